This design comes from an exercise in tuning for small area and a short achievable clock period on the open sky130 flow, not from production work.
Where RTL was checked, it was by simulation tests only, not by an equivalence proof against the original.
Runs are listed by start time; runs that overlapped did not see each other's results, and the first one shown may already differ from the original design.
Some runs may be left out. An edit can pass the tests and still lose a function that they never use.
Function not checked in runs 3 to 6, 8, 11, 12, 14 and 19: the RTL went through the layout flow alone.
Power and IR drop assume default switching activity.

==> design.v <==
`timescale 1ns / 1ps
module half_adder(
    output logic sum,
    output logic carry,
    input logic inp1,
    input logic inp2
    );
    assign sum = inp1^inp2;
    assign carry = inp1 & inp2;
endmodule
`timescale 1ns / 1ps
module full_adder_one_bit(
    output logic sum,
    output logic carry,
    input logic inp0,
    input logic inp1,
    input logic cin
    );
    logic sumToSecond, carryToXor0,carryToXor1;
    half_adder u0(.sum(sumToSecond), .carry(carryToXor0),.inp1(inp0), .inp2(inp1));
    half_adder u1(.sum(sum), .carry(carryToXor1), .inp1(sumToSecond), .inp2(cin));
    assign carry = carryToXor0 | carryToXor1;
endmodule
`timescale 1ns / 1ps
module full_adder_four_bit(
    output logic [3:0] sum,
    output logic carry,
    input logic [3:0] inp0,
    input logic [3:0] inp1,
    input logic cin
    );
    logic carry0, carry1, carry2;
    full_adder_one_bit u0(.sum(sum[0]), .carry(carry0), .inp0(inp0[0]), .inp1(inp1[0]), .cin(cin));
    full_adder_one_bit u1(.sum(sum[1]), .carry(carry1), .inp0(inp0[1]), .inp1(inp1[1]), .cin(carry0));
    full_adder_one_bit u2(.sum(sum[2]), .carry(carry2), .inp0(inp0[2]), .inp1(inp1[2]), .cin(carry1));
    full_adder_one_bit u3(.sum(sum[3]), .carry(carry), .inp0(inp0[3]), .inp1(inp1[3]), .cin(carry2));
endmodule
`timescale 1ns / 1ps
module full_adder_sixteen_bit(
    output logic [15:0] sum,
    output logic carry,
    input logic [15:0] inp0,
    input logic [15:0] inp1,
    input logic cin
    );
    logic carry0, carry1, carry2;
    full_adder_four_bit u0(.sum(sum[3:0]), .carry(carry0), .inp0(inp0[3:0]), .inp1(inp1[3:0]), .cin(cin));
    full_adder_four_bit u1(.sum(sum[7:4]), .carry(carry1), .inp0(inp0[7:4]), .inp1(inp1[7:4]), .cin(carry0));
    full_adder_four_bit u2(.sum(sum[11:8]), .carry(carry2), .inp0(inp0[11:8]), .inp1(inp1[11:8]), .cin(carry1));
    full_adder_four_bit u3(.sum(sum[15:12]), .carry(carry), .inp0(inp0[15:12]), .inp1(inp1[15:12]), .cin(carry2));
endmodule
`timescale 1ns / 1ps
module full_adder_thirtytwo_bit(
    output logic [31:0] sum,
    output logic carry,
    input logic [31:0] inp0,
    input logic [31:0] inp1,
    input logic sign,
    input logic cin
    );
    logic carry0;
    full_adder_sixteen_bit u0(.sum(sum[15:0]), .carry(carry0), .inp0(inp0[15:0]), .inp1(inp1[15:0]), .cin(cin));
    full_adder_sixteen_bit u1(.sum(sum[31:16]), .carry(carry), .inp0(inp0[31:16]), .inp1(inp1[31:16]), .cin(carry0));
endmodule
`timescale 1ns / 1ps
module and_thirtytwo_bit(
    output logic [31:0] result,
    input logic [31:0] inpA,
    input logic [31:0] inpB
    );
    always @* begin
        for(integer i=0; i<32; i++) begin
            if(inpA[i]==1 && inpB[i]==1) result[i]=1;
            else result[i]=0;
        end
    end
endmodule
`timescale 1ns / 1ps
module or_thirtytwo_bit(
    output logic [31:0] result,
    input logic [31:0] inpA,
    input logic [31:0] inpB
    );
    always @* begin
        for(integer i=0; i<32; i++) begin
            if(inpA[i]==1 || inpB[i]==1) result[i] = 1;
            else result[i] = 0;
        end    
    end
endmodule
`timescale 1ns / 1ps
module xor_thirtytwo_bit(
    output logic [31:0] result,
    input logic [31:0] inpA,
    input logic [31:0] inpB
    );
    always @* begin
        for(integer i=0; i<32; i++) begin
            if(inpA[i]==inpB[i]) result[i]=0;
            else result[i]=1;
        end
    end
endmodule
`timescale 1ns / 1ps
module multiplier(
    output logic [31:0] outMult,
    input logic [31:0] inpMultA,
    input logic [31:0] inpMultB
    );
    logic [63:0] product; 
    logic [5:0] count;
    always @* begin
        product = {32'd0, inpMultB};
        for(count = 6'd0; count < 6'd32; count++) begin
            if(product[0] == 1'b1) begin
                product[63:32] = product[63:32] + inpMultA;
            end
            product = product >>> 1;
        end
        outMult = product[31:0];   
    end 
endmodule
`timescale 1ns / 1ps
module divider(
    output logic [31:0] result,
    input logic [31:0] divisorIn,
    input logic [31:0] dividendIn
    );
    logic [31:0] divisor, dividend;
    logic signDivisor,signDividend;
    logic [63:0] remainder;
    logic [5:0] count;
    always @* begin
        divisor = divisorIn;
        dividend = dividendIn;
        signDivisor = divisor[31];
        signDividend = dividend[31];
        if(signDivisor == 1'b1) divisor[31:0] = ~divisor[31:0] + 1'b1;
        if(signDividend == 1'b1) dividend[31:0] = ~dividend[31:0] + 1'b1;
        remainder = {32'b0, dividend};
        remainder = remainder <<< 1;
        for(count = 6'd0; count < 6'd32; count++) begin
            remainder[63:32] = remainder[63:32] - divisor;
            if(remainder[63] == 1'b0) begin
                remainder = remainder <<< 1;
                remainder[0] = 1'b1;
            end
            else if(remainder[63] == 1'b1) begin
                remainder[63:32] = remainder[63:32] + divisor;
                remainder = remainder <<< 1'b1;
                remainder[0] = 1'b0;
            end
        end
        remainder[63:32] = remainder[63:32] >>> 1;
        if(signDivisor == signDividend) result = remainder[31:0];
        else result = ~remainder[31:0] +1'b1;
    end
endmodule
`timescale 1ns / 1ps
module arithmetic_logic_unit(
    output logic [31:0] aluResult,
    output logic outZero,
    input logic [31:0] inpReadData1,
    input logic [31:0] inpData2,
    input logic [2:0] aluControl
    );
    logic [31:0] outDivide, outAdd, outSub, outMult, outOr, outXor, outAnd, inpData3;
    logic overflow, overflowSub;
    assign inpData3 = ~inpData2 + 1'b1;
    full_adder_thirtytwo_bit u0( .sum(outAdd), .carry(overflow), .inp0(inpReadData1), .inp1(inpData2), .cin(1'b0));
    divider u1(.result(outDivide), .divisorIn(inpData2), .dividendIn(inpReadData1));    
    multiplier u2(.outMult(outMult), .inpMultA(inpReadData1), .inpMultB(inpData2));
    or_thirtytwo_bit u3(.result(outOr), .inpA(inpReadData1), .inpB(inpData2));
    xor_thirtytwo_bit u4(.result(outXor), .inpA(inpReadData1), .inpB(inpData2));
    and_thirtytwo_bit u5(.result(outAnd), .inpA(inpReadData1), .inpB(inpData2));
    full_adder_thirtytwo_bit u6( .sum(outSub), .carry(overflowSub), .inp0(inpReadData1), .inp1(inpData3), .cin(1'b0));
    always @* begin
        outZero <= 1'b0;
        case(aluControl[2:0])
            3'b000: aluResult <= outAdd;
            3'b001: begin
                aluResult <= outSub;
                if(outSub==32'd0)outZero <= 1'b1;                
            end
            3'b010: aluResult <= outMult;
            3'b011: aluResult <= outDivide;
            3'b100: aluResult <= outAnd;
            3'b101: aluResult <= outOr;
            3'b110: aluResult <= outXor;
            default: aluResult <= inpReadData1;  
        endcase    
    end
endmodule
`timescale 1ns / 1ps
module ALU_control(
    output logic [2:0] alu_control_out,
    input logic [5:0] func,
    input logic [1:0] alu_op
    );
    assign alu_control_out[0] = ((alu_op==2'b00 && func===6'b100010)||(alu_op==2'b00 && func===6'b011010)||(alu_op==2'b00 && func===6'b100101)||(alu_op===2'b01)) ? 1'b1:1'b0;
    assign alu_control_out[1] = ((alu_op==2'b00 && func===6'b010010)||(alu_op==2'b00 && func===6'b011010)||(alu_op==2'b00 && func===6'b100110)) ? 1'b1:1'b0;
    assign alu_control_out[2] = ((alu_op==2'b00 && func===6'b101000)||(alu_op===2'b00 && func===6'b100101)||(alu_op===2'b00 && func===6'b100110)||(alu_op===2'b10)) ? 1'b1:1'b0;
endmodule
`timescale 1ns / 1ps
module control(
    output logic regDst,
    output logic aluSrc,
    output logic memToReg,
    output logic regWrite,
    output logic memRead,
    output logic memWrite,
    output logic branch, 
    output logic jump,
    output logic [1:0] aluOp,
    input logic [5:0] instruction
    );
    assign regDst = (instruction == 6'b000000) ? 1:0;
    assign jump = (instruction == 6'b000010)? 1:0;
    assign branch = (instruction == 6'b000100) ? 1:0;
    assign memRead = (instruction == 6'b100011) ? 1:0;
    assign memToReg = (instruction == 6'b100011) ? 1:0;
    assign memWrite = (instruction == 6'b101011) ? 1:0;
    assign aluSrc = ((instruction == 6'b100011)||(instruction==6'b101011)|| instruction==6'b001000) ? 1:0;
    assign regWrite = ((instruction == 6'b000000 ) || (instruction==6'b100011)|| instruction==6'b001000) ? 1:0;
    assign aluOp[0] = ((instruction==6'b100011)||(instruction==6'b101011)||(instruction==6'b000100)|| instruction==6'b001000) ? 1:0;
    assign aluOp[1] = ((instruction==6'b100011)||(instruction==6'b101011)|| instruction==6'b001000 || instruction==6'b000010) ? 1:0;
endmodule
`timescale 1ns / 1ps
module program_counter(
    output logic [31:0] outPC,
    input logic [31:0] inpPC,
    input logic rst,
    input logic clk
    );
    always @(posedge clk or posedge rst) begin
        if(rst) outPC <= 32'b000000;
        else outPC <= inpPC;
    end    
endmodule
`timescale 1ns / 1ps
module register_files(
    output [31:0] read_Data_One,
    output [31:0] read_Data_Two,
    input [31:0] write_Data,
    input [4:0] read_Reg_One_Addr,
    input [4:0] read_Reg_Two_Addr,
    input [4:0] write_Addr,
    input write_Ena,
    input rst,  
    input clk
    );
    logic [31:0] q_regfile [0:31];
    always @(posedge clk or posedge rst) begin
        if(rst) begin
           for(integer i=0; i<32; i++) begin
                q_regfile[i] = 32'd0;
            end 
        end
        else if(write_Ena == 1 && write_Addr!=5'd0) q_regfile[write_Addr] = write_Data;
    end
    assign read_Data_One = q_regfile[read_Reg_One_Addr];
    assign read_Data_Two = q_regfile[read_Reg_Two_Addr];
endmodule
`timescale 1ns / 1ps
module sign_extension(
    output [31:0] sign_Extended_Out,
    input [15:0] inp_Instruction
    );
    assign sign_Extended_Out = (inp_Instruction[15]) ? {16'hFFFF , inp_Instruction} : {16'h0000 , inp_Instruction};
endmodule
`timescale 1ns / 1ps
module shift_register_from_sign_extension(
    output logic [31:0] shiftData,
    input logic [31:0] inpData
    );
    assign shiftData = {inpData[29:0], 2'b00};
endmodule
`timescale 1ns / 1ps
module shift_register_from_instruction_memory(
    output logic [27:0] shiftedOutput,
    input logic [25:0] inpData
    );
    assign shiftedOutput = {inpData[25:0], 2'b00}; 
endmodule
`timescale 1ns / 1ps
module mux_2x1 #(parameter BIT_SIZE=32)(
    output logic [BIT_SIZE-1:0] dataOut,
    input logic [BIT_SIZE-1:0] dataA,
    input logic [BIT_SIZE-1:0] dataB,
    input logic dataSel
    );
    assign dataOut = (dataSel) ? dataB : dataA;
endmodule
`timescale 1ns / 1ps
module and_gate(
    output logic andOut,
    input logic inpBranch,
    input logic inpZero
    );
    assign andOut = (inpBranch * inpZero);
endmodule
`timescale 1ns / 1ps
module top_CPU_Design(
    output logic [31:0] topPCOut, 
    input logic clk, 
    input logic rst,
    input logic [31:0] instr,
    output logic [31:0] dmem_addr,
    output logic [31:0] dmem_wdata,
    output logic dmem_we,
    output logic dmem_re,
    input logic [31:0] dmem_rdata
    );
    logic regDst, jump, branch, memRead, memToReg, memWrite, aluSrc, regWrite, zero, andOut;
    logic [1:0] aluOp;
    logic [2:0] aluCtrlToAlu;
    logic [4:0] muxLRegOut;
    logic [31:0] pcOut; 
    logic [27:0] upperLShift2Out;
    logic [31:0] instrMemOut, regData1Out, regData2Out, signExtendOut, lowerRShift2Out, dataMemReadOut;
    logic [31:0] muxTopR1Out, muxTopR2Out, muxLAluOut, muxRDataMem;
    logic [31:0] aluResultOut, pcAdderOut, jbrAdderOut;
    logic pcAdderCarry, jbrAdderCarry;
    assign instrMemOut = instr;
    assign dataMemReadOut = memRead ? dmem_rdata : 32'b0;
    assign dmem_addr = aluResultOut;
    assign dmem_wdata = regData2Out;
    assign dmem_we = memWrite;
    assign dmem_re = memRead;
    program_counter u0(.outPC(pcOut), .inpPC(muxTopR2Out), .rst(rst), .clk(clk));
    register_files u2(.read_Data_One(regData1Out), .read_Data_Two(regData2Out), .write_Data(muxRDataMem), .read_Reg_One_Addr(instrMemOut[25:21]), .read_Reg_Two_Addr(instrMemOut[20:16]), .write_Addr(muxLRegOut), .write_Ena(regWrite), .rst(rst), .clk(clk));
    control u4(.regDst(regDst), .aluSrc(aluSrc), .memToReg(memToReg), .regWrite(regWrite), .memRead(memRead), .memWrite(memWrite), .branch(branch), .jump(jump), .aluOp(aluOp), .instruction(instrMemOut[31:26]));
    ALU_control u5(.alu_control_out(aluCtrlToAlu), .func(instrMemOut[5:0]), .alu_op(aluOp));
    sign_extension u6(.sign_Extended_Out(signExtendOut), .inp_Instruction(instrMemOut[15:0]));
    shift_register_from_sign_extension u7(.shiftData(lowerRShift2Out), .inpData(signExtendOut));
    shift_register_from_instruction_memory u8(.shiftedOutput(upperLShift2Out), .inpData(instrMemOut[25:0]));  
    mux_2x1 #(.BIT_SIZE(5))u9(.dataOut(muxLRegOut), .dataA(instrMemOut[20:16]), .dataB(instrMemOut[15:11]), .dataSel(regDst));         
    mux_2x1 #(.BIT_SIZE(32)) u10(.dataOut(muxLAluOut), .dataA(regData2Out), .dataB(signExtendOut), .dataSel(aluSrc));     
    mux_2x1 #(.BIT_SIZE(32)) u11(.dataOut(muxRDataMem), .dataA(aluResultOut), .dataB(dataMemReadOut), .dataSel(memToReg));                                                                     
    mux_2x1 #(.BIT_SIZE(32)) u12(.dataOut(muxTopR1Out), .dataA(pcAdderOut), .dataB(jbrAdderOut), .dataSel(andOut));                                                                                           
    mux_2x1 #(.BIT_SIZE(32)) u13(.dataOut(muxTopR2Out), .dataA(muxTopR1Out), .dataB({pcAdderOut[31:28],upperLShift2Out}), .dataSel(jump));
    arithmetic_logic_unit u14(.aluResult(aluResultOut), .outZero(zero), .inpReadData1(regData1Out), .inpData2(muxLAluOut), .aluControl(aluCtrlToAlu));
    full_adder_thirtytwo_bit u15(.sum(pcAdderOut), .carry(pcAdderCarry), .inp0(pcOut), .inp1(32'd4), .sign(1'b0), .cin(1'b0));
    full_adder_thirtytwo_bit u16(.sum(jbrAdderOut), .carry(jbrAdderCarry), .inp0(pcAdderOut), .inp1(lowerRShift2Out), .sign(1'b0), .cin(1'b0));
    and_gate u17(.andOut(andOut), .inpBranch(branch), .inpZero(zero));                                                                                           
 always @* begin
    topPCOut = pcOut;
 end
endmodule
==> run.sh <==
#!/bin/bash
# synth_recipe.tcl (not shown) runs the flow's synth.tcl, then flattens the netlist and writes it again
# the make line also repeats each setting of config.mk as NAME=value (left out here)
make -C /OpenROAD-flow-scripts/flow DESIGN_CONFIG=/design/flow/config.mk WORK_HOME=/design/flow/orfs CLKGATE_MAP_FILE= SYNTH_SCRIPT=/design/flow/synth_recipe.tcl finish
==> config.mk <==
export PLATFORM = sky130hd
export DESIGN_NAME = top_CPU_Design
export DESIGN_NICKNAME = top_CPU_Design
export VERILOG_FILES = /design/flow/design.v
export SDC_FILE = /design/flow/constraint.sdc
export NUM_CORES = 8
export LEC_CHECK = 0
export CAP_MARGIN = 20
export CORE_MARGIN = 2
export CORE_UTILIZATION = 40
export SETUP_SLACK_MARGIN = 5
export SLEW_MARGIN = 20
==> constraint.sdc <==
create_clock -name core_clock -period 360.0 [get_ports {clk}]
set_input_delay 72.0000 -clock core_clock [delete_from_list [all_inputs] [get_ports {clk}]]
set_output_delay 72.0000 -clock core_clock [all_outputs]
set_load 0.01 [all_outputs]
==> flow_results.org, run 1 <==
** Timing
- The number of pins with negative max-slew slack in the final report was 0.
- Hold timing on the final database bottoms out at a slack of a little over 0.4 ns.
- Final setup viols :: 0
- Max-slew headroom :: between 10% and 20%
- The worst path in the final design needs a cycle of approximately 340 ns, including I/O delays and setup.
- Measured slew at the worst slew-check pin :: around 1.3 ns
- Worst clock skew :: between 0.07 and 0.08 ns
- For this run, the top clock speed supported by timing is between 2 and 3 MHz.
- Setup repair after global routing left no endpoint under its margin.
- Setup total negative slack on the finished layout was measured at 0 ns.
- Of the available clock period, the critical path in the final layout requires between 90 and 100%.
- Total count of hold-check failures in the final report :: 0

** Worst setup path
- Counting stages on the worst path, the most repeated cell is sky130_fd_sc_hd__o21ai_0.
- Required time worst endpoint :: around 290 ns
- Worst Setup SP :: instr[19]
- Number of stages on the worst setup path :: 821
- Of all nets on the critical path, the largest fanout is 63.
- Worst path slowest cell :: sky130_fd_sc_hd__clkdlybuf4s50_1
- Minimum setup slack among reg-to-reg paths :: approximately 170 ns
- In this design, the largest share of critical-path delay is due to compound AO/OA/AOI/OAI gates.
- STA classifies the critical path endpoint as an output pin.
- Destination of the worst register-to-register timing path :: u2.q_regfile[8][16]
- Length in cells of the worst reg-to-reg path :: 1102
- CP Class :: primary input to output pin
- Critical R2R Launch :: u2.q_regfile[21][5]
- For the worst setup path, the data arrival time is 263.81 ns.
- Startpoint kind of the worst setup timing path :: primary input
- Counting both buffers and inverters, the worst setup path holds a total of 38.
- The most critical setup path has its endpoint at dmem_addr[18].
- Slowest Stage Delay on Critical Path :: about 0.64 ns

** Logic synthesis
- The mapped netlist covers approximately 170000 um2.
- The synthesized design contains 0 enable-type register cells.
- Among all flip-flop cells after synthesis, the most frequent one is sky130_fd_sc_hd__dfrtp_1.
- Synthesis inferred ~1.1k register bits.
- After synthesis, the share of cell area in mux cells is about 3.3%.
- Ranked by total cell area, the synthesized netlist is headed by sky130_fd_sc_hd__ha_1 18%, sky130_fd_sc_hd__dfrtp_1 16%, sky130_fd_sc_hd__xnor2_1 8.3%, sky130_fd_sc_hd__a21oi_1 6.8%, sky130_fd_sc_hd__o21ai_0 5.7%.
- The biggest area contributor in the post-synthesis netlist is sky130_fd_sc_hd__ha_1.
- After Yosys synthesis, and, or, nand and nor cells account for between 10% and 20% of the synthesized area.
- The synthesized netlist devotes a little over a quarter of its cell area to compound gates.
- The synthesized netlist devotes 20.71% of its cell area to adder and majority cells.
- Number of instances in the synthesized netlist :: 22.38k
- Proportion of register bits with asynchronous set or reset after synthesis :: between 90% and 100%
- After synthesis, the mean cell area works out to 7.532 um2.
- Register area share after synthesis :: between 10% and 20%
- After synthesis, the netlist uses approximately 120 different library cells.
- Summed over its instances, the top area cell type makes up a little under a fifth of the synthesized netlist area.
- After Yosys synthesis, XOR and XNOR cells account for 10.70% of the synthesized area.
- Number of warning messages in the yosys log :: 10
- By area, the combinational part of the netlist is dominated by compound AO/OA/AOI/OAI gates.

** Routing
- After detailed routing, the number of vias per cell comes to roughly 6.2.
- Dividing the detail-routed wire length by the instance count gives around 28 um.
- Number of nets with antenna violations after detailed routing :: 0
- The routed design has approximately 800000 um of wire.
- Summing over every cut layer, the via total after detailed routing is between 150k and 200k.
- After detailed routing, the number of remaining DRC violations is 0.
- After the first detailed-routing iteration, the DRC count stood at just under 20k.
- Length of the first detailed-routing pass in iterations :: 8

** Floorplan
- about 160 I/O pins were placed.
- Floorplan row count :: about 240
- The total area inside the core boundary comes to around 420000 um2.
- Die Height :: approximately 650 um
- The die is about 650 um wide.
- The floorplan step defined a die boundary enclosing 426600 um2.
- For this configuration, the core starts out at a cell density of about two fifths.

** GRT
- The initial antenna violation count is 66.
- Vias in the first global route :: 162.4k
- Entering global routing, the biggest net connects ~180 pins.
- The total overflow left after global routing is 0.
- All-layer global routing usage :: between 30% and 40%
- Wire length of the first global-routing pass :: approximately 1100000 um

** Clocking
- The H-tree was split into 3 levels.
- No sink is reached through more buffers than the 3 on the longest clock path.
- Latest clock arrival within the worst-skew pair :: about 0.82 ns
- For this design, the sink count on the clock tree is 1054.
- TritonCTS clock tree :: done
- The number of clock buffers added by TritonCTS is roughly 120.
- Number of buffers added to fix hold violations after cts :: 0
- Clock-pin slew was measured on the worst setup and hold paths at around 0.070 ns.
- Library cell used as clock root buffer :: sky130_fd_sc_hd__clkbuf_16

** Cells and area
- Summing all multi-input logic gate instances after layout gives 134900 um2.
- After the last flow step, the layout net total stands at ~25k.
- Once layout is done, the placed cells without fillers occupy about 190000 um2.
- Number of fill cells :: between 40k and 50k
- Number of standard cells in the final layout excluding fillers :: roughly 28k
- Proportion of layout cells with a drive suffix above 1 :: between 8 and 9%
- Register area :: 26380 um2
- Area growth from synthesis to final layout :: 9.994%

** Placed design
- Total cell area at the placement stage :: about 180000 um2
- Placed cell count :: about 28k
- IO Port Bufs :: ~160
- Final weighted congestion in routability-driven placement :: about 1.1
- Half-perimeter wire length after placement :: around 570000 um

** Min path
- Endpoint of the worst hold path :: u2.q_regfile[0][20]
- Number of cells on the worst hold path :: 0
- In this run the most critical hold path is launched from u2.q_regfile[0][20].
- HP Class :: flip-flop to flip-flop

** Run
- Max-cap violations :: 0

** Run status
- Result of the run :: timing/DRC/antenna clean
==> cells in the final DEF (no fill, tap or decap), drive strengths merged, types with 408 or more instances in the layout <==
cell	n
dfrtp	1054
xor2	436
buf	620
o31ai	408
o21bai	624
o21ai	1938
a21o	477
nor2	1978
inv	1619
nand3	543
xnor2	1602
mux2	414
nand2	2052
ha	2491
a21oi	2286
==> metal layers <==
layer | routed length [um] | part of all wire (%) | vias up | global-route usage [%]
met1 | 302600 | 38 | 81890 | 42.31
met5 | 1121 | 0.14 | - | 0.6112
met4 | 68170 | 8.6 | 65 | 24.01
li1 | - | - | 79530 | -
met2 | 331700 | 42 | 9204 | 54.76
met3 | 84620 | 11 | 2993 | 10.30
==> what timing repair did <==
item,in CTS,in global routing
pin swaps,1,63
gates cloned,0,14
setup buffers,2,85
setup endpoints to repair,32,32
resized for setup,31,405
==> sequential cells by signal, summed over array words and instances, names as in the netlist <==
name          count
u2.q_regfile   1024
u0.outPC         30
==> area by class of cell <==
cell class | instances | area share [%]
sequential | 1054 | 14.22
clock inverter | 62 | 0.5250
timing repair buffer | 785 | 3.715
inverter | 1621 | 3.286
antenna | 27 | 0.03644
tap | 5520 | 3.725
clock buffer | 149 | 1.757
multi-input combinational | 18710 | 72.73
==> cell usage after synthesis, types with 31 or more instances <==
master and count:
sky130_fd_sc_hd__dfrtp_1 1054, sky130_fd_sc_hd__mux2_2 413, sky130_fd_sc_hd__buf_1 101, sky130_fd_sc_hd__buf_4 39
sky130_fd_sc_hd__nor3_1 172, sky130_fd_sc_hd__o21bai_1 624, sky130_fd_sc_hd__nand2_1 2052, sky130_fd_sc_hd__a22o_1 204
sky130_fd_sc_hd__ha_1 2491, sky130_fd_sc_hd__and3_1 174, sky130_fd_sc_hd__o21a_1 149, sky130_fd_sc_hd__nand4_1 221
sky130_fd_sc_hd__o21ai_0 1926, sky130_fd_sc_hd__o31ai_1 393, sky130_fd_sc_hd__a21boi_0 253, sky130_fd_sc_hd__clkbuf_1 798
sky130_fd_sc_hd__a22oi_1 379, sky130_fd_sc_hd__nor4_1 71, sky130_fd_sc_hd__xnor2_1 1600, sky130_fd_sc_hd__mux2i_1 90
sky130_fd_sc_hd__inv_1 1596, sky130_fd_sc_hd__and2_1 153, sky130_fd_sc_hd__a21oi_1 2286, sky130_fd_sc_hd__buf_2 59
sky130_fd_sc_hd__nor2_1 1974, sky130_fd_sc_hd__a2111oi_0 34, sky130_fd_sc_hd__or2_2 32, sky130_fd_sc_hd__nand2b_1 277
sky130_fd_sc_hd__nor2b_1 200, sky130_fd_sc_hd__and4_1 31, sky130_fd_sc_hd__a31oi_1 74, sky130_fd_sc_hd__nand3_1 539
sky130_fd_sc_hd__a211oi_1 42, sky130_fd_sc_hd__xor2_1 436, sky130_fd_sc_hd__or3_1 81, sky130_fd_sc_hd__a21o_1 477
sky130_fd_sc_hd__fa_1 187, sky130_fd_sc_hd__a221oi_1 204
==> stage by stage <==
step                      utilization [%]  setup slack [ns]
final                               44.16             24.19
after global routing                44.15             4.333
after global placement              42.49            0.1849
after CTS                           43.59             5.061
after floorplan                         -             27.63
after detailed placement            42.54             2.843
==> logic make-up (layout without fill, tap and decap cells) <==
group / after synthesis / count (layout)
other: 1 / 29
XOR/XNOR: 2045 / 2045
flip-flops: 1054 / 1054
buffers and inverters: 2625 / 2617
adder cells (fa/ha/maj): 2678 / 2678
AO/OA/AOI/OAI: 7386 / 7386
AND/OR/NAND/NOR: 6087 / 6093
multiplexers: 505 / 505
Power of run 1 is not shown: the default activity estimate is doubtful for this run.
==> run 2: too many edits to list; what changed since run 1 <==
design.v: 349 -> 11777 lines; modules unchanged: 16
  multiplier: edited, 18 -> 7 lines
  multiplier_core: new, 3016 lines, not shown
  divider: edited, 35 -> 16 lines
  divider_core: new, 8428 lines, shown in part
  arithmetic_logic_unit: edited, 34 -> 26 lines
  register_files: edited, 23 -> 35 lines
  top_CPU_Design: edited, 47 -> 59 lines
  code outside the modules changed too, not shown
==> module multiplier as of run 2 <==
module multiplier(
    output logic [31:0] outMult,
    input  logic [31:0] inpMultA,
    input  logic [31:0] inpMultB
    );
    multiplier_core u_core(.p(outMult), .x(inpMultA), .y(inpMultB));
endmodule
==> module divider as of run 2 <==
module divider(
    output logic [31:0] result,
    input  logic [31:0] divisorIn,
    input  logic [31:0] dividendIn
    );
    logic sx, sd, bz;
    logic [31:0] a, b, q, qf;
    assign sx = dividendIn[31];
    assign sd = divisorIn[31];
    assign a = sx ? -dividendIn : dividendIn;
    assign b = sd ? -divisorIn : divisorIn;
    assign bz = (divisorIn == 32'd0);
    divider_core u_core(.q(q), .a(a), .b(b));
    assign qf = {q[31:1], q[0] & ~(bz & a[31])};
    assign result = (sx ^ sd) ? -qf : qf;
endmodule
==> module divider_core as of run 2, first 95 of 8428 lines <==
module divider_core(
    output logic [31:0] q,
    input  logic [31:0] a,
    input  logic [31:0] b
    );
    logic [31:0] z;
    assign z[31] = 1'b1;
    genvar i;
    for (i = 30; i >= 0; i--) begin : g_z
        assign z[i] = z[i+1] & ~b[i+1];
    end
    logic r0g0_1;
    logic r0s_2;
    logic r0R_3;
    logic r1g0_4;
    logic r1gi_5;
    logic r1pi_6;
    logic r1g_7;
    logic r1p_8;
    logic r1s_9;
    logic r1s_10;
    logic r1R_11;
    logic r1R_12;
    logic r2g0_13;
    logic r2gi_14;
    logic r2pi_15;
    logic r2gi_16;
    logic r2pi_17;
    logic r2g_18;
    logic r2p_19;
    logic r2g_20;
    logic r2p_21;
    logic r2s_22;
    logic r2s_23;
    logic r2s_24;
    logic r2R_25;
    logic r2R_26;
    logic r2R_27;
    logic r3g0_28;
    logic r3gi_29;
    logic r3pi_30;
    logic r3gi_31;
    logic r3pi_32;
    logic r3gi_33;
    logic r3pi_34;
    logic r3g_35;
    logic r3p_36;
    logic r3g_37;
    logic r3p_38;
    logic r3g_39;
    logic r3p_40;
    logic r3g_41;
    logic r3p_42;
    logic r3s_43;
    logic r3s_44;
    logic r3s_45;
    logic r3s_46;
    logic r3R_47;
    logic r3R_48;
    logic r3R_49;
    logic r3R_50;
    logic r4g0_51;
    logic r4gi_52;
    logic r4pi_53;
    logic r4gi_54;
    logic r4pi_55;
    logic r4gi_56;
    logic r4pi_57;
    logic r4gi_58;
    logic r4pi_59;
    logic r4g_60;
    logic r4p_61;
    logic r4g_62;
    logic r4p_63;
    logic r4g_64;
    logic r4p_65;
    logic r4g_66;
    logic r4p_67;
    logic r4g_68;
    logic r4p_69;
    logic r4s_70;
    logic r4s_71;
    logic r4s_72;
    logic r4s_73;
    logic r4s_74;
    logic r4R_75;
    logic r4R_76;
    logic r4R_77;
    logic r4R_78;
    logic r4R_79;
    logic r5g0_80;
    logic r5gi_81;
    logic r5pi_82;
    logic r5gi_83;
    logic r5pi_84;
==> module arithmetic_logic_unit as of run 2 <==
module arithmetic_logic_unit(
    output logic [31:0] aluResult,
    output logic [31:0] sumOut,
    input logic [31:0] opA,
    input logic [31:0] opB,
    input logic [31:0] regB,
    input logic sub,
    input logic selMul,
    input logic selDiv,
    input logic selAnd,
    input logic selOr,
    input logic selXor
    );
    logic [31:0] outDivide, outMult, outOther;
    assign sumOut = opA + (opB ^ {32{sub}}) + {31'd0, sub};
    divider u1(.result(outDivide), .divisorIn(regB), .dividendIn(opA));
    multiplier u2(.outMult(outMult), .inpMultA(opA), .inpMultB(regB));
    always_comb begin
        if (selMul) outOther = outMult;
        else if (selAnd) outOther = opA & regB;
        else if (selOr) outOther = opA | regB;
        else if (selXor) outOther = opA ^ regB;
        else outOther = sumOut;
    end
    assign aluResult = selDiv ? outDivide : outOther;
endmodule
==> module register_files as of run 2 <==
module register_files(
    output [31:0] read_Data_One,
    output [31:0] read_Data_Two,
    input [31:0] write_Data,
    input [4:0] read_Reg_One_Addr,
    input [4:0] read_Reg_Two_Addr,
    input [4:0] write_Addr,
    input write_Ena,
    input rst,
    input clk
    );
    logic [31:0] rf [0:31];
    logic [31:0] valid;
    logic [31:0] wsel;
    assign rf[0] = 32'd0;
    assign valid[0] = 1'b0;
    assign wsel[0] = 1'b0;
    genvar i;
    for (i = 1; i < 32; i++) begin : g_reg
        logic [31:0] data;
        logic v;
        assign wsel[i] = write_Ena && (write_Addr == i);
        always_ff @(posedge clk) begin
            if (wsel[i]) data <= write_Data;
        end
        always_ff @(posedge clk or posedge rst) begin
            if (rst) v <= 1'b0;
            else if (wsel[i]) v <= 1'b1;
        end
        assign rf[i] = data;
        assign valid[i] = v;
    end
    assign read_Data_One = rf[read_Reg_One_Addr] & {32{valid[read_Reg_One_Addr]}};
    assign read_Data_Two = rf[read_Reg_Two_Addr] & {32{valid[read_Reg_Two_Addr]}};
endmodule
==> module top_CPU_Design as of run 2 <==
module top_CPU_Design(
    output logic [31:0] topPCOut,
    input logic clk,
    input logic rst,
    input logic [31:0] instr,
    output logic [31:0] dmem_addr,
    output logic [31:0] dmem_wdata,
    output logic dmem_we,
    output logic dmem_re,
    input logic [31:0] dmem_rdata
    );
    logic [5:0] op, funct;
    logic isR, isAddi, isLw, isSw, isBeq, isJ, regWrite;
    logic sub, selMul, selDiv, selAnd, selOr, selXor;
    logic [4:0] wAddr;
    logic [31:0] simm, regA, regB, opB, aluResult, sumOut, wData;
    logic [31:2] pc, pc4, brTarget, pcNext;
    assign op = instr[31:26];
    assign funct = instr[5:0];
    assign isR = (op == 6'b000000);
    assign isAddi = (op == 6'b001000);
    assign isLw = (op == 6'b100011);
    assign isSw = (op == 6'b101011);
    assign isBeq = (op == 6'b000100);
    assign isJ = (op == 6'b000010);
    assign regWrite = isR | isLw | isAddi;
    assign wAddr = isR ? instr[15:11] : instr[20:16];
    assign sub = isR & (funct == 6'b100010);
    assign selMul = isR & (funct == 6'b010010);
    assign selDiv = isR & (funct == 6'b011010);
    assign selAnd = isR & (funct == 6'b101000);
    assign selOr = isR & (funct == 6'b100101);
    assign selXor = isR & (funct == 6'b100110);
    assign simm = {{16{instr[15]}}, instr[15:0]};
    assign opB = (isAddi | isLw | isSw) ? simm : regB;
    register_files u2(.read_Data_One(regA), .read_Data_Two(regB), .write_Data(wData),
        .read_Reg_One_Addr(instr[25:21]), .read_Reg_Two_Addr(instr[20:16]),
        .write_Addr(wAddr), .write_Ena(regWrite), .rst(rst), .clk(clk));
    arithmetic_logic_unit u14(.aluResult(aluResult), .sumOut(sumOut), .opA(regA), .opB(opB),
        .regB(regB), .sub(sub), .selMul(selMul), .selDiv(selDiv), .selAnd(selAnd),
        .selOr(selOr), .selXor(selXor));
    assign wData = isLw ? dmem_rdata : aluResult;
    assign dmem_addr = sumOut;
    assign dmem_wdata = regB;
    assign dmem_we = isSw;
    assign dmem_re = isLw;
    assign pc4 = pc + 30'd1;
    assign brTarget = pc4 + simm[29:0];
    always_comb begin
        if (isJ) pcNext = {pc4[31:28], instr[25:0]};
        else if (isBeq && regA == regB) pcNext = brTarget;
        else pcNext = pc4;
    end
    always_ff @(posedge clk or posedge rst) begin
        if (rst) pc <= 30'd0;
        else pc <= pcNext;
    end
    assign topPCOut = {pc, 2'b00};
endmodule
==> run 2 against run 1 <==
  * Design area fell by 42%
  * First-iteration DRC count fell by 18%
  * Largest cell class unchanged
  * Synthesized area fell by 43%
  * Clock skew fell by 0.015 ns
  * Worst hold slack improved by 0.085 ns
  * Still clean on timing, DRC and antenna
==> flow_results.org, run 2 <==
** Floorplan
- Die Footprint :: 244500 um2 (-43%)
- Total core area :: 239900 um2 (-43%)
- X dimension of the die :: 494.5 um (-24%)
- The overall die height is 494.5 um (-24%).
- Initial cell density of the core :: 40.12% (about the same)
- The I/O pin total came to 164 (unchanged).
- The count of standard-cell rows came to 180 (-24%).

** Worst setup path
- CP Data Arrival Time :: 190.51 ns (-73.30 ns)
- Critical R2R Launch :: u2.g_reg[23].v
- Slowest Stage Delay on Critical Path :: 1.07 ns (+0.43 ns)
- Cell repeated most along the worst path :: sky130_fd_sc_hd__o21a_1
- The maximum fanout count along the critical path was 41 (-35%).
- The most critical setup path has its startpoint at instr[21].
- On the critical path, the stage with the largest delay is an instance of sky130_fd_sc_hd__a222oi_1.
- The required arrival time at the worst endpoint is 360.41 ns (+72.41 ns).
- The worst setup path is of the primary input to flip-flop kind.
- The slack of the worst reg-to-reg path was 242.38 ns (+73.83 ns).
- Startpoint kind of the worst setup timing path :: primary input
- Crit path capture type :: flip-flop

** Run status
- The run finished with no timing, DRC or antenna violations.

** Logic synthesis
- The cell count after synthesis was 10.10k (-55%).
- Yosys top cell area share :: 30.95% (+12 points)
- Number of warning messages in the yosys log :: 4 (-6)
- Post-synth top area cell :: sky130_fd_sc_hd__edfxtp_1
- Most frequent cells after synthesis :: 992 x sky130_fd_sc_hd__edfxtp_1, 977 x sky130_fd_sc_hd__nand2_1, 810 x sky130_fd_sc_hd__nor2_1
- The count of state elements after synthesis came to 1053 (-0.095%).
- The share of synthesized area occupied by flip-flops and latches is 32.54% (+17 points).
- Proportion of register bits with asynchronous set or reset after synthesis :: 5.793% (-94 points)
- Most common cell in the synthesized netlist :: sky130_fd_sc_hd__edfxtp_1
- Most instantiated flip-flop cell in the synthesis netlist :: sky130_fd_sc_hd__edfxtp_1
- Avg Inst Size Synth :: 9.527 um2 (+26%)
- Sorting the synthesized cells by area gives the leading types as sky130_fd_sc_hd__edfxtp_1 31%, sky130_fd_sc_hd__fa_1 12%, sky130_fd_sc_hd__ha_1 8.5%, sky130_fd_sc_hd__a22oi_1 3.8%, sky130_fd_sc_hd__nand2_1 3.8%.
- The netlist area before placement is 96240 um2 (-43%).
- The distinct cell type count of the synthesized netlist was 131 (+5.6%).
- Number of flops mapped to enable cells by yosys :: 992 (+992)

** Routing
- Via density :: 7.035 (+13%)
- Total Wirelength :: 533200 um (-32%)
- The detail-routed net length per standard cell came to 39.47 um (+40%).
- Number of nets with antenna violations after detailed routing :: 0 (unchanged)
- DRC violation total after the first TritonRoute iteration :: 16.27k (-18%)
- The post-route DRC violation count was 0 (unchanged).
- The total number of vias was 95.02k (-45%).
- Length of the first detailed-routing pass in iterations :: 17 (+9)

** GRT
- The largest net degree at the start of global routing came to 62 (-65%).
- The initial antenna violation count is 58 (-12%).
- The global router's overall resource usage is 42.41% (+7.0 points).
- Vias in the first global route :: 91.37k (-44%)
- Wire length of the first global-routing pass :: 728200 um (-35%)
- The total overflow reported by the global router was 0 (unchanged).

** Clocking
- The clock insertion delay at the later pin of the skew report was 0.81 ns (about the same).
- The hold-fix buffer count after cts came to 0 (unchanged).
- Library cell used as clock root buffer :: sky130_fd_sc_hd__clkbuf_16
- The number of cells upsized or downsized after cts came to 0 (-100%).
- The buffer count from post-CTS setup fixing came to 0 (-2).
- TritonCTS clock tree :: done
- The number of levels in the clock H-tree is 3 (unchanged).
- The maximum buffer depth of the clock tree was 3 (unchanged).
- Worst-path clk slew :: 0.06 ns (about the same)
- Num Clock Sinks :: 1053 (-0.095%)
- Num CTS Buffers :: 100 (-14%)

** Min path
- HP Start :: u2.g_reg[14].v
- The tightest min-delay check is of the flip-flop to flip-flop type.

** Timing
- The sum of negative setup slack is 0 ns (unchanged).
- Measured slew at the worst slew-check pin :: 1.278 ns (-0.05001 ns)
- Final setup viols :: 0 (unchanged)
- Total count of hold-check failures in the final report :: 0 (unchanged)
- The timing-limited maximum frequency was 5.261 MHz (+77%).
- The number of pins with negative max-slew slack in the final report came to 0 (unchanged).
- The clock skew came to 0.05639 ns (-0.01475 ns).
- Max-slew headroom :: 14.82% (+3.5 points)
- The time the worst path needs with I/O delays and setup was 190.10 ns (-145.71 ns).
- The fraction of the cycle the final worst path needs came to 52.80% (-40 points).
- The worst setup margin came to 169.91 ns (+145.71 ns).
- RSZ-0062 raised after global routing :: false

** Cells and area
- Final standard cell area without fillers :: 106800 um2 (-42%)
- Area growth from synthesis to final layout :: 11.01%
- The layout net count is 11.48k (-54%).
- Largest register FFs :: 992 (-3.1%)
- Post-layout utilization of the core :: 44.54% (+0.38 points)
- Leading cell type in the layout, fill and taps excluded :: sky130_fd_sc_hd__edfxtp_1
- Leading cell types in the layout, fill and taps excluded :: 992 x sky130_fd_sc_hd__edfxtp_1, 977 x sky130_fd_sc_hd__nand2_1, 735 x sky130_fd_sc_hd__nor2_1
- The fraction of final layout cells sized beyond drive strength 1 was 9.911% (+1.8 points).

** Placed design
- IO Port Bufs :: 161 (unchanged)
- Half-perimeter wire length after placement :: 365400 um (-36%)
- Worst setup timing slack at the placement stage :: 171.90 ns (+169.06 ns)
- The final RePlAce weighted congestion is 1.064 (+1.1%).
- The cell area after placement came to 103300 um2 (-42%).

** Run
- The number of maximum-capacitance violations was 0 (unchanged).
[run 2: worst max-delay path: cells and delay by family]
| kind | cells | cell delay [ns] |
|---|---|---|
| xor+xnor | 1 | 0.43 |
| simple gates | 116 | 29.53 |
| buf+inv | 43 | 9.27 |
| fa+ha+maj | 37 | 12.27 |
| compound gates | 260 | 60.93 |
| mux | 15 | 5.64 |
[run 2: area by class of cell]
type / count / area [um2]
diodes: 41 / 102.6
multi-input cells: 7850 / 61130
well taps: 3185 / 3985
repair buffers: 552 / 4553
inverters: 641 / 2409
clock buffers: 112 / 2609
flip-flops and latches: 1053 / 31320
fillers: 22920 / 133000
clock inverters: 74 / 726.9
[run 2: routing by layer]
layer  share of wire [%]  track usage [%]  up-vias  wire length [um]
li1                    -                -    37390                 -
met1                  34            49.43    46280            181200
met2                  41            61.95     8454            220100
met3                  13            14.69     2858             71870
met4                  11            36.85       42             59560
met5               0.092           0.7436        -               490
[run 2: metrics by stage]
stage	instances	hold slack (ns)
after global placement	13280	0.4718
after global routing	13480	0.5155
after CTS	13470	0.4944
after floorplan	10100	0.4515
after detailed placement	13280	0.4783
final	13510	0.4942
[run 2: worst paths after layout]
| check | cells past startpoint | endpoint |
|---|---|---|
| worst max register to register | 472 | u2.g_reg[23].data[26] |
| worst min-delay path | 1 | u2.g_reg[14].v |
| worst max-delay path | 472 | u2.g_reg[23].data[26] |
| worst min register to register | 1 | u2.g_reg[14].v |
| max in group asynchronous | 3 | u2.g_reg[17].v |
| min in group asynchronous | 3 | pc[10] |
[run 2: logic make-up after synthesis]
family          after synthesis  share of synthesized area (%)
mux                         185                          2.196
other cells                   1                       0.003897
compound gates             2279                          16.72
flops                      1053                          32.54
xor+xnor                    482                          4.394
simple gates               3691                          19.02
fa+ha+maj                  1211                          20.12
buf+inv                    1200                          5.007
Power of run 2 is not shown: default switching activity piles up to over one toggle a cycle in this logic, so the estimate is an artifact.
## Run 3: large edit since run 2, in outline
design.v: 11777 -> 10753 lines; modules unchanged: 18
  divider: edited, 16 -> 7398 lines, shown in part
  arithmetic_logic_unit: edited, 26 -> 26 lines
  register_files: edited, 35 -> 55 lines
  top_CPU_Design: edited, 59 -> 61 lines
  removed: divider_core
==> module divider, changes in run 3, first 75 of 7405 lines <==
@@ -1,16 +1,7398 @@
 module divider(
     output logic [31:0] result,
+    input  logic clk,
     input  logic [31:0] divisorIn,
     input  logic [31:0] dividendIn
     );
-    logic sx, sd, bz;
-    logic [31:0] a, b, q, qf;
+    logic sx, sd, neg, fix;
+    logic [31:0] a, b, z1, z2;
     assign sx = dividendIn[31];
     assign sd = divisorIn[31];
     assign a = sx ? -dividendIn : dividendIn;
     assign b = sd ? -divisorIn : divisorIn;
-    assign bz = (divisorIn == 32'd0);
-    divider_core u_core(.q(q), .a(a), .b(b));
-    assign qf = {q[31:1], q[0] & ~(bz & a[31])};
-    assign result = (sx ^ sd) ? -qf : qf;
+    assign neg = sx ^ sd;
+    assign fix = (divisorIn == 32'd0) && a[31];
+    assign z1[31] = 1'b1;
+    assign z2[31] = 1'b1;
+    genvar i;
+    for (i = 30; i >= 0; i--) begin : g_z
+        assign z1[i] = z1[i+1] & ~b[i+1];
+        assign z2[i] = z2[i+1] & ~s_b[i+1];
+    end
+    logic r0c_1;
+    logic r0s_2;
+    logic r0q_3;
+    logic r0R_4;
+    logic r1c_5;
+    logic r1s_6;
+    logic r1s_7;
+    logic r1c_8;
+    logic r1q_9;
+    logic r1R_10;
+    logic r1R_11;
+    logic r2c_12;
+    logic r2s_13;
+    logic r2s_14;
+    logic r2c_15;
+    logic r2s_16;
+    logic r2c_17;
+    logic r2q_18;
+    logic r2R_19;
+    logic r2R_20;
+    logic r2R_21;
+    logic r3c_22;
+    logic r3s_23;
+    logic r3s_24;
+    logic r3c_25;
+    logic r3s_26;
+    logic r3c_27;
+    logic r3s_28;
+    logic r3c_29;
+    logic r3q_30;
+    logic r3R_31;
+    logic r3R_32;
+    logic r3R_33;
+    logic r3R_34;
+    logic r4c_35;
+    logic r4s_36;
+    logic r4s_37;
+    logic r4c_38;
+    logic r4s_39;
+    logic r4c_40;
+    logic r4s_41;
+    logic r4c_42;
+    logic r4s_43;
+    logic r4c_44;
+    logic r4q_45;
+    logic r4R_46;
+    logic r4R_47;
==> module arithmetic_logic_unit as of run 3 <==
module arithmetic_logic_unit(
    output logic [31:0] aluResult,
    output logic [31:0] sumOut,
    output logic [31:0] divResult,
    input logic clk,
    input logic [31:0] opA,
    input logic [31:0] opB,
    input logic [31:0] regB,
    input logic sub,
    input logic selMul,
    input logic selAnd,
    input logic selOr,
    input logic selXor
    );
    logic [31:0] outMult;
    assign sumOut = opA + (opB ^ {32{sub}}) + {31'd0, sub};
    divider u1(.result(divResult), .clk(clk), .divisorIn(regB), .dividendIn(opA));
    multiplier u2(.outMult(outMult), .inpMultA(opA), .inpMultB(regB));
    always_comb begin
        if (selMul) aluResult = outMult;
        else if (selAnd) aluResult = opA & regB;
        else if (selOr) aluResult = opA | regB;
        else if (selXor) aluResult = opA ^ regB;
        else aluResult = sumOut;
    end
endmodule
==> module register_files as of run 3 <==
module register_files(
    output logic [31:0] read_Data_One,
    output logic [31:0] read_Data_Two,
    input [31:0] write_Data,
    input [4:0] read_Reg_One_Addr,
    input [4:0] read_Reg_Two_Addr,
    input [4:0] write_Addr,
    input write_Ena,
    input write_Div,
    input [31:0] div_Result,
    input rst,
    input clk
    );
    logic [31:0] rf [0:31];
    logic [31:0] valid, readable;
    logic pend_v, pend_div;
    logic [4:0] pend_tag;
    logic [31:0] pend_data, pend_value;
    always_ff @(posedge clk or posedge rst) begin
        if (rst) pend_v <= 1'b0;
        else pend_v <= write_Ena && (write_Addr != 5'd0);
    end
    always_ff @(posedge clk) begin
        pend_tag <= write_Addr;
        pend_div <= write_Div;
        pend_data <= write_Data;
    end
    assign pend_value = pend_div ? div_Result : pend_data;
    assign rf[0] = 32'd0;
    assign valid[0] = 1'b0;
    assign readable[0] = 1'b0;
    genvar i;
    for (i = 1; i < 32; i++) begin : g_reg
        logic [31:0] data;
        logic v, we;
        assign we = pend_v && (pend_tag == i);
        always_ff @(posedge clk) begin
            if (we) data <= pend_value;
        end
        always_ff @(posedge clk or posedge rst) begin
            if (rst) v <= 1'b0;
            else if (we) v <= 1'b1;
        end
        assign rf[i] = data;
        assign valid[i] = v;
        assign readable[i] = v && !we;
    end
    logic byp1, byp2;
    assign byp1 = pend_v && (pend_tag == read_Reg_One_Addr);
    assign byp2 = pend_v && (pend_tag == read_Reg_Two_Addr);
    assign read_Data_One = (rf[read_Reg_One_Addr] & {32{readable[read_Reg_One_Addr]}})
                         | (pend_value & {32{byp1}});
    assign read_Data_Two = (rf[read_Reg_Two_Addr] & {32{readable[read_Reg_Two_Addr]}})
                         | (pend_value & {32{byp2}});
endmodule
==> module top_CPU_Design, changes in run 3 <==
@@ -13,7 +13,7 @@
     logic isR, isAddi, isLw, isSw, isBeq, isJ, regWrite;
     logic sub, selMul, selDiv, selAnd, selOr, selXor;
     logic [4:0] wAddr;
-    logic [31:0] simm, regA, regB, opB, aluResult, sumOut, wData;
+    logic [31:0] simm, regA, regB, opB, aluResult, sumOut, wData, divResult;
     logic [31:2] pc, pc4, brTarget, pcNext;
     assign op = instr[31:26];
     assign funct = instr[5:0];
@@ -35,9 +35,11 @@
     assign opB = (isAddi | isLw | isSw) ? simm : regB;
     register_files u2(.read_Data_One(regA), .read_Data_Two(regB), .write_Data(wData),
         .read_Reg_One_Addr(instr[25:21]), .read_Reg_Two_Addr(instr[20:16]),
-        .write_Addr(wAddr), .write_Ena(regWrite), .rst(rst), .clk(clk));
-    arithmetic_logic_unit u14(.aluResult(aluResult), .sumOut(sumOut), .opA(regA), .opB(opB),
-        .regB(regB), .sub(sub), .selMul(selMul), .selDiv(selDiv), .selAnd(selAnd),
+        .write_Addr(wAddr), .write_Ena(regWrite), .write_Div(selDiv),
+        .div_Result(divResult), .rst(rst), .clk(clk));
+    arithmetic_logic_unit u14(.aluResult(aluResult), .sumOut(sumOut), .divResult(divResult),
+        .clk(clk), .opA(regA), .opB(opB),
+        .regB(regB), .sub(sub), .selMul(selMul), .selAnd(selAnd),
         .selOr(selOr), .selXor(selXor));
     assign wData = isLw ? dmem_rdata : aluResult;
     assign dmem_addr = sumOut;
==> run 3 against run 2 <==
  * Die area decreased by 1.7%
  * Synthesized cell count down 6.9%
  * Register-to-register slack gained 1.9 ns
  * Design area fell by 0.85%
  * Sequential share of layout area increased by 2.5 points
  * Still clean
  * Routed wire length shrank 13%
  * Maximum frequency rose by 24%
  * Via count shrank 8.7%
  * Utilization up 0.50 points
  * Setup slack improved by 36 ns
==> flow_results.org, run 3 <==
** Run status
- Result of the run :: timing/DRC/antenna clean

** Logic synthesis
- The netlist area before placement was 94560 um2 (-1.7%).
- Cells taking the most area after synthesis :: sky130_fd_sc_hd__edfxtp_1 32%, sky130_fd_sc_hd__fa_1 13%, sky130_fd_sc_hd__ha_1 7.2%, sky130_fd_sc_hd__a22oi_1 5.6%, sky130_fd_sc_hd__nand2_1 3.8%
- The cell count after synthesis was 9407 (-6.9%).
- The distinct cell type count of the synthesized netlist was 118 (-9.9%).
- Most common cell in the synthesized netlist :: sky130_fd_sc_hd__edfxtp_1
- Avg Inst Size Synth :: 10.05 um2 (+5.5%)
- Number of warning messages in the yosys log :: 5 (+1)
- Post-synth top area cell :: sky130_fd_sc_hd__edfxtp_1
- Number of flops mapped to enable cells by yosys :: 992 (unchanged)
- The count of state elements after synthesis came to 1174 (+11%).
- The fraction of post-synthesis cell area in the top cell type by area was 31.50% (+0.55 points).
- The fraction of registers with async set/reset is 5.281% (-0.51 points).
- The share of synthesized area occupied by flip-flops and latches is 35.68% (+3.1 points).
- Most instantiated flip-flop cell in the synthesis netlist :: sky130_fd_sc_hd__edfxtp_1
- In the synthesized netlist, the cells that appear most often are 992 x sky130_fd_sc_hd__edfxtp_1, 945 x sky130_fd_sc_hd__nand2_1, 778 x sky130_fd_sc_hd__nor2_1.

** Run
- Max-cap violations :: 0 (unchanged)

** GRT
- All-layer global routing usage :: 37.50% (-4.9 points)
- The total overflow reported by the global router came to 0 (unchanged).
- The largest net degree at the start of global routing was 63 (+1.6%).
- Wire length of the first global-routing pass :: 644200 um (-12%)
- Vias in the first global route :: 84.32k (-7.7%)
- Number of antenna violations at the first check in global routing :: 23 (-60%)

** Timing
- Worst hold margin :: 0.4700 ns (-0.02413 ns)
- The number of setup violations in the final report was 0 (unchanged).
- The fraction of the cycle the final worst path needs came to 42.69% (-10 points).
- The time the worst path needs with I/O delays and setup came to 153.70 ns (-36.39 ns).
- Fmax :: 6.506 MHz (+24%)
- The actual slew at the worst max-slew pin came to 1.249 ns (-0.02876 ns).
- Worst clock skew :: 0.08909 ns (+0.03270 ns)
- Setup repair after global routing left no endpoint under its margin.
- The relative slew slack was 16.09% (+1.3 points).
- Pins over their slew limit :: 0 (unchanged)
- The final hold violation count was 0 (unchanged).
- Setup tns final :: 0 ns (unchanged)

** Cells and area
- The area growth from synthesis to layout is 12.02%.
- Leading cell type in the layout, fill and taps excluded :: sky130_fd_sc_hd__edfxtp_1
- The fraction of final layout cells sized beyond drive strength 1 is 10.41% (+0.50 points).
- The layout net count was 10.77k (-6.2%).
- The number of flip-flops under the largest register name came to 992 (unchanged).
- The number of filler instances in the final layout came to 22.31k (-2.6%).
- In the layout the commonest cells are 992 x sky130_fd_sc_hd__edfxtp_1, 944 x sky130_fd_sc_hd__nand2_1, 707 x sky130_fd_sc_hd__a22oi_1.

** Floorplan
- The area of the core is 235200 um2 (-1.9%).
- The count of standard-cell rows is 178 (-1.1%).
- The overall die height is 490.2 um (-0.87%).
- The I/O pin total was 164 (unchanged).
- X dimension of the die :: 490.2 um (-0.87%)
- The initial core utilization was 40.21% (+0.082 points).
- The total die area was 240300 um2 (-1.7%).

** Routing
- Count of unresolved DRC violations after routing :: 0 (unchanged)
- The overall routed net length is 465400 um (-13%).
- The total number of vias is 86.78k (-8.7%).
- The post-detailed-route via-to-cell ratio came to 6.785 (-3.6%).
- The detail-routed net length per standard cell is 36.39 um (-7.8%).
- Number of nets with antenna violations after detailed routing :: 0 (unchanged)
- Length of the first detailed-routing pass in iterations :: 12 (-5)
- DRC violation total after the first TritonRoute iteration :: 14.36k (-12%)

** Clocking
- Post-CTS Resized :: 0 (unchanged)
- Number of buffers added to fix hold violations after cts :: 0 (unchanged)
- The maximum buffer depth of the clock tree came to 3 (unchanged).
- Post-CTS setup buffer count :: 0 (unchanged)
- Library cell used as clock root buffer :: sky130_fd_sc_hd__clkbuf_16
- Num CTS Buffers :: 119 (+19%)
- The clock-pin slew on the worst setup and hold paths is 0.06 ns (about the same).
- TritonCTS clock tree :: done
- The number of levels in the clock H-tree is 3 (unchanged).
- The clock insertion delay at the later pin of the skew report was 0.81 ns (about the same).
- Num Clock Sinks :: 1174 (+11%)

** Worst setup path
- The number of buffers and inverters on the critical path came to 5 (-88%).
- Worst path slowest cell :: sky130_fd_sc_hd__nor2_4
- The most critical setup path has its startpoint at instr[23].
- Minimum setup slack among reg-to-reg paths :: 244.28 ns (+1.90 ns)
- The required arrival time at the worst endpoint is 288.00 ns (-72.41 ns).
- Critical R2R Launch :: u14.u1.s_b[1]
- Startpoint kind of the worst setup timing path :: primary input
- Length in cells of the worst reg-to-reg path :: 378 (-20%)
- Crit path capture type :: output pin
- The arrival time reported for the critical path endpoint was 81.70 ns (-108.81 ns).
- In this design, the largest share of critical-path delay is due to compound AO/OA/AOI/OAI gates.
- The cell that appears most often on the critical path is sky130_fd_sc_hd__o21ai_0.
- The worst setup path is of the primary input to output pin kind.
- The maximum fanout count along the critical path came to 24 (-41%).
- In this run the critical register-to-register path is captured at u14.u1.s_R[13].
- The biggest cell delay along the critical path was 1.09 ns (+0.02 ns).

** Min path
- The tightest min-delay check is of the flip-flop to flip-flop type.
- The hold-critical path depth came to 1 (unchanged).
- HP Start :: u2.g_reg[7].v
- Endpoint of the worst hold path :: u2.g_reg[7].v

** Placed design
- The count of input and output buffers is 161 (unchanged).
- The post-detailed-placement half-perimeter wirelength was 317200 um (-13%).
- The final RePlAce weighted congestion is 1.044 (-1.9%).
## run 3: routing by layer
layer  up-vias  routed length [um]  global-route usage [%]
met5         -                 153                       0
met1     42810              169000                   46.73
met2      7180              195600                   56.06
met4        22               38800                   23.83
met3      2096               61810                   12.05
li1      34660                   -                       -
## run 3: how the worst max path moves through the flow
stage                               end  slack [ns]  depth (start not counted)
after floorplan           dmem_addr[30]      209.23                         37
after global placement    dmem_addr[30]      206.42                         32
after detailed placement  dmem_addr[30]      206.81                         32
after CTS                 dmem_addr[30]      206.77                         33
after global routing      dmem_addr[30]      205.77                         32
final                     dmem_addr[30]      206.30                         32
## run 3: metrics by stage
stage / std cells / setup slack, ns / util (%) / area (um2)
2_1_floorplan: 9408 / 209.23 / - / 94560
3_3_place_gp: 12550 / 206.42 / 43.22 / 101600
3_5_place_dp: 12550 / 206.81 / 43.23 / 101700
4_1_cts: 12770 / 206.77 / 44.99 / 105800
5_1_grt: 12770 / 205.77 / 45.02 / 105900
6_report: 12790 / 206.30 / 45.04 / 105900
## run 3: cell families (layout without fill, tap and decap cells)
group / after synthesis / count (layout) / synth area share [%]
AND/OR/NAND/NOR: 2714 / 2714 / 13.25
AO/OA/AOI/OAI: 2434 / 2434 / 18.16
adder cells (fa/ha/maj): 1179 / 1179 / 20.62
flip-flops: 1174 / 1174 / 35.68
buffers and inverters: 1152 / 1366 / 4.658
XOR/XNOR: 479 / 479 / 4.437
multiplexers: 274 / 274 / 3.194
other: 1 / 20 / 0.003966
## run 3: layout make-up
cell class | instances | area (um2) | share of cell area [%]
clock inverter | 86 | 1070 | 1.010
sequential | 1174 | 33740 | 31.86
clock buffer | 137 | 3077 | 2.905
tap | 3150 | 3941 | 3.721
antenna | 18 | 45.04 | 0.04252
inverter | 648 | 2434 | 2.297
timing repair buffer | 495 | 4134 | 3.903
multi-input combinational | 7082 | 57480 | 54.27
Power of run 3 is left out for the same reason.
==> run 4: too many edits to list; what changed since run 3 <==
design.v: 10753 -> 9489 lines; modules unchanged: 19
  multiplier_core: edited, 3016 -> 1734 lines, shown in part
  register_files: edited, 55 -> 66 lines
  top_CPU_Design: edited, 61 -> 68 lines
==> module multiplier_core as of run 4, first 98 of 1734 lines <==
module multiplier_core(
    output logic [31:0] p,
    input  logic [31:0] x,
    input  logic [31:0] y
    );
    logic b0one_1;
    logic b0two_2;
    logic b0neg_3;
    logic pp0_4;
    logic pp0_5;
    logic pp0_6;
    logic pp0_7;
    logic pp0_8;
    logic pp0_9;
    logic pp0_10;
    logic pp0_11;
    logic pp0_12;
    logic pp0_13;
    logic pp0_14;
    logic pp0_15;
    logic pp0_16;
    logic pp0_17;
    logic pp0_18;
    logic pp0_19;
    logic pp0_20;
    logic pp0_21;
    logic pp0_22;
    logic pp0_23;
    logic pp0_24;
    logic pp0_25;
    logic pp0_26;
    logic pp0_27;
    logic pp0_28;
    logic pp0_29;
    logic pp0_30;
    logic pp0_31;
    logic pp0_32;
    logic pp0_33;
    logic pp0_34;
    logic pp0_35;
    logic b1one_36;
    logic b1two_37;
    logic b1neg_38;
    logic pp1_39;
    logic pp1_40;
    logic pp1_41;
    logic pp1_42;
    logic pp1_43;
    logic pp1_44;
    logic pp1_45;
    logic pp1_46;
    logic pp1_47;
    logic pp1_48;
    logic pp1_49;
    logic pp1_50;
    logic pp1_51;
    logic pp1_52;
    logic pp1_53;
    logic pp1_54;
    logic pp1_55;
    logic pp1_56;
    logic pp1_57;
    logic pp1_58;
    logic pp1_59;
    logic pp1_60;
    logic pp1_61;
    logic pp1_62;
    logic pp1_63;
    logic pp1_64;
    logic pp1_65;
    logic pp1_66;
    logic pp1_67;
    logic pp1_68;
    logic b2one_69;
    logic b2two_70;
    logic b2neg_71;
    logic pp2_72;
    logic pp2_73;
    logic pp2_74;
    logic pp2_75;
    logic pp2_76;
    logic pp2_77;
    logic pp2_78;
    logic pp2_79;
    logic pp2_80;
    logic pp2_81;
    logic pp2_82;
    logic pp2_83;
    logic pp2_84;
    logic pp2_85;
    logic pp2_86;
    logic pp2_87;
    logic pp2_88;
    logic pp2_89;
    logic pp2_90;
    logic pp2_91;
    logic pp2_92;
    logic pp2_93;
==> module register_files, changes in run 4 <==
@@ -48,8 +48,19 @@
     logic byp1, byp2;
     assign byp1 = pend_v && (pend_tag == read_Reg_One_Addr);
     assign byp2 = pend_v && (pend_tag == read_Reg_Two_Addr);
-    assign read_Data_One = (rf[read_Reg_One_Addr] & {32{readable[read_Reg_One_Addr]}})
-                         | (pend_value & {32{byp1}});
-    assign read_Data_Two = (rf[read_Reg_Two_Addr] & {32{readable[read_Reg_Two_Addr]}})
-                         | (pend_value & {32{byp2}});
+    logic [31:0] sel1, sel2;
+    assign sel1[0] = 1'b0;
+    assign sel2[0] = 1'b0;
+    for (i = 1; i < 32; i++) begin : g_sel
+        assign sel1[i] = (read_Reg_One_Addr == i) && readable[i];
+        assign sel2[i] = (read_Reg_Two_Addr == i) && readable[i];
+    end
+    always_comb begin
+        read_Data_One = pend_value & {32{byp1}};
+        read_Data_Two = pend_value & {32{byp2}};
+        for (int k = 1; k < 32; k++) begin
+            read_Data_One = read_Data_One | (rf[k] & {32{sel1[k]}});
+            read_Data_Two = read_Data_Two | (rf[k] & {32{sel2[k]}});
+        end
+    end
 endmodule
==> module top_CPU_Design, changes in run 4 <==
@@ -46,8 +46,15 @@
     assign dmem_wdata = regB;
     assign dmem_we = isSw;
     assign dmem_re = isLw;
-    assign pc4 = pc + 30'd1;
-    assign brTarget = pc4 + simm[29:0];
+    logic [30:0] incCarry, brCarry;
+    assign incCarry[0] = 1'b1;
+    assign brCarry[0] = 1'b0;
+    for (genvar i = 0; i < 30; i++) begin : g_pcadd
+        assign pc4[i+2] = pc[i+2] ^ incCarry[i];
+        assign incCarry[i+1] = pc[i+2] & incCarry[i];
+        assign brTarget[i+2] = pc4[i+2] ^ simm[i] ^ brCarry[i];
+        assign brCarry[i+1] = (pc4[i+2] & simm[i]) | (brCarry[i] & (pc4[i+2] ^ simm[i]));
+    end
     always_comb begin
         if (isJ) pcNext = {pc4[31:28], instr[25:0]};
         else if (isBeq && regA == regB) pcNext = brTarget;
==> run 4 against run 3 <==
  * Still clean on timing, DRC and antenna
  * Worst hold slack improved by 0.030 ns
  * Critical path depth increased by 5
  * Clock skew decreased by 0.027 ns
  * Critical endpoint unchanged
  * Largest cell class unchanged
==> flow_results.org, run 4 <==
** Timing
- Final critical-path required period :: 153.49 ns (-0.2090 ns)
- The relative slew slack was 12.21% (-3.9 points).
- Pins over their slew limit :: 0 (unchanged)
- Final setup viols :: 0 (unchanged)
- Worst setup margin :: 206.51 ns (+0.2090 ns)
- Setup tns final :: 0 ns (unchanged)
- The clock skew came to 0.06233 ns (-0.02676 ns).
- Measured slew at the worst slew-check pin :: 1.307 ns (+0.05785 ns)
- The final hold violation count came to 0 (unchanged).
- The timing-limited maximum frequency is 6.515 MHz (+0.14%).
- Fin crit share :: 42.64% (-0.058 points)
- Setup repair after global routing left no endpoint under its margin.

** Clocking
- Post-CTS setup buffer count :: 0 (unchanged)
- Latest clock arrival within the worst-skew pair :: 0.85 ns (+0.04 ns)
- Post-CTS Resized :: 0 (unchanged)
- Num Clock Sinks :: 1174 (unchanged)
- Library cell used as clock root buffer :: sky130_fd_sc_hd__clkbuf_16
- The hold-fix buffer count after cts is 0 (unchanged).
- Buffer depth of the longest clock path :: 3 (unchanged)
- TritonCTS built the clock tree.
- H-tree level count :: 4 (+1)
- Num CTS Buffers :: 130 (+9.2%)
- Worst-path clk slew :: 0.05 ns (about the same)

** Floorplan
- The total die area is 230300 um2 (-4.2%).
- Die Height :: 479.9 um (-2.1%)
- X dimension of the die :: 479.9 um (-2.1%)
- Total core area :: 224900 um2 (-4.4%)
- The I/O pin total came to 164 (unchanged).
- The count of standard-cell rows is 174 (-2.2%).
- Initial cell density of the core :: 40.29% (+0.080 points)

** Logic synthesis
- The commonest cells after synthesis are 992 x sky130_fd_sc_hd__edfxtp_1, 564 x sky130_fd_sc_hd__ha_1, 555 x sky130_fd_sc_hd__nand2_1.
- Avg Inst Size Synth :: 10.34 um2 (+2.8%)
- Netlist area before placement :: 90600 um2 (-4.2%)
- The share of synthesized area occupied by flip-flops and latches is 37.24% (+1.6 points).
- Proportion of register bits with asynchronous set or reset after synthesis :: 5.281% (unchanged)
- The cell count after synthesis was 8764 (-6.8%).
- sky130_fd_sc_hd__edfxtp_1 is the most common cell in the netlist.
- Simple-Gate Fraction of Synth Area :: 10.94% (-2.3 points)
- Number of warning messages in the yosys log :: 5 (unchanged)
- Ranked by total cell area, the synthesized netlist is headed by sky130_fd_sc_hd__edfxtp_1 33%, sky130_fd_sc_hd__fa_1 9.7%, sky130_fd_sc_hd__ha_1 7.8%, sky130_fd_sc_hd__xnor2_1 5.0%, sky130_fd_sc_hd__a22oi_1 4.1%.
- Main combinational cell family by area after synthesis :: compound AO/OA/AOI/OAI gates
- The distinct cell type count of the synthesized netlist is 112 (-5.1%).
- Most instantiated flip-flop cell in the synthesis netlist :: sky130_fd_sc_hd__edfxtp_1
- The area fraction in compound gates after synthesis is 20.53% (+2.4 points).
- Post-synth top area cell :: sky130_fd_sc_hd__edfxtp_1
- Xor/xnor cell area share of the yosys netlist :: 6.458% (+2.0 points)
- Adder-Cell Fraction of Synth Area :: 17.53% (-3.1 points)
- Portion of netlist area occupied by mux cells :: 2.989% (-0.21 points)
- Number of storage elements in the synthesis netlist :: 1174 (unchanged)
- The number of flops mapped to enable cells by yosys was 992 (unchanged).
- The fraction of post-synthesis cell area in the top cell type by area was 32.88% (+1.4 points).

** Worst setup path
- The cell that appears most often on the critical path is sky130_fd_sc_hd__o21ai_0.
- Startpoint kind of the worst setup timing path :: primary input
- The worst setup path is captured at an output pin.
- Required time worst endpoint :: 288.00 ns (about the same)
- CP Data Arrival Time :: 81.49 ns (-0.21 ns)
- Worst path slowest cell :: sky130_fd_sc_hd__clkdlybuf4s50_1
- The critical path in this run is classified as primary input to output pin.
- Slowest Stage Delay on Critical Path :: 0.70 ns (-0.39 ns)
- The maximum fanout count along the critical path came to 26 (+8.3%).

** GRT
- The total overflow reported by the global router is 0 (unchanged).
- Vias in the first global route :: 81.00k (-3.9%)
- The largest net degree at the start of global routing is 63 (unchanged).
- Number of antenna violations at the first check in global routing :: 40 (+74%)
- Wire length of the first global-routing pass :: 638900 um (-0.82%)
- All-layer global routing usage :: 39.39% (+1.9 points)

** Routing
- Routed length per placed instance :: 38.87 um (+6.8%)
- The remaining antenna violation count after routing came to 0 (unchanged).
- The total number of vias is 83.67k (-3.6%).
- The first-pass iteration count of the detailed router was 14 (+2).
- The post-detailed-route via-to-cell ratio came to 6.977 (+2.8%).
- Count of unresolved DRC violations after routing :: 0 (unchanged)
- The initial DRC count was 14.61k (+1.7%).
- Total Wirelength :: 466200 um (+0.16%)

** Run
- The number of maximum-capacitance violations came to 0 (unchanged).

** Run status
- The flow ran to the end and the layout has no timing, DRC or antenna violations.

** Placed design
- The post-detailed-placement half-perimeter wirelength was 320500 um (+1.0%).
- Final weighted congestion in routability-driven placement :: 1.054 (+0.92%)
- The count of input and output buffers is 161 (unchanged).
- The worst slack at placement came to 206.84 ns (+0.03100 ns).

** Cells and area
- The fraction of final layout cells sized beyond drive strength 1 was 11.05% (+0.63 points).
- Nets :: 9947 (-7.6%)
- The library cell used most frequently in the layout, excluding fill and tap cells, is sky130_fd_sc_hd__edfxtp_1.
- Area growth from synthesis to final layout :: 12.65%
- The number of flip-flops under the largest register name came to 992 (unchanged).
- The final core area utilization is 45.38% (+0.34 points).
- Leading cell types in the layout, fill and taps excluded :: 992 x sky130_fd_sc_hd__edfxtp_1, 564 x sky130_fd_sc_hd__ha_1, 554 x sky130_fd_sc_hd__nand2_1

** Min path
- HP Class :: flip-flop to flip-flop
[run 4: final timing paths]
check	from	end	cells after the start	slack, ns
setup / recovery	instr[21]	dmem_addr[30]	37	206.51
hold / removal	u2.g_reg[4].v	u2.g_reg[4].v	1	0.50
setup reg to reg	u14.u1.s_b[0]	u14.u1.s_R[6]	371	244.44
hold reg to reg	u2.g_reg[4].v	u2.g_reg[4].v	1	0.50
max in group asynchronous	rst	u2.g_reg[27].v	3	287.67
min in group asynchronous	rst	pc[11]	3	71.74
[run 4: cell type report]
type	count	area [um2]
Multi-Input combinational cell	6573	54200
Inverter	483	1817
Antenna cell	21	52.55
Clock buffer	154	3374
Fill cell	20800	122800
Sequential cell	1174	33750
Tap cell	2992	3744
Clock inverter	81	860.8
Timing Repair Buffer	514	4265
[run 4: worst max-delay path: cells and delay by family]
| kind | cells | cell delay (ns) |
|---|---|---|
| AO/OA/AOI/OAI | 20 | 4.15 |
| XOR/XNOR | 1 | 0.16 |
| adder cells (fa/ha/maj) | 1 | 0.42 |
| buffers and inverters | 6 | 2.53 |
| AND/OR/NAND/NOR | 9 | 2.17 |
[run 4: through the flow]
step                      hold WS, ns  instance area [um2]  instances
after floorplan                0.4236                90600       8765
after global placement         0.4672                97730      11740
after detailed placement       0.4730                97760      11740
after CTS                      0.4941               102000      11970
after global routing           0.5213               102000      11980
final                          0.5003               102100      11990
[run 4: logic make-up (layout without fill, tap and decap cells)]
kind of cell	Yosys count	after routing
xor+xnor	668	668
mux	249	249
buf+inv	1018	1232
fa+ha+maj	1005	1005
flops	1174	1174
compound gates	2612	2612
other cells	1	23
simple gates	2037	2037
[run 4: routing by layer]
| layer | GRT usage [%] | routed length [um] | up-vias |
|---|---|---|---|
| met5 | 0.8906 | 669 | - |
| met4 | 32.22 | 48040 | 50 |
| met3 | 12.56 | 55120 | 2331 |
| met2 | 60.38 | 203300 | 6742 |
| met1 | 45.01 | 159100 | 40960 |
| li1 | - | - | 33580 |
Power of run 4 is left out for the same reason.
==> run 5: too many edits to list; what changed since run 4 <==
design.v: 9489 -> 8967 lines; modules unchanged: 21
  divider: edited, 7398 -> 6876 lines, shown in part
==> module divider, changes in run 5, first 68 of 12536 lines <==
@@ -443,6 +443,58 @@
     logic r15R_422;
     logic r15R_423;
     logic r15R_424;
+    logic r16c_425;
+    logic r16s_426;
+    logic r16s_427;
+    logic r16c_428;
+    logic r16s_429;
+    logic r16c_430;
+    logic r16s_431;
+    logic r16c_432;
+    logic r16s_433;
+    logic r16c_434;
+    logic r16s_435;
+    logic r16c_436;
+    logic r16s_437;
+    logic r16c_438;
+    logic r16s_439;
+    logic r16c_440;
+    logic r16s_441;
+    logic r16c_442;
+    logic r16s_443;
+    logic r16c_444;
+    logic r16s_445;
+    logic r16c_446;
+    logic r16s_447;
+    logic r16c_448;
+    logic r16s_449;
+    logic r16c_450;
+    logic r16s_451;
+    logic r16c_452;
+    logic r16s_453;
+    logic r16c_454;
+    logic r16s_455;
+    logic r16c_456;
+    logic r16s_457;
+    logic r16c_458;
+    logic r16q_459;
+    logic r16R_460;
+    logic r16R_461;
+    logic r16R_462;
+    logic r16R_463;
+    logic r16R_464;
+    logic r16R_465;
+    logic r16R_466;
+    logic r16R_467;
+    logic r16R_468;
+    logic r16R_469;
+    logic r16R_470;
+    logic r16R_471;
+    logic r16R_472;
+    logic r16R_473;
+    logic r16R_474;
+    logic r16R_475;
+    logic r16R_476;
     assign r0c_1 = a[31] | ~b[0];
     assign r0s_2 = a[31] ^ b[0];
     assign r0q_3 = z1[0] & r0c_1;
@@ -867,6532 +919,5958 @@
     assign r15R_422 = r15q_408 ? r15s_402 : r14R_373;
     assign r15R_423 = r15q_408 ? r15s_404 : r14R_374;
     assign r15R_424 = r15q_408 ? r15s_406 : r14R_375;
+    assign r16c_425 = a[15] | ~b[0];
+    assign r16s_426 = a[15] ^ b[0];
+    assign r16s_427 = r15R_409 ^ ~b[1] ^ r16c_425;
+    assign r16c_428 = (r15R_409 & ~b[1]) | (r16c_425 & (r15R_409 ^ ~b[1]));
+    assign r16s_429 = r15R_410 ^ ~b[2] ^ r16c_428;
--- a/config.mk
+++ b/config.mk
@@ -7,6 +7,7 @@
 export LEC_CHECK = 0
 export CAP_MARGIN = 20
 export CORE_MARGIN = 2
-export CORE_UTILIZATION = 40
+export CORE_UTILIZATION = 55
+export CTS_BUF_LIST = sky130_fd_sc_hd__clkbuf_4 sky130_fd_sc_hd__clkbuf_8
 export SETUP_SLACK_MARGIN = 5
 export SLEW_MARGIN = 20
==> run 5 against run 4 <==
  * Via count grew 2.1%
  * Maximum frequency shrank 0.13%
  * Synthesized cell count shrank 1.4%
  * Clock skew grew 0.077 ns
  * Register-to-register slack lost 14 ns
  * Design area shrank 1.5%
  * Setup slack lost 0.20 ns
  * Die area shrank 27%
  * Routed wire length shrank 5.4%
==> flow_results.org, run 5 <==
** Cells and area
- The fraction of final layout cells sized beyond drive strength 1 came to 12.43% (+1.4 points).
- In the layout the commonest cells are 992 x sky130_fd_sc_hd__edfxtp_1, 671 x sky130_fd_sc_hd__a22oi_1, 527 x sky130_fd_sc_hd__xnor2_1.
- Number of fill cells :: 13.41k (-36%)
- Area growth from synthesis to final layout :: 10.97%
- Leaving out fill and tap cells, the most frequent cell in the layout is sky130_fd_sc_hd__edfxtp_1.
- Largest register FFs :: 992 (unchanged)
- The layout net count is 9861 (-0.86%).

** Routing
- The post-detailed-route via-to-cell ratio is 7.659 (+9.8%).
- The total number of vias came to 85.44k (+2.1%).
- Count of unresolved DRC violations after routing :: 0 (unchanged)
- The remaining antenna violation count after routing came to 0 (unchanged).
- The detail-routed net length per standard cell was 39.52 um (+1.7%).
- The overall routed net length is 440800 um (-5.4%).
- Length of the first detailed-routing pass in iterations :: 17 (+3)
- DRC violation total after the first TritonRoute iteration :: 17.41k (+19%)

** Timing
- Pins over their slew limit :: 0 (unchanged)
- Final setup viols :: 0 (unchanged)
- Measured slew at the worst slew-check pin :: 1.289 ns (-0.01758 ns)
- The final hold violation count is 0 (unchanged).
- Fmax :: 6.507 MHz (-0.13%)
- The worst hold slack after final layout came to 0.4704 ns (-0.02987 ns).
- Worst clock skew :: 0.1393 ns (+0.07700 ns)
- Fin crit share :: 42.69% (+0.055 points)
- The sum of negative setup slack was 0 ns (unchanged).
- The time the worst path needs with I/O delays and setup was 153.69 ns (+0.1980 ns).
- The relative slew slack was 13.83% (+1.6 points).
- RSZ-0062 raised after global routing :: false

** Run status
- Result of the run :: timing/DRC/antenna clean

** Floorplan
- Die Height :: 409.9 um (-15%)
- Die Footprint :: 168000 um2 (-27%)
- The count of standard-cell rows is 148 (-15%).
- The I/O pin total was 164 (unchanged).
- The initial core utilization was 55.54% (+15 points).
- The area of the core was 163100 um2 (-27%).
- The floorplan die width is 409.9 um (-15%).

** Logic synthesis
- The distinct cell type count of the synthesized netlist was 116 (+3.6%).
- Register area share after synthesis :: 37.26% (about the same)
- Number of warning messages in the yosys log :: 5 (unchanged)
- Avg Inst Size Synth :: 10.48 um2 (+1.4%)
- Number of storage elements in the synthesis netlist :: 1175 (+0.085%)
- The post-synthesis share of cell area spent on xor and xnor gates came to 6.196% (-0.26 points).
- Main combinational cell family by area after synthesis :: compound AO/OA/AOI/OAI gates
- By area the synthesized netlist is led by sky130_fd_sc_hd__edfxtp_1 33%, sky130_fd_sc_hd__fa_1 11%, sky130_fd_sc_hd__ha_1 7.1%, sky130_fd_sc_hd__a22oi_1 5.6%, sky130_fd_sc_hd__xnor2_1 5.1%.
- Portion of netlist area occupied by mux cells :: 3.564% (+0.58 points)
- Simple-Gate Fraction of Synth Area :: 10.82% (-0.13 points)
- Yosys top cell area share :: 32.87% (about the same)
- After synthesis, the most frequently instantiated cells are 992 x sky130_fd_sc_hd__edfxtp_1, 671 x sky130_fd_sc_hd__a22oi_1, 532 x sky130_fd_sc_hd__xnor2_1.
- Most common cell in the synthesized netlist :: sky130_fd_sc_hd__edfxtp_1
- The synthesized design spends more area on one cell type than any other, namely sky130_fd_sc_hd__edfxtp_1.
- Netlist area before placement :: 90620 um2 (about the same)
- Adder-Cell Fraction of Synth Area :: 17.68% (+0.14 points)
- Synthesized-area fraction occupied by ao, oa, aoi and oai cells :: 20.23% (-0.30 points)
- In the synthesized netlist the dominant register cell turns out to be sky130_fd_sc_hd__edfxtp_1.
- Proportion of register bits with asynchronous set or reset after synthesis :: 5.277% (about the same)
- Number of flops mapped to enable cells by yosys :: 992 (unchanged)
- Number of instances in the synthesized netlist :: 8644 (-1.4%)

** Min path
- HP Class :: flip-flop to flip-flop

** Clocking
- Num Clock Sinks :: 1175 (+0.085%)
- Number of buffers added to fix hold violations after cts :: 0 (unchanged)
- Latest clock arrival within the worst-skew pair :: 1.06 ns (+0.21 ns)
- Worst-path clk slew :: 0.06 ns (about the same)
- The buffer count from post-CTS setup fixing came to 0 (unchanged).
- The number of cells upsized or downsized after cts came to 0 (unchanged).
- The number of clock buffers inserted by TritonCTS came to 192 (+48%).
- The maximum buffer depth of the clock tree came to 3 (unchanged).
- TritonCTS built the clock tree.
- The number of levels in the clock H-tree came to 4 (unchanged).
- Library cell used as clock root buffer :: sky130_fd_sc_hd__clkbuf_8

** Worst setup path
- CP Data Arrival Time :: 81.69 ns (+0.20 ns)
- Slowest Stage Delay on Critical Path :: 1.01 ns (+0.31 ns)
- Required time worst endpoint :: 288.00 ns (about the same)
- STA classifies the critical path endpoint as an output pin.
- The slowest stage of the critical path belongs to the cell sky130_fd_sc_hd__nor4_1.
- The maximum fanout count along the critical path was 21 (-19%).
- The worst setup path is of the primary input to output pin kind.
- Cell repeated most along the worst path :: sky130_fd_sc_hd__o21ai_0
- Startpoint kind of the worst setup timing path :: primary input

** GRT
- Wire length of the first global-routing pass :: 611000 um (-4.4%)
- The total overflow reported by the global router is 0 (unchanged).
- Vias in the first global route :: 81.24k (+0.30%)
- The largest net degree at the start of global routing came to 63 (unchanged).
- The global router's overall resource usage came to 51.29% (+12 points).
- The initial antenna violation count is 36 (-10%).

** Placed design
- Half-perimeter wire length after placement :: 298000 um (-7.0%)
- The count of input and output buffers was 161 (unchanged).
- Final weighted congestion in routability-driven placement :: 1.101 (+4.5%)

** Run
- The number of maximum-capacitance violations was 0 (unchanged).
[run 5: cell count changes in the layout (fill, tap and decap cells not counted), moves of 34 or more]
cell and delta:
sky130_fd_sc_hd__nand3_1 +34, sky130_fd_sc_hd__clkbuf_4 +51, sky130_fd_sc_hd__clkbuf_8 +200, sky130_fd_sc_hd__a222oi_1 -34, sky130_fd_sc_hd__ha_1 -47, sky130_fd_sc_hd__a21oi_1 -51
sky130_fd_sc_hd__a22oi_1 +181, sky130_fd_sc_hd__clkbuf_16 -131, sky130_fd_sc_hd__fa_1 +36, sky130_fd_sc_hd__xor2_1 -39, sky130_fd_sc_hd__o22ai_1 -127, sky130_fd_sc_hd__nor2_1 -39
[run 5: final cells by class]
cell class	instances	area (um2)	area share [%]
Tap cell	2175	2721	2.706
Sequential cell	1175	33760	33.58
Timing Repair Buffer	489	4094	4.071
Inverter	471	1768	1.758
Antenna cell	25	62.56	0.06222
Multi-Input combinational cell	6472	54080	53.79
Clock buffer	251	3142	3.124
Clock inverter	98	919.6	0.9146
[run 5: cells by family (layout without fill, tap and decap cells)]
| group | count (synthesis) | count (layout) |
|---|---|---|
| compound gates | 2548 | 2548 |
| simple gates | 1987 | 1987 |
| flops | 1175 | 1175 |
| buf+inv | 998 | 1309 |
| fa+ha+maj | 994 | 994 |
| xor+xnor | 641 | 641 |
| mux | 300 | 300 |
| other cells | 1 | 27 |
[run 5: per-stage QoR]
| step | worst slack [ns] | cells | area, um2 | util (%) |
|---|---|---|---|---|
| after floorplan | 208.98 | 8645 | 90620 | - |
| after global placement | 207.03 | 10780 | 96280 | 59.02 |
| after detailed placement | 206.95 | 10780 | 96320 | 59.04 |
| after CTS | 206.92 | 11130 | 100400 | 61.53 |
| after global routing | 205.95 | 11140 | 100500 | 61.61 |
| final | 206.31 | 11160 | 100600 | 61.64 |
[run 5: worst max-delay path: cells and delay by family]
| family | cells | cell delay [ns] |
|---|---|---|
| buf+inv | 3 | 1.60 |
| fa+ha+maj | 1 | 0.43 |
| xor+xnor | 2 | 0.39 |
| simple gates | 6 | 2.34 |
| compound gates | 20 | 4.88 |
[run 5: path summary, 6_finish.rpt]
check | start | end | slack [ns] | depth (start not counted)
worst max-delay path | instr[16] | dmem_addr[30] | 206.31 | 32
worst min-delay path | u2.g_reg[5].v | u2.g_reg[5].v | 0.47 | 1
min in group asynchronous | rst | pc[7] | 71.71 | 3
worst min register to register | u2.g_reg[5].v | u2.g_reg[5].v | 0.47 | 1
max in group asynchronous | rst | u2.g_reg[11].v | 287.63 | 3
worst max register to register | u14.u1.s_b[1] | u14.u1.s_R[13] | 230.70 | 396
[run 5: metal layers]
layer	GRT usage, %	part of all wire, %
met5	3.879	0.27
met4	37.48	10
met3	24.49	17
met2	72.44	40
met1	60.33	33
Power of run 5 is left out for the same reason.
==> run 6, diff against run 5 <==
==> flow/run.sh (new file) <==
#!/bin/bash
# The standard layout, with two changes: the ports are buffered by buf_2
# cells (faster than the default delay buffers), and clock tree synthesis
# uses clkbuf_4/clkbuf_8 cells without dummy loads.
set -euo pipefail
export BUFFER_PORTS_ARGS="-buffer_cell sky130_fd_sc_hd__buf_2"
export CTS_ARGS="-sink_clustering_enable -repair_clock_nets -buf_list {sky130_fd_sc_hd__clkbuf_4 sky130_fd_sc_hd__clkbuf_8} -dont_use_dummy_load"
bash standard.sh > standard.log 2>&1
==> standard.sh (new file) <==
#!/bin/bash
# synth_recipe.tcl (not shown) runs the flow's synth.tcl, then flattens the netlist and writes it again
# the make line also repeats each setting of config.mk as NAME=value (left out here)
make -C /OpenROAD-flow-scripts/flow DESIGN_CONFIG=/design/flow/config.mk WORK_HOME=/design/flow/orfs CLKGATE_MAP_FILE= SYNTH_SCRIPT=/design/flow/synth_recipe.tcl "${@:-finish}"
--- a/config.mk
+++ b/config.mk
@@ -8,6 +8,5 @@
 export CAP_MARGIN = 20
 export CORE_MARGIN = 2
 export CORE_UTILIZATION = 55
-export CTS_BUF_LIST = sky130_fd_sc_hd__clkbuf_4 sky130_fd_sc_hd__clkbuf_8
 export SETUP_SLACK_MARGIN = 5
 export SLEW_MARGIN = 20
removed: run.sh
==> run 6 against run 5 <==
  * Maximum frequency up 0.63%
  * Synthesized cell count unchanged
  * Clock skew decreased by 0.0062 ns
  * First-iteration DRC count down 3.7%
  * Worst hold slack lost 0.011 ns
  * Non-clock buffer count rose by 4
==> flow_results.org, run 6 <==
** Worst setup path
- Startpoint kind of the worst setup timing path :: primary input
- STA classifies the critical path endpoint as an output pin.
- Slowest Stage Delay on Critical Path :: 1.13 ns (+0.12 ns)
- The arrival time reported for the critical path endpoint was 80.73 ns (-0.96 ns).
- Largest fanout of any net on the critical path :: 26 (+24%)
- The number of buffers and inverters on the critical path is 5 (+2).
- Required time worst endpoint :: 288.00 ns (about the same)
- CP Class :: primary input to output pin
- Among the stages of the critical path, the cell type that occurs most often is sky130_fd_sc_hd__o21ai_0.
- Worst path slowest cell :: sky130_fd_sc_hd__a211oi_1
- On the critical path the largest part of the delay comes from compound AO/OA/AOI/OAI gates.

** Routing
- Number of nets with antenna violations after detailed routing :: 0 (unchanged)
- Count of vias placed by the detailed router :: 85.02k (-0.49%)
- The post-route DRC violation count came to 0 (unchanged).
- The detail-routed net length per standard cell is 40.46 um (+2.4%).
- The post-detailed-route via-to-cell ratio came to 7.731 (+0.94%).
- The overall routed net length was 444900 um (+0.93%).
- The first-pass iteration count of the detailed router is 14 (-3).
- The initial DRC count was 16.75k (-3.7%).

** Cells and area
- Number of fill cells :: 13.47k (+0.49%)
- Area growth from synthesis to final layout :: 8.470%
- Leading cell types in the layout, fill and taps excluded :: 992 x sky130_fd_sc_hd__edfxtp_1, 671 x sky130_fd_sc_hd__a22oi_1, 531 x sky130_fd_sc_hd__xnor2_1
- The fraction of final layout cells sized beyond drive strength 1 was 13.08% (+0.65 points).
- The layout net count is 9865 (+0.041%).
- The library cell used most frequently in the layout, excluding fill and tap cells, is sky130_fd_sc_hd__edfxtp_1.
- The area taken by flip-flops and latches is 33760 um2 (unchanged).
- The number of flip-flops under the largest register name was 992 (unchanged).
- Area used by multi-input combinational logic :: 54050 um2 (about the same)

** Logic synthesis
- Counting instances in the post-synthesis netlist gives the leading cell types as 992 x sky130_fd_sc_hd__edfxtp_1, 671 x sky130_fd_sc_hd__a22oi_1, 532 x sky130_fd_sc_hd__xnor2_1.
- The warning count from the yosys run was 5 (unchanged).
- Count of unique library cells instantiated by Yosys :: 116 (unchanged)
- Number of flops mapped to enable cells by yosys :: 992 (unchanged)
- Proportion of register bits with asynchronous set or reset after synthesis :: 5.277% (unchanged)
- The fraction of post-synthesis cell area in the top cell type by area came to 32.87% (unchanged).
- Number of instances in the synthesized netlist :: 8644 (unchanged)
- Number of storage elements in the synthesis netlist :: 1175 (unchanged)
- The netlist area before placement came to 90620 um2 (unchanged).
- Avg Inst Size Synth :: 10.48 um2 (unchanged)
- Yosys instantiated no cell more often than sky130_fd_sc_hd__edfxtp_1.
- The most used flip-flop cell after synthesis is sky130_fd_sc_hd__edfxtp_1.
- The synthesized design spends more area on one cell type than any other, namely sky130_fd_sc_hd__edfxtp_1.
- Register area share after synthesis :: 37.26% (unchanged)
- Cells taking the most area after synthesis :: sky130_fd_sc_hd__edfxtp_1 33%, sky130_fd_sc_hd__fa_1 11%, sky130_fd_sc_hd__ha_1 7.1%, sky130_fd_sc_hd__a22oi_1 5.6%, sky130_fd_sc_hd__xnor2_1 5.1%

** Timing
- The sum of negative setup slack came to 0 ns (unchanged).
- The number of setup violations in the final report is 0 (unchanged).
- Max-slew headroom :: 8.671% (-5.2 points)
- Worst setup margin :: 207.27 ns (+0.9610 ns)
- The timing-limited maximum frequency came to 6.548 MHz (+0.63%).
- RSZ-0062 raised after global routing :: false
- Measured slew at the worst slew-check pin :: 1.370 ns (+0.08067 ns)
- Fin crit share :: 42.42% (-0.27 points)
- Total count of hold-check failures in the final report :: 0 (unchanged)
- The clock skew was 0.1331 ns (-0.006192 ns).
- Final critical-path required period :: 152.73 ns (-0.9610 ns)
- Pins over their slew limit :: 0 (unchanged)

** GRT
- Overall overflow remaining after global route :: 0 (unchanged)
- The initial antenna violation count was 32 (-11%).
- The largest net degree at the start of global routing is 58 (-7.9%).
- The wire length of the first global-routing pass is 614400 um (+0.55%).
- The global router's overall resource usage came to 51.72% (+0.43 points).
- Vias in the first global route :: 81.50k (+0.32%)

** Floorplan
- The count of standard-cell rows came to 148 (unchanged).
- X dimension of the die :: 409.9 um (unchanged)
- Initial cell density of the core :: 55.54% (unchanged)
- Total core area :: 163100 um2 (unchanged)
- Die Footprint :: 168000 um2 (unchanged)
- Die Height :: 409.9 um (unchanged)
- Top Ports :: 164 (unchanged)

** Placed design
- The post-detailed-placement half-perimeter wirelength is 301700 um (+1.3%).
- Worst setup timing slack at the placement stage :: 207.83 ns (+0.8780 ns)
- Final weighted congestion in routability-driven placement :: 1.096 (-0.44%)
- The count of input and output buffers was 161 (unchanged).

** Clocking
- Buffer depth of the longest clock path :: 3 (unchanged)
- Post-CTS Resized :: 0 (unchanged)
- CTS placed an instance of sky130_fd_sc_hd__clkbuf_8 at the clock tree root.
- Num Clock Sinks :: 1175 (unchanged)
- Worst-path clk slew :: 0.05 ns (about the same)
- Num CTS Buffers :: 192 (unchanged)
- Post-CTS setup buffer count :: 0 (unchanged)
- The clock insertion delay at the later pin of the skew report is 1.03 ns (-0.03 ns).
- TritonCTS built the clock tree.
- The number of levels in the clock H-tree was 4 (unchanged).
- Number of buffers added to fix hold violations after cts :: 0 (unchanged)

** Run status
- Result of the run :: timing/DRC/antenna clean

** Run
- Max-cap violations :: 0 (unchanged)

** Min path
- HP Class :: flip-flop to flip-flop
run 6: cell counts after synthesis:
Identical to the previous run, type by type.
run 6: final timing paths:
path                                  endpoint  slack, ns  depth (start not counted)          start
worst max-delay path             dmem_addr[30]     207.27                         34      instr[17]
worst min-delay path             u2.g_reg[5].v       0.46                          1  u2.g_reg[5].v
worst max register to register  u14.u1.s_R[12]     230.63                        400  u14.u1.s_b[1]
worst min register to register   u2.g_reg[5].v       0.46                          1  u2.g_reg[5].v
max in group asynchronous               pc[11]     287.81                          3            rst
min in group asynchronous        u2.g_reg[1].v      71.10                          2            rst
run 6: area by class of cell:
| cell class | instances | share of cell area [%] |
|---|---|---|
| Antenna cell | 20 | 0.05092 |
| Clock buffer | 192 | 2.688 |
| Inverter | 471 | 1.799 |
| Multi-Input combinational cell | 6472 | 54.99 |
| Sequential cell | 1175 | 34.35 |
| Tap cell | 2175 | 2.769 |
| Timing Repair Buffer | 493 | 3.356 |
run 6: cell families after synthesis:
logic type | synth area share [%]
AO/OA/AOI/OAI | 20.23
AND/OR/NAND/NOR | 10.82
flip-flops | 37.26
buffers and inverters | 4.257
adder cells (fa/ha/maj) | 17.68
XOR/XNOR | 6.196
multiplexers | 3.564
other | 0.004138
run 6: per-layer routing:
metal / vias up / part of all wire, % / track usage (%)
li1: 33080 / - / -
met1: 40980 / 33 / 60.74
met2: 8207 / 40 / 73.37
met3: 2726 / 16 / 24.57
met4: 36 / 10 / 37.91
met5: - / 0.17 / 1.983
run 6: metrics by stage:
| stage | cell area (um2) | hold slack (ns) | utilization [%] | std cells |
|---|---|---|---|---|
| after floorplan | 90620 | 0.4324 | - | 8645 |
| after global placement | 95520 | 0.4506 | 58.55 | 10780 |
| after detailed placement | 95530 | 0.4539 | 58.56 | 10780 |
| after CTS | 98170 | 0.4618 | 60.18 | 10980 |
| after global routing | 98250 | 0.4760 | 60.22 | 10980 |
| final | 98290 | 0.4595 | 60.25 | 11000 |
run 6: worst reg2reg max path, delay by kind of cell (launching register included):
| kind | cells | cell delay (ns) |
|---|---|---|
| AOI/OAI and AO/OA | 95 | 28.45 |
| xor gates and xnor gates | 1 | 0.37 |
| adders and majority gates | 181 | 70.18 |
| buffers and inverters | 50 | 9.96 |
| DFF | 1 | 0.96 |
| muxes | 14 | 4.16 |
| and+or+nand+nor | 59 | 15.18 |
Power of run 6 is left out for the same reason.
==> run 7, diff against run 6 <==
--- a/design.v
+++ b/design.v
@@ -8734,7 +8734,7 @@
     input logic selXor
     );
     logic [31:0] outMult;
-    assign sumOut = opA + (opB ^ {32{sub}}) + {31'd0, sub};
+    alu_adder u0(.sum(sumOut), .a(opA), .b(opB ^ {32{sub}}), .cin(sub));
     divider u1(.result(divResult), .clk(clk), .divisorIn(regB), .dividendIn(opA));
     multiplier u2(.outMult(outMult), .inpMultA(opA), .inpMultB(regB));
     always_comb begin
@@ -8745,6 +8745,32 @@
         else aluResult = sumOut;
     end
 endmodule
+module alu_adder(
+    output logic [31:0] sum,
+    input logic [31:0] a,
+    input logic [31:0] b,
+    input logic cin
+    );
+    logic [31:0] g [0:5];
+    logic [31:0] p [0:5];
+    logic [31:0] p0;
+    assign p0 = a ^ b;
+    assign g[0] = {a[31:1] & b[31:1], (a[0] & b[0]) | (cin & p0[0])};
+    assign p[0] = p0;
+    for (genvar l = 0; l < 5; l++) begin : g_lvl
+        for (genvar i = 0; i < 32; i++) begin : g_bit
+            if (((i >> l) & 1) == 1) begin : g_node
+                localparam int J = ((i >> l) << l) - 1;
+                assign g[l+1][i] = g[l][i] | (p[l][i] & g[l][J]);
+                assign p[l+1][i] = p[l][i] & p[l][J];
+            end else begin : g_pass
+                assign g[l+1][i] = g[l][i];
+                assign p[l+1][i] = p[l][i];
+            end
+        end
+    end
+    assign sum = p0 ^ {g[5][30:0], cin};
+endmodule
 `timescale 1ns / 1ps
 module ALU_control(
     output logic [2:0] alu_control_out,
==> flow/run.sh (replaced) <==
#!/bin/bash
# The standard layout (standard.sh, the standard flow's own flow and synthesis), with
# two changes: the ports are buffered by buf_2 cells instead of the default
# delay buffers, and clock tree synthesis clusters up to 22 flip-flops per
# clkbuf_16 leaf buffer without dummy loads. ORFS writes each tool's log
# under orfs/logs; standard.log holds make's own output.
set -euo pipefail
export BUFFER_PORTS_ARGS="-buffer_cell sky130_fd_sc_hd__buf_2"
export CTS_ARGS="-sink_clustering_enable -repair_clock_nets -sink_clustering_size 22 -sink_clustering_max_diameter 70 -buf_list sky130_fd_sc_hd__clkbuf_16 -dont_use_dummy_load"
bash standard.sh > standard.log 2>&1
--- a/config.mk
+++ b/config.mk
@@ -7,6 +7,6 @@
 export LEC_CHECK = 0
 export CAP_MARGIN = 20
 export CORE_MARGIN = 2
-export CORE_UTILIZATION = 55
+export CORE_UTILIZATION = 40
 export SETUP_SLACK_MARGIN = 5
 export SLEW_MARGIN = 20
==> run 7 against run 6 <==
  * Still clean
  * Non-clock buffer count up 29
  * Die area grew 38%
  * Utilization decreased by 16 points
  * Setup slack better by 0.19 ns
  * Synthesized area grew 0.51%
  * Critical path depth shrank 5
  * Sequential share of layout area fell by 0.46 points
  * Maximum frequency up 0.13%
  * Flip-flop and latch count unchanged
  * Design area rose by 1.4%
  * Critical path type unchanged
  * Largest cell class unchanged
==> flow_results.org, run 7 <==
** Run status
- Result of the run :: timing/DRC/antenna clean

** Timing
- The worst setup margin was 207.46 ns (+0.1910 ns).
- Final critical-path required period :: 152.54 ns (-0.1910 ns)
- RSZ-0062 raised after global routing :: false
- The actual slew at the worst max-slew pin was 1.285 ns (-0.08487 ns).
- Total count of hold-check failures in the final report :: 0 (unchanged)
- Max-slew headroom :: 13.54% (+4.9 points)
- Pins over their slew limit :: 0 (unchanged)
- The timing-limited maximum frequency is 6.556 MHz (+0.13%).
- The fraction of the cycle the final worst path needs is 42.37% (-0.053 points).
- Worst clock skew :: 0.1194 ns (-0.01372 ns)
- The number of setup violations in the final report came to 0 (unchanged).
- The sum of negative setup slack came to 0 ns (unchanged).

** Placed design
- The worst slack at placement was 208.00 ns (+0.1750 ns).
- IO Port Bufs :: 161 (unchanged)
- Final weighted congestion in routability-driven placement :: 1.028 (-6.2%)
- The post-detailed-placement half-perimeter wirelength was 322700 um (+7.0%).

** Floorplan
- Total core area :: 226800 um2 (+39%)
- Initial cell density of the core :: 40.15% (-15 points)
- Floorplan row count :: 175 (+18%)
- The floorplan die width came to 481.2 um (+17%).
- The I/O pin total was 164 (unchanged).
- Die Footprint :: 231500 um2 (+38%)
- Die Height :: 481.2 um (+17%)

** Logic synthesis
- The fraction of registers with async set/reset is 5.277% (unchanged).
- The area share of fa/ha/maj cells after synthesis was 17.66% (about the same).
- The share of cell area taken by muxes after synthesis is 3.257% (-0.31 points).
- Number of storage elements in the synthesis netlist :: 1175 (unchanged)
- The netlist area before placement came to 91080 um2 (+0.51%).
- Yosys top cell area share :: 32.71% (-0.17 points)
- Avg Inst Size Synth :: 10.39 um2 (-0.90%)
- Number of warning messages in the yosys log :: 8 (+3)
- The largest total area in the synthesized netlist belongs to sky130_fd_sc_hd__edfxtp_1.
- Main combinational cell family by area after synthesis :: compound AO/OA/AOI/OAI gates
- The distinct cell type count of the synthesized netlist was 112 (-3.4%).
- Xor/xnor cell area share of the yosys netlist :: 6.087% (-0.11 points)
- Counting instances in the post-synthesis netlist gives the leading cell types as 992 x sky130_fd_sc_hd__edfxtp_1, 660 x sky130_fd_sc_hd__a22oi_1, 560 x sky130_fd_sc_hd__nand2_1.
- Synthesized-area fraction occupied by ao, oa, aoi and oai cells :: 20.26% (+0.038 points)
- Number of instances in the synthesized netlist :: 8767 (+1.4%)
- Number of flops mapped to enable cells by yosys :: 992 (unchanged)
- In the post-synthesis netlist, the biggest area contributors are sky130_fd_sc_hd__edfxtp_1 33%, sky130_fd_sc_hd__fa_1 11%, sky130_fd_sc_hd__ha_1 7.1%, sky130_fd_sc_hd__a22oi_1 5.4%, sky130_fd_sc_hd__xnor2_1 4.9%.
- For this run, the leading register cell type out of synthesis is sky130_fd_sc_hd__edfxtp_1.
- Register area share after synthesis :: 37.07% (-0.19 points)
- The simple logic cell fraction of the synthesized area was 11.42% (+0.60 points).
- Most common cell in the synthesized netlist :: sky130_fd_sc_hd__edfxtp_1

** Cells and area
- Number of fill cells :: 21.46k (+59%)
- Area used by multi-input combinational logic :: 54530 um2 (+0.89%)
- Register area :: 33760 um2 (unchanged)
- Largest register FFs :: 992 (unchanged)
- Nets :: 9907 (+0.43%)
- The library cells used most frequently in the layout, excluding fill and tap cells, are 992 x sky130_fd_sc_hd__edfxtp_1, 660 x sky130_fd_sc_hd__a22oi_1, 556 x sky130_fd_sc_hd__nand2_1.
- Leaving out fill and tap cells, the most frequent cell in the layout is sky130_fd_sc_hd__edfxtp_1.
- Proportion of layout cells with a drive suffix above 1 :: 11.86% (-1.2 points)
- Area growth from synthesis to final layout :: 9.400%

** Worst setup path
- In this run the critical register-to-register path is captured at u14.u1.s_R[16].
- Worst path slowest cell :: sky130_fd_sc_hd__nor4_1
- The number of cells traversed by the worst register-to-register path was 403 (+0.75%).
- The worst setup path is of the primary input to output pin kind.
- The slack of the worst reg-to-reg path is 229.28 ns (-1.35 ns).
- Critical R2R Launch :: u14.u1.s_b[2]
- Delay-heaviest family, CP :: compound AO/OA/AOI/OAI gates
- The biggest cell delay along the critical path is 1.09 ns (-0.04 ns).
- Required time worst endpoint :: 288.00 ns (about the same)
- The maximum fanout count along the critical path came to 19 (-27%).
- The number of buffers and inverters on the critical path was 5 (unchanged).
- Among the stages of the critical path, the cell type that occurs most often is sky130_fd_sc_hd__a21o_1.
- The arrival time reported for the critical path endpoint was 80.54 ns (-0.19 ns).
- STA classifies the critical path startpoint as a primary input.
- Crit path capture type :: output pin

** Clocking
- The clock insertion delay at the later pin of the skew report came to 0.79 ns (-0.24 ns).
- Post-CTS setup buffer count :: 0 (unchanged)
- The number of cells upsized or downsized after cts is 0 (unchanged).
- The tree is rooted in a sky130_fd_sc_hd__clkbuf_16.
- TritonCTS clock tree :: done
- The number of sinks on the clock net came to 1175 (unchanged).
- The maximum buffer depth of the clock tree is 3 (unchanged).
- Number of buffers added to fix hold violations after cts :: 0 (unchanged)
- Num CTS Buffers :: 90 (-53%)
- H-tree level count :: 3 (-1)
- The clock-pin slew on the worst setup and hold paths was 0.06 ns (about the same).

** Routing
- DRC violation total after the first TritonRoute iteration :: 14.95k (-11%)
- Count of vias placed by the detailed router :: 83.28k (-2.1%)
- Total Wirelength :: 467700 um (+5.1%)
- Length of the first detailed-routing pass in iterations :: 13 (-1)
- Via density :: 7.019 (-9.2%)
- Routed length per placed instance :: 39.42 um (-2.6%)
- The remaining antenna violation count after routing is 0 (unchanged).
- The post-route DRC violation count is 0 (unchanged).

** GRT
- Wire length of the first global-routing pass :: 639600 um (+4.1%)
- The initial antenna violation count is 35 (+9.4%).
- The global router's overall resource usage is 39.27% (-12 points).
- The largest net degree at the start of global routing came to 63 (+8.6%).
- Overall overflow remaining after global route :: 0 (unchanged)
- The via count of the first global-routing pass came to 79.83k (-2.0%).

** Run
- The number of maximum-capacitance violations was 0 (unchanged).

** Min path
- The min-delay analysis places its worst path in the category flip-flop to flip-flop.
- Endpoint of the worst hold path :: u2.g_reg[12].v
- Number of cells on the worst hold path :: 1 (unchanged)
- HP Start :: u2.g_reg[12].v
[run 7: changes by cell type after synthesis, moves of 18 or more]
cell and change:
sky130_fd_sc_hd__xor2_1 +18, sky130_fd_sc_hd__a2111oi_0 -25, sky130_fd_sc_hd__nand3_1 +20, sky130_fd_sc_hd__clkbuf_1 +19, sky130_fd_sc_hd__nand2_1 +38, sky130_fd_sc_hd__a222oi_1 +32
sky130_fd_sc_hd__nand4_1 -26, sky130_fd_sc_hd__xnor2_1 -26, sky130_fd_sc_hd__mux2_2 -19, sky130_fd_sc_hd__nor3_1 +46, sky130_fd_sc_hd__o22ai_1 -26, sky130_fd_sc_hd__nor2_1 +26
[run 7: metal layers]
metal	track usage [%]	up-vias	wire (um)
li1	-	33310	-
met1	47.58	41070	168000
met2	58.17	6744	196600
met3	13.89	2130	60910
met4	27.42	30	42000
met5	0.1864	-	209
[run 7: cell families after synthesis]
family          Yosys count
compound gates         2558
xor+xnor                633
fa+ha+maj               997
buf+inv                1009
flops                  1175
mux                     275
other cells               1
simple gates           2119
[run 7: area by class of cell]
class                      instances  area share (%)
antenna                           13         0.03265
clock buffer                      90           2.260
inverter                         471           1.776
multi-input combinational       6584           54.72
sequential                      1175           33.89
tap                             3009           3.779
timing repair buffer             522           3.541
[run 7: worst max-delay path by stage]
stage | startpoint | to | slack (ns) | cells after the start
after global routing | instr[16] | dmem_addr[25] | 207.40 | 29
final | instr[16] | dmem_addr[25] | 207.46 | 29
after detailed placement | instr[16] | dmem_addr[31] | 208.00 | 32
after floorplan | instr[18] | dmem_addr[31] | 209.18 | 32
after CTS | instr[16] | dmem_addr[31] | 207.98 | 32
after global placement | instr[16] | dmem_addr[31] | 207.87 | 33
[run 7: metrics by stage]
step | cell area, um2 | hold slack [ns] | cells | utilization, %
floorplan | 91080 | 0.4324 | 8768 | -
global placement | 97210 | 0.4500 | 11760 | 42.86
detailed placement | 97240 | 0.4526 | 11760 | 42.87
CTS | 99500 | 0.4714 | 11850 | 43.86
global route | 99610 | 0.4771 | 11850 | 43.91
finish | 99640 | 0.4713 | 11860 | 43.92
[run 7: worst reg2reg max path, delay by kind of cell (launching register included)]
family | cells | cell delay [ns]
adder cells (fa/ha/maj) | 182 | 71.17
AND/OR/NAND/NOR | 68 | 16.30
AO/OA/AOI/OAI | 87 | 26.59
buffers and inverters | 48 | 10.86
flip-flops | 1 | 0.89
multiplexers | 18 | 4.82
Power of run 7 is left out for the same reason.
==> run 8: too many edits to list; what changed since run 7 <==
design.v: 8993 -> 4266 lines; modules unchanged: 20
  divider: edited, 6876 -> 36 lines
  div_stage1: new, 980 lines, not shown
  div_stage2: new, 1159 lines, shown in part
  arithmetic_logic_unit: edited, 26 -> 26 lines
  removed: alu_adder
==> module divider as of run 8 <==
module divider(
    output logic [31:0] result,
    input  logic clk,
    input  logic [31:0] divisorIn,
    input  logic [31:0] dividendIn
    );
    logic sx, sd, neg, fix;
    logic [31:0] a, b, nb;
    assign sx = dividendIn[31];
    assign sd = divisorIn[31];
    assign a = sx ? -dividendIn : dividendIn;
    assign b = sd ? -divisorIn : divisorIn;
    assign nb = ~b;
    assign neg = sx ^ sd;
    assign fix = (divisorIn == 32'd0) && a[31];
    logic [20:0] R1, q1;
    div_stage1 u_s1(.R(R1), .q(q1), .a(a), .nb(nb));
    logic [31:0] s_nb;
    logic [10:0] s_a;
    logic [20:0] s_R, s_q;
    logic s_neg, s_fix;
    always_ff @(posedge clk) begin
        s_nb <= nb;
        s_a <= a[10:0];
        s_R <= R1;
        s_q <= q1;
        s_neg <= neg;
        s_fix <= fix;
    end
    logic [10:0] q2;
    div_stage2 u_s2(.q(q2), .s_a(s_a), .s_R(s_R), .s_nb(s_nb));
    logic [31:0] q, qf;
    assign q = {s_q, q2};
    assign qf = {q[31:1], q[0] & ~s_fix};
    assign result = s_neg ? -qf : qf;
endmodule
==> module div_stage2 as of run 8, first 91 of 1159 lines <==
module div_stage2(
    output logic [10:0] q,
    input  logic [10:0] s_a,
    input  logic [20:0] s_R,
    input  logic [31:0] s_nb
    );
    logic [31:0] z2;
    assign z2[31] = 1'b1;
    for (genvar i = 30; i >= 0; i--) begin : g_z
        assign z2[i] = z2[i+1] & s_nb[i+1];
    end
    logic r21c_1;
    logic r21c_2;
    logic r21c_3;
    logic r21c_4;
    logic r21c_5;
    logic r21c_6;
    logic r21c_7;
    logic r21c_8;
    logic r21c_9;
    logic r21c_10;
    logic r21c_11;
    logic r21c_12;
    logic r21c_13;
    logic r21c_14;
    logic r21c_15;
    logic r21c_16;
    logic r21c_17;
    logic r21c_18;
    logic r21c_19;
    logic r21c_20;
    logic r21c_21;
    logic r21c_22;
    logic r21q_23;
    logic r21R_24;
    logic r21R_25;
    logic r21R_26;
    logic r21R_27;
    logic r21R_28;
    logic r21R_29;
    logic r21R_30;
    logic r21R_31;
    logic r21R_32;
    logic r21R_33;
    logic r21R_34;
    logic r21R_35;
    logic r21R_36;
    logic r21R_37;
    logic r21R_38;
    logic r21R_39;
    logic r21R_40;
    logic r21R_41;
    logic r21R_42;
    logic r21R_43;
    logic r21R_44;
    logic r21R_45;
    logic r22c_46;
    logic r22c_47;
    logic r22c_48;
    logic r22c_49;
    logic r22c_50;
    logic r22c_51;
    logic r22c_52;
    logic r22c_53;
    logic r22c_54;
    logic r22c_55;
    logic r22c_56;
    logic r22c_57;
    logic r22c_58;
    logic r22c_59;
    logic r22c_60;
    logic r22c_61;
    logic r22c_62;
    logic r22c_63;
    logic r22c_64;
    logic r22c_65;
    logic r22c_66;
    logic r22c_67;
    logic r22c_68;
    logic r22q_69;
    logic r22R_70;
    logic r22R_71;
    logic r22R_72;
    logic r22R_73;
    logic r22R_74;
    logic r22R_75;
    logic r22R_76;
    logic r22R_77;
    logic r22R_78;
    logic r22R_79;
    logic r22R_80;
==> module arithmetic_logic_unit, changes in run 8 <==
@@ -13,7 +13,7 @@
     input logic selXor
     );
     logic [31:0] outMult;
-    alu_adder u0(.sum(sumOut), .a(opA), .b(opB ^ {32{sub}}), .cin(sub));
+    assign sumOut = opA + (opB ^ {32{sub}}) + {31'd0, sub};
     divider u1(.result(divResult), .clk(clk), .divisorIn(regB), .dividendIn(opA));
     multiplier u2(.outMult(outMult), .inpMultA(opA), .inpMultB(regB));
     always_comb begin
==> flow/run.sh (replaced) <==
#!/bin/bash
# The standard layout (standard.sh) with these changes:
# - synthesis: flow/synth.tcl, the standard synthesis with the divider row
#   blocks and the multiplier mapped by ABC area scripts (see synth.tcl);
# - the ports are buffered by buf_2 cells instead of the default delay
#   buffers;
# - clock tree synthesis clusters up to 22 flip-flops per clkbuf_16 leaf
#   buffer, without dummy loads.
# ORFS writes each tool's log under orfs/logs; make's output is in
# standard.log.
set -euo pipefail
F=$(pwd)/flow
export SYNTH_KEEP_MODULES="div_stage1 div_stage2 multiplier"
export MY_ABC_MAP="div_stage1=$F/area_a.script div_stage2=$F/area_a.script multiplier=$F/area_a.script"
export BUFFER_PORTS_ARGS="-buffer_cell sky130_fd_sc_hd__buf_2"
export CTS_ARGS="-sink_clustering_enable -repair_clock_nets -sink_clustering_size 22 -sink_clustering_max_diameter 70 -buf_list sky130_fd_sc_hd__clkbuf_16 -dont_use_dummy_load"
bash standard.sh SYNTH_SCRIPT=$F/synth.tcl finish > standard.log 2>&1
==> flow/area_a.script (new file) <==
strash
dch
map -a
topo
stime -c
==> flow/area_b.script (new file) <==
strash
&get -n
&st
&dch
&nf -a
&put
topo
stime -c
==> flow/synth.tcl (new file) <==
# The standard synthesis (synth_recipe.tcl: ORFS synth.tcl without the fsm
# and share passes, then flattened and renamed), with one change: the
# divider's two row blocks and the multiplier are kept as separate modules
# through technology mapping (SYNTH_KEEP_MODULES) and mapped by ABC with the
# area scripts named in MY_ABC_MAP; the rest of the design is mapped with
# ORFS's standard script as before. Flip-flops are mapped before ABC and are
# the same cells, with the same names, as in the standard synthesis.
proc synth {args} { yosys synth -nofsm -noshare {*}$args }
proc abc {args} {
  set i [lsearch -exact $args -script]
  set d [lsearch -exact $args -D]
  set base $args
  if {$d >= 0} { set base [lreplace $base $d [expr {$d+1}]] }
  foreach item $::env(MY_ABC_MAP) {
    lassign [split $item =] m scr
    yosys abc {*}[lreplace $base $i [expr {$i+1}] -script $scr] $m
  }
  yosys abc {*}$args $::env(DESIGN_NAME)
}
source $::env(SCRIPTS_DIR)/synth.tcl
# left out here: clear keep_hierarchy, flatten, clean up, hide names made inside functions, write 1_2_yosys.v
==> run 8 against run 7 <==
  * Highest routed layer unchanged
  * Die area fell by 7.7%
  * Worst hold slack improved by 0.042 ns
  * Non-clock buffer count fell by 43
  * Register-to-register slack got worse by 15 ns
  * Clock skew fell by 0.0013 ns
==> flow_results.org, run 8 <==
** Placed design
- The count of input and output buffers came to 161 (unchanged).
- The cell area after placement was 89760 um2 (-7.7%).
- Half-perimeter wire length after placement :: 267100 um (-17%)
- Final weighted congestion in routability-driven placement :: 1.032 (+0.30%)

** Routing
- The detail-routed net length per standard cell is 35.15 um (-11%).
- The first-pass iteration count of the detailed router was 13 (unchanged).
- The post-route DRC violation count came to 0 (unchanged).
- The post-detailed-route via-to-cell ratio came to 6.702 (-4.5%).
- The initial DRC count is 14.02k (-6.3%).
- The overall routed net length was 413700 um (-12%).
- Count of vias placed by the detailed router :: 78.87k (-5.3%)
- Number of nets with antenna violations after detailed routing :: 0 (unchanged)

** Min path
- The path with the worst hold slack has its endpoint at u2.g_reg[3].v.
- HP Start :: u2.g_reg[3].v
- The path class of the tightest hold or removal check is flip-flop to flip-flop.
- The hold-critical path depth was 1 (unchanged).

** Timing
- Measured slew at the worst slew-check pin :: 1.353 ns (+0.06751 ns)
- Setup repair after global routing left no endpoint under its margin.
- The fraction of the cycle the final worst path needs came to 42.38% (about the same).
- The number of setup violations in the final report is 0 (unchanged).
- Setup tns final :: 0 ns (unchanged)
- The clock skew was 0.1181 ns (-0.001280 ns).
- Total count of hold-check failures in the final report :: 0 (unchanged)
- Final critical-path required period :: 152.55 ns (+0.01500 ns)
- The worst hold slack after final layout came to 0.5135 ns (+0.04226 ns).
- Fmax :: 6.555 MHz (about the same)
- The number of pins with negative max-slew slack in the final report was 0 (unchanged).
- Max-slew headroom :: 9.135% (-4.4 points)

** Worst setup path
- The worst register-to-register path begins at u14.u1.s_nb[0].
- Crit path capture type :: output pin
- Number of stages on the worst setup path :: 553 (+1800%)
- The worst setup path is launched from a flip-flop.
- In this run the critical register-to-register path is captured at u14.u1.s_R[16].
- Cell repeated most along the worst path :: sky130_fd_sc_hd__o21ai_0
- On the critical path, the stage with the largest delay is an instance of sky130_fd_sc_hd__nand4_1.
- Delay-heaviest family, CP :: compound AO/OA/AOI/OAI gates
- Slowest Stage Delay on Critical Path :: 0.83 ns (-0.26 ns)
- The critical path is of the flip-flop to output pin type.
- Length in cells of the worst reg-to-reg path :: 1031 (+160%)
- Worst Setup SP :: u14.u1.s_nb[0]
- CP Data Arrival Time :: 80.55 ns (about the same)
- Required time worst endpoint :: 288.00 ns (about the same)
- Endpoint of the most critical setup path :: dmem_addr[23]
- The slack of the worst reg-to-reg path was 213.87 ns (-15.41 ns).
- Bufs and invs on worst path :: 27 (+22)
- The maximum fanout count along the critical path came to 33 (+14).

** Logic synthesis
- The distinct cell type count of the synthesized netlist was 87 (-22%).
- Most frequent cells after synthesis :: 1327 x sky130_fd_sc_hd__nand2_1, 992 x sky130_fd_sc_hd__edfxtp_1, 884 x sky130_fd_sc_hd__xor2_1
- Avg Inst Size Synth :: 9.588 um2 (-7.7%)
- Of all cell types, the one taking the most synthesized area is sky130_fd_sc_hd__edfxtp_1.
- Number of storage elements in the synthesis netlist :: 1179 (+0.34%)
- Among all flip-flop cells after synthesis, the most frequent one is sky130_fd_sc_hd__edfxtp_1.
- The fraction of post-synthesis cell area in the top cell type by area came to 35.44% (+2.7 points).
- The warning count from the yosys run is 5 (-3).
- Yosys attributes the largest share of cell area to sky130_fd_sc_hd__edfxtp_1 35%, sky130_fd_sc_hd__xor2_1 9.2%, sky130_fd_sc_hd__nand2_1 5.9%, sky130_fd_sc_hd__fa_1 5.9%, sky130_fd_sc_hd__xnor2_1 4.3%.
- Most common cell in the synthesized netlist :: sky130_fd_sc_hd__nand2_1
- Netlist area before placement :: 84050 um2 (-7.7%)
- Register area share after synthesis :: 40.26% (+3.2 points)
- Number of instances in the synthesized netlist :: 8766 (-0.011%)
- Number of flops mapped to enable cells by yosys :: 992 (unchanged)
- The fraction of registers with async set/reset is 5.259% (-0.018 points).

** Cells and area
- The layout net count is 9409 (-5.0%).
- Leaving out fill and tap cells, the most frequent cells in the layout are 1327 x sky130_fd_sc_hd__nand2_1, 992 x sky130_fd_sc_hd__edfxtp_1, 884 x sky130_fd_sc_hd__xor2_1.
- The number of flip-flops under the largest register name came to 992 (unchanged).
- The fraction of final layout cells sized beyond drive strength 1 was 8.749% (-3.1 points).
- Final standard cell area without fillers :: 92080 um2 (-7.6%)
- Leading cell type in the layout, fill and taps excluded :: sky130_fd_sc_hd__nand2_1
- Register area :: 33840 um2 (+0.24%)
- Number of fill cells :: 19.97k (-6.9%)
- Area growth from synthesis to final layout :: 9.559%
- Area used by multi-input combinational logic :: 46870 um2 (-14%)

** GRT
- Wire length of the first global-routing pass :: 568100 um (-11%)
- The global router's overall resource usage came to 37.13% (-2.1 points).
- The largest net degree at the start of global routing came to 63 (unchanged).
- The total overflow reported by the global router is 0 (unchanged).
- Number of antenna violations at the first check in global routing :: 24 (-31%)
- Vias in the first global route :: 73.64k (-7.8%)

** Clocking
- The buffer count from post-CTS setup fixing is 0 (unchanged).
- Clock tree synthesis selected as its root buffer the cell sky130_fd_sc_hd__clkbuf_16.
- Post-CTS Resized :: 0 (unchanged)
- Worst-path clk slew :: 0.05 ns (about the same)
- The number of clock buffers inserted by TritonCTS is 89 (-1.1%).
- H-tree level count :: 3 (unchanged)
- Num Clock Sinks :: 1179 (+0.34%)
- TritonCTS clock tree :: done
- The hold-fix buffer count after cts was 0 (unchanged).
- The clock insertion delay at the later pin of the skew report came to 0.80 ns (about the same).
- Buffer depth of the longest clock path :: 3 (unchanged)

** Floorplan
- The total die area is 213800 um2 (-7.7%).
- The count of standard-cell rows was 168 (-4.0%).
- The overall die height came to 462.4 um (-3.9%).
- Initial cell density of the core :: 40.19% (about the same)
- Total core area :: 209200 um2 (-7.8%)
- Top Ports :: 164 (unchanged)
- X dimension of the die :: 462.4 um (-3.9%)

** Run
- The number of maximum-capacitance violations came to 0 (unchanged).

** Run status
- Result of the run :: timing/DRC/antenna clean
==> run 8: logic make-up (layout without fill, tap and decap cells) <==
logic type      count (synthesis)  after routing  synth area share [%]
compound gates               2453           2453                 20.08
simple gates                 2351           2351                 12.22
xor+xnor                     1294           1294                 13.48
flops                        1179           1179                 40.26
buf+inv                      1029           1200                 5.070
fa+ha+maj                     431            431                 8.530
mux                            28             28                0.3543
other cells                     1             27              0.004462
==> run 8: worst min-delay path by stage <==
stage,startpoint,to,slack (ns),cells after the start
floorplan,u2.g_reg[10].v,u2.g_reg[10].v,0.44,2
global placement,u2.g_reg[3].v,u2.g_reg[3].v,0.49,1
==> run 8: layout make-up <==
cell class                      instances  share of cell area (%)
Clock buffer                           89                   2.419
Sequential cell                      1179                   36.75
Inverter                              632                   2.583
Tap cell                             2805                   3.811
Timing Repair Buffer                  479                   3.468
Multi-Input combinational cell       6559                   50.90
Antenna cell                           25                 0.06794
==> run 8: Yosys stat by module, one instance, submodules excluded <==
module	cells inside	flops+latches	area, um2
top_CPU_Design	4454	1179	56060
multiplier	1155	0	10470
div_stage2	1716	0	9543
div_stage1	1441	0	7980
==> run 8: layer usage <==
layer | up-vias | global-route usage, % | wire, um
met5 | - | 0.6684 | 149
met4 | 18 | 25.55 | 36510
met3 | 1953 | 14.79 | 59260
met2 | 6499 | 55.44 | 173700
met1 | 38080 | 43.61 | 144100
li1 | 32320 | - | -
==> run 8: stage by stage <==
stage               util, %  instances  worst slack [ns]
floorplan                 -       8767            210.03
global placement      42.91      11650            208.86
detailed placement    42.92      11650            209.01
CTS                   43.98      11740            207.95
global route          44.00      11750            192.93
finish                44.03      11770            207.45
Power of run 8 is not shown: the default activity estimate is doubtful for this run.
==> run 9: too many edits to list; what changed since run 8 <==
design.v: 4266 -> 4266 lines; modules unchanged: 21
  divider: edited, 36 -> 36 lines
  div_stage1: edited, 980 -> 812 lines, not shown
  div_stage2: edited, 1159 -> 1327 lines, shown in part
==> module divider as of run 9 <==
module divider(
    output logic [31:0] result,
    input  logic clk,
    input  logic [31:0] divisorIn,
    input  logic [31:0] dividendIn
    );
    logic sx, sd, neg, fix;
    logic [31:0] a, b, nb;
    assign sx = dividendIn[31];
    assign sd = divisorIn[31];
    assign a = sx ? -dividendIn : dividendIn;
    assign b = sd ? -divisorIn : divisorIn;
    assign nb = ~b;
    assign neg = sx ^ sd;
    assign fix = (divisorIn == 32'd0) && a[31];
    logic [18:0] R1, q1;
    div_stage1 u_s1(.R(R1), .q(q1), .a(a), .nb(nb));
    logic [31:0] s_nb;
    logic [12:0] s_a;
    logic [18:0] s_R, s_q;
    logic s_neg, s_fix;
    always_ff @(posedge clk) begin
        s_nb <= nb;
        s_a <= a[12:0];
        s_R <= R1;
        s_q <= q1;
        s_neg <= neg;
        s_fix <= fix;
    end
    logic [12:0] q2;
    div_stage2 u_s2(.q(q2), .s_a(s_a), .s_R(s_R), .s_nb(s_nb));
    logic [31:0] q, qf;
    assign q = {s_q, q2};
    assign qf = {q[31:1], q[0] & ~s_fix};
    assign result = s_neg ? -qf : qf;
endmodule
==> module div_stage2 as of run 9, first 91 of 1327 lines <==
module div_stage2(
    output logic [12:0] q,
    input  logic [12:0] s_a,
    input  logic [18:0] s_R,
    input  logic [31:0] s_nb
    );
    logic [31:0] z2;
    assign z2[31] = 1'b1;
    for (genvar i = 30; i >= 0; i--) begin : g_z
        assign z2[i] = z2[i+1] & s_nb[i+1];
    end
    logic r19c_1;
    logic r19c_2;
    logic r19c_3;
    logic r19c_4;
    logic r19c_5;
    logic r19c_6;
    logic r19c_7;
    logic r19c_8;
    logic r19c_9;
    logic r19c_10;
    logic r19c_11;
    logic r19c_12;
    logic r19c_13;
    logic r19c_14;
    logic r19c_15;
    logic r19c_16;
    logic r19c_17;
    logic r19c_18;
    logic r19c_19;
    logic r19c_20;
    logic r19q_21;
    logic r19R_22;
    logic r19R_23;
    logic r19R_24;
    logic r19R_25;
    logic r19R_26;
    logic r19R_27;
    logic r19R_28;
    logic r19R_29;
    logic r19R_30;
    logic r19R_31;
    logic r19R_32;
    logic r19R_33;
    logic r19R_34;
    logic r19R_35;
    logic r19R_36;
    logic r19R_37;
    logic r19R_38;
    logic r19R_39;
    logic r19R_40;
    logic r19R_41;
    logic r20c_42;
    logic r20c_43;
    logic r20c_44;
    logic r20c_45;
    logic r20c_46;
    logic r20c_47;
    logic r20c_48;
    logic r20c_49;
    logic r20c_50;
    logic r20c_51;
    logic r20c_52;
    logic r20c_53;
    logic r20c_54;
    logic r20c_55;
    logic r20c_56;
    logic r20c_57;
    logic r20c_58;
    logic r20c_59;
    logic r20c_60;
    logic r20c_61;
    logic r20c_62;
    logic r20q_63;
    logic r20R_64;
    logic r20R_65;
    logic r20R_66;
    logic r20R_67;
    logic r20R_68;
    logic r20R_69;
    logic r20R_70;
    logic r20R_71;
    logic r20R_72;
    logic r20R_73;
    logic r20R_74;
    logic r20R_75;
    logic r20R_76;
    logic r20R_77;
    logic r20R_78;
    logic r20R_79;
    logic r20R_80;
--- a/flow/run.sh
+++ b/flow/run.sh
@@ -11,7 +11,7 @@
 set -euo pipefail
 F=$(pwd)/flow
 export SYNTH_KEEP_MODULES="div_stage1 div_stage2 multiplier"
-export MY_ABC_MAP="div_stage1=$F/area_a.script div_stage2=$F/area_a.script multiplier=$F/area_a.script"
+export MY_ABC_MAP="div_stage1=$F/area_a.script div_stage2=$F/area_b.script multiplier=$F/area_a.script"
 export BUFFER_PORTS_ARGS="-buffer_cell sky130_fd_sc_hd__buf_2"
 export CTS_ARGS="-sink_clustering_enable -repair_clock_nets -sink_clustering_size 22 -sink_clustering_max_diameter 70 -buf_list sky130_fd_sc_hd__clkbuf_16 -dont_use_dummy_load"
 bash standard.sh SYNTH_SCRIPT=$F/synth.tcl finish > standard.log 2>&1
==> run 9 against run 8 <==
  * Highest routed layer unchanged
  * Clock skew up 0.050 ns
  * Clock-buffer cell count grew 2
  * Worst hold slack worse by 0.042 ns
  * Critical endpoint is now dmem_addr[30]
  * Maximum frequency grew 0.10%
  * Still clean on timing, DRC and antenna
  * Die area up 1.5%
  * Design area rose by 1.9%
  * Global-route usage rose by 0.26 points
  * Setup slack gained 0.16 ns
  * Routed wire length up 1.5%
  * Critical path type is now primary input to output pin
  * Largest cell class unchanged
  * Utilization rose by 0.21 points
  * Via count rose by 2.2%
==> flow_results.org, run 9 <==
** Run status
- Result of the run :: timing/DRC/antenna clean

** Logic synthesis
- The simple logic cell fraction of the synthesized area came to 13.55% (+1.3 points).
- Cells taking the most area after synthesis :: sky130_fd_sc_hd__edfxtp_1 35%, sky130_fd_sc_hd__xor2_1 7.6%, sky130_fd_sc_hd__xnor2_1 5.9%, sky130_fd_sc_hd__fa_1 5.8%, sky130_fd_sc_hd__nand2_1 3.8%
- By area, the combinational part of the netlist is dominated by compound AO/OA/AOI/OAI gates.
- Xor/xnor cell area share of the yosys netlist :: 13.46% (-0.022 points)
- Avg Inst Size Synth :: 9.767 um2 (+1.9%)
- The warning count from the yosys run is 5 (unchanged).
- The share of synthesized area occupied by flip-flops and latches came to 39.63% (-0.63 points).
- Synthesized-area fraction occupied by ao, oa, aoi and oai cells :: 20.43% (+0.35 points)
- Yosys top cell area share :: 34.92% (-0.52 points)
- The cell count after synthesis was 8733 (-0.38%).
- The most used flip-flop cell after synthesis is sky130_fd_sc_hd__edfxtp_1.
- Most frequent cells after synthesis :: 992 x sky130_fd_sc_hd__edfxtp_1, 868 x sky130_fd_sc_hd__nand2_1, 746 x sky130_fd_sc_hd__nor2_1
- The largest total area in the synthesized netlist belongs to sky130_fd_sc_hd__edfxtp_1.
- The share of cell area taken by muxes after synthesis came to 0.2142% (-0.14 points).
- Most common cell in the synthesized netlist :: sky130_fd_sc_hd__edfxtp_1
- The count of state elements after synthesis is 1177 (-0.17%).
- Adder-Cell Fraction of Synth Area :: 8.300% (-0.23 points)
- Netlist area before placement :: 85290 um2 (+1.5%)
- Number of flops mapped to enable cells by yosys :: 992 (unchanged)
- The fraction of registers with async set/reset came to 5.268% (+0.0089 points).
- Count of unique library cells instantiated by Yosys :: 97 (+11%)

** Worst setup path
- The required arrival time at the worst endpoint was 288.00 ns (about the same).
- CP Data Arrival Time :: 80.39 ns (-0.16 ns)
- Startpoint kind of the worst setup timing path :: primary input
- On the critical path, the stage with the largest delay is an instance of sky130_fd_sc_hd__or2_0.
- Largest fanout of any net on the critical path :: 21 (-36%)
- The biggest cell delay along the critical path was 0.93 ns (+0.10 ns).
- Crit path capture type :: output pin
- The number of buffers and inverters on the critical path is 6 (-78%).
- Cell repeated most along the worst path :: sky130_fd_sc_hd__buf_4
- CP Class :: primary input to output pin
- Broken down by cell family, the worst path's largest delay share belongs to compound AO/OA/AOI/OAI gates.

** Floorplan
- The I/O pin total came to 164 (unchanged).
- The count of standard-cell rows came to 169 (+0.60%).
- Die Height :: 465.8 um (+0.73%)
- The total die area is 216900 um2 (+1.5%).
- X dimension of the die :: 465.8 um (+0.73%)
- Initial cell density of the core :: 40.22% (about the same)
- The area of the core is 212100 um2 (+1.4%).

** Timing
- The final hold violation count is 0 (unchanged).
- The relative slew slack is 9.221% (+0.086 points).
- Final critical-path required period :: 152.39 ns (-0.1600 ns)
- Fin crit share :: 42.33% (-0.044 points)
- The worst hold slack after final layout was 0.4716 ns (-0.04197 ns).
- The clock skew was 0.1685 ns (+0.05034 ns).
- RSZ-0062 raised after global routing :: false
- Pins over their slew limit :: 0 (unchanged)
- The number of setup violations in the final report is 0 (unchanged).
- The sum of negative setup slack is 0 ns (unchanged).
- Fmax :: 6.562 MHz (+0.10%)
- The actual slew at the worst max-slew pin was 1.357 ns (+0.004511 ns).

** Cells and area
- Leading cell type in the layout, fill and taps excluded :: sky130_fd_sc_hd__edfxtp_1
- Number of fill cells :: 20.02k (+0.25%)
- Register area :: 33800 um2 (-0.12%)
- Leading cell types in the layout, fill and taps excluded :: 992 x sky130_fd_sc_hd__edfxtp_1, 868 x sky130_fd_sc_hd__nand2_1, 738 x sky130_fd_sc_hd__xor2_1
- Largest register FFs :: 992 (unchanged)
- The area growth from synthesis to layout is 10.00%.
- The fraction of final layout cells sized beyond drive strength 1 is 9.058% (+0.31 points).
- The layout net count is 9435 (+0.28%).
- Area used by multi-input combinational logic :: 48670 um2 (+3.8%)

** Clocking
- Latest clock arrival within the worst-skew pair :: 0.85 ns (+0.05 ns)
- The number of sinks on the clock net is 1177 (-0.17%).
- The number of cells upsized or downsized after cts was 0 (unchanged).
- TritonCTS clock tree :: done
- Library cell used as clock root buffer :: sky130_fd_sc_hd__clkbuf_16
- The hold-fix buffer count after cts was 0 (unchanged).
- Post-CTS setup buffer count :: 0 (unchanged)
- H-tree level count :: 3 (unchanged)
- Buffer depth of the longest clock path :: 3 (unchanged)
- The clock-pin slew on the worst setup and hold paths is 0.07 ns (+0.02 ns).
- The number of clock buffers inserted by TritonCTS is 91 (+2.2%).

** GRT
- The via count of the first global-routing pass was 75.59k (+2.7%).
- The global router's overall resource usage is 37.39% (+0.26 points).
- Largest net degree at the start of global routing :: 63 (unchanged)
- Overall overflow remaining after global route :: 0 (unchanged)
- Wire length of the first global-routing pass :: 580300 um (+2.1%)
- The initial antenna violation count is 24 (unchanged).

** Routing
- The remaining antenna violation count after routing came to 0 (unchanged).
- Total Wirelength :: 420100 um (+1.5%)
- The detail-routed net length per standard cell was 35.58 um (+1.2%).
- The first-pass iteration count of the detailed router is 29 (+16).
- Count of unresolved DRC violations after routing :: 0 (unchanged)
- Via density :: 6.828 (+1.9%)
- The initial DRC count is 14.58k (+4.0%).
- Count of vias placed by the detailed router :: 80.60k (+2.2%)

** Min path
- The tightest min-delay check is of the flip-flop to flip-flop type.

** Run
- The number of maximum-capacitance violations came to 0 (unchanged).

** Pwr
- Worst IR Drop VDD :: about 0.009 mV
- In this run the static leakage power is about 33 nW.
- In this run the power density over the cells is around 7.6 nW/um2.
- Power comes to slightly above 700 uW.

** Placed design
- Half-perimeter wire length after placement :: 278200 um (+4.2%)
- Final weighted congestion in routability-driven placement :: 1.016 (-1.5%)
- IO Port Bufs :: 161 (unchanged)
## run 9: per-layer routing
metal	GRT usage (%)	share of wire (%)	vias up
li1	-	-	32780
met1	45.31	35	39130
met2	55.03	42	6697
met3	13.24	14	1984
met4	26.89	9.4	14
met5	0	0.030	-
## run 9: final cells by class
class | instances | share of cell area [%]
diodes | 20 | 0.05334
clock buffers | 91 | 2.427
inverters | 513 | 2.056
multi-input cells | 6654 | 51.87
flip-flops and latches | 1177 | 36.03
well taps | 2821 | 3.762
repair buffers | 529 | 3.801
## run 9: worst reg2reg max path, delay by kind of cell, from the launching register on
family / cells / cell delay [ns]
flip-flops: 1 / 0.51
XOR/XNOR: 26 / 5.91
AO/OA/AOI/OAI: 333 / 84.20
AND/OR/NAND/NOR: 200 / 28.23
buffers and inverters: 33 / 5.93
adder cells (fa/ha/maj): 16 / 5.05
## run 9: power breakdown
part	total (mW)	internal (mW)	switching, mW
registers	0.161	0.156	0.00540
clock network	0.0922	0.0442	0.0479
logic	0.463	0.170	0.293
total	0.717	0.370	0.346
## run 9: stage by stage
stage,setup WS [ns],cells,util [%],cell area [um2]
after floorplan,209.45,8734,-,85300
after global placement,207.74,11690,43.13,91480
after detailed placement,208.11,11690,43.14,91490
after CTS,208.08,11790,44.21,93770
after global routing,204.31,11790,44.22,93780
final,207.61,11810,44.24,93830
## run 9: modules after synthesis, one instance, submodules excluded
| module | area (um2) | copies in the design |
|---|---|---|
| div_stage1 | 6613 | 1 |
| div_stage2 | 12820 | 1 |
| multiplier | 10460 | 1 |
| top_CPU_Design | 55400 | 1 |
## run 9: cell families after synthesis
logic type | count (synthesis)
fa+ha+maj | 422
mux | 18
other cells | 1
simple gates | 2494
flops | 1177
xor+xnor | 1311
buf+inv | 903
compound gates | 2407
## run 9: final timing paths
| kind | endpoint | slack [ns] | from | cells after the start |
|---|---|---|---|---|
| max | dmem_addr[30] | 207.61 | instr[17] | 27 |
| max in group asynchronous | pc[3] | 287.76 | rst | 3 |
| min in group asynchronous | u2.g_reg[12].v | 71.56 | rst | 3 |
| min | u2.g_reg[1].v | 0.47 | u2.g_reg[1].v | 1 |
| max reg2reg | u14.u1.s_R[13] | 229.89 | u14.u1.s_nb[1] | 608 |
| min reg2reg | u2.g_reg[1].v | 0.47 | u2.g_reg[1].v | 1 |
==> run 10, diff against run 9 <==
==> flow/run.sh (replaced) <==
#!/bin/bash
# The standard layout (standard.sh) with these changes:
# - synthesis: flow/synth.tcl, the standard synthesis with the divider row
#   blocks and the multiplier mapped by ABC area scripts (see synth.tcl);
# - the ports are buffered by buf_2 cells instead of the default delay
#   buffers;
# - clock tree synthesis clusters up to 12 flip-flops per leaf
#   buffer, without dummy loads.
# ORFS writes each tool's log under orfs/logs; make's output is in
# standard.log.
set -euo pipefail
F=$(pwd)/flow
export SYNTH_KEEP_MODULES="div_stage1 div_stage2 multiplier"
export MY_ABC_MAP="div_stage1=$F/area_a.script div_stage2=$F/area_b.script multiplier=$F/area_a.script"
export BUFFER_PORTS_ARGS="-buffer_cell sky130_fd_sc_hd__buf_2"
export CTS_ARGS="-sink_clustering_enable -repair_clock_nets -sink_clustering_size 12 -sink_clustering_max_diameter 50 -buf_list {sky130_fd_sc_hd__clkbuf_8 sky130_fd_sc_hd__clkbuf_16} -dont_use_dummy_load"
bash standard.sh SYNTH_SCRIPT=$F/synth.tcl finish > standard.log 2>&1
--- a/config.mk
+++ b/config.mk
@@ -5,8 +5,8 @@
 export SDC_FILE = /design/flow/constraint.sdc
 export NUM_CORES = 8
 export LEC_CHECK = 0
-export CAP_MARGIN = 20
+export CAP_MARGIN = 10
 export CORE_MARGIN = 2
 export CORE_UTILIZATION = 40
 export SETUP_SLACK_MARGIN = 5
-export SLEW_MARGIN = 20
+export SLEW_MARGIN = 10
==> run 10 against run 9 <==
  * Routed wire length up 0.53%
  * Design area up 1.5%
  * The layout now fails its checks (max-capacitance violations)
  * Utilization up 0.67 points
  * Total power up 4.9%
==> flow_results.org, run 10 <==
** Cells and area
- Nets :: 9492 (+0.60%)
- Proportion of layout cells with a drive suffix above 1 :: 9.633% (+0.57 points)
- Area growth from synthesis to final layout :: 11.68%
- The top cell types in the final layout, fill and taps aside, are 992 x sky130_fd_sc_hd__edfxtp_1, 868 x sky130_fd_sc_hd__nand2_1, 738 x sky130_fd_sc_hd__xor2_1.
- The number of flip-flops under the largest register name was 992 (unchanged).
- Leading cell type in the layout, fill and taps excluded :: sky130_fd_sc_hd__edfxtp_1

** Run status
- Layout check faults :: max-capacitance violations
- Result of the run :: failed layout checks

** Logic synthesis
- In the post-synthesis netlist, the biggest area contributors are sky130_fd_sc_hd__edfxtp_1 35%, sky130_fd_sc_hd__xor2_1 7.6%, sky130_fd_sc_hd__xnor2_1 5.9%, sky130_fd_sc_hd__fa_1 5.8%, sky130_fd_sc_hd__nand2_1 3.8%.
- The netlist area before placement is 85290 um2 (unchanged).
- Avg Inst Size Synth :: 9.767 um2 (unchanged)
- Number of warning messages in the yosys log :: 5 (unchanged)
- Of all cell types, the one taking the most synthesized area is sky130_fd_sc_hd__edfxtp_1.
- Number of instances in the synthesized netlist :: 8733 (unchanged)
- The share of synthesized area occupied by flip-flops and latches came to 39.63% (unchanged).
- The count of state elements after synthesis came to 1177 (unchanged).
- Number of flops mapped to enable cells by yosys :: 992 (unchanged)
- Count of unique library cells instantiated by Yosys :: 97 (unchanged)
- By instance count, the leading cell after synthesis is sky130_fd_sc_hd__edfxtp_1.
- By count the netlist is led by 992 x sky130_fd_sc_hd__edfxtp_1, 868 x sky130_fd_sc_hd__nand2_1, 746 x sky130_fd_sc_hd__nor2_1.
- For this run, the leading register cell type out of synthesis is sky130_fd_sc_hd__edfxtp_1.
- Yosys top cell area share :: 34.92% (unchanged)
- The fraction of registers with async set/reset is 5.268% (unchanged).

** Placed design
- The post-detailed-placement half-perimeter wirelength was 278000 um (about the same).
- The final RePlAce weighted congestion was 1.016 (unchanged).
- The count of input and output buffers came to 161 (unchanged).
- Worst setup timing slack at the placement stage :: 208.09 ns (-0.01700 ns)

** Clocking
- Post-CTS setup buffer count :: 0 (unchanged)
- The clock insertion delay at the later pin of the skew report came to 0.88 ns (+0.03 ns).
- The hold-fix buffer count after cts was 0 (unchanged).
- Num CTS Buffers :: 149 (+64%)
- Buffer depth of the longest clock path :: 3 (unchanged)
- The number of levels in the clock H-tree is 4 (+1).
- Post-CTS Resized :: 0 (unchanged)
- TritonCTS built the clock tree.
- Num Clock Sinks :: 1177 (unchanged)
- The clock-pin slew on the worst setup and hold paths is 0.04 ns (-0.03 ns).
- The cell sitting at the root of the clock tree is a sky130_fd_sc_hd__clkbuf_16.

** Timing
- The actual slew at the worst max-slew pin was 1.557 ns (+0.1995 ns).
- The number of pins with negative max-slew slack in the final report is 3 (+3).
- Total count of hold-check failures in the final report :: 0 (unchanged)
- Fin crit share :: 42.27% (-0.066 points)
- Setup repair after global routing left no endpoint under its margin.
- The number of setup violations in the final report is 0 (unchanged).
- Final critical-path required period :: 152.16 ns (-0.2380 ns)
- Max-slew headroom :: -4.731% (-14 points)
- Worst setup margin :: 207.85 ns (+0.2380 ns)
- Setup tns final :: 0 ns (unchanged)
- The clock skew came to 0.1742 ns (+0.005748 ns).
- Fmax :: 6.572 MHz (+0.16%)

** Worst setup path
- Among the stages of the critical path, the cell type that occurs most often is sky130_fd_sc_hd__buf_4.
- Required time worst endpoint :: 288.00 ns (about the same)
- Crit path capture type :: output pin
- Startpoint kind of the worst setup timing path :: primary input
- CP Class :: primary input to output pin
- On the critical path, the stage with the largest delay is an instance of sky130_fd_sc_hd__or2_0.
- The arrival time reported for the critical path endpoint came to 80.15 ns (-0.24 ns).
- Largest fanout of any net on the critical path :: 21 (unchanged)
- The biggest cell delay along the critical path is 0.92 ns (about the same).

** GRT
- The initial antenna violation count is 24 (unchanged).
- The largest net degree at the start of global routing came to 63 (unchanged).
- The global router's overall resource usage came to 37.65% (+0.26 points).
- The total overflow reported by the global router is 0 (unchanged).
- The via count of the first global-routing pass was 76.08k (+0.64%).
- The wire length of the first global-routing pass came to 583400 um (+0.53%).

** Routing
- Routed length per placed instance :: 35.63 um (+0.12%)
- The detailed-route wire length on metal 1 is 149600 um (+0.81%).
- Highest signal layer in the routed design :: met5
- DRC violation total after the first TritonRoute iteration :: 14.44k (-0.93%)
- Met3 wire len :: 57630 um (+0.10%)
- Number of nets with antenna violations after detailed routing :: 0 (unchanged)
- The overall routed net length is 422300 um (+0.53%).
- Via density :: 6.832 (about the same)
- Count of unresolved DRC violations after routing :: 0 (unchanged)
- Detailed-routed wire length on met2 :: 176700 um (+1.2%)
- Count of vias placed by the detailed router :: 80.99k (+0.48%)
- The first-pass iteration count of the detailed router was 29 (unchanged).

** Pwr
- Worst IR Drop VDD :: 0.009364 mV (+6.7%)
- The net switching power is 353.2 uW (+2.0%).
- Combinational power share :: 61.8% (-2.8 points)
- The power density relative to cell area is 7.888 nW/um2 (+3.3%).
- The sequential share of power is 21.5% (-1.0 points).
- The leakage dissipation came to 33.62 nW (+2.2%).
- Portion of total power attributed to the clock network :: 16.7% (+3.8 points)
- Total power :: 751.4 uW (+4.9%)
- The switching share of total power came to 47.01% (-1.3 points).
- Internal Dissipation :: 398.1 uW (+7.5%)

** Floorplan
- Top Ports :: 164 (unchanged)
- Initial cell density of the core :: 40.22% (unchanged)
- Floorplan row count :: 169 (unchanged)
- X dimension of the die :: 465.8 um (unchanged)
- The total die area is 216900 um2 (unchanged).
- Total core area :: 212100 um2 (unchanged)
- The overall die height is 465.8 um (unchanged).

** Run
- The number of maximum-capacitance violations is 1 (+1).

** Min path
- HP Class :: flip-flop to flip-flop
==> run 10: changes by cell type in the layout (fill, tap and decap cells not counted), sizes merged <==
cell / before / now
clkbuf: 91 / 149
diode: 20 / 12
buf: 529 / 528
==> run 10: kinds of logic after synthesis <==
| kind of cell | after synthesis | synth area share (%) |
|---|---|---|
| compound gates | 2407 | 20.43 |
| fa+ha+maj | 422 | 8.300 |
| flops | 1177 | 39.63 |
| simple gates | 2494 | 13.55 |
| other cells | 1 | 0.004397 |
| xor+xnor | 1311 | 13.46 |
| buf+inv | 903 | 4.405 |
| mux | 18 | 0.2142 |
==> run 10: power groups by stage <==
stage	sequential, mW	clock [mW]	combinational (mW)
after floorplan	0.164	0	0.363
after global placement	0.164	0	0.446
after detailed placement	0.164	0	0.455
after CTS	0.162	0.125	0.459
after global routing	0.162	0.130	0.513
final	0.162	0.126	0.464
==> run 10: layout make-up <==
type	count	area [um2]
Timing Repair Buffer	528	3561
Multi-Input combinational cell	6654	48670
Fill cell	19890	116800
Sequential cell	1177	33800
Clock buffer	149	3729
Antenna cell	12	30.03
Inverter	513	1929
Tap cell	2821	3530
==> run 10: worst paths after layout <==
kind,start,end,slack [ns],cells past startpoint
worst min register to register,u2.g_reg[1].v,u2.g_reg[1].v,0.48,1
min in group asynchronous,rst,pc[16],71.53,3
max in group asynchronous,rst,u2.g_reg[26].v,287.85,3
worst max register to register,u14.u1.s_nb[1],u14.u1.s_R[6],230.14,607
worst min-delay path,u2.g_reg[1].v,u2.g_reg[1].v,0.48,1
worst max-delay path,instr[16],dmem_addr[30],207.85,27
==> run 10: worst max-delay path, delay by kind of cell <==
family | cells | cell delay (ns)
XOR/XNOR | 2 | 0.30
AND/OR/NAND/NOR | 7 | 2.16
AO/OA/AOI/OAI | 11 | 3.54
adder cells (fa/ha/maj) | 1 | 0.39
buffers and inverters | 6 | 1.68
==> run 10: per-stage QoR <==
| step | instances | hold slack, ns | utilization, % | instance area (um2) |
|---|---|---|---|---|
| after CTS | 11840 | 0.4737 | 44.89 | 95210 |
| final | 11850 | 0.4793 | 44.91 | 95250 |
| after floorplan | 8734 | 0.4329 | - | 85300 |
| after global placement | 11690 | 0.4565 | 43.13 | 91480 |
| after detailed placement | 11690 | 0.4645 | 43.13 | 91480 |
| after global routing | 11840 | 0.4965 | 44.90 | 95230 |
==> run 10: routing by layer <==
layer | vias to the layer above | global-route usage (%)
li1 | 32890 | -
met1 | 39410 | 45.68
met2 | 6696 | 55.95
met3 | 1969 | 13.12
met4 | 24 | 26.13
met5 | - | 0.1098
==> run 10: Yosys stat by module (local to each module, per instance) <==
module / cell area (um2) / cells
top_CPU_Design: 55400 / 4347
div_stage2: 12820 / 2045
multiplier: 10460 / 1154
div_stage1: 6613 / 1187
--- run 11: outline of the changes from run 10 ---
design.v: 4266 -> 4629 lines; modules unchanged: 20
  divider: edited, 36 -> 36 lines
  div_stage1: edited, 812 -> 1158 lines, not shown
  div_stage2: edited, 1327 -> 1337 lines, shown in part
  register_files: edited, 66 -> 63 lines
  rf_read: new, 10 lines
==> module divider as of run 11 <==
module divider(
    output logic [31:0] result,
    input  logic clk,
    input  logic [31:0] divisorIn,
    input  logic [31:0] dividendIn
    );
    logic sx, sd, neg, fix;
    logic [31:0] a, b, nb;
    assign sx = dividendIn[31];
    assign sd = divisorIn[31];
    assign a = sx ? -dividendIn : dividendIn;
    assign b = sd ? -divisorIn : divisorIn;
    assign nb = ~b;
    assign neg = sx ^ sd;
    assign fix = (divisorIn == 32'd0) && a[31];
    logic [20:0] R1, q1;
    div_stage1 u_s1(.R(R1), .q(q1), .a(a), .nb(nb));
    logic [31:0] s_nb;
    logic [10:0] s_a;
    logic [20:0] s_R, s_q;
    logic s_neg, s_fix;
    always_ff @(posedge clk) begin
        s_nb <= nb;
        s_a <= a[10:0];
        s_R <= R1;
        s_q <= q1;
        s_neg <= neg;
        s_fix <= fix;
    end
    logic [10:0] q2;
    div_stage2 u_s2(.q(q2), .s_a(s_a), .s_R(s_R), .s_nb(s_nb));
    logic [31:0] q, qf;
    assign q = {s_q, q2};
    assign qf = {q[31:1], q[0] & ~s_fix};
    assign result = s_neg ? -qf : qf;
endmodule
==> module div_stage2, changes in run 11, first 58 of 2659 lines <==
@@ -1,1327 +1,1337 @@
 module div_stage2(
-    output logic [12:0] q,
-    input  logic [12:0] s_a,
-    input  logic [18:0] s_R,
+    output logic [10:0] q,
+    input  logic [10:0] s_a,
+    input  logic [20:0] s_R,
     input  logic [31:0] s_nb
     );
     logic [31:0] z2;
+    logic z2_l0_1;
+    assign z2_l0_1 = s_nb[30] & s_nb[31];
+    logic z2_l0_3;
+    assign z2_l0_3 = s_nb[28] & s_nb[29];
+    logic z2_l0_5;
+    assign z2_l0_5 = s_nb[26] & s_nb[27];
+    logic z2_l0_7;
+    assign z2_l0_7 = s_nb[24] & s_nb[25];
+    logic z2_l0_9;
+    assign z2_l0_9 = s_nb[22] & s_nb[23];
+    logic z2_l0_11;
+    assign z2_l0_11 = s_nb[20] & s_nb[21];
+    logic z2_l0_13;
+    assign z2_l0_13 = s_nb[18] & s_nb[19];
+    logic z2_l0_15;
+    assign z2_l0_15 = s_nb[16] & s_nb[17];
+    logic z2_l0_17;
+    assign z2_l0_17 = s_nb[14] & s_nb[15];
+    logic z2_l0_19;
+    assign z2_l0_19 = s_nb[12] & s_nb[13];
+    logic z2_l0_21;
+    assign z2_l0_21 = s_nb[10] & s_nb[11];
+    logic z2_l0_23;
+    assign z2_l0_23 = s_nb[8] & s_nb[9];
+    logic z2_l0_25;
+    assign z2_l0_25 = s_nb[6] & s_nb[7];
+    logic z2_l0_27;
+    assign z2_l0_27 = s_nb[4] & s_nb[5];
+    logic z2_l0_29;
+    assign z2_l0_29 = s_nb[2] & s_nb[3];
+    logic z2_l1_2;
+    assign z2_l1_2 = s_nb[29] & z2_l0_1;
+    logic z2_l1_3;
+    assign z2_l1_3 = z2_l0_3 & z2_l0_1;
+    logic z2_l1_6;
+    assign z2_l1_6 = s_nb[25] & z2_l0_5;
+    logic z2_l1_7;
+    assign z2_l1_7 = z2_l0_7 & z2_l0_5;
+    logic z2_l1_10;
+    assign z2_l1_10 = s_nb[21] & z2_l0_9;
+    logic z2_l1_11;
+    assign z2_l1_11 = z2_l0_11 & z2_l0_9;
+    logic z2_l1_14;
+    assign z2_l1_14 = s_nb[17] & z2_l0_13;
+    logic z2_l1_15;
+    assign z2_l1_15 = z2_l0_15 & z2_l0_13;
+    logic z2_l1_18;
==> module register_files, changes in run 11 <==
@@ -49,18 +49,15 @@
     assign byp1 = pend_v && (pend_tag == read_Reg_One_Addr);
     assign byp2 = pend_v && (pend_tag == read_Reg_Two_Addr);
     logic [31:0] sel1, sel2;
-    assign sel1[0] = 1'b0;
-    assign sel2[0] = 1'b0;
-    for (i = 1; i < 32; i++) begin : g_sel
-        assign sel1[i] = (read_Reg_One_Addr == i) && readable[i];
-        assign sel2[i] = (read_Reg_Two_Addr == i) && readable[i];
+    logic [1023:0] rdata;
+    for (i = 0; i < 31; i++) begin : g_sel
+        assign sel1[i] = (read_Reg_One_Addr == i + 1) && readable[i+1];
+        assign sel2[i] = (read_Reg_Two_Addr == i + 1) && readable[i+1];
+        assign rdata[32*i +: 32] = rf[i+1];
     end
-    always_comb begin
-        read_Data_One = pend_value & {32{byp1}};
-        read_Data_Two = pend_value & {32{byp2}};
-        for (int k = 1; k < 32; k++) begin
-            read_Data_One = read_Data_One | (rf[k] & {32{sel1[k]}});
-            read_Data_Two = read_Data_Two | (rf[k] & {32{sel2[k]}});
-        end
-    end
+    assign sel1[31] = byp1;
+    assign sel2[31] = byp2;
+    assign rdata[1023:992] = pend_value;
+    rf_read u_r1(.rd(read_Data_One), .sel(sel1), .data(rdata));
+    rf_read u_r2(.rd(read_Data_Two), .sel(sel2), .data(rdata));
 endmodule
==> module rf_read as of run 11 <==
module rf_read(
    output logic [31:0] rd,
    input logic [31:0] sel,
    input logic [1023:0] data
    );
    always_comb begin
        rd = 32'd0;
        for (int k = 0; k < 32; k++) rd = rd | (data[32*k +: 32] & {32{sel[k]}});
    end
endmodule
==> flow/run.sh (replaced) <==
#!/bin/bash
# The standard layout (standard.sh) with these changes:
# - synthesis: flow/synth.tcl, the standard synthesis with the divider row
#   blocks and the multiplier mapped by ABC area scripts (see synth.tcl);
# - the ports are buffered by buf_2 cells instead of the default delay
#   buffers;
# - clock tree synthesis clusters up to 22 flip-flops per clkbuf_16 leaf
#   buffer, without dummy loads.
# ORFS writes each tool's log under orfs/logs; make's output is in
# standard.log.
set -euo pipefail
F=$(pwd)/flow
export SYNTH_KEEP_MODULES="div_stage1 div_stage2 multiplier rf_read"
export MY_ABC_MAP="div_stage1=$F/area_a.script div_stage2=$F/area_a.script multiplier=$F/area_a.script rf_read=$F/area_b.script"
export BUFFER_PORTS_ARGS="-buffer_cell sky130_fd_sc_hd__buf_2"
export CTS_ARGS="-sink_clustering_enable -repair_clock_nets -sink_clustering_size 22 -sink_clustering_max_diameter 70 -buf_list sky130_fd_sc_hd__clkbuf_16 -dont_use_dummy_load"
bash standard.sh SYNTH_SCRIPT=$F/synth.tcl finish > standard.log 2>&1
--- a/config.mk
+++ b/config.mk
@@ -5,8 +5,8 @@
 export SDC_FILE = /design/flow/constraint.sdc
 export NUM_CORES = 8
 export LEC_CHECK = 0
-export CAP_MARGIN = 10
+export CAP_MARGIN = 20
 export CORE_MARGIN = 2
 export CORE_UTILIZATION = 40
 export SETUP_SLACK_MARGIN = 5
-export SLEW_MARGIN = 10
+export SLEW_MARGIN = 20
==> run 11 against run 10 <==
  * The run now finishes clean
  * Maximum frequency is 0.56% higher
  * Sequential share of layout area is 2.0 points higher
  * Design area is 5.3% lower
  * Routed wire length is 20% lower
  * Worst hold slack worse by 0.016 ns
  * Setup slack better by 0.85 ns
  * Non-clock buffer count is 80 lower
  * Via count is 11% lower
  * Clock-buffer cell count is 68 lower
==> flow_results.org, run 11 <==
** Run status
- The flow ran to the end and the layout has no timing, DRC or antenna violations.

** Cells and area
- Largest register FFs :: 992 (unchanged)
- Nets :: 9177 (-3.3%)
- Final standard cell area without fillers :: 90190 um2 (-5.3%)
- Leading cell types in the layout, fill and taps excluded :: 1287 x sky130_fd_sc_hd__nand2_1, 992 x sky130_fd_sc_hd__edfxtp_1, 896 x sky130_fd_sc_hd__xor2_1
- Proportion of layout cells with a drive suffix above 1 :: 8.431% (-1.2 points)
- The count of placed standard cells in the final layout, fillers left out was 11.41k (-3.8%).
- The final core area utilization is 44.17% (-0.74 points).
- Leading cell type in the layout, fill and taps excluded :: sky130_fd_sc_hd__nand2_1
- Area growth from synthesis to final layout :: 10.04%

** Worst setup path
- Cell repeated most along the worst path :: sky130_fd_sc_hd__o21ai_0
- The number of buffers and inverters on the critical path is 16 (+10).
- The number of cells traversed by the worst register-to-register path is 1000 (+65%).
- The biggest cell delay along the critical path was 0.82 ns (-0.10 ns).
- Worst path slowest cell :: sky130_fd_sc_hd__xor2_1
- The most critical setup path has its startpoint at u14.u1.s_nb[2].
- The slack of the worst reg-to-reg path came to 218.90 ns (-11.24 ns).
- Required time worst endpoint :: 288.00 ns (about the same)
- The kind of cell with the highest combined delay along the critical path is compound AO/OA/AOI/OAI gates.
- Startpoint kind of the worst setup timing path :: flip-flop
- The most critical setup path has its endpoint at dmem_addr[31].
- The worst setup path is of the flip-flop to output pin kind.
- CP Data Arrival Time :: 79.31 ns (-0.84 ns)
- Crit path capture type :: output pin
- Critical R2R Launch :: u14.u1.s_nb[2]
- The critical path depth was 548 (+1900%).
- The maximum fanout count along the critical path is 33 (+57%).
- The endpoint identified for the worst register-to-register timing path is u14.u1.s_R[16].

** Routing
- The initial DRC count was 9621 (-33%).
- The post-detailed-route via-to-cell ratio is 6.353 (-7.0%).
- The overall routed net length is 338700 um (-20%).
- The first-pass iteration count of the detailed router came to 7 (-76%).
- The remaining antenna violation count after routing is 0 (unchanged).
- Routed length per placed instance :: 29.69 um (-17%)
- The total number of vias came to 72.47k (-11%).
- The post-route DRC violation count was 0 (unchanged).

** Logic synthesis
- Number of flops mapped to enable cells by yosys :: 992 (unchanged)
- Most instantiated flip-flop cell in the synthesis netlist :: sky130_fd_sc_hd__edfxtp_1
- Count of unique library cells instantiated by Yosys :: 77 (-21%)
- The largest total area in the synthesized netlist belongs to sky130_fd_sc_hd__edfxtp_1.
- Simple-Gate Fraction of Synth Area :: 12.44% (-1.1 points)
- The share of cell area taken by muxes after synthesis is 0.3191% (+0.10 points).
- The average cell area after synthesis is 9.818 um2 (+0.52%).
- The netlist area before placement came to 81960 um2 (-3.9%).
- Number of storage elements in the synthesis netlist :: 1179 (+0.17%)
- The area fraction in compound gates after synthesis is 19.49% (-0.94 points).
- The area share of fa/ha/maj cells after synthesis is 8.748% (+0.45 points).
- Cells taking the most area after synthesis :: sky130_fd_sc_hd__edfxtp_1 36%, sky130_fd_sc_hd__xor2_1 9.6%, sky130_fd_sc_hd__fa_1 6.0%, sky130_fd_sc_hd__nand2_1 5.9%, sky130_fd_sc_hd__a22oi_1 4.8%
- Most frequent cells after synthesis :: 1287 x sky130_fd_sc_hd__nand2_1, 992 x sky130_fd_sc_hd__edfxtp_1, 896 x sky130_fd_sc_hd__xor2_1
- Number of instances in the synthesized netlist :: 8348 (-4.4%)
- The share of synthesized area occupied by flip-flops and latches came to 41.29% (+1.7 points).
- Main combinational cell family by area after synthesis :: compound AO/OA/AOI/OAI gates
- Among all cell types in the netlist, the one instantiated most often is sky130_fd_sc_hd__nand2_1.
- The fraction of post-synthesis cell area in the top cell type by area is 36.35% (+1.4 points).
- Proportion of register bits with asynchronous set or reset after synthesis :: 5.259% (-0.0089 points)
- The post-synthesis share of cell area spent on xor and xnor gates came to 13.87% (+0.41 points).
- The warning count from the yosys run came to 6 (+1).

** Clocking
- Number of buffers added to fix hold violations after cts :: 0 (unchanged)
- Latest clock arrival within the worst-skew pair :: 0.74 ns (-0.14 ns)
- Buffer depth of the longest clock path :: 3 (unchanged)
- The number of sinks on the clock net is 1179 (+0.17%).
- TritonCTS clock tree :: done
- Post-CTS setup buffer count :: 0 (unchanged)
- The number of levels in the clock H-tree was 3 (-1).
- Worst-path clk slew :: 0.05 ns (about the same)
- CTS placed an instance of sky130_fd_sc_hd__clkbuf_16 at the clock tree root.
- The number of clock buffers inserted by TritonCTS is 81 (-46%).
- The number of cells upsized or downsized after cts was 0 (unchanged).

** Timing
- Fmax :: 6.609 MHz (+0.56%)
- The clock skew was 0.1140 ns (-0.06018 ns).
- Setup tns final :: 0 ns (unchanged)
- Total count of hold-check failures in the final report :: 0 (unchanged)
- Fin crit share :: 42.03% (-0.24 points)
- Final critical-path required period :: 151.31 ns (-0.8490 ns)
- Setup repair after global routing left no endpoint under its margin.
- Pins over their slew limit :: 0 (-3)
- Measured slew at the worst slew-check pin :: 1.310 ns (-0.2463 ns)
- The number of setup violations in the final report is 0 (unchanged).
- The relative slew slack was 11.90% (+17 points).

** GRT
- The met1 layer usage reported by global route came to 38.85% (-6.8 points).
- The routing usage on met2 is 48.82% (-7.1 points).
- The total overflow reported by the global router came to 0 (unchanged).
- Layer carrying the most global-route usage :: met2
- All-layer global routing usage :: 31.45% (-6.2 points)
- The initial antenna violation count came to 28 (+17%).
- Vias in the first global route :: 69.50k (-8.6%)
- The wire length of the first global-routing pass came to 485800 um (-17%).
- The largest net degree at the start of global routing was 63 (unchanged).
- The met3 track demand over resource in global routing is 8.265% (-4.9 points).

** Floorplan
- Floorplan row count :: 166 (-1.8%)
- The total die area is 208500 um2 (-3.9%).
- The overall die height was 456.7 um (-2.0%).
- Total core area :: 204200 um2 (-3.7%)
- X dimension of the die :: 456.7 um (-2.0%)
- The initial core utilization was 40.14% (-0.075 points).
- Top Ports :: 164 (unchanged)

** Placed design
- The post-detailed-placement half-perimeter wirelength is 225900 um (-19%).
- The cell count after placement was 11.31k (-3.3%).
- IO Port Bufs :: 161 (unchanged)
- Final weighted congestion in routability-driven placement :: 1.039 (+2.2%)
- The cell area after placement came to 88090 um2 (-3.7%).

** Min path
- Number of cells on the worst hold path :: 1 (unchanged)
- HP Class :: flip-flop to flip-flop
- Endpoint of the worst hold path :: u2.g_reg[31].v
- The startpoint identified for the worst hold timing path is u2.g_reg[31].v.

** Run
- The number of maximum-capacitance violations was 0 (-1).
run 11: cell count changes after synthesis, moves of 146 or more:
cell	previous run	this run
sky130_fd_sc_hd__nand2_1	868	1287
sky130_fd_sc_hd__and2_0	147	1
sky130_fd_sc_hd__clkbuf_1	238	80
sky130_fd_sc_hd__xnor2_1	573	402
sky130_fd_sc_hd__xor2_1	738	896
sky130_fd_sc_hd__o21ai_0	371	609
sky130_fd_sc_hd__nor2_1	746	389
run 11: cell type report:
cell class	count	area, um2
fill	19420	114000
antenna	12	30.03
tap	2688	3363
multi-input combinational	6420	45770
inverter	578	2172
sequential	1179	33850
timing repair buffer	448	2980
clock buffer	81	2027
run 11: cell families after synthesis:
| logic type | Yosys count |
|---|---|
| flip-flops | 1179 |
| multiplexers | 25 |
| other | 1 |
| AO/OA/AOI/OAI | 2351 |
| adder cells (fa/ha/maj) | 431 |
| AND/OR/NAND/NOR | 2313 |
| XOR/XNOR | 1298 |
| buffers and inverters | 750 |
run 11: stage by stage:
step	setup slack [ns]	hold slack (ns)
2_1_floorplan	209.18	0.4324
6_report	208.69	0.4637
3_3_place_gp	209.55	0.4451
4_1_cts	209.27	0.4627
3_5_place_dp	209.62	0.4482
5_1_grt	197.16	0.4747
run 11: how the worst max path moves through the flow:
| stage | slack [ns] | endpoint | from |
|---|---|---|---|
| after detailed placement | 209.62 | dmem_addr[16] | instr[17] |
| after global placement | 209.55 | dmem_addr[16] | instr[17] |
| after floorplan | 209.18 | dmem_addr[30] | instr[17] |
run 11: per-module statistics from Yosys (local to each module, per instance):
module	times used	area (um2)	cells inside
rf_read	2	4965	640
div_stage1	1	8066	1466
multiplier	1	10470	1154
div_stage2	1	9482	1700
top_CPU_Design	1	44010	2748
run 11: metal layers:
| metal | part of all wire [%] | vias to the layer above | wire length [um] |
|---|---|---|---|
| met5 | 0.053 | - | 181 |
| met4 | 7.7 | 28 | 26000 |
| met3 | 11 | 1075 | 36960 |
| met2 | 44 | 4438 | 149200 |
| met1 | 37 | 35540 | 126300 |
| li1 | - | 31380 | - |
Power of run 11 is not shown: the default activity estimate is doubtful for this run.
## Run 12: large edit since run 11, in outline
design.v: 4629 -> 4649 lines; modules unchanged: 22
  divider: edited, 36 -> 31 lines
  div_abs: new, 18 lines
  div_negate: new, 7 lines
  div_stage1: edited, 1158 -> 1248 lines, not shown
  div_stage2: edited, 1337 -> 1247 lines, shown in part
==> module divider as of run 12 <==
module divider(
    output logic [31:0] result,
    input  logic clk,
    input  logic [31:0] divisorIn,
    input  logic [31:0] dividendIn
    );
    logic neg, fix;
    logic [31:0] a, nb;
    div_abs u_abs(.a(a), .nb(nb), .neg(neg), .fix(fix), .divisorIn(divisorIn),
        .dividendIn(dividendIn));
    logic [21:0] R1, q1;
    div_stage1 u_s1(.R(R1), .q(q1), .a(a), .nb(nb));
    logic [31:0] s_nb;
    logic [9:0] s_a;
    logic [21:0] s_R, s_q;
    logic s_neg, s_fix;
    always_ff @(posedge clk) begin
        s_nb <= nb;
        s_a <= a[9:0];
        s_R <= R1;
        s_q <= q1;
        s_neg <= neg;
        s_fix <= fix;
    end
    logic [9:0] q2;
    div_stage2 u_s2(.q(q2), .s_a(s_a), .s_R(s_R), .s_nb(s_nb));
    logic [31:0] q, qf;
    assign q = {s_q, q2};
    assign qf = {q[31:1], q[0] & ~s_fix};
    div_negate u_neg(.result(result), .qf(qf), .neg(s_neg));
endmodule
==> module div_abs as of run 12 <==
module div_abs(
    output logic [31:0] a,
    output logic [31:0] nb,
    output logic neg,
    output logic fix,
    input  logic [31:0] divisorIn,
    input  logic [31:0] dividendIn
    );
    logic sx, sd;
    logic [31:0] b;
    assign sx = dividendIn[31];
    assign sd = divisorIn[31];
    assign a = sx ? -dividendIn : dividendIn;
    assign b = sd ? -divisorIn : divisorIn;
    assign nb = ~b;
    assign neg = sx ^ sd;
    assign fix = (divisorIn == 32'd0) && a[31];
endmodule
==> module div_negate as of run 12 <==
module div_negate(
    output logic [31:0] result,
    input  logic [31:0] qf,
    input  logic neg
    );
    assign result = neg ? -qf : qf;
endmodule
==> module div_stage2 as of run 12, first 60 of 1247 lines <==
module div_stage2(
    output logic [9:0] q,
    input  logic [9:0] s_a,
    input  logic [21:0] s_R,
    input  logic [31:0] s_nb
    );
    logic [31:0] z2;
    logic z2_l0_1;
    assign z2_l0_1 = s_nb[30] & s_nb[31];
    logic z2_l0_3;
    assign z2_l0_3 = s_nb[28] & s_nb[29];
    logic z2_l0_5;
    assign z2_l0_5 = s_nb[26] & s_nb[27];
    logic z2_l0_7;
    assign z2_l0_7 = s_nb[24] & s_nb[25];
    logic z2_l0_9;
    assign z2_l0_9 = s_nb[22] & s_nb[23];
    logic z2_l0_11;
    assign z2_l0_11 = s_nb[20] & s_nb[21];
    logic z2_l0_13;
    assign z2_l0_13 = s_nb[18] & s_nb[19];
    logic z2_l0_15;
    assign z2_l0_15 = s_nb[16] & s_nb[17];
    logic z2_l0_17;
    assign z2_l0_17 = s_nb[14] & s_nb[15];
    logic z2_l0_19;
    assign z2_l0_19 = s_nb[12] & s_nb[13];
    logic z2_l0_21;
    assign z2_l0_21 = s_nb[10] & s_nb[11];
    logic z2_l0_23;
    assign z2_l0_23 = s_nb[8] & s_nb[9];
    logic z2_l0_25;
    assign z2_l0_25 = s_nb[6] & s_nb[7];
    logic z2_l0_27;
    assign z2_l0_27 = s_nb[4] & s_nb[5];
    logic z2_l0_29;
    assign z2_l0_29 = s_nb[2] & s_nb[3];
    logic z2_l1_2;
    assign z2_l1_2 = s_nb[29] & z2_l0_1;
    logic z2_l1_3;
    assign z2_l1_3 = z2_l0_3 & z2_l0_1;
    logic z2_l1_6;
    assign z2_l1_6 = s_nb[25] & z2_l0_5;
    logic z2_l1_7;
    assign z2_l1_7 = z2_l0_7 & z2_l0_5;
    logic z2_l1_10;
    assign z2_l1_10 = s_nb[21] & z2_l0_9;
    logic z2_l1_11;
    assign z2_l1_11 = z2_l0_11 & z2_l0_9;
    logic z2_l1_14;
    assign z2_l1_14 = s_nb[17] & z2_l0_13;
    logic z2_l1_15;
    assign z2_l1_15 = z2_l0_15 & z2_l0_13;
    logic z2_l1_18;
    assign z2_l1_18 = s_nb[13] & z2_l0_17;
    logic z2_l1_19;
    assign z2_l1_19 = z2_l0_19 & z2_l0_17;
    logic z2_l1_22;
    assign z2_l1_22 = s_nb[9] & z2_l0_21;
    logic z2_l1_23;
--- a/flow/run.sh
+++ b/flow/run.sh
@@ -10,8 +10,8 @@
 # standard.log.
 set -euo pipefail
 F=$(pwd)/flow
-export SYNTH_KEEP_MODULES="div_stage1 div_stage2 multiplier rf_read"
-export MY_ABC_MAP="div_stage1=$F/area_a.script div_stage2=$F/area_a.script multiplier=$F/area_a.script rf_read=$F/area_b.script"
+export SYNTH_KEEP_MODULES="div_stage1 div_stage2 multiplier rf_read div_abs div_negate"
+export MY_ABC_MAP="div_stage1=$F/area_a.script div_stage2=$F/area_a.script multiplier=$F/area_a.script rf_read=$F/area_b.script div_abs=speed div_negate=speed"
 export BUFFER_PORTS_ARGS="-buffer_cell sky130_fd_sc_hd__buf_2"
 export CTS_ARGS="-sink_clustering_enable -repair_clock_nets -sink_clustering_size 22 -sink_clustering_max_diameter 70 -buf_list sky130_fd_sc_hd__clkbuf_16 -dont_use_dummy_load"
 bash standard.sh SYNTH_SCRIPT=$F/synth.tcl finish > standard.log 2>&1
==> flow/synth.tcl (replaced) <==
# The standard synthesis (synth_recipe.tcl: ORFS synth.tcl without the fsm
# and share passes, then flattened and renamed), with one change: the
# divider's two row blocks and the multiplier are kept as separate modules
# through technology mapping (SYNTH_KEEP_MODULES) and mapped by ABC with the
# scripts named in MY_ABC_MAP ("speed": ORFS's standard script); the rest
# of the design is mapped with ORFS's standard script as before. Flip-flops are mapped before ABC and are
# the same cells, with the same names, as in the standard synthesis.
proc synth {args} { yosys synth -nofsm -noshare {*}$args }
proc abc {args} {
  set i [lsearch -exact $args -script]
  set d [lsearch -exact $args -D]
  set base $args
  if {$d >= 0} { set base [lreplace $base $d [expr {$d+1}]] }
  foreach item $::env(MY_ABC_MAP) {
    lassign [split $item =] m scr
    if {$scr eq "speed"} {
      yosys abc {*}$args $m
    } else {
      yosys abc {*}[lreplace $base $i [expr {$i+1}] -script $scr] $m
    }
  }
  yosys abc {*}$args $::env(DESIGN_NAME)
}
source $::env(SCRIPTS_DIR)/synth.tcl
# left out here: clear keep_hierarchy, flatten, clean up, hide names made inside functions, write 1_2_yosys.v
==> run 12 against run 11 <==
  * First-iteration DRC count shrank 9.2%
  * Utilization about the same
  * Routed wire length down 5.7%
  * Critical path depth fell by 526
  * Cell count grew 0.39%
  * Critical endpoint is now dmem_addr[28]
  * Worst hold slack gained 0.0026 ns
  * Highest routed layer unchanged
  * Global-route usage down 2.0 points
  * Design area increased by 0.48%
  * Die area up 0.98%
  * Clock skew barely moved
  * Sequential share of layout area is 0.16 points lower
  * Synthesized area grew 0.99%
==> flow_results.org, run 12 <==
** Logic synthesis
- The share of synthesized area occupied by flip-flops and latches was 40.91% (-0.38 points).
- Number of flops mapped to enable cells by yosys :: 992 (unchanged)
- The share of cell area taken by muxes after synthesis was 0.6394% (+0.32 points).
- Number of storage elements in the synthesis netlist :: 1180 (+0.085%)
- Avg Inst Size Synth :: 9.837 um2 (+0.20%)
- The post-synthesis share of cell area spent on xor and xnor gates was 13.56% (-0.32 points).
- Simple-Gate Fraction of Synth Area :: 12.69% (+0.25 points)
- Synthesized-area fraction occupied by ao, oa, aoi and oai cells :: 19.60% (+0.10 points)
- Cells taking the most area after synthesis :: sky130_fd_sc_hd__edfxtp_1 36%, sky130_fd_sc_hd__xor2_1 9.3%, sky130_fd_sc_hd__fa_1 5.9%, sky130_fd_sc_hd__nand2_1 5.9%, sky130_fd_sc_hd__a22oi_1 4.8%
- The distinct cell type count of the synthesized netlist came to 86 (+12%).
- Adder-Cell Fraction of Synth Area :: 8.686% (-0.062 points)
- Most frequent cells after synthesis :: 1298 x sky130_fd_sc_hd__nand2_1, 992 x sky130_fd_sc_hd__edfxtp_1, 879 x sky130_fd_sc_hd__xor2_1
- Netlist area before placement :: 82770 um2 (+0.99%)
- Number of instances in the synthesized netlist :: 8414 (+0.79%)
- The warning count from the yosys run was 6 (unchanged).
- Proportion of register bits with asynchronous set or reset after synthesis :: 5.254% (about the same)
- The biggest area contributor in the post-synthesis netlist is sky130_fd_sc_hd__edfxtp_1.
- The most used flip-flop cell after synthesis is sky130_fd_sc_hd__edfxtp_1.
- Yosys top cell area share :: 35.99% (-0.36 points)
- Yosys instantiated no cell more often than sky130_fd_sc_hd__nand2_1.
- Main combinational cell family by area after synthesis :: compound AO/OA/AOI/OAI gates

** Timing
- The relative slew slack is 27.82% (+16 points).
- Worst clock skew :: 0.1138 ns (-0.0002110 ns)
- The final hold violation count came to 0 (unchanged).
- The actual slew at the worst max-slew pin was 1.081 ns (-0.2291 ns).
- Setup repair after global routing left no endpoint under its margin.
- Fin crit share :: 41.72% (-0.31 points)
- Pins over their slew limit :: 0 (unchanged)
- Setup tns final :: 0 ns (unchanged)
- The number of setup violations in the final report came to 0 (unchanged).
- Fmax :: 6.659 MHz (+0.75%)
- Final critical-path required period :: 150.18 ns (-1.125 ns)

** Clocking
- The maximum buffer depth of the clock tree was 3 (unchanged).
- The number of cells upsized or downsized after cts is 0 (unchanged).
- The clock-pin slew on the worst setup and hold paths was 0.03 ns (-0.02 ns).
- Post-CTS setup buffer count :: 0 (unchanged)
- TritonCTS clock tree :: done
- The number of sinks on the clock net was 1180 (+0.085%).
- The number of levels in the clock H-tree came to 3 (unchanged).
- Library cell used as clock root buffer :: sky130_fd_sc_hd__clkbuf_16
- Number of buffers added to fix hold violations after cts :: 0 (unchanged)
- The clock insertion delay at the later pin of the skew report was 0.75 ns (about the same).
- The number of clock buffers inserted by TritonCTS was 80 (-1.2%).

** Floorplan
- Die Footprint :: 210600 um2 (+0.98%)
- Total core area :: 205200 um2 (+0.51%)
- X dimension of the die :: 458.9 um (+0.49%)
- The count of standard-cell rows was 166 (unchanged).
- The overall die height was 458.9 um (+0.49%).
- The initial core utilization was 40.33% (+0.19 points).
- The I/O pin total is 164 (unchanged).

** Routing
- The remaining antenna violation count after routing was 0 (unchanged).
- DRC violation total after the first TritonRoute iteration :: 8733 (-9.2%)
- Total Wirelength :: 319300 um (-5.7%)
- Routed length per placed instance :: 27.88 um (-6.1%)
- The first-pass iteration count of the detailed router came to 6 (-1).
- The post-route DRC violation count came to 0 (unchanged).
- The post-detailed-route via-to-cell ratio was 6.286 (-1.1%).
- Count of vias placed by the detailed router :: 71.97k (-0.68%)

** Pwr
- Summed over all cells, the static leakage comes to around 32 nW.
- IR analysis of the VDD net gives a maximum drop of about 0.0071 mV.
- For this design the ratio of total power to cell area is roughly 6.7 nW/um2.
- Power comes to 604.5 uW.

** GRT
- The met1 layer usage reported by global route came to 36.67% (-2.2 points).
- Wire length of the first global-routing pass :: 460500 um (-5.2%)
- Global-route track usage on met3 :: 6.719% (-1.5 points)
- The via count of the first global-routing pass came to 69.64k (+0.20%).
- The total overflow reported by the global router was 0 (unchanged).
- Layer carrying the most global-route usage :: met2
- Largest net degree at the start of global routing :: 63 (unchanged)
- The routing usage on met2 was 46.80% (-2.0 points).
- The initial antenna violation count is 42 (+50%).
- The global router's overall resource usage is 29.42% (-2.0 points).

** Placed design
- The final RePlAce weighted congestion came to 1.024 (-1.5%).
- IO Port Bufs :: 161 (unchanged)
- Half-perimeter wire length after placement :: 212100 um (-6.1%)

** Cells and area
- In the layout the commonest cells are 1298 x sky130_fd_sc_hd__nand2_1, 992 x sky130_fd_sc_hd__edfxtp_1, 870 x sky130_fd_sc_hd__xor2_1.
- Proportion of layout cells with a drive suffix above 1 :: 8.598% (+0.17 points)
- Number of fill cells :: 19.62k (+0.99%)
- From synthesis to final layout, the design area changed by 9.480%.
- Leading cell type in the layout, fill and taps excluded :: sky130_fd_sc_hd__nand2_1
- Largest register FFs :: 992 (unchanged)
- Nets :: 9217 (+0.44%)

** Run
- Max-cap violations :: 0 (unchanged)

** Worst setup path
- CP Class :: primary input to output pin
- CP Data Arrival Time :: 78.18 ns (-1.13 ns)
- Minimum setup slack among reg-to-reg paths :: 217.17 ns (-1.73 ns)
- Required time worst endpoint :: 288.00 ns (about the same)
- Startpoint kind of the worst setup timing path :: primary input
- The maximum fanout count along the critical path was 32 (-3.0%).
- The worst setup path is captured at an output pin.

** Min path
- HP Class :: flip-flop to flip-flop

** Run status
- The flow ran to the end and the layout has no timing, DRC or antenna violations.
==> run 12: cell types whose count changed after synthesis, sizes merged, moves of 14 or more <==
cell / delta
mux2: +28
a222oi: -16
a21o: +16
o21ai: +16
xor2: -17
a21oi: -37
nand3: +14
nor2: -46
==> run 12: critical path: stages <==
cell,delay (ns)
sky130_fd_sc_hd__buf_2,0.26
sky130_fd_sc_hd__nand2b_1,0.32
sky130_fd_sc_hd__or2_2,0.25
sky130_fd_sc_hd__nor3_2,0.06
sky130_fd_sc_hd__buf_4,0.30
sky130_fd_sc_hd__a22o_1,0.27
sky130_fd_sc_hd__a221oi_1,0.30
sky130_fd_sc_hd__nand4_1,0.58
sky130_fd_sc_hd__or3_1,0.54
sky130_fd_sc_hd__buf_4,0.27
sky130_fd_sc_hd__a21oi_1,0.21
sky130_fd_sc_hd__xor2_1,0.17
sky130_fd_sc_hd__ha_1,0.40
sky130_fd_sc_hd__nand4_1,0.19
sky130_fd_sc_hd__nor2_1,0.07
sky130_fd_sc_hd__a211o_1,0.30
sky130_fd_sc_hd__o31ai_1,0.61
sky130_fd_sc_hd__o21ai_1,0.32
sky130_fd_sc_hd__a21o_1,0.24
sky130_fd_sc_hd__a21oi_1,0.17
sky130_fd_sc_hd__xnor2_1,0.14
sky130_fd_sc_hd__buf_2,0.16
==> run 12: logic make-up (layout without fill, tap and decap cells) <==
group / after synthesis / in the layout
mux: 47 / 47
buf+inv: 773 / 1104
compound gates: 2365 / 2365
fa+ha+maj: 433 / 433
simple gates: 2334 / 2334
other cells: 1 / 18
xor+xnor: 1281 / 1281
flops: 1180 / 1180
==> run 12: layer usage <==
layer / up-vias / part of all wire (%)
met3: 970 / 10
met1: 35360 / 38
met2: 4048 / 45
met5: - / 0.039
li1: 31570 / -
met4: 20 / 6.6
==> run 12: worst paths after layout <==
path                       cells after the start             end           start
max                                           22   dmem_addr[28]       instr[17]
min reg2reg                                    1   u2.g_reg[9].v   u2.g_reg[9].v
min                                            1   u2.g_reg[9].v   u2.g_reg[9].v
min in group asynchronous                      3          pc[28]             rst
max reg2reg                                 1010  u14.u1.s_R[16]  u14.u1.s_nb[0]
max in group asynchronous                      3   u2.g_reg[9].v             rst
==> run 12: through the flow <==
stage / hold slack, ns / instances / area, um2 / util, % / setup slack (ns)
floorplan: 0.4324 / 8415 / 82770 / - / 209.33
finish: 0.4662 / 11450 / 90620 / 44.16 / 209.82
CTS: 0.4659 / 11430 / 90580 / 44.14 / 210.06
global route: 0.4812 / 11440 / 90590 / 44.14 / 197.25
detailed placement: 0.4492 / 11350 / 88570 / 43.16 / 210.08
global placement: 0.4453 / 11350 / 88570 / 43.16 / 210.07
==> run 12: per-module statistics from Yosys (local to each module, per instance) <==
| module | cells inside | copies in the design |
|---|---|---|
| div_abs | 190 | 1 |
| div_negate | 99 | 1 |
| div_stage1 | 1611 | 1 |
| div_stage2 | 1570 | 1 |
| multiplier | 1151 | 1 |
| rf_read | 640 | 2 |
| top_CPU_Design | 2513 | 1 |
==> run 12: report_power, final <==
| part | switching, mW | internal, mW | total (mW) | leakage, nW |
|---|---|---|---|---|
| Clock | 0.0450 | 0.0393 | 0.0843 | 0.986 |
| Combinational | 0.228 | 0.131 | 0.358 | 19.6 |
| Sequential | 0.00539 | 0.157 | 0.162 | 11.0 |
==> run 12: cell type report <==
type / count / area [um2] / share of cell area, %
inverters: 590 / 2215 / 2.444
flip-flops and latches: 1180 / 33860 / 37.37
multi-input cells: 6462 / 46280 / 51.07
clock buffers: 80 / 2002 / 2.209
repair buffers: 434 / 2855 / 3.151
diodes: 16 / 40.04 / 0.04418
well taps: 2688 / 3363 / 3.712
==> run 13, diff against run 12 <==
--- a/design.v
+++ b/design.v
@@ -1848,10 +1848,15 @@
     input  logic [31:0] divisorIn,
     input  logic [31:0] dividendIn
     );
-    logic neg, fix;
-    logic [31:0] a, nb;
-    div_abs u_abs(.a(a), .nb(nb), .neg(neg), .fix(fix), .divisorIn(divisorIn),
-        .dividendIn(dividendIn));
+    logic sx, sd, neg, fix;
+    logic [31:0] a, b, nb;
+    assign sx = dividendIn[31];
+    assign sd = divisorIn[31];
+    assign a = sx ? -dividendIn : dividendIn;
+    assign b = sd ? -divisorIn : divisorIn;
+    assign nb = ~b;
+    assign neg = sx ^ sd;
+    assign fix = (divisorIn == 32'd0) && a[31];
     logic [21:0] R1, q1;
     div_stage1 u_s1(.R(R1), .q(q1), .a(a), .nb(nb));
     logic [31:0] s_nb;
@@ -1871,32 +1876,7 @@
     logic [31:0] q, qf;
     assign q = {s_q, q2};
     assign qf = {q[31:1], q[0] & ~s_fix};
-    div_negate u_neg(.result(result), .qf(qf), .neg(s_neg));
-endmodule
-module div_abs(
-    output logic [31:0] a,
-    output logic [31:0] nb,
-    output logic neg,
-    output logic fix,
-    input  logic [31:0] divisorIn,
-    input  logic [31:0] dividendIn
-    );
-    logic sx, sd;
-    logic [31:0] b;
-    assign sx = dividendIn[31];
-    assign sd = divisorIn[31];
-    assign a = sx ? -dividendIn : dividendIn;
-    assign b = sd ? -divisorIn : divisorIn;
-    assign nb = ~b;
-    assign neg = sx ^ sd;
-    assign fix = (divisorIn == 32'd0) && a[31];
-endmodule
-module div_negate(
-    output logic [31:0] result,
-    input  logic [31:0] qf,
-    input  logic neg
-    );
-    assign result = neg ? -qf : qf;
+    assign result = s_neg ? -qf : qf;
 endmodule
 module div_stage1(
     output logic [21:0] R,
--- a/flow/run.sh
+++ b/flow/run.sh
@@ -10,8 +10,8 @@
 # standard.log.
 set -euo pipefail
 F=$(pwd)/flow
-export SYNTH_KEEP_MODULES="div_stage1 div_stage2 multiplier rf_read div_abs div_negate"
-export MY_ABC_MAP="div_stage1=$F/area_a.script div_stage2=$F/area_a.script multiplier=$F/area_a.script rf_read=$F/area_b.script div_abs=speed div_negate=speed"
+export SYNTH_KEEP_MODULES="div_stage1 div_stage2 multiplier rf_read"
+export MY_ABC_MAP="div_stage1=$F/area_a.script div_stage2=$F/area_a.script multiplier=$F/area_a.script rf_read=$F/area_b.script"
 export BUFFER_PORTS_ARGS="-buffer_cell sky130_fd_sc_hd__buf_2"
 export CTS_ARGS="-sink_clustering_enable -repair_clock_nets -sink_clustering_size 22 -sink_clustering_max_diameter 70 -buf_list sky130_fd_sc_hd__clkbuf_16 -dont_use_dummy_load"
 bash standard.sh SYNTH_SCRIPT=$F/synth.tcl finish > standard.log 2>&1
==> flow/synth.tcl (replaced) <==
# The standard synthesis (synth_recipe.tcl: ORFS synth.tcl without the fsm
# and share passes, then flattened and renamed), with one change: the
# divider's two row blocks and the multiplier are kept as separate modules
# through technology mapping (SYNTH_KEEP_MODULES) and mapped by ABC with the
# area scripts named in MY_ABC_MAP; the rest of the design is mapped with
# ORFS's standard script as before. Flip-flops are mapped before ABC and are
# the same cells, with the same names, as in the standard synthesis.
proc synth {args} { yosys synth -nofsm -noshare {*}$args }
proc abc {args} {
  set i [lsearch -exact $args -script]
  set d [lsearch -exact $args -D]
  set base $args
  if {$d >= 0} { set base [lreplace $base $d [expr {$d+1}]] }
  foreach item $::env(MY_ABC_MAP) {
    lassign [split $item =] m scr
    yosys abc {*}[lreplace $base $i [expr {$i+1}] -script $scr] $m
  }
  yosys abc {*}$args $::env(DESIGN_NAME)
}
source $::env(SCRIPTS_DIR)/synth.tcl
# left out here: clear keep_hierarchy, flatten, clean up, hide names made inside functions, write 1_2_yosys.v
==> run 13 against run 12 <==
  * Still clean
  * Sequential share of layout area up 0.075 points
  * Via count up 0.98%
  * Maximum frequency up 0.20%
  * Register-to-register slack worse by 1.5 ns
  * Synthesized area is 0.69% lower
  * Design area shrank 0.19%
  * Die area decreased by 0.69%
  * Clock skew is 0.019 ns higher
  * Largest cell class unchanged
  * Combinational power grew 3%
==> flow_results.org, run 13 <==
** Logic synthesis
- The average cell area after synthesis is 9.796 um2 (-0.42%).
- Register area share after synthesis :: 41.20% (+0.28 points)
- Most common cell in the synthesized netlist :: sky130_fd_sc_hd__nand2_1
- The largest total area in the synthesized netlist belongs to sky130_fd_sc_hd__edfxtp_1.
- In the post-synthesis netlist, the biggest area contributors are sky130_fd_sc_hd__edfxtp_1 36%, sky130_fd_sc_hd__xor2_1 9.4%, sky130_fd_sc_hd__fa_1 6.0%, sky130_fd_sc_hd__nand2_1 5.9%, sky130_fd_sc_hd__a22oi_1 4.8%.
- Netlist area before placement :: 82200 um2 (-0.69%)
- Most instantiated flip-flop cell in the synthesis netlist :: sky130_fd_sc_hd__edfxtp_1
- Most frequent cells after synthesis :: 1291 x sky130_fd_sc_hd__nand2_1, 992 x sky130_fd_sc_hd__edfxtp_1, 880 x sky130_fd_sc_hd__xor2_1
- Number of instances in the synthesized netlist :: 8391 (-0.27%)
- The count of state elements after synthesis was 1180 (unchanged).
- The distinct cell type count of the synthesized netlist is 75 (-13%).
- The warning count from the yosys run was 6 (unchanged).
- The fraction of post-synthesis cell area in the top cell type by area is 36.24% (+0.25 points).
- Proportion of register bits with asynchronous set or reset after synthesis :: 5.254% (unchanged)
- Number of flops mapped to enable cells by yosys :: 992 (unchanged)

** Placed design
- The count of input and output buffers is 161 (unchanged).
- The post-detailed-placement half-perimeter wirelength was 231100 um (+8.9%).
- The final RePlAce weighted congestion came to 1.036 (+1.2%).

** Clocking
- TritonCTS built the clock tree.
- The number of levels in the clock H-tree came to 3 (unchanged).
- Buffer depth of the longest clock path :: 3 (unchanged)
- Num CTS Buffers :: 85 (+6.3%)
- Post-CTS Resized :: 0 (unchanged)
- Library cell used as clock root buffer :: sky130_fd_sc_hd__clkbuf_16
- Num Clock Sinks :: 1180 (unchanged)
- Latest clock arrival within the worst-skew pair :: 0.75 ns (about the same)
- The buffer count from post-CTS setup fixing is 0 (unchanged).
- The hold-fix buffer count after cts is 0 (unchanged).
- Worst-path clk slew :: 0.06 ns (+0.03 ns)

** Timing
- The sum of negative setup slack was 0 ns (unchanged).
- The relative slew slack came to 21.57% (-6.2 points).
- The final hold violation count is 0 (unchanged).
- The number of pins with negative max-slew slack in the final report is 0 (unchanged).
- The worst hold slack after final layout was 0.4603 ns (-0.005968 ns).
- The fraction of the cycle the final worst path needs was 41.63% (-0.085 points).
- RSZ-0062 raised after global routing :: false
- Worst clock skew :: 0.1325 ns (+0.01867 ns)
- The time the worst path needs with I/O delays and setup came to 149.87 ns (-0.3070 ns).
- Final setup viols :: 0 (unchanged)
- Fmax :: 6.672 MHz (+0.20%)
- Measured slew at the worst slew-check pin :: 1.176 ns (+0.09521 ns)

** GRT
- Number of antenna violations at the first check in global routing :: 30 (-29%)
- GRT met2 Usage :: 49.85% (+3.1 points)
- The via count of the first global-routing pass came to 69.47k (-0.25%).
- Met1 Use GR :: 38.35% (+1.7 points)
- The total overflow reported by the global router came to 0 (unchanged).
- All-layer global routing usage :: 31.63% (+2.2 points)
- Wire length of the first global-routing pass :: 486200 um (+5.6%)
- After global routing, the most crowded layer is met2.
- The largest net degree at the start of global routing came to 63 (unchanged).
- The met3 track demand over resource in global routing was 7.796% (+1.1 points).

** Floorplan
- The total die area was 209100 um2 (-0.69%).
- The floorplan die width is 457.3 um (-0.34%).
- Top Ports :: 164 (unchanged)
- The initial core utilization was 40.22% (-0.12 points).
- The overall die height came to 457.3 um (-0.34%).
- Total core area :: 204400 um2 (-0.40%)
- The count of standard-cell rows is 166 (unchanged).

** Min path
- In this run the worst hold path is classified as flip-flop to flip-flop.

** Cells and area
- In the layout the commonest cells are 1291 x sky130_fd_sc_hd__nand2_1, 992 x sky130_fd_sc_hd__edfxtp_1, 880 x sky130_fd_sc_hd__xor2_1.
- The final core area utilization was 44.25% (+0.095 points).
- Proportion of layout cells with a drive suffix above 1 :: 8.713% (+0.11 points)
- Largest register FFs :: 992 (unchanged)
- Leading cell type in the layout, fill and taps excluded :: sky130_fd_sc_hd__nand2_1
- Nets :: 9217 (unchanged)
- Area growth from synthesis to final layout :: 10.03%

** Worst setup path
- Startpoint kind of the worst setup timing path :: primary input
- Slowest Stage Delay on Critical Path :: 0.57 ns (-0.04 ns)
- The required arrival time at the worst endpoint is 288.00 ns (about the same).
- The critical path is of the primary input to output pin type.
- The maximum fanout count along the critical path was 32 (unchanged).
- Worst path slowest cell :: sky130_fd_sc_hd__or3b_2
- CP Data Arrival Time :: 77.87 ns (-0.31 ns)
- Cell repeated most along the worst path :: sky130_fd_sc_hd__a21oi_1
- Crit path capture type :: output pin
- The critical path goes through buf_2 > or3b_2 > nor3_2 > buf_4 > a22o_1 > a221oi_1 > nand4_1 > or3_1 > buf_4 > a21oi_1 > xor2_1 > ha_1 > nand2_1 > o21bai_1 > a21oi_1 > o21ai_0 > nor2b_1 > a211o_1 > a21oi_1 > xnor2_1 > buf_2.

** Pwr
- The worst-case vdd ir drop is 0.01046 mV (+47%).
- The internal power component was 329.1 uW (+0.80%).
- Leakage power summed over all cells :: 31.54 nW (-0.24%)
- Relative contribution of sequential cells to total power :: 26.1% (-0.7 points)
- The overall power after layout came to 619.8 uW (+2.5%).
- Areal power density over the cells :: 6.853 nW/um2 (+2.7%)
- The part of the power in combinational logic is 59.7% (+0.4 points).
- The net switching power was 290.7 uW (+4.6%).
- The clock share of power is 14.2% (+0.3 points).
- The switching share of total power is 46.90% (+0.91 points).

** Routing
- DRC violation total after the first TritonRoute iteration :: 8869 (+1.6%)
- Length of the first detailed-routing pass in iterations :: 10 (+4)
- Count of vias placed by the detailed router :: 72.68k (+0.98%)
- The post-detailed-route via-to-cell ratio is 6.349 (+1.0%).
- The overall routed net length came to 341400 um (+6.9%).
- The post-route DRC violation count was 0 (unchanged).
- Number of nets with antenna violations after detailed routing :: 0 (unchanged)
- Routed length per placed instance :: 29.83 um (+7.0%)

** Run
- The number of maximum-capacitance violations was 0 (unchanged).

** Run status
- The flow ran to the end and the layout has no timing, DRC or antenna violations.
[run 13: cell type report]
type / count / area, um2
inverter: 589 / 2211
fill: 19470 / 113900
antenna: 13 / 32.53
clock buffer: 85 / 2127
multi-input combinational: 6446 / 45900
tap: 2688 / 3363
timing repair buffer: 446 / 2945
sequential: 1180 / 33870
[run 13: kinds of logic after synthesis]
| kind of cell | synth area share (%) |
|---|---|
| AND/OR/NAND/NOR | 12.44 |
| adder cells (fa/ha/maj) | 8.746 |
| XOR/XNOR | 13.64 |
| other | 0.004562 |
| buffers and inverters | 3.918 |
| flip-flops | 41.20 |
| multiplexers | 0.3303 |
| AO/OA/AOI/OAI | 19.72 |
[run 13: power groups by stage]
stage | clock, mW | combinational [mW] | sequential [mW]
after global placement | 0 | 0.358 | 0.165
final | 0.0879 | 0.370 | 0.162
after CTS | 0.0887 | 0.367 | 0.162
after floorplan | 0 | 0.295 | 0.164
after detailed placement | 0 | 0.363 | 0.165
[run 13: stage by stage]
| stage | std cells | setup slack (ns) | cell area [um2] |
|---|---|---|---|
| finish | 11450 | 210.13 | 90440 |
| global placement | 11350 | 210.21 | 88280 |
| floorplan | 8392 | 209.96 | 82200 |
| CTS | 11430 | 210.21 | 90400 |
| global route | 11440 | 194.92 | 90410 |
| detailed placement | 11350 | 210.23 | 88280 |
[run 13: path summary, 6_finish.rpt]
kind | start | end | slack [ns] | cells after the start
setup reg to reg | u14.u1.s_nb[0] | u14.u1.s_R[4] | 215.63 | 995
max in group asynchronous | rst | u2.g_reg[10].v | 287.90 | 3
setup / recovery | instr[16] | dmem_addr[31] | 210.13 | 21
hold reg to reg | u2.g_reg[20].v | u2.g_reg[20].v | 0.46 | 1
hold / removal | u2.g_reg[20].v | u2.g_reg[20].v | 0.46 | 1
min in group asynchronous | rst | pc[24] | 71.52 | 3
[run 13: per-layer routing]
metal / share of wire, % / up-vias / routed length, um
li1: - / 31510 / -
met1: 37 / 35540 / 127300
met2: 45 / 4312 / 152300
met3: 10 / 1291 / 34640
met4: 7.9 / 24 / 26980
met5: 0.056 / - / 192
[run 13: critical path: cells and delay by family]
kind	cells	cell delay, ns
xor gates and xnor gates	2	0.70
buffers and inverters	4	1.41
and+or+nand+nor	6	1.66
AOI/OAI and AO/OA	8	1.55
adders and majority gates	1	0.46
[run 13: Yosys stat by module (local to each module, per instance)]
module          cells  area [um2]  copies in the design
top_CPU_Design   2780       44200                     1
multiplier       1150       10450                     1
div_stage1       1611        8856                     1
div_stage2       1570        8753                     1
rf_read           640        4965                     2
==> run 14, diff against run 13 <==
--- a/design.v
+++ b/design.v
@@ -4515,10 +4515,16 @@
     input logic [31:0] sel,
     input logic [1023:0] data
     );
-    always_comb begin
-        rd = 32'd0;
-        for (int k = 0; k < 32; k++) rd = rd | (data[32*k +: 32] & {32{sel[k]}});
+    logic [31:0] t [0:10];
+    logic [1055:0] dx;
+    logic [32:0] sx;
+    assign dx = {32'd0, data};
+    assign sx = {1'b0, sel};
+    for (genvar g = 0; g < 11; g++) begin : g_grp
+        assign t[g] = ~((dx[96*g +: 32] & {32{sx[3*g]}}) | (dx[96*g+32 +: 32] & {32{sx[3*g+1]}})
+                      | (dx[96*g+64 +: 32] & {32{sx[3*g+2]}}));
     end
+    assign rd = ~(t[0] & t[1] & t[2] & t[3] & t[4] & t[5] & t[6] & t[7] & t[8] & t[9] & t[10]);
 endmodule
 `timescale 1ns / 1ps
 module sign_extension(
--- a/flow/run.sh
+++ b/flow/run.sh
@@ -11,7 +11,7 @@
 set -euo pipefail
 F=$(pwd)/flow
 export SYNTH_KEEP_MODULES="div_stage1 div_stage2 multiplier rf_read"
-export MY_ABC_MAP="div_stage1=$F/area_a.script div_stage2=$F/area_a.script multiplier=$F/area_a.script rf_read=$F/area_b.script"
+export MY_ABC_MAP="div_stage1=$F/area_a.script div_stage2=$F/area_a.script multiplier=$F/area_a.script rf_read=$F/area_c.script"
 export BUFFER_PORTS_ARGS="-buffer_cell sky130_fd_sc_hd__buf_2"
 export CTS_ARGS="-sink_clustering_enable -repair_clock_nets -sink_clustering_size 22 -sink_clustering_max_diameter 70 -buf_list sky130_fd_sc_hd__clkbuf_16 -dont_use_dummy_load"
 bash standard.sh SYNTH_SCRIPT=$F/synth.tcl finish > standard.log 2>&1
==> flow/area_c.script (new file) <==
strash
dch
amap
topo
stime -c
==> run 14 against run 13 <==
  * Via count shrank 3.3%
  * Clock skew grew 0.013 ns
  * Sequential share of layout area grew 0.46 points
  * Utilization is essentially flat
  * Highest routed layer unchanged
  * Total power shrank 1.0%
  * Setup slack lost 0.34 ns
  * Flip-flop and latch count is the same
  * Combinational power shrank 2%
  * First-iteration DRC count grew 30%
  * Still clean
==> flow_results.org, run 14 <==
** Run status
- Result of the run :: timing/DRC/antenna clean

** Worst setup path
- In this run the critical register-to-register path is captured at u14.u1.s_R[16].
- In this run the critical register-to-register path is launched from u14.u1.s_nb[0].
- The required arrival time at the worst endpoint is 288.00 ns (about the same).
- Crit path capture type :: output pin
- The maximum fanout count along the critical path was 32 (unchanged).
- The worst setup path is of the primary input to output pin kind.
- The number of cells traversed by the worst register-to-register path came to 1006 (+1.1%).
- Startpoint kind of the worst setup timing path :: primary input
- The slack of the worst reg-to-reg path was 216.72 ns (+1.09 ns).
- CP Data Arrival Time :: 78.22 ns (+0.35 ns)

** Min path
- In this run the worst hold path is classified as flip-flop to flip-flop.
- Endpoint of the worst hold path :: u2.g_reg[21].v
- Number of cells on the worst hold path :: 1 (unchanged)
- HP Start :: u2.g_reg[21].v

** Cells and area
- Leading cell type in the layout, fill and taps excluded :: sky130_fd_sc_hd__nand2_1
- The post-route standard cell area excluding fillers is 89340 um2 (-1.2%).
- Leading cell types in the layout, fill and taps excluded :: 1291 x sky130_fd_sc_hd__nand2_1, 992 x sky130_fd_sc_hd__edfxtp_1, 880 x sky130_fd_sc_hd__xor2_1
- Proportion of layout cells with a drive suffix above 1 :: 8.791% (+0.078 points)
- Largest register FFs :: 992 (unchanged)
- The final core area utilization came to 44.25% (about the same).
- Area growth from synthesis to final layout :: 10.18%
- The layout net count is 8946 (-2.9%).

** Timing
- The clock skew was 0.1451 ns (+0.01258 ns).
- The number of setup violations in the final report was 0 (unchanged).
- The final hold violation count came to 0 (unchanged).
- Final critical-path required period :: 150.22 ns (+0.3440 ns)
- Setup tns final :: 0 ns (unchanged)
- The relative slew slack is 17.75% (-3.8 points).
- The worst setup margin is 209.78 ns (-0.3440 ns).
- Fin crit share :: 41.73% (+0.096 points)
- RSZ-0062 raised after global routing :: false
- The timing-limited maximum frequency came to 6.657 MHz (-0.23%).
- The number of pins with negative max-slew slack in the final report was 0 (unchanged).
- Measured slew at the worst slew-check pin :: 1.225 ns (+0.04852 ns)

** Clocking
- H-tree level count :: 3 (unchanged)
- The maximum buffer depth of the clock tree is 3 (unchanged).
- TritonCTS built the clock tree.
- Number of buffers added to fix hold violations after cts :: 0 (unchanged)
- Post-CTS Resized :: 0 (unchanged)
- The number of clock buffers inserted by TritonCTS came to 89 (+4.7%).
- The number of sinks on the clock net came to 1180 (unchanged).
- Library cell used as clock root buffer :: sky130_fd_sc_hd__clkbuf_16
- The clock-pin slew on the worst setup and hold paths is 0.04 ns (-0.02 ns).
- The buffer count from post-CTS setup fixing came to 0 (unchanged).
- The clock insertion delay at the later pin of the skew report was 0.78 ns (+0.03 ns).

** Logic synthesis
- Portion of netlist area occupied by mux cells :: 0.3349% (+0.0045 points)
- The post-synthesis share of cell area spent on xor and xnor gates came to 13.83% (+0.19 points).
- The synthesized design spends more area on one cell type than any other, namely sky130_fd_sc_hd__edfxtp_1.
- The share of synthesized area occupied by flip-flops and latches is 41.76% (+0.57 points).
- Simple-Gate Fraction of Synth Area :: 12.03% (-0.41 points)
- Yosys top cell area share :: 36.74% (+0.50 points)
- Proportion of register bits with asynchronous set or reset after synthesis :: 5.254% (unchanged)
- Adder-Cell Fraction of Synth Area :: 8.867% (+0.12 points)
- By area, the combinational part of the netlist is dominated by compound AO/OA/AOI/OAI gates.
- Most instantiated flip-flop cell in the synthesis netlist :: sky130_fd_sc_hd__edfxtp_1
- The count of state elements after synthesis is 1180 (unchanged).
- Cells taking the most area after synthesis :: sky130_fd_sc_hd__edfxtp_1 37%, sky130_fd_sc_hd__xor2_1 9.5%, sky130_fd_sc_hd__a222oi_1 6.5%, sky130_fd_sc_hd__fa_1 6.1%, sky130_fd_sc_hd__nand2_1 6.0%
- The warning count from the yosys run was 7 (+1).
- Netlist area before placement :: 81080 um2 (-1.4%)
- Number of flops mapped to enable cells by yosys :: 992 (unchanged)
- Synthesized-area fraction occupied by ao, oa, aoi and oai cells :: 19.20% (-0.52 points)
- Count of unique library cells instantiated by Yosys :: 75 (unchanged)
- The average cell area after synthesis came to 9.965 um2 (+1.7%).
- Number of instances in the synthesized netlist :: 8137 (-3.0%)
- In the post-synthesis netlist, the cell with the most instances is sky130_fd_sc_hd__nand2_1.
- Most frequent cells after synthesis :: 1291 x sky130_fd_sc_hd__nand2_1, 992 x sky130_fd_sc_hd__edfxtp_1, 880 x sky130_fd_sc_hd__xor2_1

** Routing
- Length of the first detailed-routing pass in iterations :: 14 (+4)
- Routed length per placed instance :: 27.11 um (-9.1%)
- Count of vias placed by the detailed router :: 70.29k (-3.3%)
- The remaining antenna violation count after routing is 0 (unchanged).
- The post-route DRC violation count came to 0 (unchanged).
- The overall routed net length came to 302700 um (-11%).
- The initial DRC count is 11.53k (+30%).
- Via density :: 6.295 (-0.85%)

** Floorplan
- The floorplan die width is 454.2 um (-0.67%).
- Total core area :: 201900 um2 (-1.2%)
- Die Footprint :: 206300 um2 (-1.3%)
- The count of standard-cell rows was 165 (-0.60%).
- The initial core utilization is 40.16% (-0.060 points).
- Top Ports :: 164 (unchanged)
- The overall die height is 454.2 um (-0.67%).

** Run
- The number of maximum-capacitance violations was 0 (unchanged).

** Placed design
- The post-detailed-placement half-perimeter wirelength is 212700 um (-7.9%).
- Final weighted congestion in routability-driven placement :: 0.9806 (-5.3%)
- Total cell area at the placement stage :: 87000 um2 (-1.4%)
- The count of input and output buffers is 161 (unchanged).
- Worst setup timing slack at the placement stage :: 209.93 ns (-0.3030 ns)

** GRT
- The largest net degree at the start of global routing was 64 (+1.6%).
- The initial antenna violation count is 11 (-63%).
- The wire length of the first global-routing pass was 442400 um (-9.0%).
- Overall overflow remaining after global route :: 0 (unchanged)
- Vias in the first global route :: 67.00k (-3.6%)
- The global router's overall resource usage is 28.55% (-3.1 points).

** Pwr
- The power density relative to cell area was 6.867 nW/um2 (+0.21%).
- The leakage dissipation is 31.28 nW (-0.83%).
- Worst IR Drop VDD :: 0.008915 mV (-15%)
- The overall power after layout is 613.5 uW (-1.0%).
==> run 14: cell type report <==
class / count / area [um2]
Timing Repair Buffer: 425 / 2858
Inverter: 590 / 2216
Clock buffer: 89 / 2227
Antenna cell: 19 / 47.55
Sequential cell: 1180 / 33860
Fill cell: 19100 / 112600
Tap cell: 2672 / 3343
Multi-Input combinational cell: 6191 / 44790
==> run 14: cells by family after synthesis <==
group           Yosys count
compound gates         2196
other cells               1
flops                  1180
buf+inv                 767
fa+ha+maj               433
xor+xnor               1280
mux                      26
simple gates           2254
==> run 14: where the power goes <==
group	total, mW	switching, mW	internal, mW
sequential	0.162	0.00495	0.157
clock	0.0891	0.0458	0.0433
combinational	0.363	0.232	0.131
==> run 14: worst max-delay path, stage by stage <==
cell                       delay (ns)
sky130_fd_sc_hd__buf_2           0.19
sky130_fd_sc_hd__nand2b_1        0.49
sky130_fd_sc_hd__nor3_2          0.09
sky130_fd_sc_hd__buf_4           0.32
sky130_fd_sc_hd__a222oi_1        0.41
sky130_fd_sc_hd__nand4_1         0.17
sky130_fd_sc_hd__a211oi_1        0.41
sky130_fd_sc_hd__nand4_1         0.17
sky130_fd_sc_hd__a211oi_1        0.36
sky130_fd_sc_hd__nand3_1         0.55
sky130_fd_sc_hd__nand2_1         0.18
sky130_fd_sc_hd__o21ai_0         0.12
sky130_fd_sc_hd__xnor2_1         0.17
sky130_fd_sc_hd__ha_1            0.41
sky130_fd_sc_hd__and3_1          0.23
sky130_fd_sc_hd__a221o_1         0.29
sky130_fd_sc_hd__a221o_1         0.29
sky130_fd_sc_hd__a21o_1          0.23
sky130_fd_sc_hd__a221oi_1        0.44
sky130_fd_sc_hd__o21ai_0         0.28
sky130_fd_sc_hd__xor2_1          0.20
sky130_fd_sc_hd__buf_2           0.16
==> run 14: worst max path at each step <==
stage | endpoint | slack (ns) | from
6_report | dmem_addr[24] | 209.78 | instr[18]
4_1_cts | dmem_addr[29] | 209.90 | instr[18]
3_5_place_dp | dmem_addr[29] | 209.93 | instr[18]
3_3_place_gp | dmem_addr[24] | 209.91 | instr[18]
2_1_floorplan | dmem_addr[24] | 209.70 | instr[16]
==> run 14: metrics by stage <==
stage          hold slack, ns  instances
6_report               0.4623      11170
5_1_grt                0.4711      11160
4_1_cts                0.4640      11140
3_5_place_dp           0.4463      11060
3_3_place_gp           0.4454      11050
2_1_floorplan          0.4324       8138
==> run 14: Yosys stat by module (local to each module, per instance) <==
| module | flip-flops and latches | area (um2) | cells inside |
|---|---|---|---|
| multiplier | 0 | 10460 | 1152 |
| top_CPU_Design | 1180 | 44200 | 2780 |
| rf_read | 0 | 4404 | 512 |
| div_stage2 | 0 | 8753 | 1570 |
| div_stage1 | 0 | 8856 | 1611 |
==> run 14: layer usage <==
layer / share of wire, % / vias to the layer above / global-route usage [%]
met5: 0.012 / - / 0
met4: 5.1 / 6 / 13.00
met3: 11 / 738 / 6.115
met2: 44 / 4345 / 44.69
met1: 39 / 34230 / 37.84
li1: - / 30970 / -
==> run 15, diff against run 14 <==
--- a/design.v
+++ b/design.v
@@ -1844,27 +1844,390 @@
 endmodule
 module divider(
     output logic [31:0] result,
+    output logic [31:0] nbOut,
     input  logic clk,
     input  logic [31:0] divisorIn,
-    input  logic [31:0] dividendIn
+    input  logic [31:0] dividendIn,
+    input  logic [31:0] s_nb
     );
     logic sx, sd, neg, fix;
     logic [31:0] a, b, nb;
     assign sx = dividendIn[31];
     assign sd = divisorIn[31];
-    assign a = sx ? -dividendIn : dividendIn;
-    assign b = sd ? -divisorIn : divisorIn;
+    logic na_o0_1;
+    assign na_o0_1 = dividendIn[1] | dividendIn[0];
+    logic na_o0_3;
+    assign na_o0_3 = dividendIn[3] | dividendIn[2];
+    logic na_o0_5;
+    assign na_o0_5 = dividendIn[5] | dividendIn[4];
+    logic na_o0_7;
+    assign na_o0_7 = dividendIn[7] | dividendIn[6];
+    logic na_o0_9;
+    assign na_o0_9 = dividendIn[9] | dividendIn[8];
+    logic na_o0_11;
+    assign na_o0_11 = dividendIn[11] | dividendIn[10];
+    logic na_o0_13;
+    assign na_o0_13 = dividendIn[13] | dividendIn[12];
+    logic na_o0_15;
+    assign na_o0_15 = dividendIn[15] | dividendIn[14];
+    logic na_o0_17;
+    assign na_o0_17 = dividendIn[17] | dividendIn[16];
+    logic na_o0_19;
+    assign na_o0_19 = dividendIn[19] | dividendIn[18];
+    logic na_o0_21;
+    assign na_o0_21 = dividendIn[21] | dividendIn[20];
+    logic na_o0_23;
+    assign na_o0_23 = dividendIn[23] | dividendIn[22];
+    logic na_o0_25;
+    assign na_o0_25 = dividendIn[25] | dividendIn[24];
+    logic na_o0_27;
+    assign na_o0_27 = dividendIn[27] | dividendIn[26];
+    logic na_o0_29;
+    assign na_o0_29 = dividendIn[29] | dividendIn[28];
+    logic na_o1_2;
+    assign na_o1_2 = dividendIn[2] | na_o0_1;
+    logic na_o1_3;
+    assign na_o1_3 = na_o0_3 | na_o0_1;
+    logic na_o1_6;
+    assign na_o1_6 = dividendIn[6] | na_o0_5;
+    logic na_o1_7;
+    assign na_o1_7 = na_o0_7 | na_o0_5;
+    logic na_o1_10;
+    assign na_o1_10 = dividendIn[10] | na_o0_9;
+    logic na_o1_11;
+    assign na_o1_11 = na_o0_11 | na_o0_9;
+    logic na_o1_14;
+    assign na_o1_14 = dividendIn[14] | na_o0_13;
+    logic na_o1_15;
+    assign na_o1_15 = na_o0_15 | na_o0_13;
+    logic na_o1_18;
+    assign na_o1_18 = dividendIn[18] | na_o0_17;
+    logic na_o1_19;
+    assign na_o1_19 = na_o0_19 | na_o0_17;
+    logic na_o1_22;
+    assign na_o1_22 = dividendIn[22] | na_o0_21;
+    logic na_o1_23;
+    assign na_o1_23 = na_o0_23 | na_o0_21;
+    logic na_o1_26;
+    assign na_o1_26 = dividendIn[26] | na_o0_25;
+    logic na_o1_27;
+    assign na_o1_27 = na_o0_27 | na_o0_25;
+    logic na_o1_30;
+    assign na_o1_30 = dividendIn[30] | na_o0_29;
+    logic na_o2_4;
+    assign na_o2_4 = dividendIn[4] | na_o1_3;
+    logic na_o2_5;
+    assign na_o2_5 = na_o0_5 | na_o1_3;
+    logic na_o2_6;
+    assign na_o2_6 = na_o1_6 | na_o1_3;
+    logic na_o2_7;
+    assign na_o2_7 = na_o1_7 | na_o1_3;
+    logic na_o2_12;
+    assign na_o2_12 = dividendIn[12] | na_o1_11;
+    logic na_o2_13;
+    assign na_o2_13 = na_o0_13 | na_o1_11;
+    logic na_o2_14;
+    assign na_o2_14 = na_o1_14 | na_o1_11;
+    logic na_o2_15;
+    assign na_o2_15 = na_o1_15 | na_o1_11;
+    logic na_o2_20;
+    assign na_o2_20 = dividendIn[20] | na_o1_19;
+    logic na_o2_21;
+    assign na_o2_21 = na_o0_21 | na_o1_19;
+    logic na_o2_22;
+    assign na_o2_22 = na_o1_22 | na_o1_19;
+    logic na_o2_23;
+    assign na_o2_23 = na_o1_23 | na_o1_19;
+    logic na_o2_28;
+    assign na_o2_28 = dividendIn[28] | na_o1_27;
+    logic na_o2_29;
+    assign na_o2_29 = na_o0_29 | na_o1_27;
+    logic na_o2_30;
+    assign na_o2_30 = na_o1_30 | na_o1_27;
+    logic na_o3_8;
+    assign na_o3_8 = dividendIn[8] | na_o2_7;
+    logic na_o3_9;
+    assign na_o3_9 = na_o0_9 | na_o2_7;
+    logic na_o3_10;
+    assign na_o3_10 = na_o1_10 | na_o2_7;
+    logic na_o3_11;
+    assign na_o3_11 = na_o1_11 | na_o2_7;
+    logic na_o3_12;
+    assign na_o3_12 = na_o2_12 | na_o2_7;
+    logic na_o3_13;
+    assign na_o3_13 = na_o2_13 | na_o2_7;
+    logic na_o3_14;
+    assign na_o3_14 = na_o2_14 | na_o2_7;
+    logic na_o3_15;
+    assign na_o3_15 = na_o2_15 | na_o2_7;
+    logic na_o3_24;
+    assign na_o3_24 = dividendIn[24] | na_o2_23;
+    logic na_o3_25;
+    assign na_o3_25 = na_o0_25 | na_o2_23;
+    logic na_o3_26;
+    assign na_o3_26 = na_o1_26 | na_o2_23;
+    logic na_o3_27;
+    assign na_o3_27 = na_o1_27 | na_o2_23;
+    logic na_o3_28;
+    assign na_o3_28 = na_o2_28 | na_o2_23;
+    logic na_o3_29;
+    assign na_o3_29 = na_o2_29 | na_o2_23;
+    logic na_o3_30;
+    assign na_o3_30 = na_o2_30 | na_o2_23;
+    logic na_o4_16;
+    assign na_o4_16 = dividendIn[16] | na_o3_15;
+    logic na_o4_17;
+    assign na_o4_17 = na_o0_17 | na_o3_15;
+    logic na_o4_18;
+    assign na_o4_18 = na_o1_18 | na_o3_15;
+    logic na_o4_19;
+    assign na_o4_19 = na_o1_19 | na_o3_15;
+    logic na_o4_20;
+    assign na_o4_20 = na_o2_20 | na_o3_15;
+    logic na_o4_21;
+    assign na_o4_21 = na_o2_21 | na_o3_15;
+    logic na_o4_22;
+    assign na_o4_22 = na_o2_22 | na_o3_15;
+    logic na_o4_23;
+    assign na_o4_23 = na_o2_23 | na_o3_15;
+    logic na_o4_24;
+    assign na_o4_24 = na_o3_24 | na_o3_15;
+    logic na_o4_25;
+    assign na_o4_25 = na_o3_25 | na_o3_15;
+    logic na_o4_26;
+    assign na_o4_26 = na_o3_26 | na_o3_15;
+    logic na_o4_27;
+    assign na_o4_27 = na_o3_27 | na_o3_15;
+    logic na_o4_28;
+    assign na_o4_28 = na_o3_28 | na_o3_15;
+    logic na_o4_29;
+    assign na_o4_29 = na_o3_29 | na_o3_15;
+    logic na_o4_30;
+    assign na_o4_30 = na_o3_30 | na_o3_15;
+    assign a[0] = dividendIn[0];
+    assign a[1] = dividendIn[1] ^ (sx & dividendIn[0]);
+    assign a[2] = dividendIn[2] ^ (sx & na_o0_1);
+    assign a[3] = dividendIn[3] ^ (sx & na_o1_2);
+    assign a[4] = dividendIn[4] ^ (sx & na_o1_3);
+    assign a[5] = dividendIn[5] ^ (sx & na_o2_4);
+    assign a[6] = dividendIn[6] ^ (sx & na_o2_5);
+    assign a[7] = dividendIn[7] ^ (sx & na_o2_6);
+    assign a[8] = dividendIn[8] ^ (sx & na_o2_7);
+    assign a[9] = dividendIn[9] ^ (sx & na_o3_8);
+    assign a[10] = dividendIn[10] ^ (sx & na_o3_9);
+    assign a[11] = dividendIn[11] ^ (sx & na_o3_10);
+    assign a[12] = dividendIn[12] ^ (sx & na_o3_11);
+    assign a[13] = dividendIn[13] ^ (sx & na_o3_12);
+    assign a[14] = dividendIn[14] ^ (sx & na_o3_13);
+    assign a[15] = dividendIn[15] ^ (sx & na_o3_14);
+    assign a[16] = dividendIn[16] ^ (sx & na_o3_15);
+    assign a[17] = dividendIn[17] ^ (sx & na_o4_16);
+    assign a[18] = dividendIn[18] ^ (sx & na_o4_17);
+    assign a[19] = dividendIn[19] ^ (sx & na_o4_18);
+    assign a[20] = dividendIn[20] ^ (sx & na_o4_19);
+    assign a[21] = dividendIn[21] ^ (sx & na_o4_20);
+    assign a[22] = dividendIn[22] ^ (sx & na_o4_21);
+    assign a[23] = dividendIn[23] ^ (sx & na_o4_22);
+    assign a[24] = dividendIn[24] ^ (sx & na_o4_23);
+    assign a[25] = dividendIn[25] ^ (sx & na_o4_24);
+    assign a[26] = dividendIn[26] ^ (sx & na_o4_25);
+    assign a[27] = dividendIn[27] ^ (sx & na_o4_26);
+    assign a[28] = dividendIn[28] ^ (sx & na_o4_27);
+    assign a[29] = dividendIn[29] ^ (sx & na_o4_28);
+    assign a[30] = dividendIn[30] ^ (sx & na_o4_29);
+    assign a[31] = dividendIn[31] ^ (sx & na_o4_30);
+    logic nd_o0_1;
+    assign nd_o0_1 = divisorIn[1] | divisorIn[0];
+    logic nd_o0_3;
+    assign nd_o0_3 = divisorIn[3] | divisorIn[2];
+    logic nd_o0_5;
+    assign nd_o0_5 = divisorIn[5] | divisorIn[4];
+    logic nd_o0_7;
+    assign nd_o0_7 = divisorIn[7] | divisorIn[6];
+    logic nd_o0_9;
+    assign nd_o0_9 = divisorIn[9] | divisorIn[8];
+    logic nd_o0_11;
+    assign nd_o0_11 = divisorIn[11] | divisorIn[10];
+    logic nd_o0_13;
+    assign nd_o0_13 = divisorIn[13] | divisorIn[12];
+    logic nd_o0_15;
+    assign nd_o0_15 = divisorIn[15] | divisorIn[14];
+    logic nd_o0_17;
+    assign nd_o0_17 = divisorIn[17] | divisorIn[16];
+    logic nd_o0_19;
+    assign nd_o0_19 = divisorIn[19] | divisorIn[18];
+    logic nd_o0_21;
+    assign nd_o0_21 = divisorIn[21] | divisorIn[20];
+    logic nd_o0_23;
+    assign nd_o0_23 = divisorIn[23] | divisorIn[22];
+    logic nd_o0_25;
+    assign nd_o0_25 = divisorIn[25] | divisorIn[24];
+    logic nd_o0_27;
+    assign nd_o0_27 = divisorIn[27] | divisorIn[26];
+    logic nd_o0_29;
+    assign nd_o0_29 = divisorIn[29] | divisorIn[28];
+    logic nd_o1_2;
+    assign nd_o1_2 = divisorIn[2] | nd_o0_1;
+    logic nd_o1_3;
+    assign nd_o1_3 = nd_o0_3 | nd_o0_1;
+    logic nd_o1_6;
+    assign nd_o1_6 = divisorIn[6] | nd_o0_5;
+    logic nd_o1_7;
+    assign nd_o1_7 = nd_o0_7 | nd_o0_5;
+    logic nd_o1_10;
+    assign nd_o1_10 = divisorIn[10] | nd_o0_9;
+    logic nd_o1_11;
+    assign nd_o1_11 = nd_o0_11 | nd_o0_9;
+    logic nd_o1_14;
+    assign nd_o1_14 = divisorIn[14] | nd_o0_13;
+    logic nd_o1_15;
+    assign nd_o1_15 = nd_o0_15 | nd_o0_13;
+    logic nd_o1_18;
+    assign nd_o1_18 = divisorIn[18] | nd_o0_17;
+    logic nd_o1_19;
+    assign nd_o1_19 = nd_o0_19 | nd_o0_17;
+    logic nd_o1_22;
+    assign nd_o1_22 = divisorIn[22] | nd_o0_21;
+    logic nd_o1_23;
+    assign nd_o1_23 = nd_o0_23 | nd_o0_21;
+    logic nd_o1_26;
+    assign nd_o1_26 = divisorIn[26] | nd_o0_25;
+    logic nd_o1_27;
+    assign nd_o1_27 = nd_o0_27 | nd_o0_25;
+    logic nd_o1_30;
+    assign nd_o1_30 = divisorIn[30] | nd_o0_29;
+    logic nd_o2_4;
+    assign nd_o2_4 = divisorIn[4] | nd_o1_3;
+    logic nd_o2_5;
+    assign nd_o2_5 = nd_o0_5 | nd_o1_3;
+    logic nd_o2_6;
+    assign nd_o2_6 = nd_o1_6 | nd_o1_3;
+    logic nd_o2_7;
+    assign nd_o2_7 = nd_o1_7 | nd_o1_3;
+    logic nd_o2_12;
+    assign nd_o2_12 = divisorIn[12] | nd_o1_11;
+    logic nd_o2_13;
+    assign nd_o2_13 = nd_o0_13 | nd_o1_11;
+    logic nd_o2_14;
+    assign nd_o2_14 = nd_o1_14 | nd_o1_11;
+    logic nd_o2_15;
+    assign nd_o2_15 = nd_o1_15 | nd_o1_11;
+    logic nd_o2_20;
+    assign nd_o2_20 = divisorIn[20] | nd_o1_19;
+    logic nd_o2_21;
+    assign nd_o2_21 = nd_o0_21 | nd_o1_19;
+    logic nd_o2_22;
+    assign nd_o2_22 = nd_o1_22 | nd_o1_19;
+    logic nd_o2_23;
+    assign nd_o2_23 = nd_o1_23 | nd_o1_19;
+    logic nd_o2_28;
+    assign nd_o2_28 = divisorIn[28] | nd_o1_27;
+    logic nd_o2_29;
+    assign nd_o2_29 = nd_o0_29 | nd_o1_27;
+    logic nd_o2_30;
+    assign nd_o2_30 = nd_o1_30 | nd_o1_27;
+    logic nd_o3_8;
+    assign nd_o3_8 = divisorIn[8] | nd_o2_7;
+    logic nd_o3_9;
+    assign nd_o3_9 = nd_o0_9 | nd_o2_7;
+    logic nd_o3_10;
+    assign nd_o3_10 = nd_o1_10 | nd_o2_7;
+    logic nd_o3_11;
+    assign nd_o3_11 = nd_o1_11 | nd_o2_7;
+    logic nd_o3_12;
+    assign nd_o3_12 = nd_o2_12 | nd_o2_7;
+    logic nd_o3_13;
+    assign nd_o3_13 = nd_o2_13 | nd_o2_7;
+    logic nd_o3_14;
+    assign nd_o3_14 = nd_o2_14 | nd_o2_7;
+    logic nd_o3_15;
+    assign nd_o3_15 = nd_o2_15 | nd_o2_7;
+    logic nd_o3_24;
+    assign nd_o3_24 = divisorIn[24] | nd_o2_23;
+    logic nd_o3_25;
+    assign nd_o3_25 = nd_o0_25 | nd_o2_23;
+    logic nd_o3_26;
+    assign nd_o3_26 = nd_o1_26 | nd_o2_23;
+    logic nd_o3_27;
+    assign nd_o3_27 = nd_o1_27 | nd_o2_23;
+    logic nd_o3_28;
+    assign nd_o3_28 = nd_o2_28 | nd_o2_23;
+    logic nd_o3_29;
+    assign nd_o3_29 = nd_o2_29 | nd_o2_23;
+    logic nd_o3_30;
+    assign nd_o3_30 = nd_o2_30 | nd_o2_23;
+    logic nd_o4_16;
+    assign nd_o4_16 = divisorIn[16] | nd_o3_15;
+    logic nd_o4_17;
+    assign nd_o4_17 = nd_o0_17 | nd_o3_15;
+    logic nd_o4_18;
+    assign nd_o4_18 = nd_o1_18 | nd_o3_15;
+    logic nd_o4_19;
+    assign nd_o4_19 = nd_o1_19 | nd_o3_15;
+    logic nd_o4_20;
+    assign nd_o4_20 = nd_o2_20 | nd_o3_15;
+    logic nd_o4_21;
+    assign nd_o4_21 = nd_o2_21 | nd_o3_15;
+    logic nd_o4_22;
+    assign nd_o4_22 = nd_o2_22 | nd_o3_15;
+    logic nd_o4_23;
+    assign nd_o4_23 = nd_o2_23 | nd_o3_15;
+    logic nd_o4_24;
+    assign nd_o4_24 = nd_o3_24 | nd_o3_15;
+    logic nd_o4_25;
+    assign nd_o4_25 = nd_o3_25 | nd_o3_15;
+    logic nd_o4_26;
+    assign nd_o4_26 = nd_o3_26 | nd_o3_15;
+    logic nd_o4_27;
+    assign nd_o4_27 = nd_o3_27 | nd_o3_15;
+    logic nd_o4_28;
+    assign nd_o4_28 = nd_o3_28 | nd_o3_15;
+    logic nd_o4_29;
+    assign nd_o4_29 = nd_o3_29 | nd_o3_15;
+    logic nd_o4_30;
+    assign nd_o4_30 = nd_o3_30 | nd_o3_15;
+    assign b[0] = divisorIn[0];
+    assign b[1] = divisorIn[1] ^ (sd & divisorIn[0]);
+    assign b[2] = divisorIn[2] ^ (sd & nd_o0_1);
+    assign b[3] = divisorIn[3] ^ (sd & nd_o1_2);
+    assign b[4] = divisorIn[4] ^ (sd & nd_o1_3);
+    assign b[5] = divisorIn[5] ^ (sd & nd_o2_4);
+    assign b[6] = divisorIn[6] ^ (sd & nd_o2_5);
+    assign b[7] = divisorIn[7] ^ (sd & nd_o2_6);
+    assign b[8] = divisorIn[8] ^ (sd & nd_o2_7);
+    assign b[9] = divisorIn[9] ^ (sd & nd_o3_8);
+    assign b[10] = divisorIn[10] ^ (sd & nd_o3_9);
+    assign b[11] = divisorIn[11] ^ (sd & nd_o3_10);
+    assign b[12] = divisorIn[12] ^ (sd & nd_o3_11);
+    assign b[13] = divisorIn[13] ^ (sd & nd_o3_12);
+    assign b[14] = divisorIn[14] ^ (sd & nd_o3_13);
+    assign b[15] = divisorIn[15] ^ (sd & nd_o3_14);
+    assign b[16] = divisorIn[16] ^ (sd & nd_o3_15);
+    assign b[17] = divisorIn[17] ^ (sd & nd_o4_16);
+    assign b[18] = divisorIn[18] ^ (sd & nd_o4_17);
+    assign b[19] = divisorIn[19] ^ (sd & nd_o4_18);
+    assign b[20] = divisorIn[20] ^ (sd & nd_o4_19);
+    assign b[21] = divisorIn[21] ^ (sd & nd_o4_20);
+    assign b[22] = divisorIn[22] ^ (sd & nd_o4_21);
+    assign b[23] = divisorIn[23] ^ (sd & nd_o4_22);
+    assign b[24] = divisorIn[24] ^ (sd & nd_o4_23);
+    assign b[25] = divisorIn[25] ^ (sd & nd_o4_24);
+    assign b[26] = divisorIn[26] ^ (sd & nd_o4_25);
+    assign b[27] = divisorIn[27] ^ (sd & nd_o4_26);
+    assign b[28] = divisorIn[28] ^ (sd & nd_o4_27);
+    assign b[29] = divisorIn[29] ^ (sd & nd_o4_28);
+    assign b[30] = divisorIn[30] ^ (sd & nd_o4_29);
+    assign b[31] = divisorIn[31] ^ (sd & nd_o4_30);
     assign nb = ~b;
     assign neg = sx ^ sd;
     assign fix = (divisorIn == 32'd0) && a[31];
     logic [21:0] R1, q1;
     div_stage1 u_s1(.R(R1), .q(q1), .a(a), .nb(nb));
-    logic [31:0] s_nb;
+    assign nbOut = nb;
     logic [9:0] s_a;
     logic [21:0] s_R, s_q;
     logic s_neg, s_fix;
     always_ff @(posedge clk) begin
-        s_nb <= nb;
         s_a <= a[9:0];
         s_R <= R1;
         s_q <= q1;
@@ -1876,7 +2239,188 @@
     logic [31:0] q, qf;
     assign q = {s_q, q2};
     assign qf = {q[31:1], q[0] & ~s_fix};
-    assign result = s_neg ? -qf : qf;
+    logic nq_o0_1;
+    assign nq_o0_1 = qf[1] | qf[0];
+    logic nq_o0_3;
+    assign nq_o0_3 = qf[3] | qf[2];
+    logic nq_o0_5;
+    assign nq_o0_5 = qf[5] | qf[4];
+    logic nq_o0_7;
+    assign nq_o0_7 = qf[7] | qf[6];
+    logic nq_o0_9;
+    assign nq_o0_9 = qf[9] | qf[8];
+    logic nq_o0_11;
+    assign nq_o0_11 = qf[11] | qf[10];
+    logic nq_o0_13;
+    assign nq_o0_13 = qf[13] | qf[12];
+    logic nq_o0_15;
+    assign nq_o0_15 = qf[15] | qf[14];
+    logic nq_o0_17;
+    assign nq_o0_17 = qf[17] | qf[16];
+    logic nq_o0_19;
+    assign nq_o0_19 = qf[19] | qf[18];
+    logic nq_o0_21;
+    assign nq_o0_21 = qf[21] | qf[20];
+    logic nq_o0_23;
+    assign nq_o0_23 = qf[23] | qf[22];
+    logic nq_o0_25;
+    assign nq_o0_25 = qf[25] | qf[24];
+    logic nq_o0_27;
+    assign nq_o0_27 = qf[27] | qf[26];
+    logic nq_o0_29;
+    assign nq_o0_29 = qf[29] | qf[28];
+    logic nq_o1_2;
+    assign nq_o1_2 = qf[2] | nq_o0_1;
+    logic nq_o1_3;
+    assign nq_o1_3 = nq_o0_3 | nq_o0_1;
+    logic nq_o1_6;
+    assign nq_o1_6 = qf[6] | nq_o0_5;
+    logic nq_o1_7;
+    assign nq_o1_7 = nq_o0_7 | nq_o0_5;
+    logic nq_o1_10;
+    assign nq_o1_10 = qf[10] | nq_o0_9;
+    logic nq_o1_11;
+    assign nq_o1_11 = nq_o0_11 | nq_o0_9;
+    logic nq_o1_14;
+    assign nq_o1_14 = qf[14] | nq_o0_13;
+    logic nq_o1_15;
+    assign nq_o1_15 = nq_o0_15 | nq_o0_13;
+    logic nq_o1_18;
+    assign nq_o1_18 = qf[18] | nq_o0_17;
+    logic nq_o1_19;
+    assign nq_o1_19 = nq_o0_19 | nq_o0_17;
+    logic nq_o1_22;
+    assign nq_o1_22 = qf[22] | nq_o0_21;
+    logic nq_o1_23;
+    assign nq_o1_23 = nq_o0_23 | nq_o0_21;
+    logic nq_o1_26;
+    assign nq_o1_26 = qf[26] | nq_o0_25;
+    logic nq_o1_27;
+    assign nq_o1_27 = nq_o0_27 | nq_o0_25;
+    logic nq_o1_30;
+    assign nq_o1_30 = qf[30] | nq_o0_29;
+    logic nq_o2_4;
+    assign nq_o2_4 = qf[4] | nq_o1_3;
+    logic nq_o2_5;
+    assign nq_o2_5 = nq_o0_5 | nq_o1_3;
+    logic nq_o2_6;
+    assign nq_o2_6 = nq_o1_6 | nq_o1_3;
+    logic nq_o2_7;
+    assign nq_o2_7 = nq_o1_7 | nq_o1_3;
+    logic nq_o2_12;
+    assign nq_o2_12 = qf[12] | nq_o1_11;
+    logic nq_o2_13;
+    assign nq_o2_13 = nq_o0_13 | nq_o1_11;
+    logic nq_o2_14;
+    assign nq_o2_14 = nq_o1_14 | nq_o1_11;
+    logic nq_o2_15;
+    assign nq_o2_15 = nq_o1_15 | nq_o1_11;
+    logic nq_o2_20;
+    assign nq_o2_20 = qf[20] | nq_o1_19;
+    logic nq_o2_21;
+    assign nq_o2_21 = nq_o0_21 | nq_o1_19;
+    logic nq_o2_22;
+    assign nq_o2_22 = nq_o1_22 | nq_o1_19;
+    logic nq_o2_23;
+    assign nq_o2_23 = nq_o1_23 | nq_o1_19;
+    logic nq_o2_28;
+    assign nq_o2_28 = qf[28] | nq_o1_27;
+    logic nq_o2_29;
+    assign nq_o2_29 = nq_o0_29 | nq_o1_27;
+    logic nq_o2_30;
+    assign nq_o2_30 = nq_o1_30 | nq_o1_27;
+    logic nq_o3_8;
+    assign nq_o3_8 = qf[8] | nq_o2_7;
+    logic nq_o3_9;
+    assign nq_o3_9 = nq_o0_9 | nq_o2_7;
+    logic nq_o3_10;
+    assign nq_o3_10 = nq_o1_10 | nq_o2_7;
+    logic nq_o3_11;
+    assign nq_o3_11 = nq_o1_11 | nq_o2_7;
+    logic nq_o3_12;
+    assign nq_o3_12 = nq_o2_12 | nq_o2_7;
+    logic nq_o3_13;
+    assign nq_o3_13 = nq_o2_13 | nq_o2_7;
+    logic nq_o3_14;
+    assign nq_o3_14 = nq_o2_14 | nq_o2_7;
+    logic nq_o3_15;
+    assign nq_o3_15 = nq_o2_15 | nq_o2_7;
+    logic nq_o3_24;
+    assign nq_o3_24 = qf[24] | nq_o2_23;
+    logic nq_o3_25;
+    assign nq_o3_25 = nq_o0_25 | nq_o2_23;
+    logic nq_o3_26;
+    assign nq_o3_26 = nq_o1_26 | nq_o2_23;
+    logic nq_o3_27;
+    assign nq_o3_27 = nq_o1_27 | nq_o2_23;
+    logic nq_o3_28;
+    assign nq_o3_28 = nq_o2_28 | nq_o2_23;
+    logic nq_o3_29;
+    assign nq_o3_29 = nq_o2_29 | nq_o2_23;
+    logic nq_o3_30;
+    assign nq_o3_30 = nq_o2_30 | nq_o2_23;
+    logic nq_o4_16;
+    assign nq_o4_16 = qf[16] | nq_o3_15;
+    logic nq_o4_17;
+    assign nq_o4_17 = nq_o0_17 | nq_o3_15;
+    logic nq_o4_18;
+    assign nq_o4_18 = nq_o1_18 | nq_o3_15;
+    logic nq_o4_19;
+    assign nq_o4_19 = nq_o1_19 | nq_o3_15;
+    logic nq_o4_20;
+    assign nq_o4_20 = nq_o2_20 | nq_o3_15;
+    logic nq_o4_21;
+    assign nq_o4_21 = nq_o2_21 | nq_o3_15;
+    logic nq_o4_22;
+    assign nq_o4_22 = nq_o2_22 | nq_o3_15;
+    logic nq_o4_23;
+    assign nq_o4_23 = nq_o2_23 | nq_o3_15;
+    logic nq_o4_24;
+    assign nq_o4_24 = nq_o3_24 | nq_o3_15;
+    logic nq_o4_25;
+    assign nq_o4_25 = nq_o3_25 | nq_o3_15;
+    logic nq_o4_26;
+    assign nq_o4_26 = nq_o3_26 | nq_o3_15;
+    logic nq_o4_27;
+    assign nq_o4_27 = nq_o3_27 | nq_o3_15;
+    logic nq_o4_28;
+    assign nq_o4_28 = nq_o3_28 | nq_o3_15;
+    logic nq_o4_29;
+    assign nq_o4_29 = nq_o3_29 | nq_o3_15;
+    logic nq_o4_30;
+    assign nq_o4_30 = nq_o3_30 | nq_o3_15;
+    assign result[0] = qf[0];
+    assign result[1] = qf[1] ^ (s_neg & qf[0]);
+    assign result[2] = qf[2] ^ (s_neg & nq_o0_1);
+    assign result[3] = qf[3] ^ (s_neg & nq_o1_2);
+    assign result[4] = qf[4] ^ (s_neg & nq_o1_3);
+    assign result[5] = qf[5] ^ (s_neg & nq_o2_4);
+    assign result[6] = qf[6] ^ (s_neg & nq_o2_5);
+    assign result[7] = qf[7] ^ (s_neg & nq_o2_6);
+    assign result[8] = qf[8] ^ (s_neg & nq_o2_7);
+    assign result[9] = qf[9] ^ (s_neg & nq_o3_8);
+    assign result[10] = qf[10] ^ (s_neg & nq_o3_9);
+    assign result[11] = qf[11] ^ (s_neg & nq_o3_10);
+    assign result[12] = qf[12] ^ (s_neg & nq_o3_11);
+    assign result[13] = qf[13] ^ (s_neg & nq_o3_12);
+    assign result[14] = qf[14] ^ (s_neg & nq_o3_13);
+    assign result[15] = qf[15] ^ (s_neg & nq_o3_14);
+    assign result[16] = qf[16] ^ (s_neg & nq_o3_15);
+    assign result[17] = qf[17] ^ (s_neg & nq_o4_16);
+    assign result[18] = qf[18] ^ (s_neg & nq_o4_17);
+    assign result[19] = qf[19] ^ (s_neg & nq_o4_18);
+    assign result[20] = qf[20] ^ (s_neg & nq_o4_19);
+    assign result[21] = qf[21] ^ (s_neg & nq_o4_20);
+    assign result[22] = qf[22] ^ (s_neg & nq_o4_21);
+    assign result[23] = qf[23] ^ (s_neg & nq_o4_22);
+    assign result[24] = qf[24] ^ (s_neg & nq_o4_23);
+    assign result[25] = qf[25] ^ (s_neg & nq_o4_24);
+    assign result[26] = qf[26] ^ (s_neg & nq_o4_25);
+    assign result[27] = qf[27] ^ (s_neg & nq_o4_26);
+    assign result[28] = qf[28] ^ (s_neg & nq_o4_27);
+    assign result[29] = qf[29] ^ (s_neg & nq_o4_28);
+    assign result[30] = qf[30] ^ (s_neg & nq_o4_29);
+    assign result[31] = qf[31] ^ (s_neg & nq_o4_30);
 endmodule
 module div_stage1(
     output logic [21:0] R,
@@ -4378,7 +4922,9 @@
     output logic [31:0] aluResult,
     output logic [31:0] sumOut,
     output logic [31:0] divResult,
+    output logic [31:0] divNb,
     input logic clk,
+    input logic [31:0] divSnb,
     input logic [31:0] opA,
     input logic [31:0] opB,
     input logic [31:0] regB,
@@ -4390,7 +4936,8 @@
     );
     logic [31:0] outMult;
     assign sumOut = opA + (opB ^ {32{sub}}) + {31'd0, sub};
-    divider u1(.result(divResult), .clk(clk), .divisorIn(regB), .dividendIn(opA));
+    divider u1(.result(divResult), .nbOut(divNb), .clk(clk), .divisorIn(regB), .dividendIn(opA),
+        .s_nb(divSnb));
     multiplier u2(.outMult(outMult), .inpMultA(opA), .inpMultB(regB));
     always_comb begin
         if (selMul) aluResult = outMult;
@@ -4457,6 +5004,8 @@
     input write_Ena,
     input write_Div,
     input [31:0] div_Result,
+    input [31:0] div_Nb,
+    output logic [31:0] pend_data,
     input rst,
     input clk
     );
@@ -4464,7 +5013,7 @@
     logic [31:0] valid, readable;
     logic pend_v, pend_div;
     logic [4:0] pend_tag;
-    logic [31:0] pend_data, pend_value;
+    logic [31:0] pend_value;
     always_ff @(posedge clk or posedge rst) begin
         if (rst) pend_v <= 1'b0;
         else pend_v <= write_Ena && (write_Addr != 5'd0);
@@ -4472,7 +5021,7 @@
     always_ff @(posedge clk) begin
         pend_tag <= write_Addr;
         pend_div <= write_Div;
-        pend_data <= write_Data;
+        pend_data <= write_Div ? div_Nb : write_Data;
     end
     assign pend_value = pend_div ? div_Result : pend_data;
     assign rf[0] = 32'd0;
@@ -4580,7 +5129,7 @@
     logic isR, isAddi, isLw, isSw, isBeq, isJ, regWrite;
     logic sub, selMul, selDiv, selAnd, selOr, selXor;
     logic [4:0] wAddr;
-    logic [31:0] simm, regA, regB, opB, aluResult, sumOut, wData, divResult;
+    logic [31:0] simm, regA, regB, opB, aluResult, sumOut, wData, divResult, divNb, pendData;
     logic [31:2] pc, pc4, brTarget, pcNext;
     assign op = instr[31:26];
     assign funct = instr[5:0];
@@ -4603,9 +5152,9 @@
     register_files u2(.read_Data_One(regA), .read_Data_Two(regB), .write_Data(wData),
         .read_Reg_One_Addr(instr[25:21]), .read_Reg_Two_Addr(instr[20:16]),
         .write_Addr(wAddr), .write_Ena(regWrite), .write_Div(selDiv),
-        .div_Result(divResult), .rst(rst), .clk(clk));
+        .div_Result(divResult), .div_Nb(divNb), .pend_data(pendData), .rst(rst), .clk(clk));
     arithmetic_logic_unit u14(.aluResult(aluResult), .sumOut(sumOut), .divResult(divResult),
-        .clk(clk), .opA(regA), .opB(opB),
+        .divNb(divNb), .clk(clk), .divSnb(pendData), .opA(regA), .opB(opB),
         .regB(regB), .sub(sub), .selMul(selMul), .selAnd(selAnd),
         .selOr(selOr), .selXor(selXor));
     assign wData = isLw ? dmem_rdata : aluResult;
==> run 15 against run 14 <==
  * Cell count is 0.32% lower
  * Global-route usage grew 1.9 points
  * Die area is 0.99% lower
  * Clock power shrank 6.2%
  * Clock skew shrank 0.013 ns
  * Routed wire length is 5.9% higher
  * Sequential power fell by 2%
  * Sequential share of layout area shrank 0.31 points
  * Clock-buffer cell count down 8
  * Total power decreased by 17%
  * Maximum frequency fell by 0.34%
==> flow_results.org, run 15 <==
** Timing
- Worst hold margin :: 0.4673 ns (+0.005029 ns)
- The worst setup margin is 209.26 ns (-0.5180 ns).
- Measured slew at the worst slew-check pin :: 1.172 ns (-0.05309 ns)
- The final hold violation count is 0 (unchanged).
- Setup tns final :: 0 ns (unchanged)
- The clock skew came to 0.1322 ns (-0.01290 ns).
- The timing-limited maximum frequency came to 6.634 MHz (-0.34%).
- The time the worst path needs with I/O delays and setup is 150.74 ns (+0.5180 ns).
- The fraction of the cycle the final worst path needs is 41.87% (+0.14 points).
- The relative slew slack is 21.87% (+4.1 points).
- Setup repair after global routing left no endpoint under its margin.
- The number of setup violations in the final report came to 0 (unchanged).
- Pins over their slew limit :: 0 (unchanged)

** Floorplan
- The overall die height was 452.0 um (-0.50%).
- Initial cell density of the core :: 40.21% (+0.046 points)
- Top Ports :: 164 (unchanged)
- The count of standard-cell rows is 164 (-0.61%).
- The area of the core was 199700 um2 (-1.1%).
- The total die area was 204300 um2 (-0.99%).
- X dimension of the die :: 452.0 um (-0.50%)

** Clocking
- The maximum buffer depth of the clock tree was 3 (unchanged).
- TritonCTS built the clock tree.
- The number of cells upsized or downsized after cts is 0 (unchanged).
- The number of clock buffers inserted by TritonCTS was 81 (-9.0%).
- Worst-path clk slew :: 0.04 ns (about the same)
- Post-CTS setup buffer count :: 0 (unchanged)
- H-tree level count :: 3 (unchanged)
- Num Clock Sinks :: 1148 (-2.7%)
- Latest clock arrival within the worst-skew pair :: 0.75 ns (-0.03 ns)
- Number of buffers added to fix hold violations after cts :: 0 (unchanged)
- Library cell used as clock root buffer :: sky130_fd_sc_hd__clkbuf_16

** GRT
- Largest net degree at the start of global routing :: 64 (unchanged)
- Wire length of the first global-routing pass :: 460500 um (+4.1%)
- The total overflow reported by the global router was 0 (unchanged).
- The via count of the first global-routing pass is 66.97k (-0.036%).
- All-layer global routing usage :: 30.45% (+1.9 points)
- Number of antenna violations at the first check in global routing :: 10 (-1)

** Worst setup path
- The required arrival time at the worst endpoint is 288.00 ns (about the same).
- Tracing the worst setup path back leads to its startpoint at instr[16].
- The slack of the worst reg-to-reg path was 214.77 ns (-1.95 ns).
- Following the worst setup path forward leads to its endpoint at dmem_addr[30].
- Startpoint kind of the worst setup timing path :: primary input
- Crit path capture type :: output pin
- CP Class :: primary input to output pin
- Length in cells of the worst reg-to-reg path :: 997 (-0.89%)
- The worst register-to-register path ends at u14.u1.s_R[18].
- The maximum fanout count along the critical path came to 32 (unchanged).
- The startpoint identified for the worst register-to-register timing path is u2.pend_data[0].
- The arrival time reported for the critical path endpoint was 78.74 ns (+0.52 ns).

** Logic synthesis
- Summed over all instances, the cell type with the most area after synthesis is sky130_fd_sc_hd__edfxtp_1.
- The cell count after synthesis came to 8110 (-0.33%).
- The warning count from the yosys run came to 7 (unchanged).
- The netlist area before placement was 80270 um2 (-1.0%).
- By area the synthesized netlist is led by sky130_fd_sc_hd__edfxtp_1 37%, sky130_fd_sc_hd__xor2_1 9.3%, sky130_fd_sc_hd__a222oi_1 6.4%, sky130_fd_sc_hd__fa_1 6.1%, sky130_fd_sc_hd__nand2_1 6.0%.
- By instance count, the leading cell after synthesis is sky130_fd_sc_hd__nand2_1.
- The share of synthesized area occupied by flip-flops and latches came to 41.39% (-0.38 points).
- The distinct cell type count of the synthesized netlist came to 80 (+6.7%).
- Avg Inst Size Synth :: 9.898 um2 (-0.67%)
- The number of flops mapped to enable cells by yosys is 992 (unchanged).
- Most instantiated flip-flop cell in the synthesis netlist :: sky130_fd_sc_hd__edfxtp_1
- Counting instances in the post-synthesis netlist gives the leading cell types as 1279 x sky130_fd_sc_hd__nand2_1, 992 x sky130_fd_sc_hd__edfxtp_1, 855 x sky130_fd_sc_hd__xor2_1.
- Proportion of register bits with asynchronous set or reset after synthesis :: 5.401% (+0.15 points)
- The fraction of post-synthesis cell area in the top cell type by area was 37.11% (+0.37 points).
- Number of storage elements in the synthesis netlist :: 1148 (-2.7%)

** Pwr
- Portion of total power attributed to the clock network :: 16.3% (+1.8 points)
- The sequential share of power was 30.9% (+4.6 points).
- The switching share of total power is 44.72% (-1.3 points).
- The part of the power in combinational logic is 52.8% (-6.3 points).
- Net Switching :: 229.0 uW (-19%)
- Areal power density over the cells :: 5.793 nW/um2 (-16%)
- Worst IR Drop VDD :: 0.01125 mV (+26%)
- The internal power component was 283.0 uW (-15%).
- The overall power after layout is 512.0 uW (-17%).
- The leakage dissipation is 31.66 nW (+1.2%).

** Min path
- HP Class :: flip-flop to flip-flop

** Run
- The number of maximum-capacitance violations is 0 (unchanged).

** Cells and area
- Leaving out fill and tap cells, the most frequent cell in the layout is sky130_fd_sc_hd__nand2_1.
- Number of standard cells in the final layout excluding fillers :: 11.13k (-0.32%)
- Leading cell types in the layout, fill and taps excluded :: 1279 x sky130_fd_sc_hd__nand2_1, 992 x sky130_fd_sc_hd__edfxtp_1, 855 x sky130_fd_sc_hd__xor2_1
- Proportion of layout cells with a drive suffix above 1 :: 8.897% (+0.11 points)
- The number of flip-flops under the largest register name came to 992 (unchanged).
- The layout-stage area growth over the synthesis result was 10.10% (about the same).
- Nets :: 8932 (-0.16%)

** Placed design
- Placed cell count :: 11.04k (-0.14%)
- The final RePlAce weighted congestion is 0.9872 (+0.67%).
- The count of input and output buffers was 161 (unchanged).
- Worst setup timing slack at the placement stage :: 209.37 ns (-0.5570 ns)
- Half-perimeter wire length after placement :: 223900 um (+5.3%)

** Routing
- The highest layer touched by signal routing is met5.
- The detailed-route wire length on metal 1 is 121200 um (+2.7%).
- The overall routed net length came to 320400 um (+5.9%).
- Via density :: 6.317 (+0.34%)
- Count of vias placed by the detailed router :: 70.30k (+0.014%)
- The post-route DRC violation count is 0 (unchanged).
- The first-pass iteration count of the detailed router is 14 (unchanged).
- Routed length per placed instance :: 28.79 um (+6.2%)
- The initial DRC count came to 11.53k (+0.017%).
- Detailed-routed wire length on met2 :: 145700 um (+8.2%)
- The detailed-routed wire length on met3 came to 31680 um (-8.2%).
- The remaining antenna violation count after routing was 0 (unchanged).

** Run status
- Result of the run :: timing/DRC/antenna clean
[run 15: changes by cell type after synthesis, sizes merged, moves of 15 or more]
cell and change:
xor2 -25, dfxtp -32, xnor2 +28, nor2 +42, a21oi +28, o21ai -23
nor4 +24, nor3 -15
[run 15: final cells by class]
cell class                 instances  area [um2]
antenna                           10       25.02
sequential                      1148       33220
clock buffer                      81        2027
tap                             2656        3323
multi-input combinational       6193       44590
inverter                         593        2226
timing repair buffer             449        2968
fill                           18880      111300
[run 15: per-stage QoR]
step                area [um2]  utilization (%)
CTS                      88350            44.25
global placement         86310            43.23
global route             88360            44.26
detailed placement       86320            43.24
floorplan                80280                -
finish                   88380            44.26
[run 15: routing by layer]
layer  up-vias  GRT usage [%]
li1      30910              -
met1     34380          38.52
met2      4105          48.46
met3       897          5.472
met4         8          18.55
met5         -        0.09328
[run 15: worst min-delay path by stage]
stage	startpoint	cells after the start	slack, ns	endpoint
floorplan	u2.g_reg[12].v	1	0.43	u2.g_reg[12].v
global placement	u2.g_reg[27].v	1	0.45	u2.g_reg[27].v
detailed placement	u2.g_reg[27].v	1	0.45	u2.g_reg[27].v
CTS	u2.g_reg[3].v	1	0.47	u2.g_reg[3].v
finish	u2.g_reg[3].v	1	0.47	u2.g_reg[3].v
[run 15: cell families after synthesis]
group / after synthesis / synth area share [%]
XOR/XNOR: 1283 / 14.00
multiplexers: 6 / 0.07949
adder cells (fa/ha/maj): 430 / 8.910
other: 1 / 0.004672
AND/OR/NAND/NOR: 2282 / 12.31
AO/OA/AOI/OAI: 2190 / 19.29
buffers and inverters: 770 / 4.021
flip-flops: 1148 / 41.39
[run 15: worst max-delay path, stage by stage]
cell                       delay, ns
sky130_fd_sc_hd__buf_2          0.24
sky130_fd_sc_hd__nand2b_1       0.31
sky130_fd_sc_hd__or2_2          0.26
sky130_fd_sc_hd__nor3_2         0.06
sky130_fd_sc_hd__buf_4          0.32
sky130_fd_sc_hd__a222oi_1       0.44
sky130_fd_sc_hd__nand4_1        0.31
sky130_fd_sc_hd__a211oi_1       0.44
sky130_fd_sc_hd__nand4_1        0.21
sky130_fd_sc_hd__a211oi_1       0.25
sky130_fd_sc_hd__nand3_1        0.61
sky130_fd_sc_hd__a21oi_1        0.38
sky130_fd_sc_hd__xnor2_1        0.12
sky130_fd_sc_hd__ha_1           0.42
sky130_fd_sc_hd__a21oi_1        0.15
sky130_fd_sc_hd__o21ai_0        0.11
sky130_fd_sc_hd__a31oi_1        0.28
sky130_fd_sc_hd__o21ai_0        0.41
sky130_fd_sc_hd__o41ai_1        0.62
sky130_fd_sc_hd__o21ai_0        0.21
sky130_fd_sc_hd__a31oi_1        0.24
sky130_fd_sc_hd__xnor2_1        0.17
sky130_fd_sc_hd__buf_2          0.17
[run 15: modules after synthesis (local to each module, per instance)]
module / cells inside / flops+latches / times used
div_stage2: 1570 / 0 / 1
top_CPU_Design: 2746 / 1148 / 1
div_stage1: 1611 / 0 / 1
multiplier: 1159 / 0 / 1
rf_read: 512 / 0 / 2
[run 15: power groups by stage]
stage          Combinational [mW]  Clock [mW]  Sequential (mW)
6_report                    0.270      0.0836            0.158
4_1_cts                     0.269      0.0847            0.158
3_5_place_dp                0.267           0            0.161
3_3_place_gp                0.264           0            0.161
2_1_floorplan               0.207           0            0.160
==> run 16, diff against run 15 <==
==> flow/run.sh (replaced) <==
#!/bin/bash
# The standard layout (standard.sh) with these changes:
# - synthesis: flow/synth.tcl, the standard synthesis with the divider row
#   blocks and the multiplier mapped by ABC area scripts (see synth.tcl);
# - the ports are buffered by buf_2 cells instead of the default delay
#   buffers;
# - clock tree synthesis clusters up to 30 flip-flops per clkbuf_16 leaf
#   buffer, without dummy loads.
# ORFS writes each tool's log under orfs/logs; make's output is in
# standard.log.
set -euo pipefail
F=$(pwd)/flow
export SYNTH_KEEP_MODULES="div_stage1 div_stage2 multiplier rf_read"
export MY_ABC_MAP="div_stage1=$F/area_a.script div_stage2=$F/area_a.script multiplier=$F/area_a.script rf_read=$F/area_c.script"
export BUFFER_PORTS_ARGS="-buffer_cell sky130_fd_sc_hd__buf_2"
export CTS_ARGS="-sink_clustering_enable -repair_clock_nets -sink_clustering_size 30 -sink_clustering_max_diameter 60 -buf_list sky130_fd_sc_hd__clkbuf_16 -dont_use_dummy_load"
bash standard.sh SYNTH_SCRIPT=$F/synth.tcl finish > standard.log 2>&1
==> run 16 against run 15 <==
  * Setup slack got worse by 0.11 ns
  * Design area increased by 0.25%
  * Still clean
  * Die area unchanged
  * First-iteration DRC count decreased by 1.9%
  * Largest cell class unchanged
  * Clock skew grew 0.044 ns
==> flow_results.org, run 16 <==
** Logic synthesis
- Netlist area before placement :: 80270 um2 (unchanged)
- Proportion of register bits with asynchronous set or reset after synthesis :: 5.401% (unchanged)
- The share of cell area taken by muxes after synthesis came to 0.07949% (unchanged).
- The fraction of post-synthesis cell area in the top cell type by area was 37.11% (unchanged).
- Avg Inst Size Synth :: 9.898 um2 (unchanged)
- Xor/xnor cell area share of the yosys netlist :: 14.00% (unchanged)
- In the synthesized netlist the dominant register cell turns out to be sky130_fd_sc_hd__edfxtp_1.
- The cell count after synthesis is 8110 (unchanged).
- Number of flops mapped to enable cells by yosys :: 992 (unchanged)
- By count the netlist is led by 1279 x sky130_fd_sc_hd__nand2_1, 992 x sky130_fd_sc_hd__edfxtp_1, 855 x sky130_fd_sc_hd__xor2_1.
- The count of state elements after synthesis was 1148 (unchanged).
- The simple logic cell fraction of the synthesized area came to 12.31% (unchanged).
- The warning count from the yosys run came to 7 (unchanged).
- The area fraction in compound gates after synthesis is 19.29% (unchanged).
- Of all cell types, the one taking the most synthesized area is sky130_fd_sc_hd__edfxtp_1.
- The share of synthesized area occupied by flip-flops and latches is 41.39% (unchanged).
- In the post-synthesis netlist, the biggest area contributors are sky130_fd_sc_hd__edfxtp_1 37%, sky130_fd_sc_hd__xor2_1 9.3%, sky130_fd_sc_hd__a222oi_1 6.4%, sky130_fd_sc_hd__fa_1 6.1%, sky130_fd_sc_hd__nand2_1 6.0%.
- The area share of fa/ha/maj cells after synthesis came to 8.910% (unchanged).
- After synthesis, the largest family of logic cells by area is compound AO/OA/AOI/OAI gates.
- The distinct cell type count of the synthesized netlist is 80 (unchanged).
- In the post-synthesis netlist, the cell with the most instances is sky130_fd_sc_hd__nand2_1.

** Timing
- Fmax :: 6.630 MHz (about the same)
- The number of setup violations in the final report came to 0 (unchanged).
- Worst clock skew :: 0.1760 ns (+0.04386 ns)
- The sum of negative setup slack was 0 ns (unchanged).
- Setup repair after global routing left no endpoint under its margin.
- The relative slew slack was 21.16% (-0.72 points).
- The time the worst path needs with I/O delays and setup came to 150.84 ns (+0.1050 ns).
- Pins over their slew limit :: 0 (unchanged)
- The final hold violation count was 0 (unchanged).
- Fin crit share :: 41.90% (about the same)
- The actual slew at the worst max-slew pin is 1.183 ns (+0.01076 ns).

** Worst setup path
- The number of buffers and inverters on the critical path is 3 (unchanged).
- The worst setup path is of the primary input to output pin kind.
- Cell repeated most along the worst path :: sky130_fd_sc_hd__o21ai_0
- Crit path capture type :: output pin
- The signal on the critical path passes through buf_2 > nand2b_1 > or2_2 > nor3_2 > buf_4 > a222oi_1 > nand4_1 > a211oi_1 > nand4_1 > a211oi_1 > nand3_1 > a21oi_1 > xnor2_1 > ha_1 > a21oi_1 > o21ai_0 > a31oi_1 > o21ai_0 > o41ai_1 > o21ai_0 > a31oi_1 > xnor2_1 > buf_2.
- Required time worst endpoint :: 288.00 ns (about the same)
- The maximum fanout count along the critical path came to 32 (unchanged).
- Worst path slowest cell :: sky130_fd_sc_hd__nand3_1
- Length in cells of the worst reg-to-reg path :: 998 (+0.10%)
- Slowest Stage Delay on Critical Path :: 0.62 ns (about the same)
- The worst setup path is launched from a primary input.
- Destination of the worst register-to-register timing path :: u14.u1.s_R[16]
- CP Data Arrival Time :: 78.84 ns (+0.10 ns)
- Delay-heaviest family, CP :: compound AO/OA/AOI/OAI gates
- The slack of the worst reg-to-reg path was 214.85 ns (+0.08 ns).
- Critical R2R Launch :: u2.pend_data[0]

** Floorplan
- X dimension of the die :: 452.0 um (unchanged)
- Floorplan row count :: 164 (unchanged)
- Total core area :: 199700 um2 (unchanged)
- Die Height :: 452.0 um (unchanged)
- Die Footprint :: 204300 um2 (unchanged)
- Initial cell density of the core :: 40.21% (unchanged)
- Top Ports :: 164 (unchanged)

** Pwr
- Combinational power share :: 52.3% (-0.5 points)
- The sequential share of power came to 30.5% (-0.4 points).
- The worst-case vdd ir drop is 0.01118 mV (-0.66%).
- Internal Dissipation :: 287.2 uW (+1.5%)
- The switching share of total power is 44.55% (-0.17 points).
- Areal power density over the cells :: 5.845 nW/um2 (+0.90%)
- Net Switching :: 230.7 uW (+0.76%)
- The clock share of power was 17.1% (+0.8 points).
- The leakage dissipation is 31.77 nW (+0.35%).

** Clocking
- Num CTS Buffers :: 90 (+11%)
- Latest clock arrival within the worst-skew pair :: 0.81 ns (+0.06 ns)
- The number of cells upsized or downsized after cts came to 0 (unchanged).
- The number of levels in the clock H-tree came to 3 (unchanged).
- TritonCTS built the clock tree.
- Num Clock Sinks :: 1148 (unchanged)
- Clock tree synthesis selected as its root buffer the cell sky130_fd_sc_hd__clkbuf_16.
- The buffer count from post-CTS setup fixing came to 0 (unchanged).
- The clock-pin slew on the worst setup and hold paths was 0.05 ns (about the same).
- Number of buffers added to fix hold violations after cts :: 0 (unchanged)
- The maximum buffer depth of the clock tree is 3 (unchanged).

** Cells and area
- Number of fill cells :: 18.85k (-0.17%)
- Leading cell types in the layout, fill and taps excluded :: 1279 x sky130_fd_sc_hd__nand2_1, 992 x sky130_fd_sc_hd__edfxtp_1, 855 x sky130_fd_sc_hd__xor2_1
- Largest register FFs :: 992 (unchanged)
- The footprint of the multi-input gates is 44590 um2 (unchanged).
- Proportion of layout cells with a drive suffix above 1 :: 8.993% (+0.097 points)
- Register area :: 33220 um2 (unchanged)
- The post-route standard cell area excluding fillers came to 88600 um2 (+0.25%).
- The layout net count came to 8941 (+0.10%).
- Compared with the post-synthesis result, the final layout area differs by 10.37%.
- Leaving out fill and tap cells, the most frequent cell in the layout is sky130_fd_sc_hd__nand2_1.

** Min path
- For hold timing, the worst endpoint is u2.g_reg[26].v.
- HP Class :: flip-flop to flip-flop
- Number of cells on the worst hold path :: 1 (unchanged)
- The worst hold path begins at u2.g_reg[26].v.

** Routing
- The first-pass iteration count of the detailed router was 15 (+1).
- DRC violation total after the first TritonRoute iteration :: 11.32k (-1.9%)
- Via density :: 6.324 (+0.12%)
- The remaining antenna violation count after routing was 0 (unchanged).
- Routed length per placed instance :: 28.81 um (about the same)
- The post-route DRC violation count was 0 (unchanged).
- Count of vias placed by the detailed router :: 70.44k (+0.19%)
- The overall routed net length is 320900 um (+0.14%).

** Placed design
- IO Port Bufs :: 161 (unchanged)
- Total cell area at the placement stage :: 86320 um2 (unchanged)
- Half-perimeter wire length after placement :: 223900 um (unchanged)
- Final weighted congestion in routability-driven placement :: 0.9872 (unchanged)

** GRT
- The largest net degree at the start of global routing came to 64 (unchanged).
- All-layer global routing usage :: 30.46% (about the same)
- The total overflow reported by the global router is 0 (unchanged).
- The via count of the first global-routing pass is 67.02k (+0.063%).
- Number of antenna violations at the first check in global routing :: 11 (+1)
- Wire length of the first global-routing pass :: 461100 um (+0.13%)

** Run
- Max-cap violations :: 0 (unchanged)

** Run status
- The run finished with no timing, DRC or antenna violations.
==> run 16: cell counts after synthesis <==
Identical to the previous run, type by type.
==> run 16: cell families (layout without fill, tap and decap cells) <==
| logic type | count (synthesis) | in the layout |
|---|---|---|
| AND/OR/NAND/NOR | 2282 | 2282 |
| AO/OA/AOI/OAI | 2190 | 2190 |
| multiplexers | 6 | 6 |
| flip-flops | 1148 | 1148 |
| other | 1 | 11 |
| buffers and inverters | 770 | 1132 |
| adder cells (fa/ha/maj) | 430 | 430 |
| XOR/XNOR | 1283 | 1283 |
==> run 16: per-module statistics from Yosys, one instance, submodules excluded <==
module	area, um2	cells inside
div_stage1	8856	1611
div_stage2	8753	1570
top_CPU_Design	43380	2746
rf_read	4404	512
multiplier	10470	1159
==> run 16: routing by layer <==
metal	share of wire, %	global-route usage, %	routed length [um]
met4	6.7	17.99	21550
met1	38	38.54	121900
met5	0.025	0.09328	80
met3	9.6	5.462	30900
met2	46	48.75	146400
==> run 16: how the worst max path moves through the flow <==
| stage | startpoint | to | slack (ns) | cells after the start |
|---|---|---|---|---|
| finish | instr[16] | dmem_addr[30] | 209.16 | 23 |
| CTS | instr[16] | dmem_addr[30] | 209.35 | 23 |
| detailed placement | instr[16] | dmem_addr[30] | 209.37 | 23 |
| global placement | instr[16] | dmem_addr[30] | 209.37 | 23 |
| floorplan | instr[17] | dmem_addr[30] | 208.82 | 21 |
==> run 16: worst reg2reg max path: cells and delay by family (launching register included) <==
kind / cells / cell delay (ns)
buffers and inverters: 54 / 12.03
flip-flops: 1 / 0.54
XOR/XNOR: 27 / 5.76
AND/OR/NAND/NOR: 369 / 39.86
AO/OA/AOI/OAI: 518 / 75.54
adder cells (fa/ha/maj): 30 / 11.15
==> run 16: power groups by stage <==
stage	clock network, mW	registers, mW	logic, mW
global placement	0	0.161	0.264
finish	0.0888	0.158	0.271
floorplan	0	0.160	0.207
detailed placement	0	0.161	0.267
CTS	0.0900	0.158	0.269
==> run 16: layout make-up <==
class	instances	area share, %
diodes	9	0.02542
multi-input cells	6193	50.32
inverters	593	2.512
well taps	2656	3.751
clock buffers	90	2.542
flip-flops and latches	1148	37.50
repair buffers	449	3.350
==> run 16: through the flow <==
stage | hold slack [ns] | util [%] | setup slack (ns) | std cells | power (mW)
finish | 0.4639 | 44.38 | 209.16 | 11140 | 0.5179
global route | 0.4722 | 44.37 | 195.02 | 11130 | 0.5487
CTS | 0.4616 | 44.36 | 209.35 | 11130 | 0.5174
detailed placement | 0.4491 | 43.24 | 209.37 | 11040 | 0.4286
global placement | 0.4465 | 43.23 | 209.37 | 11040 | 0.4249
floorplan | 0.4324 | - | 208.82 | 8111 | 0.3670
==> run 17, diff against run 16 <==
==> flow/run.sh (replaced) <==
#!/bin/bash
# The standard layout (standard.sh) with these changes:
# - synthesis: flow/synth.tcl, the standard synthesis with ABC scripts chosen
#   per module: area-oriented mapping (area_a: dch + map -a; area_c: amap)
#   for the divider rows, the multiplier and the register file read ports,
#   and a delay-aware area mapping (area_b: dch + &nf -a) for the rest;
# - the ports are buffered by buf_2 cells instead of the default delay
#   buffers;
# - clock tree synthesis clusters up to 22 flip-flops per clkbuf_16 leaf
#   buffer, without dummy loads.
# ORFS writes each tool's log under orfs/logs; make's output is in
# standard.log.
set -euo pipefail
F=$(pwd)/flow
export SYNTH_KEEP_MODULES="div_stage1 div_stage2 multiplier rf_read"
export MY_ABC_MAP="div_stage1=$F/area_a.script div_stage2=$F/area_a.script multiplier=$F/area_a.script rf_read=$F/area_c.script"
export MY_TOP_SCRIPT=$F/area_b.script
export BUFFER_PORTS_ARGS="-buffer_cell sky130_fd_sc_hd__buf_2"
export CTS_ARGS="-sink_clustering_enable -repair_clock_nets -sink_clustering_size 22 -sink_clustering_max_diameter 70 -buf_list sky130_fd_sc_hd__clkbuf_16 -dont_use_dummy_load"
bash standard.sh SYNTH_SCRIPT=$F/synth.tcl finish > standard.log 2>&1
==> flow/synth.tcl (replaced) <==
# The standard synthesis (synth_recipe.tcl: ORFS synth.tcl without the fsm
# and share passes, then flattened and renamed), with one change in
# technology mapping: the modules named in SYNTH_KEEP_MODULES (the divider's
# two row blocks, the multiplier and the register file read ports) are kept
# as separate modules through mapping and mapped by ABC with the scripts
# given in MY_ABC_MAP (module=script), and the top module with the script in
# MY_TOP_SCRIPT; the hierarchy is then flattened as in the standard
# synthesis. Flip-flops are mapped before ABC, so they are the same cells,
# with the same names, as in the standard synthesis.
proc synth {args} { yosys synth -nofsm -noshare {*}$args }
proc abc {args} {
  set i [lsearch -exact $args -script]
  set d [lsearch -exact $args -D]
  set base $args
  if {$d >= 0} { set base [lreplace $base $d [expr {$d+1}]] }
  foreach item $::env(MY_ABC_MAP) {
    lassign [split $item =] m scr
    yosys abc {*}[lreplace $base $i [expr {$i+1}] -script $scr] $m
  }
  yosys abc {*}[lreplace $base $i [expr {$i+1}] -script $::env(MY_TOP_SCRIPT)] $::env(DESIGN_NAME)
}
source $::env(SCRIPTS_DIR)/synth.tcl
# left out here: clear keep_hierarchy, flatten, clean up, hide names made inside functions, write 1_2_yosys.v
==> run 17 against run 16 <==
  * Flip-flop and latch count unchanged
  * Still clean on timing, DRC and antenna
  * Combinational power up 3%
  * Global-route usage fell by 0.69 points
  * Design area is 0.36% lower
  * Largest cell class unchanged
  * Worst hold slack improved by 0.027 ns
  * Sequential share of layout area increased by 0.14 points
  * Utilization decreased by 0.070 points
==> flow_results.org, run 17 <==
** Timing
- Worst hold margin :: 0.4909 ns (+0.02698 ns)
- Measured slew at the worst slew-check pin :: 1.103 ns (-0.08014 ns)
- The fraction of the cycle the final worst path needs came to 41.66% (-0.24 points).
- The clock skew came to 0.1232 ns (-0.05286 ns).
- Pins over their slew limit :: 0 (unchanged)
- The time the worst path needs with I/O delays and setup is 149.96 ns (-0.8770 ns).
- Worst setup margin :: 210.04 ns (+0.8770 ns)
- The relative slew slack was 26.50% (+5.3 points).
- The timing-limited maximum frequency is 6.668 MHz (+0.58%).
- Final setup viols :: 0 (unchanged)
- The sum of negative setup slack is 0 ns (unchanged).
- Total count of hold-check failures in the final report :: 0 (unchanged)
- Setup repair after global routing left no endpoint under its margin.

** Floorplan
- The area of the core came to 199200 um2 (-0.21%).
- The I/O pin total came to 164 (unchanged).
- The overall die height is 451.2 um (-0.17%).
- X dimension of the die :: 451.2 um (-0.17%)
- The total die area came to 203600 um2 (-0.34%).
- Initial cell density of the core :: 40.15% (-0.056 points)
- The count of standard-cell rows was 164 (unchanged).

** Worst setup path
- Minimum setup slack among reg-to-reg paths :: 214.04 ns (-0.81 ns)
- The arrival time reported for the critical path endpoint is 77.96 ns (-0.88 ns).
- STA classifies the critical path startpoint as a primary input.
- The most critical setup path has its endpoint at dmem_addr[24].
- In this run the critical register-to-register path is launched from u2.pend_data[0].
- STA classifies the critical path endpoint as an output pin.
- CP Class :: primary input to output pin
- Largest fanout of any net on the critical path :: 34 (+6.3%)
- Required time worst endpoint :: 288.00 ns (about the same)
- The most critical setup path has its startpoint at instr[20].
- The endpoint identified for the worst register-to-register timing path is u14.u1.s_R[16].
- The number of cells traversed by the worst register-to-register path came to 1001 (+0.30%).

** Logic synthesis
- Count of unique library cells instantiated by Yosys :: 61 (-24%)
- The count of state elements after synthesis came to 1148 (unchanged).
- The average cell area after synthesis is 9.903 um2 (about the same).
- The commonest cells after synthesis are 1339 x sky130_fd_sc_hd__nand2_1, 992 x sky130_fd_sc_hd__edfxtp_1, 879 x sky130_fd_sc_hd__xor2_1.
- The fraction of registers with async set/reset was 5.401% (unchanged).
- Yosys top cell area share :: 37.24% (+0.13 points)
- Number of instances in the synthesized netlist :: 8078 (-0.39%)
- The warning count from the yosys run is 7 (unchanged).
- Yosys instantiated no cell more often than sky130_fd_sc_hd__nand2_1.
- Number of flops mapped to enable cells by yosys :: 992 (unchanged)
- Netlist area before placement :: 80000 um2 (-0.34%)
- Register area share after synthesis :: 41.53% (+0.14 points)
- Post-synth top area cell :: sky130_fd_sc_hd__edfxtp_1
- The most used flip-flop cell after synthesis is sky130_fd_sc_hd__edfxtp_1.
- Sorting the synthesized cells by area gives the leading types as sky130_fd_sc_hd__edfxtp_1 37%, sky130_fd_sc_hd__xor2_1 9.6%, sky130_fd_sc_hd__a222oi_1 6.4%, sky130_fd_sc_hd__nand2_1 6.3%, sky130_fd_sc_hd__fa_1 6.2%.

** Clocking
- The clock-pin slew on the worst setup and hold paths is 0.04 ns (about the same).
- H-tree level count :: 3 (unchanged)
- Latest clock arrival within the worst-skew pair :: 0.75 ns (-0.06 ns)
- Post-CTS setup buffer count :: 0 (unchanged)
- Library cell used as clock root buffer :: sky130_fd_sc_hd__clkbuf_16
- The maximum buffer depth of the clock tree is 3 (unchanged).
- The number of sinks on the clock net came to 1148 (unchanged).
- The hold-fix buffer count after cts is 0 (unchanged).
- The number of clock buffers inserted by TritonCTS is 78 (-13%).
- TritonCTS built the clock tree.
- Post-CTS Resized :: 0 (unchanged)

** Routing
- The post-detailed-route via-to-cell ratio came to 6.238 (-1.4%).
- Routed length per placed instance :: 28.01 um (-2.8%)
- The total number of vias came to 69.74k (-1.0%).
- Length of the first detailed-routing pass in iterations :: 17 (+2)
- DRC violation total after the first TritonRoute iteration :: 10.76k (-5.0%)
- Count of unresolved DRC violations after routing :: 0 (unchanged)
- Total Wirelength :: 313100 um (-2.4%)
- Number of nets with antenna violations after detailed routing :: 0 (unchanged)

** Cells and area
- Leading cell type in the layout, fill and taps excluded :: sky130_fd_sc_hd__nand2_1
- Register area :: 33220 um2 (unchanged)
- The fraction of final layout cells sized beyond drive strength 1 came to 8.102% (-0.89 points).
- Number of standard cells in the final layout excluding fillers :: 11.18k (+0.37%)
- Final standard cell area without fillers :: 88280 um2 (-0.36%)
- The layout net count was 8984 (+0.48%).
- The number of filler instances in the final layout was 18.99k (+0.74%).
- Area growth from synthesis to final layout :: 10.35% (about the same)
- Largest register FFs :: 992 (unchanged)
- The footprint of the multi-input gates came to 44510 um2 (-0.16%).
- Leading cell types in the layout, fill and taps excluded :: 1338 x sky130_fd_sc_hd__nand2_1, 992 x sky130_fd_sc_hd__edfxtp_1, 879 x sky130_fd_sc_hd__xor2_1

** Placed design
- The worst slack at placement is 210.13 ns (+0.7580 ns).
- The cell count after placement is 11.09k (+0.48%).
- The cell area after placement is 86250 um2 (about the same).
- The post-detailed-placement half-perimeter wirelength is 221700 um (-0.97%).
- Final weighted congestion in routability-driven placement :: 0.9741 (-1.3%)
- IO Port Bufs :: 161 (unchanged)

** GRT
- All-layer global routing usage :: 29.77% (-0.69 points)
- The initial antenna violation count came to 12 (+1).
- The total overflow reported by the global router is 0 (unchanged).
- Wire length of the first global-routing pass :: 452500 um (-1.9%)
- Vias in the first global route :: 66.21k (-1.2%)
- Largest net degree at the start of global routing :: 63 (-1.6%)

** Run
- Max-cap violations :: 0 (unchanged)

** Pwr
- The leakage dissipation was 31.16 nW (-1.9%).
- The clock share of power was 15.7% (-1.4 points).
- The sequential share of power was 30.6% (about the same).
- The net switching power was 233.4 uW (+1.1%).
- The worst-case vdd ir drop was 0.009275 mV (-17%).
- Areal power density over the cells :: 5.891 nW/um2 (+0.77%)
- The internal power component is 286.6 uW (-0.19%).
- Combinational power share :: 53.7% (+1.4 points)
- The switching share of total power was 44.88% (+0.33 points).

** Run status
- Result of the run :: timing/DRC/antenna clean

** Min path
- HP Class :: flip-flop to flip-flop
run 17: changes by cell type after synthesis, moves of 13 or more:
| cell | delta |
|---|---|
| sky130_fd_sc_hd__o21a_1 | +24 |
| sky130_fd_sc_hd__nand2_1 | +60 |
| sky130_fd_sc_hd__xor2_1 | +24 |
| sky130_fd_sc_hd__clkinv_1 | +147 |
| sky130_fd_sc_hd__o22ai_1 | +14 |
| sky130_fd_sc_hd__o211ai_1 | +25 |
| sky130_fd_sc_hd__xnor2_1 | -22 |
| sky130_fd_sc_hd__inv_1 | -138 |
| sky130_fd_sc_hd__o21ai_0 | +72 |
| sky130_fd_sc_hd__clkbuf_1 | -81 |
| sky130_fd_sc_hd__nand3_1 | +13 |
| sky130_fd_sc_hd__or2_2 | -29 |
| sky130_fd_sc_hd__a21oi_1 | -40 |
run 17: critical path, stage by stage:
cell and delay (ns):
sky130_fd_sc_hd__buf_2 0.65, sky130_fd_sc_hd__nor4_2 0.13, sky130_fd_sc_hd__buf_4 0.34, sky130_fd_sc_hd__a222oi_1 0.42, sky130_fd_sc_hd__nand4_1 0.33, sky130_fd_sc_hd__a211oi_1 0.40
sky130_fd_sc_hd__nand4_1 0.29, sky130_fd_sc_hd__a211oi_1 0.30, sky130_fd_sc_hd__nand3_1 0.12, sky130_fd_sc_hd__buf_4 0.22, sky130_fd_sc_hd__nand2_1 0.07, sky130_fd_sc_hd__o21ai_0 0.09
sky130_fd_sc_hd__xnor2_1 0.15, sky130_fd_sc_hd__ha_1 0.45, sky130_fd_sc_hd__a21oi_1 0.09, sky130_fd_sc_hd__o21ai_0 0.18, sky130_fd_sc_hd__a21oi_1 0.12, sky130_fd_sc_hd__o31ai_1 0.66
sky130_fd_sc_hd__a21o_1 0.21, sky130_fd_sc_hd__a21oi_1 0.08, sky130_fd_sc_hd__xnor2_1 0.38, sky130_fd_sc_hd__buf_2 0.22
run 17: metrics by stage:
stage	total power [mW]	utilization, %
final	0.5200	44.31
after global routing	0.5547	44.30
after global placement	0.4359	43.28
after detailed placement	0.4396	43.29
after floorplan	0.3772	-
after CTS	0.5213	44.27
run 17: final cells by class:
cell class / count / area share [%]
repair buffers: 447 / 3.390
clock buffers: 78 / 2.211
inverters: 601 / 2.557
diodes: 7 / 0.01984
flip-flops and latches: 1148 / 37.63
multi-input cells: 6242 / 50.42
well taps: 2656 / 3.764
run 17: how the worst min path moves through the flow:
stage / depth (start not counted) / endpoint / from / slack (ns)
floorplan: 1 / u2.g_reg[29].v / u2.g_reg[29].v / 0.44
global placement: 1 / u2.g_reg[15].v / u2.g_reg[15].v / 0.46
detailed placement: 1 / u2.g_reg[29].v / u2.g_reg[29].v / 0.47
CTS: 1 / u2.g_reg[29].v / u2.g_reg[29].v / 0.49
finish: 1 / u2.g_reg[30].v / u2.g_reg[30].v / 0.49
run 17: kinds of logic (layout without fill, tap and decap cells):
| family | Yosys count | in the layout | synth area share (%) |
|---|---|---|---|
| compound gates | 2237 | 2237 | 19.63 |
| xor+xnor | 1285 | 1285 | 14.07 |
| fa+ha+maj | 430 | 430 | 8.940 |
| buf+inv | 689 | 1126 | 3.646 |
| flops | 1148 | 1148 | 41.53 |
| mux | 7 | 7 | 0.09072 |
| other cells | 1 | 9 | 0.004688 |
| simple gates | 2281 | 2281 | 12.09 |
run 17: power groups by stage:
stage / Clock, mW / Sequential, mW / Combinational, mW
after floorplan: 0 / 0.162 / 0.215
after global placement: 0 / 0.162 / 0.274
after detailed placement: 0 / 0.162 / 0.278
after CTS: 0.0827 / 0.159 / 0.280
final: 0.0816 / 0.159 / 0.279
run 17: Yosys stat by module, one instance, submodules excluded:
module / times used / area [um2] / flops+latches
rf_read: 2 / 4404 / 0
top_CPU_Design: 1 / 43110 / 1148
div_stage1: 1 / 8856 / 0
div_stage2: 1 / 8753 / 0
multiplier: 1 / 10470 / 0
run 17: layer usage:
metal / wire, um / GRT usage [%] / vias up
li1: - / - / 31070
met1: 121000 / 37.88 / 34100
met2: 141300 / 47.25 / 3831
met3: 29990 / 6.114 / 732
met4: 20850 / 16.51 / 8
met5: 57 / 0 / -
==> run 18, diff against run 17 <==
--- a/config.mk
+++ b/config.mk
@@ -7,6 +7,6 @@
 export LEC_CHECK = 0
 export CAP_MARGIN = 20
 export CORE_MARGIN = 2
-export CORE_UTILIZATION = 40
+export CORE_UTILIZATION = 50
 export SETUP_SLACK_MARGIN = 5
 export SLEW_MARGIN = 20
==> run 18 against run 17 <==
  * Sequential share of layout area increased by 0.29 points
  * Setup slack got worse by 0.63 ns
  * Flip-flop and latch count unchanged
  * Register-to-register slack improved by 1.3 ns
  * Utilization increased by 11 points
  * Critical path depth decreased by 1
  * Clock power increased by 4.5%
  * Global-route usage increased by 6.4 points
  * Critical path type unchanged
  * Largest cell class unchanged
  * Highest routed layer unchanged
==> flow_results.org, run 18 <==
** Run status
- The flow ran to the end and the layout has no timing, DRC or antenna violations.

** Floorplan
- X dimension of the die :: 404.0 um (-10%)
- Top Ports :: 164 (unchanged)
- The overall die height came to 404.0 um (-10%).
- Die Footprint :: 163200 um2 (-20%)
- Total core area :: 158600 um2 (-20%)
- Floorplan row count :: 146 (-11%)
- The initial core utilization came to 50.45% (+10 points).

** Pwr
- Portion of total power attributed to the clock network :: 16.7% (+1.0 points)
- Internal Dissipation :: 289.4 uW (+0.96%)
- Combinational power share :: 52.3% (-1.4 points)
- The leakage dissipation is 31.17 nW (about the same).
- The worst-case vdd ir drop was 0.01053 mV (+14%).
- Net Switching :: 222.2 uW (-4.8%)
- Relative contribution of sequential cells to total power :: 31.0% (+0.4 points)
- Areal power density over the cells :: 5.840 nW/um2 (-0.86%)
- Net switching share of the total power :: 43.43% (-1.4 points)

** Clocking
- The hold-fix buffer count after cts is 0 (unchanged).
- The clock insertion delay at the later pin of the skew report was 0.76 ns (about the same).
- The cell sitting at the root of the clock tree is a sky130_fd_sc_hd__clkbuf_16.
- The maximum buffer depth of the clock tree is 3 (unchanged).
- The buffer count from post-CTS setup fixing came to 0 (unchanged).
- Num Clock Sinks :: 1148 (unchanged)
- TritonCTS clock tree :: done
- The number of cells upsized or downsized after cts came to 0 (unchanged).
- Worst-path clk slew :: 0.05 ns (about the same)
- Num CTS Buffers :: 84 (+7.7%)
- The number of levels in the clock H-tree came to 3 (unchanged).

** Logic synthesis
- By area the synthesized netlist is led by sky130_fd_sc_hd__edfxtp_1 37%, sky130_fd_sc_hd__xor2_1 9.6%, sky130_fd_sc_hd__a222oi_1 6.4%, sky130_fd_sc_hd__nand2_1 6.3%, sky130_fd_sc_hd__fa_1 6.2%.
- In the synthesized netlist the dominant register cell turns out to be sky130_fd_sc_hd__edfxtp_1.
- Most frequent cells after synthesis :: 1339 x sky130_fd_sc_hd__nand2_1, 992 x sky130_fd_sc_hd__edfxtp_1, 879 x sky130_fd_sc_hd__xor2_1
- Post-synth top area cell :: sky130_fd_sc_hd__edfxtp_1
- Yosys top cell area share :: 37.24% (unchanged)
- The count of state elements after synthesis is 1148 (unchanged).
- Number of instances in the synthesized netlist :: 8078 (unchanged)
- The distinct cell type count of the synthesized netlist is 61 (unchanged).
- Most common cell in the synthesized netlist :: sky130_fd_sc_hd__nand2_1
- The netlist area before placement came to 80000 um2 (unchanged).
- Number of flops mapped to enable cells by yosys :: 992 (unchanged)
- Number of warning messages in the yosys log :: 7 (unchanged)
- The average cell area after synthesis came to 9.903 um2 (unchanged).
- The share of synthesized area occupied by flip-flops and latches came to 41.53% (unchanged).
- The fraction of registers with async set/reset was 5.401% (unchanged).

** Worst setup path
- The number of cells traversed by the worst register-to-register path was 1006 (+0.50%).
- Required time worst endpoint :: 288.00 ns (about the same)
- CP Data Arrival Time :: 78.59 ns (+0.63 ns)
- Critical R2R Launch :: u2.pend_data[0]
- CP Class :: primary input to output pin
- Ordered cell list for the critical path :: buf_2 > nand2b_1 > nor4_2 > buf_4 > a222oi_1 > nand4_1 > a211oi_1 > nand4_1 > a211oi_1 > nand3_1 > nand2_1 > o21ai_0 > xnor2_1 > ha_1 > nand2_1 > nor2_1 > nand2_1 > o21ai_0 > a21o_1 > xor2_1 > buf_2
- The slack of the worst reg-to-reg path is 215.37 ns (+1.33 ns).
- Among the stages of the critical path, the cell type that occurs most often is sky130_fd_sc_hd__nand2_1.
- Broken down by cell family, the worst path's largest delay share belongs to compound AO/OA/AOI/OAI gates.
- STA classifies the critical path endpoint as an output pin.
- The number of buffers and inverters on the critical path came to 3 (-1).
- Largest fanout of any net on the critical path :: 32 (-5.9%)
- The biggest cell delay along the critical path is 0.64 ns (-0.02 ns).
- Startpoint kind of the worst setup timing path :: primary input
- Destination of the worst register-to-register timing path :: u14.u1.s_R[6]
- Worst path slowest cell :: sky130_fd_sc_hd__nand3_1

** Cells and area
- Compared with the post-synthesis result, the final layout area differs by 9.508%.
- Nets :: 8977 (-0.078%)
- The final core area utilization came to 55.25% (+11 points).
- Proportion of layout cells with a drive suffix above 1 :: 8.027% (-0.076 points)
- The number of flip-flops under the largest register name came to 992 (unchanged).
- In the layout the commonest cells are 1339 x sky130_fd_sc_hd__nand2_1, 992 x sky130_fd_sc_hd__edfxtp_1, 879 x sky130_fd_sc_hd__xor2_1.
- Leaving out fill and tap cells, the most frequent cell in the layout is sky130_fd_sc_hd__nand2_1.
- The post-route standard cell area excluding fillers is 87600 um2 (-0.77%).

** Timing
- Final critical-path required period :: 150.59 ns (+0.6300 ns)
- Measured slew at the worst slew-check pin :: 1.149 ns (+0.04621 ns)
- The timing-limited maximum frequency was 6.640 MHz (-0.42%).
- The clock skew was 0.1532 ns (+0.02999 ns).
- Fin crit share :: 41.83% (+0.18 points)
- Setup repair after global routing left no endpoint under its margin.
- The relative slew slack came to 23.42% (-3.1 points).
- The number of setup violations in the final report was 0 (unchanged).
- Pins over their slew limit :: 0 (unchanged)
- The worst setup margin was 209.41 ns (-0.6300 ns).
- The sum of negative setup slack came to 0 ns (unchanged).
- The final hold violation count came to 0 (unchanged).

** GRT
- Number of antenna violations at the first check in global routing :: 9 (-3)
- The global router's overall resource usage was 36.19% (+6.4 points).
- Wire length of the first global-routing pass :: 441400 um (-2.5%)
- The largest net degree at the start of global routing is 65 (+3.2%).
- Vias in the first global route :: 66.43k (+0.34%)
- The total overflow reported by the global router is 0 (unchanged).

** Routing
- The remaining antenna violation count after routing was 0 (unchanged).
- Count of unresolved DRC violations after routing :: 0 (unchanged)
- Via density :: 6.669 (+6.9%)
- DRC violation total after the first TritonRoute iteration :: 12.26k (+14%)
- The detail-routed net length per standard cell came to 28.55 um (+1.9%).
- Count of vias placed by the detailed router :: 70.57k (+1.2%)
- Length of the first detailed-routing pass in iterations :: 17 (unchanged)
- The overall routed net length came to 302100 um (-3.5%).

** Placed design
- The count of input and output buffers is 161 (unchanged).
- The cell area after placement is 85460 um2 (-0.92%).
- Final weighted congestion in routability-driven placement :: 0.9447 (-3.0%)
- The worst slack at placement came to 209.73 ns (-0.3980 ns).
- Half-perimeter wire length after placement :: 207400 um (-6.5%)

** Run
- The number of maximum-capacitance violations came to 0 (unchanged).

** Min path
- HP Start :: u2.g_reg[30].v
- Number of cells on the worst hold path :: 1 (unchanged)
- HP Class :: flip-flop to flip-flop
- Endpoint of the worst hold path :: u2.g_reg[30].v
==> run 18: changes by cell type in the layout (fill, tap and decap cells not counted), moves of 2 or more <==
| cell | previous run | this run |
|---|---|---|
| sky130_fd_sc_hd__buf_4 | 284 | 272 |
| sky130_fd_sc_hd__xnor2_1 | 395 | 392 |
| sky130_fd_sc_hd__nor4_2 | 29 | 26 |
| sky130_fd_sc_hd__diode_2 | 7 | 2 |
| sky130_fd_sc_hd__nor4_4 | 0 | 2 |
| sky130_fd_sc_hd__clkbuf_16 | 78 | 84 |
| sky130_fd_sc_hd__xnor2_2 | 11 | 14 |
==> run 18: power by group through the flow <==
| stage | clock (mW) | combinational [mW] | sequential (mW) |
|---|---|---|---|
| 2_1_floorplan | 0 | 0.215 | 0.162 |
| 3_3_place_gp | 0 | 0.261 | 0.161 |
| 3_5_place_dp | 0 | 0.265 | 0.161 |
| 4_1_cts | 0.0863 | 0.266 | 0.158 |
| 6_report | 0.0853 | 0.268 | 0.159 |
==> run 18: layout make-up <==
cell class / instances / area, um2
multi-input cells: 6242 / 44550
clock buffers: 84 / 2102
inverters: 601 / 2257
flip-flops and latches: 1148 / 33220
repair buffers: 434 / 2875
diodes: 2 / 5.005
fillers: 14110 / 70960
well taps: 2072 / 2592
==> run 18: per-layer routing <==
layer | part of all wire, % | GRT usage [%]
met2 | 42 | 53.59
met4 | 4.8 | 15.04
met5 | 0.017 | 0
met3 | 12 | 8.098
met1 | 40 | 51.19
==> run 18: metrics by stage <==
stage	cells	hold WS (ns)	total power [mW]
after detailed placement	10500	0.4597	0.4266
after global placement	10500	0.4557	0.4224
final	10580	0.4684	0.5116
after CTS	10580	0.4736	0.5112
after global routing	10580	0.4882	0.5467
after floorplan	8079	0.4350	0.3772
==> run 18: worst max-delay path by stage <==
stage | startpoint | endpoint | slack [ns] | cells past startpoint
6_report | instr[19] | dmem_addr[18] | 209.41 | 21
4_1_cts | instr[17] | dmem_addr[18] | 209.74 | 21
3_5_place_dp | instr[19] | dmem_addr[18] | 209.73 | 21
3_3_place_gp | instr[16] | dmem_addr[18] | 209.70 | 21
2_1_floorplan | instr[17] | dmem_addr[21] | 209.85 | 21
==> run 18: kinds of logic (layout without fill, tap and decap cells) <==
kind of cell,count (synthesis),in the layout,share of synthesized area (%)
AO/OA/AOI/OAI,2237,2237,19.63
XOR/XNOR,1285,1285,14.07
adder cells (fa/ha/maj),430,430,8.940
buffers and inverters,689,1119,3.646
flip-flops,1148,1148,41.53
multiplexers,7,7,0.09072
other,1,4,0.004688
AND/OR/NAND/NOR,2281,2281,12.09
==> run 18: per-module statistics from Yosys (local to each module, per instance) <==
module,copies in the design,area (um2)
top_CPU_Design,1,43110
multiplier,1,10470
div_stage1,1,8856
div_stage2,1,8753
rf_read,2,4404
--- run 19: outline of the changes from run 18 ---
design.v: 5184 -> 4792 lines; modules unchanged: 24
  multiplier_core: edited, 1734 -> 1342 lines, shown in part
==> module multiplier_core as of run 19, first 99 of 1342 lines <==
module multiplier_core(
    output logic [31:0] p,
    input  logic [31:0] x,
    input  logic [31:0] y
    );
    logic x3s_1;
    logic x3c_2;
    logic x3s_3;
    logic x3c_4;
    logic x3s_5;
    logic x3c_6;
    logic x3s_7;
    logic x3c_8;
    logic x3s_9;
    logic x3c_10;
    logic x3s_11;
    logic x3c_12;
    logic x3s_13;
    logic x3c_14;
    logic x3s_15;
    logic x3c_16;
    logic x3s_17;
    logic x3c_18;
    logic x3s_19;
    logic x3c_20;
    logic x3s_21;
    logic x3c_22;
    logic x3s_23;
    logic x3c_24;
    logic x3s_25;
    logic x3c_26;
    logic x3s_27;
    logic x3c_28;
    logic x3s_29;
    logic x3c_30;
    logic x3s_31;
    logic x3c_32;
    logic x3s_33;
    logic x3c_34;
    logic x3s_35;
    logic x3c_36;
    logic x3s_37;
    logic x3c_38;
    logic x3s_39;
    logic x3c_40;
    logic x3s_41;
    logic x3c_42;
    logic x3s_43;
    logic x3c_44;
    logic x3s_45;
    logic x3c_46;
    logic x3s_47;
    logic x3c_48;
    logic x3s_49;
    logic x3c_50;
    logic x3s_51;
    logic x3c_52;
    logic x3s_53;
    logic x3c_54;
    logic x3s_55;
    logic x3c_56;
    logic x3s_57;
    logic x3c_58;
    logic x3s_59;
    logic x3c_60;
    logic x3s_61;
    logic e0s1_62;
    logic e0s3_63;
    logic e0s2_64;
    logic e0s4_65;
    logic pp0_66;
    logic pp0_67;
    logic pp0_68;
    logic pp0_69;
    logic pp0_70;
    logic pp0_71;
    logic pp0_72;
    logic pp0_73;
    logic pp0_74;
    logic pp0_75;
    logic pp0_76;
    logic pp0_77;
    logic pp0_78;
    logic pp0_79;
    logic pp0_80;
    logic pp0_81;
    logic pp0_82;
    logic pp0_83;
    logic pp0_84;
    logic pp0_85;
    logic pp0_86;
    logic pp0_87;
    logic pp0_88;
    logic pp0_89;
    logic pp0_90;
    logic pp0_91;
    logic pp0_92;
    logic pp0_93;
    logic pp0_94;
--- a/config.mk
+++ b/config.mk
@@ -7,6 +7,6 @@
 export LEC_CHECK = 0
 export CAP_MARGIN = 20
 export CORE_MARGIN = 2
-export CORE_UTILIZATION = 50
+export CORE_UTILIZATION = 40
 export SETUP_SLACK_MARGIN = 5
 export SLEW_MARGIN = 20
==> run 19 against run 18 <==
  * Setup slack worse by 0.13 ns
  * Highest routed layer unchanged
  * Synthesized cell count up 1.3%
  * Largest cell class unchanged
  * Non-clock buffer count rose by 12
  * Synthesized area shrank 0.12%
  * Utilization decreased by 11 points
  * Critical path depth is 501 higher
  * First-iteration DRC count decreased by 1.4%
  * Via count grew 2.0%
  * Worst hold slack worse by 0.0051 ns
  * Critical path type is now primary input to flip-flop
  * Register-to-register slack got worse by 2.7 ns
==> flow_results.org, run 19 <==
** Worst setup path
- Destination of the worst register-to-register timing path :: u14.u1.s_R[6]
- Crit path capture type :: flip-flop
- In this design, the critical path's most frequently occurring cell is sky130_fd_sc_hd__o21ai_0.
- The number of buffers and inverters on the critical path is 31 (+28).
- In this run the critical register-to-register path is launched from u2.pend_data[2].
- The number of cells traversed by the worst register-to-register path was 1002 (-0.40%).
- The cell family contributing the most delay on the critical path is compound AO/OA/AOI/OAI gates.
- Worst path slowest cell :: sky130_fd_sc_hd__o211a_1
- Minimum setup slack among reg-to-reg paths :: 212.72 ns (-2.65 ns)
- In this run the worst setup path begins at instr[16].
- The biggest cell delay along the critical path is 0.87 ns (+0.23 ns).
- CP Data Arrival Time :: 151.24 ns (+72.65 ns)
- The critical path ends at u14.u1.s_R[6].
- CP Class :: primary input to flip-flop
- The required arrival time at the worst endpoint is 360.52 ns (+72.52 ns).
- The worst setup path is launched from a primary input.
- Largest fanout of any net on the critical path :: 32 (unchanged)
- Number of stages on the worst setup path :: 522 (+2400%)

** Logic synthesis
- Proportion of register bits with asynchronous set or reset after synthesis :: 5.401% (unchanged)
- Most frequent cells after synthesis :: 1409 x sky130_fd_sc_hd__nand2_1, 992 x sky130_fd_sc_hd__edfxtp_1, 802 x sky130_fd_sc_hd__xor2_1
- Register area share after synthesis :: 41.58% (+0.049 points)
- Avg Inst Size Synth :: 9.764 um2 (-1.4%)
- Number of storage elements in the synthesis netlist :: 1148 (unchanged)
- The distinct cell type count of the synthesized netlist was 62 (+1.6%).
- For this run, the leading register cell type out of synthesis is sky130_fd_sc_hd__edfxtp_1.
- By instance count, the leading cell after synthesis is sky130_fd_sc_hd__nand2_1.
- sky130_fd_sc_hd__edfxtp_1 takes more of the synthesized area than any other cell.
- Yosys top cell area share :: 37.28% (+0.044 points)
- Netlist area before placement :: 79900 um2 (-0.12%)
- Number of warning messages in the yosys log :: 7 (unchanged)
- By area the synthesized netlist is led by sky130_fd_sc_hd__edfxtp_1 37%, sky130_fd_sc_hd__xor2_1 8.8%, sky130_fd_sc_hd__nand2_1 6.6%, sky130_fd_sc_hd__a222oi_1 6.4%, sky130_fd_sc_hd__fa_1 5.0%.
- Number of flops mapped to enable cells by yosys :: 992 (unchanged)
- The cell count after synthesis came to 8183 (+1.3%).

** Clocking
- The number of cells upsized or downsized after cts came to 0 (unchanged).
- The number of clock buffers inserted by TritonCTS was 83 (-1.2%).
- Num Clock Sinks :: 1148 (unchanged)
- Buffer depth of the longest clock path :: 3 (unchanged)
- Number of buffers added to fix hold violations after cts :: 0 (unchanged)
- Post-CTS setup buffer count :: 0 (unchanged)
- Worst-path clk slew :: 0.04 ns (about the same)
- The clock insertion delay at the later pin of the skew report came to 0.79 ns (+0.03 ns).
- The tree is rooted in a sky130_fd_sc_hd__clkbuf_16.
- TritonCTS built the clock tree.
- H-tree level count :: 3 (unchanged)

** Cells and area
- The layout net count came to 9063 (+0.96%).
- Number of fill cells :: 19.04k (+35%)
- Leading cell types in the layout, fill and taps excluded :: 1409 x sky130_fd_sc_hd__nand2_1, 992 x sky130_fd_sc_hd__edfxtp_1, 802 x sky130_fd_sc_hd__xor2_1
- Leading cell type in the layout, fill and taps excluded :: sky130_fd_sc_hd__nand2_1
- Relative to the synthesized area, the layout overhead comes to 10.45%.
- The fraction of final layout cells sized beyond drive strength 1 is 8.058% (+0.031 points).
- Largest register FFs :: 992 (unchanged)

** Routing
- The total number of vias is 71.98k (+2.0%).
- Count of unresolved DRC violations after routing :: 0 (unchanged)
- Routed length per placed instance :: 28.32 um (-0.78%)
- Via density :: 6.377 (-4.4%)
- The first-pass iteration count of the detailed router is 15 (-2).
- DRC violation total after the first TritonRoute iteration :: 12.09k (-1.4%)
- Number of nets with antenna violations after detailed routing :: 0 (unchanged)
- The overall routed net length was 319700 um (+5.8%).

** Min path
- Endpoint of the worst hold path :: u2.g_reg[15].v
- The hold-critical path depth was 1 (unchanged).
- HP Start :: u2.g_reg[15].v
- HP Class :: flip-flop to flip-flop

** GRT
- Wire length of the first global-routing pass :: 461200 um (+4.5%)
- Overall overflow remaining after global route :: 0 (unchanged)
- Number of antenna violations at the first check in global routing :: 11 (+2)
- Vias in the first global route :: 68.83k (+3.6%)
- All-layer global routing usage :: 30.31% (-5.9 points)
- Largest net degree at the start of global routing :: 64 (-1.5%)

** Run status
- Result of the run :: timing/DRC/antenna clean

** Placed design
- The final RePlAce weighted congestion was 1.012 (+7.1%).
- Half-perimeter wire length after placement :: 220800 um (+6.5%)
- The count of input and output buffers is 161 (unchanged).
- The worst slack at placement came to 209.74 ns (+0.006000 ns).

** Timing
- The relative slew slack is 24.25% (+0.83 points).
- The number of pins with negative max-slew slack in the final report came to 0 (unchanged).
- Total count of hold-check failures in the final report :: 0 (unchanged)
- The clock skew came to 0.1957 ns (+0.04248 ns).
- The fraction of the cycle the final worst path needs was 41.87% (about the same).
- The timing-limited maximum frequency came to 6.635 MHz (about the same).
- The number of setup violations in the final report is 0 (unchanged).
- Worst hold margin :: 0.4633 ns (-0.005126 ns)
- The actual slew at the worst max-slew pin was 1.126 ns (-0.02285 ns).
- RSZ-0062 raised after global routing :: false
- Worst setup margin :: 209.27 ns (-0.1330 ns)
- The sum of negative setup slack was 0 ns (unchanged).
- The time the worst path needs with I/O delays and setup was 150.73 ns (+0.1330 ns).

** Floorplan
- Top Ports :: 164 (unchanged)
- Initial cell density of the core :: 40.14% (-10 points)
- Die Footprint :: 203300 um2 (+25%)
- The overall die height came to 450.9 um (+12%).
- Total core area :: 199000 um2 (+26%)
- X dimension of the die :: 450.9 um (+12%)
- The count of standard-cell rows is 164 (+12%).

** Run
- The number of maximum-capacitance violations was 0 (unchanged).
==> run 19: how the worst max path moves through the flow <==
stage / startpoint / end / slack, ns / depth (start not counted)
after floorplan: instr[17] / dmem_addr[21] / 209.64 / 21
after global placement: instr[16] / dmem_addr[29] / 209.87 / 22
after CTS: instr[19] / dmem_addr[29] / 209.84 / 22
==> run 19: layout make-up <==
cell class / instances / area [um2] / area share [%]
antenna: 6 / 15.01 / 0.01701
clock buffer: 83 / 2077 / 2.353
inverter: 607 / 2280 / 2.583
multi-input combinational: 6341 / 44390 / 50.30
sequential: 1148 / 33220 / 37.65
tap: 2656 / 3323 / 3.766
timing repair buffer: 446 / 2945 / 3.337
==> run 19: Yosys stat by module, one instance, submodules excluded <==
module | copies in the design | flip-flops and latches | area (um2)
rf_read | 2 | 0 | 4404
top_CPU_Design | 1 | 1148 | 43110
div_stage2 | 1 | 0 | 8753
div_stage1 | 1 | 0 | 8856
multiplier | 1 | 0 | 10380
==> run 19: metrics by stage <==
stage	cell area, um2	util, %	cells
4_1_cts	88240	44.33	11280
2_1_floorplan	79900	-	8184
6_report	88250	44.34	11290
5_1_grt	88250	44.34	11290
3_3_place_gp	86160	43.29	11200
3_5_place_dp	86160	43.29	11200
==> run 19: per-layer routing <==
layer	up-vias	GRT usage, %	part of all wire, %
met5	-	0.09470	0.0091
met4	4	16.37	6.0
met3	922	7.096	11
met2	4533	47.54	45
met1	34880	38.65	38
li1	31640	-	-
==> run 19: logic make-up (layout without fill, tap and decap cells) <==
logic type | count (synthesis) | count (layout) | synth area share, %
buffers and inverters | 695 | 1136 | 3.678
other | 1 | 8 | 0.004693
adder cells (fa/ha/maj) | 400 | 400 | 8.030
AND/OR/NAND/NOR | 2374 | 2374 | 12.59
multiplexers | 8 | 8 | 0.1034
AO/OA/AOI/OAI | 2362 | 2362 | 20.92
flip-flops | 1148 | 1148 | 41.58
XOR/XNOR | 1195 | 1195 | 13.10
Power of run 19 is not shown: the default activity estimate is doubtful for this run.

==> separate check: timing with driven ports <==
No port has a modelled driver above. Below, the same layouts with a new extraction and two added sets of constraints. Step 1 (the two cells are an assumption about what drives the block):
set clk [get_ports {clk}]
set_driving_cell -lib_cell sky130_fd_sc_hd__clkbuf_16 $clk
set_driving_cell -lib_cell sky130_fd_sc_hd__buf_2 [delete_from_list [all_inputs] $clk]
Step 2 also shifts input and output timing later by t, the mid clock arrival at the registers, as if the neighbouring blocks saw the same clock. a / b / c = ideal ports / drivers / drivers and shift; a / b = the first two.
run | shift t [ns] | setup WS [ns] | worst register clock-pin slew, ns | worst slew at a driven data input, ns
run 1 | 0.865 | 24.195 / 24.173 / 24.173 | 0.07 / 0.07 | 0.38
run 2 | 0.857 | 169.905 / 169.958 / 169.100 | 0.08 / 0.08 | 0.07
run 3 | 0.859 | 206.299 / 206.208 / 206.208 | 0.07 / 0.07 | 0.14
run 4 | 0.911 | 206.508 / 206.481 / 206.481 | 0.07 / 0.07 | 0.08
run 5 | 1.077 | 206.310 / 206.254 / 206.254 | 0.09 / 0.09 | 0.06
run 6 | 1.041 | 207.271 / 207.250 / 207.250 | 0.07 / 0.07 | 0.18
run 7 | 0.814 | 207.462 / 207.438 / 207.438 | 0.09 / 0.09 | 0.06
run 8 | 0.828 | 207.447 / 207.357 / 208.185 | 0.10 / 0.10 | 0.11
run 9 | 0.843 | 207.607 / 207.587 / 207.587 | 0.09 / 0.09 | 0.18
run 10 | 0.871 | 207.845 / 207.822 / 207.822 | 0.06 / 0.06 | 0.16
run 11 | 0.776 | 208.694 / 208.603 / 209.345 | 0.09 / 0.09 | 0.08
run 12 | 0.779 | 209.819 / 209.798 / 209.798 | 0.09 / 0.09 | 0.09
run 13 | 0.774 | 210.126 / 210.104 / 210.104 | 0.09 / 0.09 | 0.10
run 14 | 0.790 | 209.782 / 209.750 / 209.750 | 0.09 / 0.09 | 0.33
run 15 | 0.769 | 209.264 / 209.243 / 209.243 | 0.09 / 0.09 | 0.26
run 16 | 0.810 | 209.159 / 209.138 / 209.138 | 0.10 / 0.10 | 0.23
run 17 | 0.758 | 210.036 / 210.010 / 210.010 | 0.09 / 0.09 | 0.06
run 18 | 0.756 | 209.406 / 209.333 / 209.333 | 0.09 / 0.09 | 0.10
run 19 | 0.781 | 209.273 / 209.320 / 208.539 | 0.09 / 0.09 | 0.08
For run 2, which loses most, drivers alone change the setup slack by +0.053 ns; drivers and shift together by -0.805 ns.
